This design comes from an exercise in tuning for small area on the open sky130 flow, not from production work. Where RTL was checked, it was by simulation tests only, not by an equivalence proof against the original. Order is by start time. A run may have started before the one above it ended, and the first run may already hold edits. The series may have gaps, and a smaller design here may also do less where the tests do not look. The RTL of runs 2 to 4, 6 to 10, 20, 23, 24, 29, 30 and 33 was laid out without a check of its function.

## flow/config.mk

```make
export PLATFORM = sky130hd
export DESIGN_NAME = FloatingPointMultiplier
export DESIGN_NICKNAME = FloatingPointMultiplier
export VERILOG_FILES = /design/flow/design.v
export SDC_FILE = /design/flow/constraint.sdc
export NUM_CORES = 4
export LEC_CHECK = 0
export CAP_MARGIN = 20
export CORE_MARGIN = 2
export CORE_UTILIZATION = 40
export SLEW_MARGIN = 20
```

## flow/constraint.sdc

```tcl
create_clock -name core_clock -period 6.8 [get_ports {clk_pll}]
set_input_delay 1.3600 -clock core_clock [delete_from_list [all_inputs] [get_ports {clk_pll}]]
set_output_delay 1.3600 -clock core_clock [all_outputs]
set_load 0.01 [all_outputs]
```

## flow/design.v

```verilog
`timescale 1ns / 1ps
module FPExpAdder(
	input wire [7 : 0] in,
	input wire [7 : 0] change,
	output reg [7 : 0] out
    );
	reg [8 : 0] res;
	always @(*)
	begin
		res = in + change;
		out = res[7:0];
		if(in[7] == 1'b0 && change[7] == 1'b0)
		begin
			if(res[7]) 
			begin
				out = 127;
			end
		end
		else if(in[7] == 1'b1 && change[7] == 1'b1)
		begin
			if(!res[7]) 
			begin
				out = -128;
			end
		end
	end
endmodule
`timescale 1ns / 1ps
module FloatingPointMultiplier( 
	input wire [26 : 0] in_1,
	input wire [26 : 0] in_2,
	input wire clk_pll,
	output wire [26 : 0] out
    );
	wire in_1_sign;
	wire [7 : 0] in_1_exp;
	wire [17 : 0] in_1_fraction;
	wire in_2_sign;
	wire [7 : 0] in_2_exp;
	wire [17 : 0] in_2_fraction;
	reg out_sign;
	reg [7 : 0] out_exp;
	reg [17 : 0] out_fraction;
	assign in_1_sign = in_1[26];
	assign in_1_exp = in_1[25 : 18];
	assign in_1_fraction = in_1[17 : 0];
	assign in_2_sign = in_2[26];
	assign in_2_exp = in_2[25 : 18];
	assign in_2_fraction = in_2[17 : 0];
	assign out[26] = out_sign;
	assign out[25 : 18] = out_exp;
	assign out[17 : 0] = out_fraction;
	reg [7 : 0] fp_exp_adder_in;
	reg [7 : 0] fp_exp_adder_change;
	wire [7 : 0] fp_exp_adder_out;
	FPExpAdder fp_exp_adder (
		.in(fp_exp_adder_in),
		.change(fp_exp_adder_change),
		.out(fp_exp_adder_out)
	);
	reg pipe_sign;
	reg [7:0] pipe_exp;
	reg [35:0] pipe_prod;
	always @(posedge clk_pll)
	begin
		pipe_sign <= in_1_sign ^ in_2_sign;
		pipe_prod <= in_1_fraction * in_2_fraction;
		pipe_exp <= fp_exp_adder_out;
	end
	always @(*)
	begin
		fp_exp_adder_in = in_1_exp;
		fp_exp_adder_change = in_2_exp;
	end
	reg [7 : 0] fp_exp_sub_adder_in;
	reg [7 : 0] fp_exp_sub_adder_change;
	wire [7 : 0] fp_exp_sub_adder_out;
	FPExpAdder fp_exp_sub_adder (
		.in(fp_exp_sub_adder_in),
		.change(fp_exp_sub_adder_change),
		.out(fp_exp_sub_adder_out)
	);
	always @(*)
	begin
		out_sign = pipe_sign;
		fp_exp_sub_adder_in = pipe_exp;
		if(pipe_prod[35])
		begin
			fp_exp_sub_adder_change = 0;
			out_fraction = pipe_prod[35:18];
		end
		else
		begin
			fp_exp_sub_adder_change = -1;
			out_fraction = pipe_prod[34:17];
		end
		out_exp = fp_exp_sub_adder_out;
	end
endmodule
```

## flow/run.sh

```bash
#!/bin/bash
# synth_recipe.tcl (not shown) runs the flow's synth.tcl, then flattens the netlist and writes it again
# the make line also repeats each setting of config.mk as NAME=value (left out here)
make -C /OpenROAD-flow-scripts/flow DESIGN_CONFIG=/design/flow/config.mk WORK_HOME=/design/flow/orfs CLKGATE_MAP_FILE= SYNTH_SCRIPT=/design/flow/synth_recipe.tcl finish
```

==> results by group, run 1 <==
Run status
  • Outcome: finished clean

Flow run
  • Maxcap violations: 0

Synthesis
  • Average cell area after synthesis: 8.76 um^2
  • Asr flop ratio synth: 0%
  • Predominant post-synthesis flop cell: dfxtp_1
  • Synth cell types: 50
  • Post-synth EDFFs: 0
  • Register bit total from synthesis: 28
  • Seq/Total Area, Yosys: 4.74%
  • Post-Syn Instances: 1,351
  • Syn. warnings: 2
  • Mapped Area: 0.0118 mm^2

Worst setup path
  • Crit path launch type: input port
  • Slowest CP cell: fa_1
  • Crit-path cells: dlygate4sd2_1 > buf_6 > and2_4 > fa_1 > inv_1 > fa_1 > fa_1 > inv_2 > fa_1 > fa_1 > inv_2 > fa_1 > inv_2 > ha_4 > nand2_4 > nor4_4 > a31oi_4 > a2111oi_4 > nor3b_4 > o21bai_2 > xor2_1
  • Crit-path max cell delay: 0.53 ns
  • Worst Path Max Fanout: 7
  • Critical Path AT: 6.81 ns
  • CP most frequent cell: fa_1
  • Bufs and invs on worst path: 6
  • Family with the most delay on the worst path: adder cells
  • Crit end category: flop
  • Required time worst endpoint: 6.99 ns
  • Setup CP Type: input port to flop

Detailed routing
  • First DRT Iteration DRCs: 432
  • Residual DRC count: 0
  • DR vias: 9,694
  • Post-Route WL: 30.7 mm
  • First-pass iteration count of the detailed router: 5
  • Post-route ant nets: 0
  • Drt via density: 4.92
  • Post-DR wirelength/cell: 15.6 um

Global route
  • Vias in the first global route: 10,755
  • First-pass GRT wire length: 51.0 mm
  • GRT Overall Usage: 20.4%
  • Pin count of the biggest net entering global routing: 23
  • GRT overflow: 0
  • Initial antenna violation count: 0

Die
  • Initial Util: 40.9%
  • Die height: 176 um
  • Die Wd: 176 um
  • Io pins: 82
  • Row count: 62
  • Core region area: 0.0289 mm^2
  • Full die area: 0.0310 mm^2

Hold path
  • Worst hold path type: input port to flop

Cells and area
  • Number of fill cells: 2,688
  • Leading cell types in the layout, fill and taps excluded: 282 x inv_1, 237 x fa_1, 208 x nand2_1, 145 x buf_4, 125 x and2_1
  • Area grow syn2layout: 29.8%
  • N_diodes: 0
  • Non-Filler Instances: 1,969
  • Final core utilization: 53.1%
  • Most common cell after layout, fill and taps aside: inv_1
  • Layout cell share with drive strength beyond 1: 21.8%
  • # nets final: 2,023

Placement
  • Dpl ws: -0.614 ns
  • Dpl hpwl: 25.3 mm
  • Port Buffer Count: 81
  • Global placer's final weighted congestion: 0.877
  • Placed Cells: 1,914

STA
  • Crit share post-route: 97.4%
  • # setup viols final: 0
  • F_max: 151 MHz
  • Total negative setup slack: 0 ns
  • Setup ws final: 0.177 ns
  • Final hold viol count: 0
  • Max Slew Vio Count: 0
  • Worst slew pin tran: 0.549 ns
  • Post-route minimum period: 6.62 ns
  • RSZ-0062 raised after global routing: yes
  • Max_slew headroom: 63.4%

Clocking
  • Root buf cell: clkbuf_16
  • Clock-pin slew on the worst setup and hold paths: 0.06 ns
  • CTS tree: yes
  • Clock Sinks: 28
  • H-tree levels: 1
  • Hold-fix buffers at CTS: 0
  • CTS Buf Count: 3
  • CTS max path bufs: 2
==> final cells by class <==
class | count | area, um^2 | area share (%)
multi-input combinational | 965 | 10400 | 67.7
tap | 384 | 480 | 3.13
timing repair buffer | 284 | 2700 | 17.6
inverter | 304 | 1140 | 7.43
clock buffer | 4 | 88.8 | 0.578
sequential | 28 | 561 | 3.65
==> registers in the layout (all words and copies together), names as in the netlist <==
register and count:
pipe_sign 1, pipe_prod 19, pipe_exp 8
==> logic make-up after synthesis <==
logic type | share of synthesized area, %
AOI/OAI and AO/OA | 6.29
xor gates and xnor gates | 2.29
adders and majority gates | 56.7
buffers and inverters | 11.4
DFF | 4.74
muxes | 1.62
and+or+nand+nor | 17.0
==> routing by layer <==
layer | vias to the layer above | track usage (%) | share of wire [%]
met4 | 0 | 4.20 | 2.2
met3 | 54 | 2.09 | 4.3
met2 | 209 | 39.7 | 53
li1 | 4509 | - | -
met1 | 4922 | 24.1 | 40
met5 | - | 0 | 0
==> through the flow <==
step / hold WS (ns) / instance area (um^2)
after CTS: 1.67 / 14800
after floorplan: 1.45 / 11800
after global routing: 1.67 / 15400
after detailed placement: 1.94 / 14200
final: 1.67 / 15400
after global placement: 1.93 / 14200
==> cell usage after synthesis (13+ instances only) <==
cell type  instances  area, um^2
and2_1           134         838
clkbuf_1          50         188
o21ai_0           20         100
fa_1             257        5140
nand2_1          218         818
a21o_1            13        97.6
dfxtp_1           28         561
xnor2_1           20         175
nor2_1            23        86.3
ha_1             125        1560
a21oi_1           50         250
inv_1            304        1140
mux2_2            17         191
==> final timing paths <==
path	start	end	slack (ns)	cells past startpoint
max	in_1[11]	pipe_prod[29]	0.18	21
min	in_1[26]	pipe_sign	1.67	2
==> repair_timing <==
item                                    in CTS  in global routing
endpoints found under the setup margin      13                 12
cloned                                       2                  8
gates resized for setup                     83                152
buffers inserted                            27                 20
pin swaps                                   50                 89
Power of run 1 is left out: the tool's default activity adds up to more than one toggle a clock period on the data nets, which glitch-free logic cannot reach.
==> inputs of run 2 (changes only) <==
==> flow/design.v (replaced) <==
`timescale 1ns / 1ps
module FPExpAdder(
	input wire [7 : 0] in,
	input wire [7 : 0] change,
	output reg [7 : 0] out
    );
	reg [8 : 0] res;
	always @(*)
	begin
		res = in + change;
		out = res[7:0];
		if(in[7] == 1'b0 && change[7] == 1'b0)
		begin
			if(res[7]) 
			begin
				out = 127;
			end
		end
		else if(in[7] == 1'b1 && change[7] == 1'b1)
		begin
			if(!res[7]) 
			begin
				out = -128;
			end
		end
	end
endmodule
`timescale 1ns / 1ps
module FloatingPointMultiplier(
	input wire [26 : 0] in_1,
	input wire [26 : 0] in_2,
	input wire clk_pll,
	output wire [26 : 0] out
    );
	wire pp_0_0 = ~(in_1[0] & in_2[0]);
	wire pp_0_1 = ~(in_1[0] & in_2[1]);
	wire pp_0_2 = ~(in_1[0] & in_2[2]);
	wire pp_0_3 = ~(in_1[0] & in_2[3]);
	wire pp_0_4 = ~(in_1[0] & in_2[4]);
	wire pp_0_5 = ~(in_1[0] & in_2[5]);
	wire pp_0_6 = ~(in_1[0] & in_2[6]);
	wire pp_0_7 = ~(in_1[0] & in_2[7]);
	wire pp_0_8 = ~(in_1[0] & in_2[8]);
	wire pp_0_9 = ~(in_1[0] & in_2[9]);
	wire pp_0_10 = ~(in_1[0] & in_2[10]);
	wire pp_0_11 = ~(in_1[0] & in_2[11]);
	wire pp_0_12 = ~(in_1[0] & in_2[12]);
	wire pp_0_13 = ~(in_1[0] & in_2[13]);
	wire pp_0_14 = ~(in_1[0] & in_2[14]);
	wire pp_0_15 = ~(in_1[0] & in_2[15]);
	wire pp_0_16 = ~(in_1[0] & in_2[16]);
	wire pp_1_0 = ~(in_1[1] & in_2[0]);
	wire pp_1_1 = ~(in_1[1] & in_2[1]);
	wire pp_1_2 = ~(in_1[1] & in_2[2]);
	wire pp_1_3 = ~(in_1[1] & in_2[3]);
	wire pp_1_4 = ~(in_1[1] & in_2[4]);
	wire pp_1_5 = ~(in_1[1] & in_2[5]);
	wire pp_1_6 = ~(in_1[1] & in_2[6]);
	wire pp_1_7 = ~(in_1[1] & in_2[7]);
	wire pp_1_8 = ~(in_1[1] & in_2[8]);
	wire pp_1_9 = ~(in_1[1] & in_2[9]);
	wire pp_1_10 = ~(in_1[1] & in_2[10]);
	wire pp_1_11 = ~(in_1[1] & in_2[11]);
	wire pp_1_12 = ~(in_1[1] & in_2[12]);
	wire pp_1_13 = ~(in_1[1] & in_2[13]);
	wire pp_1_14 = ~(in_1[1] & in_2[14]);
	wire pp_1_15 = ~(in_1[1] & in_2[15]);
	wire pp_1_16 = ~(in_1[1] & in_2[16]);
	wire pp_2_0 = ~(in_1[2] & in_2[0]);
	wire pp_2_1 = ~(in_1[2] & in_2[1]);
	wire pp_2_2 = ~(in_1[2] & in_2[2]);
	wire pp_2_3 = ~(in_1[2] & in_2[3]);
	wire pp_2_4 = ~(in_1[2] & in_2[4]);
	wire pp_2_5 = ~(in_1[2] & in_2[5]);
	wire pp_2_6 = ~(in_1[2] & in_2[6]);
	wire pp_2_7 = ~(in_1[2] & in_2[7]);
	wire pp_2_8 = ~(in_1[2] & in_2[8]);
	wire pp_2_9 = ~(in_1[2] & in_2[9]);
	wire pp_2_10 = ~(in_1[2] & in_2[10]);
	wire pp_2_11 = ~(in_1[2] & in_2[11]);
	wire pp_2_12 = ~(in_1[2] & in_2[12]);
	wire pp_2_13 = ~(in_1[2] & in_2[13]);
	wire pp_2_14 = ~(in_1[2] & in_2[14]);
	wire pp_2_15 = ~(in_1[2] & in_2[15]);
	wire pp_2_16 = ~(in_1[2] & in_2[16]);
	wire pp_3_0 = ~(in_1[3] & in_2[0]);
	wire pp_3_1 = ~(in_1[3] & in_2[1]);
	wire pp_3_2 = ~(in_1[3] & in_2[2]);
	wire pp_3_3 = ~(in_1[3] & in_2[3]);
	wire pp_3_4 = ~(in_1[3] & in_2[4]);
	wire pp_3_5 = ~(in_1[3] & in_2[5]);
	wire pp_3_6 = ~(in_1[3] & in_2[6]);
	wire pp_3_7 = ~(in_1[3] & in_2[7]);
	wire pp_3_8 = ~(in_1[3] & in_2[8]);
	wire pp_3_9 = ~(in_1[3] & in_2[9]);
	wire pp_3_10 = ~(in_1[3] & in_2[10]);
	wire pp_3_11 = ~(in_1[3] & in_2[11]);
	wire pp_3_12 = ~(in_1[3] & in_2[12]);
	wire pp_3_13 = ~(in_1[3] & in_2[13]);
	wire pp_3_14 = ~(in_1[3] & in_2[14]);
	wire pp_3_15 = ~(in_1[3] & in_2[15]);
	wire pp_3_16 = ~(in_1[3] & in_2[16]);
	wire pp_4_0 = ~(in_1[4] & in_2[0]);
	wire pp_4_1 = ~(in_1[4] & in_2[1]);
	wire pp_4_2 = ~(in_1[4] & in_2[2]);
	wire pp_4_3 = ~(in_1[4] & in_2[3]);
	wire pp_4_4 = ~(in_1[4] & in_2[4]);
	wire pp_4_5 = ~(in_1[4] & in_2[5]);
	wire pp_4_6 = ~(in_1[4] & in_2[6]);
	wire pp_4_7 = ~(in_1[4] & in_2[7]);
	wire pp_4_8 = ~(in_1[4] & in_2[8]);
	wire pp_4_9 = ~(in_1[4] & in_2[9]);
	wire pp_4_10 = ~(in_1[4] & in_2[10]);
	wire pp_4_11 = ~(in_1[4] & in_2[11]);
	wire pp_4_12 = ~(in_1[4] & in_2[12]);
	wire pp_4_13 = ~(in_1[4] & in_2[13]);
	wire pp_4_14 = ~(in_1[4] & in_2[14]);
	wire pp_4_15 = ~(in_1[4] & in_2[15]);
	wire pp_4_16 = ~(in_1[4] & in_2[16]);
	wire pp_5_0 = ~(in_1[5] & in_2[0]);
	wire pp_5_1 = ~(in_1[5] & in_2[1]);
	wire pp_5_2 = ~(in_1[5] & in_2[2]);
	wire pp_5_3 = ~(in_1[5] & in_2[3]);
	wire pp_5_4 = ~(in_1[5] & in_2[4]);
	wire pp_5_5 = ~(in_1[5] & in_2[5]);
	wire pp_5_6 = ~(in_1[5] & in_2[6]);
	wire pp_5_7 = ~(in_1[5] & in_2[7]);
	wire pp_5_8 = ~(in_1[5] & in_2[8]);
	wire pp_5_9 = ~(in_1[5] & in_2[9]);
	wire pp_5_10 = ~(in_1[5] & in_2[10]);
	wire pp_5_11 = ~(in_1[5] & in_2[11]);
	wire pp_5_12 = ~(in_1[5] & in_2[12]);
	wire pp_5_13 = ~(in_1[5] & in_2[13]);
	wire pp_5_14 = ~(in_1[5] & in_2[14]);
	wire pp_5_15 = ~(in_1[5] & in_2[15]);
	wire pp_5_16 = ~(in_1[5] & in_2[16]);
	wire pp_6_0 = ~(in_1[6] & in_2[0]);
	wire pp_6_1 = ~(in_1[6] & in_2[1]);
	wire pp_6_2 = ~(in_1[6] & in_2[2]);
	wire pp_6_3 = ~(in_1[6] & in_2[3]);
	wire pp_6_4 = ~(in_1[6] & in_2[4]);
	wire pp_6_5 = ~(in_1[6] & in_2[5]);
	wire pp_6_6 = ~(in_1[6] & in_2[6]);
	wire pp_6_7 = ~(in_1[6] & in_2[7]);
	wire pp_6_8 = ~(in_1[6] & in_2[8]);
	wire pp_6_9 = ~(in_1[6] & in_2[9]);
	wire pp_6_10 = ~(in_1[6] & in_2[10]);
	wire pp_6_11 = ~(in_1[6] & in_2[11]);
	wire pp_6_12 = ~(in_1[6] & in_2[12]);
	wire pp_6_13 = ~(in_1[6] & in_2[13]);
	wire pp_6_14 = ~(in_1[6] & in_2[14]);
	wire pp_6_15 = ~(in_1[6] & in_2[15]);
	wire pp_6_16 = ~(in_1[6] & in_2[16]);
	wire pp_7_0 = ~(in_1[7] & in_2[0]);
	wire pp_7_1 = ~(in_1[7] & in_2[1]);
	wire pp_7_2 = ~(in_1[7] & in_2[2]);
	wire pp_7_3 = ~(in_1[7] & in_2[3]);
	wire pp_7_4 = ~(in_1[7] & in_2[4]);
	wire pp_7_5 = ~(in_1[7] & in_2[5]);
	wire pp_7_6 = ~(in_1[7] & in_2[6]);
	wire pp_7_7 = ~(in_1[7] & in_2[7]);
	wire pp_7_8 = ~(in_1[7] & in_2[8]);
	wire pp_7_9 = ~(in_1[7] & in_2[9]);
	wire pp_7_10 = ~(in_1[7] & in_2[10]);
	wire pp_7_11 = ~(in_1[7] & in_2[11]);
	wire pp_7_12 = ~(in_1[7] & in_2[12]);
	wire pp_7_13 = ~(in_1[7] & in_2[13]);
	wire pp_7_14 = ~(in_1[7] & in_2[14]);
	wire pp_7_15 = ~(in_1[7] & in_2[15]);
	wire pp_7_16 = ~(in_1[7] & in_2[16]);
	wire pp_8_0 = ~(in_1[8] & in_2[0]);
	wire pp_8_1 = ~(in_1[8] & in_2[1]);
	wire pp_8_2 = ~(in_1[8] & in_2[2]);
	wire pp_8_3 = ~(in_1[8] & in_2[3]);
	wire pp_8_4 = ~(in_1[8] & in_2[4]);
	wire pp_8_5 = ~(in_1[8] & in_2[5]);
	wire pp_8_6 = ~(in_1[8] & in_2[6]);
	wire pp_8_7 = ~(in_1[8] & in_2[7]);
	wire pp_8_8 = ~(in_1[8] & in_2[8]);
	wire pp_8_9 = ~(in_1[8] & in_2[9]);
	wire pp_8_10 = ~(in_1[8] & in_2[10]);
	wire pp_8_11 = ~(in_1[8] & in_2[11]);
	wire pp_8_12 = ~(in_1[8] & in_2[12]);
	wire pp_8_13 = ~(in_1[8] & in_2[13]);
	wire pp_8_14 = ~(in_1[8] & in_2[14]);
	wire pp_8_15 = ~(in_1[8] & in_2[15]);
	wire pp_8_16 = ~(in_1[8] & in_2[16]);
	wire pp_9_0 = ~(in_1[9] & in_2[0]);
	wire pp_9_1 = ~(in_1[9] & in_2[1]);
	wire pp_9_2 = ~(in_1[9] & in_2[2]);
	wire pp_9_3 = ~(in_1[9] & in_2[3]);
	wire pp_9_4 = ~(in_1[9] & in_2[4]);
	wire pp_9_5 = ~(in_1[9] & in_2[5]);
	wire pp_9_6 = ~(in_1[9] & in_2[6]);
	wire pp_9_7 = ~(in_1[9] & in_2[7]);
	wire pp_9_8 = ~(in_1[9] & in_2[8]);
	wire pp_9_9 = ~(in_1[9] & in_2[9]);
	wire pp_9_10 = ~(in_1[9] & in_2[10]);
	wire pp_9_11 = ~(in_1[9] & in_2[11]);
	wire pp_9_12 = ~(in_1[9] & in_2[12]);
	wire pp_9_13 = ~(in_1[9] & in_2[13]);
	wire pp_9_14 = ~(in_1[9] & in_2[14]);
	wire pp_9_15 = ~(in_1[9] & in_2[15]);
	wire pp_9_16 = ~(in_1[9] & in_2[16]);
	wire pp_10_0 = ~(in_1[10] & in_2[0]);
	wire pp_10_1 = ~(in_1[10] & in_2[1]);
	wire pp_10_2 = ~(in_1[10] & in_2[2]);
	wire pp_10_3 = ~(in_1[10] & in_2[3]);
	wire pp_10_4 = ~(in_1[10] & in_2[4]);
	wire pp_10_5 = ~(in_1[10] & in_2[5]);
	wire pp_10_6 = ~(in_1[10] & in_2[6]);
	wire pp_10_7 = ~(in_1[10] & in_2[7]);
	wire pp_10_8 = ~(in_1[10] & in_2[8]);
	wire pp_10_9 = ~(in_1[10] & in_2[9]);
	wire pp_10_10 = ~(in_1[10] & in_2[10]);
	wire pp_10_11 = ~(in_1[10] & in_2[11]);
	wire pp_10_12 = ~(in_1[10] & in_2[12]);
	wire pp_10_13 = ~(in_1[10] & in_2[13]);
	wire pp_10_14 = ~(in_1[10] & in_2[14]);
	wire pp_10_15 = ~(in_1[10] & in_2[15]);
	wire pp_10_16 = ~(in_1[10] & in_2[16]);
	wire pp_11_0 = ~(in_1[11] & in_2[0]);
	wire pp_11_1 = ~(in_1[11] & in_2[1]);
	wire pp_11_2 = ~(in_1[11] & in_2[2]);
	wire pp_11_3 = ~(in_1[11] & in_2[3]);
	wire pp_11_4 = ~(in_1[11] & in_2[4]);
	wire pp_11_5 = ~(in_1[11] & in_2[5]);
	wire pp_11_6 = ~(in_1[11] & in_2[6]);
	wire pp_11_7 = ~(in_1[11] & in_2[7]);
	wire pp_11_8 = ~(in_1[11] & in_2[8]);
	wire pp_11_9 = ~(in_1[11] & in_2[9]);
	wire pp_11_10 = ~(in_1[11] & in_2[10]);
	wire pp_11_11 = ~(in_1[11] & in_2[11]);
	wire pp_11_12 = ~(in_1[11] & in_2[12]);
	wire pp_11_13 = ~(in_1[11] & in_2[13]);
	wire pp_11_14 = ~(in_1[11] & in_2[14]);
	wire pp_11_15 = ~(in_1[11] & in_2[15]);
	wire pp_11_16 = ~(in_1[11] & in_2[16]);
	wire pp_12_0 = ~(in_1[12] & in_2[0]);
	wire pp_12_1 = ~(in_1[12] & in_2[1]);
	wire pp_12_2 = ~(in_1[12] & in_2[2]);
	wire pp_12_3 = ~(in_1[12] & in_2[3]);
	wire pp_12_4 = ~(in_1[12] & in_2[4]);
	wire pp_12_5 = ~(in_1[12] & in_2[5]);
	wire pp_12_6 = ~(in_1[12] & in_2[6]);
	wire pp_12_7 = ~(in_1[12] & in_2[7]);
	wire pp_12_8 = ~(in_1[12] & in_2[8]);
	wire pp_12_9 = ~(in_1[12] & in_2[9]);
	wire pp_12_10 = ~(in_1[12] & in_2[10]);
	wire pp_12_11 = ~(in_1[12] & in_2[11]);
	wire pp_12_12 = ~(in_1[12] & in_2[12]);
	wire pp_12_13 = ~(in_1[12] & in_2[13]);
	wire pp_12_14 = ~(in_1[12] & in_2[14]);
	wire pp_12_15 = ~(in_1[12] & in_2[15]);
	wire pp_12_16 = ~(in_1[12] & in_2[16]);
	wire pp_13_0 = ~(in_1[13] & in_2[0]);
	wire pp_13_1 = ~(in_1[13] & in_2[1]);
	wire pp_13_2 = ~(in_1[13] & in_2[2]);
	wire pp_13_3 = ~(in_1[13] & in_2[3]);
	wire pp_13_4 = ~(in_1[13] & in_2[4]);
	wire pp_13_5 = ~(in_1[13] & in_2[5]);
	wire pp_13_6 = ~(in_1[13] & in_2[6]);
	wire pp_13_7 = ~(in_1[13] & in_2[7]);
	wire pp_13_8 = ~(in_1[13] & in_2[8]);
	wire pp_13_9 = ~(in_1[13] & in_2[9]);
	wire pp_13_10 = ~(in_1[13] & in_2[10]);
	wire pp_13_11 = ~(in_1[13] & in_2[11]);
	wire pp_13_12 = ~(in_1[13] & in_2[12]);
	wire pp_13_13 = ~(in_1[13] & in_2[13]);
	wire pp_13_14 = ~(in_1[13] & in_2[14]);
	wire pp_13_15 = ~(in_1[13] & in_2[15]);
	wire pp_13_16 = ~(in_1[13] & in_2[16]);
	wire pp_14_0 = ~(in_1[14] & in_2[0]);
	wire pp_14_1 = ~(in_1[14] & in_2[1]);
	wire pp_14_2 = ~(in_1[14] & in_2[2]);
	wire pp_14_3 = ~(in_1[14] & in_2[3]);
	wire pp_14_4 = ~(in_1[14] & in_2[4]);
	wire pp_14_5 = ~(in_1[14] & in_2[5]);
	wire pp_14_6 = ~(in_1[14] & in_2[6]);
	wire pp_14_7 = ~(in_1[14] & in_2[7]);
	wire pp_14_8 = ~(in_1[14] & in_2[8]);
	wire pp_14_9 = ~(in_1[14] & in_2[9]);
	wire pp_14_10 = ~(in_1[14] & in_2[10]);
	wire pp_14_11 = ~(in_1[14] & in_2[11]);
	wire pp_14_12 = ~(in_1[14] & in_2[12]);
	wire pp_14_13 = ~(in_1[14] & in_2[13]);
	wire pp_14_14 = ~(in_1[14] & in_2[14]);
	wire pp_14_15 = ~(in_1[14] & in_2[15]);
	wire pp_14_16 = ~(in_1[14] & in_2[16]);
	wire pp_15_0 = ~(in_1[15] & in_2[0]);
	wire pp_15_1 = ~(in_1[15] & in_2[1]);
	wire pp_15_2 = ~(in_1[15] & in_2[2]);
	wire pp_15_3 = ~(in_1[15] & in_2[3]);
	wire pp_15_4 = ~(in_1[15] & in_2[4]);
	wire pp_15_5 = ~(in_1[15] & in_2[5]);
	wire pp_15_6 = ~(in_1[15] & in_2[6]);
	wire pp_15_7 = ~(in_1[15] & in_2[7]);
	wire pp_15_8 = ~(in_1[15] & in_2[8]);
	wire pp_15_9 = ~(in_1[15] & in_2[9]);
	wire pp_15_10 = ~(in_1[15] & in_2[10]);
	wire pp_15_11 = ~(in_1[15] & in_2[11]);
	wire pp_15_12 = ~(in_1[15] & in_2[12]);
	wire pp_15_13 = ~(in_1[15] & in_2[13]);
	wire pp_15_14 = ~(in_1[15] & in_2[14]);
	wire pp_15_15 = ~(in_1[15] & in_2[15]);
	wire pp_15_16 = ~(in_1[15] & in_2[16]);
	wire pp_16_0 = ~(in_1[16] & in_2[0]);
	wire pp_16_1 = ~(in_1[16] & in_2[1]);
	wire pp_16_2 = ~(in_1[16] & in_2[2]);
	wire pp_16_3 = ~(in_1[16] & in_2[3]);
	wire pp_16_4 = ~(in_1[16] & in_2[4]);
	wire pp_16_5 = ~(in_1[16] & in_2[5]);
	wire pp_16_6 = ~(in_1[16] & in_2[6]);
	wire pp_16_7 = ~(in_1[16] & in_2[7]);
	wire pp_16_8 = ~(in_1[16] & in_2[8]);
	wire pp_16_9 = ~(in_1[16] & in_2[9]);
	wire pp_16_10 = ~(in_1[16] & in_2[10]);
	wire pp_16_11 = ~(in_1[16] & in_2[11]);
	wire pp_16_12 = ~(in_1[16] & in_2[12]);
	wire pp_16_13 = ~(in_1[16] & in_2[13]);
	wire pp_16_14 = ~(in_1[16] & in_2[14]);
	wire pp_16_15 = ~(in_1[16] & in_2[15]);
	wire pp_16_16 = ~(in_1[16] & in_2[16]);
	wire x1_0 = ~in_1[0];
	wire x2_0 = ~in_2[0];
	wire x1_1 = ~in_1[1];
	wire x2_1 = ~in_2[1];
	wire x1_2 = ~in_1[2];
	wire x2_2 = ~in_2[2];
	wire x1_3 = ~in_1[3];
	wire x2_3 = ~in_2[3];
	wire x1_4 = ~in_1[4];
	wire x2_4 = ~in_2[4];
	wire x1_5 = ~in_1[5];
	wire x2_5 = ~in_2[5];
	wire x1_6 = ~in_1[6];
	wire x2_6 = ~in_2[6];
	wire x1_7 = ~in_1[7];
	wire x2_7 = ~in_2[7];
	wire x1_8 = ~in_1[8];
	wire x2_8 = ~in_2[8];
	wire x1_9 = ~in_1[9];
	wire x2_9 = ~in_2[9];
	wire x1_10 = ~in_1[10];
	wire x2_10 = ~in_2[10];
	wire x1_11 = ~in_1[11];
	wire x2_11 = ~in_2[11];
	wire x1_12 = ~in_1[12];
	wire x2_12 = ~in_2[12];
	wire x1_13 = ~in_1[13];
	wire x2_13 = ~in_2[13];
	wire x1_14 = ~in_1[14];
	wire x2_14 = ~in_2[14];
	wire x1_15 = ~in_1[15];
	wire x2_15 = ~in_2[15];
	wire x1_16 = ~in_1[16];
	wire x2_16 = ~in_2[16];
	wire s1, c2;
	FullAdder fa_s1 (.a(pp_0_2), .b(pp_1_1), .ci(pp_2_0), .s(s1), .co(c2));
	wire s3, c4;
	FullAdder fa_s3 (.a(pp_0_3), .b(pp_1_2), .ci(pp_2_1), .s(s3), .co(c4));
	wire s5, c6;
	FullAdder fa_s5 (.a(pp_3_0), .b(c2), .ci(s3), .s(s5), .co(c6));
	wire s7, c8;
	FullAdder fa_s7 (.a(pp_0_4), .b(pp_1_3), .ci(pp_2_2), .s(s7), .co(c8));
	wire s9, c10;
	FullAdder fa_s9 (.a(pp_3_1), .b(pp_4_0), .ci(c4), .s(s9), .co(c10));
	wire s11, c12;
	FullAdder fa_s11 (.a(s7), .b(s9), .ci(c6), .s(s11), .co(c12));
	wire s13, c14;
	FullAdder fa_s13 (.a(pp_0_5), .b(pp_1_4), .ci(pp_2_3), .s(s13), .co(c14));
	wire s15, c16;
	FullAdder fa_s15 (.a(pp_3_2), .b(pp_4_1), .ci(pp_5_0), .s(s15), .co(c16));
	wire s17, c18;
	FullAdder fa_s17 (.a(c8), .b(s13), .ci(s15), .s(s17), .co(c18));
	wire s19, c20;
	FullAdder fa_s19 (.a(c10), .b(s17), .ci(c12), .s(s19), .co(c20));
	wire s21, c22;
	FullAdder fa_s21 (.a(pp_0_6), .b(pp_1_5), .ci(pp_2_4), .s(s21), .co(c22));
	wire s23, c24;
	FullAdder fa_s23 (.a(pp_3_3), .b(pp_4_2), .ci(pp_5_1), .s(s23), .co(c24));
	wire s25, c26;
	FullAdder fa_s25 (.a(pp_6_0), .b(c14), .ci(c16), .s(s25), .co(c26));
	wire s27, c28;
	FullAdder fa_s27 (.a(s21), .b(s23), .ci(c18), .s(s27), .co(c28));
	wire s29, c30;
	FullAdder fa_s29 (.a(s25), .b(s27), .ci(c20), .s(s29), .co(c30));
	wire s31, c32;
	FullAdder fa_s31 (.a(pp_0_7), .b(pp_1_6), .ci(pp_2_5), .s(s31), .co(c32));
	wire s33, c34;
	FullAdder fa_s33 (.a(pp_3_4), .b(pp_4_3), .ci(pp_5_2), .s(s33), .co(c34));
	wire s35, c36;
	FullAdder fa_s35 (.a(pp_6_1), .b(pp_7_0), .ci(c22), .s(s35), .co(c36));
	wire s37, c38;
	FullAdder fa_s37 (.a(c24), .b(s31), .ci(s33), .s(s37), .co(c38));
	wire s39, c40;
	FullAdder fa_s39 (.a(c26), .b(s35), .ci(s37), .s(s39), .co(c40));
	wire s41, c42;
	FullAdder fa_s41 (.a(c28), .b(s39), .ci(c30), .s(s41), .co(c42));
	wire s43, c44;
	FullAdder fa_s43 (.a(pp_0_8), .b(pp_1_7), .ci(pp_2_6), .s(s43), .co(c44));
	wire s45, c46;
	FullAdder fa_s45 (.a(pp_3_5), .b(pp_4_4), .ci(pp_5_3), .s(s45), .co(c46));
	wire s47, c48;
	FullAdder fa_s47 (.a(pp_6_2), .b(pp_7_1), .ci(pp_8_0), .s(s47), .co(c48));
	wire s49, c50;
	FullAdder fa_s49 (.a(c32), .b(c34), .ci(s43), .s(s49), .co(c50));
	wire s51, c52;
	FullAdder fa_s51 (.a(s45), .b(s47), .ci(c36), .s(s51), .co(c52));
	wire s53, c54;
	FullAdder fa_s53 (.a(c38), .b(s49), .ci(s51), .s(s53), .co(c54));
	wire s55 = ~(c40 ^ s53);
	wire c56 = c40 | s53;
	wire s57, c58;
	FullAdder fa_s57 (.a(pp_0_9), .b(pp_1_8), .ci(pp_2_7), .s(s57), .co(c58));
	wire s59, c60;
	FullAdder fa_s59 (.a(pp_3_6), .b(pp_4_5), .ci(pp_5_4), .s(s59), .co(c60));
	wire s61, c62;
	FullAdder fa_s61 (.a(pp_6_3), .b(pp_7_2), .ci(pp_8_1), .s(s61), .co(c62));
	wire s63, c64;
	FullAdder fa_s63 (.a(pp_9_0), .b(c44), .ci(c46), .s(s63), .co(c64));
	wire s65, c66;
	FullAdder fa_s65 (.a(c48), .b(s57), .ci(s59), .s(s65), .co(c66));
	wire s67, c68;
	FullAdder fa_s67 (.a(s61), .b(c50), .ci(s63), .s(s67), .co(c68));
	wire s69, c70;
	FullAdder fa_s69 (.a(s65), .b(c52), .ci(s67), .s(s69), .co(c70));
	wire s71, c72;
	FullAdder fa_s71 (.a(c54), .b(s69), .ci(c56), .s(s71), .co(c72));
	wire s73, c74;
	FullAdder fa_s73 (.a(pp_0_10), .b(pp_10_0), .ci(pp_1_9), .s(s73), .co(c74));
	wire s75, c76;
	FullAdder fa_s75 (.a(pp_2_8), .b(pp_3_7), .ci(pp_4_6), .s(s75), .co(c76));
	wire s77, c78;
	FullAdder fa_s77 (.a(pp_5_5), .b(pp_6_4), .ci(pp_7_3), .s(s77), .co(c78));
	wire s79, c80;
	FullAdder fa_s79 (.a(pp_8_2), .b(pp_9_1), .ci(c58), .s(s79), .co(c80));
	wire s81, c82;
	FullAdder fa_s81 (.a(c60), .b(c62), .ci(s73), .s(s81), .co(c82));
	wire s83, c84;
	FullAdder fa_s83 (.a(s75), .b(s77), .ci(c64), .s(s83), .co(c84));
	wire s85, c86;
	FullAdder fa_s85 (.a(s79), .b(c66), .ci(s81), .s(s85), .co(c86));
	wire s87, c88;
	FullAdder fa_s87 (.a(s83), .b(c68), .ci(s85), .s(s87), .co(c88));
	wire s89 = ~(c70 ^ s87);
	wire c90 = c70 | s87;
	wire s91, c92;
	FullAdder fa_s91 (.a(pp_0_11), .b(pp_10_1), .ci(pp_11_0), .s(s91), .co(c92));
	wire s93, c94;
	FullAdder fa_s93 (.a(pp_1_10), .b(pp_2_9), .ci(pp_3_8), .s(s93), .co(c94));
	wire s95, c96;
	FullAdder fa_s95 (.a(pp_4_7), .b(pp_5_6), .ci(pp_6_5), .s(s95), .co(c96));
	wire s97, c98;
	FullAdder fa_s97 (.a(pp_7_4), .b(pp_8_3), .ci(pp_9_2), .s(s97), .co(c98));
	wire s99, c100;
	FullAdder fa_s99 (.a(c74), .b(c76), .ci(c78), .s(s99), .co(c100));
	wire s101, c102;
	FullAdder fa_s101 (.a(s91), .b(s93), .ci(s95), .s(s101), .co(c102));
	wire s103, c104;
	FullAdder fa_s103 (.a(s97), .b(c80), .ci(c82), .s(s103), .co(c104));
	wire s105, c106;
	FullAdder fa_s105 (.a(s99), .b(s101), .ci(c84), .s(s105), .co(c106));
	wire s107, c108;
	FullAdder fa_s107 (.a(s103), .b(c86), .ci(s105), .s(s107), .co(c108));
	wire s109, c110;
	FullAdder fa_s109 (.a(c88), .b(c90), .ci(s107), .s(s109), .co(c110));
	wire s111, c112;
	FullAdder fa_s111 (.a(pp_0_12), .b(pp_10_2), .ci(pp_11_1), .s(s111), .co(c112));
	wire s113, c114;
	FullAdder fa_s113 (.a(pp_12_0), .b(pp_1_11), .ci(pp_2_10), .s(s113), .co(c114));
	wire s115, c116;
	FullAdder fa_s115 (.a(pp_3_9), .b(pp_4_8), .ci(pp_5_7), .s(s115), .co(c116));
	wire s117, c118;
	FullAdder fa_s117 (.a(pp_6_6), .b(pp_7_5), .ci(pp_8_4), .s(s117), .co(c118));
	wire s119, c120;
	FullAdder fa_s119 (.a(pp_9_3), .b(c92), .ci(c94), .s(s119), .co(c120));
	wire s121, c122;
	FullAdder fa_s121 (.a(c96), .b(c98), .ci(s111), .s(s121), .co(c122));
	wire s123, c124;
	FullAdder fa_s123 (.a(s113), .b(s115), .ci(s117), .s(s123), .co(c124));
	wire s125, c126;
	FullAdder fa_s125 (.a(c100), .b(c102), .ci(s119), .s(s125), .co(c126));
	wire s127, c128;
	FullAdder fa_s127 (.a(s121), .b(s123), .ci(c104), .s(s127), .co(c128));
	wire s129, c130;
	FullAdder fa_s129 (.a(s125), .b(c106), .ci(s127), .s(s129), .co(c130));
	wire s131 = ~(c108 ^ s129);
	wire c132 = c108 | s129;
	wire s133, c134;
	FullAdder fa_s133 (.a(pp_0_13), .b(pp_10_3), .ci(pp_11_2), .s(s133), .co(c134));
	wire s135, c136;
	FullAdder fa_s135 (.a(pp_12_1), .b(pp_13_0), .ci(pp_1_12), .s(s135), .co(c136));
	wire s137, c138;
	FullAdder fa_s137 (.a(pp_2_11), .b(pp_3_10), .ci(pp_4_9), .s(s137), .co(c138));
	wire s139, c140;
	FullAdder fa_s139 (.a(pp_5_8), .b(pp_6_7), .ci(pp_7_6), .s(s139), .co(c140));
	wire s141, c142;
	FullAdder fa_s141 (.a(pp_8_5), .b(pp_9_4), .ci(c112), .s(s141), .co(c142));
	wire s143, c144;
	FullAdder fa_s143 (.a(c114), .b(c116), .ci(c118), .s(s143), .co(c144));
	wire s145, c146;
	FullAdder fa_s145 (.a(s133), .b(s135), .ci(s137), .s(s145), .co(c146));
	wire s147, c148;
	FullAdder fa_s147 (.a(s139), .b(c120), .ci(s141), .s(s147), .co(c148));
	wire s149, c150;
	FullAdder fa_s149 (.a(c122), .b(c124), .ci(s143), .s(s149), .co(c150));
	wire s151, c152;
	FullAdder fa_s151 (.a(s145), .b(c126), .ci(s147), .s(s151), .co(c152));
	wire s153, c154;
	FullAdder fa_s153 (.a(s149), .b(c128), .ci(s151), .s(s153), .co(c154));
	wire s155 = ~(c130 ^ s153);
	wire c156 = c130 | s153;
	wire s157, c158;
	FullAdder fa_s157 (.a(pp_0_14), .b(pp_10_4), .ci(pp_11_3), .s(s157), .co(c158));
	wire s159, c160;
	FullAdder fa_s159 (.a(pp_12_2), .b(pp_13_1), .ci(pp_14_0), .s(s159), .co(c160));
	wire s161, c162;
	FullAdder fa_s161 (.a(pp_1_13), .b(pp_2_12), .ci(pp_3_11), .s(s161), .co(c162));
	wire s163, c164;
	FullAdder fa_s163 (.a(pp_4_10), .b(pp_5_9), .ci(pp_6_8), .s(s163), .co(c164));
	wire s165, c166;
	FullAdder fa_s165 (.a(pp_7_7), .b(pp_8_6), .ci(pp_9_5), .s(s165), .co(c166));
	wire s167, c168;
	FullAdder fa_s167 (.a(c134), .b(c136), .ci(c138), .s(s167), .co(c168));
	wire s169, c170;
	FullAdder fa_s169 (.a(c140), .b(s157), .ci(s159), .s(s169), .co(c170));
	wire s171, c172;
	FullAdder fa_s171 (.a(s161), .b(s163), .ci(s165), .s(s171), .co(c172));
	wire s173, c174;
	FullAdder fa_s173 (.a(c142), .b(c144), .ci(c146), .s(s173), .co(c174));
	wire s175, c176;
	FullAdder fa_s175 (.a(s167), .b(s169), .ci(s171), .s(s175), .co(c176));
	wire s177, c178;
	FullAdder fa_s177 (.a(c148), .b(c150), .ci(s173), .s(s177), .co(c178));
	wire s179, c180;
	FullAdder fa_s179 (.a(s175), .b(c152), .ci(s177), .s(s179), .co(c180));
	wire s181 = ~(c154 ^ s179);
	wire c182 = c154 | s179;
	wire s183, c184;
	FullAdder fa_s183 (.a(pp_0_15), .b(pp_10_5), .ci(pp_11_4), .s(s183), .co(c184));
	wire s185, c186;
	FullAdder fa_s185 (.a(pp_12_3), .b(pp_13_2), .ci(pp_14_1), .s(s185), .co(c186));
	wire s187, c188;
	FullAdder fa_s187 (.a(pp_15_0), .b(pp_1_14), .ci(pp_2_13), .s(s187), .co(c188));
	wire s189, c190;
	FullAdder fa_s189 (.a(pp_3_12), .b(pp_4_11), .ci(pp_5_10), .s(s189), .co(c190));
	wire s191, c192;
	FullAdder fa_s191 (.a(pp_6_9), .b(pp_7_8), .ci(pp_8_7), .s(s191), .co(c192));
	wire s193, c194;
	FullAdder fa_s193 (.a(pp_9_6), .b(c158), .ci(c160), .s(s193), .co(c194));
	wire s195, c196;
	FullAdder fa_s195 (.a(c162), .b(c164), .ci(c166), .s(s195), .co(c196));
	wire s197, c198;
	FullAdder fa_s197 (.a(s183), .b(s185), .ci(s187), .s(s197), .co(c198));
	wire s199, c200;
	FullAdder fa_s199 (.a(s189), .b(s191), .ci(c168), .s(s199), .co(c200));
	wire s201, c202;
	FullAdder fa_s201 (.a(c170), .b(c172), .ci(s193), .s(s201), .co(c202));
	wire s203, c204;
	FullAdder fa_s203 (.a(s195), .b(s197), .ci(s199), .s(s203), .co(c204));
	wire s205, c206;
	FullAdder fa_s205 (.a(c174), .b(c176), .ci(s201), .s(s205), .co(c206));
	wire s207, c208;
	FullAdder fa_s207 (.a(s203), .b(c178), .ci(s205), .s(s207), .co(c208));
	wire s209 = ~(c180 ^ s207);
	wire c210 = c180 | s207;
	wire s211, c212;
	FullAdder fa_s211 (.a(pp_0_16), .b(pp_10_6), .ci(pp_11_5), .s(s211), .co(c212));
	wire s213, c214;
	FullAdder fa_s213 (.a(pp_12_4), .b(pp_13_3), .ci(pp_14_2), .s(s213), .co(c214));
	wire s215, c216;
	FullAdder fa_s215 (.a(pp_15_1), .b(pp_16_0), .ci(pp_1_15), .s(s215), .co(c216));
	wire s217, c218;
	FullAdder fa_s217 (.a(pp_2_14), .b(pp_3_13), .ci(pp_4_12), .s(s217), .co(c218));
	wire s219, c220;
	FullAdder fa_s219 (.a(pp_5_11), .b(pp_6_10), .ci(pp_7_9), .s(s219), .co(c220));
	wire s221, c222;
	FullAdder fa_s221 (.a(pp_8_8), .b(pp_9_7), .ci(c184), .s(s221), .co(c222));
	wire s223, c224;
	FullAdder fa_s223 (.a(c186), .b(c188), .ci(c190), .s(s223), .co(c224));
	wire s225, c226;
	FullAdder fa_s225 (.a(c192), .b(s211), .ci(s213), .s(s225), .co(c226));
	wire s227, c228;
	FullAdder fa_s227 (.a(s215), .b(s217), .ci(s219), .s(s227), .co(c228));
	wire s229, c230;
	FullAdder fa_s229 (.a(c194), .b(c196), .ci(s221), .s(s229), .co(c230));
	wire s231, c232;
	FullAdder fa_s231 (.a(c198), .b(s223), .ci(s225), .s(s231), .co(c232));
	wire s233, c234;
	FullAdder fa_s233 (.a(s227), .b(c200), .ci(c202), .s(s233), .co(c234));
	wire s235, c236;
	FullAdder fa_s235 (.a(s229), .b(s231), .ci(c204), .s(s235), .co(c236));
	wire s237, c238;
	FullAdder fa_s237 (.a(s233), .b(c206), .ci(s235), .s(s237), .co(c238));
	wire s239 = ~(c208 ^ s237);
	wire c240 = c208 | s237;
	wire s241, c242;
	FullAdder fa_s241 (.a(x1_0), .b(x2_0), .ci(pp_10_7), .s(s241), .co(c242));
	wire s243, c244;
	FullAdder fa_s243 (.a(pp_11_6), .b(pp_12_5), .ci(pp_13_4), .s(s243), .co(c244));
	wire s245, c246;
	FullAdder fa_s245 (.a(pp_14_3), .b(pp_15_2), .ci(pp_16_1), .s(s245), .co(c246));
	wire s247, c248;
	FullAdder fa_s247 (.a(pp_1_16), .b(pp_2_15), .ci(pp_3_14), .s(s247), .co(c248));
	wire s249, c250;
	FullAdder fa_s249 (.a(pp_4_13), .b(pp_5_12), .ci(pp_6_11), .s(s249), .co(c250));
	wire s251, c252;
	FullAdder fa_s251 (.a(pp_7_10), .b(pp_8_9), .ci(pp_9_8), .s(s251), .co(c252));
	wire s253, c254;
	FullAdder fa_s253 (.a(c212), .b(c214), .ci(c216), .s(s253), .co(c254));
	wire s255, c256;
	FullAdder fa_s255 (.a(c218), .b(c220), .ci(s241), .s(s255), .co(c256));
	wire s257, c258;
	FullAdder fa_s257 (.a(s243), .b(s245), .ci(s247), .s(s257), .co(c258));
	wire s259, c260;
	FullAdder fa_s259 (.a(s249), .b(s251), .ci(c222), .s(s259), .co(c260));
	wire s261, c262;
	FullAdder fa_s261 (.a(c224), .b(c226), .ci(c228), .s(s261), .co(c262));
	wire s263, c264;
	FullAdder fa_s263 (.a(s253), .b(s255), .ci(s257), .s(s263), .co(c264));
	wire s265, c266;
	FullAdder fa_s265 (.a(s259), .b(c230), .ci(c232), .s(s265), .co(c266));
	wire s267, c268;
	FullAdder fa_s267 (.a(s261), .b(s263), .ci(c234), .s(s267), .co(c268));
	wire s269, c270;
	FullAdder fa_s269 (.a(s265), .b(c236), .ci(s267), .s(s269), .co(c270));
	wire s271 = ~(c238 ^ s269);
	wire c272 = c238 | s269;
	wire s273, c274;
	FullAdder fa_s273 (.a(x1_1), .b(x2_1), .ci(pp_10_8), .s(s273), .co(c274));
	wire s275, c276;
	FullAdder fa_s275 (.a(pp_11_7), .b(pp_12_6), .ci(pp_13_5), .s(s275), .co(c276));
	wire s277, c278;
	FullAdder fa_s277 (.a(pp_14_4), .b(pp_15_3), .ci(pp_16_2), .s(s277), .co(c278));
	wire s279, c280;
	FullAdder fa_s279 (.a(pp_2_16), .b(pp_3_15), .ci(pp_4_14), .s(s279), .co(c280));
	wire s281, c282;
	FullAdder fa_s281 (.a(pp_5_13), .b(pp_6_12), .ci(pp_7_11), .s(s281), .co(c282));
	wire s283, c284;
	FullAdder fa_s283 (.a(pp_8_10), .b(pp_9_9), .ci(c242), .s(s283), .co(c284));
	wire s285, c286;
	FullAdder fa_s285 (.a(c244), .b(c246), .ci(c248), .s(s285), .co(c286));
	wire s287, c288;
	FullAdder fa_s287 (.a(c250), .b(c252), .ci(s273), .s(s287), .co(c288));
	wire s289, c290;
	FullAdder fa_s289 (.a(s275), .b(s277), .ci(s279), .s(s289), .co(c290));
	wire s291, c292;
	FullAdder fa_s291 (.a(s281), .b(s283), .ci(c254), .s(s291), .co(c292));
	wire s293, c294;
	FullAdder fa_s293 (.a(c256), .b(c258), .ci(s285), .s(s293), .co(c294));
	wire s295, c296;
	FullAdder fa_s295 (.a(s287), .b(s289), .ci(c260), .s(s295), .co(c296));
	wire s297, c298;
	FullAdder fa_s297 (.a(c262), .b(s291), .ci(c264), .s(s297), .co(c298));
	wire s299, c300;
	FullAdder fa_s299 (.a(s293), .b(s295), .ci(c266), .s(s299), .co(c300));
	wire s301, c302;
	FullAdder fa_s301 (.a(s297), .b(c268), .ci(s299), .s(s301), .co(c302));
	wire s303 = ~(c270 ^ s301);
	wire c304 = c270 | s301;
	wire s305, c306;
	FullAdder fa_s305 (.a(x1_2), .b(x2_2), .ci(pp_10_9), .s(s305), .co(c306));
	wire s307, c308;
	FullAdder fa_s307 (.a(pp_11_8), .b(pp_12_7), .ci(pp_13_6), .s(s307), .co(c308));
	wire s309, c310;
	FullAdder fa_s309 (.a(pp_14_5), .b(pp_15_4), .ci(pp_16_3), .s(s309), .co(c310));
	wire s311, c312;
	FullAdder fa_s311 (.a(pp_3_16), .b(pp_4_15), .ci(pp_5_14), .s(s311), .co(c312));
	wire s313, c314;
	FullAdder fa_s313 (.a(pp_6_13), .b(pp_7_12), .ci(pp_8_11), .s(s313), .co(c314));
	wire s315, c316;
	FullAdder fa_s315 (.a(pp_9_10), .b(c274), .ci(c276), .s(s315), .co(c316));
	wire s317, c318;
	FullAdder fa_s317 (.a(c278), .b(c280), .ci(c282), .s(s317), .co(c318));
	wire s319, c320;
	FullAdder fa_s319 (.a(s305), .b(s307), .ci(s309), .s(s319), .co(c320));
	wire s321, c322;
	FullAdder fa_s321 (.a(s311), .b(s313), .ci(c284), .s(s321), .co(c322));
	wire s323, c324;
	FullAdder fa_s323 (.a(c286), .b(c288), .ci(s315), .s(s323), .co(c324));
	wire s325, c326;
	FullAdder fa_s325 (.a(c290), .b(s317), .ci(s319), .s(s325), .co(c326));
	wire s327, c328;
	FullAdder fa_s327 (.a(s321), .b(c292), .ci(c294), .s(s327), .co(c328));
	wire s329, c330;
	FullAdder fa_s329 (.a(s323), .b(s325), .ci(c296), .s(s329), .co(c330));
	wire s331, c332;
	FullAdder fa_s331 (.a(s327), .b(c298), .ci(s329), .s(s331), .co(c332));
	wire s333, c334;
	FullAdder fa_s333 (.a(c300), .b(s331), .ci(c302), .s(s333), .co(c334));
	wire s335, c336;
	FullAdder fa_s335 (.a(x1_3), .b(x2_3), .ci(pp_10_10), .s(s335), .co(c336));
	wire s337, c338;
	FullAdder fa_s337 (.a(pp_11_9), .b(pp_12_8), .ci(pp_13_7), .s(s337), .co(c338));
	wire s339, c340;
	FullAdder fa_s339 (.a(pp_14_6), .b(pp_15_5), .ci(pp_16_4), .s(s339), .co(c340));
	wire s341, c342;
	FullAdder fa_s341 (.a(pp_4_16), .b(pp_5_15), .ci(pp_6_14), .s(s341), .co(c342));
	wire s343, c344;
	FullAdder fa_s343 (.a(pp_7_13), .b(pp_8_12), .ci(pp_9_11), .s(s343), .co(c344));
	wire s345, c346;
	FullAdder fa_s345 (.a(c306), .b(c308), .ci(c310), .s(s345), .co(c346));
	wire s347, c348;
	FullAdder fa_s347 (.a(c312), .b(c314), .ci(s335), .s(s347), .co(c348));
	wire s349, c350;
	FullAdder fa_s349 (.a(s337), .b(s339), .ci(s341), .s(s349), .co(c350));
	wire s351, c352;
	FullAdder fa_s351 (.a(s343), .b(c316), .ci(c318), .s(s351), .co(c352));
	wire s353, c354;
	FullAdder fa_s353 (.a(c320), .b(s345), .ci(s347), .s(s353), .co(c354));
	wire s355, c356;
	FullAdder fa_s355 (.a(s349), .b(c322), .ci(c324), .s(s355), .co(c356));
	wire s357, c358;
	FullAdder fa_s357 (.a(s351), .b(c326), .ci(s353), .s(s357), .co(c358));
	wire s359, c360;
	FullAdder fa_s359 (.a(s355), .b(c328), .ci(s357), .s(s359), .co(c360));
	wire s361, c362;
	FullAdder fa_s361 (.a(c330), .b(s359), .ci(c332), .s(s361), .co(c362));
	wire s363, c364;
	FullAdder fa_s363 (.a(x1_4), .b(x2_4), .ci(pp_10_11), .s(s363), .co(c364));
	wire s365, c366;
	FullAdder fa_s365 (.a(pp_11_10), .b(pp_12_9), .ci(pp_13_8), .s(s365), .co(c366));
	wire s367, c368;
	FullAdder fa_s367 (.a(pp_14_7), .b(pp_15_6), .ci(pp_16_5), .s(s367), .co(c368));
	wire s369, c370;
	FullAdder fa_s369 (.a(pp_5_16), .b(pp_6_15), .ci(pp_7_14), .s(s369), .co(c370));
	wire s371, c372;
	FullAdder fa_s371 (.a(pp_8_13), .b(pp_9_12), .ci(c336), .s(s371), .co(c372));
	wire s373, c374;
	FullAdder fa_s373 (.a(c338), .b(c340), .ci(c342), .s(s373), .co(c374));
	wire s375, c376;
	FullAdder fa_s375 (.a(c344), .b(s363), .ci(s365), .s(s375), .co(c376));
	wire s377, c378;
	FullAdder fa_s377 (.a(s367), .b(s369), .ci(s371), .s(s377), .co(c378));
	wire s379, c380;
	FullAdder fa_s379 (.a(c346), .b(c348), .ci(c350), .s(s379), .co(c380));
	wire s381, c382;
	FullAdder fa_s381 (.a(s373), .b(s375), .ci(c352), .s(s381), .co(c382));
	wire s383, c384;
	FullAdder fa_s383 (.a(s377), .b(c354), .ci(s379), .s(s383), .co(c384));
	wire s385, c386;
	FullAdder fa_s385 (.a(s381), .b(c356), .ci(c358), .s(s385), .co(c386));
	wire s387, c388;
	FullAdder fa_s387 (.a(s383), .b(s385), .ci(c360), .s(s387), .co(c388));
	wire s389, c390;
	FullAdder fa_s389 (.a(x1_5), .b(x2_5), .ci(pp_10_12), .s(s389), .co(c390));
	wire s391, c392;
	FullAdder fa_s391 (.a(pp_11_11), .b(pp_12_10), .ci(pp_13_9), .s(s391), .co(c392));
	wire s393, c394;
	FullAdder fa_s393 (.a(pp_14_8), .b(pp_15_7), .ci(pp_16_6), .s(s393), .co(c394));
	wire s395, c396;
	FullAdder fa_s395 (.a(pp_6_16), .b(pp_7_15), .ci(pp_8_14), .s(s395), .co(c396));
	wire s397, c398;
	FullAdder fa_s397 (.a(pp_9_13), .b(c364), .ci(c366), .s(s397), .co(c398));
	wire s399, c400;
	FullAdder fa_s399 (.a(c368), .b(c370), .ci(s389), .s(s399), .co(c400));
	wire s401, c402;
	FullAdder fa_s401 (.a(s391), .b(s393), .ci(s395), .s(s401), .co(c402));
	wire s403, c404;
	FullAdder fa_s403 (.a(c372), .b(c374), .ci(c376), .s(s403), .co(c404));
	wire s405, c406;
	FullAdder fa_s405 (.a(s397), .b(s399), .ci(s401), .s(s405), .co(c406));
	wire s407, c408;
	FullAdder fa_s407 (.a(c378), .b(c380), .ci(s403), .s(s407), .co(c408));
	wire s409, c410;
	FullAdder fa_s409 (.a(s405), .b(c382), .ci(c384), .s(s409), .co(c410));
	wire s411, c412;
	FullAdder fa_s411 (.a(s407), .b(s409), .ci(c386), .s(s411), .co(c412));
	wire s413, c414;
	FullAdder fa_s413 (.a(x1_6), .b(x2_6), .ci(pp_10_13), .s(s413), .co(c414));
	wire s415, c416;
	FullAdder fa_s415 (.a(pp_11_12), .b(pp_12_11), .ci(pp_13_10), .s(s415), .co(c416));
	wire s417, c418;
	FullAdder fa_s417 (.a(pp_14_9), .b(pp_15_8), .ci(pp_16_7), .s(s417), .co(c418));
	wire s419, c420;
	FullAdder fa_s419 (.a(pp_7_16), .b(pp_8_15), .ci(pp_9_14), .s(s419), .co(c420));
	wire s421, c422;
	FullAdder fa_s421 (.a(c390), .b(c392), .ci(c394), .s(s421), .co(c422));
	wire s423, c424;
	FullAdder fa_s423 (.a(c396), .b(s413), .ci(s415), .s(s423), .co(c424));
	wire s425, c426;
	FullAdder fa_s425 (.a(s417), .b(s419), .ci(c398), .s(s425), .co(c426));
	wire s427, c428;
	FullAdder fa_s427 (.a(c400), .b(c402), .ci(s421), .s(s427), .co(c428));
	wire s429, c430;
	FullAdder fa_s429 (.a(s423), .b(s425), .ci(c404), .s(s429), .co(c430));
	wire s431, c432;
	FullAdder fa_s431 (.a(c406), .b(s427), .ci(c408), .s(s431), .co(c432));
	wire s433, c434;
	FullAdder fa_s433 (.a(s429), .b(c410), .ci(s431), .s(s433), .co(c434));
	wire s435, c436;
	FullAdder fa_s435 (.a(x1_7), .b(x2_7), .ci(pp_10_14), .s(s435), .co(c436));
	wire s437, c438;
	FullAdder fa_s437 (.a(pp_11_13), .b(pp_12_12), .ci(pp_13_11), .s(s437), .co(c438));
	wire s439, c440;
	FullAdder fa_s439 (.a(pp_14_10), .b(pp_15_9), .ci(pp_16_8), .s(s439), .co(c440));
	wire s441, c442;
	FullAdder fa_s441 (.a(pp_8_16), .b(pp_9_15), .ci(c414), .s(s441), .co(c442));
	wire s443, c444;
	FullAdder fa_s443 (.a(c416), .b(c418), .ci(c420), .s(s443), .co(c444));
	wire s445, c446;
	FullAdder fa_s445 (.a(s435), .b(s437), .ci(s439), .s(s445), .co(c446));
	wire s447, c448;
	FullAdder fa_s447 (.a(s441), .b(c422), .ci(c424), .s(s447), .co(c448));
	wire s449, c450;
	FullAdder fa_s449 (.a(s443), .b(s445), .ci(c426), .s(s449), .co(c450));
	wire s451, c452;
	FullAdder fa_s451 (.a(c428), .b(s447), .ci(s449), .s(s451), .co(c452));
	wire s453, c454;
	FullAdder fa_s453 (.a(c430), .b(s451), .ci(c432), .s(s453), .co(c454));
	wire s455, c456;
	FullAdder fa_s455 (.a(x1_8), .b(x2_8), .ci(pp_10_15), .s(s455), .co(c456));
	wire s457, c458;
	FullAdder fa_s457 (.a(pp_11_14), .b(pp_12_13), .ci(pp_13_12), .s(s457), .co(c458));
	wire s459, c460;
	FullAdder fa_s459 (.a(pp_14_11), .b(pp_15_10), .ci(pp_16_9), .s(s459), .co(c460));
	wire s461, c462;
	FullAdder fa_s461 (.a(pp_9_16), .b(c436), .ci(c438), .s(s461), .co(c462));
	wire s463, c464;
	FullAdder fa_s463 (.a(c440), .b(s455), .ci(s457), .s(s463), .co(c464));
	wire s465, c466;
	FullAdder fa_s465 (.a(s459), .b(c442), .ci(c444), .s(s465), .co(c466));
	wire s467, c468;
	FullAdder fa_s467 (.a(s461), .b(c446), .ci(s463), .s(s467), .co(c468));
	wire s469, c470;
	FullAdder fa_s469 (.a(c448), .b(s465), .ci(s467), .s(s469), .co(c470));
	wire s471, c472;
	FullAdder fa_s471 (.a(c450), .b(s469), .ci(c452), .s(s471), .co(c472));
	wire s473, c474;
	FullAdder fa_s473 (.a(x1_9), .b(x2_9), .ci(pp_10_16), .s(s473), .co(c474));
	wire s475, c476;
	FullAdder fa_s475 (.a(pp_11_15), .b(pp_12_14), .ci(pp_13_13), .s(s475), .co(c476));
	wire s477, c478;
	FullAdder fa_s477 (.a(pp_14_12), .b(pp_15_11), .ci(pp_16_10), .s(s477), .co(c478));
	wire s479, c480;
	FullAdder fa_s479 (.a(c456), .b(c458), .ci(c460), .s(s479), .co(c480));
	wire s481, c482;
	FullAdder fa_s481 (.a(s473), .b(s475), .ci(s477), .s(s481), .co(c482));
	wire s483, c484;
	FullAdder fa_s483 (.a(c462), .b(c464), .ci(s479), .s(s483), .co(c484));
	wire s485, c486;
	FullAdder fa_s485 (.a(s481), .b(c466), .ci(c468), .s(s485), .co(c486));
	wire s487, c488;
	FullAdder fa_s487 (.a(s483), .b(s485), .ci(c470), .s(s487), .co(c488));
	wire s489, c490;
	FullAdder fa_s489 (.a(x1_10), .b(x2_10), .ci(pp_11_16), .s(s489), .co(c490));
	wire s491, c492;
	FullAdder fa_s491 (.a(pp_12_15), .b(pp_13_14), .ci(pp_14_13), .s(s491), .co(c492));
	wire s493, c494;
	FullAdder fa_s493 (.a(pp_15_12), .b(pp_16_11), .ci(c474), .s(s493), .co(c494));
	wire s495, c496;
	FullAdder fa_s495 (.a(c476), .b(c478), .ci(s489), .s(s495), .co(c496));
	wire s497, c498;
	FullAdder fa_s497 (.a(s491), .b(s493), .ci(c480), .s(s497), .co(c498));
	wire s499, c500;
	FullAdder fa_s499 (.a(c482), .b(s495), .ci(c484), .s(s499), .co(c500));
	wire s501, c502;
	FullAdder fa_s501 (.a(s497), .b(c486), .ci(s499), .s(s501), .co(c502));
	wire s503, c504;
	FullAdder fa_s503 (.a(x1_11), .b(x2_11), .ci(pp_12_16), .s(s503), .co(c504));
	wire s505, c506;
	FullAdder fa_s505 (.a(pp_13_15), .b(pp_14_14), .ci(pp_15_13), .s(s505), .co(c506));
	wire s507, c508;
	FullAdder fa_s507 (.a(pp_16_12), .b(c490), .ci(c492), .s(s507), .co(c508));
	wire s509, c510;
	FullAdder fa_s509 (.a(s503), .b(s505), .ci(c494), .s(s509), .co(c510));
	wire s511, c512;
	FullAdder fa_s511 (.a(c496), .b(s507), .ci(s509), .s(s511), .co(c512));
	wire s513, c514;
	FullAdder fa_s513 (.a(c498), .b(s511), .ci(c500), .s(s513), .co(c514));
	wire s515, c516;
	FullAdder fa_s515 (.a(x1_12), .b(x2_12), .ci(pp_13_16), .s(s515), .co(c516));
	wire s517, c518;
	FullAdder fa_s517 (.a(pp_14_15), .b(pp_15_14), .ci(pp_16_13), .s(s517), .co(c518));
	wire s519, c520;
	FullAdder fa_s519 (.a(c504), .b(c506), .ci(s515), .s(s519), .co(c520));
	wire s521, c522;
	FullAdder fa_s521 (.a(s517), .b(c508), .ci(s519), .s(s521), .co(c522));
	wire s523, c524;
	FullAdder fa_s523 (.a(c510), .b(s521), .ci(c512), .s(s523), .co(c524));
	wire s525, c526;
	FullAdder fa_s525 (.a(x1_13), .b(x2_13), .ci(pp_14_16), .s(s525), .co(c526));
	wire s527, c528;
	FullAdder fa_s527 (.a(pp_15_15), .b(pp_16_14), .ci(c516), .s(s527), .co(c528));
	wire s529, c530;
	FullAdder fa_s529 (.a(c518), .b(s525), .ci(s527), .s(s529), .co(c530));
	wire s531, c532;
	FullAdder fa_s531 (.a(c520), .b(s529), .ci(c522), .s(s531), .co(c532));
	wire s533, c534;
	FullAdder fa_s533 (.a(x1_14), .b(x2_14), .ci(pp_15_16), .s(s533), .co(c534));
	wire s535, c536;
	FullAdder fa_s535 (.a(pp_16_15), .b(c526), .ci(s533), .s(s535), .co(c536));
	wire s537, c538;
	FullAdder fa_s537 (.a(c528), .b(s535), .ci(c530), .s(s537), .co(c538));
	wire s539, c540;
	FullAdder fa_s539 (.a(x1_15), .b(x2_15), .ci(pp_16_16), .s(s539), .co(c540));
	wire s541, c542;
	FullAdder fa_s541 (.a(c534), .b(s539), .ci(c536), .s(s541), .co(c542));
	wire s543, c544;
	FullAdder fa_s543 (.a(x1_16), .b(x2_16), .ci(c540), .s(s543), .co(c544));
	wire g0 = 1'b0;
	wire p0 = ~pp_0_0;
	wire h0 = ~pp_0_0;
	wire g1 = ~pp_0_1 & ~pp_1_0;
	wire p1 = ~pp_0_1 | ~pp_1_0;
	wire h1 = ~pp_0_1 ^ ~pp_1_0;
	wire g2 = 1'b0;
	wire p2 = ~s1;
	wire h2 = ~s1;
	wire g3 = 1'b0;
	wire p3 = ~s5;
	wire h3 = ~s5;
	wire g4 = 1'b0;
	wire p4 = ~s11;
	wire h4 = ~s11;
	wire g5 = 1'b0;
	wire p5 = ~s19;
	wire h5 = ~s19;
	wire g6 = 1'b0;
	wire p6 = ~s29;
	wire h6 = ~s29;
	wire g7 = 1'b0;
	wire p7 = ~s41;
	wire h7 = ~s41;
	wire g8 = ~s55 & ~c42;
	wire p8 = ~s55 | ~c42;
	wire h8 = ~s55 ^ ~c42;
	wire g9 = 1'b0;
	wire p9 = ~s71;
	wire h9 = ~s71;
	wire g10 = ~s89 & ~c72;
	wire p10 = ~s89 | ~c72;
	wire h10 = ~s89 ^ ~c72;
	wire g11 = 1'b0;
	wire p11 = ~s109;
	wire h11 = ~s109;
	wire g12 = ~s131 & ~c110;
	wire p12 = ~s131 | ~c110;
	wire h12 = ~s131 ^ ~c110;
	wire g13 = ~c132 & ~s155;
	wire p13 = ~c132 | ~s155;
	wire h13 = ~c132 ^ ~s155;
	wire g14 = ~c156 & ~s181;
	wire p14 = ~c156 | ~s181;
	wire h14 = ~c156 ^ ~s181;
	wire g15 = ~c182 & ~s209;
	wire p15 = ~c182 | ~s209;
	wire h15 = ~c182 ^ ~s209;
	wire g16 = ~c210 & ~s239;
	wire p16 = ~c210 | ~s239;
	wire h16 = ~c210 ^ ~s239;
	wire g17 = ~c240 & ~s271;
	wire p17 = ~c240 | ~s271;
	wire h17 = ~c240 ^ ~s271;
	wire g18 = ~c272 & ~s303;
	wire p18 = ~c272 | ~s303;
	wire h18 = ~c272 ^ ~s303;
	wire g19 = ~c304 & ~s333;
	wire p19 = ~c304 | ~s333;
	wire h19 = ~c304 ^ ~s333;
	wire g20 = ~s361 & ~c334;
	wire p20 = ~s361 | ~c334;
	wire h20 = ~s361 ^ ~c334;
	wire g21 = ~s387 & ~c362;
	wire p21 = ~s387 | ~c362;
	wire h21 = ~s387 ^ ~c362;
	wire g22 = ~c388 & ~s411;
	wire p22 = ~c388 | ~s411;
	wire h22 = ~c388 ^ ~s411;
	wire g23 = ~c412 & ~s433;
	wire p23 = ~c412 | ~s433;
	wire h23 = ~c412 ^ ~s433;
	wire g24 = ~c434 & ~s453;
	wire p24 = ~c434 | ~s453;
	wire h24 = ~c434 ^ ~s453;
	wire g25 = ~s471 & ~c454;
	wire p25 = ~s471 | ~c454;
	wire h25 = ~s471 ^ ~c454;
	wire g26 = ~s487 & ~c472;
	wire p26 = ~s487 | ~c472;
	wire h26 = ~s487 ^ ~c472;
	wire g27 = ~c488 & ~s501;
	wire p27 = ~c488 | ~s501;
	wire h27 = ~c488 ^ ~s501;
	wire g28 = ~c502 & ~s513;
	wire p28 = ~c502 | ~s513;
	wire h28 = ~c502 ^ ~s513;
	wire g29 = ~s523 & ~c514;
	wire p29 = ~s523 | ~c514;
	wire h29 = ~s523 ^ ~c514;
	wire g30 = ~s531 & ~c524;
	wire p30 = ~s531 | ~c524;
	wire h30 = ~s531 ^ ~c524;
	wire g31 = ~s537 & ~c532;
	wire p31 = ~s537 | ~c532;
	wire h31 = ~s537 ^ ~c532;
	wire g32 = ~s541 & ~c538;
	wire p32 = ~s541 | ~c538;
	wire h32 = ~s541 ^ ~c538;
	wire g33 = ~s543 & ~c542;
	wire p33 = ~s543 | ~c542;
	wire h33 = ~s543 ^ ~c542;
	wire g34 = 1'b1 & ~c544;
	wire p34 = 1'b1 | ~c544;
	wire h34 = 1'b1 ^ ~c544;
	wire g35 = 1'b0;
	wire p35 = 1'b0;
	wire h35 = 1'b0;
	wire G545 = g1 | (p1 & g0);
	wire P546 = p1 & p0;
	wire G547 = g2 | (p2 & G545);
	wire P548 = p2 & P546;
	wire G549 = g3 | (p3 & G547);
	wire P550 = p3 & P548;
	wire G551 = g4 | (p4 & G549);
	wire P552 = p4 & P550;
	wire G553 = g5 | (p5 & G551);
	wire P554 = p5 & P552;
	wire G555 = g6 | (p6 & G553);
	wire P556 = p6 & P554;
	wire G557 = g10 | (p10 & g9);
	wire P558 = p10 & p9;
	wire G559 = g7 | (p7 & G555);
	wire P560 = p7 & P556;
	wire G561 = g13 | (p13 & g12);
	wire P562 = p13 & p12;
	wire G563 = G557 | (P558 & g8);
	wire P564 = P558 & p8;
	wire G565 = g15 | (p15 & g14);
	wire P566 = p15 & p14;
	wire G567 = G561 | (P562 & g11);
	wire P568 = P562 & p11;
	wire G569 = G563 | (P564 & G559);
	wire P570 = P564 & P560;
	wire G571 = g16 | (p16 & G565);
	wire P572 = p16 & P566;
	wire G573 = G567 | (P568 & G569);
	wire P574 = P568 & P570;
	wire G575 = G571 | (P572 & G573);
	wire P576 = P572 & P574;
	wire G577 = g17 | (p17 & G575);
	wire P578 = p17 & P576;
	wire G579 = g19 | (p19 & g18);
	wire P580 = p19 & p18;
	wire G581 = g21 | (p21 & g20);
	wire P582 = p21 & p20;
	wire G583 = g23 | (p23 & g22);
	wire P584 = p23 & p22;
	wire G585 = g25 | (p25 & g24);
	wire P586 = p25 & p24;
	wire G587 = g27 | (p27 & g26);
	wire P588 = p27 & p26;
	wire G589 = g29 | (p29 & g28);
	wire P590 = p29 & p28;
	wire G591 = g31 | (p31 & g30);
	wire P592 = p31 & p30;
	wire G593 = g33 | (p33 & g32);
	wire P594 = p33 & p32;
	wire G595 = g18 | (p18 & G577);
	wire P596 = p18 & P578;
	wire G597 = G579 | (P580 & G577);
	wire P598 = P580 & P578;
	wire G599 = g22 | (p22 & G581);
	wire P600 = p22 & P582;
	wire G601 = G583 | (P584 & G581);
	wire P602 = P584 & P582;
	wire G603 = g26 | (p26 & G585);
	wire P604 = p26 & P586;
	wire G605 = G587 | (P588 & G585);
	wire P606 = P588 & P586;
	wire G607 = g30 | (p30 & G589);
	wire P608 = p30 & P590;
	wire G609 = G591 | (P592 & G589);
	wire P610 = P592 & P590;
	wire G611 = g34 | (p34 & G593);
	wire P612 = p34 & P594;
	wire G613 = g20 | (p20 & G597);
	wire P614 = p20 & P598;
	wire G615 = G581 | (P582 & G597);
	wire P616 = P582 & P598;
	wire G617 = G599 | (P600 & G597);
	wire P618 = P600 & P598;
	wire G619 = G601 | (P602 & G597);
	wire P620 = P602 & P598;
	wire G621 = g28 | (p28 & G605);
	wire P622 = p28 & P606;
	wire G623 = G589 | (P590 & G605);
	wire P624 = P590 & P606;
	wire G625 = G607 | (P608 & G605);
	wire P626 = P608 & P606;
	wire G627 = G609 | (P610 & G605);
	wire P628 = P610 & P606;
	wire G629 = g24 | (p24 & G619);
	wire P630 = p24 & P620;
	wire G631 = G585 | (P586 & G619);
	wire P632 = P586 & P620;
	wire G633 = G603 | (P604 & G619);
	wire P634 = P604 & P620;
	wire G635 = G605 | (P606 & G619);
	wire P636 = P606 & P620;
	wire G637 = G621 | (P622 & G619);
	wire P638 = P622 & P620;
	wire G639 = G623 | (P624 & G619);
	wire P640 = P624 & P620;
	wire G641 = G625 | (P626 & G619);
	wire P642 = P626 & P620;
	wire G643 = G627 | (P628 & G619);
	wire P644 = P628 & P620;
	wire G645 = g32 | (p32 & G643);
	wire P646 = p32 & P644;
	wire G647 = G593 | (P594 & G643);
	wire P648 = P594 & P644;
	wire G649 = G611 | (P612 & G643);
	wire P650 = P612 & P644;
	wire [35 : 17] prod = {(h35 ^ G649), (h34 ^ G647), (h33 ^ G645), (h32 ^ G643), (h31 ^ G641), (h30 ^ G639), (h29 ^ G637), (h28 ^ G635), (h27 ^ G633), (h26 ^ G631), (h25 ^ G629), (h24 ^ G619), (h23 ^ G617), (h22 ^ G615), (h21 ^ G613), (h20 ^ G597), (h19 ^ G595), (h18 ^ G577), (h17 ^ G575)};
	wire [7 : 0] exp_sum;
	FPExpAdder fp_exp_adder (
		.in(in_1[25 : 18]),
		.change(in_2[25 : 18]),
		.out(exp_sum)
	);
	reg pipe_sign;
	reg [7 : 0] pipe_exp;
	reg [35 : 17] pipe_prod;
	always @(posedge clk_pll)
	begin
		pipe_sign <= in_1[26] ^ in_2[26];
		pipe_prod <= prod;
		pipe_exp <= exp_sum;
	end
	wire [7 : 0] exp_dec;
	FPExpAdder fp_exp_sub_adder (
		.in(pipe_exp),
		.change(8'hff),
		.out(exp_dec)
	);
	assign out[26] = pipe_sign;
	assign out[25 : 18] = pipe_prod[35] ? pipe_exp : exp_dec;
	assign out[17] = 1'b1;
	assign out[16 : 0] = pipe_prod[35] ? pipe_prod[34 : 18] : pipe_prod[33 : 17];
endmodule
module FullAdder(
	input wire a,
	input wire b,
	input wire ci,
	output wire s,
	output wire co
    );
	assign s = a ^ b ^ ci;
	assign co = (a & b) | (a & ci) | (b & ci);
endmodule
--- a/flow/config.mk
+++ b/flow/config.mk
@@ -10,2 +10,3 @@
 export CORE_UTILIZATION = 40
 export SLEW_MARGIN = 20
+export SYNTH_HIERARCHICAL = 1
==> run 2 against run 1 <==
  * Still clean
  * Via count fell by 20%
  * Synthesized area is 17% lower
  * Die area down 16%
  * Sequential share of layout area grew 0.90 points
  * Non-clock buffer count shrank 74
  * Fmax shrank 1.1%
  * Critical path depth rose by 1
  * Worst setup slack worse by 0.072 ns
  * Global-route usage is 1.5 points higher
  * Count of clock-buffer cells in the layout fell by 1
  * First-iteration DRC count up 19%
  * Critical path type unchanged
  * Critical endpoint is now pipe_prod[24]
  * Largest cell class unchanged
  * Highest routed layer unchanged
==> results by group, run 2 <==
Run status
  • Outcome: finished clean

Worst setup path
  • Critical Path AT: 6.84 ns (+0.03 ns)
  • Slowest CP cell: fa_1
  • Worst Setup EP: pipe_prod[24]
  • Crit-path cells: dlygate4sd2_1 > buf_6 > nand2_4 > fa_2 > fa_2 > fa_1 > fa_2 > fa_1 > fa_1 > inv_2 > ha_4 > nor2_1 > or3_1 > o22a_1 > fa_2 > o21bai_4 > o211ai_1 > and2_1 > nor2_1 > nor2_1 > o21bai_1 > fa_1
  • Crit-path max cell delay: 0.51 ns (-0.02 ns)
  • Required time worst endpoint: 6.95 ns (-0.04 ns)
  • Crit path launch type: input port
  • Crit end category: flop
  • Worst Path Max Fanout: 6 (-1)
  • Crit path from: in_1[3]
  • Setup CP Type: input port to flop

Die
  • Full die area: 0.0259 mm^2 (-16%)
  • Initial Util: 40.6% (-0.30 points)
  • Core region area: 0.0242 mm^2 (-16%)
  • Row count: 57 (-8.1%)
  • Io pins: 82 (unchanged)
  • Die Wd: 161 um (-8.6%)
  • Die height: 161 um (-8.6%)

STA
  • Max_slew headroom: 58.7% (-4.7 points)
  • Crit share post-route: 98.4% (+1.1 points)
  • Worst slew pin tran: 0.620 ns (+0.0705 ns)
  • F_max: 149 MHz (-1.1%)
  • Final hold viol count: 0 (unchanged)
  • Max Slew Vio Count: 0 (unchanged)
  • RSZ-0062 raised after global routing: yes
  • Setup ws final: 0.106 ns (-0.0719 ns)
  • Final Hold Slack: 1.67 ns (+0.00444 ns)
  • Total negative setup slack: 0 ns (unchanged)
  • Post-route minimum period: 6.69 ns (+0.0719 ns)
  • # setup viols final: 0 (unchanged)

Cells and area
  • Final core utilization: 51.0% (-2.1 points)
  • Area grow syn2layout: 25.5%
  • Max reg flops: 19 (unchanged)
  • Leading cell types in the layout, fill and taps excluded: 290 x nand2_1, 234 x fa_1, 103 x inv_1, 96 x buf_4, 57 x ha_1
  • Number of fill cells: 2,258 (-16%)
  • Most common cell after layout, fill and taps aside: nand2_1
  • Top reg by flops: pipe_prod
  • N_diodes: 0 (unchanged)
  • Largest regs: pipe_prod: 19 flops, pipe_exp: 8 flops, pipe_sign: 1 flops
  • Layout cell share with drive strength beyond 1: 21.1% (-0.72 points)
  • # nets final: 1,558 (-23%)

Synthesis
  • Mapped Area: 0.00985 mm^2 (-17%)
  • Count leader, synth: nand2_1
  • Cell taking the most area after synthesis: fa_1
  • Synth top cells by count: 299 x nand2_1, 272 x fa_1, 105 x inv_1
  • Predominant post-synthesis flop cell: dfxtp_1
  • Register bit total from synthesis: 28 (unchanged)
  • Asr flop ratio synth: 0% (unchanged)
  • Synth area leaders: fa_1 55%, nand2_1 11%, ha_1 7.5%
  • Post-Syn Instances: 1,020 (-25%)
  • Top-area cell type share of the netlist area: 55.3% (+12 points)
  • Seq/Total Area, Yosys: 5.69% (+0.96 points)
  • Syn. warnings: 8 (+6)
  • Synth cell types: 50 (unchanged)
  • Post-synth EDFFs: 0 (unchanged)
  • Average cell area after synthesis: 9.65 um^2 (+10%)

Placement
  • Global placer's final weighted congestion: 0.895 (+2.1%)
  • Dpl hpwl: 22.7 mm (-10%)
  • Dpl ws: -0.855 ns (-0.241 ns)
  • Port Buffer Count: 78 (-3.7%)

Clocking
  • CTS Buf Count: 3 (unchanged)
  • Root buf cell: clkbuf_16
  • Clock Sinks: 28 (unchanged)
  • Clock-pin slew on the worst setup and hold paths: 0.07 ns (about the same)
  • CTS max path bufs: 2 (unchanged)
  • CTS tree: yes
  • H-tree levels: 1 (unchanged)

Detailed routing
  • Drt via density: 5.17 (+5.0%)
  • Post-DR wirelength/cell: 18.5 um (+18%)
  • Post-route ant nets: 0 (unchanged)
  • Residual DRC count: 0 (unchanged)
  • DR vias: 7,726 (-20%)
  • Post-Route WL: 27.6 mm (-10%)
  • First-pass iteration count of the detailed router: 5 (unchanged)
  • First DRT Iteration DRCs: 515 (+19%)

Global route
  • GRT Overall Usage: 21.9% (+1.5 points)
  • GRT overflow: 0 (unchanged)
  • Vias in the first global route: 8,406 (-22%)
  • Pin count of the biggest net entering global routing: 26 (+13%)
  • Initial antenna violation count: 0 (unchanged)
  • First-pass GRT wire length: 43.8 mm (-14%)

Flow run
  • Maxcap violations: 0 (unchanged)

Hold path
  • Hold path startpoint: in_1[26]
  • Worst hold path type: input port to flop
-- run 2: kinds of logic (layout without fill, tap and decap cells) --
group	Yosys count	count (layout)	share of synthesized area, %
mux	26	26	2.96
compound gates	75	75	5.31
fa+ha+maj	332	332	62.9
buf+inv	178	318	6.89
simple gates	363	363	14.7
flops	28	28	5.69
xor+xnor	17	17	1.51
other cells	1	11	0.0381
-- run 2: final cells by class --
| type | instances | area, um^2 | area share [%] |
|---|---|---|---|
| Multi-Input combinational cell | 824 | 8890 | 71.9 |
| Sequential cell | 28 | 562 | 4.55 |
| Inverter | 105 | 394 | 3.19 |
| Clock buffer | 3 | 75.1 | 0.608 |
| Tap cell | 324 | 405 | 3.28 |
| Timing Repair Buffer | 210 | 2030 | 16.4 |
-- run 2: modules after synthesis, one instance, submodules excluded --
module                   cells inside  flops+latches  times used  cell area, um^2
FloatingPointMultiplier           649             28           1             3780
FPExpAdder                         54              0           2              402
FullAdder                           1              0         263             20.0
-- run 2: per-layer routing --
layer,part of all wire [%],GRT usage [%],vias to the layer above
met5,0,0,-
met4,2.6,5.68,0
met3,6.7,4.24,59
met2,50,36.8,314
met1,41,29.3,3954
li1,-,-,3399
-- run 2: how the worst min path moves through the flow --
stage | to | slack, ns | cells after the start
after global routing | pipe_sign | 1.68 | 2
after detailed placement | pipe_sign | 1.94 | 2
final | pipe_sign | 1.67 | 2
after CTS | pipe_sign | 1.67 | 2
after floorplan | pipe_sign | 1.45 | 1
after global placement | pipe_sign | 1.93 | 2
-- run 2: through the flow --
step	instances	instance area, um^2
after CTS	1490	12200
after floorplan	1030	10000
after global placement	1478	11900
after detailed placement	1478	11900
after global routing	1494	12400
final	1494	12400
-- run 2: worst max-delay path: cells and delay by family --
kind	cells	cell delay (ns)
adder cells (fa/ha/maj)	9	3.60
AND/OR/NAND/NOR	6	0.77
buffers and inverters	3	0.41
AO/OA/AOI/OAI	4	0.71
-- run 2: what timing repair did --
action                                  in CTS  in global routing
cloned                                       2                  1
setup buffers                                7                  4
endpoints found under the setup margin      16                 11
pin swaps                                   11                 18
resized for setup                           89                 76
hold buffers                                 0                  0
Power of run 2 is not shown: the default activity estimate is doubtful for this run.
==> inputs of run 3 (changes only) <==
--- a/flow/design.v
+++ b/flow/design.v
@@ -3,26 +3,36 @@
 	input wire [7 : 0] in,
 	input wire [7 : 0] change,
-	output reg [7 : 0] out
+	output wire [7 : 0] out
     );
-	reg [8 : 0] res;
-	always @(*)
-	begin
-		res = in + change;
-		out = res[7:0];
-		if(in[7] == 1'b0 && change[7] == 1'b0)
-		begin
-			if(res[7]) 
-			begin
-				out = 127;
-			end
+	wire [8 : 0] c;
+	wire [7 : 0] s;
+	assign c[0] = 1'b0;
+	assign s[0] = in[0] ^ change[0];
+	assign c[1] = in[0] & change[0];
+	genvar i;
+	generate
+		for (i = 1; i < 8; i = i + 1) begin : bit_add
+			FullAdder fa (.a(in[i]), .b(change[i]), .ci(c[i]), .s(s[i]), .co(c[i + 1]));
 		end
-		else if(in[7] == 1'b1 && change[7] == 1'b1)
-		begin
-			if(!res[7]) 
-			begin
-				out = -128;
-			end
+	endgenerate
+	wire ovf = c[7] ^ c[8];
+	assign out[7] = ovf ? in[7] : s[7];
+	assign out[6 : 0] = ovf ? {7{~in[7]}} : s[6 : 0];
+endmodule
+module FPExpDec(
+	input wire [7 : 0] in,
+	input wire norm,
+	output wire [7 : 0] out
+    );
+	wire [7 : 0] z;
+	assign z[0] = 1'b1;
+	genvar i;
+	generate
+		for (i = 1; i < 8; i = i + 1) begin : zero_chain
+			assign z[i] = z[i - 1] & ~in[i - 1];
 		end
-	end
+	endgenerate
+	wire dec = ~norm & ~(in[7] & z[7]);
+	assign out = in ^ (z & {8{dec}});
 endmodule
 `timescale 1ns / 1ps
@@ -1123,21 +1133,23 @@
 	reg pipe_sign;
 	reg [7 : 0] pipe_exp;
-	reg [35 : 17] pipe_prod;
+	reg pipe_norm;
+	reg [34 : 17] pipe_nprod;
 	always @(posedge clk_pll)
 	begin
 		pipe_sign <= in_1[26] ^ in_2[26];
-		pipe_prod <= prod;
+		pipe_norm <= prod[35];
+		pipe_nprod <= ~prod[34 : 17];
 		pipe_exp <= exp_sum;
 	end
-	wire [7 : 0] exp_dec;
-	FPExpAdder fp_exp_sub_adder (
+	wire [7 : 0] exp_out;
+	FPExpDec fp_exp_dec (
 		.in(pipe_exp),
-		.change(8'hff),
-		.out(exp_dec)
+		.norm(pipe_norm),
+		.out(exp_out)
 	);
 	assign out[26] = pipe_sign;
-	assign out[25 : 18] = pipe_prod[35] ? pipe_exp : exp_dec;
+	assign out[25 : 18] = exp_out;
 	assign out[17] = 1'b1;
-	assign out[16 : 0] = pipe_prod[35] ? pipe_prod[34 : 18] : pipe_prod[33 : 17];
+	assign out[16 : 0] = ~(pipe_norm ? pipe_nprod[34 : 18] : pipe_nprod[33 : 17]);
 endmodule
 module FullAdder(
==> run 3 against run 2 <==
  * The layout now fails its checks (setup timing)
  * Count of clock-buffer cells in the layout grew 1
  * Fmax shrank 2.1%
  * Non-clock buffer count grew 25
  * Sequential share of layout area grew 0.098 points
  * Cell count shrank 3.9%
  * First-iteration DRC count shrank 11%
  * Routed wire length shrank 6.6%
  * Core utilization grew 0.92 points
  * Die area shrank 4.5%
  * Worst setup slack lost 0.15 ns
==> results by group, run 3 <==
Run status
  • Outcome: finished with violations
  • Violated checks: setup timing

Global route
  • Initial antenna violation count: 0 (unchanged)
  • First-pass GRT wire length: 41.4 mm (-5.6%)
  • Pin count of the biggest net entering global routing: 20 (-23%)
  • GRT overflow: 0 (unchanged)
  • GRT Overall Usage: 21.9% (about the same)
  • Vias in the first global route: 7,785 (-7.4%)

Clocking
  • Hold-fix buffers at CTS: 0 (unchanged)
  • Clock Sinks: 28 (unchanged)
  • Root buf cell: clkbuf_16
  • CTS tree: yes
  • H-tree levels: 1 (unchanged)
  • CTS max path bufs: 2 (unchanged)
  • Clock-pin slew on the worst setup and hold paths: 0.07 ns (about the same)
  • CTS Buf Count: 3 (unchanged)

Detailed routing
  • Residual DRC count: 0 (unchanged)
  • Post-Route WL: 25.8 mm (-6.6%)
  • DR vias: 7,107 (-8.0%)
  • First DRT Iteration DRCs: 459 (-11%)
  • Drt via density: 4.95 (-4.2%)
  • Post-DR wirelength/cell: 18.0 um (-2.8%)
  • Post-route ant nets: 0 (unchanged)
  • First-pass iteration count of the detailed router: 5 (unchanged)

Cells and area
  • Area grow syn2layout: 28.5%
  • # nets final: 1,490 (-4.4%)
  • Largest regs: pipe_nprod: 18 flops, pipe_exp: 8 flops
  • Most common cell after layout, fill and taps aside: nand2_1
  • Max reg flops: 18 (-1)
  • Number of fill cells: 2,138 (-5.3%)
  • Non-Filler Instances: 1,435 (-3.9%)
  • Top reg by flops: pipe_nprod
  • Leading cell types in the layout, fill and taps excluded: 273 x nand2_1, 237 x fa_1, 128 x buf_4, 110 x inv_1, 46 x clkdlybuf4s50_1
  • Layout cell share with drive strength beyond 1: 24.2% (+3.1 points)
  • N_diodes: 0 (unchanged)

Worst setup path
  • Crit end category: flop
  • Bufs and invs on worst path: 5 (+2)
  • Crit-path max cell delay: 0.54 ns (+0.03 ns)
  • Crit path launch type: input port
  • Critical Path AT: 7.00 ns (+0.16 ns)
  • Slowest CP cell: fa_1
  • Setup CP Type: input port to flop
  • Required time worst endpoint: 6.96 ns (about the same)
  • Worst Path Max Fanout: 6 (unchanged)
  • Family with the most delay on the worst path: adder cells
  • CP most frequent cell: fa_1

Die
  • Io pins: 82 (unchanged)
  • Core region area: 0.0233 mm^2 (-4.1%)
  • Full die area: 0.0247 mm^2 (-4.5%)
  • Die height: 157 um (-2.3%)
  • Initial Util: 40.4% (-0.22 points)
  • Row count: 56 (-1.8%)
  • Die Wd: 157 um (-2.3%)

Synthesis
  • Synth Area in XOR/XNOR: 1.60% (+0.086 points)
  • Synth top cells by count: 290 x nand2_1, 275 x fa_1, 111 x inv_1
  • Seq/Total Area, Yosys: 5.97% (+0.27 points)
  • Average cell area after synthesis: 9.88 um^2 (+2.3%)
  • Mux share of post-synthesis cell area: 3.00% (+0.036 points)
  • Syn. warnings: 7 (-1)
  • Predominant post-synthesis flop cell: dfxtp_1
  • Synth cell types: 49 (-2.0%)
  • Mapped Area: 0.00939 mm^2 (-4.6%)
  • Count leader, synth: nand2_1
  • Cell taking the most area after synthesis: fa_1
  • Post-synth EDFFs: 0 (unchanged)
  • Post-Syn Instances: 951 (-6.8%)
  • Register bit total from synthesis: 28 (unchanged)
  • Synth area leaders: fa_1 59%, nand2_1 12%, dfxtp_1 6.0%
  • Largest family of logic cells by synthesized area: adder cells
  • Top-area cell type share of the netlist area: 58.6% (+3.3 points)
  • Synth Area in Compound Gates: 3.28% (-2.0 points)
  • Adder-cell share of the synthesized area: 64.5% (+1.6 points)
  • Asr flop ratio synth: 0% (unchanged)
  • Post-Synth Simple-Gate Area: 14.1% (-0.63 points)

STA
  • Max Slew Vio Count: 0 (unchanged)
  • Total negative setup slack: -0.0923 ns (-0.0923 ns)
  • Setup ws final: -0.0396 ns (-0.145 ns)
  • RSZ-0062 raised after global routing: yes
  • # setup viols final: 3 (+3)
  • Crit share post-route: 101% (+2.1 points)
  • F_max: 146 MHz (-2.1%)
  • Final hold viol count: 0 (unchanged)
  • Post-route minimum period: 6.84 ns (+0.145 ns)

Flow run
  • Maxcap violations: 0 (unchanged)

Placement
  • Placed Cells: 1,399 (-5.3%)
  • Dpl ws: -1.06 ns (-0.206 ns)
  • Port Buffer Count: 78 (unchanged)
  • Dpl hpwl: 21.3 mm (-5.9%)
  • Global placer's final weighted congestion: 0.865 (-3.4%)

Hold path
  • Worst Hold End: pipe_sign
  • Worst hold path type: input port to flop
  • Hold depth: 2 (unchanged)
  • Hold path startpoint: in_1[26]
-- run 3: changes by cell type after synthesis, moves of 12 or more --
cell	delta
mux2i_1	+23
ha_1	-16
mux2_2	-24
nor2_1	-13
buf_1	-13
clkbuf_1	+12
-- run 3: worst max path at each step --
stage | from | endpoint | depth (start not counted)
2_1_floorplan | in_1[0] | pipe_nprod[33] | 25
3_3_place_gp | in_2[3] | pipe_nprod[32] | 23
3_5_place_dp | in_2[3] | pipe_nprod[32] | 23
4_1_cts | in_1[0] | pipe_nprod[24] | 25
5_1_grt | in_1[2] | pipe_nprod[32] | 25
6_report | in_1[1] | pipe_nprod[33] | 25
-- run 3: kinds of logic (layout without fill, tap and decap cells) --
logic type,Yosys count,after routing
xor+xnor,15,15
compound gates,43,43
simple gates,332,332
flops,28,28
buf+inv,185,350
fa+ha+maj,320,320
other cells,1,1
mux,27,27
-- run 3: metal layers --
metal / track usage [%] / part of all wire, %
met3: 3.47 / 5.9
met4: 3.64 / 1.4
met1: 32.2 / 44
met5: 0 / 0
met2: 35.0 / 49
-- run 3: area by class of cell --
type | instances | area, um^2 | area share (%)
inverters | 111 | 417 | 3.45
flip-flops and latches | 28 | 561 | 4.64
clock buffers | 4 | 88.8 | 0.736
repair buffers | 235 | 2170 | 18.0
well taps | 319 | 399 | 3.31
multi-input cells | 738 | 8430 | 69.9
-- run 3: what timing repair did --
| item | 4_1_cts | 5_1_grt |
|---|---|---|
| gates resized for setup | 152 | 59 |
| setup endpoints to repair | 17 | 13 |
| pin swaps | 41 | 39 |
| setup buffers | 26 | 9 |
-- run 3: modules after synthesis, one instance, submodules excluded --
module	area [um^2]	cells	times used	flops+latches
FPExpAdder	155	18	1	0
FPExpDec	180	26	1	0
FloatingPointMultiplier	3650	637	1	28
FullAdder	20.0	1	270	0
-- run 3: per-stage QoR --
step | util (%) | instance area [um^2] | hold WS, ns
after CTS | 50.9 | 11900 | 1.66
after global routing | 51.9 | 12100 | 1.67
after floorplan | - | 9730 | 1.45
after global placement | 48.9 | 11400 | 1.93
final | 51.9 | 12100 | 1.66
after detailed placement | 48.9 | 11400 | 1.94
Power of run 3 is not shown: the default activity estimate is doubtful for this run.
==> inputs of run 4 (changes only) <==
--- a/flow/config.mk
+++ b/flow/config.mk
@@ -9,4 +9,5 @@
 export CORE_MARGIN = 2
 export CORE_UTILIZATION = 40
+export GPL_TIMING_DRIVEN = 0
 export SLEW_MARGIN = 20
 export SYNTH_HIERARCHICAL = 1
==> run 4 against run 3 <==
  * Still fails the layout checks on setup timing
  * Via count fell by 0.91%
  * Critical path depth fell by 2
  * Count of clock-buffer cells in the layout is 1 lower
  * Die area stayed put
  * First-iteration DRC count is 20% higher
  * Sequential share of layout area up 0.12 points
  * Cell count fell by 4.5%
  * Core utilization fell by 1.3 points
  * Flip-flop and latch count is the same
  * Worst setup slack got worse by 0.039 ns
  * Global-route usage shrank 0.19 points
==> results by group, run 4 <==
Global route
  • GRT Overall Usage: 21.7% (-0.19 points)
  • Met1 Use GR: 29.2% (-3.0 points)
  • Grt peak-use layer: met2
  • Met3 usage: 2.92% (-0.55 points)
  • Initial antenna violation count: 0 (unchanged)
  • GRT overflow: 0 (unchanged)
  • Met2 GRT Util: 37.2% (+2.2 points)
  • First-pass GRT wire length: 40.6 mm (-1.8%)
  • Pin count of the biggest net entering global routing: 19 (-5.0%)
  • Vias in the first global route: 7,425 (-4.6%)

Placement
  • Dpl hpwl: 20.4 mm (-4.2%)
  • Port Buffer Count: 44 (-44%)
  • Dpl ws: -1.09 ns (-0.0278 ns)
  • Global placer's final weighted congestion: 0.881 (+1.8%)

STA
  • Setup ws final: -0.0785 ns (-0.0389 ns)
  • Final hold viol count: 0 (unchanged)
  • Worst slew pin tran: 0.577 ns
  • Post-route minimum period: 6.88 ns (+0.0389 ns)
  • Crit share post-route: 101% (+0.57 points)
  • Max Slew Vio Count: 0 (unchanged)
  • F_max: 145 MHz (-0.57%)
  • RSZ-0062 raised after global routing: yes
  • Max_slew headroom: 61.6%
  • # setup viols final: 7 (+4)

Detailed routing
  • Post-route ant nets: 0 (unchanged)
  • Residual DRC count: 0 (unchanged)
  • DR vias: 7,042 (-0.91%)
  • First DRT Iteration DRCs: 551 (+20%)
  • Post-Route WL: 26.1 mm (+1.1%)
  • Post-DR wirelength/cell: 19.0 um (+5.9%)
  • First-pass iteration count of the detailed router: 5 (unchanged)
  • Drt via density: 5.14 (+3.8%)

Synthesis
  • Synth area leaders: fa_1 59%, nand2_1 12%, dfxtp_1 6.0%
  • Top-area cell type share of the netlist area: 58.6% (unchanged)
  • Mapped Area: 0.00939 mm^2 (unchanged)
  • Asr flop ratio synth: 0% (unchanged)
  • Seq/Total Area, Yosys: 5.97% (unchanged)
  • Count leader, synth: nand2_1
  • Synth cell types: 49 (unchanged)
  • Average cell area after synthesis: 9.88 um^2 (unchanged)
  • Synth top cells by count: 290 x nand2_1, 275 x fa_1, 111 x inv_1
  • Post-synth EDFFs: 0 (unchanged)
  • Predominant post-synthesis flop cell: dfxtp_1
  • Post-Syn Instances: 951 (unchanged)
  • Register bit total from synthesis: 28 (unchanged)
  • Cell taking the most area after synthesis: fa_1
  • Syn. warnings: 7 (unchanged)

Clocking
  • Root buf cell: clkbuf_16
  • Hold-fix buffers at CTS: 0 (unchanged)
  • CTS Buf Count: 3 (unchanged)
  • CTS tree: yes
  • CTS max path bufs: 2 (unchanged)
  • H-tree levels: 1 (unchanged)
  • Clock Sinks: 28 (unchanged)
  • Clock-pin slew on the worst setup and hold paths: 0.07 ns (about the same)

Worst setup path
  • Critical Path AT: 7.04 ns (+0.04 ns)
  • CP Depth: 23 (-8.0%)
  • Slowest CP cell: fa_1
  • Crit-path max cell delay: 0.57 ns (+0.03 ns)
  • Setup CP Type: input port to flop
  • CP most frequent cell: fa_2
  • Worst Path Max Fanout: 4 (-2)
  • Crit end category: flop
  • Crit-path cells: clkbuf_16 > clkbuf_16 > nand2_4 > fa_2 > fa_2 > fa_2 > fa_1 > fa_1 > fa_1 > nor3b_2 > maj3_2 > a21oi_4 > o21ai_4 > a221oi_2 > nor2_2 > fa_2 > and2b_2 > o2111ai_4 > a31oi_4 > o21ai_4 > inv_2 > fa_2 > inv_1
  • Bufs and invs on worst path: 4 (-1)
  • Crit path launch type: input port
  • Family with the most delay on the worst path: adder cells
  • Required time worst endpoint: 6.96 ns (about the same)

Hold path
  • Hold depth: 2 (unchanged)
  • Worst hold path type: input port to flop

Die
  • Die height: 157 um (unchanged)
  • Full die area: 0.0247 mm^2 (unchanged)
  • Die Wd: 157 um (unchanged)
  • Initial Util: 40.4% (unchanged)
  • Row count: 56 (unchanged)
  • Core region area: 0.0233 mm^2 (unchanged)
  • Io pins: 82 (unchanged)

Cells and area
  • Largest regs: pipe_nprod: 18 flops, pipe_exp: 8 flops
  • Max reg flops: 18 (unchanged)
  • Top reg by flops: pipe_nprod
  • # nets final: 1,426 (-4.3%)
  • Most common cell after layout, fill and taps aside: nand2_1
  • Layout cell share with drive strength beyond 1: 17.9% (-6.3 points)
  • Area grow syn2layout: 25.2%
  • Leading cell types in the layout, fill and taps excluded: 276 x nand2_1, 258 x fa_1, 109 x inv_1, 52 x buf_4, 44 x clkdlybuf4s50_1
  • N_diodes: 0 (unchanged)

Run status
  • Outcome: finished with violations
  • Violated checks: setup timing

Flow run
  • Maxcap violations: 0 (unchanged)
[run 4: cell types whose count changed in the layout (fill, tap and decap cells not counted), sizes merged]
cell           delta
clkdlybuf4s50     -2
clkbuf           +55
dlymetal6s2s      -5
clkdlybuf4s15     -4
dlygate4sd2       -2
buf             -107
[run 4: final timing paths]
kind                  startpoint        endpoint
worst min-delay path    in_1[26]       pipe_sign
worst max-delay path     in_1[5]  pipe_nprod[32]
[run 4: per-module statistics from Yosys, one instance, submodules excluded]
module / area (um^2) / copies in the design / cells
FPExpAdder: 155 / 1 / 18
FPExpDec: 180 / 1 / 26
FullAdder: 20.0 / 270 / 1
FloatingPointMultiplier: 3650 / 1 / 637
[run 4: logic make-up after synthesis]
logic type	count (synthesis)	synth area share, %
xor+xnor	15	1.60
fa+ha+maj	320	64.5
buf+inv	185	7.53
flops	28	5.97
simple gates	332	14.1
compound gates	43	3.28
other cells	1	0.0399
mux	27	3.00
[run 4: cell type report]
class	instances	area, um^2
Multi-Input combinational cell	738	8390
Timing Repair Buffer	98	875
Inverter	111	417
Tap cell	319	399
Clock buffer	3	75.1
Fill cell	2122	11500
Buffer	73	1050
Sequential cell	28	561
[run 4: per-layer routing]
layer	share of wire, %	wire (um)
met1	40	10400
met2	52	13500
met3	5.8	1510
met4	2.7	698
met5	0	0
[run 4: per-stage QoR]
stage                     setup TNS (ns)  area (um^2)  cells  hold WS, ns  utilization, %
after floorplan                  -0.0257         9730    951         1.45               -
after global routing               -2.13        11800   1370         1.68            50.6
final                             -0.292        11800   1370         1.66            50.6
after detailed placement          -11.25        10600   1314         1.94            45.4
after global placement            -10.59        10600   1314         1.93            45.4
after CTS                         -0.183        11400   1351         1.66            49.2
[run 4: what timing repair did]
item / CTS / global route
buffers inserted: 34 / 19
pin swaps: 16 / 22
setup endpoints to repair: 15 / 10
gates cloned: 1 / 0
gates resized for setup: 97 / 51
Power of run 4 is not shown: the default activity estimate is doubtful for this run.
==> run 5: too many edits to list; what changed since run 4 <==
flow/design.v: 1164 -> 1497 lines; modules unchanged: 2
  FloatingPointMultiplier: edited, 1116 -> 1430 lines, not shown
  FullAdder: edited, 10 -> 4 lines, not shown
  HalfAdderN: new, 4 lines, not shown
  Aoi21: new, 3 lines, not shown
  Oai21: new, 3 lines, not shown
  Nand2: new, 3 lines, not shown
  Nor2: new, 3 lines
  Inv: new, 3 lines
  Xor2: new, 3 lines
  Xnor2: new, 3 lines, not shown
==> module Nor2 as of run 5 <==
module Nor2(input wire a, input wire b, output wire y);
	assign y = ~(a | b);
endmodule
==> module Inv as of run 5 <==
module Inv(input wire a, output wire y);
	assign y = ~a;
endmodule
==> module Xor2 as of run 5 <==
module Xor2(input wire a, input wire b, output wire y);
	assign y = a ^ b;
endmodule
--- a/flow/config.mk
+++ b/flow/config.mk
@@ -9,5 +9,4 @@
 export CORE_MARGIN = 2
 export CORE_UTILIZATION = 40
-export GPL_TIMING_DRIVEN = 0
 export SLEW_MARGIN = 20
 export SYNTH_HIERARCHICAL = 1
==> run 5 against run 4 <==
  * Now clean on timing, DRC and antenna
  * Non-clock buffer count grew 3
  * Routed wire length shrank 5.0%
  * Worst setup slack gained 0.39 ns
  * Synthesized area grew 2.7%
  * Die area grew 2.6%
  * Flip-flop and latch count is the same
  * Cell count grew 7.5%
  * Final area shrank 2.8%
  * Count of clock-buffer cells in the layout is the same
  * Global-route usage shrank 0.76 points
  * Synthesized cell count grew 11%
  * Fmax grew 5.9%
  * Critical endpoint is now pipe_nprod[34]
==> results by group, run 5 <==
Run status
  • Outcome: finished clean

Synthesis
  • Register bit total from synthesis: 28 (unchanged)
  • Synth area leaders: fa_1 56%, nand2_1 13%, dfxtp_1 5.8%
  • Synth top cells by count: 339 x nand2_1, 269 x fa_1, 136 x inv_1
  • Synth cell types: 32 (-35%)
  • Count leader, synth: nand2_1
  • Post-synth EDFFs: 0 (unchanged)
  • Mapped Area: 0.00965 mm^2 (+2.7%)
  • Post-Syn Instances: 1,051 (+11%)
  • Predominant post-synthesis flop cell: dfxtp_1
  • Seq/Total Area, Yosys: 5.81% (-0.16 points)
  • Syn. warnings: 7 (unchanged)
  • Asr flop ratio synth: 0% (unchanged)
  • Average cell area after synthesis: 9.18 um^2 (-7.1%)
  • Top-area cell type share of the netlist area: 55.8% (-2.8 points)
  • Cell taking the most area after synthesis: fa_1

Detailed routing
  • Residual DRC count: 0 (unchanged)
  • Post-Route WL: 24.8 mm (-5.0%)
  • Post-DR wirelength/cell: 16.8 um (-12%)
  • Post-route ant nets: 0 (unchanged)
  • DR vias: 7,331 (+4.1%)
  • Drt via density: 4.98 (-3.2%)
  • First DRT Iteration DRCs: 339 (-38%)
  • First-pass iteration count of the detailed router: 7 (+2)

Worst setup path
  • Worst Path Max Fanout: 5 (+1)
  • Slowest CP cell: clkdlybuf4s50_1
  • CP most frequent cell: fa_1
  • Crit end category: flop
  • Crit-path max cell delay: 0.69 ns (+0.12 ns)
  • Family with the most delay on the worst path: adder cells
  • Crit path launch type: input port
  • Crit-path cells: clkdlybuf4s50_1 > nand2_1 > fa_1 > fa_1 > fa_1 > fa_1 > fa_1 > fa_1 > inv_1 > ha_1 > inv_1 > nand2_1 > a21oi_2 > o21ai_1 > buf_4 > a21oi_2 > o21ai_1 > buf_4 > a21oi_2 > o21ai_1 > xor2_1
  • Setup CP Type: input port to flop
  • Required time worst endpoint: 6.96 ns (about the same)
  • Bufs and invs on worst path: 5 (+1)
  • Critical Path AT: 6.65 ns (-0.39 ns)

Hold path
  • Hold depth: 2 (unchanged)
  • Hold path startpoint: in_1[26]
  • Worst hold path type: input port to flop
  • Worst Hold End: pipe_sign

Cells and area
  • # nets final: 1,492 (+4.6%)
  • Leading cell types in the layout, fill and taps excluded: 339 x nand2_1, 269 x fa_1, 136 x inv_1, 80 x buf_4, 78 x clkdlybuf4s50_1
  • Area grow syn2layout: 18.5%
  • Max reg flops: 18 (unchanged)
  • Top reg by flops: pipe_nprod
  • Reg area: 561 um^2 (unchanged)
  • Layout cell share with drive strength beyond 1: 12.3% (-5.6 points)
  • Area of the multi-input gates: 0.00819 mm^2 (-2.4%)
  • N_diodes: 0 (unchanged)
  • Largest regs: pipe_nprod: 18 flops, pipe_exp: 8 flops
  • Most common cell after layout, fill and taps aside: nand2_1
  • Number of fill cells: 2,323 (+9.5%)
  • Final core utilization: 48.6% (-2.0 points)

Global route
  • First-pass GRT wire length: 42.3 mm (+4.1%)
  • GRT Overall Usage: 20.9% (-0.76 points)
  • Vias in the first global route: 8,403 (+13%)
  • Initial antenna violation count: 0 (unchanged)
  • Pin count of the biggest net entering global routing: 20 (+1)
  • GRT overflow: 0 (unchanged)

Die
  • Die Wd: 159 um (+1.3%)
  • Die height: 159 um (+1.3%)
  • Full die area: 0.0254 mm^2 (+2.6%)
  • Row count: 56 (unchanged)
  • Initial Util: 41.0% (+0.60 points)
  • Io pins: 82 (unchanged)
  • Core region area: 0.0235 mm^2 (+1.2%)

STA
  • Max Slew Vio Count: 0 (unchanged)
  • Total negative setup slack: 0 ns (+0.292 ns)
  • Crit share post-route: 95.5% (-5.7 points)
  • RSZ-0062 raised after global routing: no
  • F_max: 154 MHz (+5.9%)
  • # setup viols final: 0 (-7)
  • Post-route minimum period: 6.49 ns (-0.386 ns)
  • Final hold viol count: 0 (unchanged)

Clocking
  • Root buf cell: clkbuf_16
  • CTS tree: yes
  • # Post-CTS Setup Buffers: 0 (-100%)
  • H-tree levels: 1 (unchanged)
  • Hold-fix buffers at CTS: 0 (unchanged)
  • CTS Buf Count: 3 (unchanged)
  • Cts repair resizes: 0 (-100%)
  • CTS max path bufs: 2 (unchanged)
  • Clock Sinks: 28 (unchanged)
  • Clock-pin slew on the worst setup and hold paths: 0.07 ns (about the same)

Placement
  • Port Buffer Count: 78 (+77%)
  • Dpl hpwl: 20.7 mm (+1.4%)
  • Global placer's final weighted congestion: 0.857 (-2.8%)

Flow run
  • Maxcap violations: 0 (unchanged)
run 5: worst max-delay path by stage:
stage / from / endpoint / slack, ns / cells after the start
after floorplan: in_1[10] / pipe_norm / 0.35 / 19
after global placement: in_2[16] / pipe_nprod[34] / 0.09 / 21
after detailed placement: in_2[16] / pipe_nprod[34] / 0.04 / 21
after CTS: in_2[16] / pipe_nprod[34] / 0.31 / 21
after global routing: in_2[13] / pipe_norm / 0.05 / 22
final: in_2[16] / pipe_nprod[34] / 0.31 / 21
run 5: per-module statistics from Yosys, one instance, submodules excluded, a selection:
module,times used,area (um^2),flops+latches,cells inside
Inv,51,3.75,0,1
FloatingPointMultiplier,1,2340,28,442
Nand2,50,3.75,0,1
Oai21,25,5.00,0,1
Xor2,31,8.76,0,1
FPExpAdder,1,155,0,18
FPExpDec,1,180,0,26
run 5: final cells by class:
type,instances,area share [%]
Clock buffer,3,0.657
Inverter,136,4.47
Multi-Input combinational cell,813,71.6
Sequential cell,28,4.90
Tap cell,319,3.49
Timing Repair Buffer,174,14.9
run 5: kinds of logic after synthesis:
group | synth area share (%)
AO/OA/AOI/OAI | 4.93
multiplexers | 2.92
XOR/XNOR | 3.73
AND/OR/NAND/NOR | 15.8
flip-flops | 5.81
adder cells (fa/ha/maj) | 57.4
buffers and inverters | 9.39
other | 0.0389
run 5: per-stage QoR:
| step | setup WS, ns | instance area, um^2 | instances | hold WS (ns) |
|---|---|---|---|---|
| after floorplan | 0.353 | 9650 | 1051 | 1.45 |
| after global placement | 0.0856 | 11400 | 1470 | 1.93 |
| after detailed placement | 0.0441 | 11400 | 1470 | 1.94 |
| after CTS | 0.306 | 11400 | 1473 | 1.66 |
| after global routing | 0.0476 | 11400 | 1473 | 1.68 |
| final | 0.308 | 11400 | 1473 | 1.66 |
run 5: layer usage:
| layer | global-route usage, % | share of wire (%) | up-vias |
|---|---|---|---|
| met4 | 5.74 | 2.8 | 0 |
| met3 | 4.06 | 7.0 | 51 |
| li1 | - | - | 3277 |
| met1 | 26.1 | 40 | 3733 |
| met2 | 37.2 | 51 | 270 |
| met5 | 0 | 0 | - |
Power of run 5 is not shown: the default activity estimate is doubtful for this run.
--- run 6: outline of the changes from run 5 ---
flow/design.v: 1497 -> 1540 lines; modules unchanged: 10
  FloatingPointMultiplier: edited, 1430 -> 1470 lines, not shown
  HalfAdder: new, 4 lines
  Or2: new, 3 lines
  removed: HalfAdderN
==> module HalfAdder as of run 6 <==
module HalfAdder(input wire a, input wire b, output wire s, output wire co);
	assign s = a ^ b;
	assign co = a & b;
endmodule
==> module Or2 as of run 6 <==
module Or2(input wire a, input wire b, output wire y);
	assign y = a | b;
endmodule
==> run 6 against run 5 <==
  * Still clean on timing, DRC and antenna
  * Final area decreased by 4.1%
  * Via count decreased by 1.7%
  * First-iteration DRC count rose by 47%
  * Die area is 1.8% lower
  * Routed wire length rose by 2.8%
  * Worst hold slack better by 0.0068 ns
  * Global-route usage up 0.51 points
  * Non-clock buffer count down 15
  * Sequential share of layout area increased by 0.21 points
  * Synthesized cell count down 3.6%
  * Flip-flop and latch count stayed put
==> results by group, run 6 <==
Die
  • Die Wd: 158 um (-0.91%)
  • Io pins: 82 (unchanged)
  • Initial Util: 40.6% (-0.40 points)
  • Die height: 158 um (-0.91%)
  • Core region area: 0.0233 mm^2 (-0.89%)
  • Full die area: 0.0249 mm^2 (-1.8%)
  • Row count: 56 (unchanged)

Cells and area
  • Leading cell types in the layout, fill and taps excluded: 338 x nor2_1, 269 x fa_1, 98 x inv_1, 80 x buf_4, 78 x clkdlybuf4s50_1
  • N_diodes: 0 (unchanged)
  • Most common cell after layout, fill and taps aside: nor2_1
  • # nets final: 1,439 (-3.6%)
  • Number of fill cells: 2,204 (-5.1%)
  • Reg area: 561 um^2 (unchanged)
  • Largest regs: pipe_nprod: 18 flops, pipe_exp: 8 flops
  • Layout cell share with drive strength beyond 1: 10.6% (-1.7 points)
  • Max reg flops: 18 (unchanged)
  • Final core utilization: 47.0% (-1.6 points)
  • Design Area, Final: 0.0110 mm^2 (-4.1%)
  • Area grow syn2layout: 15.8%
  • Top reg by flops: pipe_nprod
  • Area of the multi-input gates: 0.00814 mm^2 (-0.50%)

Synthesis
  • Mapped Area: 0.00947 mm^2 (-1.9%)
  • Syn. warnings: 7 (unchanged)
  • Count leader, synth: nor2_1
  • Predominant post-synthesis flop cell: dfxtp_1
  • Top-area cell type share of the netlist area: 56.9% (+1.1 points)
  • Average cell area after synthesis: 9.35 um^2 (+1.8%)
  • Synth area leaders: fa_1 57%, nor2_1 13%, dfxtp_1 5.9%
  • Register bit total from synthesis: 28 (unchanged)
  • Seq/Total Area, Yosys: 5.92% (+0.11 points)
  • Asr flop ratio synth: 0% (unchanged)
  • Post-Syn Instances: 1,013 (-3.6%)
  • Synth cell types: 33 (+3.1%)
  • Synth top cells by count: 338 x nor2_1, 269 x fa_1, 98 x inv_1
  • Cell taking the most area after synthesis: fa_1
  • Post-synth EDFFs: 0 (unchanged)

Clocking
  • Root buf cell: clkbuf_16
  • Clock-pin slew on the worst setup and hold paths: 0.07 ns (about the same)
  • CTS max path bufs: 2 (unchanged)
  • Hold-fix buffers at CTS: 0 (unchanged)
  • Cts repair resizes: 0 (unchanged)
  • CTS tree: yes
  • # Post-CTS Setup Buffers: 0 (unchanged)
  • Clock Sinks: 28 (unchanged)
  • H-tree levels: 1 (unchanged)
  • CTS Buf Count: 3 (unchanged)

STA
  • Total negative setup slack: 0 ns (unchanged)
  • Final hold viol count: 0 (unchanged)
  • Max_slew headroom: 62.1%
  • Setup ws final: 0.212 ns (-0.0957 ns)
  • RSZ-0062 raised after global routing: no
  • # setup viols final: 0 (unchanged)
  • Post-route minimum period: 6.59 ns (+0.0957 ns)
  • F_max: 152 MHz (-1.5%)
  • Max Slew Vio Count: 0 (unchanged)
  • Crit share post-route: 96.9% (+1.4 points)
  • Worst slew pin tran: 0.569 ns

Global route
  • Pin count of the biggest net entering global routing: 21 (+5.0%)
  • First-pass GRT wire length: 40.4 mm (-4.4%)
  • GRT overflow: 0 (unchanged)
  • GRT Overall Usage: 21.4% (+0.51 points)
  • Initial antenna violation count: 0 (unchanged)
  • Vias in the first global route: 7,758 (-7.7%)

Worst setup path
  • Crit path launch type: input port
  • Critical Path AT: 6.75 ns (+0.10 ns)
  • Setup CP Type: input port to flop
  • Required time worst endpoint: 6.97 ns (about the same)
  • Crit end category: flop
  • Worst Path Max Fanout: 8 (+3)

Placement
  • Dpl hpwl: 22.1 mm (+6.5%)
  • Dpl ws: 0.00285 ns (-0.0412 ns)
  • Global placer's final weighted congestion: 0.958 (+12%)
  • Port Buffer Count: 78 (unchanged)
  • Placement-stage cell area: 0.0109 mm^2 (-4.3%)

Detailed routing
  • Post-DR wirelength/cell: 17.9 um (+6.6%)
  • Post-route ant nets: 0 (unchanged)
  • First DRT Iteration DRCs: 497 (+47%)
  • First-pass iteration count of the detailed router: 7 (unchanged)
  • Residual DRC count: 0 (unchanged)
  • Post-Route WL: 25.5 mm (+2.8%)
  • Drt via density: 5.07 (+1.9%)
  • DR vias: 7,204 (-1.7%)

Hold path
  • Worst hold path type: input port to flop
  • Hold depth: 2 (unchanged)

Flow run
  • Maxcap violations: 0 (unchanged)

Run status
  • Outcome: finished clean
## run 6: cell count changes after synthesis, sizes merged
cell | before | now
xor2 | 34 | 27
xnor2 | 5 | 12
o21ai | 27 | 37
nor2 | 50 | 338
inv | 136 | 98
clkbuf | 0 | 2
buf | 74 | 72
nand2 | 339 | 51
a21oi | 37 | 27
## run 6: cell families (layout without fill, tap and decap cells)
| group | Yosys count | in the layout | synth area share (%) |
|---|---|---|---|
| xor gates and xnor gates | 39 | 39 | 3.81 |
| other | 1 | 1 | 0.0396 |
| muxes | 27 | 27 | 2.97 |
| DFF | 28 | 28 | 5.92 |
| AOI/OAI and AO/OA | 67 | 67 | 4.63 |
| buffers and inverters | 172 | 261 | 8.06 |
| adders and majority gates | 281 | 281 | 58.5 |
| and+or+nand+nor | 398 | 398 | 16.1 |
## run 6: final timing paths
path / from / end
min: in_1[26] / pipe_sign
max: in_1[6] / pipe_nprod[27]
## run 6: critical path, stage by stage
cell and delay (ns):
clkdlybuf4s50_1 0.51, inv_1 0.38, nor2_1 0.13, fa_1 0.50, fa_1 0.51, fa_1 0.40
fa_1 0.40, fa_1 0.46, fa_1 0.39, fa_1 0.53, nor2_1 0.07, nor2_1 0.17
a21oi_2 0.10, o21ai_1 0.27, buf_4 0.25, a21oi_2 0.06, o21ai_1 0.09, xnor2_1 0.17
## run 6: modules after synthesis (local to each module, per instance), excerpt
module / cell area, um^2 / flops+latches
Xnor2: 8.76 / 0
Nand2: 3.75 / 0
Nor2: 3.75 / 0
HalfAdder: 12.5 / 0
Oai21: 5.00 / 0
FPExpDec: 180 / 0
Aoi21: 8.76 / 0
## run 6: area by class of cell
class                   instances  share of cell area (%)
clock buffers                   4                   0.810
repair buffers                159                    12.8
inverters                      98                    3.36
flip-flops and latches         28                    5.11
well taps                     319                    3.64
multi-input cells             813                    74.3
## run 6: per-stage QoR
stage	instances	hold slack, ns
global placement	1417	1.93
global route	1421	1.67
floorplan	1013	1.45
detailed placement	1417	1.95
finish	1421	1.67
CTS	1421	1.67
## run 6: layer usage
metal / part of all wire [%] / global-route usage [%] / up-vias
met2: 52 / 38.3 / 309
met5: 0 / 0 / -
li1: - / - / 3181
met3: 7.2 / 3.78 / 80
met4: 3.6 / 6.67 / 0
met1: 38 / 26.4 / 3634
Power of run 6 is not shown: the default activity estimate is doubtful for this run.
==> inputs of run 7 (changes only) <==
--- a/flow/config.mk
+++ b/flow/config.mk
@@ -9,4 +9,5 @@
 export CORE_MARGIN = 2
 export CORE_UTILIZATION = 40
+export GPL_TIMING_DRIVEN = 0
 export SLEW_MARGIN = 20
 export SYNTH_HIERARCHICAL = 1
==> run 7 against run 6 <==
  * Count of clock-buffer cells in the layout down 1
  * Critical endpoint is now pipe_norm
  * Still clean on timing, DRC and antenna
  * Largest cell class unchanged
  * Critical path depth up 3
  * Cell count down 0.99%
  * Fmax about the same
  * Critical path type unchanged
  * Via count down 3.1%
  * Worst setup slack worse by 0.0017 ns
  * Worst hold slack worse by 0.011 ns
  * Synthesized area unchanged
==> results by group, run 7 <==
Worst setup path
  • Crit-path max cell delay: 0.57 ns (+0.04 ns)
  • Bufs and invs on worst path: 6 (+3)
  • Crit path launch type: input port
  • CP most frequent cell: fa_1
  • Setup CP Type: input port to flop
  • Family with the most delay on the worst path: adder cells
  • Worst Path Max Fanout: 10 (+2)
  • Slowest CP cell: fa_1
  • Critical Path AT: 6.75 ns (about the same)
  • Crit end category: flop
  • Crit-path cells: clkdlybuf4s50_1 > inv_1 > buf_2 > clkbuf_4 > nor2_1 > fa_1 > fa_1 > fa_1 > fa_1 > fa_1 > fa_1 > nor2_1 > o21ai_1 > a21oi_2 > buf_4 > o21ai_4 > a21oi_2 > o21ai_1 > a21oi_2 > xor2_2 > inv_1
  • Required time worst endpoint: 6.96 ns (about the same)

Cells and area
  • Top reg by flops: pipe_nprod
  • # nets final: 1,425 (-0.97%)
  • Largest regs: pipe_nprod: 18 flops, pipe_exp: 8 flops
  • Most common cell after layout, fill and taps aside: nor2_1
  • N_diodes: 0 (unchanged)
  • Number of fill cells: 2,227 (+1.0%)
  • Max reg flops: 18 (unchanged)
  • Reg area: 561 um^2 (unchanged)
  • Area grow syn2layout: 15.9%
  • Design Area, Final: 0.0110 mm^2 (+0.14%)
  • Layout cell share with drive strength beyond 1: 11.3% (+0.69 points)
  • Area of the multi-input gates: 0.00823 mm^2 (+1.1%)
  • Leading cell types in the layout, fill and taps excluded: 323 x nor2_1, 267 x fa_1, 98 x inv_1, 73 x clkdlybuf4s50_1, 50 x nand2_1

Synthesis
  • Post-synth EDFFs: 0 (unchanged)
  • Post-Syn Instances: 1,013 (unchanged)
  • Count leader, synth: nor2_1
  • Average cell area after synthesis: 9.35 um^2 (unchanged)
  • Asr flop ratio synth: 0% (unchanged)
  • Synth cell types: 33 (unchanged)
  • Synth area leaders: fa_1 57%, nor2_1 13%, dfxtp_1 5.9%
  • Synth top cells by count: 338 x nor2_1, 269 x fa_1, 98 x inv_1
  • Top-area cell type share of the netlist area: 56.9% (unchanged)
  • Syn. warnings: 7 (unchanged)
  • Register bit total from synthesis: 28 (unchanged)
  • Predominant post-synthesis flop cell: dfxtp_1
  • Mapped Area: 0.00947 mm^2 (unchanged)
  • Seq/Total Area, Yosys: 5.92% (unchanged)
  • Cell taking the most area after synthesis: fa_1

Clocking
  • CTS tree: yes
  • Root buf cell: clkbuf_16
  • CTS max path bufs: 2 (unchanged)
  • Clock Sinks: 28 (unchanged)
  • H-tree levels: 1 (unchanged)
  • Clock-pin slew on the worst setup and hold paths: 0.07 ns (about the same)
  • CTS Buf Count: 3 (unchanged)

Flow run
  • Maxcap violations: 0 (unchanged)

Global route
  • Vias in the first global route: 7,442 (-4.1%)
  • First-pass GRT wire length: 38.5 mm (-4.7%)
  • GRT Overall Usage: 20.1% (-1.4 points)
  • GRT overflow: 0 (unchanged)
  • Initial antenna violation count: 0 (unchanged)
  • Pin count of the biggest net entering global routing: 20 (-4.8%)

Placement
  • Placement-stage cell area: 0.0106 mm^2 (-2.1%)
  • Global placer's final weighted congestion: 0.886 (-7.5%)
  • Dpl hpwl: 19.9 mm (-10%)
  • Port Buffer Count: 78 (unchanged)

Die
  • Full die area: 0.0249 mm^2 (unchanged)
  • Die Wd: 158 um (unchanged)
  • Io pins: 82 (unchanged)
  • Die height: 158 um (unchanged)
  • Core region area: 0.0233 mm^2 (unchanged)
  • Row count: 56 (unchanged)
  • Initial Util: 40.6% (unchanged)

STA
  • Final hold viol count: 0 (unchanged)
  • F_max: 152 MHz (about the same)
  • Post-route minimum period: 6.59 ns (+0.00170 ns)
  • Crit share post-route: 96.9% (about the same)
  • Final Hold Slack: 1.66 ns (-0.0115 ns)
  • Max Slew Vio Count: 0 (unchanged)
  • RSZ-0062 raised after global routing: no
  • # setup viols final: 0 (unchanged)

Detailed routing
  • First DRT Iteration DRCs: 322 (-35%)
  • Post-DR wirelength/cell: 17.0 um (-5.2%)
  • First-pass iteration count of the detailed router: 5 (-2)
  • DR vias: 6,982 (-3.1%)
  • Post-Route WL: 23.9 mm (-6.2%)
  • Post-route ant nets: 0 (unchanged)
  • Residual DRC count: 0 (unchanged)
  • Drt via density: 4.96 (-2.1%)

Hold path
  • Worst hold path type: input port to flop

Run status
  • Outcome: finished clean
[run 7: cell count changes in the layout (fill, tap and decap cells not counted), moves of 3 or more]
cell / previous run / this run
buf_2: 0 / 22
buf_4: 80 / 18
buf_6: 0 / 8
buf_8: 0 / 3
clkbuf_4: 0 / 11
clkdlybuf4s50_1: 78 / 73
dlymetal6s2s_1: 0 / 5
nor2_1: 338 / 323
nor2_2: 0 / 12
nor2_4: 0 / 3
[run 7: cells by family after synthesis]
kind of cell,after synthesis,synth area share (%)
AO/OA/AOI/OAI,67,4.63
XOR/XNOR,39,3.81
adder cells (fa/ha/maj),281,58.5
buffers and inverters,172,8.06
flip-flops,28,5.92
multiplexers,27,2.97
other,1,0.0396
AND/OR/NAND/NOR,398,16.1
[run 7: modules after synthesis (local to each module, per instance)]
module / cells / area [um^2] / copies in the design / flip-flops and latches
Aoi21: 1 / 8.76 / 25 / 0
FPExpAdder: 18 / 155 / 1 / 0
FPExpDec: 26 / 180 / 1 / 0
FloatingPointMultiplier: 408 / 2210 / 1 / 28
FullAdder: 1 / 20.0 / 269 / 0
HalfAdder: 1 / 12.5 / 10 / 0
Inv: 1 / 3.75 / 87 / 0
Nand2: 1 / 3.75 / 50 / 0
Nor2: 1 / 3.75 / 49 / 0
Oai21: 1 / 5.00 / 35 / 0
Xnor2: 1 / 8.76 / 12 / 0
Xor2: 1 / 8.76 / 24 / 0
[run 7: path summary, 6_finish.rpt]
path	startpoint	to	slack (ns)	cells past startpoint
worst min-delay path	in_1[26]	pipe_sign	1.66	2
worst max-delay path	in_1[16]	pipe_norm	0.21	21
[run 7: repair_timing]
action                                  4_1_cts  5_1_grt
endpoints found under the setup margin       13       15
pin swaps                                     3        4
buffers inserted                              3        5
gates resized for setup                      13       74
hold buffers                                  0        0
cloned                                        0        0
[run 7: cell type report]
cell class / instances / share of cell area, %
buffer: 59 / 4.05
clock buffer: 3 / 0.684
clock inverter: 1 / 0.274
inverter: 98 / 3.35
multi-input combinational: 813 / 75.0
sequential: 28 / 5.11
tap: 319 / 3.64
timing repair buffer: 86 / 7.89
[run 7: layer usage]
metal / track usage, % / part of all wire [%] / vias to the layer above
li1: - / - / 3147
met1: 26.9 / 41 / 3562
met2: 35.1 / 52 / 249
met3: 2.57 / 5.8 / 24
met4: 3.94 / 1.5 / 0
met5: 0 / 0 / -
[run 7: through the flow]
stage	worst slack (ns)	util (%)	setup TNS [ns]	cells
final	0.210	47.0	0	1407
after global routing	0.00780	47.0	0	1407
after CTS	0.0282	46.1	0	1404
after detailed placement	-1.08	45.6	-9.56	1410
after global placement	-1.07	45.6	-9.76	1410
after floorplan	0.260	-	0	1013
Power of run 7 is not shown: the default activity estimate is doubtful for this run.
==> inputs of run 8 (changes only) <==
==> flow/flow/run.sh (new file) <==
#!/bin/bash
# Layout flow: the standard synthesis and layout, with the smallest buffer
# cell for the port buffers instead of the one buffer_ports picks by default.
set -euo pipefail
bash standard.sh synth > synth.log 2>&1
bash standard.sh 'BUFFER_PORTS_ARGS=-buffer_cell sky130_fd_sc_hd__buf_1' finish > layout.log 2>&1
==> flow/standard.sh (new file) <==
#!/bin/bash
# synth_recipe.tcl (not shown) runs the flow's synth.tcl, then flattens the netlist and writes it again
# the make line also repeats each setting of config.mk as NAME=value (left out here)
make -C /OpenROAD-flow-scripts/flow DESIGN_CONFIG=/design/flow/config.mk WORK_HOME=/design/flow/orfs CLKGATE_MAP_FILE= SYNTH_SCRIPT=/design/flow/synth_recipe.tcl "${@:-finish}"
--- a/flow/config.mk
+++ b/flow/config.mk
@@ -9,5 +9,4 @@
 export CORE_MARGIN = 2
 export CORE_UTILIZATION = 40
-export GPL_TIMING_DRIVEN = 0
 export SLEW_MARGIN = 20
 export SYNTH_HIERARCHICAL = 1
removed: flow/run.sh
==> run 8 against run 7 <==
  * Synthesized area unchanged
  * Cell count down 0.64%
  * Final area down 6.3%
  * Critical endpoint unchanged
  * Worst hold slack worse by 0.37 ns
  * Highest routed layer unchanged
  * Worst setup slack better by 0.26 ns
  * Still clean
  * Via count up 0.43%
  * Die area unchanged
  * Synthesized cell count unchanged
  * Count of clock-buffer cells in the layout unchanged
  * Critical path depth down 2
  * Routed wire length up 3.9%
  * First-iteration DRC count up 6.8%
==> results by group, run 8 <==
Synthesis
  • Mapped Area: 0.00947 mm^2 (unchanged)
  • Synth area leaders: fa_1 57%, nor2_1 13%, dfxtp_1 5.9%
  • Top-area cell type share of the netlist area: 56.9% (unchanged)
  • Synth cell types: 33 (unchanged)
  • Asr flop ratio synth: 0% (unchanged)
  • Cell taking the most area after synthesis: fa_1
  • Count leader, synth: nor2_1
  • Synth Area in Compound Gates: 4.63% (unchanged)
  • Register bit total from synthesis: 28 (unchanged)
  • Syn. warnings: 7 (unchanged)
  • Synth Area in XOR/XNOR: 3.81% (unchanged)
  • Synth top cells by count: 338 x nor2_1, 269 x fa_1, 98 x inv_1
  • Average cell area after synthesis: 9.35 um^2 (unchanged)
  • Mux share of post-synthesis cell area: 2.97% (unchanged)
  • Predominant post-synthesis flop cell: dfxtp_1
  • Adder-cell share of the synthesized area: 58.5% (unchanged)
  • Seq/Total Area, Yosys: 5.92% (unchanged)
  • Largest family of logic cells by synthesized area: adder cells
  • Post-Synth Simple-Gate Area: 16.1% (unchanged)
  • Post-Syn Instances: 1,013 (unchanged)
  • Post-synth EDFFs: 0 (unchanged)

Worst setup path
  • Required time worst endpoint: 6.95 ns (about the same)
  • Critical Path AT: 6.48 ns (-0.27 ns)
  • Setup CP Type: input port to flop
  • Crit-path max cell delay: 0.49 ns (-0.08 ns)
  • Crit-path cells: buf_1 > inv_1 > nor2_1 > fa_1 > fa_1 > fa_1 > fa_1 > fa_1 > fa_1 > fa_1 > nor2_1 > nor2_1 > a21oi_2 > o21ai_1 > a21oi_2 > o21ai_1 > a21oi_2 > xor2_1 > inv_1
  • CP most frequent cell: fa_1
  • Crit end category: flop
  • Worst Path Max Fanout: 11 (+1)
  • Crit path launch type: input port
  • Slowest CP cell: fa_1

Flow run
  • Maxcap violations: 0 (unchanged)

Placement
  • Port Buffer Count: 78 (unchanged)
  • Global placer's final weighted congestion: 0.913 (+3.0%)
  • Dpl hpwl: 21.2 mm (+6.6%)

Global route
  • Initial antenna violation count: 0 (unchanged)
  • Pin count of the biggest net entering global routing: 21 (+5.0%)
  • GRT Overall Usage: 21.1% (+1.0 points)
  • First-pass GRT wire length: 40.0 mm (+3.8%)
  • GRT overflow: 0 (unchanged)
  • Vias in the first global route: 7,741 (+4.0%)

Hold path
  • Worst Hold End: pipe_sign
  • Hold depth: 2 (unchanged)
  • Worst hold path type: input port to flop
  • Hold path startpoint: in_1[26]

Clocking
  • Hold-fix buffers at CTS: 0 (unchanged)
  • CTS Buf Count: 3 (unchanged)
  • CTS tree: yes
  • Root buf cell: clkbuf_16
  • Clock-pin slew on the worst setup and hold paths: 0.06 ns (about the same)
  • CTS max path bufs: 2 (unchanged)
  • # Post-CTS Setup Buffers: 0 (-3)
  • Cts repair resizes: 0 (-13)
  • Clock Sinks: 28 (unchanged)
  • H-tree levels: 1 (unchanged)

Cells and area
  • Leading cell types in the layout, fill and taps excluded: 338 x nor2_1, 269 x fa_1, 98 x inv_1, 78 x buf_1, 59 x buf_4
  • Max reg flops: 18 (unchanged)
  • Largest regs: pipe_nprod: 18 flops, pipe_exp: 8 flops
  • N_diodes: 0 (unchanged)
  • Top reg by flops: pipe_nprod
  • # nets final: 1,417 (-0.56%)
  • Area grow syn2layout: 8.60%
  • Layout cell share with drive strength beyond 1: 8.71% (-2.6 points)
  • Most common cell after layout, fill and taps aside: nor2_1

STA
  • Post-route minimum period: 6.33 ns (-0.261 ns)
  • Final hold viol count: 0 (unchanged)
  • Worst slew pin tran: 0.584 ns
  • Max Slew Vio Count: 0 (unchanged)
  • Crit share post-route: 93.1% (-3.8 points)
  • Final Hold Slack: 1.29 ns (-0.369 ns)
  • F_max: 158 MHz (+4.1%)
  • Total negative setup slack: 0 ns (unchanged)
  • Max_slew headroom: 61.1%
  • # setup viols final: 0 (unchanged)
  • RSZ-0062 raised after global routing: no

Run status
  • Outcome: finished clean

Detailed routing
  • Residual DRC count: 0 (unchanged)
  • Post-route ant nets: 0 (unchanged)
  • Post-Route WL: 24.8 mm (+3.9%)
  • First-pass iteration count of the detailed router: 5 (unchanged)
  • DR vias: 7,012 (+0.43%)
  • Drt via density: 5.02 (+1.1%)
  • First DRT Iteration DRCs: 344 (+6.8%)
  • Post-DR wirelength/cell: 17.7 um (+4.5%)

Die
  • Core region area: 0.0233 mm^2 (unchanged)
  • Row count: 56 (unchanged)
  • Io pins: 82 (unchanged)
  • Initial Util: 40.6% (unchanged)
  • Die height: 158 um (unchanged)
  • Die Wd: 158 um (unchanged)
  • Full die area: 0.0249 mm^2 (unchanged)
==> run 8: cell types whose count changed in the layout (fill, tap and decap cells not counted), moves of 5 or more <==
cell             delta
buf_4              +41
clkdlybuf4s50_1    -73
nor2_1             +15
buf_2              -22
clkbuf_4           -11
nor2_2             -12
buf_1              +77
dlymetal6s2s_1      -5
buf_6               -8
==> run 8: cell families (layout without fill, tap and decap cells) <==
group / after synthesis / after routing
multiplexers: 27 / 27
AO/OA/AOI/OAI: 67 / 67
other: 1 / 1
buffers and inverters: 172 / 238
AND/OR/NAND/NOR: 398 / 398
XOR/XNOR: 39 / 39
adder cells (fa/ha/maj): 281 / 281
flip-flops: 28 / 28
==> run 8: how the worst max path moves through the flow <==
stage | startpoint | endpoint | slack, ns | cells past startpoint
floorplan | in_2[15] | pipe_norm | 0.26 | 20
global placement | in_2[3] | pipe_norm | 0.23 | 19
detailed placement | in_2[3] | pipe_norm | 0.17 | 19
CTS | in_2[3] | pipe_norm | 0.42 | 19
global route | in_2[3] | pipe_norm | 0.08 | 19
finish | in_2[3] | pipe_norm | 0.47 | 19
==> run 8: critical path, delay by kind of cell <==
family | cells | cell delay, ns
XOR/XNOR | 1 | 0.14
AO/OA/AOI/OAI | 5 | 0.76
adder cells (fa/ha/maj) | 7 | 3.04
AND/OR/NAND/NOR | 3 | 0.55
buffers and inverters | 3 | 0.62
==> run 8: per-module statistics from Yosys, one instance, submodules excluded, excerpt <==
| module | cells | copies in the design | flops+latches | cell area (um^2) |
|---|---|---|---|---|
| HalfAdder | 1 | 10 | 0 | 12.5 |
| Xor2 | 1 | 24 | 0 | 8.76 |
| FPExpAdder | 18 | 1 | 0 | 155 |
| Xnor2 | 1 | 12 | 0 | 8.76 |
| Nor2 | 1 | 49 | 0 | 3.75 |
| FPExpDec | 26 | 1 | 0 | 180 |
| Oai21 | 1 | 35 | 0 | 5.00 |
| Aoi21 | 1 | 25 | 0 | 8.76 |
| Nand2 | 1 | 50 | 0 | 3.75 |
==> run 8: metal layers <==
metal | track usage, % | share of wire [%] | vias to the layer above
met2 | 37.1 | 51 | 248
met4 | 6.41 | 3.3 | 0
met3 | 2.90 | 6.7 | 48
met5 | 0 | 0 | -
li1 | - | - | 3135
met1 | 27.1 | 39 | 3581
==> run 8: metrics by stage <==
step / util, % / std cells / instance area (um^2) / setup slack, ns
after floorplan: - / 1013 / 9470 / 0.260
after global placement: 43.7 / 1395 / 10200 / 0.231
after detailed placement: 43.7 / 1395 / 10200 / 0.166
after CTS: 44.1 / 1398 / 10300 / 0.424
after global routing: 44.1 / 1398 / 10300 / 0.0823
final: 44.1 / 1398 / 10300 / 0.472
==> run 8: final cells by class <==
type                    instances  area, um^2
multi-input cells             813        8140
well taps                     319         399
flip-flops and latches         28         561
clock buffers                   3        75.1
repair buffers                137         736
fillers                      2283       13100
inverters                      98         368
Power of run 8 is not shown: the default activity estimate is doubtful for this run.
==> inputs of run 9 (changes only) <==
==> flow/flow/run.sh (replaced) <==
#!/bin/bash
# Layout flow: the standard synthesis and layout, with the smallest buffer
# cell for the port buffers, synthesis buffers removed at floorplan and no
# timing-driven buffering during global placement (timing is repaired after CTS).
set -euo pipefail
bash standard.sh synth > synth.log 2>&1
bash standard.sh 'BUFFER_PORTS_ARGS=-buffer_cell sky130_fd_sc_hd__buf_1' REMOVE_ABC_BUFFERS=1 GPL_TIMING_DRIVEN=0 finish > layout.log 2>&1
==> run 9 against run 8 <==
  * Non-clock buffer count up 46
  * Routed wire length up 2.7%
  * Worst hold slack worse by 0.0060 ns
  * Cell count up 3.7%
  * Worst setup slack worse by 0.29 ns
  * Still clean
  * Count of clock-buffer cells in the layout unchanged
  * Sequential share of layout area down 0.33 points
  * Fmax down 4.4%
==> results by group, run 9 <==
Clocking
  • Clock Sinks: 28 (unchanged)
  • CTS max path bufs: 2 (unchanged)
  • CTS Buf Count: 3 (unchanged)
  • CTS tree: yes
  • H-tree levels: 1 (unchanged)
  • Clock-pin slew on the worst setup and hold paths: 0.07 ns (about the same)
  • Root buf cell: clkbuf_16

Synthesis
  • Average cell area after synthesis: 9.35 um^2 (unchanged)
  • Count leader, synth: nor2_1
  • Synth Area in XOR/XNOR: 3.81% (unchanged)
  • Synth cell types: 33 (unchanged)
  • Synth top cells by count: 338 x nor2_1, 269 x fa_1, 98 x inv_1
  • Adder-cell share of the synthesized area: 58.5% (unchanged)
  • Synth area leaders: fa_1 57%, nor2_1 13%, dfxtp_1 5.9%
  • Cell taking the most area after synthesis: fa_1
  • Mux share of post-synthesis cell area: 2.97% (unchanged)
  • Seq/Total Area, Yosys: 5.92% (unchanged)
  • Asr flop ratio synth: 0% (unchanged)
  • Syn. warnings: 7 (unchanged)
  • Post-Syn Instances: 1,013 (unchanged)
  • Mapped Area: 0.00947 mm^2 (unchanged)
  • Post-synth EDFFs: 0 (unchanged)
  • Top-area cell type share of the netlist area: 56.9% (unchanged)
  • Synth Area in Compound Gates: 4.63% (unchanged)
  • Predominant post-synthesis flop cell: dfxtp_1
  • Register bit total from synthesis: 28 (unchanged)
  • Largest family of logic cells by synthesized area: adder cells
  • Post-Synth Simple-Gate Area: 16.1% (unchanged)

Detailed routing
  • DR top layer: met4
  • Met2 WL: 13.0 mm (+2.6%)
  • Post-route ant nets: 0 (unchanged)
  • Met1 wire length: 9.89 mm (+2.8%)
  • Residual DRC count: 0 (unchanged)
  • Met3 WL post-DR: 2.04 mm (+22%)
  • First DRT Iteration DRCs: 509 (+48%)
  • Post-DR wirelength/cell: 17.6 um (-1.0%)
  • DR vias: 7,411 (+5.7%)
  • First-pass iteration count of the detailed router: 5 (unchanged)
  • Post-Route WL: 25.5 mm (+2.7%)
  • Drt via density: 5.11 (+1.9%)

Hold path
  • Worst hold path type: input port to flop
  • Hold depth: 2 (unchanged)

STA
  • Max_slew headroom: 52.8% (-8.3 points)
  • Post-route minimum period: 6.62 ns (+0.294 ns)
  • Final hold viol count: 0 (unchanged)
  • # setup viols final: 0 (unchanged)
  • Crit share post-route: 97.4% (+4.3 points)
  • F_max: 151 MHz (-4.4%)
  • Worst slew pin tran: 0.707 ns (+0.124 ns)
  • Max Slew Vio Count: 0 (unchanged)

Worst setup path
  • Setup CP Type: input port to flop
  • Crit path launch type: input port
  • Worst Path Max Fanout: 14 (+3)
  • Crit end category: flop
  • Required time worst endpoint: 6.96 ns (about the same)
  • Critical Path AT: 6.78 ns (+0.30 ns)

Cells and area
  • Layout cell share with drive strength beyond 1: 16.5% (+7.8 points)
  • Area grow syn2layout: 15.8%
  • Max reg flops: 18 (unchanged)
  • # nets final: 1,468 (+3.6%)
  • Leading cell types in the layout, fill and taps excluded: 337 x nor2_1, 269 x fa_1, 96 x buf_4, 73 x buf_1, 65 x inv_1
  • Final core utilization: 47.0% (+2.9 points)
  • Most common cell after layout, fill and taps aside: nor2_1
  • Largest regs: pipe_nprod: 18 flops, pipe_exp: 8 flops
  • Top reg by flops: pipe_nprod
  • N_diodes: 0 (unchanged)

Die
  • Die Wd: 158 um (unchanged)
  • Row count: 56 (unchanged)
  • Core region area: 0.0233 mm^2 (unchanged)
  • Die height: 158 um (unchanged)
  • Full die area: 0.0249 mm^2 (unchanged)
  • Initial Util: 40.6% (unchanged)
  • Io pins: 82 (unchanged)

Global route
  • Pin count of the biggest net entering global routing: 21 (unchanged)
  • First-pass GRT wire length: 37.9 mm (-5.2%)
  • GRT Overall Usage: 19.8% (-1.3 points)
  • Initial antenna violation count: 0 (unchanged)
  • GRT overflow: 0 (unchanged)
  • Vias in the first global route: 7,281 (-5.9%)

Flow run
  • Maxcap violations: 0 (unchanged)

Placement
  • Dpl hpwl: 18.4 mm (-13%)
  • Port Buffer Count: 78 (unchanged)
  • Global placer's final weighted congestion: 0.837 (-8.3%)

Run status
  • Outcome: finished clean
[run 9: cell counts after synthesis]
No cell type changed its count.
[run 9: path summary, 6_finish.rpt]
kind / start / end / slack [ns]
worst min-delay path: in_1[26] / pipe_sign / 1.28
worst max-delay path: in_1[13] / pipe_norm / 0.18
[run 9: critical path: stages]
cell	delay, ns
buf_1	0.19
clkinvlp_4	0.35
nor2_1	0.26
fa_1	0.47
fa_1	0.41
fa_1	0.50
fa_1	0.42
fa_1	0.52
fa_1	0.42
ha_1	0.33
nand2_1	0.08
o21ai_1	0.36
a21oi_4	0.15
o21ai_4	0.39
a21oi_2	0.13
o21ai_1	0.18
a21oi_2	0.05
xor2_1	0.14
inv_1	0.04
[run 9: cell type report]
class	count	area (um^2)
Clock buffer	3	75.1
Fill cell	2239	12400
Inverter	98	492
Timing Repair inverter	5	25.0
Multi-Input combinational cell	813	8180
Tap cell	319	399
Timing Repair Buffer	183	1200
Clock inverter	1	30.0
Sequential cell	28	562
[run 9: per-stage QoR]
step | setup WS [ns] | area (um^2) | instances | TNS (ns) | hold WS, ns
3_3_place_gp | -0.721 | 9760 | 1336 | -5.85 | 1.55
5_1_grt | -0.0537 | 11000 | 1450 | -0.0784 | 1.28
2_1_floorplan | 0.315 | 9070 | 939 | 0 | 1.45
3_5_place_dp | -0.745 | 9760 | 1336 | -6.71 | 1.56
4_1_cts | 0.0250 | 9890 | 1340 | 0 | 1.28
6_report | 0.177 | 11000 | 1450 | 0 | 1.28
[run 9: per-module statistics from Yosys (local to each module, per instance)]
module	area, um^2	flip-flops and latches
FullAdder	20.0	0
Xnor2	8.76	0
Aoi21	8.76	0
Nand2	3.75	0
FPExpDec	180	0
Nor2	3.75	0
FloatingPointMultiplier	2210	28
Xor2	8.76	0
Oai21	5.00	0
FPExpAdder	155	0
Inv	3.75	0
HalfAdder	12.5	0
[run 9: layer usage]
layer	track usage, %	up-vias
li1	-	3235
met1	26.7	3780
met2	34.5	349
met3	3.07	47
met4	3.33	0
met5	0	-
[run 9: cells by family after synthesis]
| group | after synthesis |
|---|---|
| flip-flops | 28 |
| AO/OA/AOI/OAI | 67 |
| adder cells (fa/ha/maj) | 281 |
| buffers and inverters | 172 |
| XOR/XNOR | 39 |
| AND/OR/NAND/NOR | 398 |
| multiplexers | 27 |
| other | 1 |
[run 9: what timing repair did]
action | 4_1_cts | 5_1_grt
hold buffers | 0 | 0
cloned | 0 | 5
setup endpoints to repair | 11 | 18
resized for setup | 4 | 40
buffers inserted | 0 | 105
Power of run 9 is not shown: the default activity estimate is doubtful for this run.
==> inputs of run 10 (changes only) <==
==> flow/flow/run.sh (replaced) <==
#!/bin/bash
# Layout flow: the standard synthesis and layout, with the smallest buffer
# cell for the port buffers, synthesis buffers removed at floorplan, no
# timing-driven buffering during global placement, and cells on paths with
# slack sized down after global routing.
set -euo pipefail
bash standard.sh synth > synth.log 2>&1
bash standard.sh 'BUFFER_PORTS_ARGS=-buffer_cell sky130_fd_sc_hd__buf_1' REMOVE_ABC_BUFFERS=1 GPL_TIMING_DRIVEN=0 RECOVER_POWER=100 finish > layout.log 2>&1
==> run 10 against run 9 <==
  * Still clean on timing, DRC and antenna
  * Worst hold slack better by 0.00070 ns
  * Routed wire length about the same
  * Die area unchanged
  * Global-route usage unchanged
  * Synthesized area unchanged
  * Count of clock-buffer cells in the layout unchanged
==> results by group, run 10 <==
Cells and area
  • Most common cell after layout, fill and taps aside: nor2_1
  • Number of fill cells: 2,241 (+0.089%)
  • Final core utilization: 46.8% (-0.17 points)
  • Max reg flops: 18 (unchanged)
  • Area grow syn2layout: 15.4%
  • # nets final: 1,468 (unchanged)
  • Leading cell types in the layout, fill and taps excluded: 337 x nor2_1, 269 x fa_1, 95 x buf_4, 72 x buf_1, 65 x inv_1
  • Largest regs: pipe_nprod: 18 flops, pipe_exp: 8 flops
  • Design Area, Final: 0.0109 mm^2 (-0.35%)
  • Top reg by flops: pipe_nprod
  • Layout cell share with drive strength beyond 1: 15.9% (-0.62 points)
  • N_diodes: 0 (unchanged)

Synthesis
  • Count leader, synth: nor2_1
  • Post-Synth Simple-Gate Area: 16.1% (unchanged)
  • Predominant post-synthesis flop cell: dfxtp_1
  • Post-synth EDFFs: 0 (unchanged)
  • Cell taking the most area after synthesis: fa_1
  • Top-area cell type share of the netlist area: 56.9% (unchanged)
  • Synth cell types: 33 (unchanged)
  • Synth Area in Compound Gates: 4.63% (unchanged)
  • Mux share of post-synthesis cell area: 2.97% (unchanged)
  • Synth Area in XOR/XNOR: 3.81% (unchanged)
  • Mapped Area: 0.00947 mm^2 (unchanged)
  • Average cell area after synthesis: 9.35 um^2 (unchanged)
  • Adder-cell share of the synthesized area: 58.5% (unchanged)
  • Synth top cells by count: 338 x nor2_1, 269 x fa_1, 98 x inv_1
  • Post-Syn Instances: 1,013 (unchanged)
  • Synth area leaders: fa_1 57%, nor2_1 13%, dfxtp_1 5.9%
  • Syn. warnings: 7 (unchanged)
  • Largest family of logic cells by synthesized area: adder cells
  • Asr flop ratio synth: 0% (unchanged)
  • Seq/Total Area, Yosys: 5.92% (unchanged)
  • Register bit total from synthesis: 28 (unchanged)

Clocking
  • H-tree levels: 1 (unchanged)
  • Hold-fix buffers at CTS: 0 (unchanged)
  • CTS tree: yes
  • Root buf cell: clkbuf_16
  • Clock Sinks: 28 (unchanged)
  • CTS max path bufs: 2 (unchanged)
  • Clock-pin slew on the worst setup and hold paths: 0.07 ns (about the same)
  • CTS Buf Count: 3 (unchanged)

Worst setup path
  • Required time worst endpoint: 6.96 ns (about the same)
  • Crit end category: flop
  • Worst Setup EP: pipe_norm
  • Bufs and invs on worst path: 3 (unchanged)
  • Worst Path Max Fanout: 14 (unchanged)
  • Critical Path AT: 6.78 ns (about the same)
  • CP Depth: 19 (unchanged)
  • Crit-path max cell delay: 0.52 ns (about the same)
  • Crit-path cells: buf_1 > clkinvlp_4 > nor2_1 > fa_1 > fa_1 > fa_1 > fa_1 > fa_1 > fa_1 > ha_1 > nand2_1 > o21ai_1 > a21oi_4 > o21ai_4 > a21oi_2 > o21ai_1 > a21oi_2 > xor2_1 > inv_1
  • Crit path launch type: input port
  • Crit path from: in_1[13]
  • Setup CP Type: input port to flop
  • Slowest CP cell: fa_1
  • CP most frequent cell: fa_1
  • Family with the most delay on the worst path: adder cells

Detailed routing
  • Drt via density: 5.12 (about the same)
  • Post-Route WL: 25.5 mm (about the same)
  • Residual DRC count: 0 (unchanged)
  • Post-DR wirelength/cell: 17.6 um (about the same)
  • First-pass iteration count of the detailed router: 5 (unchanged)
  • Post-route ant nets: 0 (unchanged)
  • First DRT Iteration DRCs: 502 (-1.4%)
  • DR vias: 7,417 (+0.081%)

Die
  • Die height: 158 um (unchanged)
  • Die Wd: 158 um (unchanged)
  • Core region area: 0.0233 mm^2 (unchanged)
  • Full die area: 0.0249 mm^2 (unchanged)
  • Row count: 56 (unchanged)
  • Initial Util: 40.6% (unchanged)
  • Io pins: 82 (unchanged)

Global route
  • GRT overflow: 0 (unchanged)
  • GRT Overall Usage: 19.8% (unchanged)
  • Initial antenna violation count: 0 (unchanged)
  • First-pass GRT wire length: 37.9 mm (unchanged)
  • Vias in the first global route: 7,281 (unchanged)
  • Pin count of the biggest net entering global routing: 21 (unchanged)

STA
  • Final hold viol count: 0 (unchanged)
  • # setup viols final: 0 (unchanged)
  • F_max: 151 MHz (about the same)
  • Worst slew pin tran: 1.04 ns (+0.333 ns)
  • Max_slew headroom: 30.5% (-22 points)
  • Post-route minimum period: 6.62 ns (-0.00544 ns)
  • Crit share post-route: 97.3% (about the same)
  • Max Slew Vio Count: 0 (unchanged)

Hold path
  • Worst hold path type: input port to flop

Flow run
  • Maxcap violations: 0 (unchanged)

Placement
  • Port Buffer Count: 78 (unchanged)
  • Global placer's final weighted congestion: 0.837 (unchanged)
  • Placement-stage cell area: 0.00976 mm^2 (unchanged)
  • Dpl hpwl: 18.4 mm (unchanged)

Run status
  • Outcome: finished clean
-- run 10: area by class of cell --
type / instances / area (um^2) / area share (%)
repair buffers: 183 / 1200 / 11.0
clock inverters: 1 / 30.0 / 0.275
clock buffers: 3 / 75.1 / 0.687
well taps: 319 / 399 / 3.65
flip-flops and latches: 28 / 561 / 5.13
multi-input cells: 813 / 8140 / 74.6
inverters: 98 / 492 / 4.50
repair inverters: 5 / 25.0 / 0.229
-- run 10: layer usage --
layer  wire length, um  vias to the layer above  track usage, %
met3              2030                       52            3.07
met4               574                        0            3.33
met2             13000                      343            34.5
met5                 0                        -               0
li1                  -                     3236               -
met1              9910                     3786            26.7
-- run 10: worst min-delay path by stage --
stage,start,endpoint,slack (ns),depth (start not counted)
floorplan,in_1[26],pipe_sign,1.45,1
global placement,in_1[26],pipe_sign,1.55,2
detailed placement,in_1[26],pipe_sign,1.56,2
CTS,in_1[26],pipe_sign,1.28,2
global route,in_1[26],pipe_sign,1.28,2
finish,in_1[26],pipe_sign,1.29,2
-- run 10: Yosys stat by module, one instance, submodules excluded --
module / cells inside / copies in the design / cell area, um^2 / flip-flops and latches
Aoi21: 1 / 25 / 8.76 / 0
FPExpAdder: 18 / 1 / 155 / 0
FPExpDec: 26 / 1 / 180 / 0
FloatingPointMultiplier: 408 / 1 / 2210 / 28
FullAdder: 1 / 269 / 20.0 / 0
HalfAdder: 1 / 10 / 12.5 / 0
Inv: 1 / 87 / 3.75 / 0
Nand2: 1 / 50 / 3.75 / 0
Nor2: 1 / 49 / 3.75 / 0
Oai21: 1 / 35 / 5.00 / 0
Xnor2: 1 / 12 / 8.76 / 0
Xor2: 1 / 24 / 8.76 / 0
-- run 10: timing repair --
item	CTS	global route
setup buffers	0	105
endpoints found under the setup margin	11	18
resized for setup	4	40
cloned	0	5
-- run 10: logic make-up (layout without fill, tap and decap cells) --
family,Yosys count,count (layout)
AND/OR/NAND/NOR,398,398
XOR/XNOR,39,39
other,1,1
buffers and inverters,172,290
multiplexers,27,27
adder cells (fa/ha/maj),281,281
flip-flops,28,28
AO/OA/AOI/OAI,67,67
-- run 10: metrics by stage --
| stage | instances | setup TNS, ns | worst slack, ns | hold slack, ns |
|---|---|---|---|---|
| final | 1450 | 0 | 0.183 | 1.29 |
| after global routing | 1450 | -0.0760 | -0.0513 | 1.28 |
| after floorplan | 939 | 0 | 0.315 | 1.45 |
| after CTS | 1340 | 0 | 0.0250 | 1.28 |
| after detailed placement | 1336 | -6.71 | -0.745 | 1.56 |
| after global placement | 1336 | -5.85 | -0.721 | 1.55 |
Power of run 10 is not shown: the default activity estimate is doubtful for this run.
==> inputs of run 11 (changes only) <==
--- a/flow/design.v
+++ b/flow/design.v
@@ -3,11 +3,9 @@
 	input wire [7 : 0] in,
 	input wire [7 : 0] change,
-	output wire [7 : 0] out
+	output wire [7 : 0] nout
     );
 	wire [8 : 0] c;
 	wire [7 : 0] s;
-	assign c[0] = 1'b0;
-	assign s[0] = in[0] ^ change[0];
-	assign c[1] = in[0] & change[0];
+	HalfAdder ha0 (.a(in[0]), .b(change[0]), .s(s[0]), .co(c[1]));
 	genvar i;
 	generate
@@ -16,10 +14,13 @@
 		end
 	endgenerate
-	wire ovf = c[7] ^ c[8];
-	assign out[7] = ovf ? in[7] : s[7];
-	assign out[6 : 0] = ovf ? {7{~in[7]}} : s[6 : 0];
+	wire ovf;
+	Xor2 x_ovf (.a(c[7]), .b(c[8]), .y(ovf));
+	wire set_ones = ovf & ~in[7];
+	wire nset_zeros = ~(ovf & in[7]);
+	assign nout[6 : 0] = ~((s[6 : 0] | {7{set_ones}}) & {7{nset_zeros}});
+	Xnor2 x_sign (.a(s[7]), .b(ovf), .y(nout[7]));
 endmodule
 module FPExpDec(
-	input wire [7 : 0] in,
+	input wire [7 : 0] nin,
 	input wire norm,
 	output wire [7 : 0] out
@@ -30,9 +31,16 @@
 	generate
 		for (i = 1; i < 8; i = i + 1) begin : zero_chain
-			assign z[i] = z[i - 1] & ~in[i - 1];
+			assign z[i] = z[i - 1] & nin[i - 1];
+		end
+	endgenerate
+	wire min_exp = ~nin[7] & z[7];
+	wire dec = ~(norm | min_exp);
+	wire [7 : 0] nflip;
+	generate
+		for (i = 0; i < 8; i = i + 1) begin : out_bit
+			Nand2 n_flip (.a(dec), .b(z[i]), .y(nflip[i]));
+			Xor2 x_out (.a(nin[i]), .b(nflip[i]), .y(out[i]));
 		end
 	endgenerate
-	wire dec = ~norm & ~(in[7] & z[7]);
-	assign out = in ^ (z & {8{dec}});
 endmodule
 `timescale 1ns / 1ps
@@ -1181,310 +1189,278 @@
 	Aoi21 u_aoi21_3 (.a(n116), .b(n117), .c(n114), .y(n118));
 	wire n119;
-	Inv u_inv_21 (.a(n19), .y(n119));
+	Nand2 u_nand2_42 (.a(n117), .b(n115), .y(n119));
 	wire n120;
-	Nand2 u_nand2_42 (.a(n119), .b(n115), .y(n120));
+	Oai21 u_oai21_6 (.a(n23), .b(n24), .c(n20), .y(n120));
 	wire n121;
-	Oai21 u_oai21_6 (.a(n23), .b(n24), .c(n20), .y(n121));
+	Nor2 u_nor2_33 (.a(n24), .b(n21), .y(n121));
 	wire n122;
-	Nor2 u_nor2_33 (.a(n24), .b(n21), .y(n122));
+	Oai21 u_oai21_7 (.a(n29), .b(n30), .c(n26), .y(n122));
 	wire n123;
-	Oai21 u_oai21_7 (.a(n29), .b(n30), .c(n26), .y(n123));
+	Nor2 u_nor2_34 (.a(n30), .b(n27), .y(n123));
 	wire n124;
-	Nor2 u_nor2_34 (.a(n30), .b(n27), .y(n124));
+	Oai21 u_oai21_8 (.a(n35), .b(n36), .c(n32), .y(n124));
 	wire n125;
-	Oai21 u_oai21_8 (.a(n35), .b(n36), .c(n32), .y(n125));
+	Nor2 u_nor2_35 (.a(n36), .b(n33), .y(n125));
 	wire n126;
-	Nor2 u_nor2_35 (.a(n36), .b(n33), .y(n126));
+	Oai21 u_oai21_9 (.a(n41), .b(n42), .c(n38), .y(n126));
 	wire n127;
-	Oai21 u_oai21_9 (.a(n41), .b(n42), .c(n38), .y(n127));
+	Nor2 u_nor2_36 (.a(n42), .b(n39), .y(n127));
 	wire n128;
-	Nor2 u_nor2_36 (.a(n42), .b(n39), .y(n128));
+	Oai21 u_oai21_10 (.a(n47), .b(n48), .c(n44), .y(n128));
 	wire n129;
-	Oai21 u_oai21_10 (.a(n47), .b(n48), .c(n44), .y(n129));
+	Nor2 u_nor2_37 (.a(n48), .b(n45), .y(n129));
 	wire n130;
-	Nor2 u_nor2_37 (.a(n48), .b(n45), .y(n130));
+	Oai21 u_oai21_11 (.a(n53), .b(n54), .c(n50), .y(n130));
 	wire n131;
-	Oai21 u_oai21_11 (.a(n53), .b(n54), .c(n50), .y(n131));
+	Nor2 u_nor2_38 (.a(n54), .b(n51), .y(n131));
 	wire n132;
-	Nor2 u_nor2_38 (.a(n54), .b(n51), .y(n132));
+	Oai21 u_oai21_12 (.a(n59), .b(n60), .c(n56), .y(n132));
 	wire n133;
-	Oai21 u_oai21_12 (.a(n59), .b(n60), .c(n56), .y(n133));
+	Nor2 u_nor2_39 (.a(n60), .b(n57), .y(n133));
 	wire n134;
-	Nor2 u_nor2_39 (.a(n60), .b(n57), .y(n134));
+	Oai21 u_oai21_13 (.a(n65), .b(n66), .c(n62), .y(n134));
 	wire n135;
-	Oai21 u_oai21_13 (.a(n65), .b(n66), .c(n62), .y(n135));
+	Nor2 u_nor2_40 (.a(n66), .b(n63), .y(n135));
 	wire n136;
-	Nor2 u_nor2_40 (.a(n66), .b(n63), .y(n136));
+	Inv u_inv_21 (.a(n68), .y(n136));
 	wire n137;
-	Inv u_inv_22 (.a(n68), .y(n137));
+	Nand2 u_nand2_43 (.a(n1), .b(n136), .y(n137));
 	wire n138;
-	Nand2 u_nand2_43 (.a(n1), .b(n137), .y(n138));
+	Inv u_inv_22 (.a(n1), .y(n138));
 	wire n139;
-	Inv u_inv_23 (.a(n1), .y(n139));
+	Nor2 u_nor2_41 (.a(n138), .b(n69), .y(n139));
 	wire n140;
-	Nor2 u_nor2_41 (.a(n139), .b(n69), .y(n140));
+	Inv u_inv_23 (.a(n26), .y(n140));
 	wire n141;
-	Inv u_inv_24 (.a(n26), .y(n141));
+	Inv u_inv_24 (.a(n27), .y(n141));
 	wire n142;
-	Inv u_inv_25 (.a(n27), .y(n142));
+	Aoi21 u_aoi21_4 (.a(n140), .b(n141), .c(n120), .y(n142));
 	wire n143;
-	Aoi21 u_aoi21_4 (.a(n141), .b(n142), .c(n121), .y(n143));
+	Inv u_inv_25 (.a(n121), .y(n143));
 	wire n144;
-	Inv u_inv_26 (.a(n122), .y(n144));
+	Nor2 u_nor2_42 (.a(n27), .b(n143), .y(n144));
 	wire n145;
-	Nor2 u_nor2_42 (.a(n27), .b(n144), .y(n145));
+	Aoi21 u_aoi21_5 (.a(n122), .b(n123), .c(n120), .y(n145));
 	wire n146;
-	Aoi21 u_aoi21_5 (.a(n123), .b(n124), .c(n121), .y(n146));
+	Nand2 u_nand2_44 (.a(n123), .b(n121), .y(n146));
 	wire n147;
-	Nand2 u_nand2_44 (.a(n124), .b(n122), .y(n147));
+	Inv u_inv_26 (.a(n38), .y(n147));
 	wire n148;
-	Inv u_inv_27 (.a(n38), .y(n148));
+	Inv u_inv_27 (.a(n39), .y(n148));
 	wire n149;
-	Inv u_inv_28 (.a(n39), .y(n149));
+	Aoi21 u_aoi21_6 (.a(n147), .b(n148), .c(n124), .y(n149));
 	wire n150;
-	Aoi21 u_aoi21_6 (.a(n148), .b(n149), .c(n125), .y(n150));
+	Nand2 u_nand2_45 (.a(n148), .b(n125), .y(n150));
 	wire n151;
-	Inv u_inv_29 (.a(n39), .y(n151));
+	Aoi21 u_aoi21_7 (.a(n126), .b(n127), .c(n124), .y(n151));
 	wire n152;
-	Nand2 u_nand2_45 (.a(n151), .b(n126), .y(n152));
+	Nand2 u_nand2_46 (.a(n127), .b(n125), .y(n152));
 	wire n153;
-	Aoi21 u_aoi21_7 (.a(n127), .b(n128), .c(n125), .y(n153));
+	Inv u_inv_28 (.a(n50), .y(n153));
 	wire n154;
-	Nand2 u_nand2_46 (.a(n128), .b(n126), .y(n154));
+	Inv u_inv_29 (.a(n51), .y(n154));
 	wire n155;
-	Inv u_inv_30 (.a(n50), .y(n155));
+	Aoi21 u_aoi21_8 (.a(n153), .b(n154), .c(n128), .y(n155));
 	wire n156;
-	Inv u_inv_31 (.a(n51), .y(n156));
+	Nand2 u_nand2_47 (.a(n154), .b(n129), .y(n156));
 	wire n157;
-	Aoi21 u_aoi21_8 (.a(n155), .b(n156), .c(n129), .y(n157));
+	Aoi21 u_aoi21_9 (.a(n130), .b(n131), .c(n128), .y(n157));
 	wire n158;
-	Inv u_inv_32 (.a(n51), .y(n158));
+	Nand2 u_nand2_48 (.a(n131), .b(n129), .y(n158));
 	wire n159;
-	Nand2 u_nand2_47 (.a(n158), .b(n130), .y(n159));
+	Inv u_inv_30 (.a(n62), .y(n159));
 	wire n160;
-	Aoi21 u_aoi21_9 (.a(n131), .b(n132), .c(n129), .y(n160));
+	Inv u_inv_31 (.a(n63), .y(n160));
 	wire n161;
-	Nand2 u_nand2_48 (.a(n132), .b(n130), .y(n161));
+	Aoi21 u_aoi21_10 (.a(n159), .b(n160), .c(n132), .y(n161));
 	wire n162;
-	Inv u_inv_33 (.a(n62), .y(n162));
+	Nand2 u_nand2_49 (.a(n160), .b(n133), .y(n162));
 	wire n163;
-	Inv u_inv_34 (.a(n63), .y(n163));
+	Aoi21 u_aoi21_11 (.a(n134), .b(n135), .c(n132), .y(n163));
 	wire n164;
-	Aoi21 u_aoi21_10 (.a(n162), .b(n163), .c(n133), .y(n164));
+	Nand2 u_nand2_50 (.a(n135), .b(n133), .y(n164));
 	wire n165;
-	Inv u_inv_35 (.a(n63), .y(n165));
+	Oai21 u_oai21_14 (.a(n32), .b(n33), .c(n145), .y(n165));
 	wire n166;
-	Nand2 u_nand2_49 (.a(n165), .b(n134), .y(n166));
+	Nor2 u_nor2_43 (.a(n33), .b(n146), .y(n166));
 	wire n167;
-	Aoi21 u_aoi21_11 (.a(n135), .b(n136), .c(n133), .y(n167));
+	Inv u_inv_32 (.a(n124), .y(n167));
 	wire n168;
-	Nand2 u_nand2_50 (.a(n136), .b(n134), .y(n168));
+	Inv u_inv_33 (.a(n125), .y(n168));
 	wire n169;
-	Oai21 u_oai21_14 (.a(n32), .b(n33), .c(n146), .y(n169));
+	Oai21 u_oai21_15 (.a(n167), .b(n168), .c(n145), .y(n169));
 	wire n170;
-	Nor2 u_nor2_43 (.a(n33), .b(n147), .y(n170));
+	Nor2 u_nor2_44 (.a(n168), .b(n146), .y(n170));
 	wire n171;
-	Inv u_inv_36 (.a(n125), .y(n171));
+	Oai21 u_oai21_16 (.a(n149), .b(n150), .c(n145), .y(n171));
 	wire n172;
-	Inv u_inv_37 (.a(n126), .y(n172));
+	Nor2 u_nor2_45 (.a(n150), .b(n146), .y(n172));
 	wire n173;
-	Oai21 u_oai21_15 (.a(n171), .b(n172), .c(n146), .y(n173));
+	Oai21 u_oai21_17 (.a(n151), .b(n152), .c(n145), .y(n173));
 	wire n174;
-	Inv u_inv_38 (.a(n126), .y(n174));
+	Nor2 u_nor2_46 (.a(n152), .b(n146), .y(n174));
 	wire n175;
-	Nor2 u_nor2_44 (.a(n174), .b(n147), .y(n175));
+	Oai21 u_oai21_18 (.a(n56), .b(n57), .c(n157), .y(n175));
 	wire n176;
-	Oai21 u_oai21_16 (.a(n150), .b(n152), .c(n146), .y(n176));
+	Nor2 u_nor2_47 (.a(n57), .b(n158), .y(n176));
 	wire n177;
-	Nor2 u_nor2_45 (.a(n152), .b(n147), .y(n177));
+	Inv u_inv_34 (.a(n132), .y(n177));
 	wire n178;
-	Oai21 u_oai21_17 (.a(n153), .b(n154), .c(n146), .y(n178));
+	Inv u_inv_35 (.a(n133), .y(n178));
 	wire n179;
-	Nor2 u_nor2_46 (.a(n154), .b(n147), .y(n179));
+	Oai21 u_oai21_19 (.a(n177), .b(n178), .c(n157), .y(n179));
 	wire n180;
-	Oai21 u_oai21_18 (.a(n56), .b(n57), .c(n160), .y(n180));
+	Nor2 u_nor2_48 (.a(n178), .b(n158), .y(n180));
 	wire n181;
-	Nor2 u_nor2_47 (.a(n57), .b(n161), .y(n181));
+	Oai21 u_oai21_20 (.a(n161), .b(n162), .c(n157), .y(n181));
 	wire n182;
-	Inv u_inv_39 (.a(n133), .y(n182));
+	Nor2 u_nor2_49 (.a(n162), .b(n158), .y(n182));
 	wire n183;
-	Inv u_inv_40 (.a(n134), .y(n183));
+	Oai21 u_oai21_21 (.a(n163), .b(n164), .c(n157), .y(n183));
 	wire n184;
-	Oai21 u_oai21_19 (.a(n182), .b(n183), .c(n160), .y(n184));
+	Nor2 u_nor2_50 (.a(n164), .b(n158), .y(n184));
 	wire n185;
-	Inv u_inv_41 (.a(n134), .y(n185));
+	Inv u_inv_36 (.a(n44), .y(n185));
 	wire n186;
-	Nor2 u_nor2_48 (.a(n185), .b(n161), .y(n186));
+	Inv u_inv_37 (.a(n45), .y(n186));
 	wire n187;
-	Oai21 u_oai21_20 (.a(n164), .b(n166), .c(n160), .y(n187));
+	Aoi21 u_aoi21_12 (.a(n185), .b(n186), .c(n173), .y(n187));
 	wire n188;
-	Nor2 u_nor2_49 (.a(n166), .b(n161), .y(n188));
+	Nand2 u_nand2_51 (.a(n186), .b(n174), .y(n188));
 	wire n189;
-	Oai21 u_oai21_21 (.a(n167), .b(n168), .c(n160), .y(n189));
+	Aoi21 u_aoi21_13 (.a(n128), .b(n129), .c(n173), .y(n189));
 	wire n190;
-	Nor2 u_nor2_50 (.a(n168), .b(n161), .y(n190));
+	Nand2 u_nand2_52 (.a(n129), .b(n174), .y(n190));
 	wire n191;
-	Inv u_inv_42 (.a(n44), .y(n191));
+	Inv u_inv_38 (.a(n155), .y(n191));
 	wire n192;
-	Inv u_inv_43 (.a(n45), .y(n192));
+	Inv u_inv_39 (.a(n156), .y(n192));
 	wire n193;
-	Aoi21 u_aoi21_12 (.a(n191), .b(n192), .c(n178), .y(n193));
+	Aoi21 u_aoi21_14 (.a(n191), .b(n192), .c(n173), .y(n193));
 	wire n194;
-	Inv u_inv_44 (.a(n45), .y(n194));
+	Nand2 u_nand2_53 (.a(n192), .b(n174), .y(n194));
 	wire n195;
-	Nand2 u_nand2_51 (.a(n194), .b(n179), .y(n195));
+	Inv u_inv_40 (.a(n157), .y(n195));
 	wire n196;
-	Aoi21 u_aoi21_13 (.a(n129), .b(n130), .c(n178), .y(n196));
+	Inv u_inv_41 (.a(n158), .y(n196));
 	wire n197;
-	Nand2 u_nand2_52 (.a(n130), .b(n179), .y(n197));
+	Aoi21 u_aoi21_15 (.a(n195), .b(n196), .c(n173), .y(n197));
 	wire n198;
-	Inv u_inv_45 (.a(n157), .y(n198));
+	Nand2 u_nand2_54 (.a(n196), .b(n174), .y(n198));
 	wire n199;
-	Inv u_inv_46 (.a(n159), .y(n199));
+	Aoi21 u_aoi21_16 (.a(n175), .b(n176), .c(n173), .y(n199));
 	wire n200;
-	Aoi21 u_aoi21_14 (.a(n198), .b(n199), .c(n178), .y(n200));
+	Nand2 u_nand2_55 (.a(n176), .b(n174), .y(n200));
 	wire n201;
-	Inv u_inv_47 (.a(n159), .y(n201));
+	Aoi21 u_aoi21_17 (.a(n179), .b(n180), .c(n173), .y(n201));
 	wire n202;
-	Nand2 u_nand2_53 (.a(n201), .b(n179), .y(n202));
+	Nand2 u_nand2_56 (.a(n180), .b(n174), .y(n202));
 	wire n203;
-	Inv u_inv_48 (.a(n160), .y(n203));
+	Aoi21 u_aoi21_18 (.a(n181), .b(n182), .c(n173), .y(n203));
 	wire n204;
-	Inv u_inv_49 (.a(n161), .y(n204));
+	Nand2 u_nand2_57 (.a(n182), .b(n174), .y(n204));
 	wire n205;
-	Aoi21 u_aoi21_15 (.a(n203), .b(n204), .c(n178), .y(n205));
+	Aoi21 u_aoi21_19 (.a(n183), .b(n184), .c(n173), .y(n205));
 	wire n206;
-	Inv u_inv_50 (.a(n161), .y(n206));
+	Nand2 u_nand2_58 (.a(n184), .b(n174), .y(n206));
 	wire n207;
-	Nand2 u_nand2_54 (.a(n206), .b(n179), .y(n207));
+	Oai21 u_oai21_22 (.a(n68), .b(n69), .c(n205), .y(n207));
 	wire n208;
-	Aoi21 u_aoi21_16 (.a(n180), .b(n181), .c(n178), .y(n208));
+	Nor2 u_nor2_51 (.a(n69), .b(n206), .y(n208));
 	wire n209;
-	Nand2 u_nand2_55 (.a(n181), .b(n179), .y(n209));
+	Inv u_inv_42 (.a(n139), .y(n209));
 	wire n210;
-	Aoi21 u_aoi21_17 (.a(n184), .b(n186), .c(n178), .y(n210));
+	Oai21 u_oai21_23 (.a(n137), .b(n209), .c(n205), .y(n210));
 	wire n211;
-	Nand2 u_nand2_56 (.a(n186), .b(n179), .y(n211));
+	Nor2 u_nor2_52 (.a(n209), .b(n206), .y(n211));
 	wire n212;
-	Aoi21 u_aoi21_18 (.a(n187), .b(n188), .c(n178), .y(n212));
+	Oai21 u_oai21_24 (.a(n20), .b(n21), .c(n118), .y(n212));
 	wire n213;
-	Nand2 u_nand2_57 (.a(n188), .b(n179), .y(n213));
+	Inv u_inv_43 (.a(n120), .y(n213));
 	wire n214;
-	Aoi21 u_aoi21_19 (.a(n189), .b(n190), .c(n178), .y(n214));
+	Oai21 u_oai21_25 (.a(n213), .b(n143), .c(n118), .y(n214));
 	wire n215;
-	Nand2 u_nand2_58 (.a(n190), .b(n179), .y(n215));
+	Inv u_inv_44 (.a(n144), .y(n215));
 	wire n216;
-	Oai21 u_oai21_22 (.a(n68), .b(n69), .c(n214), .y(n216));
+	Oai21 u_oai21_26 (.a(n142), .b(n215), .c(n118), .y(n216));
 	wire n217;
-	Nor2 u_nor2_51 (.a(n69), .b(n215), .y(n217));
+	Oai21 u_oai21_27 (.a(n145), .b(n146), .c(n118), .y(n217));
 	wire n218;
-	Inv u_inv_51 (.a(n140), .y(n218));
+	Inv u_inv_45 (.a(n118), .y(n218));
 	wire n219;
-	Oai21 u_oai21_23 (.a(n138), .b(n218), .c(n214), .y(n219));
+	Aoi21 u_aoi21_20 (.a(n165), .b(n166), .c(n218), .y(n219));
 	wire n220;
-	Inv u_inv_52 (.a(n140), .y(n220));
+	Aoi21 u_aoi21_21 (.a(n169), .b(n170), .c(n218), .y(n220));
 	wire n221;
-	Nor2 u_nor2_52 (.a(n220), .b(n215), .y(n221));
+	Aoi21 u_aoi21_22 (.a(n171), .b(n172), .c(n218), .y(n221));
 	wire n222;
-	Oai21 u_oai21_24 (.a(n20), .b(n21), .c(n118), .y(n222));
+	Aoi21 u_aoi21_23 (.a(n173), .b(n174), .c(n218), .y(n222));
 	wire n223;
-	Inv u_inv_53 (.a(n121), .y(n223));
+	Oai21 u_oai21_28 (.a(n187), .b(n188), .c(n118), .y(n223));
 	wire n224;
-	Inv u_inv_54 (.a(n122), .y(n224));
+	Oai21 u_oai21_29 (.a(n189), .b(n190), .c(n118), .y(n224));
 	wire n225;
-	Oai21 u_oai21_25 (.a(n223), .b(n224), .c(n118), .y(n225));
+	Oai21 u_oai21_30 (.a(n193), .b(n194), .c(n118), .y(n225));
 	wire n226;
-	Inv u_inv_55 (.a(n145), .y(n226));
+	Oai21 u_oai21_31 (.a(n197), .b(n198), .c(n118), .y(n226));
 	wire n227;
-	Oai21 u_oai21_26 (.a(n143), .b(n226), .c(n118), .y(n227));
+	Oai21 u_oai21_32 (.a(n199), .b(n200), .c(n118), .y(n227));
 	wire n228;
-	Oai21 u_oai21_27 (.a(n146), .b(n147), .c(n118), .y(n228));
+	Oai21 u_oai21_33 (.a(n201), .b(n202), .c(n118), .y(n228));
 	wire n229;
-	Inv u_inv_56 (.a(n118), .y(n229));
+	Oai21 u_oai21_34 (.a(n203), .b(n204), .c(n118), .y(n229));
 	wire n230;
-	Aoi21 u_aoi21_20 (.a(n169), .b(n170), .c(n229), .y(n230));
+	Oai21 u_oai21_35 (.a(n205), .b(n206), .c(n118), .y(n230));
 	wire n231;
-	Inv u_inv_57 (.a(n118), .y(n231));
+	Aoi21 u_aoi21_24 (.a(n207), .b(n208), .c(n218), .y(n231));
 	wire n232;
-	Aoi21 u_aoi21_21 (.a(n173), .b(n175), .c(n231), .y(n232));
+	Aoi21 u_aoi21_25 (.a(n210), .b(n211), .c(n218), .y(n232));
 	wire n233;
-	Inv u_inv_58 (.a(n118), .y(n233));
+	Xor2 u_xor2_18 (.a(n22), .b(n118), .y(n233));
 	wire n234;
-	Aoi21 u_aoi21_22 (.a(n176), .b(n177), .c(n233), .y(n234));
+	Xnor2 u_xnor2_1 (.a(n25), .b(n212), .y(n234));
 	wire n235;
-	Inv u_inv_59 (.a(n118), .y(n235));
+	Xnor2 u_xnor2_2 (.a(n28), .b(n214), .y(n235));
 	wire n236;
-	Aoi21 u_aoi21_23 (.a(n178), .b(n179), .c(n235), .y(n236));
+	Xnor2 u_xnor2_3 (.a(n31), .b(n216), .y(n236));
 	wire n237;
-	Oai21 u_oai21_28 (.a(n193), .b(n195), .c(n118), .y(n237));
+	Xnor2 u_xnor2_4 (.a(n34), .b(n217), .y(n237));
 	wire n238;
-	Oai21 u_oai21_29 (.a(n196), .b(n197), .c(n118), .y(n238));
+	Xor2 u_xor2_19 (.a(n37), .b(n219), .y(n238));
 	wire n239;
-	Oai21 u_oai21_30 (.a(n200), .b(n202), .c(n118), .y(n239));
+	Xor2 u_xor2_20 (.a(n40), .b(n220), .y(n239));
 	wire n240;
-	Oai21 u_oai21_31 (.a(n205), .b(n207), .c(n118), .y(n240));
+	Xor2 u_xor2_21 (.a(n43), .b(n221), .y(n240));
 	wire n241;
-	Oai21 u_oai21_32 (.a(n208), .b(n209), .c(n118), .y(n241));
+	Xor2 u_xor2_22 (.a(n46), .b(n222), .y(n241));
 	wire n242;
-	Oai21 u_oai21_33 (.a(n210), .b(n211), .c(n118), .y(n242));
+	Xnor2 u_xnor2_5 (.a(n49), .b(n223), .y(n242));
 	wire n243;
-	Oai21 u_oai21_34 (.a(n212), .b(n213), .c(n118), .y(n243));
+	Xnor2 u_xnor2_6 (.a(n52), .b(n224), .y(n243));
 	wire n244;
-	Oai21 u_oai21_35 (.a(n214), .b(n215), .c(n118), .y(n244));
+	Xnor2 u_xnor2_7 (.a(n55), .b(n225), .y(n244));
 	wire n245;
-	Inv u_inv_60 (.a(n118), .y(n245));
+	Xnor2 u_xnor2_8 (.a(n58), .b(n226), .y(n245));
 	wire n246;
-	Aoi21 u_aoi21_24 (.a(n216), .b(n217), .c(n245), .y(n246));
+	Xnor2 u_xnor2_9 (.a(n61), .b(n227), .y(n246));
 	wire n247;
-	Inv u_inv_61 (.a(n118), .y(n247));
+	Xnor2 u_xnor2_10 (.a(n64), .b(n228), .y(n247));
 	wire n248;
-	Aoi21 u_aoi21_25 (.a(n219), .b(n221), .c(n247), .y(n248));
+	Xnor2 u_xnor2_11 (.a(n67), .b(n229), .y(n248));
 	wire n249;
-	Xor2 u_xor2_18 (.a(n22), .b(n118), .y(n249));
+	Xnor2 u_xnor2_12 (.a(n70), .b(n230), .y(n249));
 	wire n250;
-	Xnor2 u_xnor2_1 (.a(n25), .b(n222), .y(n250));
+	Xor2 u_xor2_23 (.a(n1), .b(n231), .y(n250));
 	wire n251;
-	Xnor2 u_xnor2_2 (.a(n28), .b(n225), .y(n251));
-	wire n252;
-	Xnor2 u_xnor2_3 (.a(n31), .b(n227), .y(n252));
-	wire n253;
-	Xnor2 u_xnor2_4 (.a(n34), .b(n228), .y(n253));
-	wire n254;
-	Xor2 u_xor2_19 (.a(n37), .b(n230), .y(n254));
-	wire n255;
-	Xor2 u_xor2_20 (.a(n40), .b(n232), .y(n255));
-	wire n256;
-	Xor2 u_xor2_21 (.a(n43), .b(n234), .y(n256));
-	wire n257;
-	Xor2 u_xor2_22 (.a(n46), .b(n236), .y(n257));
-	wire n258;
-	Xnor2 u_xnor2_5 (.a(n49), .b(n237), .y(n258));
-	wire n259;
-	Xnor2 u_xnor2_6 (.a(n52), .b(n238), .y(n259));
-	wire n260;
-	Xnor2 u_xnor2_7 (.a(n55), .b(n239), .y(n260));
-	wire n261;
-	Xnor2 u_xnor2_8 (.a(n58), .b(n240), .y(n261));
-	wire n262;
-	Xnor2 u_xnor2_9 (.a(n61), .b(n241), .y(n262));
-	wire n263;
-	Xnor2 u_xnor2_10 (.a(n64), .b(n242), .y(n263));
-	wire n264;
-	Xnor2 u_xnor2_11 (.a(n67), .b(n243), .y(n264));
-	wire n265;
-	Xnor2 u_xnor2_12 (.a(n70), .b(n244), .y(n265));
-	wire n266;
-	Xor2 u_xor2_23 (.a(n1), .b(n246), .y(n266));
-	wire n267;
-	Xor2 u_xor2_24 (.a(f524), .b(n248), .y(n267));
-	wire [35 : 17] nprod = {n267, n266, n265, n264, n263, n262, n261, n260, n259, n258, n257, n256, n255, n254, n253, n252, n251, n250, n249};
-	wire [7 : 0] exp_sum;
+	Xor2 u_xor2_24 (.a(f524), .b(n232), .y(n251));
+	wire [35 : 17] nprod = {n251, n250, n249, n248, n247, n246, n245, n244, n243, n242, n241, n240, n239, n238, n237, n236, n235, n234, n233};
+	wire [7 : 0] nexp_sum;
 	FPExpAdder fp_exp_adder (
 		.in(in_1[25 : 18]),
 		.change(in_2[25 : 18]),
-		.out(exp_sum)
+		.nout(nexp_sum)
 	);
 	reg pipe_sign;
-	reg [7 : 0] pipe_exp;
+	reg [7 : 0] pipe_nexp;
 	reg pipe_norm;
 	reg [34 : 17] pipe_nprod;
@@ -1494,9 +1470,9 @@
 		pipe_norm <= ~nprod[35];
 		pipe_nprod <= nprod[34 : 17];
-		pipe_exp <= exp_sum;
+		pipe_nexp <= nexp_sum;
 	end
 	wire [7 : 0] exp_out;
 	FPExpDec fp_exp_dec (
-		.in(pipe_exp),
+		.nin(pipe_nexp),
 		.norm(pipe_norm),
 		.out(exp_out)
==> flow/flow/run.sh (replaced) <==
#!/bin/bash
# Layout flow: the standard synthesis and layout, with the smallest buffer
# cell for the port buffers instead of the one buffer_ports picks by default.
set -euo pipefail
bash standard.sh synth > synth.log 2>&1
bash standard.sh 'BUFFER_PORTS_ARGS=-buffer_cell sky130_fd_sc_hd__buf_1' finish > layout.log 2>&1
--- a/flow/config.mk
+++ b/flow/config.mk
@@ -8,5 +8,6 @@
 export CAP_MARGIN = 20
 export CORE_MARGIN = 2
-export CORE_UTILIZATION = 40
+export CORE_UTILIZATION = 65
+export PLACE_DENSITY = 0.8
 export SLEW_MARGIN = 20
 export SYNTH_HIERARCHICAL = 1
==> run 11 against run 10 <==
  * Worst hold slack improved by 0.016 ns
  * Final area decreased by 8.8%
  * First-iteration DRC count increased by 11%
  * Sequential share of layout area increased by 0.50 points
  * Non-clock buffer count decreased by 52
==> results by group, run 11 <==
Run status
  • Outcome: finished clean

Detailed routing
  • Post-route ant nets: 0 (unchanged)
  • Residual DRC count: 0 (unchanged)
  • DR vias: 7,151 (-3.6%)
  • Post-Route WL: 22.6 mm (-11%)
  • First DRT Iteration DRCs: 559 (+11%)
  • Drt via density: 5.79 (+13%)
  • First-pass iteration count of the detailed router: 6 (+1)
  • Post-DR wirelength/cell: 18.3 um (+4.0%)

Cells and area
  • Max reg flops: 18 (unchanged)
  • Most common cell after layout, fill and taps aside: nor2_1
  • # nets final: 1,391 (-5.2%)
  • Top reg by flops: pipe_nprod
  • N_diodes: 0 (unchanged)
  • Largest regs: pipe_nprod: 18 flops, pipe_nexp: 8 flops
  • Leading cell types in the layout, fill and taps excluded: 337 x nor2_1, 269 x fa_1, 78 x buf_1, 74 x inv_1, 59 x nand2_1
  • Area grow syn2layout: 6.80%
  • Layout cell share with drive strength beyond 1: 7.96% (-8.0 points)

Clocking
  • Clock-pin slew on the worst setup and hold paths: 0.06 ns (about the same)
  • Cts repair resizes: 0 (-4)
  • Hold-fix buffers at CTS: 0 (unchanged)
  • H-tree levels: 1 (unchanged)
  • Root buf cell: clkbuf_16
  • CTS tree: yes
  • CTS max path bufs: 2 (unchanged)
  • CTS Buf Count: 3 (unchanged)
  • # Post-CTS Setup Buffers: 0 (unchanged)
  • Clock Sinks: 28 (unchanged)

Synthesis
  • Cell taking the most area after synthesis: fa_1
  • Mapped Area: 0.00933 mm^2 (-1.5%)
  • Average cell area after synthesis: 9.40 um^2 (+0.59%)
  • Adder-cell share of the synthesized area: 59.2% (+0.75 points)
  • Seq/Total Area, Yosys: 6.01% (+0.090 points)
  • Largest family of logic cells by synthesized area: adder cells
  • Synth top cells by count: 337 x nor2_1, 269 x fa_1, 74 x inv_1
  • Asr flop ratio synth: 0% (unchanged)
  • Syn. warnings: 7 (unchanged)
  • Predominant post-synthesis flop cell: dfxtp_1
  • Register bit total from synthesis: 28 (unchanged)
  • Synth area leaders: fa_1 58%, nor2_1 14%, dfxtp_1 6.0%
  • Top-area cell type share of the netlist area: 57.7% (+0.86 points)
  • Synth Area in Compound Gates: 4.66% (+0.030 points)
  • Post-Syn Instances: 992 (-2.1%)
  • Post-synth EDFFs: 0 (unchanged)
  • Synth Area in XOR/XNOR: 4.41% (+0.61 points)
  • Mux share of post-synthesis cell area: 1.82% (-1.1 points)
  • Post-Synth Simple-Gate Area: 16.7% (+0.57 points)
  • Count leader, synth: nor2_1
  • Synth cell types: 25 (-24%)

Global route
  • GRT Overall Usage: 31.9% (+12 points)
  • Vias in the first global route: 7,648 (+5.0%)
  • GRT overflow: 0 (unchanged)
  • Pin count of the biggest net entering global routing: 19 (-9.5%)
  • First-pass GRT wire length: 36.8 mm (-3.0%)
  • Initial antenna violation count: 0 (unchanged)

STA
  • Max Slew Vio Count: 0 (unchanged)
  • Total negative setup slack: 0 ns (unchanged)
  • Setup ws final: 0.521 ns (+0.338 ns)
  • Max_slew headroom: 37.2% (+6.6 points)
  • Final hold viol count: 0 (unchanged)
  • # setup viols final: 0 (unchanged)
  • RSZ-0062 raised after global routing: no
  • F_max: 159 MHz (+5.4%)
  • Post-route minimum period: 6.28 ns (-0.338 ns)
  • Worst slew pin tran: 0.941 ns (-0.0996 ns)
  • Crit share post-route: 92.3% (-5.0 points)

Hold path
  • Hold depth: 2 (unchanged)
  • Worst hold path type: input port to flop

Die
  • Die height: 124 um (-22%)
  • Row count: 43 (-23%)
  • Io pins: 82 (unchanged)
  • Initial Util: 66.9% (+26 points)
  • Core region area: 0.0139 mm^2 (-40%)
  • Full die area: 0.0153 mm^2 (-39%)
  • Die Wd: 124 um (-22%)

Worst setup path
  • Crit path launch type: input port
  • Worst Path Max Fanout: 12 (-2)
  • Crit end category: flop
  • Critical Path AT: 6.44 ns (-0.34 ns)
  • Required time worst endpoint: 6.96 ns (about the same)
  • Setup CP Type: input port to flop

Placement
  • Global placer's final weighted congestion: 0.964 (+15%)
  • Dpl hpwl: 19.3 mm (+4.7%)
  • Port Buffer Count: 78 (unchanged)
  • Dpl ws: 0.300 ns (+1.05 ns)

Flow run
  • Maxcap violations: 0 (unchanged)
run 11: changes by cell type after synthesis, sizes merged, moves of 3 or more:
| cell | previous run | this run |
|---|---|---|
| or4 | 3 | 0 |
| mux2i | 24 | 17 |
| nand2 | 51 | 59 |
| a21oi | 27 | 31 |
| inv | 98 | 74 |
| mux2 | 3 | 0 |
| xor2 | 27 | 34 |
| nor3 | 3 | 0 |
run 11: path summary, 6_finish.rpt:
check  startpoint        end  slack, ns
max       in_1[7]  pipe_norm       0.52
min      in_1[26]  pipe_sign       1.30
run 11: cell type report:
type	instances	area (um^2)
clock buffers	3	75.1
clock inverters	1	30.0
fillers	1034	3970
repair buffers	131	691
multi-input cells	818	8100
inverters	74	278
flip-flops and latches	28	561
well taps	180	225
run 11: worst max-delay path: stages:
cell     delay, ns
buf_1         0.11
inv_1         0.45
buf_4         0.26
nor2_1        0.06
fa_1          0.45
fa_1          0.53
fa_1          0.45
fa_1          0.54
fa_1          0.48
fa_1          0.59
nor2_1        0.09
nor2_1        0.17
nand2_1       0.16
nor2_1        0.20
nand2_1       0.12
nor2_1        0.15
a21oi_2       0.07
xor2_1        0.15
inv_1         0.04
run 11: layer usage:
layer / up-vias / routed length [um] / track usage [%]
met1: 3515 / 8000 / 41.1
met3: 99 / 2060 / 5.04
li1: 3078 / - / -
met4: 0 / 1100 / 14.6
met5: - / 0 / 0
met2: 459 / 11400 / 53.7
run 11: Yosys stat by module (local to each module, per instance), excerpt:
module | cells | flops+latches
FloatingPointMultiplier | 408 | 28
HalfAdder | 1 | 0
Xor2 | 1 | 0
Xnor2 | 1 | 0
Aoi21 | 1 | 0
Oai21 | 1 | 0
Inv | 1 | 0
Nand2 | 1 | 0
Nor2 | 1 | 0
run 11: cells by family after synthesis:
family,count (synthesis)
AO/OA/AOI/OAI,68
XOR/XNOR,47
adder cells (fa/ha/maj),280
buffers and inverters,146
flip-flops,28
multiplexers,17
other,2
AND/OR/NAND/NOR,404
run 11: per-stage QoR:
step | instance area [um^2] | utilization (%) | hold slack [ns] | instances
global placement | 9860 | 70.7 | 1.58 | 1231
CTS | 9960 | 71.5 | 1.31 | 1235
floorplan | 9330 | - | 1.45 | 992
global route | 9960 | 71.5 | 1.32 | 1235
detailed placement | 9860 | 70.7 | 1.58 | 1231
finish | 9960 | 71.5 | 1.30 | 1235
Power of run 11 is not shown: the default activity estimate is doubtful for this run.
==> inputs of run 12 (changes only) <==
--- a/flow/config.mk
+++ b/flow/config.mk
@@ -8,6 +8,5 @@
 export CAP_MARGIN = 20
 export CORE_MARGIN = 2
-export CORE_UTILIZATION = 65
-export PLACE_DENSITY = 0.8
+export CORE_UTILIZATION = 40
 export SLEW_MARGIN = 20
 export SYNTH_HIERARCHICAL = 1
==> run 12 against run 11 <==
  * Still clean on timing, DRC and antenna
  * First-iteration DRC count is 30% lower
  * Routed wire length is 6.7% higher
  * Count of clock-buffer cells in the layout is 1 higher
  * Synthesized cell count stayed put
  * Critical path type unchanged
==> results by group, run 12 <==
Detailed routing
  • First-pass iteration count of the detailed router: 5 (-1)
  • First DRT Iteration DRCs: 392 (-30%)
  • Post-Route WL: 24.1 mm (+6.7%)
  • Post-route ant nets: 0 (unchanged)
  • Post-DR wirelength/cell: 17.5 um (-4.0%)
  • Drt via density: 5.02 (-13%)
  • Residual DRC count: 0 (unchanged)
  • DR vias: 6,886 (-3.7%)

Clocking
  • Cts repair resizes: 0 (unchanged)
  • Hold-fix buffers at CTS: 0 (unchanged)
  • Root buf cell: clkbuf_16
  • Clock-pin slew on the worst setup and hold paths: 0.06 ns (about the same)
  • CTS tree: yes
  • # Post-CTS Setup Buffers: 0 (unchanged)
  • Clock Sinks: 28 (unchanged)
  • H-tree levels: 1 (unchanged)
  • CTS Buf Count: 3 (unchanged)
  • CTS max path bufs: 2 (unchanged)

Die
  • Die Wd: 157 um (+27%)
  • Full die area: 0.0246 mm^2 (+60%)
  • Row count: 55 (+28%)
  • Die height: 157 um (+27%)
  • Initial Util: 40.9% (-26 points)
  • Io pins: 82 (unchanged)
  • Core region area: 0.0228 mm^2 (+63%)

Hold path
  • Worst hold path type: input port to flop

Cells and area
  • Most common cell after layout, fill and taps aside: nor2_1
  • Top reg by flops: pipe_nprod
  • Max reg flops: 18 (unchanged)
  • N_diodes: 0 (unchanged)
  • Layout cell share with drive strength beyond 1: 8.40% (+0.43 points)
  • # nets final: 1,396 (+0.36%)
  • Largest regs: pipe_nprod: 18 flops, pipe_nexp: 8 flops
  • Design Area, Final: 0.0102 mm^2 (+2.0%)
  • Leading cell types in the layout, fill and taps excluded: 337 x nor2_1, 269 x fa_1, 78 x buf_1, 74 x inv_1, 59 x nand2_1
  • Area grow syn2layout: 8.95%

Synthesis
  • Synth Area in XOR/XNOR: 4.41% (unchanged)
  • Seq/Total Area, Yosys: 6.01% (unchanged)
  • Synth cell types: 25 (unchanged)
  • Synth top cells by count: 337 x nor2_1, 269 x fa_1, 74 x inv_1
  • Adder-cell share of the synthesized area: 59.2% (unchanged)
  • Predominant post-synthesis flop cell: dfxtp_1
  • Post-Synth Simple-Gate Area: 16.7% (unchanged)
  • Syn. warnings: 7 (unchanged)
  • Count leader, synth: nor2_1
  • Largest family of logic cells by synthesized area: adder cells
  • Post-synth EDFFs: 0 (unchanged)
  • Mux share of post-synthesis cell area: 1.82% (unchanged)
  • Cell taking the most area after synthesis: fa_1
  • Post-Syn Instances: 992 (unchanged)
  • Average cell area after synthesis: 9.40 um^2 (unchanged)
  • Synth area leaders: fa_1 58%, nor2_1 14%, dfxtp_1 6.0%
  • Asr flop ratio synth: 0% (unchanged)
  • Synth Area in Compound Gates: 4.66% (unchanged)
  • Register bit total from synthesis: 28 (unchanged)
  • Top-area cell type share of the netlist area: 57.7% (unchanged)
  • Mapped Area: 0.00933 mm^2 (unchanged)

Worst setup path
  • Setup CP Type: input port to flop
  • Crit path launch type: input port
  • Required time worst endpoint: 6.97 ns (about the same)
  • Worst Path Max Fanout: 12 (unchanged)
  • Crit end category: flop
  • Critical Path AT: 6.39 ns (-0.05 ns)

STA
  • RSZ-0062 raised after global routing: no
  • # setup viols final: 0 (unchanged)
  • Setup ws final: 0.578 ns (+0.0577 ns)
  • Final hold viol count: 0 (unchanged)
  • Max Slew Vio Count: 0 (unchanged)
  • Total negative setup slack: 0 ns (unchanged)
  • Crit share post-route: 91.5% (-0.85 points)
  • Post-route minimum period: 6.22 ns (-0.0577 ns)
  • Worst slew pin tran: 0.951 ns (+0.00960 ns)
  • Max_slew headroom: 36.5% (-0.64 points)
  • F_max: 161 MHz (+0.93%)

Placement
  • Port Buffer Count: 78 (unchanged)
  • Placement-stage cell area: 0.0101 mm^2 (+2.2%)
  • Dpl ws: 0.313 ns (+0.0128 ns)
  • Global placer's final weighted congestion: 0.913 (-5.2%)
  • Dpl hpwl: 20.8 mm (+8.0%)

Flow run
  • Maxcap violations: 0 (unchanged)

Global route
  • First-pass GRT wire length: 39.2 mm (+6.5%)
  • Initial antenna violation count: 0 (unchanged)
  • Vias in the first global route: 7,520 (-1.7%)
  • Pin count of the biggest net entering global routing: 19 (unchanged)
  • GRT Overall Usage: 20.9% (-11 points)
  • GRT overflow: 0 (unchanged)

Run status
  • Outcome: finished clean
## run 12: changes by cell type in the layout (fill, tap and decap cells not counted)
cell       previous run  this run
buf_4                53        57
clkbuf_8              0         1
buf_12                0         1
bufinv_16             1         0
## run 12: worst max-delay path, stage by stage
cell and delay, ns:
buf_1 0.11, inv_1 0.36, nor2_1 0.12, fa_1 0.53, fa_1 0.46, fa_1 0.45, fa_1 0.39, fa_1 0.45
fa_1 0.39, fa_1 0.54, nor2_1 0.09, nor2_1 0.17, a21oi_2 0.10, o21ai_1 0.29, buf_4 0.24, a21oi_2 0.06
o21ai_1 0.10, xnor2_1 0.16
## run 12: per-module statistics from Yosys (local to each module, per instance), a selection
module / cells inside / flip-flops and latches / copies in the design / cell area [um^2]
Oai21: 1 / 0 / 35 / 5.00
FullAdder: 1 / 0 / 269 / 20.0
Nand2: 1 / 0 / 58 / 3.75
Aoi21: 1 / 0 / 25 / 8.76
Xnor2: 1 / 0 / 13 / 8.76
FPExpDec: 9 / 0 / 1 / 63.8
FloatingPointMultiplier: 408 / 28 / 1 / 2210
Inv: 1 / 0 / 72 / 3.75
Xor2: 1 / 0 / 33 / 8.76
FPExpAdder: 10 / 0 / 1 / 56.3
Nor2: 1 / 0 / 49 / 3.75
## run 12: kinds of logic after synthesis
logic type | count (synthesis)
buffers and inverters | 146
adders and majority gates | 280
AOI/OAI and AO/OA | 68
other | 2
and+or+nand+nor | 404
DFF | 28
muxes | 17
xor gates and xnor gates | 47
## run 12: per-layer routing
layer  track usage, %  wire (um)
met3             3.18       1660
met5                0          0
met2             36.5      12200
met1             26.4       9180
met4             7.65       1020
## run 12: stage by stage
stage | instances | hold WS (ns) | utilization [%]
after floorplan | 992 | 1.45 | -
after global placement | 1369 | 1.55 | 44.2
after detailed placement | 1369 | 1.57 | 44.2
after CTS | 1373 | 1.29 | 44.6
after global routing | 1373 | 1.29 | 44.6
final | 1373 | 1.29 | 44.6
## run 12: path summary, 6_finish.rpt
kind	startpoint	to	slack (ns)	depth (start not counted)
max	in_1[10]	pipe_nprod[27]	0.58	18
min	in_1[26]	pipe_sign	1.29	2
## run 12: layout make-up
type,instances,area [um^2]
well taps,313,392
clock buffers,4,88.8
multi-input cells,818,8100
repair buffers,136,741
fillers,2206,12600
inverters,74,278
flip-flops and latches,28,561
Power of run 12 is not shown: the default activity estimate is doubtful for this run.
## Run 13: large edit since run 12, in outline
flow/design.v: 1516 -> 1510 lines; modules unchanged: 12
  FloatingPointMultiplier: edited, 1438 -> 1432 lines, not shown
==> flow/flow/run.sh (replaced) <==
#!/bin/bash
# Layout flow: the standard synthesis and layout, with
# - the smallest buffer cell for the port buffers instead of the one
#   buffer_ports picks by default,
# - every combinational cell sized down before global placement
#   (flow/downsize.tcl), so that timing repair sizes up only what it needs.
set -euo pipefail
bash standard.sh synth > synth.log 2>&1
bash standard.sh 'BUFFER_PORTS_ARGS=-buffer_cell sky130_fd_sc_hd__buf_1' \
  "PRE_GLOBAL_PLACE_TCL=$PWD/flow/downsize.tcl" finish > layout.log 2>&1
==> flow/flow/downsize.tcl (new file) <==
# Before global placement: give every combinational cell the smallest-area
# variant of its own cell (same function and pins). Timing repair later sizes up only what needs it.
set db [ord::get_db]
set block [ord::get_db_block]
set swapped 0
foreach inst [$block getInsts] {
  set master [$inst getMaster]
  set name [$master getName]
  if {![regexp {^(sky130_fd_sc_hd__([a-z0-9]+))_([0-9]+)$} $name -> base kind size]} { continue }
  # leave sequential, clock, tap, fill and delay cells alone
  if {[regexp {^(df|dl|sdf|edf|sedf|clk|tap|fill|decap|conb|diode|lpflow|probe|dly|macro)} $kind]} { continue }
  set best $master
  foreach s {0 1 2 4 6 8 12 16} {
    set m [$db findMaster "${base}_$s"]
    if {$m == "NULL" || $m == ""} { continue }
    if {[$m getWidth] < [$best getWidth]} {
      set best $m
    }
  }
  if {$best != $master} {
    $inst swapMaster $best
    incr swapped
  }
}
puts "downsize.tcl: swapped $swapped instances to smaller cells"
--- a/flow/config.mk
+++ b/flow/config.mk
@@ -9,4 +9,5 @@
 export CORE_MARGIN = 2
 export CORE_UTILIZATION = 40
+export CTS_BUF_LIST = sky130_fd_sc_hd__clkbuf_4 sky130_fd_sc_hd__clkbuf_8
 export SLEW_MARGIN = 20
 export SYNTH_HIERARCHICAL = 1
==> run 13 against run 12 <==
  * Still clean
  * Synthesized area is 1.5% lower
  * Worst hold slack worse by 0.029 ns
  * Flip-flop and latch count unchanged
  * Cell count decreased by 1.2%
  * Critical path depth rose by 6
  * Via count shrank 2.2%
  * First-iteration DRC count is 15% higher
  * Fmax decreased by 3.3%
  * Routed wire length down 1.3%
==> results by group, run 13 <==
Cells and area
  • Number of fill cells: 2,239 (+1.5%)
  • Top reg by flops: pipe_nprod
  • # nets final: 1,407 (+0.79%)
  • N_diodes: 0 (unchanged)
  • Area grow syn2layout: 9.56%
  • Layout cell share with drive strength beyond 1: 7.10% (-1.3 points)
  • Max reg flops: 18 (unchanged)
  • Most common cell after layout, fill and taps aside: nor2_1
  • Largest regs: pipe_nprod: 18 flops, pipe_nexp: 8 flops
  • Leading cell types in the layout, fill and taps excluded: 329 x nor2_1, 269 x fa_1, 103 x inv_1, 78 x buf_1, 72 x buf_4

Die
  • Io pins: 82 (unchanged)
  • Die Wd: 156 um (-0.73%)
  • Full die area: 0.0242 mm^2 (-1.4%)
  • Core region area: 0.0226 mm^2 (-0.91%)
  • Die height: 156 um (-0.73%)
  • Initial Util: 40.7% (-0.24 points)
  • Row count: 55 (unchanged)

STA
  • RSZ-0062 raised after global routing: no
  • Max_slew headroom: 63.6% (+27 points)
  • Final Hold Slack: 1.26 ns (-0.0289 ns)
  • Crit share post-route: 94.6% (+3.1 points)
  • Total negative setup slack: 0 ns (unchanged)
  • Worst slew pin tran: 0.547 ns (-0.404 ns)
  • Setup ws final: 0.368 ns (-0.210 ns)
  • # setup viols final: 0 (unchanged)
  • Max Slew Vio Count: 0 (unchanged)
  • F_max: 155 MHz (-3.3%)
  • Final hold viol count: 0 (unchanged)
  • Post-route minimum period: 6.43 ns (+0.210 ns)

Synthesis
  • Top-area cell type share of the netlist area: 58.6% (+0.87 points)
  • Post-Synth Simple-Gate Area: 16.3% (-0.40 points)
  • Synth Area in XOR/XNOR: 4.48% (+0.067 points)
  • Register bit total from synthesis: 28 (unchanged)
  • Adder-cell share of the synthesized area: 60.1% (+0.90 points)
  • Asr flop ratio synth: 0% (unchanged)
  • Post-synth EDFFs: 0 (unchanged)
  • Post-Syn Instances: 989 (-0.30%)
  • Largest family of logic cells by synthesized area: adder cells
  • Mux share of post-synthesis cell area: 1.85% (+0.028 points)
  • Count leader, synth: nor2_1
  • Synth top cells by count: 329 x nor2_1, 269 x fa_1, 103 x inv_1
  • Seq/Total Area, Yosys: 6.10% (+0.091 points)
  • Mapped Area: 0.00919 mm^2 (-1.5%)
  • Average cell area after synthesis: 9.29 um^2 (-1.2%)
  • Predominant post-synthesis flop cell: dfxtp_1
  • Synth area leaders: fa_1 59%, nor2_1 13%, dfxtp_1 6.1%
  • Cell taking the most area after synthesis: fa_1
  • Synth Area in Compound Gates: 3.61% (-1.0 points)
  • Synth cell types: 25 (unchanged)
  • Syn. warnings: 7 (unchanged)

Global route
  • Initial antenna violation count: 0 (unchanged)
  • GRT Overall Usage: 21.0% (+0.063 points)
  • Pin count of the biggest net entering global routing: 19 (unchanged)
  • First-pass GRT wire length: 39.3 mm (+0.27%)
  • Vias in the first global route: 7,523 (+0.040%)
  • GRT overflow: 0 (unchanged)

Detailed routing
  • Post-route ant nets: 0 (unchanged)
  • Post-DR wirelength/cell: 17.5 um (about the same)
  • Drt via density: 4.97 (-1.0%)
  • First DRT Iteration DRCs: 451 (+15%)
  • First-pass iteration count of the detailed router: 6 (+1)
  • Post-Route WL: 23.8 mm (-1.3%)
  • DR vias: 6,733 (-2.2%)
  • Residual DRC count: 0 (unchanged)

Worst setup path
  • Setup CP Type: input port to flop
  • Crit-path max cell delay: 0.56 ns (+0.02 ns)
  • Slowest CP cell: fa_1
  • CP most frequent cell: fa_1
  • Required time worst endpoint: 6.98 ns (about the same)
  • Critical Path AT: 6.61 ns (+0.22 ns)
  • Worst Path Max Fanout: 6 (-6)
  • Crit path launch type: input port
  • Crit-path cells: buf_1 > inv_1 > buf_4 > nor2_1 > fa_1 > fa_1 > fa_1 > fa_1 > fa_1 > ha_1 > nor2_1 > nor2_1 > a21oi_1 > o21ai_1 > a21oi_1 > o21ai_1 > a21oi_1 > buf_4 > o21ai_1 > a21oi_1 > buf_4 > o21ai_1 > xnor2_1 > inv_1
  • Crit end category: flop

Clocking
  • CTS max path bufs: 2 (unchanged)
  • Root buf cell: clkbuf_8
  • CTS tree: yes
  • # Post-CTS Setup Buffers: 0 (unchanged)
  • Clock-pin slew on the worst setup and hold paths: 0.10 ns (+0.04 ns)
  • Cts repair resizes: 0 (unchanged)
  • CTS Buf Count: 3 (unchanged)
  • Hold-fix buffers at CTS: 0 (unchanged)
  • H-tree levels: 1 (unchanged)
  • Clock Sinks: 28 (unchanged)

Placement
  • Port Buffer Count: 78 (unchanged)
  • Dpl hpwl: 21.2 mm (+1.8%)
  • Dpl ws: 0.0825 ns (-0.231 ns)
  • Global placer's final weighted congestion: 0.939 (+2.8%)

Hold path
  • Worst hold path type: input port to flop

Run status
  • Outcome: finished clean

Flow run
  • Maxcap violations: 0 (unchanged)
==> run 13: per-layer routing <==
metal | GRT usage [%] | routed length, um | up-vias
met5 | 0 | 0 | -
met4 | 4.41 | 479 | 0
met3 | 4.19 | 1660 | 35
met2 | 36.6 | 12100 | 252
met1 | 27.3 | 9530 | 3391
li1 | - | - | 3055
==> run 13: final timing paths <==
kind,slack [ns],cells after the start,end,start
worst min-delay path,1.26,2,pipe_sign,in_1[26]
worst max-delay path,0.37,24,pipe_norm,in_2[9]
==> run 13: kinds of logic after synthesis <==
family                     Yosys count
adders and majority gates          280
AOI/OAI and AO/OA                   52
buffers and inverters              175
and+or+nand+nor                    388
other                                2
xor gates and xnor gates            47
DFF                                 28
muxes                               17
==> run 13: Yosys stat by module, one instance, submodules excluded <==
module	flip-flops and latches	cells
Xor2	0	1
Nand2	0	1
Oai21	0	1
FPExpDec	0	9
Aoi21	0	1
FullAdder	0	1
FPExpAdder	0	10
Nor2	0	1
Inv	0	1
Xnor2	0	1
HalfAdder	0	1
FloatingPointMultiplier	28	408
==> run 13: area by class of cell <==
type                    count  area (um^2)  area share (%)
clock inverters             1         30.0           0.298
flip-flops and latches     28          561            5.57
inverters                 103          387            3.84
well taps                 285          357            3.54
clock buffers               3         41.3           0.410
repair buffers            150          833            8.28
multi-input cells         786         7860            78.1
==> run 13: worst max-delay path, delay by kind of cell <==
family | cells | cell delay, ns
buffers and inverters | 6 | 0.99
xor gates and xnor gates | 1 | 0.15
and+or+nand+nor | 3 | 0.41
adders and majority gates | 6 | 2.57
AOI/OAI and AO/OA | 8 | 1.12
==> run 13: stage by stage <==
step / area [um^2] / utilization (%) / std cells
6_report: 10100 / 44.6 / 1356
5_1_grt: 10100 / 44.6 / 1356
4_1_cts: 10100 / 44.6 / 1356
3_5_place_dp: 9990 / 44.3 / 1352
3_3_place_gp: 9990 / 44.3 / 1352
2_1_floorplan: 9190 / - / 989
Power of run 13 is not shown: the default activity estimate is doubtful for this run.
==> inputs of run 14 (changes only) <==
==> flow/flow/run.sh (replaced) <==
#!/bin/bash
# Layout flow: the standard synthesis and layout, with
# - the smallest buffer cell for the port buffers instead of the one
#   buffer_ports picks by default,
# - timing-driven global placement that does not keep the buffers its
#   virtual repair inserts (GPL_KEEP_OVERFLOW=0); timing is repaired later.
set -euo pipefail
bash standard.sh synth > synth.log 2>&1
bash standard.sh 'BUFFER_PORTS_ARGS=-buffer_cell sky130_fd_sc_hd__buf_1' \
  GPL_KEEP_OVERFLOW=0 finish > layout.log 2>&1
--- a/flow/config.mk
+++ b/flow/config.mk
@@ -9,5 +9,4 @@
 export CORE_MARGIN = 2
 export CORE_UTILIZATION = 40
-export CTS_BUF_LIST = sky130_fd_sc_hd__clkbuf_4 sky130_fd_sc_hd__clkbuf_8
 export SLEW_MARGIN = 20
 export SYNTH_HIERARCHICAL = 1
removed: flow/flow/downsize.tcl
==> run 14 against run 13 <==
  * Routed wire length is 1.2% lower
  * Non-clock buffer count decreased by 69
  * Synthesized cell count stayed put
  * Count of clock-buffer cells in the layout did not move
  * Worst setup slack better by 0.069 ns
  * Sequential share of layout area rose by 0.22 points
  * Critical endpoint unchanged
  * Via count is essentially flat
  * Die area stayed put
==> results by group, run 14 <==
Run status
  • Outcome: finished clean

Worst setup path
  • Slowest CP cell: fa_1
  • Crit path launch type: input port
  • Family with the most delay on the worst path: adder cells
  • Setup CP Type: input port to flop
  • Crit-path cells: buf_1 > inv_1 > nor2_1 > fa_1 > fa_1 > fa_1 > fa_1 > fa_1 > ha_1 > nor2_1 > nor2_1 > a21oi_2 > o21ai_1 > a21oi_2 > o21ai_2 > a21oi_4 > o21ai_4 > a21oi_2 > o21ai_1 > xnor2_1 > inv_1
  • CP most frequent cell: fa_1
  • Crit end category: flop
  • Critical Path AT: 6.53 ns (-0.08 ns)
  • Worst Path Max Fanout: 8 (+2)
  • Required time worst endpoint: 6.96 ns (-0.02 ns)
  • Crit-path max cell delay: 0.59 ns (+0.03 ns)
  • Bufs and invs on worst path: 3 (-3)

Global route
  • Pin count of the biggest net entering global routing: 19 (unchanged)
  • Grt peak-use layer: met2
  • GRT overflow: 0 (unchanged)
  • Met3 usage: 2.58% (-1.6 points)
  • First-pass GRT wire length: 38.8 mm (-1.1%)
  • Met1 Use GR: 27.8% (+0.52 points)
  • Vias in the first global route: 7,438 (-1.1%)
  • Met2 GRT Util: 35.0% (-1.6 points)
  • Initial antenna violation count: 0 (unchanged)
  • GRT Overall Usage: 20.6% (-0.35 points)

Placement
  • Placement-stage cell area: 0.00954 mm^2 (-4.6%)
  • Port Buffer Count: 78 (unchanged)
  • Placed Cells: 1,280 (-5.3%)
  • Dpl hpwl: 19.9 mm (-6.3%)
  • Global placer's final weighted congestion: 0.876 (-6.8%)

Die
  • Full die area: 0.0242 mm^2 (unchanged)
  • Initial Util: 40.7% (unchanged)
  • Core region area: 0.0226 mm^2 (unchanged)
  • Die height: 156 um (unchanged)
  • Die Wd: 156 um (unchanged)
  • Row count: 55 (unchanged)
  • Io pins: 82 (unchanged)

Synthesis
  • Seq/Total Area, Yosys: 6.10% (unchanged)
  • Synth area leaders: fa_1 59%, nor2_1 13%, dfxtp_1 6.1%
  • Predominant post-synthesis flop cell: dfxtp_1
  • Register bit total from synthesis: 28 (unchanged)
  • Synth cell types: 25 (unchanged)
  • Cell taking the most area after synthesis: fa_1
  • Syn. warnings: 7 (unchanged)
  • Synth top cells by count: 329 x nor2_1, 269 x fa_1, 103 x inv_1
  • Top-area cell type share of the netlist area: 58.6% (unchanged)
  • Post-Syn Instances: 989 (unchanged)
  • Post-synth EDFFs: 0 (unchanged)
  • Average cell area after synthesis: 9.29 um^2 (unchanged)
  • Count leader, synth: nor2_1
  • Mapped Area: 0.00919 mm^2 (unchanged)
  • Asr flop ratio synth: 0% (unchanged)

Cells and area
  • Most common cell after layout, fill and taps aside: nor2_1
  • Non-Filler Instances: 1,287 (-5.1%)
  • Design Area, Final: 0.00969 mm^2 (-3.8%)
  • Largest regs: pipe_nprod: 18 flops, pipe_nexp: 8 flops
  • Area grow syn2layout: 5.42%
  • N_diodes: 0 (unchanged)
  • Leading cell types in the layout, fill and taps excluded: 329 x nor2_1, 269 x fa_1, 103 x inv_1, 78 x buf_1, 51 x nand2_1
  • Layout cell share with drive strength beyond 1: 2.99% (-4.1 points)
  • Max reg flops: 18 (unchanged)
  • Top reg by flops: pipe_nprod
  • # nets final: 1,338 (-4.9%)
  • Number of fill cells: 2,273 (+1.5%)

STA
  • RSZ-0062 raised after global routing: no
  • F_max: 157 MHz (+1.1%)
  • # setup viols final: 0 (unchanged)
  • Final hold viol count: 0 (unchanged)
  • Worst slew pin tran: 0.986 ns (+0.439 ns)
  • Post-route minimum period: 6.36 ns (-0.0687 ns)
  • Crit share post-route: 93.6% (-1.0 points)
  • Final Hold Slack: 1.28 ns (+0.0185 ns)
  • Max Slew Vio Count: 0 (unchanged)
  • Max_slew headroom: 34.2% (-29 points)

Clocking
  • Clock Sinks: 28 (unchanged)
  • Clock-pin slew on the worst setup and hold paths: 0.07 ns (-0.03 ns)
  • CTS max path bufs: 2 (unchanged)
  • Hold-fix buffers at CTS: 0 (unchanged)
  • CTS tree: yes
  • Root buf cell: clkbuf_16
  • H-tree levels: 1 (unchanged)
  • CTS Buf Count: 3 (unchanged)

Flow run
  • Maxcap violations: 0 (unchanged)

Hold path
  • Worst Hold End: pipe_sign
  • Worst hold path type: input port to flop
  • Hold path startpoint: in_1[26]
  • Hold depth: 2 (unchanged)

Detailed routing
  • Residual DRC count: 0 (unchanged)
  • Drt via density: 5.23 (+5.3%)
  • DR vias: 6,729 (-0.059%)
  • Post-DR wirelength/cell: 18.2 um (+4.1%)
  • Post-Route WL: 23.5 mm (-1.2%)
  • First DRT Iteration DRCs: 494 (+9.5%)
  • Post-route ant nets: 0 (unchanged)
  • First-pass iteration count of the detailed router: 5 (-1)
==> run 14: per-module statistics from Yosys (local to each module, per instance), excerpt <==
| module | area (um^2) | copies in the design | cells | flops+latches |
|---|---|---|---|---|
| Inv | 3.75 | 101 | 1 | 0 |
| FloatingPointMultiplier | 2130 | 1 | 408 | 28 |
| FPExpAdder | 56.3 | 1 | 10 | 0 |
| FullAdder | 20.0 | 269 | 1 | 0 |
| Nand2 | 3.75 | 50 | 1 | 0 |
| Aoi21 | 8.76 | 19 | 1 | 0 |
==> run 14: cell families after synthesis <==
group / share of synthesized area (%)
AO/OA/AOI/OAI: 3.61
XOR/XNOR: 4.48
adder cells (fa/ha/maj): 60.1
buffers and inverters: 7.49
flip-flops: 6.10
multiplexers: 1.85
other: 0.0817
AND/OR/NAND/NOR: 16.3
==> run 14: per-stage QoR <==
step	setup WS (ns)	util [%]	setup TNS, ns
detailed placement	-0.617	42.2	-4.69
floorplan	0.291	-	0
finish	0.437	42.9	0
global route	0.0624	42.9	0
global placement	-0.524	42.2	-3.86
CTS	0.132	42.8	0
==> run 14: repair_timing <==
item,4_1_cts,5_1_grt
setup endpoints to repair,11,5
setup buffers,0,3
cloned,0,0
gates resized for setup,2,2
pin swaps,0,1
==> run 14: area by class of cell <==
class	count	area [um^2]	share of cell area, %
multi-input combinational	786	7960	82.2
sequential	28	561	5.79
tap	285	357	3.68
inverter	103	387	3.99
clock buffer	3	75.1	0.775
clock inverter	1	30.0	0.310
timing repair buffer	81	315	3.26
==> run 14: how the worst max path moves through the flow <==
stage                         from        end  cells after the start
after global routing       in_1[6]  pipe_norm                     21
after CTS                 in_1[10]  pipe_norm                     21
final                      in_2[3]  pipe_norm                     21
after floorplan           in_2[14]  pipe_norm                     21
after detailed placement  in_1[10]  pipe_norm                     21
after global placement    in_1[10]  pipe_norm                     21
==> run 14: metal layers <==
layer / up-vias / part of all wire (%)
met2: 308 / 50
met3: 59 / 6.5
li1: 2913 / -
met4: 0 / 3.5
met5: - / 0
met1: 3449 / 40
Power of run 14 is not shown: the default activity estimate is doubtful for this run.
==> inputs of run 15 (changes only) <==
==> flow/flow/run.sh (replaced) <==
#!/bin/bash
# Layout flow: the standard synthesis and layout, with
# - the smallest buffer cell for the port buffers instead of the one
#   buffer_ports picks by default,
# - every combinational cell sized down before global placement
#   (flow/downsize.tcl), so that timing repair sizes up only what it needs,
# - timing-driven global placement that does not keep the buffers its
#   virtual repair inserts (GPL_KEEP_OVERFLOW=0); timing is repaired later.
set -euo pipefail
bash standard.sh synth > synth.log 2>&1
bash standard.sh 'BUFFER_PORTS_ARGS=-buffer_cell sky130_fd_sc_hd__buf_1' \
  "PRE_GLOBAL_PLACE_TCL=$PWD/flow/downsize.tcl" GPL_KEEP_OVERFLOW=0 finish > layout.log 2>&1
==> flow/flow/downsize.tcl (new file) <==
# Before global placement: give every combinational cell the smallest-area
# variant of its own cell (same function and pins). Timing repair later sizes up only what needs it.
set db [ord::get_db]
set block [ord::get_db_block]
set swapped 0
foreach inst [$block getInsts] {
  set master [$inst getMaster]
  set name [$master getName]
  if {![regexp {^(sky130_fd_sc_hd__([a-z0-9]+))_([0-9]+)$} $name -> base kind size]} { continue }
  # leave sequential, clock, tap, fill and delay cells alone
  if {[regexp {^(df|dl|sdf|edf|sedf|clk|tap|fill|decap|conb|diode|lpflow|probe|dly|macro)} $kind]} { continue }
  set best $master
  foreach s {0 1 2 4 6 8 12 16} {
    set m [$db findMaster "${base}_$s"]
    if {$m == "NULL" || $m == ""} { continue }
    if {[$m getWidth] < [$best getWidth]} {
      set best $m
    }
  }
  if {$best != $master} {
    $inst swapMaster $best
    incr swapped
  }
}
puts "downsize.tcl: swapped $swapped instances to smaller cells"
--- a/flow/config.mk
+++ b/flow/config.mk
@@ -9,4 +9,5 @@
 export CORE_MARGIN = 2
 export CORE_UTILIZATION = 40
+export CTS_BUF_LIST = sky130_fd_sc_hd__clkbuf_4 sky130_fd_sc_hd__clkbuf_8
 export SLEW_MARGIN = 20
 export SYNTH_HIERARCHICAL = 1
==> run 15 against run 14 <==
  * Still clean on timing, DRC and antenna
  * Fmax down 0.15%
  * Synthesized cell count unchanged
  * Cell count down 0.23%
==> results by group, run 15 <==
Run status
  • Outcome: finished clean

Die
  • Row count: 55 (unchanged)
  • Die height: 156 um (unchanged)
  • Core region area: 0.0226 mm^2 (unchanged)
  • Die Wd: 156 um (unchanged)
  • Full die area: 0.0242 mm^2 (unchanged)
  • Initial Util: 40.7% (unchanged)
  • Io pins: 82 (unchanged)

Synthesis
  • Seq/Total Area, Yosys: 6.10% (unchanged)
  • Syn. warnings: 7 (unchanged)
  • Post-synth EDFFs: 0 (unchanged)
  • Post-Syn Instances: 989 (unchanged)
  • Top-area cell type share of the netlist area: 58.6% (unchanged)
  • Mapped Area: 0.00919 mm^2 (unchanged)
  • Average cell area after synthesis: 9.29 um^2 (unchanged)
  • Predominant post-synthesis flop cell: dfxtp_1
  • Cell taking the most area after synthesis: fa_1
  • Asr flop ratio synth: 0% (unchanged)
  • Synth top cells by count: 329 x nor2_1, 269 x fa_1, 103 x inv_1
  • Register bit total from synthesis: 28 (unchanged)
  • Synth area leaders: fa_1 59%, nor2_1 13%, dfxtp_1 6.1%
  • Synth cell types: 25 (unchanged)
  • Count leader, synth: nor2_1

Worst setup path
  • Critical Path AT: 6.55 ns (+0.02 ns)
  • Worst Path Max Fanout: 9 (+1)
  • Crit-path max cell delay: 0.53 ns (-0.06 ns)
  • Crit end category: flop
  • Crit-path cells: buf_1 > inv_1 > nor2_1 > fa_1 > fa_1 > fa_1 > fa_1 > fa_1 > ha_1 > nor2_1 > nor2_1 > a21oi_1 > o21ai_1 > a21oi_2 > o21ai_2 > a21oi_4 > o21ai_4 > a21oi_2 > o21ai_1 > xnor2_1 > inv_1
  • Required time worst endpoint: 6.98 ns (+0.02 ns)
  • CP Depth: 21 (unchanged)
  • Crit path launch type: input port
  • Setup CP Type: input port to flop
  • Slowest CP cell: fa_1
  • Bufs and invs on worst path: 3 (unchanged)
  • Family with the most delay on the worst path: adder cells
  • Worst Setup EP: pipe_norm
  • Crit path from: in_1[4]
  • CP most frequent cell: fa_1

Flow run
  • Maxcap violations: 0 (unchanged)

Detailed routing
  • Post-Route WL: 23.2 mm (-1.1%)
  • DR vias: 6,630 (-1.5%)
  • Post-route ant nets: 0 (unchanged)
  • Post-DR wirelength/cell: 18.1 um (-0.88%)
  • First-pass iteration count of the detailed router: 5 (unchanged)
  • Residual DRC count: 0 (unchanged)
  • First DRT Iteration DRCs: 531 (+7.5%)
  • Drt via density: 5.16 (-1.2%)

Cells and area
  • Area grow syn2layout: 4.04%
  • Largest regs: pipe_nprod: 18 flops, pipe_nexp: 8 flops
  • Number of fill cells: 2,260 (-0.57%)
  • Reg area: 561 um^2 (unchanged)
  • Most common cell after layout, fill and taps aside: nor2_1
  • Final core utilization: 42.4% (-0.56 points)
  • Layout cell share with drive strength beyond 1: 1.40% (-1.6 points)
  • # nets final: 1,335 (-0.22%)
  • Area of the multi-input gates: 0.00789 mm^2 (-0.88%)
  • Leading cell types in the layout, fill and taps excluded: 329 x nor2_1, 269 x fa_1, 98 x inv_1, 78 x buf_1, 51 x nand2_1
  • Max reg flops: 18 (unchanged)
  • Top reg by flops: pipe_nprod
  • N_diodes: 0 (unchanged)

Clocking
  • Clock-pin slew on the worst setup and hold paths: 0.10 ns (+0.03 ns)
  • Clock Sinks: 28 (unchanged)
  • CTS max path bufs: 2 (unchanged)
  • CTS tree: yes
  • CTS Buf Count: 3 (unchanged)
  • Root buf cell: clkbuf_8
  • H-tree levels: 1 (unchanged)

Global route
  • GRT overflow: 0 (unchanged)
  • Vias in the first global route: 7,236 (-2.7%)
  • Initial antenna violation count: 0 (unchanged)
  • First-pass GRT wire length: 38.0 mm (-2.2%)
  • Pin count of the biggest net entering global routing: 19 (unchanged)
  • GRT Overall Usage: 20.2% (-0.44 points)

STA
  • # setup viols final: 0 (unchanged)
  • Final Hold Slack: 1.26 ns (-0.0191 ns)
  • Final hold viol count: 0 (unchanged)
  • Total negative setup slack: 0 ns (unchanged)
  • Max_slew headroom: 34.2% (about the same)
  • Post-route minimum period: 6.37 ns (+0.00983 ns)
  • F_max: 157 MHz (-0.15%)
  • Crit share post-route: 93.7% (+0.14 points)
  • Max Slew Vio Count: 0 (unchanged)
  • Worst slew pin tran: 0.986 ns (-0.0000581 ns)
  • RSZ-0062 raised after global routing: no

Hold path
  • Worst hold path type: input port to flop

Placement
  • Port Buffer Count: 78 (unchanged)
  • Global placer's final weighted congestion: 0.878 (+0.32%)
  • Dpl hpwl: 19.8 mm (-0.61%)
==> run 15: cell counts after synthesis <==
No cell type changed its count.
==> run 15: metal layers <==
metal	share of wire [%]	GRT usage, %
met4	2.0	3.93
met5	0	0
met3	6.4	3.19
met2	52	35.8
met1	39	26.5
==> run 15: Yosys stat by module (local to each module, per instance), a selection <==
module	cell area, um^2	flops+latches
HalfAdder	12.5	0
FloatingPointMultiplier	2130	28
Xor2	8.76	0
Oai21	5.00	0
Xnor2	8.76	0
FPExpDec	63.8	0
FPExpAdder	56.3	0
Aoi21	8.76	0
Nor2	3.75	0
Inv	3.75	0
==> run 15: worst min path at each step <==
stage                     slack [ns]      from   endpoint  cells after the start
final                           1.26  in_2[26]  pipe_sign                      2
after global routing            1.24  in_1[26]  pipe_sign                      2
after CTS                       1.25  in_2[26]  pipe_sign                      2
after detailed placement        1.56  in_2[26]  pipe_sign                      2
after global placement          1.55  in_1[26]  pipe_sign                      2
after floorplan                 1.45  in_1[26]  pipe_sign                      1
==> run 15: cell type report <==
type | instances | area share (%)
Multi-Input combinational cell | 786 | 82.6
Clock inverter | 1 | 0.314
Clock buffer | 3 | 0.432
Tap cell | 285 | 3.73
Sequential cell | 28 | 5.86
Inverter | 103 | 4.04
Timing Repair Buffer | 78 | 3.06
==> run 15: cells by family after synthesis <==
family / Yosys count / synth area share, %
fa+ha+maj: 280 / 60.1
compound gates: 52 / 3.61
flops: 28 / 6.10
buf+inv: 175 / 7.49
simple gates: 388 / 16.3
xor+xnor: 47 / 4.48
mux: 17 / 1.85
other cells: 2 / 0.0817
==> run 15: repair_timing <==
action	4_1_cts	5_1_grt
pin swaps	0	0
setup buffers	0	0
endpoints found under the hold margin	0	0
setup endpoints to repair	4	11
hold buffers	0	0
resized for setup	2	10
==> run 15: through the flow <==
step | worst slack (ns) | instances | area [um^2]
5_1_grt | 0.00659 | 1284 | 9560
6_report | 0.427 | 1284 | 9560
3_3_place_gp | -0.523 | 1280 | 9450
4_1_cts | 0.0224 | 1284 | 9530
3_5_place_dp | -0.582 | 1280 | 9450
2_1_floorplan | 0.291 | 989 | 9190
Power of run 15 is not shown: the default activity estimate is doubtful for this run.
## Run 16: large edit since run 15, in outline
flow/design.v: 1510 -> 1462 lines; modules unchanged: 12
  FloatingPointMultiplier: edited, 1432 -> 1384 lines, not shown
==> flow/flow/run.sh (replaced) <==
#!/bin/bash
# Layout flow: the standard synthesis and layout, with
# - the smallest buffer cell for the port buffers instead of the one
#   buffer_ports picks by default,
# - every combinational cell sized down before global placement
#   (flow/downsize.tcl), so that timing repair sizes up only what it needs,
# - timing-driven global placement that does not keep the buffers its
#   virtual repair inserts (GPL_KEEP_OVERFLOW=0); timing is repaired later,
# - clock tree synthesis without dummy loads.
set -euo pipefail
bash standard.sh synth > synth.log 2>&1
bash standard.sh 'BUFFER_PORTS_ARGS=-buffer_cell sky130_fd_sc_hd__buf_1' \
  "PRE_GLOBAL_PLACE_TCL=$PWD/flow/downsize.tcl" GPL_KEEP_OVERFLOW=0 \
  'CTS_ARGS=-sink_clustering_enable -repair_clock_nets -dont_use_dummy_load -buf_list {sky130_fd_sc_hd__clkbuf_4 sky130_fd_sc_hd__clkbuf_8}' \
  finish > layout.log 2>&1
==> run 16 against run 15 <==
  * Synthesized cell count shrank 2.4%
  * Worst hold slack gained 0.0018 ns
  * Critical path depth shrank 1
  * Global-route usage grew 0.36 points
  * Sequential share of layout area is essentially flat
  * Via count shrank 0.17%
  * Routed wire length grew 1.0%
  * Die area is essentially flat
  * Fmax shrank 2.7%
  * Flip-flop and latch count is the same
  * Final area shrank 0.41%
  * Cell count shrank 1.8%
==> results by group, run 16 <==
Placement
  • Placement-stage cell area: 0.00938 mm^2 (-0.81%)
  • Global placer's final weighted congestion: 0.818 (-6.9%)
  • Dpl hpwl: 17.3 mm (-12%)
  • Port Buffer Count: 78 (unchanged)

Worst setup path
  • Crit path launch type: input port
  • Family with the most delay on the worst path: adder cells
  • Worst Path Max Fanout: 18 (+9)
  • Critical Path AT: 6.73 ns (+0.18 ns)
  • Crit-path cells: buf_2 > nand2_1 > fa_1 > fa_1 > fa_1 > fa_1 > fa_1 > xnor2_1 > nand2_1 > a21oi_1 > o21ai_1 > a21oi_1 > o21ai_1 > a21oi_2 > o21ai_2 > a21oi_4 > o21ai_2 > a21oi_1 > xnor2_1 > inv_1
  • Crit end category: flop
  • Setup CP Type: input port to flop
  • Slowest CP cell: fa_1
  • Crit-path max cell delay: 0.55 ns (+0.02 ns)
  • Required time worst endpoint: 6.98 ns (about the same)
  • CP most frequent cell: fa_1
  • Bufs and invs on worst path: 2 (-1)

Synthesis
  • Syn. warnings: 7 (unchanged)
  • Mapped Area: 0.00919 mm^2 (about the same)
  • Post-Syn Instances: 965 (-2.4%)
  • Count leader, synth: nand2_1
  • Seq/Total Area, Yosys: 6.10% (about the same)
  • Cell taking the most area after synthesis: fa_1
  • Top-area cell type share of the netlist area: 58.6% (about the same)
  • Post-synth EDFFs: 0 (unchanged)
  • Asr flop ratio synth: 0% (unchanged)
  • Synth area leaders: fa_1 59%, nand2_1 14%, dfxtp_1 6.1%
  • Predominant post-synthesis flop cell: dfxtp_1
  • Synth top cells by count: 338 x nand2_1, 269 x fa_1, 69 x inv_1
  • Register bit total from synthesis: 28 (unchanged)
  • Synth cell types: 26 (+4.0%)
  • Average cell area after synthesis: 9.53 um^2 (+2.5%)

STA
  • RSZ-0062 raised after global routing: no
  • Max_slew headroom: 27.2% (-7.0 points)
  • Max Slew Vio Count: 0 (unchanged)
  • # setup viols final: 0 (unchanged)
  • Total negative setup slack: 0 ns (unchanged)
  • Post-route minimum period: 6.55 ns (+0.177 ns)
  • Worst slew pin tran: 1.09 ns (+0.106 ns)
  • F_max: 153 MHz (-2.7%)
  • Final hold viol count: 0 (unchanged)
  • Crit share post-route: 96.3% (+2.6 points)

Clocking
  • H-tree levels: 1 (unchanged)
  • CTS tree: yes
  • Clock-pin slew on the worst setup and hold paths: 0.09 ns (about the same)
  • CTS max path bufs: 2 (unchanged)
  • CTS Buf Count: 3 (unchanged)
  • Clock Sinks: 28 (unchanged)
  • # Post-CTS Setup Buffers: 0 (unchanged)
  • Root buf cell: clkbuf_8

Detailed routing
  • Post-Route WL: 23.4 mm (+1.0%)
  • Residual DRC count: 0 (unchanged)
  • First-pass iteration count of the detailed router: 4 (-1)
  • First DRT Iteration DRCs: 288 (-46%)
  • DR vias: 6,619 (-0.17%)
  • Post-route ant nets: 0 (unchanged)
  • Drt via density: 5.25 (+1.7%)
  • Post-DR wirelength/cell: 18.6 um (+2.9%)

Flow run
  • Maxcap violations: 0 (unchanged)

Cells and area
  • Layout cell share with drive strength beyond 1: 4.30% (+2.9 points)
  • Max reg flops: 18 (unchanged)
  • Area grow syn2layout: 3.57%
  • Largest regs: pipe_nprod: 18 flops, pipe_nexp: 8 flops
  • Reg area: 561 um^2 (unchanged)
  • Design Area, Final: 0.00952 mm^2 (-0.41%)
  • # nets final: 1,303 (-2.4%)
  • Most common cell after layout, fill and taps aside: nand2_1
  • Leading cell types in the layout, fill and taps excluded: 338 x nand2_1, 269 x fa_1, 69 x inv_1, 45 x buf_1, 42 x nor2_1
  • N_diodes: 0 (unchanged)
  • Top reg by flops: pipe_nprod
  • Area of the multi-input gates: 0.00791 mm^2 (+0.17%)
  • Number of fill cells: 2,243 (-0.75%)

Global route
  • GRT overflow: 0 (unchanged)
  • Initial antenna violation count: 0 (unchanged)
  • Pin count of the biggest net entering global routing: 19 (unchanged)
  • First-pass GRT wire length: 38.3 mm (+0.78%)
  • GRT Overall Usage: 20.6% (+0.36 points)
  • Vias in the first global route: 7,368 (+1.8%)

Die
  • Io pins: 82 (unchanged)
  • Row count: 55 (unchanged)
  • Core region area: 0.0226 mm^2 (unchanged)
  • Die height: 156 um (about the same)
  • Initial Util: 40.7% (about the same)
  • Full die area: 0.0242 mm^2 (about the same)
  • Die Wd: 156 um (about the same)

Run status
  • Outcome: finished clean

Hold path
  • Hold depth: 2 (unchanged)
  • Worst Hold End: pipe_sign
  • Worst hold path type: input port to flop
  • Hold path startpoint: in_2[26]
==> run 16: cell count changes after synthesis, moves of 15 or more <==
cell	change
nor2_1	-287
inv_1	-34
clkbuf_1	-66
nand2_1	+287
xnor2_1	+15
buf_2	+66
==> run 16: cell type report <==
class	instances	area share [%]
inverters	69	2.72
multi-input cells	796	83.0
repair buffers	80	4.18
well taps	285	3.75
flip-flops and latches	28	5.89
clock buffers	3	0.434
==> run 16: kinds of logic after synthesis <==
| group | Yosys count | share of synthesized area (%) |
|---|---|---|
| xor gates and xnor gates | 57 | 5.43 |
| and+or+nand+nor | 398 | 16.9 |
| adders and majority gates | 270 | 58.7 |
| buffers and inverters | 141 | 7.02 |
| AOI/OAI and AO/OA | 52 | 3.85 |
| other | 2 | 0.0817 |
| muxes | 17 | 1.85 |
| DFF | 28 | 6.10 |
==> run 16: how the worst max path moves through the flow <==
| stage | cells past startpoint | startpoint | end |
|---|---|---|---|
| 4_1_cts | 20 | in_2[3] | pipe_norm |
| 3_5_place_dp | 22 | in_2[8] | pipe_norm |
| 2_1_floorplan | 21 | in_1[12] | pipe_norm |
| 5_1_grt | 20 | in_2[13] | pipe_norm |
| 3_3_place_gp | 22 | in_1[3] | pipe_norm |
| 6_report | 20 | in_2[13] | pipe_norm |
==> run 16: through the flow <==
step / util (%) / setup slack (ns) / hold WS (ns) / instances
final: 42.2 / 0.249 / 1.26 / 1261
after global routing: 42.2 / 0.0000773 / 1.25 / 1261
after floorplan: - / 0.452 / 1.45 / 965
after detailed placement: 41.5 / -1.12 / 1.57 / 1258
after CTS: 42.8 / 0.00549 / 1.25 / 1261
after global placement: 41.4 / -1.08 / 1.55 / 1256
==> run 16: modules after synthesis, one instance, submodules excluded, a selection <==
module / area, um^2 / flops+latches
Aoi21: 8.76 / 0
FPExpAdder: 56.3 / 0
FPExpDec: 63.8 / 0
FloatingPointMultiplier: 2210 / 28
FullAdder: 20.0 / 0
HalfAdder: 12.5 / 0
Inv: 3.75 / 0
Nand2: 3.75 / 0
Oai21: 5.00 / 0
Or2: 6.26 / 0
Xnor2: 8.76 / 0
Xor2: 8.76 / 0
==> run 16: timing repair <==
action / in CTS / in global routing
hold buffers: 0 / 0
resized for setup: 68 / 65
setup endpoints to repair: 12 / 11
==> run 16: layer usage <==
| layer | up-vias | part of all wire (%) | routed length, um | global-route usage [%] |
|---|---|---|---|---|
| li1 | 2863 | - | - | - |
| met1 | 3421 | 40 | 9440 | 26.7 |
| met2 | 285 | 50 | 11700 | 35.3 |
| met3 | 50 | 7.0 | 1650 | 3.64 |
| met4 | 0 | 3.0 | 700 | 6.38 |
| met5 | - | 0 | 0 | 0 |
Power of run 16 is not shown: the default activity estimate is doubtful for this run.
==> inputs of run 17 (changes only) <==
--- a/flow/flow/run.sh
+++ b/flow/flow/run.sh
@@ -7,4 +7,6 @@
 # - timing-driven global placement that does not keep the buffers its
 #   virtual repair inserts (GPL_KEEP_OVERFLOW=0); timing is repaired later,
+# - input port buffers with many loads sized up to buf_2 after global
+#   placement (flow/portbuf.tcl),
 # - clock tree synthesis without dummy loads.
 set -euo pipefail
@@ -12,4 +14,5 @@
 bash standard.sh 'BUFFER_PORTS_ARGS=-buffer_cell sky130_fd_sc_hd__buf_1' \
   "PRE_GLOBAL_PLACE_TCL=$PWD/flow/downsize.tcl" GPL_KEEP_OVERFLOW=0 \
+  "POST_GLOBAL_PLACE_TCL=$PWD/flow/portbuf.tcl" \
   'CTS_ARGS=-sink_clustering_enable -repair_clock_nets -dont_use_dummy_load -buf_list {sky130_fd_sc_hd__clkbuf_4 sky130_fd_sc_hd__clkbuf_8}' \
   finish > layout.log 2>&1
==> flow/flow/portbuf.tcl (new file) <==
# After global placement: an input port buffer that drives many cells gets the
# next size up (buf_2) rather than having the timing repair pick a clock or
# delay buffer for it later.
set db [ord::get_db]
set block [ord::get_db_block]
set buf2 [$db findMaster sky130_fd_sc_hd__buf_2]
set n 0
foreach inst [$block getInsts] {
  if {[[$inst getMaster] getName] != "sky130_fd_sc_hd__buf_1"} { continue }
  foreach it [$inst getITerms] {
    if {[$it isOutputSignal]} {
      set net [$it getNet]
      if {$net != "NULL" && [llength [$net getITerms]] > 8} {
        $inst swapMaster $buf2
        incr n
      }
    }
  }
}
puts "portbuf.tcl: sized up $n buffers driving more than 7 cells"
==> run 17 against run 16 <==
  * Still clean on timing, DRC and antenna
  * Flip-flop and latch count did not move
  * Non-clock buffer count is 1 lower
  * First-iteration DRC count grew 34%
  * Worst hold slack about the same
  * Synthesized cell count did not move
  * Die area stayed put
  * Routed wire length is 0.22% higher
  * Fmax grew 1.5%
  * Synthesized area unchanged
  * Highest routed layer unchanged
==> results by group, run 17 <==
Detailed routing
  • Post-Route WL: 23.5 mm (+0.22%)
  • First DRT Iteration DRCs: 387 (+34%)
  • First-pass iteration count of the detailed router: 7 (+3)
  • Post-DR wirelength/cell: 18.6 um (+0.30%)
  • DR vias: 6,572 (-0.71%)
  • Drt via density: 5.22 (-0.63%)
  • Post-route ant nets: 0 (unchanged)
  • Residual DRC count: 0 (unchanged)

STA
  • Max_slew headroom: 35.9% (+8.7 points)
  • Max Slew Vio Count: 0 (unchanged)
  • Worst slew pin tran: 0.960 ns (-0.132 ns)
  • RSZ-0062 raised after global routing: no
  • Crit share post-route: 94.9% (-1.4 points)
  • F_max: 155 MHz (+1.5%)
  • Post-route minimum period: 6.45 ns (-0.0968 ns)
  • Final Hold Slack: 1.26 ns (-0.000140 ns)
  • Final hold viol count: 0 (unchanged)
  • # setup viols final: 0 (unchanged)

Cells and area
  • N_diodes: 0 (unchanged)
  • Max reg flops: 18 (unchanged)
  • Leading cell types in the layout, fill and taps excluded: 338 x nand2_1, 269 x fa_1, 69 x inv_1, 44 x buf_1, 42 x nor2_1
  • # nets final: 1,302 (-0.077%)
  • Layout cell share with drive strength beyond 1: 4.31% (+0.0044 points)
  • Most common cell after layout, fill and taps aside: nand2_1
  • Area grow syn2layout: 3.35%
  • Design Area, Final: 0.00950 mm^2 (-0.21%)
  • Reg area: 561 um^2 (unchanged)
  • Largest regs: pipe_nprod: 18 flops, pipe_nexp: 8 flops
  • Top reg by flops: pipe_nprod
  • Number of fill cells: 2,224 (-0.85%)
  • Final core utilization: 42.1% (-0.089 points)
  • Area of the multi-input gates: 0.00791 mm^2 (unchanged)

Hold path
  • Hold depth: 2 (unchanged)
  • Hold path startpoint: in_2[26]
  • Worst hold path type: input port to flop
  • Worst Hold End: pipe_sign

Placement
  • Dpl hpwl: 17.2 mm (-0.76%)
  • Placement-stage cell area: 0.00939 mm^2 (+0.17%)
  • Port Buffer Count: 78 (unchanged)

Synthesis
  • Post-Synth Simple-Gate Area: 16.9% (unchanged)
  • Mapped Area: 0.00919 mm^2 (unchanged)
  • Synth Area in Compound Gates: 3.85% (unchanged)
  • Top-area cell type share of the netlist area: 58.6% (unchanged)
  • Count leader, synth: nand2_1
  • Synth top cells by count: 338 x nand2_1, 269 x fa_1, 69 x inv_1
  • Synth cell types: 26 (unchanged)
  • Synth Area in XOR/XNOR: 5.43% (unchanged)
  • Synth area leaders: fa_1 59%, nand2_1 14%, dfxtp_1 6.1%
  • Seq/Total Area, Yosys: 6.10% (unchanged)
  • Mux share of post-synthesis cell area: 1.85% (unchanged)
  • Syn. warnings: 7 (unchanged)
  • Post-Syn Instances: 965 (unchanged)
  • Average cell area after synthesis: 9.53 um^2 (unchanged)
  • Adder-cell share of the synthesized area: 58.7% (unchanged)
  • Register bit total from synthesis: 28 (unchanged)
  • Post-synth EDFFs: 0 (unchanged)
  • Largest family of logic cells by synthesized area: adder cells
  • Asr flop ratio synth: 0% (unchanged)
  • Cell taking the most area after synthesis: fa_1
  • Predominant post-synthesis flop cell: dfxtp_1

Clocking
  • CTS Buf Count: 3 (unchanged)
  • Clock Sinks: 28 (unchanged)
  • CTS max path bufs: 2 (unchanged)
  • Root buf cell: clkbuf_8
  • Clock-pin slew on the worst setup and hold paths: 0.09 ns (about the same)
  • H-tree levels: 1 (unchanged)
  • CTS tree: yes

Die
  • Row count: 55 (unchanged)
  • Full die area: 0.0242 mm^2 (unchanged)
  • Die height: 156 um (unchanged)
  • Core region area: 0.0226 mm^2 (unchanged)
  • Die Wd: 156 um (unchanged)
  • Io pins: 82 (unchanged)
  • Initial Util: 40.7% (unchanged)

Worst setup path
  • Critical Path AT: 6.63 ns (-0.10 ns)
  • Crit end category: flop
  • Worst Path Max Fanout: 18 (unchanged)
  • Setup CP Type: input port to flop
  • Required time worst endpoint: 6.98 ns (about the same)
  • Crit path from: in_1[12]
  • Crit path launch type: input port

Flow run
  • Maxcap violations: 0 (unchanged)

Global route
  • GRT Overall Usage: 20.7% (+0.15 points)
  • Vias in the first global route: 7,285 (-1.1%)
  • Initial antenna violation count: 0 (unchanged)
  • Pin count of the biggest net entering global routing: 19 (unchanged)
  • First-pass GRT wire length: 38.5 mm (+0.56%)
  • GRT overflow: 0 (unchanged)

Run status
  • Outcome: finished clean
-- run 17: area by class of cell --
cell class | count | share of cell area, %
Multi-Input combinational cell | 796 | 83.2
Sequential cell | 28 | 5.90
Timing Repair Buffer | 79 | 3.98
Tap cell | 285 | 3.75
Inverter | 69 | 2.73
Clock buffer | 3 | 0.435
-- run 17: per-stage QoR --
| stage | setup TNS, ns | cells | setup slack (ns) |
|---|---|---|---|
| finish | 0 | 1260 | 0.346 |
| global route | 0 | 1260 | 0.0340 |
| CTS | 0 | 1259 | 0.118 |
| detailed placement | -3.97 | 1256 | -0.615 |
| global placement | -9.80 | 1256 | -1.08 |
| floorplan | 0 | 965 | 0.452 |
-- run 17: kinds of logic after synthesis --
family | Yosys count
AO/OA/AOI/OAI | 52
XOR/XNOR | 57
adder cells (fa/ha/maj) | 270
buffers and inverters | 141
flip-flops | 28
multiplexers | 17
other | 2
AND/OR/NAND/NOR | 398
-- run 17: what timing repair did --
| item | in CTS | in global routing |
|---|---|---|
| gates resized for setup | 3 | 16 |
| setup endpoints to repair | 4 | 7 |
| hold buffers | 0 | 0 |
| setup buffers | 0 | 1 |
| pin swaps | 0 | 1 |
-- run 17: layer usage --
metal / global-route usage [%] / vias up / share of wire, % / routed length [um]
met5: 0 / - / 0 / 0
met4: 4.89 / 0 / 2.3 / 531
met3: 2.89 / 43 / 6.3 / 1490
met2: 36.1 / 250 / 50 / 11800
met1: 27.5 / 3420 / 41 / 9680
li1: - / 2859 / - / -
-- run 17: worst max-delay path, stage by stage --
cell and delay (ns):
buf_2 0.41, nand2_1 0.16, fa_1 0.47, fa_1 0.49, fa_1 0.50, fa_1 0.58
fa_1 0.48, xnor2_1 0.18, nand2_1 0.09, nand2_1 0.07, o21ai_1 0.12, a21oi_1 0.08
o21ai_1 0.40, a21oi_2 0.15, o21ai_2 0.37, a21oi_4 0.14, o21ai_2 0.25, a21oi_1 0.12
xnor2_1 0.16, inv_1 0.05
-- run 17: how the worst max path moves through the flow --
stage | endpoint | slack, ns | depth (start not counted)
final | pipe_norm | 0.35 | 20
after global routing | pipe_norm | 0.03 | 22
after CTS | pipe_norm | 0.12 | 20
after detailed placement | pipe_norm | -0.62 | 20
after global placement | pipe_norm | -1.08 | 22
after floorplan | pipe_norm | 0.45 | 21
-- run 17: modules after synthesis (local to each module, per instance), a selection --
module / cell area (um^2) / cells inside
Aoi21: 8.76 / 1
FPExpDec: 63.8 / 9
Or2: 6.26 / 1
FPExpAdder: 56.3 / 10
Oai21: 5.00 / 1
Inv: 3.75 / 1
Nor2: 3.75 / 1
FullAdder: 20.0 / 1
FloatingPointMultiplier: 2210 / 408
Nand2: 3.75 / 1
HalfAdder: 12.5 / 1
Power of run 17 is not shown: the default activity estimate is doubtful for this run.
## Run 18: large edit since run 17, in outline
flow/design.v: 1462 -> 1428 lines; modules unchanged: 12
  FloatingPointMultiplier: edited, 1384 -> 1350 lines, not shown
==> run 18 against run 17 <==
  * Final area shrank 0.80%
  * Count of clock-buffer cells in the layout is the same
  * First-iteration DRC count grew 3.4%
  * Global-route usage shrank 0.18 points
  * Synthesized cell count shrank 1.8%
  * Non-clock buffer count shrank 1
==> results by group, run 18 <==
Cells and area
  • Most common cell after layout, fill and taps aside: nand2_1
  • Area of the multi-input gates: 0.00784 mm^2 (-0.81%)
  • Design Area, Final: 0.00942 mm^2 (-0.80%)
  • Area grow syn2layout: 3.23%
  • Largest regs: pipe_nprod: 18 flops, pipe_nexp: 8 flops
  • Max reg flops: 18 (unchanged)
  • N_diodes: 0 (unchanged)
  • Leading cell types in the layout, fill and taps excluded: 321 x nand2_1, 269 x fa_1, 69 x inv_1, 44 x buf_1, 42 x nor2_1
  • Non-Filler Instances: 1,242 (-1.4%)
  • Layout cell share with drive strength beyond 1: 4.28% (-0.023 points)
  • # nets final: 1,284 (-1.4%)
  • Reg area: 561 um^2 (unchanged)
  • Top reg by flops: pipe_nprod
  • Number of fill cells: 2,174 (-2.2%)

Synthesis
  • Mapped Area: 0.00913 mm^2 (-0.69%)
  • Predominant post-synthesis flop cell: dfxtp_1
  • Average cell area after synthesis: 9.63 um^2 (+1.1%)
  • Synth area leaders: fa_1 59%, nand2_1 13%, dfxtp_1 6.1%
  • Cell taking the most area after synthesis: fa_1
  • Seq/Total Area, Yosys: 6.14% (+0.043 points)
  • Synth top cells by count: 321 x nand2_1, 269 x fa_1, 69 x inv_1
  • Syn. warnings: 7 (unchanged)
  • Top-area cell type share of the netlist area: 59.0% (+0.41 points)
  • Register bit total from synthesis: 28 (unchanged)
  • Asr flop ratio synth: 0% (unchanged)
  • Synth cell types: 26 (unchanged)
  • Post-synth EDFFs: 0 (unchanged)
  • Post-Syn Instances: 948 (-1.8%)
  • Count leader, synth: nand2_1

STA
  • Max_slew headroom: 31.7% (-4.2 points)
  • RSZ-0062 raised after global routing: no
  • Worst slew pin tran: 1.02 ns (+0.0625 ns)
  • Crit share post-route: 95.5% (+0.57 points)
  • Max Slew Vio Count: 0 (unchanged)
  • # setup viols final: 0 (unchanged)
  • Total negative setup slack: 0 ns (unchanged)
  • Post-route minimum period: 6.49 ns (+0.0386 ns)
  • Final hold viol count: 0 (unchanged)
  • F_max: 154 MHz (-0.60%)

Die
  • Row count: 55 (unchanged)
  • Initial Util: 40.6% (-0.16 points)
  • Io pins: 82 (unchanged)
  • Die Wd: 155 um (-0.34%)
  • Core region area: 0.0225 mm^2 (-0.30%)
  • Die height: 155 um (-0.34%)
  • Full die area: 0.0240 mm^2 (-0.67%)

Hold path
  • Hold path startpoint: in_1[26]
  • Worst Hold End: pipe_sign
  • Worst hold path type: input port to flop
  • Hold depth: 2 (unchanged)

Global route
  • Vias in the first global route: 7,464 (+2.5%)
  • Met3 usage: 2.81% (-0.076 points)
  • Grt peak-use layer: met2
  • GRT Overall Usage: 20.5% (-0.18 points)
  • Met1 Use GR: 26.9% (-0.63 points)
  • First-pass GRT wire length: 38.4 mm (-0.27%)
  • GRT overflow: 0 (unchanged)
  • Met2 GRT Util: 35.9% (-0.22 points)
  • Pin count of the biggest net entering global routing: 19 (unchanged)
  • Initial antenna violation count: 0 (unchanged)

Worst setup path
  • Crit path launch type: input port
  • Slowest CP cell: fa_1
  • Crit-path cells: buf_2 > nand2_1 > fa_1 > fa_1 > fa_1 > fa_1 > fa_1 > fa_1 > fa_1 > xor2_1 > nand2_1 > o21ai_2 > a21oi_4 > o21ai_2 > a21oi_1 > xnor2_1 > inv_1
  • Crit-path max cell delay: 0.53 ns (-0.05 ns)
  • Bufs and invs on worst path: 2 (unchanged)
  • Family with the most delay on the worst path: adder cells
  • Setup CP Type: input port to flop
  • Crit end category: flop
  • Worst Path Max Fanout: 18 (unchanged)
  • CP most frequent cell: fa_1
  • Critical Path AT: 6.66 ns (+0.03 ns)
  • Required time worst endpoint: 6.97 ns (about the same)

Detailed routing
  • Post-route ant nets: 0 (unchanged)
  • Drt via density: 5.29 (+1.4%)
  • Post-DR wirelength/cell: 18.6 um (about the same)
  • First DRT Iteration DRCs: 400 (+3.4%)
  • DR vias: 6,572 (unchanged)
  • Residual DRC count: 0 (unchanged)
  • First-pass iteration count of the detailed router: 4 (-3)
  • Post-Route WL: 23.2 mm (-1.4%)

Clocking
  • CTS Buf Count: 3 (unchanged)
  • # Post-CTS Setup Buffers: 0 (unchanged)
  • Hold-fix buffers at CTS: 0 (unchanged)
  • H-tree levels: 1 (unchanged)
  • CTS max path bufs: 2 (unchanged)
  • Clock-pin slew on the worst setup and hold paths: 0.09 ns (about the same)
  • CTS tree: yes
  • Clock Sinks: 28 (unchanged)
  • Root buf cell: clkbuf_8

Run status
  • Outcome: finished clean

Placement
  • Placed Cells: 1,239 (-1.4%)
  • Port Buffer Count: 78 (unchanged)
  • Dpl hpwl: 17.1 mm (-0.20%)
  • Placement-stage cell area: 0.00933 mm^2 (-0.68%)

Flow run
  • Maxcap violations: 0 (unchanged)
[run 18: stage by stage]
stage                     worst slack, ns  utilization, %  hold WS, ns
after floorplan                     0.238               -         1.45
after global placement              -1.13            41.3         1.55
after detailed placement           -0.608            41.5         1.57
after CTS                           0.147            41.7         1.25
after global routing              0.00580            41.9         1.24
final                               0.308            41.9         1.26
[run 18: per-layer routing]
layer | wire [um] | up-vias | part of all wire (%)
met5 | 0 | - | 0
met3 | 1530 | 42 | 6.6
met4 | 537 | 0 | 2.3
met2 | 11600 | 280 | 50
met1 | 9460 | 3443 | 41
li1 | - | 2807 | -
[run 18: worst max-delay path by stage]
stage	startpoint	endpoint	slack [ns]	cells after the start
4_1_cts	in_2[13]	pipe_norm	0.15	20
6_report	in_2[14]	pipe_norm	0.31	17
2_1_floorplan	in_1[10]	pipe_norm	0.24	18
5_1_grt	in_2[14]	pipe_norm	0.006	17
3_3_place_gp	in_1[4]	pipe_norm	-1.13	20
3_5_place_dp	in_2[13]	pipe_norm	-0.61	20
[run 18: cells by family (layout without fill, tap and decap cells)]
family / count (synthesis) / after routing / synth area share, %
DFF: 28 / 28 / 6.14
and+or+nand+nor: 381 / 381 / 16.4
xor gates and xnor gates: 57 / 57 / 5.47
muxes: 17 / 17 / 1.86
buffers and inverters: 141 / 150 / 7.07
adders and majority gates: 270 / 270 / 59.1
AOI/OAI and AO/OA: 52 / 52 / 3.88
other: 2 / 2 / 0.0823
[run 18: what timing repair did]
item                                    4_1_cts  5_1_grt
endpoints found under the setup margin        4        4
gates resized for setup                       3       14
endpoints found under the hold margin         0        0
[run 18: cell type report]
cell class | count | area share, %
Tap cell | 285 | 3.78
Multi-Input combinational cell | 779 | 83.2
Timing Repair Buffer | 78 | 3.88
Clock buffer | 3 | 0.438
Sequential cell | 28 | 5.95
Inverter | 69 | 2.75
[run 18: per-module statistics from Yosys (local to each module, per instance)]
module                   cells inside  times used  cell area [um^2]  flip-flops and latches
Aoi21                               1          25              8.76                       0
FPExpAdder                         10           1              56.3                       0
FPExpDec                            9           1              63.8                       0
FloatingPointMultiplier           408           1              2210                      28
FullAdder                           1         269              20.0                       0
HalfAdder                           1           1              12.5                       0
Inv                                 1          67              3.75                       0
Nand2                               1          32              3.75                       0
Nor2                                1          42              3.75                       0
Oai21                               1          19              5.00                       0
Or2                                 1          10              6.26                       0
Xnor2                               1          24              8.76                       0
Xor2                                1          32              8.76                       0
Power of run 18 is not shown: the default activity estimate is doubtful for this run.
==> inputs of run 19 (changes only) <==
--- a/flow/config.mk
+++ b/flow/config.mk
@@ -8,6 +8,6 @@
 export CAP_MARGIN = 20
 export CORE_MARGIN = 2
-export CORE_UTILIZATION = 40
-export CTS_BUF_LIST = sky130_fd_sc_hd__clkbuf_4 sky130_fd_sc_hd__clkbuf_8
+export CORE_UTILIZATION = 60
+export PLACE_DENSITY = 0.75
 export SLEW_MARGIN = 20
 export SYNTH_HIERARCHICAL = 1
==> run 19 against run 18 <==
  * Still clean
  * Worst hold slack better by 0.0044 ns
  * Cell count is 7.8% lower
  * Core utilization is 20 points higher
  * Routed wire length is 4.3% lower
  * Synthesized area stayed put
  * Sequential share of layout area is 0.082 points higher
  * Non-clock buffer count stayed put
  * Critical path type unchanged
  * Largest cell class unchanged
==> results by group, run 19 <==
Cells and area
  • Reg area: 561 um^2 (unchanged)
  • Top reg by flops: pipe_nprod
  • Number of fill cells: 1,241 (-43%)
  • Largest regs: pipe_nprod: 18 flops, pipe_nexp: 8 flops
  • Area grow syn2layout: 1.84%
  • Layout cell share with drive strength beyond 1: 4.18% (-0.10 points)
  • Max reg flops: 18 (unchanged)
  • Most common cell after layout, fill and taps aside: nand2_1
  • Leading cell types in the layout, fill and taps excluded: 321 x nand2_1, 269 x fa_1, 69 x inv_1, 44 x buf_1, 42 x nor2_1
  • # nets final: 1,284 (unchanged)
  • N_diodes: 0 (unchanged)
  • Final core utilization: 61.8% (+20 points)
  • Area of the multi-input gates: 0.00784 mm^2 (about the same)

Detailed routing
  • First DRT Iteration DRCs: 494 (+24%)
  • Post-Route WL: 22.2 mm (-4.3%)
  • First-pass iteration count of the detailed router: 6 (+2)
  • Residual DRC count: 0 (unchanged)
  • Drt via density: 5.82 (+10%)
  • DR vias: 6,669 (+1.5%)
  • Post-DR wirelength/cell: 19.4 um (+3.8%)
  • Post-route ant nets: 0 (unchanged)

STA
  • Post-route minimum period: 6.53 ns (+0.0394 ns)
  • # setup viols final: 0 (unchanged)
  • Max_slew headroom: 36.9% (+5.2 points)
  • RSZ-0062 raised after global routing: no
  • Final hold viol count: 0 (unchanged)
  • Crit share post-route: 96.1% (+0.58 points)
  • F_max: 153 MHz (-0.60%)
  • Worst slew pin tran: 0.945 ns (-0.0775 ns)
  • Max Slew Vio Count: 0 (unchanged)

Synthesis
  • Post-Syn Instances: 948 (unchanged)
  • Mapped Area: 0.00913 mm^2 (unchanged)
  • Average cell area after synthesis: 9.63 um^2 (unchanged)
  • Cell taking the most area after synthesis: fa_1
  • Synth Area in Compound Gates: 3.88% (unchanged)
  • Post-Synth Simple-Gate Area: 16.4% (unchanged)
  • Synth cell types: 26 (unchanged)
  • Synth Area in XOR/XNOR: 5.47% (unchanged)
  • Count leader, synth: nand2_1
  • Synth area leaders: fa_1 59%, nand2_1 13%, dfxtp_1 6.1%
  • Predominant post-synthesis flop cell: dfxtp_1
  • Seq/Total Area, Yosys: 6.14% (unchanged)
  • Asr flop ratio synth: 0% (unchanged)
  • Synth top cells by count: 321 x nand2_1, 269 x fa_1, 69 x inv_1
  • Mux share of post-synthesis cell area: 1.86% (unchanged)
  • Top-area cell type share of the netlist area: 59.0% (unchanged)
  • Largest family of logic cells by synthesized area: adder cells
  • Syn. warnings: 7 (unchanged)
  • Register bit total from synthesis: 28 (unchanged)
  • Post-synth EDFFs: 0 (unchanged)
  • Adder-cell share of the synthesized area: 59.1% (unchanged)

Die
  • Row count: 45 (-18%)
  • Full die area: 0.0162 mm^2 (-33%)
  • Initial Util: 60.7% (+20 points)
  • Die height: 127 um (-18%)
  • Die Wd: 127 um (-18%)
  • Io pins: 82 (unchanged)
  • Core region area: 0.0150 mm^2 (-33%)

Clocking
  • Clock Sinks: 28 (unchanged)
  • # Post-CTS Setup Buffers: 0 (unchanged)
  • CTS tree: yes
  • Clock-pin slew on the worst setup and hold paths: 0.10 ns (about the same)
  • Root buf cell: clkbuf_8
  • Hold-fix buffers at CTS: 0 (unchanged)
  • H-tree levels: 1 (unchanged)
  • CTS Buf Count: 3 (unchanged)
  • CTS max path bufs: 2 (unchanged)

Hold path
  • Hold depth: 2 (unchanged)
  • Worst Hold End: pipe_sign
  • Worst hold path type: input port to flop
  • Hold path startpoint: in_1[26]

Worst setup path
  • CP most frequent cell: fa_1
  • Crit path from: in_2[15]
  • Required time worst endpoint: 6.96 ns (about the same)
  • Crit-path cells: buf_2 > nand2_1 > fa_1 > fa_1 > fa_1 > fa_1 > fa_1 > fa_1 > fa_1 > xor2_1 > nand2_1 > o21ai_2 > a21oi_4 > o21ai_1 > a21oi_1 > xnor2_1 > inv_1
  • Crit end category: flop
  • Slowest CP cell: fa_1
  • Setup CP Type: input port to flop
  • Critical Path AT: 6.69 ns (+0.03 ns)
  • Worst Path Max Fanout: 18 (unchanged)
  • Crit-path max cell delay: 0.55 ns (+0.02 ns)
  • Crit path launch type: input port

Placement
  • Port Buffer Count: 78 (unchanged)
  • Dpl hpwl: 16.3 mm (-4.9%)

Global route
  • GRT overflow: 0 (unchanged)
  • GRT Overall Usage: 29.5% (+9.0 points)
  • Pin count of the biggest net entering global routing: 19 (unchanged)
  • First-pass GRT wire length: 36.8 mm (-4.3%)
  • Initial antenna violation count: 0 (unchanged)
  • Vias in the first global route: 7,382 (-1.1%)

Run status
  • Outcome: finished clean

Flow run
  • Maxcap violations: 0 (unchanged)
run 19: worst max path at each step:
stage / to / slack (ns) / cells past startpoint
final: pipe_norm / 0.27 / 17
after CTS: pipe_norm / 0.06 / 22
after global placement: pipe_norm / -0.89 / 20
after detailed placement: pipe_norm / -0.46 / 22
after floorplan: pipe_norm / 0.24 / 18
after global routing: pipe_norm / 0.008 / 22
run 19: layout make-up:
class                           count  share of cell area, %
Tap cell                          188                   2.53
Inverter                           69                   2.79
Clock buffer                        3                  0.444
Multi-Input combinational cell    779                   84.3
Timing Repair Buffer               78                   3.90
Sequential cell                    28                   6.03
run 19: repair_timing:
action,in CTS,in global routing
endpoints found under the setup margin,3,10
hold endpoints to repair,0,0
gates resized for setup,1,14
run 19: logic make-up after synthesis:
group | count (synthesis)
adders and majority gates | 270
and+or+nand+nor | 381
DFF | 28
xor gates and xnor gates | 57
AOI/OAI and AO/OA | 52
muxes | 17
buffers and inverters | 141
other | 2
run 19: worst max-delay path, delay by kind of cell:
kind	cells	cell delay, ns
fa+ha+maj	7	3.24
compound gates	4	0.94
simple gates	2	0.26
xor+xnor	2	0.41
buf+inv	2	0.44
run 19: routing by layer:
metal | up-vias | track usage (%) | part of all wire (%)
li1 | 2803 | - | -
met1 | 3391 | 36.3 | 35
met2 | 391 | 51.6 | 52
met3 | 84 | 6.45 | 9.4
met4 | 0 | 11.0 | 4.4
met5 | - | 0 | 0
run 19: metrics by stage:
step / setup slack, ns / cell area, um^2 / setup TNS, ns / hold slack (ns) / cells
after CTS: 0.0639 / 9250 / 0 / 1.27 / 1145
after global routing: 0.00768 / 9300 / 0 / 1.27 / 1145
after global placement: -0.888 / 9170 / -7.53 / 1.55 / 1142
after floorplan: 0.238 / 9130 / 0 / 1.45 / 948
after detailed placement: -0.464 / 9210 / -2.43 / 1.56 / 1142
final: 0.268 / 9300 / 0 / 1.27 / 1145
run 19: per-module statistics from Yosys, one instance, submodules excluded, excerpt:
module | cell area, um^2 | times used | flops+latches | cells inside
Aoi21 | 8.76 | 25 | 0 | 1
FPExpAdder | 56.3 | 1 | 0 | 10
FloatingPointMultiplier | 2210 | 1 | 28 | 408
FullAdder | 20.0 | 269 | 0 | 1
HalfAdder | 12.5 | 1 | 0 | 1
Inv | 3.75 | 67 | 0 | 1
Nand2 | 3.75 | 32 | 0 | 1
Nor2 | 3.75 | 42 | 0 | 1
Oai21 | 5.00 | 19 | 0 | 1
Or2 | 6.26 | 10 | 0 | 1
Xnor2 | 8.76 | 24 | 0 | 1
Xor2 | 8.76 | 32 | 0 | 1
Power of run 19 is not shown: the default activity estimate is doubtful for this run.
==> inputs of run 20 (changes only) <==
--- a/flow/design.v
+++ b/flow/design.v
@@ -37,7 +37,10 @@
 	wire dec = ~(norm | min_exp);
 	wire [7 : 0] nflip;
+	assign nflip[0] = ~dec;
 	generate
-		for (i = 0; i < 8; i = i + 1) begin : out_bit
+		for (i = 1; i < 8; i = i + 1) begin : flip_bit
 			Nand2 n_flip (.a(dec), .b(z[i]), .y(nflip[i]));
+		end
+		for (i = 0; i < 8; i = i + 1) begin : out_bit
 			Xor2 x_out (.a(nin[i]), .b(nflip[i]), .y(out[i]));
 		end
@@ -1079,292 +1082,250 @@
 	Xor2 u_xor2_17 (.a(f523), .b(f522), .y(n73));
 	wire n74;
-	Inv u_inv_2 (.a(pp_0_0), .y(n74));
+	Nor2 u_nor2_27 (.a(f5), .b(f1), .y(n74));
 	wire n75;
-	Nand2 u_nand2_10 (.a(n23), .b(n74), .y(n75));
+	Nand2 u_nand2_10 (.a(n74), .b(n22), .y(n75));
 	wire n76;
-	Inv u_inv_3 (.a(n22), .y(n76));
+	Nand2 u_nand2_11 (.a(n74), .b(n23), .y(n76));
 	wire n77;
-	Nor2 u_nor2_27 (.a(f1), .b(n76), .y(n77));
+	Nor2 u_nor2_28 (.a(n76), .b(pp_0_0), .y(n77));
 	wire n78;
-	Nor2 u_nor2_28 (.a(f1), .b(n75), .y(n78));
+	Nor2 u_nor2_29 (.a(f19), .b(f11), .y(n78));
 	wire n79;
-	Inv u_inv_4 (.a(n77), .y(n79));
+	Aoi21 u_aoi21_1 (.a(n28), .b(n29), .c(n26), .y(n79));
 	wire n80;
-	Nor2 u_nor2_29 (.a(f5), .b(n79), .y(n80));
+	Nand2 u_nand2_12 (.a(n29), .b(n27), .y(n80));
 	wire n81;
-	Inv u_inv_5 (.a(n78), .y(n81));
+	Nor2 u_nor2_30 (.a(f41), .b(f29), .y(n81));
 	wire n82;
-	Nor2 u_nor2_30 (.a(f5), .b(n81), .y(n82));
+	Nand2 u_nand2_13 (.a(n81), .b(n78), .y(n82));
 	wire n83;
-	Inv u_inv_6 (.a(n80), .y(n83));
+	Nor2 u_nor2_31 (.a(n80), .b(f69), .y(n83));
 	wire n84;
-	Nor2 u_nor2_31 (.a(f11), .b(n83), .y(n84));
+	Aoi21 u_aoi21_2 (.a(n32), .b(n33), .c(n30), .y(n84));
 	wire n85;
-	Inv u_inv_7 (.a(n82), .y(n85));
+	Nand2 u_nand2_14 (.a(n33), .b(n31), .y(n85));
 	wire n86;
-	Nor2 u_nor2_32 (.a(f11), .b(n85), .y(n86));
+	Aoi21 u_aoi21_3 (.a(n36), .b(n37), .c(n34), .y(n86));
 	wire n87;
-	Inv u_inv_8 (.a(n84), .y(n87));
+	Nand2 u_nand2_15 (.a(n37), .b(n35), .y(n87));
 	wire n88;
-	Nor2 u_nor2_33 (.a(f19), .b(n87), .y(n88));
+	Oai21 u_oai21_1 (.a(n86), .b(n87), .c(n84), .y(n88));
 	wire n89;
-	Inv u_inv_9 (.a(n86), .y(n89));
+	Nor2 u_nor2_32 (.a(n87), .b(n85), .y(n89));
 	wire n90;
-	Nor2 u_nor2_34 (.a(f19), .b(n89), .y(n90));
+	Aoi21 u_aoi21_4 (.a(n38), .b(n39), .c(n88), .y(n90));
 	wire n91;
-	Inv u_inv_10 (.a(n88), .y(n91));
+	Nand2 u_nand2_16 (.a(n39), .b(n89), .y(n91));
 	wire n92;
-	Nor2 u_nor2_35 (.a(f29), .b(n91), .y(n92));
+	Inv u_inv_2 (.a(n79), .y(n92));
 	wire n93;
-	Inv u_inv_11 (.a(n90), .y(n93));
+	Aoi21 u_aoi21_5 (.a(n92), .b(n83), .c(n24), .y(n93));
 	wire n94;
-	Nor2 u_nor2_36 (.a(f29), .b(n93), .y(n94));
+	Nand2 u_nand2_17 (.a(n83), .b(n25), .y(n94));
 	wire n95;
-	Inv u_inv_12 (.a(f69), .y(n95));
+	Nor2 u_nor2_33 (.a(n94), .b(n82), .y(n95));
 	wire n96;
-	Nand2 u_nand2_11 (.a(n27), .b(n95), .y(n96));
+	Inv u_inv_3 (.a(n95), .y(n96));
 	wire n97;
-	Inv u_inv_13 (.a(n92), .y(n97));
+	Oai21 u_oai21_2 (.a(n93), .b(n96), .c(n75), .y(n97));
 	wire n98;
-	Nor2 u_nor2_37 (.a(f41), .b(n97), .y(n98));
+	Nand2 u_nand2_18 (.a(n95), .b(n77), .y(n98));
 	wire n99;
-	Inv u_inv_14 (.a(n94), .y(n99));
+	Inv u_inv_4 (.a(n97), .y(n99));
 	wire n100;
-	Nor2 u_nor2_38 (.a(f41), .b(n99), .y(n100));
+	Oai21 u_oai21_3 (.a(n90), .b(n91), .c(n99), .y(n100));
 	wire n101;
-	Aoi21 u_aoi21_1 (.a(n28), .b(n29), .c(n26), .y(n101));
+	Nor2 u_nor2_34 (.a(n91), .b(n98), .y(n101));
 	wire n102;
-	Inv u_inv_15 (.a(n29), .y(n102));
+	Aoi21 u_aoi21_6 (.a(n40), .b(n41), .c(n100), .y(n102));
 	wire n103;
-	Nor2 u_nor2_39 (.a(n102), .b(n96), .y(n103));
+	Aoi21 u_aoi21_7 (.a(n44), .b(n45), .c(n42), .y(n103));
 	wire n104;
-	Inv u_inv_16 (.a(n101), .y(n104));
+	Nand2 u_nand2_19 (.a(n45), .b(n43), .y(n104));
 	wire n105;
-	Aoi21 u_aoi21_2 (.a(n104), .b(n103), .c(n24), .y(n105));
+	Aoi21 u_aoi21_8 (.a(n48), .b(n49), .c(n46), .y(n105));
 	wire n106;
-	Nand2 u_nand2_12 (.a(n103), .b(n25), .y(n106));
+	Nand2 u_nand2_20 (.a(n49), .b(n47), .y(n106));
 	wire n107;
-	Aoi21 u_aoi21_3 (.a(n32), .b(n33), .c(n30), .y(n107));
+	Aoi21 u_aoi21_9 (.a(n52), .b(n53), .c(n50), .y(n107));
 	wire n108;
-	Nand2 u_nand2_13 (.a(n33), .b(n31), .y(n108));
+	Nand2 u_nand2_21 (.a(n53), .b(n51), .y(n108));
 	wire n109;
-	Aoi21 u_aoi21_4 (.a(n36), .b(n37), .c(n34), .y(n109));
+	Aoi21 u_aoi21_10 (.a(n56), .b(n57), .c(n54), .y(n109));
 	wire n110;
-	Nand2 u_nand2_14 (.a(n37), .b(n35), .y(n110));
+	Nand2 u_nand2_22 (.a(n57), .b(n55), .y(n110));
 	wire n111;
-	Inv u_inv_17 (.a(n98), .y(n111));
+	Aoi21 u_aoi21_11 (.a(n60), .b(n61), .c(n58), .y(n111));
 	wire n112;
-	Oai21 u_oai21_1 (.a(n105), .b(n106), .c(n111), .y(n112));
+	Nand2 u_nand2_23 (.a(n61), .b(n59), .y(n112));
 	wire n113;
-	Inv u_inv_18 (.a(n100), .y(n113));
+	Aoi21 u_aoi21_12 (.a(n64), .b(n65), .c(n62), .y(n113));
 	wire n114;
-	Nor2 u_nor2_40 (.a(n106), .b(n113), .y(n114));
+	Nand2 u_nand2_24 (.a(n65), .b(n63), .y(n114));
 	wire n115;
-	Oai21 u_oai21_2 (.a(n109), .b(n110), .c(n107), .y(n115));
+	Aoi21 u_aoi21_13 (.a(n68), .b(n69), .c(n66), .y(n115));
 	wire n116;
-	Nor2 u_nor2_41 (.a(n110), .b(n108), .y(n116));
+	Nand2 u_nand2_25 (.a(n69), .b(n67), .y(n116));
 	wire n117;
-	Aoi21 u_aoi21_5 (.a(n115), .b(n116), .c(n112), .y(n117));
+	Aoi21 u_aoi21_14 (.a(n72), .b(n73), .c(n70), .y(n117));
 	wire n118;
-	Nand2 u_nand2_15 (.a(n116), .b(n114), .y(n118));
+	Nand2 u_nand2_26 (.a(n73), .b(n71), .y(n118));
 	wire n119;
-	Inv u_inv_19 (.a(n38), .y(n119));
+	Inv u_inv_5 (.a(n42), .y(n119));
 	wire n120;
-	Inv u_inv_20 (.a(n39), .y(n120));
+	Inv u_inv_6 (.a(n43), .y(n120));
 	wire n121;
-	Oai21 u_oai21_3 (.a(n119), .b(n120), .c(n117), .y(n121));
+	Oai21 u_oai21_4 (.a(n119), .b(n120), .c(n102), .y(n121));
 	wire n122;
-	Nor2 u_nor2_42 (.a(n120), .b(n118), .y(n122));
+	Oai21 u_oai21_5 (.a(n103), .b(n104), .c(n102), .y(n122));
 	wire n123;
-	Aoi21 u_aoi21_6 (.a(n40), .b(n41), .c(n121), .y(n123));
+	Inv u_inv_7 (.a(n50), .y(n123));
 	wire n124;
-	Aoi21 u_aoi21_7 (.a(n44), .b(n45), .c(n42), .y(n124));
+	Inv u_inv_8 (.a(n51), .y(n124));
 	wire n125;
-	Nand2 u_nand2_16 (.a(n45), .b(n43), .y(n125));
+	Oai21 u_oai21_6 (.a(n123), .b(n124), .c(n105), .y(n125));
 	wire n126;
-	Aoi21 u_aoi21_8 (.a(n48), .b(n49), .c(n46), .y(n126));
+	Nor2 u_nor2_35 (.a(n124), .b(n106), .y(n126));
 	wire n127;
-	Nand2 u_nand2_17 (.a(n49), .b(n47), .y(n127));
+	Oai21 u_oai21_7 (.a(n107), .b(n108), .c(n105), .y(n127));
 	wire n128;
-	Aoi21 u_aoi21_9 (.a(n52), .b(n53), .c(n50), .y(n128));
+	Nor2 u_nor2_36 (.a(n108), .b(n106), .y(n128));
 	wire n129;
-	Nand2 u_nand2_18 (.a(n53), .b(n51), .y(n129));
+	Inv u_inv_9 (.a(n58), .y(n129));
 	wire n130;
-	Aoi21 u_aoi21_10 (.a(n56), .b(n57), .c(n54), .y(n130));
+	Inv u_inv_10 (.a(n59), .y(n130));
 	wire n131;
-	Nand2 u_nand2_19 (.a(n57), .b(n55), .y(n131));
+	Oai21 u_oai21_8 (.a(n129), .b(n130), .c(n109), .y(n131));
 	wire n132;
-	Aoi21 u_aoi21_11 (.a(n60), .b(n61), .c(n58), .y(n132));
+	Nor2 u_nor2_37 (.a(n130), .b(n110), .y(n132));
 	wire n133;
-	Nand2 u_nand2_20 (.a(n61), .b(n59), .y(n133));
+	Oai21 u_oai21_9 (.a(n111), .b(n112), .c(n109), .y(n133));
 	wire n134;
-	Aoi21 u_aoi21_12 (.a(n64), .b(n65), .c(n62), .y(n134));
+	Nor2 u_nor2_38 (.a(n112), .b(n110), .y(n134));
 	wire n135;
-	Nand2 u_nand2_21 (.a(n65), .b(n63), .y(n135));
+	Inv u_inv_11 (.a(n66), .y(n135));
 	wire n136;
-	Aoi21 u_aoi21_13 (.a(n68), .b(n69), .c(n66), .y(n136));
+	Inv u_inv_12 (.a(n67), .y(n136));
 	wire n137;
-	Nand2 u_nand2_22 (.a(n69), .b(n67), .y(n137));
+	Oai21 u_oai21_10 (.a(n135), .b(n136), .c(n113), .y(n137));
 	wire n138;
-	Aoi21 u_aoi21_14 (.a(n72), .b(n73), .c(n70), .y(n138));
+	Nor2 u_nor2_39 (.a(n136), .b(n114), .y(n138));
 	wire n139;
-	Nand2 u_nand2_23 (.a(n73), .b(n71), .y(n139));
+	Oai21 u_oai21_11 (.a(n115), .b(n116), .c(n113), .y(n139));
 	wire n140;
-	Inv u_inv_21 (.a(n42), .y(n140));
+	Nor2 u_nor2_40 (.a(n116), .b(n114), .y(n140));
 	wire n141;
-	Inv u_inv_22 (.a(n43), .y(n141));
+	Nor2 u_nor2_41 (.a(n21), .b(n117), .y(n141));
 	wire n142;
-	Oai21 u_oai21_4 (.a(n140), .b(n141), .c(n123), .y(n142));
+	Nor2 u_nor2_42 (.a(n21), .b(n118), .y(n142));
 	wire n143;
-	Oai21 u_oai21_5 (.a(n124), .b(n125), .c(n123), .y(n143));
+	Aoi21 u_aoi21_15 (.a(n46), .b(n47), .c(n122), .y(n143));
 	wire n144;
-	Inv u_inv_23 (.a(n50), .y(n144));
+	Inv u_inv_13 (.a(n105), .y(n144));
 	wire n145;
-	Inv u_inv_24 (.a(n51), .y(n145));
+	Inv u_inv_14 (.a(n106), .y(n145));
 	wire n146;
-	Oai21 u_oai21_6 (.a(n144), .b(n145), .c(n126), .y(n146));
+	Aoi21 u_aoi21_16 (.a(n144), .b(n145), .c(n122), .y(n146));
 	wire n147;
-	Nor2 u_nor2_43 (.a(n145), .b(n127), .y(n147));
+	Aoi21 u_aoi21_17 (.a(n125), .b(n126), .c(n122), .y(n147));
 	wire n148;
-	Oai21 u_oai21_7 (.a(n128), .b(n129), .c(n126), .y(n148));
+	Aoi21 u_aoi21_18 (.a(n127), .b(n128), .c(n122), .y(n148));
 	wire n149;
-	Nor2 u_nor2_44 (.a(n129), .b(n127), .y(n149));
+	Aoi21 u_aoi21_19 (.a(n62), .b(n63), .c(n133), .y(n149));
 	wire n150;
-	Inv u_inv_25 (.a(n58), .y(n150));
+	Nand2 u_nand2_27 (.a(n63), .b(n134), .y(n150));
 	wire n151;
-	Inv u_inv_26 (.a(n59), .y(n151));
+	Inv u_inv_15 (.a(n113), .y(n151));
 	wire n152;
-	Oai21 u_oai21_8 (.a(n150), .b(n151), .c(n130), .y(n152));
+	Inv u_inv_16 (.a(n114), .y(n152));
 	wire n153;
-	Nor2 u_nor2_45 (.a(n151), .b(n131), .y(n153));
+	Aoi21 u_aoi21_20 (.a(n151), .b(n152), .c(n133), .y(n153));
 	wire n154;
-	Oai21 u_oai21_9 (.a(n132), .b(n133), .c(n130), .y(n154));
+	Nand2 u_nand2_28 (.a(n152), .b(n134), .y(n154));
 	wire n155;
-	Nor2 u_nor2_46 (.a(n133), .b(n131), .y(n155));
+	Aoi21 u_aoi21_21 (.a(n137), .b(n138), .c(n133), .y(n155));
 	wire n156;
-	Inv u_inv_27 (.a(n66), .y(n156));
+	Nand2 u_nand2_29 (.a(n138), .b(n134), .y(n156));
 	wire n157;
-	Inv u_inv_28 (.a(n67), .y(n157));
+	Aoi21 u_aoi21_22 (.a(n139), .b(n140), .c(n133), .y(n157));
 	wire n158;
-	Oai21 u_oai21_10 (.a(n156), .b(n157), .c(n134), .y(n158));
+	Nand2 u_nand2_30 (.a(n140), .b(n134), .y(n158));
 	wire n159;
-	Nor2 u_nor2_47 (.a(n157), .b(n135), .y(n159));
+	Inv u_inv_17 (.a(n54), .y(n159));
 	wire n160;
-	Oai21 u_oai21_11 (.a(n136), .b(n137), .c(n134), .y(n160));
+	Inv u_inv_18 (.a(n55), .y(n160));
 	wire n161;
-	Nor2 u_nor2_48 (.a(n137), .b(n135), .y(n161));
+	Oai21 u_oai21_12 (.a(n159), .b(n160), .c(n148), .y(n161));
 	wire n162;
-	Nor2 u_nor2_49 (.a(n21), .b(n138), .y(n162));
+	Oai21 u_oai21_13 (.a(n109), .b(n110), .c(n148), .y(n162));
 	wire n163;
-	Nor2 u_nor2_50 (.a(n21), .b(n139), .y(n163));
+	Inv u_inv_19 (.a(n131), .y(n163));
 	wire n164;
-	Aoi21 u_aoi21_15 (.a(n46), .b(n47), .c(n143), .y(n164));
+	Inv u_inv_20 (.a(n132), .y(n164));
 	wire n165;
-	Inv u_inv_29 (.a(n126), .y(n165));
+	Oai21 u_oai21_14 (.a(n163), .b(n164), .c(n148), .y(n165));
 	wire n166;
-	Inv u_inv_30 (.a(n127), .y(n166));
+	Inv u_inv_21 (.a(n133), .y(n166));
 	wire n167;
-	Aoi21 u_aoi21_16 (.a(n165), .b(n166), .c(n143), .y(n167));
+	Inv u_inv_22 (.a(n134), .y(n167));
 	wire n168;
-	Aoi21 u_aoi21_17 (.a(n146), .b(n147), .c(n143), .y(n168));
+	Oai21 u_oai21_15 (.a(n166), .b(n167), .c(n148), .y(n168));
 	wire n169;
-	Aoi21 u_aoi21_18 (.a(n148), .b(n149), .c(n143), .y(n169));
+	Oai21 u_oai21_16 (.a(n149), .b(n150), .c(n148), .y(n169));
 	wire n170;
-	Aoi21 u_aoi21_19 (.a(n62), .b(n63), .c(n154), .y(n170));
+	Oai21 u_oai21_17 (.a(n153), .b(n154), .c(n148), .y(n170));
 	wire n171;
-	Nand2 u_nand2_24 (.a(n63), .b(n155), .y(n171));
+	Oai21 u_oai21_18 (.a(n155), .b(n156), .c(n148), .y(n171));
 	wire n172;
-	Inv u_inv_31 (.a(n134), .y(n172));
+	Oai21 u_oai21_19 (.a(n157), .b(n158), .c(n148), .y(n172));
 	wire n173;
-	Inv u_inv_32 (.a(n135), .y(n173));
+	Aoi21 u_aoi21_23 (.a(n70), .b(n71), .c(n172), .y(n173));
 	wire n174;
-	Aoi21 u_aoi21_20 (.a(n172), .b(n173), .c(n154), .y(n174));
+	Inv u_inv_23 (.a(n117), .y(n174));
 	wire n175;
-	Nand2 u_nand2_25 (.a(n173), .b(n155), .y(n175));
+	Inv u_inv_24 (.a(n118), .y(n175));
 	wire n176;
-	Aoi21 u_aoi21_21 (.a(n158), .b(n159), .c(n154), .y(n176));
+	Aoi21 u_aoi21_24 (.a(n174), .b(n175), .c(n172), .y(n176));
 	wire n177;
-	Nand2 u_nand2_26 (.a(n159), .b(n155), .y(n177));
+	Aoi21 u_aoi21_25 (.a(n141), .b(n142), .c(n172), .y(n177));
 	wire n178;
-	Aoi21 u_aoi21_22 (.a(n160), .b(n161), .c(n154), .y(n178));
+	Xnor2 u_xnor2_11 (.a(n41), .b(n100), .y(n178));
 	wire n179;
-	Nand2 u_nand2_27 (.a(n161), .b(n155), .y(n179));
+	Xor2 u_xor2_18 (.a(n43), .b(n102), .y(n179));
 	wire n180;
-	Inv u_inv_33 (.a(n54), .y(n180));
+	Xnor2 u_xnor2_12 (.a(n45), .b(n121), .y(n180));
 	wire n181;
-	Inv u_inv_34 (.a(n55), .y(n181));
+	Xnor2 u_xnor2_13 (.a(n47), .b(n122), .y(n181));
 	wire n182;
-	Oai21 u_oai21_12 (.a(n180), .b(n181), .c(n169), .y(n182));
+	Xor2 u_xor2_19 (.a(n49), .b(n143), .y(n182));
 	wire n183;
-	Oai21 u_oai21_13 (.a(n130), .b(n131), .c(n169), .y(n183));
+	Xor2 u_xor2_20 (.a(n51), .b(n146), .y(n183));
 	wire n184;
-	Inv u_inv_35 (.a(n152), .y(n184));
+	Xor2 u_xor2_21 (.a(n53), .b(n147), .y(n184));
 	wire n185;
-	Inv u_inv_36 (.a(n153), .y(n185));
+	Xor2 u_xor2_22 (.a(n55), .b(n148), .y(n185));
 	wire n186;
-	Oai21 u_oai21_14 (.a(n184), .b(n185), .c(n169), .y(n186));
+	Xnor2 u_xnor2_14 (.a(n57), .b(n161), .y(n186));
 	wire n187;
-	Inv u_inv_37 (.a(n154), .y(n187));
+	Xnor2 u_xnor2_15 (.a(n59), .b(n162), .y(n187));
 	wire n188;
-	Inv u_inv_38 (.a(n155), .y(n188));
+	Xnor2 u_xnor2_16 (.a(n61), .b(n165), .y(n188));
 	wire n189;
-	Oai21 u_oai21_15 (.a(n187), .b(n188), .c(n169), .y(n189));
+	Xnor2 u_xnor2_17 (.a(n63), .b(n168), .y(n189));
 	wire n190;
-	Oai21 u_oai21_16 (.a(n170), .b(n171), .c(n169), .y(n190));
+	Xnor2 u_xnor2_18 (.a(n65), .b(n169), .y(n190));
 	wire n191;
-	Oai21 u_oai21_17 (.a(n174), .b(n175), .c(n169), .y(n191));
+	Xnor2 u_xnor2_19 (.a(n67), .b(n170), .y(n191));
 	wire n192;
-	Oai21 u_oai21_18 (.a(n176), .b(n177), .c(n169), .y(n192));
+	Xnor2 u_xnor2_20 (.a(n69), .b(n171), .y(n192));
 	wire n193;
-	Oai21 u_oai21_19 (.a(n178), .b(n179), .c(n169), .y(n193));
+	Xnor2 u_xnor2_21 (.a(n71), .b(n172), .y(n193));
 	wire n194;
-	Aoi21 u_aoi21_23 (.a(n70), .b(n71), .c(n193), .y(n194));
+	Xor2 u_xor2_23 (.a(n73), .b(n173), .y(n194));
 	wire n195;
-	Inv u_inv_39 (.a(n138), .y(n195));
+	Xnor2 u_xnor2_22 (.a(n21), .b(n176), .y(n195));
 	wire n196;
-	Inv u_inv_40 (.a(n139), .y(n196));
-	wire n197;
-	Aoi21 u_aoi21_24 (.a(n195), .b(n196), .c(n193), .y(n197));
-	wire n198;
-	Aoi21 u_aoi21_25 (.a(n162), .b(n163), .c(n193), .y(n198));
-	wire n199;
-	Xnor2 u_xnor2_11 (.a(n41), .b(n121), .y(n199));
-	wire n200;
-	Xor2 u_xor2_18 (.a(n43), .b(n123), .y(n200));
-	wire n201;
-	Xnor2 u_xnor2_12 (.a(n45), .b(n142), .y(n201));
-	wire n202;
-	Xnor2 u_xnor2_13 (.a(n47), .b(n143), .y(n202));
-	wire n203;
-	Xor2 u_xor2_19 (.a(n49), .b(n164), .y(n203));
-	wire n204;
-	Xor2 u_xor2_20 (.a(n51), .b(n167), .y(n204));
-	wire n205;
-	Xor2 u_xor2_21 (.a(n53), .b(n168), .y(n205));
-	wire n206;
-	Xor2 u_xor2_22 (.a(n55), .b(n169), .y(n206));
-	wire n207;
-	Xnor2 u_xnor2_14 (.a(n57), .b(n182), .y(n207));
-	wire n208;
-	Xnor2 u_xnor2_15 (.a(n59), .b(n183), .y(n208));
-	wire n209;
-	Xnor2 u_xnor2_16 (.a(n61), .b(n186), .y(n209));
-	wire n210;
-	Xnor2 u_xnor2_17 (.a(n63), .b(n189), .y(n210));
-	wire n211;
-	Xnor2 u_xnor2_18 (.a(n65), .b(n190), .y(n211));
-	wire n212;
-	Xnor2 u_xnor2_19 (.a(n67), .b(n191), .y(n212));
-	wire n213;
-	Xnor2 u_xnor2_20 (.a(n69), .b(n192), .y(n213));
-	wire n214;
-	Xnor2 u_xnor2_21 (.a(n71), .b(n193), .y(n214));
-	wire n215;
-	Xor2 u_xor2_23 (.a(n73), .b(n194), .y(n215));
-	wire n216;
-	Xnor2 u_xnor2_22 (.a(n21), .b(n197), .y(n216));
-	wire n217;
-	Xnor2 u_xnor2_23 (.a(f524), .b(n198), .y(n217));
-	wire [35 : 17] nprod = {n217, n216, n215, n214, n213, n212, n211, n210, n209, n208, n207, n206, n205, n204, n203, n202, n201, n200, n199};
+	Xnor2 u_xnor2_23 (.a(f524), .b(n177), .y(n196));
+	wire [35 : 17] nprod = {n196, n195, n194, n193, n192, n191, n190, n189, n188, n187, n186, n185, n184, n183, n182, n181, n180, n179, n178};
 	wire [7 : 0] nexp_sum;
 	FPExpAdder fp_exp_adder (
--- a/flow/config.mk
+++ b/flow/config.mk
@@ -8,6 +8,6 @@
 export CAP_MARGIN = 20
 export CORE_MARGIN = 2
-export CORE_UTILIZATION = 60
-export PLACE_DENSITY = 0.75
+export CORE_UTILIZATION = 40
+export CTS_BUF_LIST = sky130_fd_sc_hd__clkbuf_4 sky130_fd_sc_hd__clkbuf_8
 export SLEW_MARGIN = 20
 export SYNTH_HIERARCHICAL = 1
==> run 20 against run 19 <==
  * Via count decreased by 3.2%
  * Critical endpoint unchanged
  * Worst hold slack about the same
  * Highest routed layer unchanged
  * Die area increased by 48%
==> results by group, run 20 <==
Run status
  • Outcome: finished clean

Synthesis
  • Post-synth EDFFs: 0 (unchanged)
  • Count leader, synth: nand2_1
  • Mapped Area: 0.00911 mm^2 (-0.16%)
  • Synth top cells by count: 323 x nand2_1, 269 x fa_1, 66 x buf_2
  • Predominant post-synthesis flop cell: dfxtp_1
  • Register bit total from synthesis: 28 (unchanged)
  • Syn. warnings: 7 (unchanged)
  • Cell taking the most area after synthesis: fa_1
  • Synth area leaders: fa_1 59%, nand2_1 13%, dfxtp_1 6.2%
  • Top-area cell type share of the netlist area: 59.1% (+0.097 points)
  • Asr flop ratio synth: 0% (unchanged)
  • Average cell area after synthesis: 9.70 um^2 (+0.69%)
  • Post-Syn Instances: 940 (-0.84%)
  • Seq/Total Area, Yosys: 6.15% (+0.010 points)
  • Synth cell types: 28 (+7.7%)

Detailed routing
  • Post-Route WL: 22.8 mm (+2.9%)
  • First-pass iteration count of the detailed router: 5 (-1)
  • Post-DR wirelength/cell: 18.5 um (-4.6%)
  • DR vias: 6,458 (-3.2%)
  • First DRT Iteration DRCs: 371 (-25%)
  • Residual DRC count: 0 (unchanged)
  • Post-route ant nets: 0 (unchanged)
  • Drt via density: 5.23 (-10%)

Die
  • Row count: 55 (+22%)
  • Die Wd: 155 um (+22%)
  • Io pins: 82 (unchanged)
  • Core region area: 0.0225 mm^2 (+50%)
  • Full die area: 0.0240 mm^2 (+48%)
  • Initial Util: 40.5% (-20 points)
  • Die height: 155 um (+22%)

Global route
  • GRT Overall Usage: 20.2% (-9.3 points)
  • GRT overflow: 0 (unchanged)
  • Vias in the first global route: 7,399 (+0.23%)
  • First-pass GRT wire length: 37.8 mm (+2.9%)
  • Initial antenna violation count: 0 (unchanged)
  • Pin count of the biggest net entering global routing: 20 (+1)

Clocking
  • H-tree levels: 1 (unchanged)
  • Clock-pin slew on the worst setup and hold paths: 0.10 ns (about the same)
  • Hold-fix buffers at CTS: 0 (unchanged)
  • Root buf cell: clkbuf_8
  • CTS Buf Count: 3 (unchanged)
  • Clock Sinks: 28 (unchanged)
  • CTS max path bufs: 2 (unchanged)
  • CTS tree: yes

Worst setup path
  • CP most frequent cell: fa_1
  • Crit end category: flop
  • Crit-path max cell delay: 0.51 ns (-0.04 ns)
  • Bufs and invs on worst path: 3 (+1)
  • Required time worst endpoint: 6.96 ns (about the same)
  • Critical Path AT: 6.58 ns (-0.11 ns)
  • Slowest CP cell: fa_1
  • Worst Path Max Fanout: 17 (-1)
  • Family with the most delay on the worst path: adder cells
  • Crit-path cells: buf_2 > nand2_1 > fa_1 > fa_1 > fa_1 > fa_1 > fa_1 > fa_1 > xnor2_1 > nand2_1 > a21oi_1 > o21ai_1 > a21oi_2 > o21ai_2 > buf_4 > a21oi_4 > o21ai_2 > a21oi_1 > xnor2_1 > inv_1
  • Setup CP Type: input port to flop
  • Crit path launch type: input port
  • CP Depth: 20 (+3)

Cells and area
  • # nets final: 1,277 (-0.55%)
  • Reg area: 561 um^2 (unchanged)
  • Largest regs: pipe_nprod: 18 flops, pipe_nexp: 8 flops
  • N_diodes: 0 (unchanged)
  • Top reg by flops: pipe_nprod
  • Max reg flops: 18 (unchanged)
  • Most common cell after layout, fill and taps aside: nand2_1
  • Layout cell share with drive strength beyond 1: 4.53% (+0.35 points)
  • Area of the multi-input gates: 0.00785 mm^2 (+0.13%)
  • Leading cell types in the layout, fill and taps excluded: 323 x nand2_1, 269 x fa_1, 60 x inv_1, 44 x buf_1, 40 x nor2_1
  • Number of fill cells: 2,204 (+78%)
  • Area grow syn2layout: 3.10%

STA
  • Max_slew headroom: 31.2% (-5.7 points)
  • RSZ-0062 raised after global routing: no
  • Final Hold Slack: 1.27 ns (+0.000430 ns)
  • Total negative setup slack: 0 ns (unchanged)
  • F_max: 156 MHz (+1.6%)
  • Post-route minimum period: 6.43 ns (-0.106 ns)
  • Max Slew Vio Count: 0 (unchanged)
  • Final hold viol count: 0 (unchanged)
  • Crit share post-route: 94.5% (-1.6 points)
  • Worst slew pin tran: 1.03 ns (+0.0849 ns)
  • # setup viols final: 0 (unchanged)

Hold path
  • Hold depth: 2 (unchanged)
  • Hold path startpoint: in_1[26]
  • Worst hold path type: input port to flop
  • Worst Hold End: pipe_sign

Placement
  • Dpl hpwl: 16.8 mm (+3.5%)
  • Port Buffer Count: 78 (unchanged)

Flow run
  • Maxcap violations: 0 (unchanged)
[run 20: changes by cell type after synthesis, sizes merged]
cell   change
conb       -1
nor2b      +1
inv        -9
nor2       -2
nand2      +2
and4b      -1
buf        +1
a41o       +1
a41oi      +1
a21oi      -1
[run 20: worst max path at each step]
stage / startpoint / slack [ns] / end
final: in_1[0] / 0.37 / pipe_norm
after detailed placement: in_2[13] / -0.59 / pipe_norm
after global routing: in_1[0] / 0.004 / pipe_norm
after global placement: in_2[13] / -1.01 / pipe_norm
after CTS: in_2[8] / 0.006 / pipe_norm
after floorplan: in_1[10] / 0.24 / pipe_norm
[run 20: logic make-up after synthesis]
logic type               Yosys count  share of synthesized area, %
multiplexers                      17                          1.87
other                              1                        0.0411
adder cells (fa/ha/maj)          270                          59.2
AND/OR/NAND/NOR                  381                          16.4
AO/OA/AOI/OAI                     53                          4.04
buffers and inverters            133                          6.84
flip-flops                        28                          6.15
XOR/XNOR                          57                          5.48
[run 20: repair_timing]
item,in CTS,in global routing
cloned,0,0
buffers inserted,0,2
endpoints found under the hold margin,0,0
pin swaps,0,1
gates resized for setup,2,9
setup endpoints to repair,4,9
[run 20: area by class of cell]
cell class              instances  share of cell area (%)
multi-input cells             779                    83.5
flip-flops and latches         28                    5.97
repair buffers                 80                    3.89
well taps                     285                    3.79
inverters                      60                    2.40
clock buffers                   3                   0.439
[run 20: metal layers]
| layer | vias to the layer above | track usage, % | part of all wire [%] |
|---|---|---|---|
| met2 | 282 | 36.1 | 51 |
| met3 | 45 | 3.37 | 7.4 |
| met4 | 0 | 4.98 | 2.8 |
| met5 | - | 0 | 0 |
| met1 | 3331 | 25.6 | 39 |
| li1 | 2800 | - | - |
[run 20: through the flow]
step | area (um^2) | utilization [%] | worst slack [ns] | cells
5_1_grt | 9400 | 41.8 | 0.00406 | 1235
3_5_place_dp | 9300 | 41.3 | -0.591 | 1230
3_3_place_gp | 9260 | 41.2 | -1.01 | 1230
4_1_cts | 9360 | 41.6 | 0.00552 | 1233
6_report | 9400 | 41.8 | 0.374 | 1235
2_1_floorplan | 9110 | - | 0.238 | 940
[run 20: modules after synthesis, one instance, submodules excluded, excerpt]
| module | cells | cell area, um^2 | times used | flip-flops and latches |
|---|---|---|---|---|
| Aoi21 | 1 | 8.76 | 25 | 0 |
| FloatingPointMultiplier | 408 | 2210 | 1 | 28 |
| FullAdder | 1 | 20.0 | 269 | 0 |
| HalfAdder | 1 | 12.5 | 1 | 0 |
| Inv | 1 | 3.75 | 58 | 0 |
| Nand2 | 1 | 3.75 | 34 | 0 |
| Nor2 | 1 | 3.75 | 40 | 0 |
| Oai21 | 1 | 5.00 | 19 | 0 |
| Xnor2 | 1 | 8.76 | 24 | 0 |
Power of run 20 is not shown: the default activity estimate is doubtful for this run.
==> inputs of run 21 (changes only) <==
--- a/flow/design.v
+++ b/flow/design.v
@@ -1354,5 +1354,12 @@
 	assign out[25 : 18] = exp_out;
 	assign out[17] = 1'b1;
-	assign out[16 : 0] = ~(pipe_norm ? pipe_nprod[34 : 18] : pipe_nprod[33 : 17]);
+	wire pipe_nnorm;
+	Inv u_nnorm (.a(pipe_norm), .y(pipe_nnorm));
+	genvar i;
+	generate
+		for (i = 0; i < 17; i = i + 1) begin : frac_mux
+			Aoi22 u_mux (.a1(pipe_nprod[18 + i]), .a2(pipe_norm), .b1(pipe_nprod[17 + i]), .b2(pipe_nnorm), .y(out[i]));
+		end
+	endgenerate
 endmodule
 module FullAdder(input wire a, input wire b, input wire ci, output wire s, output wire co);
@@ -1370,4 +1377,7 @@
 	assign y = ~(a | (b & c));
 endmodule
+module Aoi22(input wire a1, input wire a2, input wire b1, input wire b2, output wire y);
+	assign y = ~((a1 & a2) | (b1 & b2));
+endmodule
 module Oai21(input wire a, input wire b, input wire c, output wire y);
 	assign y = ~(a & (b | c));
--- a/flow/flow/run.sh
+++ b/flow/flow/run.sh
@@ -15,4 +15,4 @@
   "PRE_GLOBAL_PLACE_TCL=$PWD/flow/downsize.tcl" GPL_KEEP_OVERFLOW=0 \
   "POST_GLOBAL_PLACE_TCL=$PWD/flow/portbuf.tcl" \
-  'CTS_ARGS=-sink_clustering_enable -repair_clock_nets -dont_use_dummy_load -buf_list {sky130_fd_sc_hd__clkbuf_4 sky130_fd_sc_hd__clkbuf_8}' \
+  'CTS_ARGS=-sink_clustering_enable -sink_clustering_size 30 -sink_clustering_max_diameter 400 -repair_clock_nets -dont_use_dummy_load -buf_list {sky130_fd_sc_hd__clkbuf_4 sky130_fd_sc_hd__clkbuf_8}' \
   finish > layout.log 2>&1
==> run 21 against run 20 <==
  * Synthesized area rose by 5.1%
  * Highest routed layer unchanged
  * Critical path type unchanged
  * Global-route usage fell by 0.73 points
  * Still clean on timing, DRC and antenna
  * Count of clock-buffer cells in the layout did not move
==> results by group, run 21 <==
Worst setup path
  • Setup CP Type: input port to flop
  • CP most frequent cell: fa_1
  • Crit path launch type: input port
  • Crit path from: in_2[12]
  • Crit end category: flop
  • Slowest CP cell: fa_1
  • Critical Path AT: 6.66 ns (+0.08 ns)
  • Crit-path max cell delay: 0.52 ns (about the same)
  • Crit-path cells: buf_2 > nand2_1 > fa_1 > fa_1 > fa_1 > fa_1 > fa_1 > fa_1 > fa_1 > xor2_1 > nand2_1 > o21ai_2 > a21oi_4 > o21ai_1 > a21oi_1 > xnor2_1 > inv_1
  • Worst Path Max Fanout: 18 (+1)
  • Required time worst endpoint: 6.97 ns (about the same)

Detailed routing
  • First DRT Iteration DRCs: 398 (+7.3%)
  • Met2 WL: 12.2 mm (+4.9%)
  • Drt via density: 5.11 (-2.2%)
  • Post-route ant nets: 0 (unchanged)
  • Post-DR wirelength/cell: 18.3 um (-0.84%)
  • DR top layer: met4
  • Post-Route WL: 23.3 mm (+2.1%)
  • First-pass iteration count of the detailed router: 6 (+1)
  • Met1 wire length: 8.85 mm (+0.35%)
  • DR vias: 6,501 (+0.67%)
  • Met3 WL post-DR: 1.64 mm (-3.3%)
  • Residual DRC count: 0 (unchanged)

Cells and area
  • Non-Filler Instances: 1,271 (+2.9%)
  • Leading cell types in the layout, fill and taps excluded: 323 x nand2_1, 269 x fa_1, 61 x inv_1, 44 x buf_1, 40 x nor2_1
  • # nets final: 1,279 (+0.16%)
  • Final core utilization: 40.1% (-1.6 points)
  • Area grow syn2layout: -1.71%
  • Layout cell share with drive strength beyond 1: 4.52% (-0.0095 points)
  • Max reg flops: 18 (unchanged)
  • Most common cell after layout, fill and taps aside: nand2_1
  • Largest regs: pipe_nprod: 18 flops, pipe_nexp: 8 flops
  • Top reg by flops: pipe_nprod
  • N_diodes: 0 (unchanged)

Global route
  • Pin count of the biggest net entering global routing: 21 (+5.0%)
  • Initial antenna violation count: 0 (unchanged)
  • Vias in the first global route: 7,372 (-0.36%)
  • GRT overflow: 0 (unchanged)
  • First-pass GRT wire length: 38.8 mm (+2.7%)
  • GRT Overall Usage: 19.5% (-0.73 points)

Die
  • Die Wd: 159 um (+2.5%)
  • Io pins: 82 (unchanged)
  • Full die area: 0.0252 mm^2 (+5.0%)
  • Row count: 56 (+1.8%)
  • Initial Util: 40.8% (+0.33 points)
  • Die height: 159 um (+2.5%)
  • Core region area: 0.0235 mm^2 (+4.3%)

Synthesis
  • Top-area cell type share of the netlist area: 56.2% (-2.9 points)
  • Post-Syn Instances: 939 (-0.11%)
  • Post-synth EDFFs: 0 (unchanged)
  • Predominant post-synthesis flop cell: dfxtp_1
  • Asr flop ratio synth: 0% (unchanged)
  • Cell taking the most area after synthesis: fa_1
  • Average cell area after synthesis: 10.2 um^2 (+5.3%)
  • Synth top cells by count: 316 x nand2_1, 269 x fa_1, 66 x buf_6
  • Mapped Area: 0.00958 mm^2 (+5.1%)
  • Synth cell types: 27 (-3.6%)
  • Seq/Total Area, Yosys: 5.85% (-0.30 points)
  • Synth area leaders: fa_1 56%, nand2_1 12%, buf_6 7.8%
  • Count leader, synth: nand2_1
  • Register bit total from synthesis: 28 (unchanged)
  • Syn. warnings: 7 (unchanged)

STA
  • Max Slew Vio Count: 0 (unchanged)
  • # setup viols final: 0 (unchanged)
  • Final hold viol count: 0 (unchanged)
  • Worst slew pin tran: 0.712 ns (-0.318 ns)
  • Total negative setup slack: 0 ns (unchanged)
  • F_max: 154 MHz (-1.0%)
  • Crit share post-route: 95.5% (+0.97 points)
  • Post-route minimum period: 6.49 ns (+0.0660 ns)
  • Final Hold Slack: 1.28 ns (+0.0190 ns)
  • Max_slew headroom: 52.5% (+21 points)

Clocking
  • CTS max path bufs: 2 (unchanged)
  • CTS Buf Count: 3 (unchanged)
  • Root buf cell: clkbuf_8
  • CTS tree: yes
  • Clock-pin slew on the worst setup and hold paths: 0.09 ns (about the same)
  • H-tree levels: 1 (unchanged)
  • Hold-fix buffers at CTS: 0 (unchanged)
  • Clock Sinks: 28 (unchanged)

Flow run
  • Maxcap violations: 0 (unchanged)

Placement
  • Port Buffer Count: 78 (unchanged)
  • Dpl hpwl: 17.1 mm (+1.4%)
  • Placed Cells: 1,265 (+2.8%)

Hold path
  • Worst hold path type: input port to flop
  • Hold path startpoint: in_1[26]

Run status
  • Outcome: finished clean
==> run 21: cell types whose count changed after synthesis, sizes merged <==
cell	before	now
clkbuf	2	0
mux2i	17	0
a22oi	0	17
inv	60	61
==> run 21: cells by family (layout without fill, tap and decap cells) <==
kind of cell               after synthesis  after routing  share of synthesized area (%)
and+or+nand+nor                        381            381                           15.7
DFF                                     28             28                           5.85
buffers and inverters                  132            145                           10.8
other                                    1              1                         0.0391
adders and majority gates              270            270                           56.3
AOI/OAI and AO/OA                       70             70                           6.06
xor gates and xnor gates                57             57                           5.21
==> run 21: final timing paths <==
kind | to | slack [ns] | cells past startpoint
max | pipe_norm | 0.31 | 17
min | pipe_sign | 1.28 | 2
==> run 21: what timing repair did <==
| action | CTS | global route |
|---|---|---|
| pin swaps | 0 | 1 |
| gates cloned | 0 | 0 |
| gates resized for setup | 2 | 14 |
| setup buffers | 0 | 3 |
| endpoints found under the setup margin | 6 | 4 |
==> run 21: layout make-up <==
cell class / count / area, um^2
inverters: 61 / 229
flip-flops and latches: 28 / 561
repair buffers: 81 / 388
well taps: 319 / 399
clock buffers: 3 / 41.3
multi-input cells: 779 / 7800
fillers: 2334 / 14100
==> run 21: metrics by stage <==
| step | setup slack (ns) | area (um^2) |
|---|---|---|
| 2_1_floorplan | 0.364 | 9580 |
| 3_3_place_gp | -1.13 | 9260 |
| 3_5_place_dp | -0.666 | 9310 |
| 4_1_cts | 0.0415 | 9360 |
| 5_1_grt | -0.0134 | 9420 |
| 6_report | 0.308 | 9420 |
==> run 21: metal layers <==
metal  up-vias  track usage (%)
li1       2818                -
met1      3374             24.5
met2       271             35.7
met3        38             2.19
met4         0             4.71
met5         -                0
==> run 21: worst max-delay path, delay by kind of cell <==
family / cells / cell delay, ns
compound gates: 4 / 0.91
xor+xnor: 2 / 0.45
fa+ha+maj: 7 / 3.19
buf+inv: 2 / 0.45
simple gates: 2 / 0.28
==> run 21: modules after synthesis (local to each module, per instance), excerpt <==
module	times used	cells inside
Nand2	34	1
Or2	10	1
Xnor2	24	1
Oai21	19	1
FPExpDec	1	10
FloatingPointMultiplier	1	389
FPExpAdder	1	10
FullAdder	269	1
HalfAdder	1	1
Aoi22	17	1
Nor2	40	1
Xor2	32	1
Power of run 21 is not shown: the default activity estimate is doubtful for this run.
==> inputs of run 22 (changes only) <==
--- a/flow/flow/run.sh
+++ b/flow/flow/run.sh
@@ -15,4 +15,4 @@
   "PRE_GLOBAL_PLACE_TCL=$PWD/flow/downsize.tcl" GPL_KEEP_OVERFLOW=0 \
   "POST_GLOBAL_PLACE_TCL=$PWD/flow/portbuf.tcl" \
-  'CTS_ARGS=-sink_clustering_enable -sink_clustering_size 30 -sink_clustering_max_diameter 400 -repair_clock_nets -dont_use_dummy_load -buf_list {sky130_fd_sc_hd__clkbuf_4 sky130_fd_sc_hd__clkbuf_8}' \
+  'CTS_ARGS=-sink_clustering_enable -repair_clock_nets -dont_use_dummy_load -buf_list {sky130_fd_sc_hd__clkbuf_4 sky130_fd_sc_hd__clkbuf_8}' \
   finish > layout.log 2>&1
==> run 22 against run 21 <==
  * Still clean on timing, DRC and antenna
  * Critical path depth unchanged
  * Die area is the same
  * Fmax did not move
  * Largest cell class unchanged
  * Highest routed layer unchanged
==> results by group, run 22 <==
Worst setup path
  • Crit-path cells: buf_2 > nand2_1 > fa_1 > fa_1 > fa_1 > fa_1 > fa_1 > fa_1 > fa_1 > xor2_1 > nand2_1 > o21ai_2 > a21oi_4 > o21ai_1 > a21oi_1 > xnor2_1 > inv_1
  • Required time worst endpoint: 6.97 ns (about the same)
  • CP most frequent cell: fa_1
  • Bufs and invs on worst path: 2 (unchanged)
  • Crit end category: flop
  • Crit path launch type: input port
  • Worst Path Max Fanout: 18 (unchanged)
  • Family with the most delay on the worst path: adder cells
  • Critical Path AT: 6.66 ns (about the same)
  • Setup CP Type: input port to flop
  • Crit-path max cell delay: 0.52 ns (about the same)
  • Slowest CP cell: fa_1

Clocking
  • CTS Buf Count: 3 (unchanged)
  • H-tree levels: 1 (unchanged)
  • Root buf cell: clkbuf_8
  • CTS max path bufs: 2 (unchanged)
  • Clock-pin slew on the worst setup and hold paths: 0.09 ns (about the same)
  • CTS tree: yes
  • Clock Sinks: 28 (unchanged)

STA
  • F_max: 154 MHz (unchanged)
  • Max_slew headroom: 52.5% (unchanged)
  • Worst slew pin tran: 0.712 ns (unchanged)
  • Total negative setup slack: 0 ns (unchanged)
  • Final Hold Slack: 1.28 ns (unchanged)
  • # setup viols final: 0 (unchanged)
  • Setup ws final: 0.308 ns (unchanged)
  • Final hold viol count: 0 (unchanged)
  • Crit share post-route: 95.5% (unchanged)
  • Max Slew Vio Count: 0 (unchanged)
  • Post-route minimum period: 6.49 ns (unchanged)

Placement
  • Port Buffer Count: 78 (unchanged)
  • Placement-stage cell area: 0.00931 mm^2 (unchanged)
  • Dpl ws: -0.666 ns (unchanged)
  • Dpl hpwl: 17.1 mm (unchanged)

Detailed routing
  • Drt via density: 5.11 (unchanged)
  • Residual DRC count: 0 (unchanged)
  • DR vias: 6,501 (unchanged)
  • Post-route ant nets: 0 (unchanged)
  • First-pass iteration count of the detailed router: 6 (unchanged)
  • First DRT Iteration DRCs: 398 (unchanged)
  • Post-Route WL: 23.3 mm (unchanged)
  • Post-DR wirelength/cell: 18.3 um (unchanged)

Cells and area
  • N_diodes: 0 (unchanged)
  • Leading cell types in the layout, fill and taps excluded: 323 x nand2_1, 269 x fa_1, 61 x inv_1, 44 x buf_1, 40 x nor2_1
  • Largest regs: pipe_nprod: 18 flops, pipe_nexp: 8 flops
  • Design Area, Final: 0.00942 mm^2 (unchanged)
  • Max reg flops: 18 (unchanged)
  • Top reg by flops: pipe_nprod
  • # nets final: 1,279 (unchanged)
  • Layout cell share with drive strength beyond 1: 4.52% (unchanged)
  • Number of fill cells: 2,334 (unchanged)
  • Area grow syn2layout: -1.71% (unchanged)
  • Most common cell after layout, fill and taps aside: nand2_1

Flow run
  • Maxcap violations: 0 (unchanged)

Run status
  • Outcome: finished clean

Hold path
  • Worst hold path type: input port to flop
  • Hold depth: 2 (unchanged)
  • Worst Hold End: pipe_sign
  • Hold path startpoint: in_1[26]

Synthesis
  • Post-Syn Instances: 939 (unchanged)
  • Synth area leaders: fa_1 56%, nand2_1 12%, buf_6 7.8%
  • Asr flop ratio synth: 0% (unchanged)
  • Post-synth EDFFs: 0 (unchanged)
  • Seq/Total Area, Yosys: 5.85% (unchanged)
  • Predominant post-synthesis flop cell: dfxtp_1
  • Average cell area after synthesis: 10.2 um^2 (unchanged)
  • Cell taking the most area after synthesis: fa_1
  • Mapped Area: 0.00958 mm^2 (unchanged)
  • Synth top cells by count: 316 x nand2_1, 269 x fa_1, 66 x buf_6
  • Count leader, synth: nand2_1
  • Top-area cell type share of the netlist area: 56.2% (unchanged)
  • Synth cell types: 27 (unchanged)
  • Register bit total from synthesis: 28 (unchanged)
  • Syn. warnings: 7 (unchanged)

Global route
  • First-pass GRT wire length: 38.8 mm (unchanged)
  • GRT Overall Usage: 19.5% (unchanged)
  • Pin count of the biggest net entering global routing: 21 (unchanged)
  • GRT overflow: 0 (unchanged)
  • Initial antenna violation count: 0 (unchanged)
  • Vias in the first global route: 7,372 (unchanged)

Die
  • Core region area: 0.0235 mm^2 (unchanged)
  • Full die area: 0.0252 mm^2 (unchanged)
  • Die height: 159 um (unchanged)
  • Initial Util: 40.8% (unchanged)
  • Die Wd: 159 um (unchanged)
  • Row count: 56 (unchanged)
  • Io pins: 82 (unchanged)
-- run 22: cell counts after synthesis --
Identical to the previous run, type by type.
-- run 22: cell families after synthesis --
| kind of cell | after synthesis | share of synthesized area, % |
|---|---|---|
| simple gates | 381 | 15.7 |
| fa+ha+maj | 270 | 56.3 |
| buf+inv | 132 | 10.8 |
| compound gates | 70 | 6.06 |
| xor+xnor | 57 | 5.21 |
| flops | 28 | 5.85 |
| other cells | 1 | 0.0391 |
-- run 22: worst max-delay path by stage --
stage / from / end / cells after the start / slack, ns
detailed placement: in_2[13] / pipe_norm / 19 / -0.67
global route: in_1[1] / pipe_norm / 24 / -0.01
CTS: in_2[13] / pipe_norm / 19 / 0.04
floorplan: in_1[10] / pipe_norm / 18 / 0.36
finish: in_2[12] / pipe_norm / 17 / 0.31
global placement: in_2[13] / pipe_norm / 19 / -1.13
-- run 22: metrics by stage --
step / std cells / utilization (%)
after floorplan: 939 / -
after global placement: 1265 / 39.5
after detailed placement: 1265 / 39.6
after CTS: 1268 / 39.9
after global routing: 1271 / 40.1
final: 1271 / 40.1
-- run 22: Yosys stat by module, one instance, submodules excluded, a selection --
module	cell area, um^2	cells	copies in the design
Or2	6.26	1	10
Oai21	5.00	1	19
Xor2	8.76	1	32
Nor2	3.75	1	40
Xnor2	8.76	1	24
FPExpAdder	56.3	10	1
-- run 22: timing repair --
action,4_1_cts,5_1_grt
resized for setup,2,14
pin swaps,0,1
endpoints found under the setup margin,6,4
hold buffers,0,0
setup buffers,0,3
-- run 22: per-layer routing --
metal | global-route usage (%) | vias up | part of all wire, %
met4 | 4.71 | 0 | 2.4
li1 | - | 2818 | -
met1 | 24.5 | 3374 | 38
met2 | 35.7 | 271 | 53
met3 | 2.19 | 38 | 7.0
met5 | 0 | - | 0
-- run 22: final cells by class --
type                            count  area (um^2)  area share, %
Clock buffer                        3         41.3          0.438
Inverter                           61          229           2.43
Multi-Input combinational cell    779         7800           82.8
Sequential cell                    28          561           5.95
Tap cell                          319          399           4.24
Timing Repair Buffer               81          388           4.12
Power of run 22 is not shown: the default activity estimate is doubtful for this run.
==> inputs of run 23 (changes only) <==
--- a/flow/design.v
+++ b/flow/design.v
@@ -1138,194 +1138,268 @@
 	Nor2 u_nor2_34 (.a(n91), .b(n98), .y(n101));
 	wire n102;
-	Aoi21 u_aoi21_6 (.a(n40), .b(n41), .c(n100), .y(n102));
+	Aoi21 u_aoi21_6 (.a(n42), .b(n43), .c(n40), .y(n102));
 	wire n103;
-	Aoi21 u_aoi21_7 (.a(n44), .b(n45), .c(n42), .y(n103));
+	Nand2 u_nand2_19 (.a(n43), .b(n41), .y(n103));
 	wire n104;
-	Nand2 u_nand2_19 (.a(n45), .b(n43), .y(n104));
+	Aoi21 u_aoi21_7 (.a(n46), .b(n47), .c(n44), .y(n104));
 	wire n105;
-	Aoi21 u_aoi21_8 (.a(n48), .b(n49), .c(n46), .y(n105));
+	Nand2 u_nand2_20 (.a(n47), .b(n45), .y(n105));
 	wire n106;
-	Nand2 u_nand2_20 (.a(n49), .b(n47), .y(n106));
+	Aoi21 u_aoi21_8 (.a(n50), .b(n51), .c(n48), .y(n106));
 	wire n107;
-	Aoi21 u_aoi21_9 (.a(n52), .b(n53), .c(n50), .y(n107));
+	Nand2 u_nand2_21 (.a(n51), .b(n49), .y(n107));
 	wire n108;
-	Nand2 u_nand2_21 (.a(n53), .b(n51), .y(n108));
+	Aoi21 u_aoi21_9 (.a(n54), .b(n55), .c(n52), .y(n108));
 	wire n109;
-	Aoi21 u_aoi21_10 (.a(n56), .b(n57), .c(n54), .y(n109));
+	Nand2 u_nand2_22 (.a(n55), .b(n53), .y(n109));
 	wire n110;
-	Nand2 u_nand2_22 (.a(n57), .b(n55), .y(n110));
+	Aoi21 u_aoi21_10 (.a(n58), .b(n59), .c(n56), .y(n110));
 	wire n111;
-	Aoi21 u_aoi21_11 (.a(n60), .b(n61), .c(n58), .y(n111));
+	Nand2 u_nand2_23 (.a(n59), .b(n57), .y(n111));
 	wire n112;
-	Nand2 u_nand2_23 (.a(n61), .b(n59), .y(n112));
+	Aoi21 u_aoi21_11 (.a(n62), .b(n63), .c(n60), .y(n112));
 	wire n113;
-	Aoi21 u_aoi21_12 (.a(n64), .b(n65), .c(n62), .y(n113));
+	Nand2 u_nand2_24 (.a(n63), .b(n61), .y(n113));
 	wire n114;
-	Nand2 u_nand2_24 (.a(n65), .b(n63), .y(n114));
+	Aoi21 u_aoi21_12 (.a(n66), .b(n67), .c(n64), .y(n114));
 	wire n115;
-	Aoi21 u_aoi21_13 (.a(n68), .b(n69), .c(n66), .y(n115));
+	Nand2 u_nand2_25 (.a(n67), .b(n65), .y(n115));
 	wire n116;
-	Nand2 u_nand2_25 (.a(n69), .b(n67), .y(n116));
+	Aoi21 u_aoi21_13 (.a(n70), .b(n71), .c(n68), .y(n116));
 	wire n117;
-	Aoi21 u_aoi21_14 (.a(n72), .b(n73), .c(n70), .y(n117));
+	Nand2 u_nand2_26 (.a(n71), .b(n69), .y(n117));
 	wire n118;
-	Nand2 u_nand2_26 (.a(n73), .b(n71), .y(n118));
+	Inv u_inv_5 (.a(n72), .y(n118));
 	wire n119;
-	Inv u_inv_5 (.a(n42), .y(n119));
+	Nor2 u_nor2_35 (.a(n21), .b(n118), .y(n119));
 	wire n120;
-	Inv u_inv_6 (.a(n43), .y(n120));
+	Inv u_inv_6 (.a(n21), .y(n120));
 	wire n121;
-	Oai21 u_oai21_4 (.a(n119), .b(n120), .c(n102), .y(n121));
+	Nand2 u_nand2_27 (.a(n120), .b(n73), .y(n121));
 	wire n122;
-	Oai21 u_oai21_5 (.a(n103), .b(n104), .c(n102), .y(n122));
+	Inv u_inv_7 (.a(n44), .y(n122));
 	wire n123;
-	Inv u_inv_7 (.a(n50), .y(n123));
+	Inv u_inv_8 (.a(n45), .y(n123));
 	wire n124;
-	Inv u_inv_8 (.a(n51), .y(n124));
+	Oai21 u_oai21_4 (.a(n122), .b(n123), .c(n102), .y(n124));
 	wire n125;
-	Oai21 u_oai21_6 (.a(n123), .b(n124), .c(n105), .y(n125));
+	Inv u_inv_9 (.a(n103), .y(n125));
 	wire n126;
-	Nor2 u_nor2_35 (.a(n124), .b(n106), .y(n126));
+	Nand2 u_nand2_28 (.a(n45), .b(n125), .y(n126));
 	wire n127;
-	Oai21 u_oai21_7 (.a(n107), .b(n108), .c(n105), .y(n127));
+	Oai21 u_oai21_5 (.a(n104), .b(n105), .c(n102), .y(n127));
 	wire n128;
-	Nor2 u_nor2_36 (.a(n108), .b(n106), .y(n128));
+	Nor2 u_nor2_36 (.a(n105), .b(n103), .y(n128));
 	wire n129;
-	Inv u_inv_9 (.a(n58), .y(n129));
+	Inv u_inv_10 (.a(n52), .y(n129));
 	wire n130;
-	Inv u_inv_10 (.a(n59), .y(n130));
+	Inv u_inv_11 (.a(n53), .y(n130));
 	wire n131;
-	Oai21 u_oai21_8 (.a(n129), .b(n130), .c(n109), .y(n131));
+	Oai21 u_oai21_6 (.a(n129), .b(n130), .c(n106), .y(n131));
 	wire n132;
-	Nor2 u_nor2_37 (.a(n130), .b(n110), .y(n132));
+	Nor2 u_nor2_37 (.a(n130), .b(n107), .y(n132));
 	wire n133;
-	Oai21 u_oai21_9 (.a(n111), .b(n112), .c(n109), .y(n133));
+	Oai21 u_oai21_7 (.a(n108), .b(n109), .c(n106), .y(n133));
 	wire n134;
-	Nor2 u_nor2_38 (.a(n112), .b(n110), .y(n134));
+	Nor2 u_nor2_38 (.a(n109), .b(n107), .y(n134));
 	wire n135;
-	Inv u_inv_11 (.a(n66), .y(n135));
+	Inv u_inv_12 (.a(n60), .y(n135));
 	wire n136;
-	Inv u_inv_12 (.a(n67), .y(n136));
+	Inv u_inv_13 (.a(n61), .y(n136));
 	wire n137;
-	Oai21 u_oai21_10 (.a(n135), .b(n136), .c(n113), .y(n137));
+	Oai21 u_oai21_8 (.a(n135), .b(n136), .c(n110), .y(n137));
 	wire n138;
-	Nor2 u_nor2_39 (.a(n136), .b(n114), .y(n138));
+	Nor2 u_nor2_39 (.a(n136), .b(n111), .y(n138));
 	wire n139;
-	Oai21 u_oai21_11 (.a(n115), .b(n116), .c(n113), .y(n139));
+	Oai21 u_oai21_9 (.a(n112), .b(n113), .c(n110), .y(n139));
 	wire n140;
-	Nor2 u_nor2_40 (.a(n116), .b(n114), .y(n140));
+	Nor2 u_nor2_40 (.a(n113), .b(n111), .y(n140));
 	wire n141;
-	Nor2 u_nor2_41 (.a(n21), .b(n117), .y(n141));
+	Inv u_inv_14 (.a(n68), .y(n141));
 	wire n142;
-	Nor2 u_nor2_42 (.a(n21), .b(n118), .y(n142));
+	Inv u_inv_15 (.a(n69), .y(n142));
 	wire n143;
-	Aoi21 u_aoi21_15 (.a(n46), .b(n47), .c(n122), .y(n143));
+	Oai21 u_oai21_10 (.a(n141), .b(n142), .c(n114), .y(n143));
 	wire n144;
-	Inv u_inv_13 (.a(n105), .y(n144));
+	Nor2 u_nor2_41 (.a(n142), .b(n115), .y(n144));
 	wire n145;
-	Inv u_inv_14 (.a(n106), .y(n145));
+	Oai21 u_oai21_11 (.a(n116), .b(n117), .c(n114), .y(n145));
 	wire n146;
-	Aoi21 u_aoi21_16 (.a(n144), .b(n145), .c(n122), .y(n146));
+	Nor2 u_nor2_42 (.a(n117), .b(n115), .y(n146));
 	wire n147;
-	Aoi21 u_aoi21_17 (.a(n125), .b(n126), .c(n122), .y(n147));
+	Aoi21 u_aoi21_14 (.a(n48), .b(n49), .c(n127), .y(n147));
 	wire n148;
-	Aoi21 u_aoi21_18 (.a(n127), .b(n128), .c(n122), .y(n148));
+	Nand2 u_nand2_29 (.a(n49), .b(n128), .y(n148));
 	wire n149;
-	Aoi21 u_aoi21_19 (.a(n62), .b(n63), .c(n133), .y(n149));
+	Inv u_inv_16 (.a(n106), .y(n149));
 	wire n150;
-	Nand2 u_nand2_27 (.a(n63), .b(n134), .y(n150));
+	Inv u_inv_17 (.a(n107), .y(n150));
 	wire n151;
-	Inv u_inv_15 (.a(n113), .y(n151));
+	Aoi21 u_aoi21_15 (.a(n149), .b(n150), .c(n127), .y(n151));
 	wire n152;
-	Inv u_inv_16 (.a(n114), .y(n152));
+	Nand2 u_nand2_30 (.a(n150), .b(n128), .y(n152));
 	wire n153;
-	Aoi21 u_aoi21_20 (.a(n151), .b(n152), .c(n133), .y(n153));
+	Aoi21 u_aoi21_16 (.a(n131), .b(n132), .c(n127), .y(n153));
 	wire n154;
-	Nand2 u_nand2_28 (.a(n152), .b(n134), .y(n154));
+	Nand2 u_nand2_31 (.a(n132), .b(n128), .y(n154));
 	wire n155;
-	Aoi21 u_aoi21_21 (.a(n137), .b(n138), .c(n133), .y(n155));
+	Aoi21 u_aoi21_17 (.a(n133), .b(n134), .c(n127), .y(n155));
 	wire n156;
-	Nand2 u_nand2_29 (.a(n138), .b(n134), .y(n156));
+	Nand2 u_nand2_32 (.a(n134), .b(n128), .y(n156));
 	wire n157;
-	Aoi21 u_aoi21_22 (.a(n139), .b(n140), .c(n133), .y(n157));
+	Aoi21 u_aoi21_18 (.a(n64), .b(n65), .c(n139), .y(n157));
 	wire n158;
-	Nand2 u_nand2_30 (.a(n140), .b(n134), .y(n158));
+	Nand2 u_nand2_33 (.a(n65), .b(n140), .y(n158));
 	wire n159;
-	Inv u_inv_17 (.a(n54), .y(n159));
+	Inv u_inv_18 (.a(n114), .y(n159));
 	wire n160;
-	Inv u_inv_18 (.a(n55), .y(n160));
+	Inv u_inv_19 (.a(n115), .y(n160));
 	wire n161;
-	Oai21 u_oai21_12 (.a(n159), .b(n160), .c(n148), .y(n161));
+	Aoi21 u_aoi21_19 (.a(n159), .b(n160), .c(n139), .y(n161));
 	wire n162;
-	Oai21 u_oai21_13 (.a(n109), .b(n110), .c(n148), .y(n162));
+	Nand2 u_nand2_34 (.a(n160), .b(n140), .y(n162));
 	wire n163;
-	Inv u_inv_19 (.a(n131), .y(n163));
+	Aoi21 u_aoi21_20 (.a(n143), .b(n144), .c(n139), .y(n163));
 	wire n164;
-	Inv u_inv_20 (.a(n132), .y(n164));
+	Nand2 u_nand2_35 (.a(n144), .b(n140), .y(n164));
 	wire n165;
-	Oai21 u_oai21_14 (.a(n163), .b(n164), .c(n148), .y(n165));
+	Aoi21 u_aoi21_21 (.a(n145), .b(n146), .c(n139), .y(n165));
 	wire n166;
-	Inv u_inv_21 (.a(n133), .y(n166));
+	Nand2 u_nand2_36 (.a(n146), .b(n140), .y(n166));
 	wire n167;
-	Inv u_inv_22 (.a(n134), .y(n167));
+	Inv u_inv_20 (.a(n56), .y(n167));
 	wire n168;
-	Oai21 u_oai21_15 (.a(n166), .b(n167), .c(n148), .y(n168));
+	Inv u_inv_21 (.a(n57), .y(n168));
 	wire n169;
-	Oai21 u_oai21_16 (.a(n149), .b(n150), .c(n148), .y(n169));
+	Oai21 u_oai21_12 (.a(n167), .b(n168), .c(n155), .y(n169));
 	wire n170;
-	Oai21 u_oai21_17 (.a(n153), .b(n154), .c(n148), .y(n170));
+	Nor2 u_nor2_43 (.a(n168), .b(n156), .y(n170));
 	wire n171;
-	Oai21 u_oai21_18 (.a(n155), .b(n156), .c(n148), .y(n171));
+	Oai21 u_oai21_13 (.a(n110), .b(n111), .c(n155), .y(n171));
 	wire n172;
-	Oai21 u_oai21_19 (.a(n157), .b(n158), .c(n148), .y(n172));
+	Nor2 u_nor2_44 (.a(n111), .b(n156), .y(n172));
 	wire n173;
-	Aoi21 u_aoi21_23 (.a(n70), .b(n71), .c(n172), .y(n173));
+	Inv u_inv_22 (.a(n137), .y(n173));
 	wire n174;
-	Inv u_inv_23 (.a(n117), .y(n174));
+	Inv u_inv_23 (.a(n138), .y(n174));
 	wire n175;
-	Inv u_inv_24 (.a(n118), .y(n175));
+	Oai21 u_oai21_14 (.a(n173), .b(n174), .c(n155), .y(n175));
 	wire n176;
-	Aoi21 u_aoi21_24 (.a(n174), .b(n175), .c(n172), .y(n176));
+	Nor2 u_nor2_45 (.a(n174), .b(n156), .y(n176));
 	wire n177;
-	Aoi21 u_aoi21_25 (.a(n141), .b(n142), .c(n172), .y(n177));
+	Inv u_inv_24 (.a(n139), .y(n177));
 	wire n178;
-	Xnor2 u_xnor2_11 (.a(n41), .b(n100), .y(n178));
+	Inv u_inv_25 (.a(n140), .y(n178));
 	wire n179;
-	Xor2 u_xor2_18 (.a(n43), .b(n102), .y(n179));
+	Oai21 u_oai21_15 (.a(n177), .b(n178), .c(n155), .y(n179));
 	wire n180;
-	Xnor2 u_xnor2_12 (.a(n45), .b(n121), .y(n180));
+	Nor2 u_nor2_46 (.a(n178), .b(n156), .y(n180));
 	wire n181;
-	Xnor2 u_xnor2_13 (.a(n47), .b(n122), .y(n181));
+	Oai21 u_oai21_16 (.a(n157), .b(n158), .c(n155), .y(n181));
 	wire n182;
-	Xor2 u_xor2_19 (.a(n49), .b(n143), .y(n182));
+	Nor2 u_nor2_47 (.a(n158), .b(n156), .y(n182));
 	wire n183;
-	Xor2 u_xor2_20 (.a(n51), .b(n146), .y(n183));
+	Oai21 u_oai21_17 (.a(n161), .b(n162), .c(n155), .y(n183));
 	wire n184;
-	Xor2 u_xor2_21 (.a(n53), .b(n147), .y(n184));
+	Nor2 u_nor2_48 (.a(n162), .b(n156), .y(n184));
 	wire n185;
-	Xor2 u_xor2_22 (.a(n55), .b(n148), .y(n185));
+	Oai21 u_oai21_18 (.a(n163), .b(n164), .c(n155), .y(n185));
 	wire n186;
-	Xnor2 u_xnor2_14 (.a(n57), .b(n161), .y(n186));
+	Nor2 u_nor2_49 (.a(n164), .b(n156), .y(n186));
 	wire n187;
-	Xnor2 u_xnor2_15 (.a(n59), .b(n162), .y(n187));
+	Oai21 u_oai21_19 (.a(n165), .b(n166), .c(n155), .y(n187));
 	wire n188;
-	Xnor2 u_xnor2_16 (.a(n61), .b(n165), .y(n188));
+	Nor2 u_nor2_50 (.a(n166), .b(n156), .y(n188));
 	wire n189;
-	Xnor2 u_xnor2_17 (.a(n63), .b(n168), .y(n189));
+	Aoi21 u_aoi21_22 (.a(n72), .b(n73), .c(n187), .y(n189));
 	wire n190;
-	Xnor2 u_xnor2_18 (.a(n65), .b(n169), .y(n190));
+	Nand2 u_nand2_37 (.a(n73), .b(n188), .y(n190));
 	wire n191;
-	Xnor2 u_xnor2_19 (.a(n67), .b(n170), .y(n191));
+	Inv u_inv_26 (.a(n121), .y(n191));
 	wire n192;
-	Xnor2 u_xnor2_20 (.a(n69), .b(n171), .y(n192));
+	Aoi21 u_aoi21_23 (.a(n119), .b(n191), .c(n187), .y(n192));
 	wire n193;
-	Xnor2 u_xnor2_21 (.a(n71), .b(n172), .y(n193));
+	Nand2 u_nand2_38 (.a(n191), .b(n188), .y(n193));
 	wire n194;
-	Xor2 u_xor2_23 (.a(n73), .b(n173), .y(n194));
+	Aoi21 u_aoi21_24 (.a(n40), .b(n41), .c(n100), .y(n194));
 	wire n195;
-	Xnor2 u_xnor2_22 (.a(n21), .b(n176), .y(n195));
+	Inv u_inv_27 (.a(n102), .y(n195));
 	wire n196;
-	Xnor2 u_xnor2_23 (.a(f524), .b(n177), .y(n196));
-	wire [35 : 17] nprod = {n196, n195, n194, n193, n192, n191, n190, n189, n188, n187, n186, n185, n184, n183, n182, n181, n180, n179, n178};
+	Aoi21 u_aoi21_25 (.a(n195), .b(n125), .c(n100), .y(n196));
+	wire n197;
+	Inv u_inv_28 (.a(n126), .y(n197));
+	wire n198;
+	Aoi21 u_aoi21_26 (.a(n124), .b(n197), .c(n100), .y(n198));
+	wire n199;
+	Aoi21 u_aoi21_27 (.a(n127), .b(n128), .c(n100), .y(n199));
+	wire n200;
+	Inv u_inv_29 (.a(n100), .y(n200));
+	wire n201;
+	Oai21 u_oai21_20 (.a(n147), .b(n148), .c(n200), .y(n201));
+	wire n202;
+	Oai21 u_oai21_21 (.a(n151), .b(n152), .c(n200), .y(n202));
+	wire n203;
+	Oai21 u_oai21_22 (.a(n153), .b(n154), .c(n200), .y(n203));
+	wire n204;
+	Oai21 u_oai21_23 (.a(n155), .b(n156), .c(n200), .y(n204));
+	wire n205;
+	Aoi21 u_aoi21_28 (.a(n169), .b(n170), .c(n100), .y(n205));
+	wire n206;
+	Aoi21 u_aoi21_29 (.a(n171), .b(n172), .c(n100), .y(n206));
+	wire n207;
+	Aoi21 u_aoi21_30 (.a(n175), .b(n176), .c(n100), .y(n207));
+	wire n208;
+	Aoi21 u_aoi21_31 (.a(n179), .b(n180), .c(n100), .y(n208));
+	wire n209;
+	Aoi21 u_aoi21_32 (.a(n181), .b(n182), .c(n100), .y(n209));
+	wire n210;
+	Aoi21 u_aoi21_33 (.a(n183), .b(n184), .c(n100), .y(n210));
+	wire n211;
+	Aoi21 u_aoi21_34 (.a(n185), .b(n186), .c(n100), .y(n211));
+	wire n212;
+	Aoi21 u_aoi21_35 (.a(n187), .b(n188), .c(n100), .y(n212));
+	wire n213;
+	Oai21 u_oai21_24 (.a(n189), .b(n190), .c(n200), .y(n213));
+	wire n214;
+	Oai21 u_oai21_25 (.a(n192), .b(n193), .c(n200), .y(n214));
+	wire n215;
+	Xnor2 u_xnor2_11 (.a(n41), .b(n100), .y(n215));
+	wire n216;
+	Xor2 u_xor2_18 (.a(n43), .b(n194), .y(n216));
+	wire n217;
+	Xor2 u_xor2_19 (.a(n45), .b(n196), .y(n217));
+	wire n218;
+	Xor2 u_xor2_20 (.a(n47), .b(n198), .y(n218));
+	wire n219;
+	Xor2 u_xor2_21 (.a(n49), .b(n199), .y(n219));
+	wire n220;
+	Xnor2 u_xnor2_12 (.a(n51), .b(n201), .y(n220));
+	wire n221;
+	Xnor2 u_xnor2_13 (.a(n53), .b(n202), .y(n221));
+	wire n222;
+	Xnor2 u_xnor2_14 (.a(n55), .b(n203), .y(n222));
+	wire n223;
+	Xnor2 u_xnor2_15 (.a(n57), .b(n204), .y(n223));
+	wire n224;
+	Xor2 u_xor2_22 (.a(n59), .b(n205), .y(n224));
+	wire n225;
+	Xor2 u_xor2_23 (.a(n61), .b(n206), .y(n225));
+	wire n226;
+	Xor2 u_xor2_24 (.a(n63), .b(n207), .y(n226));
+	wire n227;
+	Xor2 u_xor2_25 (.a(n65), .b(n208), .y(n227));
+	wire n228;
+	Xor2 u_xor2_26 (.a(n67), .b(n209), .y(n228));
+	wire n229;
+	Xor2 u_xor2_27 (.a(n69), .b(n210), .y(n229));
+	wire n230;
+	Xor2 u_xor2_28 (.a(n71), .b(n211), .y(n230));
+	wire n231;
+	Xor2 u_xor2_29 (.a(n73), .b(n212), .y(n231));
+	wire n232;
+	Xor2 u_xor2_30 (.a(n21), .b(n213), .y(n232));
+	wire n233;
+	Xor2 u_xor2_31 (.a(f524), .b(n214), .y(n233));
+	wire [35 : 17] nprod = {n233, n232, n231, n230, n229, n228, n227, n226, n225, n224, n223, n222, n221, n220, n219, n218, n217, n216, n215};
 	wire [7 : 0] nexp_sum;
 	FPExpAdder fp_exp_adder (
==> run 23 against run 22 <==
  * Synthesized cell count is 3.9% higher
  * Die area increased by 2.0%
  * Core utilization is 0.39 points lower
  * Sequential share of layout area decreased by 0.12 points
  * Critical path depth rose by 1
  * Routed wire length increased by 1.1%
  * First-iteration DRC count up 4.3%
  * Worst hold slack lost 0.0021 ns
  * Final area grew 2.0%
  * Via count up 3.4%
  * Count of clock-buffer cells in the layout stayed put
==> results by group, run 23 <==
Global route
  • GRT overflow: 0 (unchanged)
  • First-pass GRT wire length: 39.5 mm (+1.7%)
  • GRT Overall Usage: 19.4% (-0.084 points)
  • Vias in the first global route: 7,608 (+3.2%)
  • Initial antenna violation count: 0 (unchanged)
  • Pin count of the biggest net entering global routing: 21 (unchanged)

Detailed routing
  • First DRT Iteration DRCs: 415 (+4.3%)
  • First-pass iteration count of the detailed router: 7 (+1)
  • Post-DR wirelength/cell: 18.0 um (-1.9%)
  • Drt via density: 5.13 (+0.28%)
  • Post-Route WL: 23.5 mm (+1.1%)
  • Residual DRC count: 0 (unchanged)
  • Post-route ant nets: 0 (unchanged)
  • DR vias: 6,719 (+3.4%)

Hold path
  • Worst Hold End: pipe_sign
  • Worst hold path type: input port to flop
  • Hold depth: 2 (unchanged)
  • Hold path startpoint: in_2[26]

Clocking
  • Clock Sinks: 28 (unchanged)
  • Clock-pin slew on the worst setup and hold paths: 0.09 ns (about the same)
  • H-tree levels: 1 (unchanged)
  • Root buf cell: clkbuf_8
  • CTS Buf Count: 3 (unchanged)
  • CTS tree: yes
  • Hold-fix buffers at CTS: 0 (unchanged)
  • CTS max path bufs: 2 (unchanged)

STA
  • Max_slew headroom: 44.3% (-8.2 points)
  • Post-route minimum period: 6.42 ns (-0.0718 ns)
  • Max Slew Vio Count: 0 (unchanged)
  • RSZ-0062 raised after global routing: no
  • Final hold viol count: 0 (unchanged)
  • Worst slew pin tran: 0.836 ns (+0.124 ns)
  • # setup viols final: 0 (unchanged)
  • F_max: 156 MHz (+1.1%)
  • Setup ws final: 0.380 ns (+0.0718 ns)
  • Crit share post-route: 94.4% (-1.1 points)

Die
  • Full die area: 0.0257 mm^2 (+2.0%)
  • Die Wd: 160 um (+1.0%)
  • Core region area: 0.0242 mm^2 (+3.0%)
  • Die height: 160 um (+1.0%)
  • Io pins: 82 (unchanged)
  • Row count: 57 (+1.8%)
  • Initial Util: 40.4% (-0.38 points)

Synthesis
  • Asr flop ratio synth: 0% (unchanged)
  • Synth Area in XOR/XNOR: 5.10% (-0.10 points)
  • Register bit total from synthesis: 28 (unchanged)
  • Post-synth EDFFs: 0 (unchanged)
  • Post-Syn Instances: 976 (+3.9%)
  • Top-area cell type share of the netlist area: 55.1% (-1.1 points)
  • Seq/Total Area, Yosys: 5.73% (-0.12 points)
  • Synth area leaders: fa_1 55%, nand2_1 12%, buf_6 7.6%
  • Synth cell types: 27 (unchanged)
  • Mux share of post-synthesis cell area: 0% (unchanged)
  • Count leader, synth: nand2_1
  • Predominant post-synthesis flop cell: dfxtp_1
  • Post-Synth Simple-Gate Area: 16.0% (+0.30 points)
  • Adder-cell share of the synthesized area: 55.2% (-1.1 points)
  • Cell taking the most area after synthesis: fa_1
  • Largest family of logic cells by synthesized area: adder cells
  • Synth Area in Compound Gates: 7.14% (+1.1 points)
  • Synth top cells by count: 324 x nand2_1, 269 x fa_1, 66 x buf_6, 66 x inv_1, 48 x nor2_1
  • Mapped Area: 0.00978 mm^2 (+2.0%)
  • Average cell area after synthesis: 10.0 um^2 (-1.8%)
  • Syn. warnings: 7 (unchanged)

Worst setup path
  • Crit end category: flop
  • Worst Path Max Fanout: 17 (-1)
  • Crit path from: in_2[0]
  • Setup CP Type: input port to flop
  • Critical Path AT: 6.59 ns (-0.07 ns)
  • Required time worst endpoint: 6.97 ns (about the same)
  • Crit path launch type: input port

Cells and area
  • Final core utilization: 39.7% (-0.39 points)
  • Top reg by flops: pipe_nprod
  • Non-Filler Instances: 1,310 (+3.1%)
  • Leading cell types in the layout, fill and taps excluded: 330 x nand2_1, 269 x fa_1, 66 x inv_1, 47 x nor2_1, 44 x buf_1
  • Largest regs: pipe_nprod: 18 flops, pipe_nexp: 8 flops
  • # nets final: 1,313 (+2.7%)
  • Max reg flops: 18 (unchanged)
  • Design Area, Final: 0.00961 mm^2 (+2.0%)
  • Layout cell share with drive strength beyond 1: 4.26% (-0.26 points)
  • Area grow syn2layout: -1.77% (about the same)
  • Most common cell after layout, fill and taps aside: nand2_1
  • N_diodes: 0 (unchanged)

Flow run
  • Maxcap violations: 0 (unchanged)

Run status
  • Outcome: finished clean

Placement
  • Placement-stage cell area: 0.00948 mm^2 (+1.8%)
  • Dpl ws: -0.293 ns (+0.373 ns)
  • Dpl hpwl: 17.4 mm (+1.6%)
  • Placed Cells: 1,307 (+3.3%)
  • Port Buffer Count: 78 (unchanged)
[run 23: changes by cell type after synthesis, sizes merged]
cell   change
a21oi     +10
inv        +5
nand2      +8
nor2       +8
o21ai      +6
xnor2      -8
xor2       +8
[run 23: kinds of logic (layout without fill, tap and decap cells)]
kind of cell / count (synthesis) / in the layout
buffers and inverters: 137 / 147
xor gates and xnor gates: 57 / 57
adders and majority gates: 270 / 270
DFF: 28 / 28
AOI/OAI and AO/OA: 86 / 86
other: 1 / 1
and+or+nand+nor: 397 / 397
[run 23: Yosys stat by module, one instance, submodules excluded, excerpt]
| module | copies in the design | cell area (um^2) | cells | flops+latches |
|---|---|---|---|---|
| FloatingPointMultiplier | 1 | 2470 | 389 | 28 |
| FullAdder | 269 | 20.0 | 1 | 0 |
| Aoi22 | 17 | 12.5 | 1 | 0 |
| Xnor2 | 16 | 8.76 | 1 | 0 |
| Aoi21 | 35 | 8.76 | 1 | 0 |
| Xor2 | 40 | 8.76 | 1 | 0 |
| Or2 | 10 | 6.26 | 1 | 0 |
| Oai21 | 25 | 5.00 | 1 | 0 |
| Nand2 | 42 | 3.75 | 1 | 0 |
| Inv | 64 | 3.75 | 1 | 0 |
| Nor2 | 48 | 3.75 | 1 | 0 |
[run 23: worst max-delay path: stages]
cell,delay [ns]
buf_2,0.34
nand2_1,0.17
fa_1,0.47
fa_1,0.49
fa_1,0.44
fa_1,0.41
fa_1,0.46
fa_1,0.39
fa_1,0.52
xor2_1,0.30
nand2_1,0.15
o21ai_2,0.27
a21oi_2,0.19
o21ai_1,0.25
a21oi_1,0.09
o21ai_1,0.10
xor2_1,0.15
inv_1,0.05
[run 23: per-stage QoR]
stage / TNS (ns) / hold slack, ns
final: 0 / 1.28
after global routing: 0 / 1.28
after CTS: 0 / 1.27
after detailed placement: -1.56 / 1.56
after global placement: -9.08 / 1.56
after floorplan: 0 / 1.45
[run 23: timing repair]
item                       CTS  global route
setup endpoints to repair    1            11
buffers inserted             0             0
pin swaps                    0             0
gates resized for setup      1            34
hold endpoints to repair     0             0
[run 23: layout make-up]
class,count,area (um^2)
inverter,66,248
sequential,28,561
tap,324,405
fill,2413,14600
timing repair buffer,78,413
clock buffer,3,41.3
multi-input combinational,811,7940
[run 23: how the worst max path moves through the flow]
stage,endpoint,slack (ns),cells after the start
5_1_grt,pipe_norm,0.08,18
2_1_floorplan,pipe_norm,0.35,19
4_1_cts,pipe_norm,0.01,18
3_3_place_gp,pipe_norm,-0.73,18
6_report,pipe_norm,0.38,18
3_5_place_dp,pipe_norm,-0.29,18
[run 23: metal layers]
metal,track usage [%],vias up,wire (um)
li1,-,2942,-
met3,1.70,41,1490
met4,4.67,0,512
met5,0,-,0
met2,35.6,252,12200
met1,24.9,3484,9310
Power of run 23 is not shown: the default activity estimate is doubtful for this run.
## Run 24: large edit since run 23, in outline
flow/design.v: 1473 -> 1491 lines; modules unchanged: 13
  FloatingPointMultiplier: edited, 1389 -> 1407 lines, not shown
==> run 24 against run 23 <==
  * Still clean
  * Synthesized area down 1.4%
  * Count of clock-buffer cells in the layout unchanged
  * Global-route usage up 0.073 points
  * Core utilization up 1.1 points
  * Critical path type unchanged
  * Critical path depth unchanged
  * Worst setup slack worse by 0.059 ns
  * First-iteration DRC count up 1.9%
  * Routed wire length up 1.5%
==> results by group, run 24 <==
Synthesis
  • Post-Syn Instances: 985 (+0.92%)
  • Count leader, synth: nor2_1
  • Post-synth EDFFs: 0 (unchanged)
  • Cell taking the most area after synthesis: fa_1
  • Mapped Area: 0.00964 mm^2 (-1.4%)
  • Asr flop ratio synth: 0% (unchanged)
  • Synth area leaders: fa_1 56%, nor2_1 12%, buf_6 6.3%
  • Synth cell types: 25 (-7.4%)
  • Predominant post-synthesis flop cell: dfxtp_1
  • Top-area cell type share of the netlist area: 55.9% (+0.81 points)
  • Register bit total from synthesis: 28 (unchanged)
  • Syn. warnings: 7 (unchanged)
  • Average cell area after synthesis: 9.78 um^2 (-2.3%)
  • Synth top cells by count: 310 x nor2_1, 269 x fa_1, 117 x inv_1
  • Seq/Total Area, Yosys: 5.82% (+0.084 points)

Cells and area
  • Area grow syn2layout: -0.182%
  • Final core utilization: 40.9% (+1.1 points)
  • N_diodes: 0 (unchanged)
  • Layout cell share with drive strength beyond 1: 4.77% (+0.51 points)
  • Max reg flops: 18 (unchanged)
  • # nets final: 1,343 (+2.3%)
  • Top reg by flops: pipe_nprod
  • Most common cell after layout, fill and taps aside: nor2_1
  • Number of fill cells: 2,416 (+0.12%)
  • Leading cell types in the layout, fill and taps excluded: 310 x nor2_1, 269 x fa_1, 88 x inv_1, 77 x buf_1, 53 x nand2_1
  • Design Area, Final: 0.00962 mm^2 (+0.14%)
  • Non-Filler Instances: 1,325 (+1.1%)
  • Largest regs: pipe_nprod: 18 flops, pipe_nexp: 8 flops

STA
  • F_max: 154 MHz (-0.91%)
  • Worst slew pin tran: 0.654 ns (-0.182 ns)
  • Post-route minimum period: 6.48 ns (+0.0593 ns)
  • # setup viols final: 0 (unchanged)
  • Max Slew Vio Count: 0 (unchanged)
  • Final hold viol count: 0 (unchanged)
  • Max_slew headroom: 56.4% (+12 points)
  • Crit share post-route: 95.3% (+0.87 points)
  • Setup ws final: 0.320 ns (-0.0593 ns)

Placement
  • Dpl ws: -0.703 ns (-0.410 ns)
  • Port Buffer Count: 78 (unchanged)
  • Placement-stage cell area: 0.00945 mm^2 (-0.28%)
  • Dpl hpwl: 19.9 mm (+15%)
  • Placed Cells: 1,311 (+0.31%)

Global route
  • Initial antenna violation count: 0 (unchanged)
  • GRT overflow: 0 (unchanged)
  • Pin count of the biggest net entering global routing: 21 (unchanged)
  • First-pass GRT wire length: 39.1 mm (-1.0%)
  • Vias in the first global route: 7,292 (-4.2%)
  • GRT Overall Usage: 19.5% (+0.073 points)

Detailed routing
  • First-pass iteration count of the detailed router: 5 (-2)
  • Post-Route WL: 23.9 mm (+1.5%)
  • Drt via density: 5.10 (-0.60%)
  • DR top layer: met4
  • Residual DRC count: 0 (unchanged)
  • Met1 wire length: 9.33 mm (+0.18%)
  • First DRT Iteration DRCs: 423 (+1.9%)
  • Met3 WL post-DR: 1.71 mm (+15%)
  • Post-DR wirelength/cell: 18.0 um (+0.37%)
  • Post-route ant nets: 0 (unchanged)
  • Met2 WL: 12.3 mm (+0.34%)
  • DR vias: 6,755 (+0.54%)

Worst setup path
  • Bufs and invs on worst path: 4 (+2)
  • Setup CP Type: input port to flop
  • Required time worst endpoint: 6.97 ns (about the same)
  • Crit end category: flop
  • Family with the most delay on the worst path: adder cells
  • Critical Path AT: 6.65 ns (+0.06 ns)
  • CP most frequent cell: fa_1
  • Worst Path Max Fanout: 9 (-8)
  • Slowest CP cell: fa_1
  • Crit-path cells: buf_1 > inv_1 > nor2_1 > fa_1 > fa_1 > fa_1 > fa_1 > fa_1 > fa_1 > xor2_1 > nand2_1 > inv_1 > a21oi_4 > o21ai_4 > a21oi_2 > o21ai_1 > xnor2_1 > inv_1
  • Crit-path max cell delay: 0.60 ns (+0.08 ns)
  • Crit path launch type: input port

Clocking
  • CTS max path bufs: 2 (unchanged)
  • Root buf cell: clkbuf_8
  • Hold-fix buffers at CTS: 0 (unchanged)
  • Clock Sinks: 28 (unchanged)
  • H-tree levels: 1 (unchanged)
  • CTS Buf Count: 3 (unchanged)
  • Clock-pin slew on the worst setup and hold paths: 0.09 ns (about the same)
  • CTS tree: yes

Die
  • Die Wd: 159 um (-0.71%)
  • Core region area: 0.0235 mm^2 (-2.6%)
  • Io pins: 82 (unchanged)
  • Row count: 56 (-1.8%)
  • Full die area: 0.0254 mm^2 (-1.4%)
  • Die height: 159 um (-0.71%)
  • Initial Util: 40.9% (+0.49 points)

Hold path
  • Worst hold path type: input port to flop

Run status
  • Outcome: finished clean

Flow run
  • Maxcap violations: 0 (unchanged)
[run 24: cell types whose count changed after synthesis, sizes merged]
cell / before / now
xnor2: 16 / 9
inv: 66 / 117
nor2: 48 / 310
o21ai: 27 / 23
xor2: 41 / 38
nand2: 331 / 53
ha: 1 / 11
or2: 10 / 0
a21oi: 40 / 28
[run 24: modules after synthesis (local to each module, per instance)]
module,cells inside,cell area [um^2],copies in the design
Aoi21,1,8.76,23
FPExpDec,10,82.6,1
HalfAdder,1,12.5,11
Aoi22,1,12.5,17
Xnor2,1,8.76,9
Inv,1,3.75,115
Xor2,1,8.76,37
Nor2,1,3.75,22
Oai21,1,5.00,21
FPExpAdder,10,56.3,1
FullAdder,1,20.0,269
FloatingPointMultiplier,389,2340,1
Nand2,1,3.75,52
[run 24: kinds of logic (layout without fill, tap and decap cells)]
kind of cell / count (synthesis) / count (layout) / synth area share (%)
compound gates: 70 / 70 / 5.95
buf+inv: 188 / 209 / 11.8
flops: 28 / 28 / 5.82
fa+ha+maj: 280 / 280 / 57.3
simple gates: 371 / 371 / 14.8
other cells: 1 / 1 / 0.0389
xor+xnor: 47 / 47 / 4.27
[run 24: final cells by class]
type                    count  area (um^2)  area share [%]
well taps                 319          399            4.15
multi-input cells         769         7790            80.9
flip-flops and latches     28          561            5.83
inverters                 117          455            4.73
clock buffers               3         41.3           0.429
repair buffers             89          377            3.91
[run 24: timing repair]
action | CTS | global route
pin swaps | 0 | 1
setup buffers | 0 | 11
endpoints found under the setup margin | 10 | 11
resized for setup | 4 | 34
[run 24: final timing paths]
kind / start / to / slack (ns) / depth (start not counted)
hold / removal: in_1[26] / pipe_sign / 1.27 / 2
setup / recovery: in_2[8] / pipe_norm / 0.32 / 18
[run 24: per-stage QoR]
| step | hold slack, ns | setup TNS, ns |
|---|---|---|
| after floorplan | 1.45 | 0 |
| after global placement | 1.55 | -4.14 |
| after global routing | 1.28 | -0.00748 |
| final | 1.27 | 0 |
| after CTS | 1.27 | 0 |
| after detailed placement | 1.56 | -4.86 |
[run 24: routing by layer]
layer  global-route usage, %  up-vias
met5                       0        -
met4                    4.67        0
li1                        -     2927
met3                    2.47       40
met2                    34.0      309
met1                    25.9     3479
Power of run 24 is not shown: the default activity estimate is doubtful for this run.
==> inputs of run 25 (changes only) <==
==> flow/design.v: back to that of run 21 <==
--- a/flow/flow/run.sh
+++ b/flow/flow/run.sh
@@ -9,10 +9,12 @@
 # - input port buffers with many loads sized up to buf_2 after global
 #   placement (flow/portbuf.tcl),
-# - clock tree synthesis without dummy loads.
+# - clock tree synthesis without dummy loads,
+# - cells on paths with timing slack sized down after global routing
+#   (RECOVER_POWER=100).
 set -euo pipefail
 bash standard.sh synth > synth.log 2>&1
 bash standard.sh 'BUFFER_PORTS_ARGS=-buffer_cell sky130_fd_sc_hd__buf_1' \
   "PRE_GLOBAL_PLACE_TCL=$PWD/flow/downsize.tcl" GPL_KEEP_OVERFLOW=0 \
-  "POST_GLOBAL_PLACE_TCL=$PWD/flow/portbuf.tcl" \
+  "POST_GLOBAL_PLACE_TCL=$PWD/flow/portbuf.tcl" RECOVER_POWER=100 \
   'CTS_ARGS=-sink_clustering_enable -repair_clock_nets -dont_use_dummy_load -buf_list {sky130_fd_sc_hd__clkbuf_4 sky130_fd_sc_hd__clkbuf_8}' \
   finish > layout.log 2>&1
==> run 25 against run 24 <==
  * Synthesized area down 0.57%
  * Worst setup slack worse by 0.012 ns
  * Core utilization down 0.74 points
  * Critical endpoint unchanged
  * Highest routed layer unchanged
  * Count of clock-buffer cells in the layout unchanged
  * Largest cell class unchanged
  * Flip-flop and latch count unchanged
==> results by group, run 25 <==
Hold path
  • Worst Hold End: pipe_sign
  • Hold path startpoint: in_1[26]
  • Hold depth: 2 (unchanged)
  • Worst hold path type: input port to flop

Detailed routing
  • Met1 wire length: 8.85 mm (-5.1%)
  • Post-Route WL: 23.3 mm (-2.6%)
  • DR top layer: met4
  • Post-route ant nets: 0 (unchanged)
  • Met3 WL post-DR: 1.64 mm (-4.3%)
  • First DRT Iteration DRCs: 398 (-5.9%)
  • Post-DR wirelength/cell: 18.3 um (+1.6%)
  • Met2 WL: 12.2 mm (-0.28%)
  • DR vias: 6,501 (-3.8%)
  • Drt via density: 5.11 (+0.33%)
  • Residual DRC count: 0 (unchanged)
  • First-pass iteration count of the detailed router: 6 (+1)

Cells and area
  • Design Area, Final: 0.00942 mm^2 (-2.1%)
  • Final core utilization: 40.1% (-0.74 points)
  • N_diodes: 0 (unchanged)
  • Max reg flops: 18 (unchanged)
  • # nets final: 1,279 (-4.8%)
  • Top reg by flops: pipe_nprod
  • Area grow syn2layout: -1.71%
  • Number of fill cells: 2,334 (-3.4%)
  • Non-Filler Instances: 1,271 (-4.1%)
  • Leading cell types in the layout, fill and taps excluded: 323 x nand2_1, 269 x fa_1, 61 x inv_1, 44 x buf_1, 40 x nor2_1
  • Layout cell share with drive strength beyond 1: 4.52% (-0.25 points)
  • Largest regs: pipe_nprod: 18 flops, pipe_nexp: 8 flops
  • Most common cell after layout, fill and taps aside: nand2_1

Placement
  • Placement-stage cell area: 0.00931 mm^2 (-1.5%)
  • Placed Cells: 1,265 (-3.5%)
  • Dpl ws: -0.666 ns (+0.0364 ns)
  • Dpl hpwl: 17.1 mm (-14%)
  • Port Buffer Count: 78 (unchanged)

Flow run
  • Maxcap violations: 0 (unchanged)

Synthesis
  • Seq/Total Area, Yosys: 5.85% (+0.033 points)
  • Predominant post-synthesis flop cell: dfxtp_1
  • Syn. warnings: 7 (unchanged)
  • Post-Syn Instances: 939 (-4.7%)
  • Top-area cell type share of the netlist area: 56.2% (+0.32 points)
  • Average cell area after synthesis: 10.2 um^2 (+4.3%)
  • Post-synth EDFFs: 0 (unchanged)
  • Synth area leaders: fa_1 56%, nand2_1 12%, buf_6 7.8%
  • Synth top cells by count: 316 x nand2_1, 269 x fa_1, 66 x buf_6
  • Mapped Area: 0.00958 mm^2 (-0.57%)
  • Register bit total from synthesis: 28 (unchanged)
  • Count leader, synth: nand2_1
  • Asr flop ratio synth: 0% (unchanged)
  • Synth cell types: 27 (+8.0%)
  • Cell taking the most area after synthesis: fa_1

Clocking
  • CTS tree: yes
  • H-tree levels: 1 (unchanged)
  • CTS Buf Count: 3 (unchanged)
  • Root buf cell: clkbuf_8
  • Clock Sinks: 28 (unchanged)
  • CTS max path bufs: 2 (unchanged)
  • Clock-pin slew on the worst setup and hold paths: 0.09 ns (about the same)

STA
  • Max Slew Vio Count: 0 (unchanged)
  • Setup ws final: 0.308 ns (-0.0125 ns)
  • Worst slew pin tran: 0.712 ns (+0.0584 ns)
  • Crit share post-route: 95.5% (+0.18 points)
  • Final hold viol count: 0 (unchanged)
  • F_max: 154 MHz (-0.19%)
  • Post-route minimum period: 6.49 ns (+0.0125 ns)
  • Max_slew headroom: 52.5% (-3.9 points)
  • # setup viols final: 0 (unchanged)

Global route
  • Pin count of the biggest net entering global routing: 21 (unchanged)
  • Vias in the first global route: 7,372 (+1.1%)
  • GRT overflow: 0 (unchanged)
  • Initial antenna violation count: 0 (unchanged)
  • First-pass GRT wire length: 38.8 mm (-0.63%)
  • GRT Overall Usage: 19.5% (about the same)

Die
  • Core region area: 0.0235 mm^2 (-0.30%)
  • Initial Util: 40.8% (-0.11 points)
  • Die Wd: 159 um (-0.28%)
  • Die height: 159 um (-0.28%)
  • Io pins: 82 (unchanged)
  • Row count: 56 (unchanged)
  • Full die area: 0.0252 mm^2 (-0.56%)

Worst setup path
  • Worst Path Max Fanout: 18 (+9)
  • Required time worst endpoint: 6.97 ns (about the same)
  • Setup CP Type: input port to flop
  • Crit path from: in_2[12]
  • Crit end category: flop
  • Crit path launch type: input port
  • Critical Path AT: 6.66 ns (about the same)

Run status
  • Outcome: finished clean
-- run 25: cell type report --
cell class                 count  area [um^2]  share of cell area [%]
multi-input combinational    779         7800                    82.8
tap                          319          399                    4.24
sequential                    28          561                    5.95
inverter                      61          229                    2.43
clock buffer                   3         41.3                   0.438
timing repair buffer          81          388                    4.12
-- run 25: timing repair --
item	CTS	global route
gates resized for setup	2	14
setup buffers	0	3
hold buffers	0	0
endpoints found under the setup margin	6	4
pin swaps	0	1
gates cloned	0	0
-- run 25: cells by family after synthesis --
logic type	Yosys count	synth area share, %
simple gates	381	15.7
xor+xnor	57	5.21
other cells	1	0.0391
compound gates	70	6.06
buf+inv	132	10.8
fa+ha+maj	270	56.3
flops	28	5.85
-- run 25: critical path, cell delays in order --
cell,delay [ns]
buf_2,0.40
nand2_1,0.17
fa_1,0.45
fa_1,0.46
fa_1,0.46
fa_1,0.44
fa_1,0.46
fa_1,0.40
fa_1,0.52
xor2_1,0.26
nand2_1,0.11
o21ai_2,0.29
a21oi_4,0.16
o21ai_1,0.33
a21oi_1,0.13
xnor2_1,0.19
inv_1,0.05
-- run 25: per-layer routing --
| layer | up-vias | GRT usage (%) |
|---|---|---|
| met5 | - | 0 |
| met1 | 3374 | 24.5 |
| met3 | 38 | 2.19 |
| met2 | 271 | 35.7 |
| li1 | 2818 | - |
| met4 | 0 | 4.71 |
-- run 25: stage by stage --
| step | hold WS [ns] | setup TNS (ns) |
|---|---|---|
| 6_report | 1.28 | 0 |
| 3_3_place_gp | 1.55 | -10.55 |
| 5_1_grt | 1.29 | -0.0134 |
| 3_5_place_dp | 1.56 | -4.71 |
| 2_1_floorplan | 1.45 | 0 |
| 4_1_cts | 1.28 | 0 |
-- run 25: Yosys stat by module, one instance, submodules excluded, excerpt --
module	flops+latches	times used	cell area, um^2	cells inside
Xnor2	0	24	8.76	1
FPExpAdder	0	1	56.3	10
Inv	0	59	3.75	1
FPExpDec	0	1	82.6	10
Nand2	0	34	3.75	1
Aoi22	0	17	12.5	1
Or2	0	10	6.26	1
-- run 25: worst max-delay path by stage --
stage                end  slack (ns)  depth (start not counted)
6_report       pipe_norm        0.31                         17
4_1_cts        pipe_norm        0.04                         19
3_5_place_dp   pipe_norm       -0.67                         19
5_1_grt        pipe_norm       -0.01                         24
2_1_floorplan  pipe_norm        0.36                         18
3_3_place_gp   pipe_norm       -1.13                         19
Power of run 25 is not shown: the default activity estimate is doubtful for this run.
==> inputs of run 26 (changes only) <==
--- a/flow/flow/run.sh
+++ b/flow/flow/run.sh
@@ -9,12 +9,10 @@
 # - input port buffers with many loads sized up to buf_2 after global
 #   placement (flow/portbuf.tcl),
-# - clock tree synthesis without dummy loads,
-# - cells on paths with timing slack sized down after global routing
-#   (RECOVER_POWER=100).
+# - clock tree synthesis without dummy loads.
 set -euo pipefail
 bash standard.sh synth > synth.log 2>&1
 bash standard.sh 'BUFFER_PORTS_ARGS=-buffer_cell sky130_fd_sc_hd__buf_1' \
   "PRE_GLOBAL_PLACE_TCL=$PWD/flow/downsize.tcl" GPL_KEEP_OVERFLOW=0 \
-  "POST_GLOBAL_PLACE_TCL=$PWD/flow/portbuf.tcl" RECOVER_POWER=100 \
+  "POST_GLOBAL_PLACE_TCL=$PWD/flow/portbuf.tcl" \
   'CTS_ARGS=-sink_clustering_enable -repair_clock_nets -dont_use_dummy_load -buf_list {sky130_fd_sc_hd__clkbuf_4 sky130_fd_sc_hd__clkbuf_8}' \
   finish > layout.log 2>&1
--- a/flow/config.mk
+++ b/flow/config.mk
@@ -10,4 +10,5 @@
 export CORE_UTILIZATION = 40
 export CTS_BUF_LIST = sky130_fd_sc_hd__clkbuf_4 sky130_fd_sc_hd__clkbuf_8
+export SETUP_SLACK_MARGIN = -0.2
 export SLEW_MARGIN = 20
 export SYNTH_HIERARCHICAL = 1
==> run 26 against run 25 <==
  * First-iteration DRC count decreased by 1.8%
  * Routed wire length decreased by 0.49%
  * Critical endpoint unchanged
  * Fmax decreased by 2.6%
  * Still clean on timing, DRC and antenna
==> results by group, run 26 <==
Synthesis
  • Synth cell types: 27 (unchanged)
  • Synth top cells by count: 316 x nand2_1, 269 x fa_1, 66 x buf_6
  • Register bit total from synthesis: 28 (unchanged)
  • Adder-cell share of the synthesized area: 56.3% (unchanged)
  • Mapped Area: 0.00958 mm^2 (unchanged)
  • Count leader, synth: nand2_1
  • Mux share of post-synthesis cell area: 0% (unchanged)
  • Post-synth EDFFs: 0 (unchanged)
  • Largest family of logic cells by synthesized area: adder cells
  • Synth Area in Compound Gates: 6.06% (unchanged)
  • Predominant post-synthesis flop cell: dfxtp_1
  • Synth area leaders: fa_1 56%, nand2_1 12%, buf_6 7.8%
  • Synth Area in XOR/XNOR: 5.21% (unchanged)
  • Asr flop ratio synth: 0% (unchanged)
  • Post-Synth Simple-Gate Area: 15.7% (unchanged)
  • Seq/Total Area, Yosys: 5.85% (unchanged)
  • Post-Syn Instances: 939 (unchanged)
  • Syn. warnings: 7 (unchanged)
  • Cell taking the most area after synthesis: fa_1
  • Average cell area after synthesis: 10.2 um^2 (unchanged)
  • Top-area cell type share of the netlist area: 56.2% (unchanged)

Worst setup path
  • Crit end category: flop
  • Crit-path cells: buf_2 > nand2_1 > fa_1 > fa_1 > fa_1 > fa_1 > fa_1 > fa_1 > xnor2_1 > nand2_1 > a21oi_1 > o21ai_1 > a21oi_1 > o21ai_2 > a21oi_4 > o21ai_1 > a21oi_1 > xnor2_1 > inv_1
  • Crit-path max cell delay: 0.51 ns (about the same)
  • CP most frequent cell: fa_1
  • Critical Path AT: 6.84 ns (+0.18 ns)
  • Required time worst endpoint: 6.98 ns (about the same)
  • Slowest CP cell: fa_1
  • Worst Path Max Fanout: 18 (unchanged)
  • Bufs and invs on worst path: 2 (unchanged)
  • Setup CP Type: input port to flop
  • Family with the most delay on the worst path: adder cells
  • Crit path launch type: input port

Cells and area
  • Design Area, Final: 0.00936 mm^2 (-0.60%)
  • Leading cell types in the layout, fill and taps excluded: 323 x nand2_1, 269 x fa_1, 61 x inv_1, 44 x buf_1, 40 x nor2_1
  • Max reg flops: 18 (unchanged)
  • Area grow syn2layout: -2.30%
  • Number of fill cells: 2,332 (-0.086%)
  • Top reg by flops: pipe_nprod
  • Layout cell share with drive strength beyond 1: 4.11% (-0.41 points)
  • N_diodes: 0 (unchanged)
  • # nets final: 1,276 (-0.23%)
  • Largest regs: pipe_nprod: 18 flops, pipe_nexp: 8 flops
  • Most common cell after layout, fill and taps aside: nand2_1
  • Non-Filler Instances: 1,268 (-0.24%)

Global route
  • Initial antenna violation count: 0 (unchanged)
  • Pin count of the biggest net entering global routing: 21 (unchanged)
  • First-pass GRT wire length: 38.8 mm (about the same)
  • Vias in the first global route: 7,376 (+0.054%)
  • GRT overflow: 0 (unchanged)
  • GRT Overall Usage: 19.4% (-0.023 points)

Clocking
  • # Post-CTS Setup Buffers: 0 (unchanged)
  • Cts repair resizes: 1 (-1)
  • H-tree levels: 1 (unchanged)
  • CTS Buf Count: 3 (unchanged)
  • Clock Sinks: 28 (unchanged)
  • Hold-fix buffers at CTS: 0 (unchanged)
  • Clock-pin slew on the worst setup and hold paths: 0.10 ns (about the same)
  • Root buf cell: clkbuf_8
  • CTS tree: yes
  • CTS max path bufs: 2 (unchanged)

STA
  • Final Hold Slack: 1.29 ns (+0.000570 ns)
  • Worst slew pin tran: 0.693 ns (-0.0190 ns)
  • Max_slew headroom: 53.7% (+1.3 points)
  • Post-route minimum period: 6.67 ns (+0.175 ns)
  • # setup viols final: 0 (unchanged)
  • Total negative setup slack: 0 ns (unchanged)
  • Final hold viol count: 0 (unchanged)
  • Max Slew Vio Count: 0 (unchanged)
  • Crit share post-route: 98.0% (+2.6 points)
  • F_max: 150 MHz (-2.6%)

Die
  • Io pins: 82 (unchanged)
  • Row count: 56 (unchanged)
  • Initial Util: 40.8% (unchanged)
  • Die Wd: 159 um (unchanged)
  • Die height: 159 um (unchanged)
  • Core region area: 0.0235 mm^2 (unchanged)
  • Full die area: 0.0252 mm^2 (unchanged)

Detailed routing
  • Post-DR wirelength/cell: 18.3 um (-0.25%)
  • First DRT Iteration DRCs: 391 (-1.8%)
  • Residual DRC count: 0 (unchanged)
  • First-pass iteration count of the detailed router: 5 (-1)
  • Post-Route WL: 23.2 mm (-0.49%)
  • DR vias: 6,507 (+0.092%)
  • Drt via density: 5.13 (+0.33%)
  • Post-route ant nets: 0 (unchanged)

Flow run
  • Maxcap violations: 0 (unchanged)

Placement
  • Placed Cells: 1,265 (unchanged)
  • Dpl hpwl: 17.1 mm (unchanged)
  • Placement-stage cell area: 0.00931 mm^2 (unchanged)
  • Port Buffer Count: 78 (unchanged)

Run status
  • Outcome: finished clean

Hold path
  • Worst hold path type: input port to flop
## run 26: cell counts after synthesis
No cell type changed its count.
## run 26: path summary, 6_finish.rpt
path / from / endpoint / slack [ns] / depth (start not counted)
hold / removal: in_1[26] / pipe_sign / 1.29 / 2
setup / recovery: in_2[13] / pipe_norm / 0.13 / 19
## run 26: per-module statistics from Yosys, one instance, submodules excluded, a selection
module | times used | cell area (um^2) | cells
HalfAdder | 1 | 12.5 | 1
Aoi21 | 25 | 8.76 | 1
FPExpAdder | 1 | 56.3 | 10
Oai21 | 19 | 5.00 | 1
FPExpDec | 1 | 82.6 | 10
Nor2 | 40 | 3.75 | 1
FullAdder | 269 | 20.0 | 1
Or2 | 10 | 6.26 | 1
Xor2 | 32 | 8.76 | 1
Inv | 59 | 3.75 | 1
FloatingPointMultiplier | 1 | 2470 | 389
Aoi22 | 17 | 12.5 | 1
Nand2 | 34 | 3.75 | 1
## run 26: cells by family after synthesis
family / after synthesis
buffers and inverters: 132
xor gates and xnor gates: 57
DFF: 28
AOI/OAI and AO/OA: 70
and+or+nand+nor: 381
adders and majority gates: 270
other: 1
## run 26: per-layer routing
metal / global-route usage, % / vias to the layer above / wire length [um]
met1: 24.5 / 3400 / 9010
met5: 0 / - / 0
met4: 4.71 / 0 / 452
met3: 2.19 / 31 / 1480
li1: - / 2813 / -
met2: 35.6 / 263 / 12200
## run 26: final cells by class
class | instances | area, um^2 | area share, %
tap | 319 | 399 | 4.26
multi-input combinational | 779 | 7800 | 83.3
timing repair buffer | 78 | 335 | 3.58
sequential | 28 | 561 | 5.99
inverter | 61 | 229 | 2.45
clock buffer | 3 | 41.3 | 0.441
## run 26: per-stage QoR
| stage | util, % | worst slack (ns) |
|---|---|---|
| after CTS | 39.8 | -0.0706 |
| after detailed placement | 39.6 | -0.666 |
| after floorplan | - | 0.364 |
| after global placement | 39.5 | -1.13 |
| after global routing | 39.9 | -0.213 |
| final | 39.9 | 0.133 |
Power of run 26 is not shown: the default activity estimate is doubtful for this run.
==> inputs of run 27 (changes only) <==
--- a/flow/config.mk
+++ b/flow/config.mk
@@ -10,5 +10,5 @@
 export CORE_UTILIZATION = 40
 export CTS_BUF_LIST = sky130_fd_sc_hd__clkbuf_4 sky130_fd_sc_hd__clkbuf_8
-export SETUP_SLACK_MARGIN = -0.2
+export SETUP_SLACK_MARGIN = -0.1
 export SLEW_MARGIN = 20
 export SYNTH_HIERARCHICAL = 1
==> run 27 against run 26 <==
  * First-iteration DRC count increased by 5.9%
  * Final area increased by 0.31%
  * Die area unchanged
  * Count of clock-buffer cells in the layout unchanged
  * Non-clock buffer count unchanged
  * Flip-flop and latch count unchanged
  * Routed wire length decreased by 0.28%
  * Worst hold slack about the same
  * Synthesized cell count unchanged
  * Via count decreased by 0.46%
  * Critical path depth decreased by 2
==> results by group, run 27 <==
Run status
  • Outcome: finished clean

Synthesis
  • Post-Syn Instances: 939 (unchanged)
  • Cell taking the most area after synthesis: fa_1
  • Synth top cells by count: 316 x nand2_1, 269 x fa_1, 66 x buf_6
  • Register bit total from synthesis: 28 (unchanged)
  • Average cell area after synthesis: 10.2 um^2 (unchanged)
  • Synth area leaders: fa_1 56%, nand2_1 12%, buf_6 7.8%
  • Post-synth EDFFs: 0 (unchanged)
  • Mapped Area: 0.00958 mm^2 (unchanged)
  • Synth Area in Compound Gates: 6.06% (unchanged)
  • Count leader, synth: nand2_1
  • Predominant post-synthesis flop cell: dfxtp_1
  • Syn. warnings: 7 (unchanged)
  • Post-Synth Simple-Gate Area: 15.7% (unchanged)
  • Adder-cell share of the synthesized area: 56.3% (unchanged)
  • Synth cell types: 27 (unchanged)
  • Synth Area in XOR/XNOR: 5.21% (unchanged)
  • Largest family of logic cells by synthesized area: adder cells
  • Top-area cell type share of the netlist area: 56.2% (unchanged)
  • Asr flop ratio synth: 0% (unchanged)
  • Mux share of post-synthesis cell area: 0% (unchanged)
  • Seq/Total Area, Yosys: 5.85% (unchanged)

STA
  • Final Hold Slack: 1.29 ns (+0.000240 ns)
  • Worst slew pin tran: 0.686 ns (-0.00723 ns)
  • Max Slew Vio Count: 0 (unchanged)
  • Final hold viol count: 0 (unchanged)
  • # setup viols final: 0 (unchanged)
  • Post-route minimum period: 6.56 ns (-0.105 ns)
  • Max_slew headroom: 54.2% (+0.48 points)
  • Crit share post-route: 96.5% (-1.5 points)
  • F_max: 152 MHz (+1.6%)
  • Total negative setup slack: 0 ns (unchanged)

Clocking
  • Clock-pin slew on the worst setup and hold paths: 0.09 ns (about the same)
  • H-tree levels: 1 (unchanged)
  • Root buf cell: clkbuf_8
  • # Post-CTS Setup Buffers: 0 (unchanged)
  • Clock Sinks: 28 (unchanged)
  • CTS max path bufs: 2 (unchanged)
  • Hold-fix buffers at CTS: 0 (unchanged)
  • CTS tree: yes
  • CTS Buf Count: 3 (unchanged)

Die
  • Core region area: 0.0235 mm^2 (unchanged)
  • Initial Util: 40.8% (unchanged)
  • Io pins: 82 (unchanged)
  • Row count: 56 (unchanged)
  • Die height: 159 um (unchanged)
  • Die Wd: 159 um (unchanged)
  • Full die area: 0.0252 mm^2 (unchanged)

Detailed routing
  • First-pass iteration count of the detailed router: 5 (unchanged)
  • First DRT Iteration DRCs: 414 (+5.9%)
  • Post-DR wirelength/cell: 18.2 um (-0.28%)
  • Drt via density: 5.11 (-0.46%)
  • Post-Route WL: 23.1 mm (-0.28%)
  • Residual DRC count: 0 (unchanged)
  • Post-route ant nets: 0 (unchanged)
  • DR vias: 6,477 (-0.46%)

Cells and area
  • Max reg flops: 18 (unchanged)
  • Top reg by flops: pipe_nprod
  • Layout cell share with drive strength beyond 1: 4.21% (+0.11 points)
  • Largest regs: pipe_nprod: 18 flops, pipe_nexp: 8 flops
  • Most common cell after layout, fill and taps aside: nand2_1
  • Area grow syn2layout: -2.00%
  • Leading cell types in the layout, fill and taps excluded: 323 x nand2_1, 269 x fa_1, 61 x inv_1, 44 x buf_1, 40 x nor2_1
  • # nets final: 1,276 (unchanged)
  • Design Area, Final: 0.00939 mm^2 (+0.31%)
  • Final core utilization: 40.0% (+0.12 points)
  • N_diodes: 0 (unchanged)

Global route
  • GRT Overall Usage: 19.4% (unchanged)
  • Initial antenna violation count: 0 (unchanged)
  • Vias in the first global route: 7,376 (unchanged)
  • First-pass GRT wire length: 38.8 mm (unchanged)
  • Pin count of the biggest net entering global routing: 21 (unchanged)
  • GRT overflow: 0 (unchanged)

Worst setup path
  • Required time worst endpoint: 6.97 ns (about the same)
  • Setup CP Type: input port to flop
  • Worst Path Max Fanout: 18 (unchanged)
  • Critical Path AT: 6.74 ns (-0.10 ns)
  • Crit end category: flop
  • Crit path launch type: input port

Placement
  • Dpl hpwl: 17.1 mm (unchanged)
  • Port Buffer Count: 78 (unchanged)
  • Placement-stage cell area: 0.00931 mm^2 (unchanged)

Flow run
  • Maxcap violations: 0 (unchanged)

Hold path
  • Worst hold path type: input port to flop
run 27: logic make-up (layout without fill, tap and decap cells):
group / Yosys count / in the layout
and+or+nand+nor: 381 / 381
adders and majority gates: 270 / 270
buffers and inverters: 132 / 142
AOI/OAI and AO/OA: 70 / 70
xor gates and xnor gates: 57 / 57
DFF: 28 / 28
other: 1 / 1
run 27: final cells by class:
| class | instances | area [um^2] |
|---|---|---|
| Multi-Input combinational cell | 779 | 7800 |
| Inverter | 61 | 229 |
| Sequential cell | 28 | 561 |
| Tap cell | 319 | 399 |
| Timing Repair Buffer | 78 | 360 |
| Fill cell | 2337 | 14100 |
| Clock buffer | 3 | 41.3 |
run 27: worst max-delay path, stage by stage:
cell and delay, ns:
buf_2 0.40, nand2_1 0.15, fa_1 0.57, fa_1 0.48, fa_1 0.44, fa_1 0.40, fa_1 0.46, fa_1 0.40
fa_1 0.52, xor2_1 0.26, nand2_1 0.11, o21ai_2 0.29, a21oi_4 0.16, o21ai_1 0.34, a21oi_1 0.13, xnor2_1 0.19
inv_1 0.05
run 27: worst paths after layout:
kind  startpoint         to  cells after the start
max     in_2[15]  pipe_norm                     17
min     in_1[26]  pipe_sign                      2
run 27: what timing repair did:
action                                  4_1_cts  5_1_grt
resized for setup                             1       13
gates cloned                                  0        0
endpoints found under the setup margin        4        6
run 27: metal layers:
| layer | wire length [um] | vias up | track usage (%) | part of all wire (%) |
|---|---|---|---|---|
| li1 | - | 2813 | - | - |
| met1 | 8950 | 3379 | 24.5 | 39 |
| met2 | 12100 | 245 | 35.6 | 53 |
| met3 | 1470 | 40 | 2.19 | 6.4 |
| met4 | 554 | 0 | 4.71 | 2.4 |
| met5 | 0 | - | 0 | 0 |
run 27: metrics by stage:
stage	cells	setup WS (ns)
after floorplan	939	0.364
after global placement	1265	-1.13
after detailed placement	1265	-0.666
after CTS	1268	-0.0706
after global routing	1268	-0.0939
final	1268	0.238
run 27: Yosys stat by module, one instance, submodules excluded:
| module | cell area [um^2] | cells | times used |
|---|---|---|---|
| Xnor2 | 8.76 | 1 | 24 |
| Or2 | 6.26 | 1 | 10 |
| Xor2 | 8.76 | 1 | 32 |
| FloatingPointMultiplier | 2470 | 389 | 1 |
| Aoi22 | 12.5 | 1 | 17 |
| Nor2 | 3.75 | 1 | 40 |
| Nand2 | 3.75 | 1 | 34 |
| Aoi21 | 8.76 | 1 | 25 |
| FPExpAdder | 56.3 | 10 | 1 |
| FPExpDec | 82.6 | 10 | 1 |
| FullAdder | 20.0 | 1 | 269 |
| HalfAdder | 12.5 | 1 | 1 |
| Inv | 3.75 | 1 | 59 |
| Oai21 | 5.00 | 1 | 19 |
Power of run 27 is not shown: the default activity estimate is doubtful for this run.
==> inputs of run 28 (changes only) <==
--- a/flow/design.v
+++ b/flow/design.v
@@ -1172,160 +1172,128 @@
 	Nand2 u_nand2_26 (.a(n73), .b(n71), .y(n118));
 	wire n119;
-	Inv u_inv_5 (.a(n42), .y(n119));
+	Oai21 u_oai21_4 (.a(n103), .b(n104), .c(n102), .y(n119));
 	wire n120;
-	Inv u_inv_6 (.a(n43), .y(n120));
+	Oai21 u_oai21_5 (.a(n107), .b(n108), .c(n105), .y(n120));
 	wire n121;
-	Oai21 u_oai21_4 (.a(n119), .b(n120), .c(n102), .y(n121));
+	Nor2 u_nor2_35 (.a(n108), .b(n106), .y(n121));
 	wire n122;
-	Oai21 u_oai21_5 (.a(n103), .b(n104), .c(n102), .y(n122));
+	Oai21 u_oai21_6 (.a(n111), .b(n112), .c(n109), .y(n122));
 	wire n123;
-	Inv u_inv_7 (.a(n50), .y(n123));
+	Nor2 u_nor2_36 (.a(n112), .b(n110), .y(n123));
 	wire n124;
-	Inv u_inv_8 (.a(n51), .y(n124));
+	Oai21 u_oai21_7 (.a(n115), .b(n116), .c(n113), .y(n124));
 	wire n125;
-	Oai21 u_oai21_6 (.a(n123), .b(n124), .c(n105), .y(n125));
+	Nor2 u_nor2_37 (.a(n116), .b(n114), .y(n125));
 	wire n126;
-	Nor2 u_nor2_35 (.a(n124), .b(n106), .y(n126));
+	Nor2 u_nor2_38 (.a(n21), .b(n117), .y(n126));
 	wire n127;
-	Oai21 u_oai21_7 (.a(n107), .b(n108), .c(n105), .y(n127));
+	Nor2 u_nor2_39 (.a(n21), .b(n118), .y(n127));
 	wire n128;
-	Nor2 u_nor2_36 (.a(n108), .b(n106), .y(n128));
+	Inv u_inv_5 (.a(n105), .y(n128));
 	wire n129;
-	Inv u_inv_9 (.a(n58), .y(n129));
+	Inv u_inv_6 (.a(n106), .y(n129));
 	wire n130;
-	Inv u_inv_10 (.a(n59), .y(n130));
+	Aoi21 u_aoi21_15 (.a(n128), .b(n129), .c(n119), .y(n130));
 	wire n131;
-	Oai21 u_oai21_8 (.a(n129), .b(n130), .c(n109), .y(n131));
+	Aoi21 u_aoi21_16 (.a(n120), .b(n121), .c(n119), .y(n131));
 	wire n132;
-	Nor2 u_nor2_37 (.a(n130), .b(n110), .y(n132));
+	Inv u_inv_7 (.a(n113), .y(n132));
 	wire n133;
-	Oai21 u_oai21_9 (.a(n111), .b(n112), .c(n109), .y(n133));
+	Inv u_inv_8 (.a(n114), .y(n133));
 	wire n134;
-	Nor2 u_nor2_38 (.a(n112), .b(n110), .y(n134));
+	Aoi21 u_aoi21_17 (.a(n132), .b(n133), .c(n122), .y(n134));
 	wire n135;
-	Inv u_inv_11 (.a(n66), .y(n135));
+	Nand2 u_nand2_27 (.a(n133), .b(n123), .y(n135));
 	wire n136;
-	Inv u_inv_12 (.a(n67), .y(n136));
+	Aoi21 u_aoi21_18 (.a(n124), .b(n125), .c(n122), .y(n136));
 	wire n137;
-	Oai21 u_oai21_10 (.a(n135), .b(n136), .c(n113), .y(n137));
+	Nand2 u_nand2_28 (.a(n125), .b(n123), .y(n137));
 	wire n138;
-	Nor2 u_nor2_39 (.a(n136), .b(n114), .y(n138));
+	Oai21 u_oai21_8 (.a(n109), .b(n110), .c(n131), .y(n138));
 	wire n139;
-	Oai21 u_oai21_11 (.a(n115), .b(n116), .c(n113), .y(n139));
+	Inv u_inv_9 (.a(n122), .y(n139));
 	wire n140;
-	Nor2 u_nor2_40 (.a(n116), .b(n114), .y(n140));
+	Inv u_inv_10 (.a(n123), .y(n140));
 	wire n141;
-	Nor2 u_nor2_41 (.a(n21), .b(n117), .y(n141));
+	Oai21 u_oai21_9 (.a(n139), .b(n140), .c(n131), .y(n141));
 	wire n142;
-	Nor2 u_nor2_42 (.a(n21), .b(n118), .y(n142));
+	Oai21 u_oai21_10 (.a(n134), .b(n135), .c(n131), .y(n142));
 	wire n143;
-	Aoi21 u_aoi21_15 (.a(n46), .b(n47), .c(n122), .y(n143));
+	Oai21 u_oai21_11 (.a(n136), .b(n137), .c(n131), .y(n143));
 	wire n144;
-	Inv u_inv_13 (.a(n105), .y(n144));
+	Inv u_inv_11 (.a(n117), .y(n144));
 	wire n145;
-	Inv u_inv_14 (.a(n106), .y(n145));
+	Inv u_inv_12 (.a(n118), .y(n145));
 	wire n146;
-	Aoi21 u_aoi21_16 (.a(n144), .b(n145), .c(n122), .y(n146));
+	Aoi21 u_aoi21_19 (.a(n144), .b(n145), .c(n143), .y(n146));
 	wire n147;
-	Aoi21 u_aoi21_17 (.a(n125), .b(n126), .c(n122), .y(n147));
+	Aoi21 u_aoi21_20 (.a(n126), .b(n127), .c(n143), .y(n147));
 	wire n148;
-	Aoi21 u_aoi21_18 (.a(n127), .b(n128), .c(n122), .y(n148));
+	Inv u_inv_13 (.a(n42), .y(n148));
 	wire n149;
-	Aoi21 u_aoi21_19 (.a(n62), .b(n63), .c(n133), .y(n149));
+	Inv u_inv_14 (.a(n43), .y(n149));
 	wire n150;
-	Nand2 u_nand2_27 (.a(n63), .b(n134), .y(n150));
+	Oai21 u_oai21_12 (.a(n148), .b(n149), .c(n102), .y(n150));
 	wire n151;
-	Inv u_inv_15 (.a(n113), .y(n151));
+	Aoi21 u_aoi21_21 (.a(n46), .b(n47), .c(n119), .y(n151));
 	wire n152;
-	Inv u_inv_16 (.a(n114), .y(n152));
+	Inv u_inv_15 (.a(n50), .y(n152));
 	wire n153;
-	Aoi21 u_aoi21_20 (.a(n151), .b(n152), .c(n133), .y(n153));
+	Inv u_inv_16 (.a(n51), .y(n153));
 	wire n154;
-	Nand2 u_nand2_28 (.a(n152), .b(n134), .y(n154));
+	Oai21 u_oai21_13 (.a(n152), .b(n153), .c(n130), .y(n154));
 	wire n155;
-	Aoi21 u_aoi21_21 (.a(n137), .b(n138), .c(n133), .y(n155));
+	Inv u_inv_17 (.a(n54), .y(n155));
 	wire n156;
-	Nand2 u_nand2_29 (.a(n138), .b(n134), .y(n156));
+	Inv u_inv_18 (.a(n55), .y(n156));
 	wire n157;
-	Aoi21 u_aoi21_22 (.a(n139), .b(n140), .c(n133), .y(n157));
+	Oai21 u_oai21_14 (.a(n155), .b(n156), .c(n131), .y(n157));
 	wire n158;
-	Nand2 u_nand2_30 (.a(n140), .b(n134), .y(n158));
+	Aoi21 u_aoi21_22 (.a(n58), .b(n59), .c(n138), .y(n158));
 	wire n159;
-	Inv u_inv_17 (.a(n54), .y(n159));
+	Aoi21 u_aoi21_23 (.a(n62), .b(n63), .c(n141), .y(n159));
 	wire n160;
-	Inv u_inv_18 (.a(n55), .y(n160));
+	Aoi21 u_aoi21_24 (.a(n66), .b(n67), .c(n142), .y(n160));
 	wire n161;
-	Oai21 u_oai21_12 (.a(n159), .b(n160), .c(n148), .y(n161));
+	Aoi21 u_aoi21_25 (.a(n70), .b(n71), .c(n143), .y(n161));
 	wire n162;
-	Oai21 u_oai21_13 (.a(n109), .b(n110), .c(n148), .y(n162));
+	Xnor2 u_xnor2_11 (.a(n41), .b(n100), .y(n162));
 	wire n163;
-	Inv u_inv_19 (.a(n131), .y(n163));
+	Xor2 u_xor2_18 (.a(n43), .b(n102), .y(n163));
 	wire n164;
-	Inv u_inv_20 (.a(n132), .y(n164));
+	Xnor2 u_xnor2_12 (.a(n45), .b(n150), .y(n164));
 	wire n165;
-	Oai21 u_oai21_14 (.a(n163), .b(n164), .c(n148), .y(n165));
+	Xnor2 u_xnor2_13 (.a(n47), .b(n119), .y(n165));
 	wire n166;
-	Inv u_inv_21 (.a(n133), .y(n166));
+	Xor2 u_xor2_19 (.a(n49), .b(n151), .y(n166));
 	wire n167;
-	Inv u_inv_22 (.a(n134), .y(n167));
+	Xor2 u_xor2_20 (.a(n51), .b(n130), .y(n167));
 	wire n168;
-	Oai21 u_oai21_15 (.a(n166), .b(n167), .c(n148), .y(n168));
+	Xnor2 u_xnor2_14 (.a(n53), .b(n154), .y(n168));
 	wire n169;
-	Oai21 u_oai21_16 (.a(n149), .b(n150), .c(n148), .y(n169));
+	Xor2 u_xor2_21 (.a(n55), .b(n131), .y(n169));
 	wire n170;
-	Oai21 u_oai21_17 (.a(n153), .b(n154), .c(n148), .y(n170));
+	Xnor2 u_xnor2_15 (.a(n57), .b(n157), .y(n170));
 	wire n171;
-	Oai21 u_oai21_18 (.a(n155), .b(n156), .c(n148), .y(n171));
+	Xnor2 u_xnor2_16 (.a(n59), .b(n138), .y(n171));
 	wire n172;
-	Oai21 u_oai21_19 (.a(n157), .b(n158), .c(n148), .y(n172));
+	Xor2 u_xor2_22 (.a(n61), .b(n158), .y(n172));
 	wire n173;
-	Aoi21 u_aoi21_23 (.a(n70), .b(n71), .c(n172), .y(n173));
+	Xnor2 u_xnor2_17 (.a(n63), .b(n141), .y(n173));
 	wire n174;
-	Inv u_inv_23 (.a(n117), .y(n174));
+	Xor2 u_xor2_23 (.a(n65), .b(n159), .y(n174));
 	wire n175;
-	Inv u_inv_24 (.a(n118), .y(n175));
+	Xnor2 u_xnor2_18 (.a(n67), .b(n142), .y(n175));
 	wire n176;
-	Aoi21 u_aoi21_24 (.a(n174), .b(n175), .c(n172), .y(n176));
+	Xor2 u_xor2_24 (.a(n69), .b(n160), .y(n176));
 	wire n177;
-	Aoi21 u_aoi21_25 (.a(n141), .b(n142), .c(n172), .y(n177));
+	Xnor2 u_xnor2_19 (.a(n71), .b(n143), .y(n177));
 	wire n178;
-	Xnor2 u_xnor2_11 (.a(n41), .b(n100), .y(n178));
+	Xor2 u_xor2_25 (.a(n73), .b(n161), .y(n178));
 	wire n179;
-	Xor2 u_xor2_18 (.a(n43), .b(n102), .y(n179));
+	Xnor2 u_xnor2_20 (.a(n21), .b(n146), .y(n179));
 	wire n180;
-	Xnor2 u_xnor2_12 (.a(n45), .b(n121), .y(n180));
-	wire n181;
-	Xnor2 u_xnor2_13 (.a(n47), .b(n122), .y(n181));
-	wire n182;
-	Xor2 u_xor2_19 (.a(n49), .b(n143), .y(n182));
-	wire n183;
-	Xor2 u_xor2_20 (.a(n51), .b(n146), .y(n183));
-	wire n184;
-	Xor2 u_xor2_21 (.a(n53), .b(n147), .y(n184));
-	wire n185;
-	Xor2 u_xor2_22 (.a(n55), .b(n148), .y(n185));
-	wire n186;
-	Xnor2 u_xnor2_14 (.a(n57), .b(n161), .y(n186));
-	wire n187;
-	Xnor2 u_xnor2_15 (.a(n59), .b(n162), .y(n187));
-	wire n188;
-	Xnor2 u_xnor2_16 (.a(n61), .b(n165), .y(n188));
-	wire n189;
-	Xnor2 u_xnor2_17 (.a(n63), .b(n168), .y(n189));
-	wire n190;
-	Xnor2 u_xnor2_18 (.a(n65), .b(n169), .y(n190));
-	wire n191;
-	Xnor2 u_xnor2_19 (.a(n67), .b(n170), .y(n191));
-	wire n192;
-	Xnor2 u_xnor2_20 (.a(n69), .b(n171), .y(n192));
-	wire n193;
-	Xnor2 u_xnor2_21 (.a(n71), .b(n172), .y(n193));
-	wire n194;
-	Xor2 u_xor2_23 (.a(n73), .b(n173), .y(n194));
-	wire n195;
-	Xnor2 u_xnor2_22 (.a(n21), .b(n176), .y(n195));
-	wire n196;
-	Xnor2 u_xnor2_23 (.a(f524), .b(n177), .y(n196));
-	wire [35 : 17] nprod = {n196, n195, n194, n193, n192, n191, n190, n189, n188, n187, n186, n185, n184, n183, n182, n181, n180, n179, n178};
+	Xnor2 u_xnor2_21 (.a(f524), .b(n147), .y(n180));
+	wire [35 : 17] nprod = {n180, n179, n178, n177, n176, n175, n174, n173, n172, n171, n170, n169, n168, n167, n166, n165, n164, n163, n162};
 	wire [7 : 0] nexp_sum;
 	FPExpAdder fp_exp_adder (
==> run 28 against run 27 <==
  * Routed wire length down 0.56%
  * Fmax up 0.86%
  * Sequential share of layout area up 0.057 points
  * Worst setup slack better by 0.056 ns
  * Synthesized area down 0.69%
  * Flip-flop and latch count unchanged
  * First-iteration DRC count down 10%
  * Count of clock-buffer cells in the layout unchanged
  * Core utilization down 0.26 points
  * Critical path type unchanged
  * Largest cell class unchanged
==> results by group, run 28 <==
Synthesis
  • Syn. warnings: 7 (unchanged)
  • Seq/Total Area, Yosys: 5.89% (+0.041 points)
  • Mux share of post-synthesis cell area: 0% (unchanged)
  • Post-Synth Simple-Gate Area: 15.7% (-0.087 points)
  • Average cell area after synthesis: 10.3 um^2 (+1.0%)
  • Asr flop ratio synth: 0% (unchanged)
  • Synth top cells by count: 314 x nand2_1, 269 x fa_1, 66 x buf_6
  • Adder-cell share of the synthesized area: 56.7% (+0.39 points)
  • Cell taking the most area after synthesis: fa_1
  • Largest family of logic cells by synthesized area: adder cells
  • Register bit total from synthesis: 28 (unchanged)
  • Post-Syn Instances: 923 (-1.7%)
  • Synth cell types: 27 (unchanged)
  • Synth area leaders: fa_1 57%, nand2_1 12%, buf_6 7.8%
  • Mapped Area: 0.00952 mm^2 (-0.69%)
  • Synth Area in Compound Gates: 5.84% (-0.22 points)
  • Predominant post-synthesis flop cell: dfxtp_1
  • Post-synth EDFFs: 0 (unchanged)
  • Count leader, synth: nand2_1
  • Top-area cell type share of the netlist area: 56.6% (+0.39 points)
  • Synth Area in XOR/XNOR: 5.25% (+0.036 points)

Detailed routing
  • Post-DR wirelength/cell: 18.3 um (+0.71%)
  • First-pass iteration count of the detailed router: 5 (unchanged)
  • First DRT Iteration DRCs: 372 (-10%)
  • Post-Route WL: 23.0 mm (-0.56%)
  • Drt via density: 5.14 (+0.70%)
  • Post-route ant nets: 0 (unchanged)
  • Residual DRC count: 0 (unchanged)
  • DR vias: 6,440 (-0.57%)

Cells and area
  • Top reg by flops: pipe_nprod
  • Area grow syn2layout: -2.25%
  • # nets final: 1,260 (-1.3%)
  • N_diodes: 0 (unchanged)
  • Most common cell after layout, fill and taps aside: nand2_1
  • Layout cell share with drive strength beyond 1: 4.29% (+0.072 points)
  • Largest regs: pipe_nprod: 18 flops, pipe_nexp: 8 flops
  • Final core utilization: 39.8% (-0.26 points)
  • Leading cell types in the layout, fill and taps excluded: 321 x nand2_1, 269 x fa_1, 55 x inv_1, 44 x buf_1, 37 x nor2_1
  • Max reg flops: 18 (unchanged)

Clocking
  • CTS tree: yes
  • Clock-pin slew on the worst setup and hold paths: 0.09 ns (about the same)
  • Root buf cell: clkbuf_8
  • # Post-CTS Setup Buffers: 0 (unchanged)
  • CTS Buf Count: 3 (unchanged)
  • CTS max path bufs: 2 (unchanged)
  • H-tree levels: 1 (unchanged)
  • Clock Sinks: 28 (unchanged)

Worst setup path
  • CP most frequent cell: fa_1
  • Slowest CP cell: fa_1
  • Family with the most delay on the worst path: adder cells
  • Worst Path Max Fanout: 18 (unchanged)
  • Crit path launch type: input port
  • Crit end category: flop
  • Crit-path max cell delay: 0.57 ns (about the same)
  • Required time worst endpoint: 6.97 ns (about the same)
  • Crit-path cells: buf_2 > nand2_1 > fa_1 > fa_1 > fa_1 > fa_1 > fa_1 > fa_1 > fa_1 > xor2_1 > nand2_1 > o21ai_2 > a21oi_2 > o21ai_1 > a21oi_1 > xnor2_1 > inv_1
  • Setup CP Type: input port to flop
  • Bufs and invs on worst path: 2 (unchanged)
  • Critical Path AT: 6.67 ns (-0.07 ns)

Global route
  • Initial antenna violation count: 0 (unchanged)
  • Met2 GRT Util: 35.3% (-0.31 points)
  • First-pass GRT wire length: 37.7 mm (-2.9%)
  • Met3 usage: 2.46% (+0.27 points)
  • Pin count of the biggest net entering global routing: 21 (unchanged)
  • Grt peak-use layer: met2
  • GRT overflow: 0 (unchanged)
  • Met1 Use GR: 25.2% (+0.67 points)
  • GRT Overall Usage: 19.6% (+0.18 points)
  • Vias in the first global route: 7,271 (-1.4%)

Die
  • Core region area: 0.0234 mm^2 (-0.30%)
  • Die height: 158 um (-0.34%)
  • Initial Util: 40.7% (-0.16 points)
  • Full die area: 0.0250 mm^2 (-0.67%)
  • Row count: 56 (unchanged)
  • Io pins: 82 (unchanged)
  • Die Wd: 158 um (-0.34%)

Hold path
  • Worst hold path type: input port to flop

STA
  • Final hold viol count: 0 (unchanged)
  • Max Slew Vio Count: 0 (unchanged)
  • Post-route minimum period: 6.51 ns (-0.0558 ns)
  • Crit share post-route: 95.7% (-0.82 points)
  • Max_slew headroom: 55.6% (+1.4 points)
  • F_max: 154 MHz (+0.86%)
  • Total negative setup slack: 0 ns (unchanged)
  • # setup viols final: 0 (unchanged)
  • Worst slew pin tran: 0.665 ns (-0.0211 ns)
  • Final Hold Slack: 1.28 ns (-0.00351 ns)

Run status
  • Outcome: finished clean

Placement
  • Dpl hpwl: 16.9 mm (-1.0%)
  • Port Buffer Count: 78 (unchanged)

Flow run
  • Maxcap violations: 0 (unchanged)
[run 28: changes by cell type after synthesis, sizes merged]
cell,delta
nand2,-2
nor2,-3
o21ai,-5
xor2,+2
inv,-6
xnor2,-2
[run 28: cell families (layout without fill, tap and decap cells)]
group,Yosys count,count (layout)
other,1,1
AO/OA/AOI/OAI,65,65
buffers and inverters,126,136
AND/OR/NAND/NOR,376,376
XOR/XNOR,57,57
flip-flops,28,28
adder cells (fa/ha/maj),270,270
[run 28: stage by stage]
| stage | instance area, um^2 | setup WS (ns) | instances |
|---|---|---|---|
| after floorplan | 9520 | 0.476 | 923 |
| after global placement | 9200 | -0.872 | 1249 |
| after detailed placement | 9240 | -0.394 | 1249 |
| after CTS | 9290 | 0.0946 | 1252 |
| after global routing | 9300 | -0.0448 | 1252 |
| final | 9300 | 0.294 | 1252 |
[run 28: routing by layer]
layer | up-vias | share of wire (%)
met1 | 3402 | 39
met2 | 229 | 52
met5 | - | 0
li1 | 2762 | -
met4 | 0 | 2.4
met3 | 47 | 6.1
[run 28: final timing paths]
check | slack, ns | cells past startpoint | to | start
worst max-delay path | 0.29 | 17 | pipe_norm | in_2[15]
worst min-delay path | 1.28 | 2 | pipe_sign | in_1[26]
[run 28: repair_timing]
| action | in CTS | in global routing |
|---|---|---|
| hold endpoints to repair | 0 | 0 |
| endpoints found under the setup margin | 1 | 6 |
| hold buffers | 0 | 0 |
| gates resized for setup | 1 | 6 |
[run 28: layout make-up]
class                   count  area [um^2]
inverters                  55          206
clock buffers               3         41.3
flip-flops and latches     28          561
well taps                 319          399
multi-input cells         769         7750
repair buffers             78          345
fillers                  2361        14100
[run 28: per-module statistics from Yosys (local to each module, per instance), excerpt]
module	cells inside	times used
FPExpAdder	10	1
HalfAdder	1	1
Aoi22	1	17
Aoi21	1	25
Or2	1	10
Nand2	1	32
Power of run 28 is not shown: the default activity estimate is doubtful for this run.
==> inputs of run 29 (changes only) <==
--- a/flow/design.v
+++ b/flow/design.v
@@ -1086,9 +1086,9 @@
 	Nand2 u_nand2_10 (.a(n74), .b(n22), .y(n75));
 	wire n76;
-	Nand2 u_nand2_11 (.a(n74), .b(n23), .y(n76));
+	Nor2 u_nor2_28 (.a(f11), .b(n75), .y(n76));
 	wire n77;
-	Nor2 u_nor2_28 (.a(n76), .b(pp_0_0), .y(n77));
+	Nor2 u_nor2_29 (.a(f29), .b(f19), .y(n77));
 	wire n78;
-	Nor2 u_nor2_29 (.a(f19), .b(f11), .y(n78));
+	Nand2 u_nand2_11 (.a(n77), .b(n76), .y(n78));
 	wire n79;
 	Aoi21 u_aoi21_1 (.a(n28), .b(n29), .c(n26), .y(n79));
@@ -1096,17 +1096,17 @@
 	Nand2 u_nand2_12 (.a(n29), .b(n27), .y(n80));
 	wire n81;
-	Nor2 u_nor2_30 (.a(f41), .b(f29), .y(n81));
+	Nor2 u_nor2_30 (.a(f41), .b(n78), .y(n81));
 	wire n82;
-	Nand2 u_nand2_13 (.a(n81), .b(n78), .y(n82));
+	Nor2 u_nor2_31 (.a(n80), .b(f69), .y(n82));
 	wire n83;
-	Nor2 u_nor2_31 (.a(n80), .b(f69), .y(n83));
+	Aoi21 u_aoi21_2 (.a(n24), .b(n25), .c(n81), .y(n83));
 	wire n84;
-	Aoi21 u_aoi21_2 (.a(n32), .b(n33), .c(n30), .y(n84));
+	Aoi21 u_aoi21_3 (.a(n32), .b(n33), .c(n30), .y(n84));
 	wire n85;
-	Nand2 u_nand2_14 (.a(n33), .b(n31), .y(n85));
+	Nand2 u_nand2_13 (.a(n33), .b(n31), .y(n85));
 	wire n86;
-	Aoi21 u_aoi21_3 (.a(n36), .b(n37), .c(n34), .y(n86));
+	Aoi21 u_aoi21_4 (.a(n36), .b(n37), .c(n34), .y(n86));
 	wire n87;
-	Nand2 u_nand2_15 (.a(n37), .b(n35), .y(n87));
+	Nand2 u_nand2_14 (.a(n37), .b(n35), .y(n87));
 	wire n88;
 	Oai21 u_oai21_1 (.a(n86), .b(n87), .c(n84), .y(n88));
@@ -1114,186 +1114,174 @@
 	Nor2 u_nor2_32 (.a(n87), .b(n85), .y(n89));
 	wire n90;
-	Aoi21 u_aoi21_4 (.a(n38), .b(n39), .c(n88), .y(n90));
+	Aoi21 u_aoi21_5 (.a(n38), .b(n39), .c(n88), .y(n90));
 	wire n91;
-	Nand2 u_nand2_16 (.a(n39), .b(n89), .y(n91));
+	Nand2 u_nand2_15 (.a(n39), .b(n89), .y(n91));
 	wire n92;
-	Inv u_inv_2 (.a(n79), .y(n92));
+	Inv u_inv_2 (.a(n82), .y(n92));
 	wire n93;
-	Aoi21 u_aoi21_5 (.a(n92), .b(n83), .c(n24), .y(n93));
+	Oai21 u_oai21_2 (.a(n79), .b(n92), .c(n83), .y(n93));
 	wire n94;
-	Nand2 u_nand2_17 (.a(n83), .b(n25), .y(n94));
+	Inv u_inv_3 (.a(n93), .y(n94));
 	wire n95;
-	Nor2 u_nor2_33 (.a(n94), .b(n82), .y(n95));
+	Oai21 u_oai21_3 (.a(n90), .b(n91), .c(n94), .y(n95));
 	wire n96;
-	Inv u_inv_3 (.a(n95), .y(n96));
+	Aoi21 u_aoi21_6 (.a(n40), .b(n41), .c(n95), .y(n96));
 	wire n97;
-	Oai21 u_oai21_2 (.a(n93), .b(n96), .c(n75), .y(n97));
+	Aoi21 u_aoi21_7 (.a(n44), .b(n45), .c(n42), .y(n97));
 	wire n98;
-	Nand2 u_nand2_18 (.a(n95), .b(n77), .y(n98));
+	Nand2 u_nand2_16 (.a(n45), .b(n43), .y(n98));
 	wire n99;
-	Inv u_inv_4 (.a(n97), .y(n99));
+	Aoi21 u_aoi21_8 (.a(n48), .b(n49), .c(n46), .y(n99));
 	wire n100;
-	Oai21 u_oai21_3 (.a(n90), .b(n91), .c(n99), .y(n100));
+	Nand2 u_nand2_17 (.a(n49), .b(n47), .y(n100));
 	wire n101;
-	Nor2 u_nor2_34 (.a(n91), .b(n98), .y(n101));
+	Aoi21 u_aoi21_9 (.a(n52), .b(n53), .c(n50), .y(n101));
 	wire n102;
-	Aoi21 u_aoi21_6 (.a(n40), .b(n41), .c(n100), .y(n102));
+	Nand2 u_nand2_18 (.a(n53), .b(n51), .y(n102));
 	wire n103;
-	Aoi21 u_aoi21_7 (.a(n44), .b(n45), .c(n42), .y(n103));
+	Aoi21 u_aoi21_10 (.a(n56), .b(n57), .c(n54), .y(n103));
 	wire n104;
-	Nand2 u_nand2_19 (.a(n45), .b(n43), .y(n104));
+	Nand2 u_nand2_19 (.a(n57), .b(n55), .y(n104));
 	wire n105;
-	Aoi21 u_aoi21_8 (.a(n48), .b(n49), .c(n46), .y(n105));
+	Aoi21 u_aoi21_11 (.a(n60), .b(n61), .c(n58), .y(n105));
 	wire n106;
-	Nand2 u_nand2_20 (.a(n49), .b(n47), .y(n106));
+	Nand2 u_nand2_20 (.a(n61), .b(n59), .y(n106));
 	wire n107;
-	Aoi21 u_aoi21_9 (.a(n52), .b(n53), .c(n50), .y(n107));
+	Aoi21 u_aoi21_12 (.a(n64), .b(n65), .c(n62), .y(n107));
 	wire n108;
-	Nand2 u_nand2_21 (.a(n53), .b(n51), .y(n108));
+	Nand2 u_nand2_21 (.a(n65), .b(n63), .y(n108));
 	wire n109;
-	Aoi21 u_aoi21_10 (.a(n56), .b(n57), .c(n54), .y(n109));
+	Aoi21 u_aoi21_13 (.a(n68), .b(n69), .c(n66), .y(n109));
 	wire n110;
-	Nand2 u_nand2_22 (.a(n57), .b(n55), .y(n110));
+	Nand2 u_nand2_22 (.a(n69), .b(n67), .y(n110));
 	wire n111;
-	Aoi21 u_aoi21_11 (.a(n60), .b(n61), .c(n58), .y(n111));
+	Aoi21 u_aoi21_14 (.a(n72), .b(n73), .c(n70), .y(n111));
 	wire n112;
-	Nand2 u_nand2_23 (.a(n61), .b(n59), .y(n112));
+	Nand2 u_nand2_23 (.a(n73), .b(n71), .y(n112));
 	wire n113;
-	Aoi21 u_aoi21_12 (.a(n64), .b(n65), .c(n62), .y(n113));
+	Oai21 u_oai21_4 (.a(n97), .b(n98), .c(n96), .y(n113));
 	wire n114;
-	Nand2 u_nand2_24 (.a(n65), .b(n63), .y(n114));
+	Oai21 u_oai21_5 (.a(n101), .b(n102), .c(n99), .y(n114));
 	wire n115;
-	Aoi21 u_aoi21_13 (.a(n68), .b(n69), .c(n66), .y(n115));
+	Nor2 u_nor2_33 (.a(n102), .b(n100), .y(n115));
 	wire n116;
-	Nand2 u_nand2_25 (.a(n69), .b(n67), .y(n116));
+	Oai21 u_oai21_6 (.a(n105), .b(n106), .c(n103), .y(n116));
 	wire n117;
-	Aoi21 u_aoi21_14 (.a(n72), .b(n73), .c(n70), .y(n117));
+	Nor2 u_nor2_34 (.a(n106), .b(n104), .y(n117));
 	wire n118;
-	Nand2 u_nand2_26 (.a(n73), .b(n71), .y(n118));
+	Oai21 u_oai21_7 (.a(n109), .b(n110), .c(n107), .y(n118));
 	wire n119;
-	Oai21 u_oai21_4 (.a(n103), .b(n104), .c(n102), .y(n119));
+	Nor2 u_nor2_35 (.a(n110), .b(n108), .y(n119));
 	wire n120;
-	Oai21 u_oai21_5 (.a(n107), .b(n108), .c(n105), .y(n120));
+	Nor2 u_nor2_36 (.a(n21), .b(n111), .y(n120));
 	wire n121;
-	Nor2 u_nor2_35 (.a(n108), .b(n106), .y(n121));
+	Nor2 u_nor2_37 (.a(n21), .b(n112), .y(n121));
 	wire n122;
-	Oai21 u_oai21_6 (.a(n111), .b(n112), .c(n109), .y(n122));
+	Inv u_inv_4 (.a(n99), .y(n122));
 	wire n123;
-	Nor2 u_nor2_36 (.a(n112), .b(n110), .y(n123));
+	Inv u_inv_5 (.a(n100), .y(n123));
 	wire n124;
-	Oai21 u_oai21_7 (.a(n115), .b(n116), .c(n113), .y(n124));
+	Aoi21 u_aoi21_15 (.a(n122), .b(n123), .c(n113), .y(n124));
 	wire n125;
-	Nor2 u_nor2_37 (.a(n116), .b(n114), .y(n125));
+	Aoi21 u_aoi21_16 (.a(n114), .b(n115), .c(n113), .y(n125));
 	wire n126;
-	Nor2 u_nor2_38 (.a(n21), .b(n117), .y(n126));
+	Inv u_inv_6 (.a(n107), .y(n126));
 	wire n127;
-	Nor2 u_nor2_39 (.a(n21), .b(n118), .y(n127));
+	Inv u_inv_7 (.a(n108), .y(n127));
 	wire n128;
-	Inv u_inv_5 (.a(n105), .y(n128));
+	Aoi21 u_aoi21_17 (.a(n126), .b(n127), .c(n116), .y(n128));
 	wire n129;
-	Inv u_inv_6 (.a(n106), .y(n129));
+	Nand2 u_nand2_24 (.a(n127), .b(n117), .y(n129));
 	wire n130;
-	Aoi21 u_aoi21_15 (.a(n128), .b(n129), .c(n119), .y(n130));
+	Aoi21 u_aoi21_18 (.a(n118), .b(n119), .c(n116), .y(n130));
 	wire n131;
-	Aoi21 u_aoi21_16 (.a(n120), .b(n121), .c(n119), .y(n131));
+	Nand2 u_nand2_25 (.a(n119), .b(n117), .y(n131));
 	wire n132;
-	Inv u_inv_7 (.a(n113), .y(n132));
+	Oai21 u_oai21_8 (.a(n103), .b(n104), .c(n125), .y(n132));
 	wire n133;
-	Inv u_inv_8 (.a(n114), .y(n133));
+	Inv u_inv_8 (.a(n116), .y(n133));
 	wire n134;
-	Aoi21 u_aoi21_17 (.a(n132), .b(n133), .c(n122), .y(n134));
+	Inv u_inv_9 (.a(n117), .y(n134));
 	wire n135;
-	Nand2 u_nand2_27 (.a(n133), .b(n123), .y(n135));
+	Oai21 u_oai21_9 (.a(n133), .b(n134), .c(n125), .y(n135));
 	wire n136;
-	Aoi21 u_aoi21_18 (.a(n124), .b(n125), .c(n122), .y(n136));
+	Oai21 u_oai21_10 (.a(n128), .b(n129), .c(n125), .y(n136));
 	wire n137;
-	Nand2 u_nand2_28 (.a(n125), .b(n123), .y(n137));
+	Oai21 u_oai21_11 (.a(n130), .b(n131), .c(n125), .y(n137));
 	wire n138;
-	Oai21 u_oai21_8 (.a(n109), .b(n110), .c(n131), .y(n138));
+	Inv u_inv_10 (.a(n111), .y(n138));
 	wire n139;
-	Inv u_inv_9 (.a(n122), .y(n139));
+	Inv u_inv_11 (.a(n112), .y(n139));
 	wire n140;
-	Inv u_inv_10 (.a(n123), .y(n140));
+	Aoi21 u_aoi21_19 (.a(n138), .b(n139), .c(n137), .y(n140));
 	wire n141;
-	Oai21 u_oai21_9 (.a(n139), .b(n140), .c(n131), .y(n141));
+	Aoi21 u_aoi21_20 (.a(n120), .b(n121), .c(n137), .y(n141));
 	wire n142;
-	Oai21 u_oai21_10 (.a(n134), .b(n135), .c(n131), .y(n142));
+	Inv u_inv_12 (.a(n42), .y(n142));
 	wire n143;
-	Oai21 u_oai21_11 (.a(n136), .b(n137), .c(n131), .y(n143));
+	Inv u_inv_13 (.a(n43), .y(n143));
 	wire n144;
-	Inv u_inv_11 (.a(n117), .y(n144));
+	Oai21 u_oai21_12 (.a(n142), .b(n143), .c(n96), .y(n144));
 	wire n145;
-	Inv u_inv_12 (.a(n118), .y(n145));
+	Aoi21 u_aoi21_21 (.a(n46), .b(n47), .c(n113), .y(n145));
 	wire n146;
-	Aoi21 u_aoi21_19 (.a(n144), .b(n145), .c(n143), .y(n146));
+	Inv u_inv_14 (.a(n50), .y(n146));
 	wire n147;
-	Aoi21 u_aoi21_20 (.a(n126), .b(n127), .c(n143), .y(n147));
+	Inv u_inv_15 (.a(n51), .y(n147));
 	wire n148;
-	Inv u_inv_13 (.a(n42), .y(n148));
+	Oai21 u_oai21_13 (.a(n146), .b(n147), .c(n124), .y(n148));
 	wire n149;
-	Inv u_inv_14 (.a(n43), .y(n149));
+	Inv u_inv_16 (.a(n54), .y(n149));
 	wire n150;
-	Oai21 u_oai21_12 (.a(n148), .b(n149), .c(n102), .y(n150));
+	Inv u_inv_17 (.a(n55), .y(n150));
 	wire n151;
-	Aoi21 u_aoi21_21 (.a(n46), .b(n47), .c(n119), .y(n151));
+	Oai21 u_oai21_14 (.a(n149), .b(n150), .c(n125), .y(n151));
 	wire n152;
-	Inv u_inv_15 (.a(n50), .y(n152));
+	Aoi21 u_aoi21_22 (.a(n58), .b(n59), .c(n132), .y(n152));
 	wire n153;
-	Inv u_inv_16 (.a(n51), .y(n153));
+	Aoi21 u_aoi21_23 (.a(n62), .b(n63), .c(n135), .y(n153));
 	wire n154;
-	Oai21 u_oai21_13 (.a(n152), .b(n153), .c(n130), .y(n154));
+	Aoi21 u_aoi21_24 (.a(n66), .b(n67), .c(n136), .y(n154));
 	wire n155;
-	Inv u_inv_17 (.a(n54), .y(n155));
+	Aoi21 u_aoi21_25 (.a(n70), .b(n71), .c(n137), .y(n155));
 	wire n156;
-	Inv u_inv_18 (.a(n55), .y(n156));
+	Xnor2 u_xnor2_11 (.a(n41), .b(n95), .y(n156));
 	wire n157;
-	Oai21 u_oai21_14 (.a(n155), .b(n156), .c(n131), .y(n157));
+	Xor2 u_xor2_18 (.a(n43), .b(n96), .y(n157));
 	wire n158;
-	Aoi21 u_aoi21_22 (.a(n58), .b(n59), .c(n138), .y(n158));
+	Xnor2 u_xnor2_12 (.a(n45), .b(n144), .y(n158));
 	wire n159;
-	Aoi21 u_aoi21_23 (.a(n62), .b(n63), .c(n141), .y(n159));
+	Xnor2 u_xnor2_13 (.a(n47), .b(n113), .y(n159));
 	wire n160;
-	Aoi21 u_aoi21_24 (.a(n66), .b(n67), .c(n142), .y(n160));
+	Xor2 u_xor2_19 (.a(n49), .b(n145), .y(n160));
 	wire n161;
-	Aoi21 u_aoi21_25 (.a(n70), .b(n71), .c(n143), .y(n161));
+	Xor2 u_xor2_20 (.a(n51), .b(n124), .y(n161));
 	wire n162;
-	Xnor2 u_xnor2_11 (.a(n41), .b(n100), .y(n162));
+	Xnor2 u_xnor2_14 (.a(n53), .b(n148), .y(n162));
 	wire n163;
-	Xor2 u_xor2_18 (.a(n43), .b(n102), .y(n163));
+	Xor2 u_xor2_21 (.a(n55), .b(n125), .y(n163));
 	wire n164;
-	Xnor2 u_xnor2_12 (.a(n45), .b(n150), .y(n164));
+	Xnor2 u_xnor2_15 (.a(n57), .b(n151), .y(n164));
 	wire n165;
-	Xnor2 u_xnor2_13 (.a(n47), .b(n119), .y(n165));
+	Xnor2 u_xnor2_16 (.a(n59), .b(n132), .y(n165));
 	wire n166;
-	Xor2 u_xor2_19 (.a(n49), .b(n151), .y(n166));
+	Xor2 u_xor2_22 (.a(n61), .b(n152), .y(n166));
 	wire n167;
-	Xor2 u_xor2_20 (.a(n51), .b(n130), .y(n167));
+	Xnor2 u_xnor2_17 (.a(n63), .b(n135), .y(n167));
 	wire n168;
-	Xnor2 u_xnor2_14 (.a(n53), .b(n154), .y(n168));
+	Xor2 u_xor2_23 (.a(n65), .b(n153), .y(n168));
 	wire n169;
-	Xor2 u_xor2_21 (.a(n55), .b(n131), .y(n169));
+	Xnor2 u_xnor2_18 (.a(n67), .b(n136), .y(n169));
 	wire n170;
-	Xnor2 u_xnor2_15 (.a(n57), .b(n157), .y(n170));
+	Xor2 u_xor2_24 (.a(n69), .b(n154), .y(n170));
 	wire n171;
-	Xnor2 u_xnor2_16 (.a(n59), .b(n138), .y(n171));
+	Xnor2 u_xnor2_19 (.a(n71), .b(n137), .y(n171));
 	wire n172;
-	Xor2 u_xor2_22 (.a(n61), .b(n158), .y(n172));
+	Xor2 u_xor2_25 (.a(n73), .b(n155), .y(n172));
 	wire n173;
-	Xnor2 u_xnor2_17 (.a(n63), .b(n141), .y(n173));
+	Xnor2 u_xnor2_20 (.a(n21), .b(n140), .y(n173));
 	wire n174;
-	Xor2 u_xor2_23 (.a(n65), .b(n159), .y(n174));
-	wire n175;
-	Xnor2 u_xnor2_18 (.a(n67), .b(n142), .y(n175));
-	wire n176;
-	Xor2 u_xor2_24 (.a(n69), .b(n160), .y(n176));
-	wire n177;
-	Xnor2 u_xnor2_19 (.a(n71), .b(n143), .y(n177));
-	wire n178;
-	Xor2 u_xor2_25 (.a(n73), .b(n161), .y(n178));
-	wire n179;
-	Xnor2 u_xnor2_20 (.a(n21), .b(n146), .y(n179));
-	wire n180;
-	Xnor2 u_xnor2_21 (.a(f524), .b(n147), .y(n180));
-	wire [35 : 17] nprod = {n180, n179, n178, n177, n176, n175, n174, n173, n172, n171, n170, n169, n168, n167, n166, n165, n164, n163, n162};
+	Xnor2 u_xnor2_21 (.a(f524), .b(n141), .y(n174));
+	wire [35 : 17] nprod = {n174, n173, n172, n171, n170, n169, n168, n167, n166, n165, n164, n163, n162, n161, n160, n159, n158, n157, n156};
 	wire [7 : 0] nexp_sum;
 	FPExpAdder fp_exp_adder (
==> run 29 against run 28 <==
  * Die area about the same
  * Cell count fell by 0.16%
  * Critical path depth increased by 2
  * Highest routed layer unchanged
==> results by group, run 29 <==
Worst setup path
  • Crit path launch type: input port
  • Crit end category: flop
  • CP most frequent cell: fa_1
  • CP Depth: 19 (+2)
  • Setup CP Type: input port to flop
  • Slowest CP cell: fa_1
  • Bufs and invs on worst path: 2 (unchanged)
  • Crit-path cells: buf_2 > nand2_1 > fa_1 > fa_1 > fa_1 > fa_1 > fa_1 > fa_1 > xnor2_1 > nand2_1 > a21oi_1 > o21ai_1 > a21oi_1 > o21ai_1 > a21oi_2 > o21ai_1 > a21oi_1 > xnor2_1 > inv_1
  • Required time worst endpoint: 6.97 ns (about the same)
  • Critical Path AT: 6.82 ns (+0.15 ns)
  • Crit-path max cell delay: 0.51 ns (-0.06 ns)
  • Family with the most delay on the worst path: adder cells
  • Worst Path Max Fanout: 18 (unchanged)

Cells and area
  • Most common cell after layout, fill and taps aside: nand2_1
  • Layout cell share with drive strength beyond 1: 4.08% (-0.21 points)
  • # nets final: 1,258 (-0.16%)
  • Top reg by flops: pipe_nprod
  • Leading cell types in the layout, fill and taps excluded: 320 x nand2_1, 269 x fa_1, 54 x inv_1, 44 x buf_1, 37 x nor2_1
  • Largest regs: pipe_nprod: 18 flops, pipe_nexp: 8 flops
  • Area grow syn2layout: -2.38%
  • Non-Filler Instances: 1,250 (-0.16%)
  • Max reg flops: 18 (unchanged)
  • N_diodes: 0 (unchanged)

STA
  • Crit share post-route: 97.8% (+2.1 points)
  • Worst slew pin tran: 0.632 ns (-0.0327 ns)
  • F_max: 150 MHz (-2.1%)
  • Final hold viol count: 0 (unchanged)
  • Post-route minimum period: 6.65 ns (+0.141 ns)
  • # setup viols final: 0 (unchanged)
  • Max_slew headroom: 57.8% (+2.2 points)
  • Max Slew Vio Count: 0 (unchanged)

Synthesis
  • Mapped Area: 0.00951 mm^2 (about the same)
  • Seq/Total Area, Yosys: 5.89% (about the same)
  • Cell taking the most area after synthesis: fa_1
  • Top-area cell type share of the netlist area: 56.6% (about the same)
  • Post-synth EDFFs: 0 (unchanged)
  • Predominant post-synthesis flop cell: dfxtp_1
  • Synth area leaders: fa_1 57%, nand2_1 12%, buf_6 7.8%
  • Synth top cells by count: 313 x nand2_1, 269 x fa_1, 66 x buf_6
  • Asr flop ratio synth: 0% (unchanged)
  • Synth cell types: 27 (unchanged)
  • Average cell area after synthesis: 10.3 um^2 (+0.14%)
  • Post-Syn Instances: 921 (-0.22%)
  • Syn. warnings: 7 (unchanged)
  • Count leader, synth: nand2_1
  • Register bit total from synthesis: 28 (unchanged)

Detailed routing
  • DR top layer: met4
  • First DRT Iteration DRCs: 350 (-5.9%)
  • Met3 WL post-DR: 1.44 mm (+3.1%)
  • Met2 WL: 12.3 mm (+1.9%)
  • Post-Route WL: 23.0 mm (+0.11%)
  • DR vias: 6,510 (+1.1%)
  • Drt via density: 5.21 (+1.2%)
  • Residual DRC count: 0 (unchanged)
  • Post-DR wirelength/cell: 18.4 um (+0.27%)
  • First-pass iteration count of the detailed router: 5 (unchanged)
  • Met1 wire length: 8.83 mm (-1.9%)
  • Post-route ant nets: 0 (unchanged)

Die
  • Io pins: 82 (unchanged)
  • Full die area: 0.0250 mm^2 (about the same)
  • Row count: 56 (unchanged)
  • Initial Util: 40.6% (about the same)
  • Die height: 158 um (about the same)
  • Core region area: 0.0234 mm^2 (unchanged)
  • Die Wd: 158 um (about the same)

Hold path
  • Hold depth: 2 (unchanged)
  • Worst hold path type: input port to flop

Run status
  • Outcome: finished clean

Placement
  • Port Buffer Count: 78 (unchanged)
  • Placed Cells: 1,247 (-0.16%)
  • Dpl hpwl: 17.1 mm (+1.0%)

Global route
  • Vias in the first global route: 7,074 (-2.7%)
  • GRT overflow: 0 (unchanged)
  • GRT Overall Usage: 19.2% (-0.39 points)
  • First-pass GRT wire length: 37.0 mm (-1.9%)
  • Initial antenna violation count: 0 (unchanged)
  • Pin count of the biggest net entering global routing: 21 (unchanged)

Clocking
  • # Post-CTS Setup Buffers: 0 (unchanged)
  • CTS Buf Count: 3 (unchanged)
  • CTS tree: yes
  • CTS max path bufs: 2 (unchanged)
  • Clock-pin slew on the worst setup and hold paths: 0.09 ns (about the same)
  • Clock Sinks: 28 (unchanged)
  • Root buf cell: clkbuf_8
  • H-tree levels: 1 (unchanged)

Flow run
  • Maxcap violations: 0 (unchanged)
-- run 29: layout make-up --
cell class,instances,area [um^2]
fill,2335,14100
multi-input combinational,768,7740
tap,319,399
clock buffer,3,41.3
sequential,28,561
inverter,54,203
timing repair buffer,78,340
-- run 29: what timing repair did --
item                                    CTS  global route
endpoints found under the setup margin    0             6
hold buffers                              0             0
resized for setup                         0             3
-- run 29: per-module statistics from Yosys (local to each module, per instance) --
module | cells inside | times used | cell area, um^2 | flip-flops and latches
Inv | 1 | 52 | 3.75 | 0
FPExpDec | 10 | 1 | 82.6 | 0
FPExpAdder | 10 | 1 | 56.3 | 0
Xnor2 | 1 | 22 | 8.76 | 0
FullAdder | 1 | 269 | 20.0 | 0
Aoi21 | 1 | 25 | 8.76 | 0
HalfAdder | 1 | 1 | 12.5 | 0
Xor2 | 1 | 34 | 8.76 | 0
Aoi22 | 1 | 17 | 12.5 | 0
Or2 | 1 | 10 | 6.26 | 0
Nand2 | 1 | 31 | 3.75 | 0
FloatingPointMultiplier | 389 | 1 | 2470 | 28
Nor2 | 1 | 37 | 3.75 | 0
Oai21 | 1 | 14 | 5.00 | 0
-- run 29: logic make-up (layout without fill, tap and decap cells) --
logic type	count (synthesis)	in the layout	synth area share (%)
simple gates	375	375	15.6
xor+xnor	57	57	5.25
compound gates	65	65	5.84
other cells	1	1	0.0394
flops	28	28	5.89
fa+ha+maj	270	270	56.8
buf+inv	125	135	10.6
-- run 29: per-stage QoR --
| step | hold slack, ns | utilization, % | area, um^2 | setup TNS (ns) | setup slack (ns) |
|---|---|---|---|---|---|
| after floorplan | 1.45 | - | 9510 | 0 | 0.476 |
| after global placement | 1.56 | 39.3 | 9190 | -7.14 | -0.781 |
| after detailed placement | 1.57 | 39.5 | 9230 | -2.06 | -0.368 |
| after CTS | 1.28 | 39.6 | 9270 | -0.108 | -0.0856 |
| after global routing | 1.29 | 39.7 | 9280 | -0.172 | -0.0987 |
| final | 1.29 | 39.7 | 9280 | 0 | 0.153 |
-- run 29: final timing paths --
kind | start | slack (ns) | endpoint
worst max-delay path | in_1[10] | 0.15 | pipe_norm
worst min-delay path | in_2[26] | 1.29 | pipe_sign
-- run 29: layer usage --
metal | global-route usage, % | vias up
met2 | 35.3 | 261
met4 | 5.11 | 0
met5 | 0 | -
met1 | 24.2 | 3443
met3 | 1.97 | 46
li1 | - | 2760
Power of run 29 is not shown: the default activity estimate is doubtful for this run.
==> inputs of run 30 (changes only) <==
--- a/flow/config.mk
+++ b/flow/config.mk
@@ -10,5 +10,4 @@
 export CORE_UTILIZATION = 40
 export CTS_BUF_LIST = sky130_fd_sc_hd__clkbuf_4 sky130_fd_sc_hd__clkbuf_8
-export SETUP_SLACK_MARGIN = -0.1
 export SLEW_MARGIN = 20
 export SYNTH_HIERARCHICAL = 1
==> run 30 against run 29 <==
  * Still clean
  * Sequential share of layout area barely moved
  * Routed wire length is 0.50% higher
  * Flip-flop and latch count is the same
  * Synthesized area did not move
  * Synthesized cell count stayed put
  * First-iteration DRC count grew 20%
  * Global-route usage is essentially flat
  * Cell count unchanged
==> results by group, run 30 <==
Clocking
  • H-tree levels: 1 (unchanged)
  • Clock Sinks: 28 (unchanged)
  • Clock-pin slew on the worst setup and hold paths: 0.09 ns (about the same)
  • CTS max path bufs: 2 (unchanged)
  • CTS tree: yes
  • Root buf cell: clkbuf_8
  • CTS Buf Count: 3 (unchanged)

STA
  • Max_slew headroom: 57.3% (-0.53 points)
  • Worst slew pin tran: 0.640 ns (+0.00799 ns)
  • # setup viols final: 0 (unchanged)
  • Final Hold Slack: 1.29 ns (-0.000190 ns)
  • RSZ-0062 raised after global routing: no
  • Max Slew Vio Count: 0 (unchanged)
  • F_max: 152 MHz (+1.3%)
  • Crit share post-route: 96.5% (-1.3 points)
  • Final hold viol count: 0 (unchanged)
  • Post-route minimum period: 6.56 ns (-0.0881 ns)
  • Setup ws final: 0.241 ns (+0.0881 ns)

Placement
  • Placement-stage cell area: 0.00923 mm^2 (unchanged)
  • Dpl hpwl: 17.1 mm (unchanged)
  • Port Buffer Count: 78 (unchanged)
  • Dpl ws: -0.368 ns (unchanged)

Detailed routing
  • First-pass iteration count of the detailed router: 7 (+2)
  • Post-DR wirelength/cell: 18.5 um (+0.50%)
  • First DRT Iteration DRCs: 420 (+20%)
  • Post-route ant nets: 0 (unchanged)
  • Post-Route WL: 23.1 mm (+0.50%)
  • Residual DRC count: 0 (unchanged)
  • DR vias: 6,515 (+0.077%)
  • Drt via density: 5.21 (about the same)

Global route
  • First-pass GRT wire length: 37.0 mm (about the same)
  • Vias in the first global route: 7,094 (+0.28%)
  • Pin count of the biggest net entering global routing: 21 (unchanged)
  • Initial antenna violation count: 0 (unchanged)
  • GRT overflow: 0 (unchanged)
  • GRT Overall Usage: 19.2% (about the same)

Worst setup path
  • Bufs and invs on worst path: 2 (unchanged)
  • Critical Path AT: 6.73 ns (-0.09 ns)
  • Family with the most delay on the worst path: adder cells
  • Crit-path cells: buf_2 > nand2_1 > fa_1 > fa_1 > fa_1 > fa_1 > fa_1 > fa_1 > xnor2_1 > nand2_1 > a21oi_1 > o21ai_1 > a21oi_1 > o21ai_2 > a21oi_2 > o21ai_1 > a21oi_1 > xnor2_1 > inv_1
  • Slowest CP cell: fa_1
  • Worst Path Max Fanout: 18 (unchanged)
  • Required time worst endpoint: 6.97 ns (about the same)
  • Crit path launch type: input port
  • Setup CP Type: input port to flop
  • CP most frequent cell: fa_1
  • Crit-path max cell delay: 0.51 ns (about the same)
  • Crit end category: flop
  • Crit path from: in_2[2]

Cells and area
  • Top reg by flops: pipe_nprod
  • Design Area, Final: 0.00930 mm^2 (+0.18%)
  • N_diodes: 0 (unchanged)
  • Max reg flops: 18 (unchanged)
  • Leading cell types in the layout, fill and taps excluded: 320 x nand2_1, 269 x fa_1, 54 x inv_1, 44 x buf_1, 37 x nor2_1
  • Largest regs: pipe_nprod: 18 flops, pipe_nexp: 8 flops
  • Most common cell after layout, fill and taps aside: nand2_1
  • Area grow syn2layout: -2.21%
  • Layout cell share with drive strength beyond 1: 4.19% (+0.11 points)
  • Final core utilization: 39.7% (+0.070 points)
  • # nets final: 1,258 (unchanged)

Synthesis
  • Count leader, synth: nand2_1
  • Syn. warnings: 7 (unchanged)
  • Cell taking the most area after synthesis: fa_1
  • Synth top cells by count: 313 x nand2_1, 269 x fa_1, 66 x buf_6
  • Asr flop ratio synth: 0% (unchanged)
  • Synth cell types: 27 (unchanged)
  • Register bit total from synthesis: 28 (unchanged)
  • Top-area cell type share of the netlist area: 56.6% (unchanged)
  • Seq/Total Area, Yosys: 5.89% (unchanged)
  • Predominant post-synthesis flop cell: dfxtp_1
  • Average cell area after synthesis: 10.3 um^2 (unchanged)
  • Mapped Area: 0.00951 mm^2 (unchanged)
  • Synth area leaders: fa_1 57%, nand2_1 12%, buf_6 7.8%
  • Post-Syn Instances: 921 (unchanged)
  • Post-synth EDFFs: 0 (unchanged)

Hold path
  • Hold path startpoint: in_2[26]
  • Worst hold path type: input port to flop
  • Hold depth: 2 (unchanged)
  • Worst Hold End: pipe_sign

Die
  • Core region area: 0.0234 mm^2 (unchanged)
  • Row count: 56 (unchanged)
  • Die height: 158 um (unchanged)
  • Initial Util: 40.6% (unchanged)
  • Die Wd: 158 um (unchanged)
  • Io pins: 82 (unchanged)
  • Full die area: 0.0250 mm^2 (unchanged)

Flow run
  • Maxcap violations: 0 (unchanged)

Run status
  • Outcome: finished clean
-- run 30: cell count changes in the layout (fill, tap and decap cells not counted) --
cell      change
buf_2         -5
clkbuf_4      +5
o21ai_1       -1
o21ai_2       +1
-- run 30: cells by family (layout without fill, tap and decap cells) --
family	after synthesis	count (layout)	share of synthesized area, %
and+or+nand+nor	375	375	15.6
AOI/OAI and AO/OA	65	65	5.84
xor gates and xnor gates	57	57	5.25
other	1	1	0.0394
adders and majority gates	270	270	56.8
DFF	28	28	5.89
buffers and inverters	125	135	10.6
-- run 30: worst max path at each step --
stage | cells past startpoint | slack, ns | endpoint
after floorplan | 18 | 0.48 | pipe_norm
after global placement | 19 | -0.78 | pipe_norm
after detailed placement | 19 | -0.37 | pipe_norm
after CTS | 19 | 0.10 | pipe_norm
after global routing | 19 | 0.005 | pipe_norm
final | 19 | 0.24 | pipe_norm
-- run 30: Yosys stat by module, one instance, submodules excluded, a selection --
module	copies in the design	cells inside
Oai21	14	1
FPExpAdder	1	10
FullAdder	269	1
Aoi22	17	1
Xor2	34	1
FloatingPointMultiplier	1	389
-- run 30: routing by layer --
metal	share of wire, %	track usage [%]	vias up
met5	0	0	-
met4	2.6	5.06	0
met3	6.5	2.05	60
met2	53	35.3	266
met1	38	24.2	3427
li1	-	-	2762
-- run 30: final cells by class --
type                    instances  area [um^2]
inverters                      54          203
clock buffers                   3         41.3
repair buffers                 78          353
fillers                      2336        14100
multi-input cells             768         7740
well taps                     319          399
flip-flops and latches         28          561
-- run 30: timing repair --
| item | 4_1_cts | 5_1_grt |
|---|---|---|
| setup buffers | 0 | 0 |
| gates resized for setup | 1 | 8 |
| setup endpoints to repair | 2 | 3 |
| pin swaps | 0 | 1 |
| hold buffers | 0 | 0 |
-- run 30: through the flow --
step                      TNS [ns]  instances
final                            0       1250
after global routing             0       1250
after CTS                        0       1250
after detailed placement     -2.06       1247
after global placement       -7.14       1247
after floorplan                  0        921
Power of run 30 is not shown: the default activity estimate is doubtful for this run.
==> inputs of run 31 (changes only) <==
--- a/flow/design.v
+++ b/flow/design.v
@@ -1282,6 +1282,7 @@
 	Xnor2 u_xnor2_20 (.a(n21), .b(n140), .y(n173));
 	wire n174;
-	Xnor2 u_xnor2_21 (.a(f524), .b(n141), .y(n174));
-	wire [35 : 17] nprod = {n174, n173, n172, n171, n170, n169, n168, n167, n166, n165, n164, n163, n162, n161, n160, n159, n158, n157, n156};
+	Xor2 u_xor2_26 (.a(f524), .b(n141), .y(n174));
+	wire [34 : 17] nprod = {n173, n172, n171, n170, n169, n168, n167, n166, n165, n164, n163, n162, n161, n160, n159, n158, n157, n156};
+	wire prod35 = n174;
 	wire [7 : 0] nexp_sum;
 	FPExpAdder fp_exp_adder (
@@ -1297,5 +1298,5 @@
 	begin
 		pipe_sign <= in_1[26] ^ in_2[26];
-		pipe_norm <= ~nprod[35];
+		pipe_norm <= prod35;
 		pipe_nprod <= nprod[34 : 17];
 		pipe_nexp <= nexp_sum;
--- a/flow/config.mk
+++ b/flow/config.mk
@@ -10,4 +10,5 @@
 export CORE_UTILIZATION = 40
 export CTS_BUF_LIST = sky130_fd_sc_hd__clkbuf_4 sky130_fd_sc_hd__clkbuf_8
+export SETUP_SLACK_MARGIN = -0.1
 export SLEW_MARGIN = 20
 export SYNTH_HIERARCHICAL = 1
==> run 31 against run 30 <==
  * Critical path depth shrank 1
  * Via count down 1.0%
  * Non-clock buffer count stayed put
  * Global-route usage grew 0.63 points
  * Worst setup slack got worse by 0.11 ns
  * Sequential share of layout area about the same
  * Critical path type unchanged
==> results by group, run 31 <==
Hold path
  • Hold depth: 2 (unchanged)
  • Worst Hold End: pipe_sign
  • Worst hold path type: input port to flop
  • Hold path startpoint: in_1[26]

Clocking
  • CTS Buf Count: 3 (unchanged)
  • CTS tree: yes
  • Root buf cell: clkbuf_8
  • # Post-CTS Setup Buffers: 0 (unchanged)
  • CTS max path bufs: 2 (unchanged)
  • H-tree levels: 1 (unchanged)
  • Clock-pin slew on the worst setup and hold paths: 0.09 ns (about the same)
  • Hold-fix buffers at CTS: 0 (unchanged)
  • Clock Sinks: 28 (unchanged)

STA
  • Total negative setup slack: 0 ns (unchanged)
  • F_max: 150 MHz (-1.7%)
  • Final hold viol count: 0 (unchanged)
  • Max_slew headroom: 52.8% (-4.4 points)
  • Final Hold Slack: 1.27 ns (-0.0122 ns)
  • Worst slew pin tran: 0.706 ns (+0.0663 ns)
  • # setup viols final: 0 (unchanged)
  • Crit share post-route: 98.1% (+1.7 points)
  • Post-route minimum period: 6.67 ns (+0.113 ns)
  • Max Slew Vio Count: 0 (unchanged)

Cells and area
  • Largest regs: pipe_nprod: 18 flops, pipe_nexp: 8 flops
  • Non-Filler Instances: 1,249 (-0.080%)
  • Max reg flops: 18 (unchanged)
  • N_diodes: 0 (unchanged)
  • Top reg by flops: pipe_nprod
  • Design Area, Final: 0.00928 mm^2 (-0.19%)
  • Layout cell share with drive strength beyond 1: 4.09% (-0.10 points)
  • Area grow syn2layout: -2.36%
  • Leading cell types in the layout, fill and taps excluded: 320 x nand2_1, 269 x fa_1, 53 x inv_1, 44 x buf_1, 37 x nor2_1
  • # nets final: 1,257 (-0.079%)
  • Most common cell after layout, fill and taps aside: nand2_1

Global route
  • GRT Overall Usage: 19.9% (+0.63 points)
  • Initial antenna violation count: 0 (unchanged)
  • First-pass GRT wire length: 37.7 mm (+1.8%)
  • Pin count of the biggest net entering global routing: 21 (unchanged)
  • Vias in the first global route: 7,264 (+2.4%)
  • GRT overflow: 0 (unchanged)

Detailed routing
  • DR top layer: met4
  • Post-route ant nets: 0 (unchanged)
  • First DRT Iteration DRCs: 371 (-12%)
  • First-pass iteration count of the detailed router: 5 (-2)
  • Post-Route WL: 23.2 mm (+0.36%)
  • Met1 wire length: 8.80 mm (+0.51%)
  • Residual DRC count: 0 (unchanged)
  • Met2 WL: 12.0 mm (-2.2%)
  • Post-DR wirelength/cell: 18.6 um (+0.44%)
  • Met3 WL post-DR: 1.54 mm (+2.5%)
  • DR vias: 6,450 (-1.0%)
  • Drt via density: 5.16 (-0.92%)

Worst setup path
  • Crit-path cells: buf_2 > nand2_1 > fa_1 > fa_1 > fa_1 > fa_1 > fa_1 > fa_1 > xnor2_1 > nand2_1 > nand2_1 > o21ai_1 > a21oi_1 > o21ai_1 > a21oi_4 > o21ai_1 > a21oi_1 > xor2_1
  • Worst Path Max Fanout: 18 (unchanged)
  • Crit path launch type: input port
  • Slowest CP cell: fa_1
  • Crit end category: flop
  • Setup CP Type: input port to flop
  • CP most frequent cell: fa_1
  • Crit-path max cell delay: 0.50 ns (about the same)
  • Required time worst endpoint: 6.96 ns (about the same)
  • Critical Path AT: 6.83 ns (+0.10 ns)

Synthesis
  • Seq/Total Area, Yosys: 5.90% (about the same)
  • Register bit total from synthesis: 28 (unchanged)
  • Count leader, synth: nand2_1
  • Predominant post-synthesis flop cell: dfxtp_1
  • Asr flop ratio synth: 0% (unchanged)
  • Post-synth EDFFs: 0 (unchanged)
  • Synth cell types: 27 (unchanged)
  • Cell taking the most area after synthesis: fa_1
  • Mapped Area: 0.00951 mm^2 (about the same)
  • Average cell area after synthesis: 10.3 um^2 (about the same)
  • Top-area cell type share of the netlist area: 56.7% (about the same)
  • Post-Syn Instances: 920 (-0.11%)
  • Syn. warnings: 7 (unchanged)
  • Synth area leaders: fa_1 57%, nand2_1 12%, buf_6 7.8%
  • Synth top cells by count: 313 x nand2_1, 269 x fa_1, 66 x buf_6

Run status
  • Outcome: finished clean

Placement
  • Dpl hpwl: 17.2 mm (+0.71%)
  • Placement-stage cell area: 0.00923 mm^2 (about the same)
  • Port Buffer Count: 78 (unchanged)
  • Placed Cells: 1,246 (-0.080%)

Die
  • Core region area: 0.0234 mm^2 (unchanged)
  • Io pins: 82 (unchanged)
  • Initial Util: 40.6% (about the same)
  • Die Wd: 158 um (about the same)
  • Row count: 56 (unchanged)
  • Die height: 158 um (about the same)
  • Full die area: 0.0250 mm^2 (about the same)

Flow run
  • Maxcap violations: 0 (unchanged)
[run 31: logic make-up (layout without fill, tap and decap cells)]
group	count (synthesis)	after routing	share of synthesized area, %
simple gates	375	375	15.6
fa+ha+maj	270	270	56.8
buf+inv	124	134	10.5
compound gates	65	65	5.84
xor+xnor	57	57	5.25
flops	28	28	5.90
other cells	1	1	0.0395
[run 31: layout make-up]
class	count	area (um^2)
well taps	319	399
repair buffers	78	335
flip-flops and latches	28	561
multi-input cells	768	7750
inverters	53	199
clock buffers	3	41.3
fillers	2379	14100
[run 31: what timing repair did]
action	in CTS	in global routing
gates resized for setup	0	2
setup endpoints to repair	0	11
hold endpoints to repair	0	0
[run 31: routing by layer]
metal	vias up	GRT usage, %
li1	2759	-
met1	3373	24.4
met2	253	35.3
met3	65	2.90
met4	0	7.89
met5	-	0
[run 31: how the worst max path moves through the flow]
stage               startpoint        endpoint  slack [ns]  cells after the start
finish                in_2[13]  pipe_nprod[33]        0.13                     18
global route           in_1[4]       pipe_norm       -0.10                     19
CTS                   in_2[13]       pipe_norm       -0.03                     18
detailed placement    in_2[13]       pipe_norm       -0.31                     18
global placement      in_2[13]  pipe_nprod[33]       -0.81                     18
floorplan             in_1[10]  pipe_nprod[33]        0.49                     17
[run 31: metrics by stage]
stage	setup slack [ns]	utilization, %
floorplan	0.491	-
global placement	-0.806	39.3
detailed placement	-0.315	39.4
CTS	-0.0306	39.6
global route	-0.101	39.7
finish	0.128	39.7
[run 31: critical path, delay by kind of cell]
kind                       cells  cell delay, ns
adders and majority gates      6            2.76
AOI/OAI and AO/OA              6            1.65
buffers and inverters          1            0.39
xor gates and xnor gates       2            0.34
and+or+nand+nor                3            0.30
[run 31: per-module statistics from Yosys (local to each module, per instance), a selection]
module                   times used  cells  flops+latches  cell area [um^2]
FPExpDec                          1     10              0              82.6
HalfAdder                         1      1              0              12.5
FPExpAdder                        1     10              0              56.3
Or2                              10      1              0              6.26
Aoi21                            25      1              0              8.76
Inv                              52      1              0              3.75
Nor2                             37      1              0              3.75
Nand2                            31      1              0              3.75
FullAdder                       269      1              0              20.0
Aoi22                            17      1              0              12.5
Xor2                             35      1              0              8.76
Oai21                            14      1              0              5.00
FloatingPointMultiplier           1    388             28              2460
Power of run 31 is not shown: the default activity estimate is doubtful for this run.
==> inputs of run 32 (changes only) <==
--- a/flow/config.mk
+++ b/flow/config.mk
@@ -10,5 +10,4 @@
 export CORE_UTILIZATION = 40
 export CTS_BUF_LIST = sky130_fd_sc_hd__clkbuf_4 sky130_fd_sc_hd__clkbuf_8
-export SETUP_SLACK_MARGIN = -0.1
 export SLEW_MARGIN = 20
 export SYNTH_HIERARCHICAL = 1
==> run 32 against run 31 <==
  * Critical path depth did not move
  * Core utilization barely moved
  * Global-route usage barely moved
  * Final area barely moved
  * Routed wire length barely moved
  * Die area did not move
==> results by group, run 32 <==
Cells and area
  • # nets final: 1,257 (unchanged)
  • Top reg by flops: pipe_nprod
  • Number of fill cells: 2,377 (-0.084%)
  • Final core utilization: 39.7% (about the same)
  • Largest regs: pipe_nprod: 18 flops, pipe_nexp: 8 flops
  • Area grow syn2layout: -2.32% (about the same)
  • Max reg flops: 18 (unchanged)
  • Layout cell share with drive strength beyond 1: 4.19% (+0.11 points)
  • N_diodes: 0 (unchanged)
  • Design Area, Final: 0.00929 mm^2 (about the same)
  • Most common cell after layout, fill and taps aside: nand2_1
  • Leading cell types in the layout, fill and taps excluded: 320 x nand2_1, 269 x fa_1, 53 x inv_1, 44 x buf_1, 37 x nor2_1

Clocking
  • CTS tree: yes
  • Hold-fix buffers at CTS: 0 (unchanged)
  • # Post-CTS Setup Buffers: 0 (unchanged)
  • Root buf cell: clkbuf_8
  • Cts repair resizes: 1 (+1)
  • CTS Buf Count: 3 (unchanged)
  • Clock-pin slew on the worst setup and hold paths: 0.09 ns (about the same)
  • Clock Sinks: 28 (unchanged)
  • CTS max path bufs: 2 (unchanged)
  • H-tree levels: 1 (unchanged)

Synthesis
  • Synth area leaders: fa_1 57%, nand2_1 12%, buf_6 7.8%
  • Mapped Area: 0.00951 mm^2 (unchanged)
  • Cell taking the most area after synthesis: fa_1
  • Register bit total from synthesis: 28 (unchanged)
  • Count leader, synth: nand2_1
  • Synth cell types: 27 (unchanged)
  • Top-area cell type share of the netlist area: 56.7% (unchanged)
  • Predominant post-synthesis flop cell: dfxtp_1
  • Average cell area after synthesis: 10.3 um^2 (unchanged)
  • Syn. warnings: 7 (unchanged)
  • Post-Syn Instances: 920 (unchanged)
  • Seq/Total Area, Yosys: 5.90% (unchanged)
  • Asr flop ratio synth: 0% (unchanged)
  • Synth top cells by count: 313 x nand2_1, 269 x fa_1, 66 x buf_6
  • Post-synth EDFFs: 0 (unchanged)

Worst setup path
  • Worst Path Max Fanout: 18 (unchanged)
  • Critical Path AT: 6.71 ns (-0.12 ns)
  • Required time worst endpoint: 6.96 ns (about the same)
  • Setup CP Type: input port to flop
  • Crit path from: in_2[13]
  • Crit path launch type: input port
  • Crit end category: flop

Detailed routing
  • Post-Route WL: 23.2 mm (about the same)
  • DR vias: 6,432 (-0.28%)
  • First DRT Iteration DRCs: 372 (+0.27%)
  • Residual DRC count: 0 (unchanged)
  • Drt via density: 5.15 (-0.28%)
  • Post-route ant nets: 0 (unchanged)
  • Post-DR wirelength/cell: 18.6 um (about the same)
  • First-pass iteration count of the detailed router: 5 (unchanged)

STA
  • Crit share post-route: 96.3% (-1.8 points)
  • Final hold viol count: 0 (unchanged)
  • Final Hold Slack: 1.27 ns (-0.000220 ns)
  • # setup viols final: 0 (unchanged)
  • Max_slew headroom: 53.5% (+0.61 points)
  • Post-route minimum period: 6.55 ns (-0.123 ns)
  • Max Slew Vio Count: 0 (unchanged)
  • RSZ-0062 raised after global routing: no
  • F_max: 153 MHz (+1.9%)
  • Worst slew pin tran: 0.697 ns (-0.00920 ns)

Global route
  • Pin count of the biggest net entering global routing: 21 (unchanged)
  • Vias in the first global route: 7,279 (+0.21%)
  • First-pass GRT wire length: 37.7 mm (+0.18%)
  • GRT overflow: 0 (unchanged)
  • Initial antenna violation count: 0 (unchanged)
  • GRT Overall Usage: 19.9% (+0.030 points)

Die
  • Initial Util: 40.6% (unchanged)
  • Row count: 56 (unchanged)
  • Io pins: 82 (unchanged)
  • Die height: 158 um (unchanged)
  • Die Wd: 158 um (unchanged)
  • Full die area: 0.0250 mm^2 (unchanged)
  • Core region area: 0.0234 mm^2 (unchanged)

Placement
  • Port Buffer Count: 78 (unchanged)
  • Placement-stage cell area: 0.00923 mm^2 (unchanged)
  • Dpl hpwl: 17.2 mm (unchanged)

Hold path
  • Hold path startpoint: in_1[26]
  • Worst hold path type: input port to flop

Run status
  • Outcome: finished clean

Flow run
  • Maxcap violations: 0 (unchanged)
[run 32: cell types whose count changed in the layout (fill, tap and decap cells not counted)]
| cell | delta |
|---|---|
| o21ai_1 | -1 |
| o21ai_2 | +1 |
[run 32: cells by family (layout without fill, tap and decap cells)]
logic type                 count (synthesis)  in the layout  share of synthesized area [%]
xor gates and xnor gates                  57             57                           5.25
buffers and inverters                    124            134                           10.5
and+or+nand+nor                          375            375                           15.6
other                                      1              1                         0.0395
DFF                                       28             28                           5.90
adders and majority gates                270            270                           56.8
AOI/OAI and AO/OA                         65             65                           5.84
[run 32: final cells by class]
type                    instances  area (um^2)  share of cell area [%]
flip-flops and latches         28          561                    6.04
repair buffers                 78          335                    3.61
well taps                     319          399                    4.30
multi-input cells             768         7750                    83.5
inverters                      53          199                    2.14
clock buffers                   3         41.3                   0.445
[run 32: path summary, 6_finish.rpt]
kind / to / slack, ns / cells after the start
worst max-delay path: pipe_nprod[33] / 0.25 / 18
worst min-delay path: pipe_sign / 1.27 / 2
[run 32: per-stage QoR]
step / setup TNS, ns / worst slack, ns / instances
global placement: -8.23 / -0.806 / 1246
global route: 0 / 0.0323 / 1249
CTS: 0 / 0.174 / 1249
finish: 0 / 0.251 / 1249
floorplan: 0 / 0.491 / 920
detailed placement: -2.18 / -0.315 / 1246
[run 32: layer usage]
| layer | wire [um] | up-vias | track usage [%] |
|---|---|---|---|
| li1 | - | 2759 | - |
| met1 | 8940 | 3354 | 24.4 |
| met3 | 1440 | 68 | 2.90 |
| met4 | 885 | 0 | 7.89 |
| met2 | 11900 | 251 | 35.3 |
| met5 | 0 | - | 0 |
[run 32: modules after synthesis, one instance, submodules excluded, a selection]
module / times used / flops+latches
HalfAdder: 1 / 0
Aoi22: 17 / 0
Inv: 52 / 0
FullAdder: 269 / 0
Nor2: 37 / 0
Xnor2: 21 / 0
Or2: 10 / 0
[run 32: critical path: stages]
cell and delay, ns:
buf_2 0.39, nand2_1 0.16, fa_1 0.49, fa_1 0.48, fa_1 0.46, fa_1 0.39, fa_1 0.50, fa_1 0.44
xnor2_1 0.17, nand2_1 0.09, nand2_1 0.05, o21ai_1 0.33, a21oi_1 0.22, o21ai_2 0.35, a21oi_4 0.15, o21ai_1 0.35
a21oi_1 0.13, xor2_1 0.17
Power of run 32 is not shown: the default activity estimate is doubtful for this run.
==> inputs of run 33 (changes only) <==
--- a/flow/design.v
+++ b/flow/design.v
@@ -5,19 +5,20 @@
 	output wire [7 : 0] nout
     );
-	wire [8 : 0] c;
-	wire [7 : 0] s;
+	wire [7 : 0] c;
+	wire [6 : 0] s;
 	HalfAdder ha0 (.a(in[0]), .b(change[0]), .s(s[0]), .co(c[1]));
 	genvar i;
 	generate
-		for (i = 1; i < 8; i = i + 1) begin : bit_add
+		for (i = 1; i < 7; i = i + 1) begin : bit_add
 			FullAdder fa (.a(in[i]), .b(change[i]), .ci(c[i]), .s(s[i]), .co(c[i + 1]));
 		end
 	endgenerate
-	wire ovf;
-	Xor2 x_ovf (.a(c[7]), .b(c[8]), .y(ovf));
-	wire set_ones = ovf & ~in[7];
-	wire nset_zeros = ~(ovf & in[7]);
-	assign nout[6 : 0] = ~((s[6 : 0] | {7{set_ones}}) & {7{nset_zeros}});
-	Xnor2 x_sign (.a(s[7]), .b(ovf), .y(nout[7]));
+	wire set_ones = ~in[7] & ~change[7] & c[7];
+	wire nset_zeros = ~(in[7] & change[7] & ~c[7]);
+	assign nout[6 : 0] = ~((s | {7{set_ones}}) & {7{nset_zeros}});
+	wire nboth, nneither;
+	Nand2 n_both (.a(in[7]), .b(change[7]), .y(nboth));
+	Nor2 n_neither (.a(in[7]), .b(change[7]), .y(nneither));
+	Oa21 o_sign (.a(nneither), .b(c[7]), .c(nboth), .y(nout[7]));
 endmodule
 module FPExpDec(
@@ -26,24 +27,17 @@
 	output wire [7 : 0] out
     );
-	wire [7 : 0] z;
-	assign z[0] = 1'b1;
-	genvar i;
-	generate
-		for (i = 1; i < 8; i = i + 1) begin : zero_chain
-			assign z[i] = z[i - 1] & nin[i - 1];
-		end
-	endgenerate
-	wire min_exp = ~nin[7] & z[7];
+	wire min_exp = ~nin[7] & (&nin[6 : 0]);
 	wire dec = ~(norm | min_exp);
-	wire [7 : 0] nflip;
-	assign nflip[0] = ~dec;
+	wire [7 : 0] b;
+	wire [6 : 0] nout;
+	assign b[0] = dec;
+	genvar i;
 	generate
-		for (i = 1; i < 8; i = i + 1) begin : flip_bit
-			Nand2 n_flip (.a(dec), .b(z[i]), .y(nflip[i]));
-		end
-		for (i = 0; i < 8; i = i + 1) begin : out_bit
-			Xor2 x_out (.a(nin[i]), .b(nflip[i]), .y(out[i]));
+		for (i = 0; i < 7; i = i + 1) begin : borrow
+			HalfAdder ha (.a(nin[i]), .b(b[i]), .s(nout[i]), .co(b[i + 1]));
+			Inv inv (.a(nout[i]), .y(out[i]));
 		end
 	endgenerate
+	Xnor2 x_top (.a(nin[7]), .b(b[7]), .y(out[7]));
 endmodule
 `timescale 1ns / 1ps
@@ -1337,4 +1331,7 @@
 	assign y = ~((a1 & a2) | (b1 & b2));
 endmodule
+module Oa21(input wire a, input wire b, input wire c, output wire y);
+	assign y = (a | b) & c;
+endmodule
 module Oai21(input wire a, input wire b, input wire c, output wire y);
 	assign y = ~(a & (b | c));
==> run 33 against run 32 <==
  * Sequential share of layout area about the same
  * Via count up 0.11%
  * Still clean
  * Die area up 0.23%
  * Largest cell class unchanged
  * Cell count unchanged
==> results by group, run 33 <==
Run status
  • Outcome: finished clean

Synthesis
  • Predominant post-synthesis flop cell: dfxtp_1
  • Post-synth EDFFs: 0 (unchanged)
  • Post-Syn Instances: 920 (unchanged)
  • Top-area cell type share of the netlist area: 56.3% (-0.34 points)
  • Average cell area after synthesis: 10.4 um^2 (+0.24%)
  • Synth cell types: 24 (-11%)
  • Register bit total from synthesis: 28 (unchanged)
  • Cell taking the most area after synthesis: fa_1
  • Asr flop ratio synth: 0% (unchanged)
  • Seq/Total Area, Yosys: 5.88% (-0.014 points)
  • Count leader, synth: nand2_1
  • Synth area leaders: fa_1 56%, nand2_1 12%, buf_6 7.9%
  • Syn. warnings: 7 (unchanged)
  • Synth top cells by count: 305 x nand2_1, 268 x fa_1, 67 x buf_6
  • Mapped Area: 0.00953 mm^2 (+0.24%)

Global route
  • GRT Overall Usage: 19.7% (-0.18 points)
  • Vias in the first global route: 7,210 (-0.95%)
  • First-pass GRT wire length: 37.8 mm (+0.15%)
  • Initial antenna violation count: 0 (unchanged)
  • GRT overflow: 0 (unchanged)
  • Pin count of the biggest net entering global routing: 20 (-4.8%)

Die
  • Die height: 158 um (+0.11%)
  • Initial Util: 40.7% (+0.096 points)
  • Io pins: 82 (unchanged)
  • Row count: 56 (unchanged)
  • Full die area: 0.0251 mm^2 (+0.23%)
  • Core region area: 0.0234 mm^2 (unchanged)
  • Die Wd: 158 um (+0.11%)

Clocking
  • Hold-fix buffers at CTS: 0 (unchanged)
  • # Post-CTS Setup Buffers: 0 (unchanged)
  • Clock Sinks: 28 (unchanged)
  • CTS Buf Count: 3 (unchanged)
  • Clock-pin slew on the worst setup and hold paths: 0.08 ns (about the same)
  • Root buf cell: clkbuf_8
  • H-tree levels: 1 (unchanged)
  • CTS max path bufs: 2 (unchanged)
  • CTS tree: yes

Cells and area
  • Leading cell types in the layout, fill and taps excluded: 313 x nand2_1, 268 x fa_1, 59 x inv_1, 45 x nor2_1, 43 x buf_1
  • Top reg by flops: pipe_nprod
  • # nets final: 1,263 (+0.48%)
  • Max reg flops: 18 (unchanged)
  • N_diodes: 0 (unchanged)
  • Most common cell after layout, fill and taps aside: nand2_1
  • Area grow syn2layout: -2.31% (about the same)
  • Largest regs: pipe_nprod: 18 flops, pipe_nexp: 8 flops
  • Final core utilization: 39.8% (+0.096 points)
  • Layout cell share with drive strength beyond 1: 4.30% (+0.11 points)

Hold path
  • Worst hold path type: input port to flop

Detailed routing
  • Met1 wire length: 8.90 mm (-0.41%)
  • First DRT Iteration DRCs: 353 (-5.1%)
  • Drt via density: 5.16 (+0.11%)
  • Post-Route WL: 23.1 mm (-0.53%)
  • Residual DRC count: 0 (unchanged)
  • DR top layer: met4
  • Met2 WL: 12.1 mm (+1.0%)
  • First-pass iteration count of the detailed router: 5 (unchanged)
  • Met3 WL post-DR: 1.34 mm (-6.6%)
  • DR vias: 6,439 (+0.11%)
  • Post-DR wirelength/cell: 18.5 um (-0.53%)
  • Post-route ant nets: 0 (unchanged)

Worst setup path
  • Crit path launch type: input port
  • Bufs and invs on worst path: 1 (unchanged)
  • Crit end category: flop
  • Crit-path cells: buf_2 > nand2_1 > fa_1 > fa_1 > fa_1 > fa_1 > fa_1 > fa_1 > xnor2_1 > nand2_1 > nand2_1 > o21ai_1 > a21oi_1 > o21ai_2 > a21oi_4 > o21ai_1 > a21oi_1 > xor2_1
  • Crit-path max cell delay: 0.51 ns (about the same)
  • Setup CP Type: input port to flop
  • Critical Path AT: 6.66 ns (-0.05 ns)
  • CP most frequent cell: fa_1
  • Slowest CP cell: fa_1
  • Worst Path Max Fanout: 18 (unchanged)
  • Required time worst endpoint: 6.95 ns (about the same)
  • Family with the most delay on the worst path: adder cells

STA
  • # setup viols final: 0 (unchanged)
  • Post-route minimum period: 6.51 ns (-0.0382 ns)
  • Worst slew pin tran: 0.629 ns (-0.0678 ns)
  • Final hold viol count: 0 (unchanged)
  • Max Slew Vio Count: 0 (unchanged)
  • Crit share post-route: 95.7% (-0.56 points)
  • Final Hold Slack: 1.27 ns (-0.00409 ns)
  • Max_slew headroom: 58.0% (+4.5 points)
  • F_max: 154 MHz (+0.59%)

Flow run
  • Maxcap violations: 0 (unchanged)

Placement
  • Dpl hpwl: 16.8 mm (-2.1%)
  • Port Buffer Count: 78 (unchanged)
## run 33: changes by cell type after synthesis, moves of 2 or more
cell,change
xor2_1,-9
nand2_1,-8
a2bb2oi_1,+7
ha_1,+7
nor2_2,+7
inv_1,+6
a21oi_1,-5
and3_2,-2
o21ai_0,-2
## run 33: final timing paths
check                 slack [ns]     start  cells after the start              to
worst max-delay path        0.29  in_1[12]                     18  pipe_nprod[33]
worst min-delay path        1.27  in_1[26]                      2       pipe_sign
## run 33: timing repair
action / in CTS / in global routing
endpoints found under the setup margin: 7 / 11
hold endpoints to repair: 0 / 0
pin swaps: 0 / 0
gates resized for setup: 1 / 6
gates cloned: 0 / 0
## run 33: cell type report
class,instances,area [um^2]
timing repair buffer,78,347
tap,319,399
fill,2382,14100
inverter,59,221
clock buffer,3,41.3
sequential,28,561
multi-input combinational,762,7740
## run 33: routing by layer
layer,GRT usage (%),vias up
met3,2.91,58
met1,24.6,3382
met5,0,-
li1,-,2761
met2,35.2,238
met4,6.69,0
## run 33: logic make-up after synthesis
kind of cell	synth area share, %
DFF	5.88
adders and majority gates	57.4
and+or+nand+nor	15.5
other	0.0394
AOI/OAI and AO/OA	6.08
xor gates and xnor gates	4.41
buffers and inverters	10.7
## run 33: per-stage QoR
stage,setup TNS (ns),std cells,instance area [um^2],worst slack (ns)
floorplan,0,920,9530,0.491
global placement,-8.82,1246,9200,-0.840
detailed placement,-3.21,1246,9240,-0.422
CTS,0,1249,9290,0.0346
global route,-0.00736,1249,9310,-0.00736
finish,0,1249,9310,0.289
## run 33: modules after synthesis (local to each module, per instance), a selection
module,flops+latches,cell area (um^2)
Aoi22,0,12.5
HalfAdder,0,12.5
Inv,0,3.75
Nand2,0,3.75
Oa21,0,7.51
Or2,0,6.26
Power of run 33 is not shown: the default activity estimate is doubtful for this run.
==> inputs of run 34 (changes only) <==
--- a/flow/design.v
+++ b/flow/design.v
@@ -5,20 +5,19 @@
 	output wire [7 : 0] nout
     );
-	wire [7 : 0] c;
-	wire [6 : 0] s;
+	wire [8 : 0] c;
+	wire [7 : 0] s;
 	HalfAdder ha0 (.a(in[0]), .b(change[0]), .s(s[0]), .co(c[1]));
 	genvar i;
 	generate
-		for (i = 1; i < 7; i = i + 1) begin : bit_add
+		for (i = 1; i < 8; i = i + 1) begin : bit_add
 			FullAdder fa (.a(in[i]), .b(change[i]), .ci(c[i]), .s(s[i]), .co(c[i + 1]));
 		end
 	endgenerate
-	wire set_ones = ~in[7] & ~change[7] & c[7];
-	wire nset_zeros = ~(in[7] & change[7] & ~c[7]);
-	assign nout[6 : 0] = ~((s | {7{set_ones}}) & {7{nset_zeros}});
-	wire nboth, nneither;
-	Nand2 n_both (.a(in[7]), .b(change[7]), .y(nboth));
-	Nor2 n_neither (.a(in[7]), .b(change[7]), .y(nneither));
-	Oa21 o_sign (.a(nneither), .b(c[7]), .c(nboth), .y(nout[7]));
+	wire ovf;
+	Xor2 x_ovf (.a(c[7]), .b(c[8]), .y(ovf));
+	wire set_ones = ovf & ~in[7];
+	wire nset_zeros = ~(ovf & in[7]);
+	assign nout[6 : 0] = ~((s[6 : 0] | {7{set_ones}}) & {7{nset_zeros}});
+	Xnor2 x_sign (.a(s[7]), .b(ovf), .y(nout[7]));
 endmodule
 module FPExpDec(
@@ -1331,7 +1330,4 @@
 	assign y = ~((a1 & a2) | (b1 & b2));
 endmodule
-module Oa21(input wire a, input wire b, input wire c, output wire y);
-	assign y = (a | b) & c;
-endmodule
 module Oai21(input wire a, input wire b, input wire c, output wire y);
 	assign y = ~(a & (b | c));
==> run 34 against run 33 <==
  * Synthesized area is 0.42% lower
  * Worst setup slack improved by 0.034 ns
  * Fmax rose by 0.52%
  * Sequential share of layout area barely moved
  * Die area is 0.41% lower
  * Global-route usage decreased by 0.13 points
  * Critical path depth down 2
  * Highest routed layer unchanged
==> results by group, run 34 <==
Clocking
  • CTS Buf Count: 3 (unchanged)
  • Root buf cell: clkbuf_8
  • Cts repair resizes: 1 (unchanged)
  • Hold-fix buffers at CTS: 0 (unchanged)
  • Clock Sinks: 28 (unchanged)
  • CTS max path bufs: 2 (unchanged)
  • Clock-pin slew on the worst setup and hold paths: 0.09 ns (about the same)
  • CTS tree: yes
  • # Post-CTS Setup Buffers: 0 (unchanged)
  • H-tree levels: 1 (unchanged)

Hold path
  • Worst hold path type: input port to flop
  • Worst Hold End: pipe_sign
  • Hold depth: 2 (unchanged)
  • Hold path startpoint: in_1[26]

Detailed routing
  • Post-route ant nets: 0 (unchanged)
  • DR vias: 6,435 (-0.062%)
  • First DRT Iteration DRCs: 425 (+20%)
  • Drt via density: 5.18 (+0.42%)
  • Residual DRC count: 0 (unchanged)
  • Post-DR wirelength/cell: 18.5 um (-0.10%)
  • Post-Route WL: 23.0 mm (-0.58%)
  • First-pass iteration count of the detailed router: 5 (unchanged)

STA
  • Final hold viol count: 0 (unchanged)
  • F_max: 154 MHz (+0.52%)
  • Max_slew headroom: 59.9% (+1.9 points)
  • RSZ-0062 raised after global routing: no
  • # setup viols final: 0 (unchanged)
  • Final Hold Slack: 1.28 ns (+0.0129 ns)
  • Max Slew Vio Count: 0 (unchanged)
  • Worst slew pin tran: 0.600 ns (-0.0290 ns)
  • Total negative setup slack: 0 ns (unchanged)
  • Crit share post-route: 95.2% (-0.50 points)
  • Post-route minimum period: 6.48 ns (-0.0340 ns)

Placement
  • Dpl hpwl: 16.8 mm (-0.39%)
  • Port Buffer Count: 78 (unchanged)
  • Placed Cells: 1,240 (-0.48%)

Global route
  • Initial antenna violation count: 0 (unchanged)
  • Vias in the first global route: 7,146 (-0.89%)
  • GRT Overall Usage: 19.6% (-0.13 points)
  • Pin count of the biggest net entering global routing: 20 (unchanged)
  • GRT overflow: 0 (unchanged)
  • First-pass GRT wire length: 37.5 mm (-0.88%)

Worst setup path
  • Setup CP Type: input port to flop
  • Worst Path Max Fanout: 18 (unchanged)
  • Critical Path AT: 6.63 ns (-0.03 ns)
  • Crit end category: flop
  • Crit path launch type: input port
  • Required time worst endpoint: 6.95 ns (about the same)
  • Crit path from: in_2[15]

Die
  • Die Wd: 158 um (-0.21%)
  • Full die area: 0.0250 mm^2 (-0.41%)
  • Core region area: 0.0234 mm^2 (unchanged)
  • Initial Util: 40.5% (-0.17 points)
  • Io pins: 82 (unchanged)
  • Row count: 56 (unchanged)
  • Die height: 158 um (-0.21%)

Synthesis
  • Mapped Area: 0.00949 mm^2 (-0.42%)
  • Average cell area after synthesis: 10.4 um^2 (+0.34%)
  • Synth cell types: 22 (-8.3%)
  • Post-Syn Instances: 913 (-0.76%)
  • Synth Area in XOR/XNOR: 4.62% (+0.20 points)
  • Mux share of post-synthesis cell area: 0% (unchanged)
  • Register bit total from synthesis: 28 (unchanged)
  • Post-synth EDFFs: 0 (unchanged)
  • Count leader, synth: nand2_1
  • Cell taking the most area after synthesis: fa_1
  • Synth area leaders: fa_1 57%, nand2_1 12%, buf_6 7.6%
  • Largest family of logic cells by synthesized area: adder cells
  • Synth Area in Compound Gates: 5.75% (-0.33 points)
  • Asr flop ratio synth: 0% (unchanged)
  • Top-area cell type share of the netlist area: 56.8% (+0.45 points)
  • Post-Synth Simple-Gate Area: 15.1% (-0.40 points)
  • Syn. warnings: 7 (unchanged)
  • Synth top cells by count: 303 x nand2_1, 269 x fa_1, 64 x buf_6
  • Adder-cell share of the synthesized area: 57.8% (+0.45 points)
  • Seq/Total Area, Yosys: 5.91% (+0.025 points)
  • Predominant post-synthesis flop cell: dfxtp_1

Cells and area
  • Leading cell types in the layout, fill and taps excluded: 313 x nand2_1, 269 x fa_1, 60 x inv_1, 44 x buf_1, 37 x nor2_1
  • Largest regs: pipe_nprod: 18 flops, pipe_nexp: 8 flops
  • Area grow syn2layout: -2.26% (about the same)
  • Most common cell after layout, fill and taps aside: nand2_1
  • N_diodes: 0 (unchanged)
  • Non-Filler Instances: 1,243 (-0.48%)
  • Number of fill cells: 2,355 (-1.1%)
  • Top reg by flops: pipe_nprod
  • Layout cell share with drive strength beyond 1: 4.33% (+0.028 points)
  • # nets final: 1,258 (-0.40%)
  • Max reg flops: 18 (unchanged)

Run status
  • Outcome: finished clean

Flow run
  • Maxcap violations: 0 (unchanged)
[run 34: how the worst max path moves through the flow]
stage / end / cells after the start
5_1_grt: pipe_nprod[33] / 18
3_3_place_gp: pipe_nprod[33] / 18
2_1_floorplan: pipe_nprod[33] / 17
4_1_cts: pipe_nprod[33] / 18
3_5_place_dp: pipe_nprod[33] / 18
6_report: pipe_nprod[33] / 16
[run 34: critical path, stage by stage]
cell     delay [ns]
buf_2          0.39
nand2_1        0.16
fa_1           0.56
fa_1           0.46
fa_1           0.48
fa_1           0.40
fa_1           0.45
fa_1           0.39
fa_1           0.52
xor2_1         0.26
nand2_1        0.10
o21ai_2        0.27
a21oi_4        0.14
o21ai_1        0.35
a21oi_1        0.13
xor2_1         0.19
[run 34: kinds of logic after synthesis]
family | count (synthesis)
simple gates | 363
fa+ha+maj | 277
buf+inv | 130
compound gates | 64
xor+xnor | 50
flops | 28
other cells | 1
[run 34: per-layer routing]
| metal | up-vias | share of wire, % | track usage [%] |
|---|---|---|---|
| li1 | 2736 | - | - |
| met1 | 3393 | 38 | 25.2 |
| met4 | 0 | 2.3 | 4.42 |
| met3 | 38 | 7.2 | 2.63 |
| met2 | 268 | 52 | 35.2 |
| met5 | - | 0 | 0 |
[run 34: area by class of cell]
class	count	area (um^2)	share of cell area [%]
Timing Repair Buffer	78	338	3.64
Inverter	60	225	2.43
Multi-Input combinational cell	755	7710	83.1
Sequential cell	28	561	6.04
Clock buffer	3	41.3	0.445
Tap cell	319	399	4.30
[run 34: per-module statistics from Yosys, one instance, submodules excluded]
module                   cells  times used
Oai21                        1          14
Xnor2                        1          22
Nor2                         1          37
Aoi22                        1          17
HalfAdder                    1           8
FullAdder                    1         269
Nand2                        1          24
Inv                          1          59
Xor2                         1          27
Or2                          1          10
FPExpDec                     3           1
FloatingPointMultiplier    388           1
Aoi21                        1          25
FPExpAdder                  10           1
[run 34: through the flow]
stage / util, % / cell area (um^2) / setup WS (ns)
after floorplan: - / 9490 / 0.491
after global placement: 39.2 / 9170 / -0.813
after detailed placement: 39.4 / 9210 / -0.385
after CTS: 39.6 / 9260 / 0.108
after global routing: 39.6 / 9270 / 0.0645
final: 39.6 / 9270 / 0.323
Power of run 34 is not shown: the default activity estimate is doubtful for this run.
==> inputs of run 35 (changes only) <==
--- a/flow/design.v
+++ b/flow/design.v
@@ -5,19 +5,24 @@
 	output wire [7 : 0] nout
     );
-	wire [8 : 0] c;
-	wire [7 : 0] s;
+	wire [7 : 0] c;
+	wire [6 : 0] s;
 	HalfAdder ha0 (.a(in[0]), .b(change[0]), .s(s[0]), .co(c[1]));
 	genvar i;
 	generate
-		for (i = 1; i < 8; i = i + 1) begin : bit_add
+		for (i = 1; i < 7; i = i + 1) begin : bit_add
 			FullAdder fa (.a(in[i]), .b(change[i]), .ci(c[i]), .s(s[i]), .co(c[i + 1]));
 		end
 	endgenerate
-	wire ovf;
-	Xor2 x_ovf (.a(c[7]), .b(c[8]), .y(ovf));
-	wire set_ones = ovf & ~in[7];
-	wire nset_zeros = ~(ovf & in[7]);
-	assign nout[6 : 0] = ~((s[6 : 0] | {7{set_ones}}) & {7{nset_zeros}});
-	Xnor2 x_sign (.a(s[7]), .b(ovf), .y(nout[7]));
+	wire set_ones = ~in[7] & ~change[7] & c[7];
+	wire nset_zeros = ~(in[7] & change[7] & ~c[7]);
+	generate
+		for (i = 0; i < 7; i = i + 1) begin : sat_bit
+			Oai21 o_sat (.a(nset_zeros), .b(s[i]), .c(set_ones), .y(nout[i]));
+		end
+	endgenerate
+	wire nboth, nneither;
+	Nand2 n_both (.a(in[7]), .b(change[7]), .y(nboth));
+	Nor2 n_neither (.a(in[7]), .b(change[7]), .y(nneither));
+	Oa21 o_sign (.a(nneither), .b(c[7]), .c(nboth), .y(nout[7]));
 endmodule
 module FPExpDec(
@@ -1330,4 +1335,7 @@
 	assign y = ~((a1 & a2) | (b1 & b2));
 endmodule
+module Oa21(input wire a, input wire b, input wire c, output wire y);
+	assign y = (a | b) & c;
+endmodule
 module Oai21(input wire a, input wire b, input wire c, output wire y);
 	assign y = ~(a & (b | c));
==> run 35 against run 34 <==
  * Still clean
  * Non-clock buffer count stayed put
  * Routed wire length fell by 1.8%
  * Die area is 0.36% lower
  * Global-route usage shrank 0.065 points
  * Via count shrank 0.96%
  * Final area is 0.16% lower
  * Worst setup slack improved by 0.037 ns
  * Synthesized cell count is 0.11% lower
  * Count of clock-buffer cells in the layout did not move
  * First-iteration DRC count rose by 1.2%
  * Core utilization is 0.055 points higher
  * Critical path depth unchanged
  * Critical path type unchanged
==> results by group, run 35 <==
Detailed routing
  • Drt via density: 5.13 (-0.88%)
  • First DRT Iteration DRCs: 430 (+1.2%)
  • First-pass iteration count of the detailed router: 5 (unchanged)
  • Residual DRC count: 0 (unchanged)
  • Post-DR wirelength/cell: 18.2 um (-1.7%)
  • Post-Route WL: 22.5 mm (-1.8%)
  • Post-route ant nets: 0 (unchanged)
  • DR vias: 6,373 (-0.96%)

Cells and area
  • Design Area, Final: 0.00926 mm^2 (-0.16%)
  • Top reg by flops: pipe_nprod
  • Leading cell types in the layout, fill and taps excluded: 313 x nand2_1, 268 x fa_1, 59 x inv_1, 44 x buf_1, 38 x nor2_1
  • Most common cell after layout, fill and taps aside: nand2_1
  • Largest regs: pipe_nprod: 18 flops, pipe_nexp: 8 flops
  • # nets final: 1,256 (-0.16%)
  • Max reg flops: 18 (unchanged)
  • Number of fill cells: 2,299 (-2.4%)
  • Layout cell share with drive strength beyond 1: 4.44% (+0.11 points)
  • N_diodes: 0 (unchanged)
  • Area grow syn2layout: -2.05%

Synthesis
  • Asr flop ratio synth: 0% (unchanged)
  • Seq/Total Area, Yosys: 5.93% (+0.022 points)
  • Post-synth EDFFs: 0 (unchanged)
  • Syn. warnings: 7 (unchanged)
  • Synth area leaders: fa_1 57%, nand2_1 12%, buf_6 7.7%
  • Top-area cell type share of the netlist area: 56.8% (about the same)
  • Cell taking the most area after synthesis: fa_1
  • Mapped Area: 0.00945 mm^2 (-0.37%)
  • Count leader, synth: nand2_1
  • Synth top cells by count: 306 x nand2_1, 268 x fa_1, 65 x buf_6
  • Predominant post-synthesis flop cell: dfxtp_1
  • Post-Syn Instances: 912 (-0.11%)
  • Average cell area after synthesis: 10.4 um^2 (-0.26%)
  • Register bit total from synthesis: 28 (unchanged)
  • Synth cell types: 22 (unchanged)

Worst setup path
  • Slowest CP cell: fa_1
  • CP Depth: 16 (unchanged)
  • Bufs and invs on worst path: 1 (unchanged)
  • Crit path from: in_2[15]
  • Crit-path cells: buf_2 > nand2_1 > fa_1 > fa_1 > fa_1 > fa_1 > fa_1 > fa_1 > fa_1 > xor2_1 > nand2_1 > o21ai_2 > a21oi_2 > o21ai_1 > a21oi_1 > xor2_1
  • Critical Path AT: 6.59 ns (-0.04 ns)
  • Worst Path Max Fanout: 18 (unchanged)
  • Crit end category: flop
  • Crit-path max cell delay: 0.54 ns (-0.02 ns)
  • Family with the most delay on the worst path: adder cells
  • Worst Setup EP: pipe_nprod[33]
  • Required time worst endpoint: 6.95 ns (about the same)
  • Crit path launch type: input port
  • Setup CP Type: input port to flop
  • CP most frequent cell: fa_1

Clocking
  • # Post-CTS Setup Buffers: 0 (unchanged)
  • Hold-fix buffers at CTS: 0 (unchanged)
  • Clock-pin slew on the worst setup and hold paths: 0.09 ns (about the same)
  • CTS tree: yes
  • Root buf cell: clkbuf_8
  • Clock Sinks: 28 (unchanged)
  • CTS Buf Count: 3 (unchanged)
  • CTS max path bufs: 2 (unchanged)
  • H-tree levels: 1 (unchanged)

STA
  • Max_slew headroom: 52.4% (-7.6 points)
  • RSZ-0062 raised after global routing: no
  • # setup viols final: 0 (unchanged)
  • F_max: 155 MHz (+0.57%)
  • Total negative setup slack: 0 ns (unchanged)
  • Crit share post-route: 94.7% (-0.54 points)
  • Post-route minimum period: 6.44 ns (-0.0367 ns)
  • Final hold viol count: 0 (unchanged)
  • Worst slew pin tran: 0.713 ns (+0.113 ns)
  • Max Slew Vio Count: 0 (unchanged)
  • Final Hold Slack: 1.27 ns (-0.0108 ns)

Placement
  • Port Buffer Count: 78 (unchanged)
  • Dpl hpwl: 16.9 mm (+0.90%)
  • Placement-stage cell area: 0.00919 mm^2 (-0.23%)

Die
  • Io pins: 82 (unchanged)
  • Die Wd: 158 um (-0.18%)
  • Core region area: 0.0233 mm^2 (-0.30%)
  • Die height: 158 um (-0.18%)
  • Full die area: 0.0249 mm^2 (-0.36%)
  • Row count: 56 (unchanged)
  • Initial Util: 40.5% (about the same)

Flow run
  • Maxcap violations: 0 (unchanged)

Run status
  • Outcome: finished clean

Global route
  • Pin count of the biggest net entering global routing: 20 (unchanged)
  • Vias in the first global route: 7,244 (+1.4%)
  • Initial antenna violation count: 0 (unchanged)
  • First-pass GRT wire length: 37.6 mm (+0.33%)
  • GRT Overall Usage: 19.5% (-0.065 points)
  • GRT overflow: 0 (unchanged)

Hold path
  • Worst hold path type: input port to flop
  • Hold path startpoint: in_1[26]
[run 35: changes by cell type after synthesis, moves of 2 or more]
cell / change
nand2_1: +3
o21ai_0: -2
a21oi_1: -5
o21ai_1: +7
nand2_2: -3
[run 35: area by class of cell]
class | count | area [um^2] | area share [%]
Multi-Input combinational cell | 755 | 7690 | 83.0
Inverter | 59 | 221 | 2.39
Sequential cell | 28 | 561 | 6.05
Timing Repair Buffer | 78 | 348 | 3.76
Clock buffer | 3 | 41.3 | 0.446
Tap cell | 319 | 399 | 4.31
[run 35: worst min path at each step]
| stage | end | slack (ns) | cells after the start |
|---|---|---|---|
| final | pipe_sign | 1.27 | 2 |
| after detailed placement | pipe_sign | 1.56 | 2 |
| after floorplan | pipe_sign | 1.45 | 1 |
| after global routing | pipe_sign | 1.27 | 2 |
| after CTS | pipe_sign | 1.27 | 2 |
| after global placement | pipe_sign | 1.55 | 2 |
[run 35: routing by layer]
metal  up-vias  wire, um  global-route usage (%)
met5         -         0                       0
met4         0       723                    5.71
met3        54      1610                    2.27
met2       266     11500                    34.6
met1      3320      8710                    25.2
li1       2733         -                       -
[run 35: kinds of logic (layout without fill, tap and decap cells)]
family | Yosys count | after routing | share of synthesized area, %
xor gates and xnor gates | 48 | 48 | 4.45
DFF | 28 | 28 | 5.93
adders and majority gates | 276 | 276 | 57.8
and+or+nand+nor | 365 | 365 | 15.2
buffers and inverters | 129 | 140 | 10.7
AOI/OAI and AO/OA | 65 | 65 | 5.85
other | 1 | 1 | 0.0397
[run 35: per-module statistics from Yosys (local to each module, per instance)]
module | copies in the design | cells | flops+latches
FloatingPointMultiplier | 1 | 388 | 28
FPExpDec | 1 | 3 | 0
FPExpAdder | 1 | 2 | 0
FullAdder | 268 | 1 | 0
Aoi22 | 17 | 1 | 0
HalfAdder | 8 | 1 | 0
Aoi21 | 25 | 1 | 0
Xnor2 | 21 | 1 | 0
Xor2 | 26 | 1 | 0
Oa21 | 1 | 1 | 0
Or2 | 10 | 1 | 0
Oai21 | 21 | 1 | 0
Inv | 59 | 1 | 0
Nand2 | 25 | 1 | 0
Nor2 | 38 | 1 | 0
[run 35: through the flow]
| stage | std cells | utilization, % | setup slack (ns) |
|---|---|---|---|
| floorplan | 912 | - | 0.495 |
| global placement | 1239 | 39.2 | -0.727 |
| detailed placement | 1239 | 39.4 | -0.270 |
| CTS | 1242 | 39.6 | 0.129 |
| global route | 1242 | 39.7 | 0.0175 |
| finish | 1242 | 39.7 | 0.360 |
[run 35: timing repair]
item                                    in CTS  in global routing
endpoints found under the setup margin       1                  7
resized for setup                            1                  8
pin swaps                                    0                  0
Power of run 35 is not shown: the default activity estimate is doubtful for this run.
==> inputs of run 36 (changes only) <==
--- a/flow/config.mk
+++ b/flow/config.mk
@@ -10,4 +10,5 @@
 export CORE_UTILIZATION = 40
 export CTS_BUF_LIST = sky130_fd_sc_hd__clkbuf_4 sky130_fd_sc_hd__clkbuf_8
+export SETUP_SLACK_MARGIN = -0.1
 export SLEW_MARGIN = 20
 export SYNTH_HIERARCHICAL = 1
==> run 36 against run 35 <==
  * Still clean
  * Via count unchanged
  * Cell count unchanged
  * Worst hold slack about the same
  * Worst setup slack worse by 0.056 ns
  * Largest cell class unchanged
==> results by group, run 36 <==
Flow run
  • Maxcap violations: 0 (unchanged)

Die
  • Io pins: 82 (unchanged)
  • Die Wd: 158 um (unchanged)
  • Row count: 56 (unchanged)
  • Die height: 158 um (unchanged)
  • Core region area: 0.0233 mm^2 (unchanged)
  • Full die area: 0.0249 mm^2 (unchanged)
  • Initial Util: 40.5% (unchanged)

Placement
  • Port Buffer Count: 78 (unchanged)
  • Dpl hpwl: 16.9 mm (unchanged)
  • Placement-stage cell area: 0.00919 mm^2 (unchanged)

Cells and area
  • Most common cell after layout, fill and taps aside: nand2_1
  • Number of fill cells: 2,303 (+0.17%)
  • # nets final: 1,256 (unchanged)
  • Max reg flops: 18 (unchanged)
  • N_diodes: 0 (unchanged)
  • Leading cell types in the layout, fill and taps excluded: 313 x nand2_1, 268 x fa_1, 59 x inv_1, 44 x buf_1, 38 x nor2_1
  • Area grow syn2layout: -2.17%
  • Largest regs: pipe_nprod: 18 flops, pipe_nexp: 8 flops
  • Design Area, Final: 0.00925 mm^2 (-0.12%)
  • Top reg by flops: pipe_nprod
  • Layout cell share with drive strength beyond 1: 4.33% (-0.11 points)

Clocking
  • CTS max path bufs: 2 (unchanged)
  • # Post-CTS Setup Buffers: 0 (unchanged)
  • Root buf cell: clkbuf_8
  • H-tree levels: 1 (unchanged)
  • Clock Sinks: 28 (unchanged)
  • Clock-pin slew on the worst setup and hold paths: 0.09 ns (about the same)
  • CTS Buf Count: 3 (unchanged)
  • CTS tree: yes

Detailed routing
  • Post-Route WL: 22.6 mm (+0.16%)
  • Drt via density: 5.13 (unchanged)
  • Post-DR wirelength/cell: 18.2 um (+0.16%)
  • First DRT Iteration DRCs: 407 (-5.3%)
  • First-pass iteration count of the detailed router: 4 (-1)
  • Residual DRC count: 0 (unchanged)
  • DR vias: 6,373 (unchanged)
  • Post-route ant nets: 0 (unchanged)

Synthesis
  • Post-Syn Instances: 912 (unchanged)
  • Asr flop ratio synth: 0% (unchanged)
  • Synth cell types: 22 (unchanged)
  • Synth area leaders: fa_1 57%, nand2_1 12%, buf_6 7.7%
  • Predominant post-synthesis flop cell: dfxtp_1
  • Register bit total from synthesis: 28 (unchanged)
  • Cell taking the most area after synthesis: fa_1
  • Post-synth EDFFs: 0 (unchanged)
  • Mapped Area: 0.00945 mm^2 (unchanged)
  • Syn. warnings: 7 (unchanged)
  • Average cell area after synthesis: 10.4 um^2 (unchanged)
  • Count leader, synth: nand2_1
  • Top-area cell type share of the netlist area: 56.8% (unchanged)
  • Synth top cells by count: 306 x nand2_1, 268 x fa_1, 65 x buf_6
  • Seq/Total Area, Yosys: 5.93% (unchanged)

Global route
  • Pin count of the biggest net entering global routing: 20 (unchanged)
  • GRT overflow: 0 (unchanged)
  • First-pass GRT wire length: 37.5 mm (-0.15%)
  • Vias in the first global route: 7,233 (-0.15%)
  • Initial antenna violation count: 0 (unchanged)
  • GRT Overall Usage: 19.5% (-0.030 points)

Hold path
  • Hold path startpoint: in_1[26]
  • Hold depth: 2 (unchanged)
  • Worst hold path type: input port to flop

STA
  • # setup viols final: 0 (unchanged)
  • Crit share post-route: 95.5% (+0.83 points)
  • Max_slew headroom: 52.4% (unchanged)
  • Final hold viol count: 0 (unchanged)
  • Max Slew Vio Count: 0 (unchanged)
  • Worst slew pin tran: 0.713 ns (unchanged)
  • F_max: 154 MHz (-0.87%)
  • Post-route minimum period: 6.50 ns (+0.0563 ns)

Run status
  • Outcome: finished clean

Worst setup path
  • Crit path launch type: input port
  • Crit path from: in_1[12]
  • Worst Path Max Fanout: 18 (unchanged)
  • Critical Path AT: 6.65 ns (+0.06 ns)
  • Setup CP Type: input port to flop
  • Required time worst endpoint: 6.95 ns (about the same)
  • Crit end category: flop
run 36: changes by cell type in the layout (fill, tap and decap cells not counted):
cell      previous run  this run
o21ai_1             19        20
clkbuf_4             5         2
buf_2               29        32
o21ai_2              2         1
run 36: per-layer routing:
layer	share of wire, %	GRT usage, %	vias up
met4	2.9	5.71	0
met1	39	25.2	3337
li1	-	-	2731
met3	6.8	2.27	45
met5	0	0	-
met2	51	34.5	260
run 36: Yosys stat by module, one instance, submodules excluded, a selection:
module / flip-flops and latches / cell area, um^2 / times used / cells inside
Aoi21: 0 / 8.76 / 25 / 1
Nand2: 0 / 3.75 / 25 / 1
Aoi22: 0 / 12.5 / 17 / 1
Inv: 0 / 3.75 / 59 / 1
Oai21: 0 / 5.00 / 21 / 1
Nor2: 0 / 3.75 / 38 / 1
run 36: worst max-delay path, stage by stage:
cell	delay [ns]
buf_2	0.39
nand2_1	0.15
fa_1	0.46
fa_1	0.44
fa_1	0.46
fa_1	0.40
fa_1	0.51
fa_1	0.46
xnor2_1	0.17
nand2_1	0.09
nand2_1	0.05
o21ai_1	0.42
a21oi_2	0.16
o21ai_2	0.30
a21oi_2	0.17
o21ai_1	0.32
a21oi_1	0.13
xor2_1	0.18
run 36: cells by family after synthesis:
family | synth area share, %
AOI/OAI and AO/OA | 5.85
xor gates and xnor gates | 4.45
adders and majority gates | 57.8
buffers and inverters | 10.7
DFF | 5.93
other | 0.0397
and+or+nand+nor | 15.2
run 36: what timing repair did:
item                                    4_1_cts  5_1_grt
endpoints found under the setup margin        0       10
endpoints found under the hold margin         0        0
hold buffers                                  0        0
resized for setup                             0        5
run 36: final timing paths:
check / end
min: pipe_sign
max: pipe_nprod[33]
run 36: per-stage QoR:
| stage | hold WS (ns) | std cells | util [%] | TNS [ns] | worst slack, ns |
|---|---|---|---|---|---|
| after floorplan | 1.45 | 912 | - | 0 | 0.495 |
| after global placement | 1.55 | 1239 | 39.2 | -7.28 | -0.727 |
| after detailed placement | 1.56 | 1239 | 39.4 | -1.55 | -0.270 |
| after CTS | 1.27 | 1242 | 39.6 | -0.00667 | -0.00667 |
| after global routing | 1.27 | 1242 | 39.6 | -0.0733 | -0.0400 |
| final | 1.27 | 1242 | 39.6 | 0 | 0.303 |
run 36: final cells by class:
class | count | area, um^2 | area share [%]
Tap cell | 319 | 399 | 4.32
Timing Repair Buffer | 78 | 340 | 3.68
Sequential cell | 28 | 561 | 6.06
Inverter | 59 | 221 | 2.39
Clock buffer | 3 | 41.3 | 0.446
Multi-Input combinational cell | 755 | 7680 | 83.1
Power of run 36 is not shown: the default activity estimate is doubtful for this run.

-- static timing again, ports no longer ideal --
How much do the figures lean on ideal ports? The routed layouts below were timed once more, with nothing changed but the port constraints. Step 1 sets driving cells, clkbuf_16 on the clock port and buf_2 on the other inputs (assumed; they add their load-dependent delay and slew). Step 2, shift: input delay + t, output delay - t, t = (earliest + latest rising clock arrival at the registers) / 2. This alone moves slack from input paths to output paths. Slacks: no drivers / after step 1 / after step 2; pairs: no drivers / after step 1.
run | t, ns | slack for setup (ns) | worst slew at a driven data input, ns
run 1 | 0.288 | 0.177 / 0.188 / -0.100 | 0.05
run 2 | 0.300 | 0.106 / 0.081 / -0.219 | 0.06
run 3 | 0.293 | -0.040 / -0.081 / -0.374 | 0.07
run 4 | 0.293 | -0.079 / -0.118 / -0.411 | 0.08
run 5 | 0.301 | 0.308 / 0.323 / 0.021 | 0.05
run 6 | 0.289 | 0.212 / 0.222 / -0.067 | 0.05
run 7 | 0.297 | 0.210 / 0.219 / -0.078 | 0.06
run 8 | 0.281 | 0.472 / 0.463 / 0.181 | 0.05
run 9 | 0.293 | 0.177 / 0.186 / -0.107 | 0.05
run 10 | 0.294 | 0.183 / 0.192 / -0.102 | 0.05
run 11 | 0.287 | 0.521 / 0.531 / 0.244 | 0.03
run 12 | 0.285 | 0.578 / 0.585 / 0.300 | 0.04
run 13 | 0.308 | 0.368 / 0.377 / 0.069 | 0.04
run 14 | 0.299 | 0.437 / 0.446 / 0.146 | 0.04
run 15 | 0.305 | 0.427 / 0.434 / 0.128 | 0.05
run 16 | 0.304 | 0.249 / 0.254 / -0.050 | 0.04
run 17 | 0.302 | 0.346 / 0.353 / 0.051 | 0.04
run 18 | 0.301 | 0.308 / 0.313 / 0.012 | 0.04
run 19 | 0.292 | 0.268 / 0.265 / -0.028 | 0.04
run 20 | 0.293 | 0.374 / 0.350 / 0.057 | 0.05
run 21 | 0.287 | 0.308 / 0.312 / 0.025 | 0.04
run 22 | 0.287 | 0.308 / 0.312 / 0.025 | 0.04
run 23 | 0.289 | 0.380 / 0.362 / 0.073 | 0.05
run 24 | 0.286 | 0.320 / 0.323 / 0.037 | 0.04
run 25 | 0.287 | 0.308 / 0.312 / 0.025 | 0.04
run 26 | 0.288 | 0.133 / 0.135 / -0.153 | 0.04
run 27 | 0.287 | 0.238 / 0.238 / -0.050 | 0.04
run 28 | 0.286 | 0.294 / 0.299 / 0.012 | 0.04
run 29 | 0.289 | 0.153 / 0.158 / -0.131 | 0.04
run 30 | 0.289 | 0.241 / 0.247 / -0.043 | 0.04
run 31 | 0.294 | 0.128 / 0.134 / -0.160 | 0.04
run 32 | 0.294 | 0.251 / 0.257 / -0.037 | 0.04
run 33 | 0.298 | 0.289 / 0.279 / -0.019 | 0.04
run 34 | 0.292 | 0.323 / 0.329 / 0.037 | 0.04
run 35 | 0.294 | 0.360 / 0.361 / 0.067 | 0.04
run 36 | 0.294 | 0.303 / 0.289 / -0.005 | 0.04
Met with ideal ports but missed after step 2: setup timing in 16 of these runs. The setup slack of run 3, which loses most, moves by -0.041 ns with the drivers and by -0.334 ns with both steps.
